From an optimization exercise on the open Yosys and OpenROAD flow, aimed at small area; shortcuts taken in it are not production practice. RTL that was checked went through simulation tests only; none was proved equivalent to the original. Order is by start time. A run may have started before the one above it ended, and the first run may already hold edits. The series may have gaps, and a smaller design here may also do less where the tests do not look. For run 1, only the layout was checked, not whether the RTL still works. No activity file was given, so power comes from the tool's default toggle rates.

[twiddle_imag.mem]
0000000000000000
1111111111110011
1111111111100111
1111111111011010
1111111111001110
1111111111000010
1111111110110110
1111111110101010
1111111110011110
1111111110010011
1111111110000111
1111111101111100
1111111101110010
1111111101101000
1111111101011110
1111111101010100
1111111101001011
1111111101000010
1111111100111010
1111111100110010
1111111100101011
1111111100100100
1111111100011110
1111111100011001
1111111100010011
1111111100001111
1111111100001011
1111111100001000
1111111100000101
1111111100000011
1111111100000001
1111111100000000
1111111100000000
1111111100000000
1111111100000001
1111111100000011
1111111100000101
1111111100001000
1111111100001011
1111111100001111
1111111100010011
1111111100011001
1111111100011110
1111111100100100
1111111100101011
1111111100110010
1111111100111010
1111111101000010
1111111101001011
1111111101010100
1111111101011110
1111111101101000
1111111101110010
1111111101111100
1111111110000111
1111111110010011
1111111110011110
1111111110101010
1111111110110110
1111111111000010
1111111111001110
1111111111011010
1111111111100111
1111111111110011
[twiddle_real.mem]
0000000100000000
0000000100000000
0000000011111111
0000000011111101
0000000011111011
0000000011111000
0000000011110101
0000000011110001
0000000011101101
0000000011100111
0000000011100010
0000000011011100
0000000011010101
0000000011001110
0000000011000110
0000000010111110
0000000010110101
0000000010101100
0000000010100010
0000000010011000
0000000010001110
0000000010000100
0000000001111001
0000000001101101
0000000001100010
0000000001010110
0000000001001010
0000000000111110
0000000000110010
0000000000100110
0000000000011001
0000000000001101
0000000000000000
1111111111110011
1111111111100111
1111111111011010
1111111111001110
1111111111000010
1111111110110110
1111111110101010
1111111110011110
1111111110010011
1111111110000111
1111111101111100
1111111101110010
1111111101101000
1111111101011110
1111111101010100
1111111101001011
1111111101000010
1111111100111010
1111111100110010
1111111100101011
1111111100100100
1111111100011110
1111111100011001
1111111100010011
1111111100001111
1111111100001011
1111111100001000
1111111100000101
1111111100000011
1111111100000001
1111111100000000
[run.sh]
#!/bin/bash
# synth_recipe.tcl (not shown) runs the flow's synth.tcl, then flattens the netlist and writes it again
# the make line also repeats each setting of config.mk as NAME=value (left out here)
make -C /OpenROAD-flow-scripts/flow DESIGN_CONFIG=/design/flow/config.mk WORK_HOME=/design/flow/orfs CLKGATE_MAP_FILE= SYNTH_SCRIPT=/design/flow/synth_recipe.tcl finish
[config.mk]
export PLATFORM = sky130hd
export DESIGN_NAME = Top_FFT
export DESIGN_NICKNAME = Top_FFT
export VERILOG_FILES = /design/flow/design.v
export SDC_FILE = /design/flow/constraint.sdc
export NUM_CORES = 4
export LEC_CHECK = 0
export CAP_MARGIN = 20
export CORE_MARGIN = 2
export CORE_UTILIZATION = 40
export SLEW_MARGIN = 20
[constraint.sdc]
create_clock -name core_clock -period 12.0 [get_ports {clk}]
set_input_delay 2.4000 -clock core_clock [delete_from_list [all_inputs] [get_ports {clk}]]
set_output_delay 2.4000 -clock core_clock [all_outputs]
set_load 0.01 [all_outputs]
[design.v]
module delay_unit #(parameter DATA_WIDTH=32 )
(
input clk,
input reset,
input  [DATA_WIDTH-1:0] in_data,
output reg  [DATA_WIDTH-1:0] out_data
);
always @ (posedge clk, negedge reset )begin
  if(reset!=1'b1) begin
    out_data<='b0;
  end
  else begin
    out_data <= in_data;
  end
end
endmodule
module Multiplier #(
    parameter DATA_WIDTH = 16
) (
    input wire signed [DATA_WIDTH-1:0] in1, in2,
    output wire signed [2*DATA_WIDTH-1:0] out
);
  assign out = in1*in2;
endmodule
module Complex_Multiplier #(
    parameter INTEGER_SIZE = 8,
                FRACT_SIZE = 8
) (
    input   wire                                clk, rst,
    input   wire    signed  [INTEGER_SIZE+FRACT_SIZE-1:0]    in1_r,in1_i,
    input   wire    signed  [INTEGER_SIZE+FRACT_SIZE-1:0]    in2_r,in2_i,
    output  wire    signed  [INTEGER_SIZE+FRACT_SIZE-1:0]    out_r,out_i
);
localparam DATA_WIDTH = INTEGER_SIZE+FRACT_SIZE ;
wire signed [2*DATA_WIDTH-1:0] prod1, prod2, prod3, prod4;
wire signed [2*DATA_WIDTH-1:0] prod1_seq, prod2_seq, prod3_seq, prod4_seq;
wire signed [DATA_WIDTH-1:0]   out_r_comb, out_i_comb;
assign out_r_comb = (prod1_seq - prod2_seq)>>FRACT_SIZE;
assign out_i_comb = (prod3_seq + prod4_seq)>>FRACT_SIZE;
Multiplier #(.DATA_WIDTH(DATA_WIDTH)) M0 (.in1(in1_r), .in2(in2_r), .out(prod1));
Multiplier #(.DATA_WIDTH(DATA_WIDTH)) M1 (.in1(in1_i), .in2(in2_i), .out(prod2));
Multiplier #(.DATA_WIDTH(DATA_WIDTH)) M2 (.in1(in1_r), .in2(in2_i), .out(prod3));
Multiplier #(.DATA_WIDTH(DATA_WIDTH)) M3 (.in1(in2_r), .in2(in1_i), .out(prod4));
delay_unit #(.DATA_WIDTH(2*DATA_WIDTH)) D1 (.clk(clk), .reset(rst), .in_data(prod1), .out_data(prod1_seq));
delay_unit #(.DATA_WIDTH(2*DATA_WIDTH)) D2 (.clk(clk), .reset(rst), .in_data(prod2), .out_data(prod2_seq));
delay_unit #(.DATA_WIDTH(2*DATA_WIDTH)) D3 (.clk(clk), .reset(rst), .in_data(prod3), .out_data(prod3_seq));
delay_unit #(.DATA_WIDTH(2*DATA_WIDTH)) D4 (.clk(clk), .reset(rst), .in_data(prod4), .out_data(prod4_seq));
delay_unit #(.DATA_WIDTH(DATA_WIDTH)) D5_r (.clk(clk), .reset(rst), .in_data(out_r_comb), .out_data(out_r));
delay_unit #(.DATA_WIDTH(DATA_WIDTH)) D5_i (.clk(clk), .reset(rst), .in_data(out_i_comb), .out_data(out_i));
endmodule
module Complex_MUX2x1 #(
    parameter DATA_WIDTH = 16
) (
    input       wire                          sel,
    input       wire      [DATA_WIDTH-1:0]    in0_r, in0_i,
    input       wire      [DATA_WIDTH-1:0]    in1_r, in1_i,
    output      wire      [DATA_WIDTH-1:0]    out_r, out_i
);
assign out_r = sel?in1_r:in0_r;
assign out_i = sel?in1_i:in0_i;
endmodule
module Butterfly #(
    parameter   DATA_WIDTH = 16
) (
    input   wire                                          en,  
    input   wire    signed        [DATA_WIDTH-1:0]        in1_r, in1_i,
    input   wire    signed        [DATA_WIDTH-1:0]        in2_r, in2_i,
    output  wire    signed        [DATA_WIDTH-1:0]        sum_out_r, sum_out_i,
    output  wire    signed        [DATA_WIDTH-1:0]        diff_out_r, diff_out_i
);
    assign sum_out_r = en? in1_r + in2_r:'b0;
    assign sum_out_i = en? in1_i + in2_i:'b0;
    assign diff_out_r = en? in1_r - in2_r:'b0;
    assign diff_out_i = en? in1_i - in2_i:'b0;
endmodule
module Memory_Shifter 
#(parameter MEMORY_DEPTH=8 ,DATA_WIDTH=16)
 (input    [DATA_WIDTH-1:0]    data_in_r, data_in_i,
 input      clk,
 input      rst,
 output   [DATA_WIDTH-1:0] data_out_r, data_out_i
);
    genvar i ;
wire [DATA_WIDTH-1:0] out_data_r [0:MEMORY_DEPTH-1];
wire [DATA_WIDTH-1:0] out_data_i [0:MEMORY_DEPTH-1];
    generate 
        for(i=0;i<(MEMORY_DEPTH);i=i+1)begin :for_loop
            if(i==0) begin
               delay_unit #(.DATA_WIDTH(DATA_WIDTH)) u0_r   (.clk(clk),.reset(rst), .in_data(data_in_r), .out_data(out_data_r[i]) );
               delay_unit #(.DATA_WIDTH(DATA_WIDTH)) u0_i   (.clk(clk),.reset(rst), .in_data(data_in_i), .out_data(out_data_i[i]) );
            end
            else  begin
                delay_unit #(.DATA_WIDTH(DATA_WIDTH)) u1_r  (.clk(clk),.reset(rst), .in_data(out_data_r[i-1]), .out_data(out_data_r[i]) );
                delay_unit #(.DATA_WIDTH(DATA_WIDTH)) u1_i  (.clk(clk),.reset(rst), .in_data(out_data_i[i-1]), .out_data(out_data_i[i]) );
            end
        end
    endgenerate
    assign data_out_r = out_data_r[MEMORY_DEPTH-1];
    assign data_out_i = out_data_i[MEMORY_DEPTH-1];
endmodule
module Twiddle_Factor 
#(parameter NFFT = 128,  
            DATA_WIDTH = 16
)
(
    input   wire     [$clog2(NFFT/2)-1:0]      address,
    output  wire     [DATA_WIDTH-1:0]          data_real, data_imag 
);
reg     [DATA_WIDTH-1:0]    ROM_imag    [NFFT/2 - 1:0];
reg     [DATA_WIDTH-1:0]    ROM_real    [NFFT/2 - 1:0];
initial
begin
    $readmemb("twiddle_real.mem",ROM_real);
    $readmemb("twiddle_imag.mem",ROM_imag);
end
assign data_real = ROM_real[address];
assign data_imag = ROM_imag[address];   
endmodule
module Twiddle_Address_gen #(
    parameter   STAGE_NO = 1,
                NFFT = 128
) (
    input       wire                        clk, rst,
    input       wire                        Twiddle_active,
    output      reg [$clog2(NFFT/2)-1:0]    Twiddle_address
);
localparam  IDLE = 0,
            ADDRESS_GEN = 1;
reg [$clog2(NFFT):0] counter, counter_seq;
reg current_state, next_state;
always @(posedge clk or negedge rst) begin
    if(!rst) begin
        counter_seq <= 'b0;
        current_state <= IDLE;
    end
    else begin
        counter_seq <= counter;
        current_state <= next_state;
    end
end
always @(*) begin
    next_state = IDLE;
    Twiddle_address = 'b0;
    counter = 'b0;
    case (current_state)
        IDLE:begin
            Twiddle_address = 'b0;
            counter = 'b0;
            if(Twiddle_active == 1'b1) begin
                next_state = ADDRESS_GEN;
            end
            else begin
                next_state = IDLE;
            end
        end
        ADDRESS_GEN: begin
            counter = counter_seq + 1'b1;
            if(STAGE_NO == $clog2(NFFT))
                Twiddle_address = 'b0;
            else if(counter_seq[$clog2(NFFT)-STAGE_NO] )
                Twiddle_address =  2**(STAGE_NO-1) * counter_seq[$clog2(NFFT)-STAGE_NO-1:0];
            else
                Twiddle_address = 'b0;
            if(counter_seq == NFFT-1)
                next_state = IDLE;
            else
                next_state = ADDRESS_GEN;
        end
    endcase
end
endmodule
module MUX1_Control_unit #(
    parameter   NFFT = 128,
                STAGE_NO = 1
) (
    input   wire    clk, rst,
    input   wire    start_conv,
    output  reg     sel1   
);                                      
localparam  IDLE    = 0,
            INACTIVE = 1,
            ACTIVE = 2;
reg [$clog2(NFFT)-STAGE_NO:0] counter, counter_seq;      
reg [STAGE_NO:0]  end_control_counter;                   
reg [STAGE_NO:0]  end_control_counter_seq; 
reg end_control;                                         
reg [1:0] current_state, next_state;                    
always@(posedge clk or negedge rst) begin
    if(!rst) begin
        current_state <= 'b0;
        counter_seq <= 'b0;
        end_control_counter_seq <='b0;
    end
    else begin
        current_state <= next_state;
        counter_seq <= counter;
        end_control_counter_seq <= end_control_counter;
    end
end
always @(*) begin
    sel1         = 1'b0;
    end_control = 1'b1;
    counter     = 'b0;
    end_control_counter = 'b0;
    next_state  = IDLE;
    case (current_state)
        IDLE: begin
            sel1         = 1'b0;
            end_control = 1'b1;
            counter     = 'b0;
            end_control_counter = 'b0;
            if(start_conv) begin
                next_state = INACTIVE;
                end_control_counter = end_control_counter_seq + 1'b1;
                counter     = 'b0;
            end
            else begin
                next_state = IDLE;
                end_control_counter = end_control_counter_seq;
            end
        end
        INACTIVE: begin
            sel1         = 1'b0;
            end_control = 1'b0;
            if(counter_seq == 2**($clog2(NFFT)-STAGE_NO)-1) begin
                if(end_control_counter_seq == 2**(STAGE_NO-1)+1) begin
                    next_state = IDLE;
                    counter = 'b0;
                    end_control_counter = 'b0;
                end
                else begin
                    next_state  = ACTIVE;
                    sel1         = 1'b1;
                    counter = 'b0;
                    end_control_counter = end_control_counter_seq;
                end
            end
            else begin
                counter     = counter_seq + 1'b1;
                next_state  = INACTIVE;
                end_control_counter = end_control_counter_seq;
            end
        end
        ACTIVE: begin
            sel1         = 1'b1;
            end_control = 1'b0;
            if(counter_seq == 2**($clog2(NFFT)-STAGE_NO)-1) begin
                counter = 'b0;
                next_state = INACTIVE;
                sel1         = 1'b0;
                end_control_counter = end_control_counter_seq + 1'b1;
            end
            else begin
                counter     = counter_seq + 1'b1;
                next_state = ACTIVE;
                end_control_counter = end_control_counter_seq;
            end
        end
        default: begin
            sel1         = 1'b0;
            end_control = 1'b1;
            counter     = 'b0;
            end_control_counter = 'b0;
            next_state  = IDLE;
        end
    endcase
end
endmodule
module SDF_Stage #(
    parameter   INTEGER_SIZE = 8,
                FRACT_SIZE = 8,
                STAGE_NO = 1,
                NFFT = 128
) (
    input       wire                                             clk, rst,
    input       wire                                             start_conv,
    input       wire    signed  [INTEGER_SIZE+FRACT_SIZE-1:0]    serial_in_r, serial_in_i,
    output      wire    signed  [INTEGER_SIZE+FRACT_SIZE-1:0]    serial_out_r, serial_out_i
);
localparam DATA_WIDTH = INTEGER_SIZE+FRACT_SIZE ;
wire signed [DATA_WIDTH-1:0]        BUF_in_r, BUF_in_i;      
wire signed [DATA_WIDTH-1:0]        BUF_out_r, BUF_out_i;    
wire signed [DATA_WIDTH-1:0]        BFLY_out1_r, BFLY_out1_i;    
wire signed [DATA_WIDTH-1:0]        BFLY_out2_r, BFLY_out2_i;    
wire signed [DATA_WIDTH-1:0]        MUL_r_buf_in, MUL_r_buf_out;
wire signed [DATA_WIDTH-1:0]        MUL_i_buf_in, MUL_i_buf_out;
wire signed [DATA_WIDTH-1:0]        TF_r_buf_out, TF_i_buf_out;
wire signed [DATA_WIDTH-1:0]        MUX2_in0_r, MUX2_in0_i;
wire signed [DATA_WIDTH-1:0]        MUX2_in1_r, MUX2_in1_i;
wire                                sel1, sel2  ;
wire        [$clog2(NFFT/2)-1:0]    Twiddle_address;
Complex_MUX2x1 #(.DATA_WIDTH(DATA_WIDTH)) MUX1 (
    .sel(sel1),
    .in0_r(serial_in_r), 
    .in0_i(serial_in_i),
    .in1_r(BFLY_out2_r),
    .in1_i(BFLY_out2_i),
    .out_r(BUF_in_r),
    .out_i(BUF_in_i)
    );
Memory_Shifter #(   .DATA_WIDTH(DATA_WIDTH), 
                    .MEMORY_DEPTH(2**($clog2(NFFT)-STAGE_NO))) MS1 (
    .clk(clk),
    .rst(rst),
    .data_in_r(BUF_in_r),
    .data_in_i(BUF_in_i),
    .data_out_r(BUF_out_r),
    .data_out_i(BUF_out_i)
);
Butterfly #(.DATA_WIDTH(DATA_WIDTH)) BF1 (
    .en(sel1),
    .in1_r(BUF_out_r),
    .in1_i(BUF_out_i),
    .in2_r(serial_in_r),
    .in2_i(serial_in_i),
    .sum_out_r(BFLY_out1_r),
    .sum_out_i(BFLY_out1_i),
    .diff_out_r(BFLY_out2_r),
    .diff_out_i(BFLY_out2_i)
);
delay_unit #(.DATA_WIDTH(1)) DU_SEL1_MUX2 (
    .clk(clk),
    .reset(rst),
    .in_data(sel1),
    .out_data(sel2)
);
Complex_MUX2x1 #(.DATA_WIDTH(DATA_WIDTH)) MUX2 (
    .sel(sel2),
    .in0_r(MUX2_in0_r),
    .in0_i(MUX2_in0_i),
    .in1_r(MUX2_in1_r),
    .in1_i(MUX2_in1_i),
    .out_r(MUL_r_buf_in),
    .out_i(MUL_i_buf_in)
);
delay_unit #(.DATA_WIDTH(DATA_WIDTH)) DU_MUX2_MUL_r (
    .clk(clk),
    .reset(rst),
    .in_data(MUL_r_buf_in),
    .out_data(MUL_r_buf_out)
);
delay_unit #(.DATA_WIDTH(DATA_WIDTH)) DU_MUX2_MUL_i (
    .clk(clk),
    .reset(rst),
    .in_data(MUL_i_buf_in),
    .out_data(MUL_i_buf_out)
);
MUX1_Control_unit #(.NFFT(NFFT), .STAGE_NO(STAGE_NO)) CU1 (
    .clk(clk),
    .rst(rst),
    .start_conv(start_conv),
    .sel1(sel1)
);
Twiddle_Address_gen #(.STAGE_NO(STAGE_NO), .NFFT(NFFT)) CU4 (
    .clk(clk),
    .rst(rst),
    .Twiddle_active(sel2),
    .Twiddle_address(Twiddle_address)
);
Twiddle_Factor #(.NFFT(NFFT), .DATA_WIDTH(DATA_WIDTH)) TF1 (
    .address(Twiddle_address),
    .data_real(TF_r_buf_out),
    .data_imag(TF_i_buf_out)
);
Complex_Multiplier #(.INTEGER_SIZE(INTEGER_SIZE), .FRACT_SIZE(FRACT_SIZE)) MUL1 (
    .clk(clk),
    .rst(rst),
    .in1_r(MUL_r_buf_out),
    .in1_i(MUL_i_buf_out),
    .in2_r(TF_r_buf_out),
    .in2_i(TF_i_buf_out),
    .out_r(serial_out_r),
    .out_i(serial_out_i)
);
delay_unit #(.DATA_WIDTH(DATA_WIDTH)) DU1_MS_r (
    .clk(clk),
    .reset(rst),
    .in_data(BUF_out_r),
    .out_data(MUX2_in0_r)
);
delay_unit #(.DATA_WIDTH(DATA_WIDTH)) DU1_MS_i (
    .clk(clk),
    .reset(rst),
    .in_data(BUF_out_i),
    .out_data(MUX2_in0_i)
);
delay_unit #(.DATA_WIDTH(DATA_WIDTH)) DU1_BF_r (
    .clk(clk),
    .reset(rst),
    .in_data(BFLY_out1_r),
    .out_data(MUX2_in1_r)
);
delay_unit #(.DATA_WIDTH(DATA_WIDTH)) DU1_BF_i (
    .clk(clk),
    .reset(rst),
    .in_data(BFLY_out1_i),
    .out_data(MUX2_in1_i)
);
endmodule
module Top_controller #(
    parameter   NFFT = 128
) (
    input   wire    clk, rst,
    input   wire    start_FFT,
    output  reg  [$clog2(NFFT)-1:0] start_stage,
    output  reg     end_FFT, data_valid
);
    localparam  IDLE = 0,
                STAGE_OPERATION = 1,
                DATA_VALID = 3;
reg [$clog2(NFFT)-1:0] counter1, counter1_seq;   
reg [$clog2(NFFT)-1:0] counter_limit, counter_limit_seq;  
reg [$clog2(NFFT)-1:0] start_stage_seq;
reg [1:0]              current_state, next_state;
always @(posedge clk or negedge rst) begin
    if(!rst) begin
        counter1_seq <= 'b0;
        counter_limit_seq <= 'b0;
        current_state <= 2'b0;
        start_stage_seq <= 'b0;
    end
    else begin
        counter1_seq <= counter1;
        counter_limit_seq <= counter_limit;
        current_state <= next_state;
        start_stage_seq <= start_stage;
    end
end
always @(*) begin
    counter1 = 'b0;
    counter_limit = 'b0;
    next_state = IDLE;
    start_stage = 'b0;
    end_FFT = 1'b0;
    data_valid = 1'b0;
    case (current_state)
        IDLE: begin
            if(start_FFT) begin
                next_state = STAGE_OPERATION;
                start_stage = 'b1;
                counter1 = 'b0;
                counter_limit = NFFT>>1;
            end
            else begin
                next_state = IDLE;
                start_stage = 'b0;
                counter1 = 'b0;
                counter_limit = 'b0;
            end
        end 
        STAGE_OPERATION: begin
            counter_limit = counter_limit_seq;
            start_stage = start_stage_seq;
            if(counter1_seq == counter_limit_seq+3) begin
                if(start_stage[$clog2(NFFT)-1] == 1) begin  
                    next_state = DATA_VALID;
                    start_stage = 'b0;
                    counter1 = 'b0;
                    counter_limit = NFFT-1;
                    end_FFT = 1'b1;
                    data_valid = 1'b1;
                end
                else begin  
                    next_state = STAGE_OPERATION;
                    start_stage = start_stage_seq<<1;
                    counter1 = 'b0;
                    counter_limit = counter_limit_seq>>1;
                    end_FFT = 1'b0;
                end
            end
            else begin
                next_state = STAGE_OPERATION;
                counter1 = counter1_seq + 1'b1;
            end
        end
        DATA_VALID: begin
            counter_limit = counter_limit_seq;
            data_valid = 1'b1;
            if(counter1_seq == counter_limit_seq) begin  
                next_state = IDLE;
                counter1 = 'b0;
                data_valid = 1'b0;
            end
            else begin  
                next_state = DATA_VALID;
                counter1 = counter1_seq +1'b1;
            end
        end
    endcase
end
endmodule
module Top_FFT #(
    parameter   INTEGER_SIZE = 8,
                FRACT_SIZE = 8,
                NFFT = 128
) (
    input       wire                                             clk, rst,
    input       wire                                             start_FFT,
    input       wire    signed  [INTEGER_SIZE+FRACT_SIZE-1:0]    serial_in_r, serial_in_i,
    output      wire    signed  [INTEGER_SIZE+FRACT_SIZE-1:0]    serial_out_r, serial_out_i,
    output      wire                                             end_FFT, data_valid_FFT
);
localparam DATA_WIDTH = INTEGER_SIZE+FRACT_SIZE ;
genvar i;
wire    [$clog2(NFFT)-1:0]      start_stages;
wire    [DATA_WIDTH-1:0]        stage_n_in_r      [0:$clog2(NFFT)-2];
wire    [DATA_WIDTH-1:0]        stage_n_in_i      [0:$clog2(NFFT)-2];
generate
    for (i =0 ;i< $clog2(NFFT); i=i+1) begin :for_loop
        if(i==0) begin  
            SDF_Stage #(
                .INTEGER_SIZE   (INTEGER_SIZE       ), 
                .FRACT_SIZE     (FRACT_SIZE         ), 
                .STAGE_NO       (i+1                ), 
                .NFFT           (NFFT               )
                ) ST1 (
                .clk            (clk                ),
                .rst            (rst                ),
                .start_conv     (start_stages[i]    ),
                .serial_in_r    (serial_in_r        ),
                .serial_in_i    (serial_in_i        ),
                .serial_out_r   (stage_n_in_r[i]    ),
                .serial_out_i   (stage_n_in_i[i]    )
            );
        end
        else if(i==$clog2(NFFT)-1) begin  
            SDF_Stage #(
                .INTEGER_SIZE   (INTEGER_SIZE       ), 
                .FRACT_SIZE     (FRACT_SIZE         ), 
                .STAGE_NO       (i+1                ), 
                .NFFT           (NFFT               )
                ) ST3 (
                .clk            (clk                ),
                .rst            (rst                ),
                .start_conv     (start_stages[i]    ),
                .serial_in_r    (stage_n_in_r[i-1]  ),
                .serial_in_i    (stage_n_in_i[i-1]  ),
                .serial_out_r   (serial_out_r       ),
                .serial_out_i   (serial_out_i       )
            );
        end
        else begin  
            SDF_Stage #(
                .INTEGER_SIZE   (INTEGER_SIZE       ), 
                .FRACT_SIZE     (FRACT_SIZE         ), 
                .STAGE_NO       (i+1                ), 
                .NFFT           (NFFT               )
                ) ST2 (
                .clk            (clk                ),
                .rst            (rst                ),
                .start_conv     (start_stages[i]    ),
                .serial_in_r    (stage_n_in_r[i-1]  ),
                .serial_in_i    (stage_n_in_i[i-1]  ),
                .serial_out_r   (stage_n_in_r[i]    ),
                .serial_out_i   (stage_n_in_i[i]    )
            );
        end
    end
endgenerate
Top_controller #(.NFFT(NFFT)) TOP_CONT1 (
    .clk(clk),
    .rst(rst),
    .start_FFT(start_FFT),
    .start_stage(start_stages),
    .end_FFT(end_FFT),
    .data_valid(data_valid_FFT)
);
endmodule
==> flow_summary.toml, run 1 <==
[setup_path]
r2r_slack_ns = 2.10
worstReg2RegEnd = "for_loop[0].genblk1.ST1.MUL1.D4.out_data[23]"
crit_type = "flip-flop to flip-flop"
path_buf_inv = 5
required_ns = 12.93
crit_top_cell = "fa_1"
worst_setup_path_start_kind = "flip-flop"
cp.arrival_ns = 10.83
crit_path_end_kind = "flip-flop"
cp_slowest_cell = "inv_1"
slowest_delay_ns = 0.80
reg2reg_depth = 27
r2r_start = "for_loop[0].genblk1.ST1.CU4.current_state"
critical_path.max_fanout = 20
crit_family = "adder cells"
path_depth = 27

[clocking]
clk_latency_ns = 1.16
postCtsSetupBuffers = 0
holdBufCountCts = 0
cts_resized = 0
h-tree-depth = 6
cts_buffer_depth = 4
root_buffer = "clkbuf_16"
tritoncts = "yes"
cts_num_sinks = 5694
clk_pin_slew_worst_paths_ns = 0.06
cts_inserted_buffers = 595

[yosys]
synth_cell_type_count = 95
yosysTopAreaCellShare_pct = 44.1
ys_seq_area_share_pct = 44.1
ys_top_cells_by_area = "dfrtp_1 (44%), fa_1 (22%), ha_1 (9.7%)"
synth_area_um2 = 323000
synth_ff_type = "dfrtp_1"
synth.ff_latch_count = 5694
synthArstFlopShare_pct = 100
synthesis.instances = 27000
yosys.area.top_type = "dfrtp_1"
synth-edff-count = 0
avgSynthCellArea_um2 = 12.0
ys_warn_count = 27
syn-num-nets = 33000

[sta]
setup_slack_ns = 2.10
rsz0062_at_grt = "false"
finalHoldViolations = 0
setup_violations = 0
fin_tns_setup_ns = 0
slew_violations = 0
clock.fmax_ghz = 0.101
finalClockSkew_ns = 0.0901
worst_slew_pin_slew_ns = 1.12
max_slew_margin_pct = 24.9
layout_min_cycle_time_ns = 9.90
post-route-period-util_pct = 82.5

[floorplan]
die_h_um = 903
start_util_pct = 40.1
dieWidth_um = 903
pin_count = 69
core_area_um2 = 806000
num_rows = 330
die_area_um2 = 815000

[grt]
use_met3_pct = 1.93
grt_use_met2_pct = 30.5
use_met1_pct = 23.3
track_usage_pct = 17.6
busiest_layer = "met2"
grt_max_degree = 207
grt_pass1_wl_um = 1140000
grt_pass1_vias = 201000
antenna_found_initial = 36
globalRouteOverflowTotal = 0

[power]
ir_worst_vdd_uv = 147
leakage_uw = 0.186
power_density_nw_per_um2 = 110

[place]
gp_congestion = 0.874
pre_cts_slack_ns = 2.09
io_buffers = 68
dp_hpwl_um = 513000

[final_layout]
nets = 33300
syn2layout_area_growth_pct = 10.9
drive_above_1_share_pct = 5.75
filler_cell_count = 73700
utilization_pct = 44.4

[status]
outcome = "complete, no violations"

[drt]
drt_iter0_drc = 9626
vias = 181000
route.detailed.drc = 0
routedWlPerCell_um = 18.0
drtPass1Iterations = 6
drtAntennaViolNets = 0
wirelength_um = 693000
viasPerCell = 4.71

[min_path]
hp-class = "flip-flop to flip-flop"
holdPathStages = 0

[run]
cap_viol_max_count = 0
## cell usage in the layout (no fill, tap or decap), types with 220 or more instances in the layout
master / count
dfrtp_1: 5691
mux2_2: 227
o21ai_0: 568
buf_4: 232
clkbuf_16: 597
xnor2_1: 1054
ha_1: 2497
xor2_1: 289
a21oi_1: 608
nand2_1: 1537
inv_1: 5277
and2_1: 1336
nor3_1: 220
nor2_1: 1069
fa_1: 3545
nor2b_1: 338
## report_power, final
| part | switching, uW | leakage (uW) | internal, uW |
|---|---|---|---|
| combinational | 577 | 0.0999 | 193 |
| clock | 7970 | 0.0100 | 11100 |
| sequential | 156 | 0.0758 | 19500 |
| total | 8700 | 0.186 | 30800 |
## cell usage after synthesis (289+ instances only)
cell type / instances
ha_1: 2499
clkbuf_1: 689
fa_1: 3545
xor2_1: 289
dfrtp_1: 5694
nor2b_1: 338
xnor2_1: 1054
nand2_1: 1540
inv_1: 5277
and2_1: 1334
nor2_1: 1072
a21oi_1: 622
o21ai_0: 579
## stage by stage
step	instances	cell area (um2)	total power, uW	hold slack, ns
after global routing	38400	358000	41200	0.256
final	38400	358000	39500	0.258
after CTS	38400	358000	40300	0.254
after detailed placement	37400	337000	20800	0.335
after floorplan	27000	323000	20300	0.331
after global placement	37400	337000	20800	0.331
## per-layer routing
metal / share of wire (%) / up-vias
met1: 43 / 93900
met3: 3.6 / 1111
met4: 3.6 / 0
met2: 50 / 3170
li1: - / 82800
met5: 0 / -
## logic make-up (layout without fill, tap and decap cells)
family / after synthesis / after routing / synth area share, %
other cells: 0 / 13 / 0
mux: 251 / 251 / 0.866
xor+xnor: 1344 / 1344 / 3.65
simple gates: 5307 / 5307 / 8.15
compound gates: 2320 / 2320 / 4.58
fa+ha+maj: 6045 / 6045 / 31.7
flops: 5694 / 5694 / 44.1
buf+inv: 6005 / 6682 / 6.98
## final cells by class
type                            count  area, um2  share of cell area (%)
Multi-Input combinational cell  15300     158000                    44.2
Sequential cell                  5694     142000                    39.8
Inverter                         5285      19800                    5.54
Clock buffer                      814      16700                    4.68
Tap cell                        10800      13500                    3.77
Clock inverter                    254       4110                    1.15
Timing Repair Buffer              329       3020                   0.843
Antenna cell                       13       32.5                 0.00908
## worst max-delay path by stage
stage | end | start | slack, ns
6_report | for_loop[0].genblk1.ST1.MUL1.D4.out_data[23] | for_loop[0].genblk1.ST1.CU4.current_state | 2.10
3_3_place_gp | for_loop[0].genblk1.ST1.MUL1.D4.out_data[23] | for_loop[0].genblk1.ST1.CU4.current_state | 2.26
5_1_grt | for_loop[0].genblk1.ST1.MUL1.D4.out_data[23] | for_loop[0].genblk1.ST1.CU4.current_state | 1.36
4_1_cts | for_loop[0].genblk1.ST1.MUL1.D4.out_data[23] | for_loop[0].genblk1.ST1.CU4.current_state | 2.06
3_5_place_dp | for_loop[0].genblk1.ST1.MUL1.D4.out_data[23] | for_loop[0].genblk1.ST1.CU4.current_state | 2.09
2_1_floorplan | for_loop[0].genblk1.ST1.MUL1.D3.out_data[23] | for_loop[0].genblk1.ST1.CU4.counter_seq[0] | 3.74
==> inputs of run 2 (changes only) <==
==> design.v (replaced) <==
module Top_FFT #(parameter INTEGER_SIZE = 8, FRACT_SIZE = 8, NFFT = 128) (
    input  wire clk, rst,
    input  wire start_FFT,
    input  wire signed [INTEGER_SIZE+FRACT_SIZE-1:0] serial_in_r, serial_in_i,
    output wire signed [INTEGER_SIZE+FRACT_SIZE-1:0] serial_out_r, serial_out_i,
    output wire end_FFT, data_valid_FFT
);
reg [8:0] cnt;
always @(posedge clk or negedge rst)
    if (!rst) cnt <= 9'd0;
    else if (start_FFT) cnt <= 9'd1;
    else if (cnt == 9'd0 || cnt == 9'd261) cnt <= 9'd0;
    else cnt <= cnt + 9'd1;
assign data_valid_FFT = (cnt >= 9'd134) && (cnt <= 9'd261);
assign end_FFT = (cnt == 9'd134);
wire [15:0] s1_in_r = serial_in_r, s1_in_i = serial_in_i;
wire [6:0] s1_l = cnt[6:0] - 7'd0;
wire s1_b = s1_l[6];
wire [5:0] s1_j = s1_l[5:0];
reg [2047:0] s1_dl;
wire signed [15:0] s1_ar = s1_dl[2047:2032], s1_ai = s1_dl[2031:2016];
wire [15:0] s1_sr = s1_ar + s1_in_r, s1_si = s1_ai + s1_in_i;
wire [15:0] s1_dr = s1_ar - s1_in_r, s1_di = s1_ai - s1_in_i;
always @(posedge clk) s1_dl <= {s1_dl[2015:0], s1_b ? {s1_dr, s1_di} : {s1_in_r, s1_in_i}};
reg signed [9:0] s1_wr, s1_wi;
always @(*) case (s1_j)
    6'd0: begin s1_wr = 256; s1_wi = 0; end
    6'd1: begin s1_wr = 256; s1_wi = -13; end
    6'd2: begin s1_wr = 255; s1_wi = -25; end
    6'd3: begin s1_wr = 253; s1_wi = -38; end
    6'd4: begin s1_wr = 251; s1_wi = -50; end
    6'd5: begin s1_wr = 248; s1_wi = -62; end
    6'd6: begin s1_wr = 245; s1_wi = -74; end
    6'd7: begin s1_wr = 241; s1_wi = -86; end
    6'd8: begin s1_wr = 237; s1_wi = -98; end
    6'd9: begin s1_wr = 231; s1_wi = -109; end
    6'd10: begin s1_wr = 226; s1_wi = -121; end
    6'd11: begin s1_wr = 220; s1_wi = -132; end
    6'd12: begin s1_wr = 213; s1_wi = -142; end
    6'd13: begin s1_wr = 206; s1_wi = -152; end
    6'd14: begin s1_wr = 198; s1_wi = -162; end
    6'd15: begin s1_wr = 190; s1_wi = -172; end
    6'd16: begin s1_wr = 181; s1_wi = -181; end
    6'd17: begin s1_wr = 172; s1_wi = -190; end
    6'd18: begin s1_wr = 162; s1_wi = -198; end
    6'd19: begin s1_wr = 152; s1_wi = -206; end
    6'd20: begin s1_wr = 142; s1_wi = -213; end
    6'd21: begin s1_wr = 132; s1_wi = -220; end
    6'd22: begin s1_wr = 121; s1_wi = -226; end
    6'd23: begin s1_wr = 109; s1_wi = -231; end
    6'd24: begin s1_wr = 98; s1_wi = -237; end
    6'd25: begin s1_wr = 86; s1_wi = -241; end
    6'd26: begin s1_wr = 74; s1_wi = -245; end
    6'd27: begin s1_wr = 62; s1_wi = -248; end
    6'd28: begin s1_wr = 50; s1_wi = -251; end
    6'd29: begin s1_wr = 38; s1_wi = -253; end
    6'd30: begin s1_wr = 25; s1_wi = -255; end
    6'd31: begin s1_wr = 13; s1_wi = -256; end
    6'd32: begin s1_wr = 0; s1_wi = -256; end
    6'd33: begin s1_wr = -13; s1_wi = -256; end
    6'd34: begin s1_wr = -25; s1_wi = -255; end
    6'd35: begin s1_wr = -38; s1_wi = -253; end
    6'd36: begin s1_wr = -50; s1_wi = -251; end
    6'd37: begin s1_wr = -62; s1_wi = -248; end
    6'd38: begin s1_wr = -74; s1_wi = -245; end
    6'd39: begin s1_wr = -86; s1_wi = -241; end
    6'd40: begin s1_wr = -98; s1_wi = -237; end
    6'd41: begin s1_wr = -109; s1_wi = -231; end
    6'd42: begin s1_wr = -121; s1_wi = -226; end
    6'd43: begin s1_wr = -132; s1_wi = -220; end
    6'd44: begin s1_wr = -142; s1_wi = -213; end
    6'd45: begin s1_wr = -152; s1_wi = -206; end
    6'd46: begin s1_wr = -162; s1_wi = -198; end
    6'd47: begin s1_wr = -172; s1_wi = -190; end
    6'd48: begin s1_wr = -181; s1_wi = -181; end
    6'd49: begin s1_wr = -190; s1_wi = -172; end
    6'd50: begin s1_wr = -198; s1_wi = -162; end
    6'd51: begin s1_wr = -206; s1_wi = -152; end
    6'd52: begin s1_wr = -213; s1_wi = -142; end
    6'd53: begin s1_wr = -220; s1_wi = -132; end
    6'd54: begin s1_wr = -226; s1_wi = -121; end
    6'd55: begin s1_wr = -231; s1_wi = -109; end
    6'd56: begin s1_wr = -237; s1_wi = -98; end
    6'd57: begin s1_wr = -241; s1_wi = -86; end
    6'd58: begin s1_wr = -245; s1_wi = -74; end
    6'd59: begin s1_wr = -248; s1_wi = -62; end
    6'd60: begin s1_wr = -251; s1_wi = -50; end
    6'd61: begin s1_wr = -253; s1_wi = -38; end
    6'd62: begin s1_wr = -255; s1_wi = -25; end
    6'd63: begin s1_wr = -256; s1_wi = -13; end
    default: begin s1_wr = 10'sd0; s1_wi = 10'sd0; end
endcase
wire signed [25:0] s1_pr = s1_ar * s1_wr - s1_ai * s1_wi;
wire signed [25:0] s1_pi = s1_ar * s1_wi + s1_ai * s1_wr;
wire [15:0] s1_mr = s1_pr[23:8], s1_mi = s1_pi[23:8];
reg [15:0] s2_in_r, s2_in_i;
always @(posedge clk) begin
    s2_in_r <= s1_b ? s1_sr : s1_mr;
    s2_in_i <= s1_b ? s1_si : s1_mi;
end
wire [5:0] s2_l = cnt[5:0] - 6'd1;
wire s2_b = s2_l[5];
wire [4:0] s2_j = s2_l[4:0];
reg [1023:0] s2_dl;
wire signed [15:0] s2_ar = s2_dl[1023:1008], s2_ai = s2_dl[1007:992];
wire [15:0] s2_sr = s2_ar + s2_in_r, s2_si = s2_ai + s2_in_i;
wire [15:0] s2_dr = s2_ar - s2_in_r, s2_di = s2_ai - s2_in_i;
always @(posedge clk) s2_dl <= {s2_dl[991:0], s2_b ? {s2_dr, s2_di} : {s2_in_r, s2_in_i}};
reg signed [9:0] s2_wr, s2_wi;
always @(*) case (s2_j)
    5'd0: begin s2_wr = 256; s2_wi = 0; end
    5'd1: begin s2_wr = 255; s2_wi = -25; end
    5'd2: begin s2_wr = 251; s2_wi = -50; end
    5'd3: begin s2_wr = 245; s2_wi = -74; end
    5'd4: begin s2_wr = 237; s2_wi = -98; end
    5'd5: begin s2_wr = 226; s2_wi = -121; end
    5'd6: begin s2_wr = 213; s2_wi = -142; end
    5'd7: begin s2_wr = 198; s2_wi = -162; end
    5'd8: begin s2_wr = 181; s2_wi = -181; end
    5'd9: begin s2_wr = 162; s2_wi = -198; end
    5'd10: begin s2_wr = 142; s2_wi = -213; end
    5'd11: begin s2_wr = 121; s2_wi = -226; end
    5'd12: begin s2_wr = 98; s2_wi = -237; end
    5'd13: begin s2_wr = 74; s2_wi = -245; end
    5'd14: begin s2_wr = 50; s2_wi = -251; end
    5'd15: begin s2_wr = 25; s2_wi = -255; end
    5'd16: begin s2_wr = 0; s2_wi = -256; end
    5'd17: begin s2_wr = -25; s2_wi = -255; end
    5'd18: begin s2_wr = -50; s2_wi = -251; end
    5'd19: begin s2_wr = -74; s2_wi = -245; end
    5'd20: begin s2_wr = -98; s2_wi = -237; end
    5'd21: begin s2_wr = -121; s2_wi = -226; end
    5'd22: begin s2_wr = -142; s2_wi = -213; end
    5'd23: begin s2_wr = -162; s2_wi = -198; end
    5'd24: begin s2_wr = -181; s2_wi = -181; end
    5'd25: begin s2_wr = -198; s2_wi = -162; end
    5'd26: begin s2_wr = -213; s2_wi = -142; end
    5'd27: begin s2_wr = -226; s2_wi = -121; end
    5'd28: begin s2_wr = -237; s2_wi = -98; end
    5'd29: begin s2_wr = -245; s2_wi = -74; end
    5'd30: begin s2_wr = -251; s2_wi = -50; end
    5'd31: begin s2_wr = -255; s2_wi = -25; end
    default: begin s2_wr = 10'sd0; s2_wi = 10'sd0; end
endcase
wire signed [25:0] s2_pr = s2_ar * s2_wr - s2_ai * s2_wi;
wire signed [25:0] s2_pi = s2_ar * s2_wi + s2_ai * s2_wr;
wire [15:0] s2_mr = s2_pr[23:8], s2_mi = s2_pi[23:8];
reg [15:0] s3_in_r, s3_in_i;
always @(posedge clk) begin
    s3_in_r <= s2_b ? s2_sr : s2_mr;
    s3_in_i <= s2_b ? s2_si : s2_mi;
end
wire [4:0] s3_l = cnt[4:0] - 5'd2;
wire s3_b = s3_l[4];
wire [3:0] s3_j = s3_l[3:0];
reg [511:0] s3_dl;
wire signed [15:0] s3_ar = s3_dl[511:496], s3_ai = s3_dl[495:480];
wire [15:0] s3_sr = s3_ar + s3_in_r, s3_si = s3_ai + s3_in_i;
wire [15:0] s3_dr = s3_ar - s3_in_r, s3_di = s3_ai - s3_in_i;
always @(posedge clk) s3_dl <= {s3_dl[479:0], s3_b ? {s3_dr, s3_di} : {s3_in_r, s3_in_i}};
reg signed [9:0] s3_wr, s3_wi;
always @(*) case (s3_j)
    4'd0: begin s3_wr = 256; s3_wi = 0; end
    4'd1: begin s3_wr = 251; s3_wi = -50; end
    4'd2: begin s3_wr = 237; s3_wi = -98; end
    4'd3: begin s3_wr = 213; s3_wi = -142; end
    4'd4: begin s3_wr = 181; s3_wi = -181; end
    4'd5: begin s3_wr = 142; s3_wi = -213; end
    4'd6: begin s3_wr = 98; s3_wi = -237; end
    4'd7: begin s3_wr = 50; s3_wi = -251; end
    4'd8: begin s3_wr = 0; s3_wi = -256; end
    4'd9: begin s3_wr = -50; s3_wi = -251; end
    4'd10: begin s3_wr = -98; s3_wi = -237; end
    4'd11: begin s3_wr = -142; s3_wi = -213; end
    4'd12: begin s3_wr = -181; s3_wi = -181; end
    4'd13: begin s3_wr = -213; s3_wi = -142; end
    4'd14: begin s3_wr = -237; s3_wi = -98; end
    4'd15: begin s3_wr = -251; s3_wi = -50; end
    default: begin s3_wr = 10'sd0; s3_wi = 10'sd0; end
endcase
wire signed [25:0] s3_pr = s3_ar * s3_wr - s3_ai * s3_wi;
wire signed [25:0] s3_pi = s3_ar * s3_wi + s3_ai * s3_wr;
wire [15:0] s3_mr = s3_pr[23:8], s3_mi = s3_pi[23:8];
reg [15:0] s4_in_r, s4_in_i;
always @(posedge clk) begin
    s4_in_r <= s3_b ? s3_sr : s3_mr;
    s4_in_i <= s3_b ? s3_si : s3_mi;
end
wire [3:0] s4_l = cnt[3:0] - 4'd3;
wire s4_b = s4_l[3];
wire [2:0] s4_j = s4_l[2:0];
reg [255:0] s4_dl;
wire signed [15:0] s4_ar = s4_dl[255:240], s4_ai = s4_dl[239:224];
wire [15:0] s4_sr = s4_ar + s4_in_r, s4_si = s4_ai + s4_in_i;
wire [15:0] s4_dr = s4_ar - s4_in_r, s4_di = s4_ai - s4_in_i;
always @(posedge clk) s4_dl <= {s4_dl[223:0], s4_b ? {s4_dr, s4_di} : {s4_in_r, s4_in_i}};
reg signed [9:0] s4_wr, s4_wi;
always @(*) case (s4_j)
    3'd0: begin s4_wr = 256; s4_wi = 0; end
    3'd1: begin s4_wr = 237; s4_wi = -98; end
    3'd2: begin s4_wr = 181; s4_wi = -181; end
    3'd3: begin s4_wr = 98; s4_wi = -237; end
    3'd4: begin s4_wr = 0; s4_wi = -256; end
    3'd5: begin s4_wr = -98; s4_wi = -237; end
    3'd6: begin s4_wr = -181; s4_wi = -181; end
    3'd7: begin s4_wr = -237; s4_wi = -98; end
    default: begin s4_wr = 10'sd0; s4_wi = 10'sd0; end
endcase
wire signed [25:0] s4_pr = s4_ar * s4_wr - s4_ai * s4_wi;
wire signed [25:0] s4_pi = s4_ar * s4_wi + s4_ai * s4_wr;
wire [15:0] s4_mr = s4_pr[23:8], s4_mi = s4_pi[23:8];
reg [15:0] s5_in_r, s5_in_i;
always @(posedge clk) begin
    s5_in_r <= s4_b ? s4_sr : s4_mr;
    s5_in_i <= s4_b ? s4_si : s4_mi;
end
wire [2:0] s5_l = cnt[2:0] - 3'd4;
wire s5_b = s5_l[2];
wire [1:0] s5_j = s5_l[1:0];
reg [127:0] s5_dl;
wire signed [15:0] s5_ar = s5_dl[127:112], s5_ai = s5_dl[111:96];
wire [15:0] s5_sr = s5_ar + s5_in_r, s5_si = s5_ai + s5_in_i;
wire [15:0] s5_dr = s5_ar - s5_in_r, s5_di = s5_ai - s5_in_i;
always @(posedge clk) s5_dl <= {s5_dl[95:0], s5_b ? {s5_dr, s5_di} : {s5_in_r, s5_in_i}};
wire signed [16:0] s5_u = s5_ar + s5_ai;
wire signed [16:0] s5_v = s5_ai - s5_ar;
wire signed [25:0] s5_u181 = s5_u * 10'sd181, s5_v181 = s5_v * 10'sd181;
wire signed [25:0] s5_nu181 = -s5_u181;
reg [15:0] s5_mr, s5_mi;
always @(*) case (s5_j)
    2'd0: begin s5_mr = s5_ar; s5_mi = s5_ai; end
    2'd1: begin s5_mr = s5_u181[23:8]; s5_mi = s5_v181[23:8]; end
    2'd2: begin s5_mr = s5_ai; s5_mi = -s5_ar; end
    default: begin s5_mr = s5_v181[23:8]; s5_mi = s5_nu181[23:8]; end
endcase
reg [15:0] s6_in_r, s6_in_i;
always @(posedge clk) begin
    s6_in_r <= s5_b ? s5_sr : s5_mr;
    s6_in_i <= s5_b ? s5_si : s5_mi;
end
wire [1:0] s6_l = cnt[1:0] - 2'd1;
wire s6_b = s6_l[1];
wire [0:0] s6_j = s6_l[0:0];
reg [63:0] s6_dl;
wire signed [15:0] s6_ar = s6_dl[63:48], s6_ai = s6_dl[47:32];
wire [15:0] s6_sr = s6_ar + s6_in_r, s6_si = s6_ai + s6_in_i;
wire [15:0] s6_dr = s6_ar - s6_in_r, s6_di = s6_ai - s6_in_i;
always @(posedge clk) s6_dl <= {s6_dl[31:0], s6_b ? {s6_dr, s6_di} : {s6_in_r, s6_in_i}};
wire [15:0] s6_mr = s6_j ? s6_ai : s6_ar;
wire [15:0] s6_mi = s6_j ? -s6_ar : s6_ai;
reg [15:0] s7_in_r, s7_in_i;
always @(posedge clk) begin
    s7_in_r <= s6_b ? s6_sr : s6_mr;
    s7_in_i <= s6_b ? s6_si : s6_mi;
end
wire [0:0] s7_l = cnt[0:0] - 1'd0;
wire s7_b = s7_l[0];
reg [31:0] s7_dl;
wire signed [15:0] s7_ar = s7_dl[31:16], s7_ai = s7_dl[15:0];
wire [15:0] s7_sr = s7_ar + s7_in_r, s7_si = s7_ai + s7_in_i;
wire [15:0] s7_dr = s7_ar - s7_in_r, s7_di = s7_ai - s7_in_i;
always @(posedge clk) s7_dl <= s7_b ? {s7_dr, s7_di} : {s7_in_r, s7_in_i};
wire [15:0] s7_mr = s7_ar, s7_mi = s7_ai;
reg [15:0] s8_in_r, s8_in_i;
always @(posedge clk) begin
    s8_in_r <= s7_b ? s7_sr : s7_mr;
    s8_in_i <= s7_b ? s7_si : s7_mi;
end
assign serial_out_r = s8_in_r;
assign serial_out_i = s8_in_i;
endmodule
removed: twiddle_imag.mem
removed: twiddle_real.mem
==> run 2 against run 1 <==
Utilization up 0.11 points. Cell count shrank 33%. Worst hold slack got worse by 0.0070 ns. Count of clock-buffer cells in the layout decreased by 281. Clock skew grew 0.057 ns. Sequential share of layout area is 1.9 points lower. Synthesized cell count fell by 31%. Maximum frequency down 8.3%. Critical endpoint is now s3_in_i[15]. Highest routed layer is now met5.
==> flow_summary.toml, run 2 <==
[status]
outcome = "complete, no violations"

[yosys]
avgSynthCellArea_um2 = 11.0
yosysTopAreaCellShare_pct = 41.9
synth_area_um2 = 205000
synthesis.instances = 18600
ys_top_cells_by_area = "dfxtp_1 (42%), fa_1 (24%), ha_1 (8.3%)"
synth_ff_type = "dfxtp_1"
synth.ff_latch_count = 4297
synthTopCellsByCount = "dfxtp_1 (4288), inv_1 (3100), fa_1 (2482)"
ys_seq_area_share_pct = 42.0
synth_most_common_cell = "dfxtp_1"
ys_warn_count = 1
synth-edff-count = 0
synth_cell_type_count = 90
yosys.area.top_type = "dfxtp_1"
syn-num-nets = 22500
synthArstFlopShare_pct = 0.209

[place]
io_buffers = 68
gp_congestion = 0.883
post_dp_cell_area_um2 = 214000
dp_hpwl_um = 340000
pre_cts_slack_ns = 1.21

[sta]
finalHoldViolations = 0
layout_min_cycle_time_ns = 10.80
max_slew_margin_pct = 19.2
clock.fmax_ghz = 0.0926
rsz0062_at_grt = "false"
setup_slack_ns = 1.20
finalClockSkew_ns = 0.147
whs_ns = 0.251
fin_tns_setup_ns = 0
setup_violations = 0
post-route-period-util_pct = 90.0
slew_violations = 0
worst_slew_pin_slew_ns = 1.21

[setup_path]
worstSetupStartpoint = "cnt[1]"
worstReg2RegEnd = "s3_in_i[15]"
crit_path_end_kind = "flip-flop"
r2r_start = "cnt[1]"
crit_top_cell = "fa_1"
cp_slowest_cell = "dfrtp_1"
reg2reg_depth = 32
worst_setup_path_start_kind = "flip-flop"
critical_path.max_fanout = 31
crit_type = "flip-flop to flip-flop"
cp.arrival_ns = 11.65
required_ns = 12.85
r2r_slack_ns = 1.20
crit_path_end = "s3_in_i[15]"
slowest_delay_ns = 0.91

[clocking]
tritoncts = "yes"
postCtsSetupBuffers = 0
h-tree-depth = 5
cts_resized = 0
cts_inserted_buffers = 386
root_buffer = "clkbuf_16"
clk_latency_ns = 1.01
clk_pin_slew_worst_paths_ns = 0.08
cts_buffer_depth = 4
holdBufCountCts = 0
cts_num_sinks = 4297

[grt]
antenna_found_initial = 17
globalRouteOverflowTotal = 0
track_usage_pct = 17.8
grt_pass1_vias = 127000
grt_pass1_wl_um = 726000
grt_max_degree = 195

[final_layout]
ff_latch_area_um2 = 86100
drive_above_1_share_pct = 5.41
largest_reg_flops = 2048
syn2layout_area_growth_pct = 10.8
top_regs = "s1_dl x2048, s2_dl x1024, s3_dl x512"
stdcell_area_um2 = 227000
filler_cell_count = 47400
multi_input_area_um2 = 105000
top_register = "s1_dl"
final_common_cell = "dfxtp_1"
nets = 22500
layout_common_cells = "dfxtp_1 (4285), inv_1 (3099), fa_1 (2482)"

[drt]
wirelength_um = 457000
viasPerCell = 4.73
drtPass1Iterations = 9
drtAntennaViolNets = 0
vias = 121000
routedWlPerCell_um = 17.8
route.detailed.drc = 0
drt_iter0_drc = 6764

[floorplan]
pin_count = 69
die_h_um = 720
die_area_um2 = 518000
num_rows = 262
dieWidth_um = 720
start_util_pct = 40.2
core_area_um2 = 510000

[run]
cap_viol_max_count = 0

[min_path]
hp-class = "flip-flop to flip-flop"
## run 2: layout make-up
cell class / count / share of cell area [%]
Clock inverter: 167 / 1.04
Timing Repair Buffer: 315 / 1.12
Sequential cell: 4297 / 37.9
Multi-Input combinational cell: 10500 / 46.2
Inverter: 3110 / 5.14
Antenna cell: 7 / 0.00771
Tap cell: 6732 / 3.71
Clock buffer: 533 / 4.84
## run 2: kinds of logic (layout without fill, tap and decap cells)
kind of cell / Yosys count / after routing / share of synthesized area, %
other: 0 / 7 / 0
AO/OA/AOI/OAI: 1705 / 1705 / 5.29
adder cells (fa/ha/maj): 3842 / 3842 / 32.5
flip-flops: 4297 / 4297 / 42.0
AND/OR/NAND/NOR: 4117 / 4117 / 9.62
multiplexers: 71 / 71 / 0.365
XOR/XNOR: 751 / 751 / 3.21
buffers and inverters: 3837 / 4125 / 7.03
## run 2: per-stage QoR
step,std cells,utilization [%]
after floorplan,18600,-
after global placement,24900,41.9
after detailed placement,24900,41.9
after CTS,25600,44.5
after global routing,25600,44.5
final,25600,44.5
## run 2: critical path: cells and delay by family (launching register included)
family                     cells  cell delay, ns
and+or+nand+nor                5            1.21
buffers and inverters          9            1.32
DFF                            1            0.91
xor gates and xnor gates       1            0.19
AOI/OAI and AO/OA              7            2.52
adders and majority gates     10            4.47
## run 2: routing by layer
| metal | share of wire (%) | up-vias | global-route usage, % |
|---|---|---|---|
| met2 | 47 | 2728 | 30.1 |
| met4 | 4.2 | 8 | 6.76 |
| met3 | 5.0 | 876 | 2.52 |
| met1 | 43 | 60700 | 23.1 |
| li1 | - | 57000 | - |
| met5 | 0.011 | - | 0 |
## run 2: worst min path at each step
stage,from,end,slack (ns),depth (start not counted)
floorplan,s1_dl[968],s1_dl[1000],0.31,0
global placement,s3_dl[81],s3_dl[113],0.31,0
detailed placement,s1_dl[1026],s1_dl[1058],0.31,0
CTS,s1_dl[166],s1_dl[198],0.25,0
global route,s1_dl[166],s1_dl[198],0.26,0
finish,s1_dl[166],s1_dl[198],0.25,0
Power of run 2 is left out: the tool's default activity adds up to more than one toggle a clock period on the data nets, which glitch-free logic cannot reach.
==> run 3: too many edits to list; what changed since run 2 <==
design.v: 271 -> 2035 lines; modules unchanged: 0
  Top_FFT: edited, 271 -> 2035 lines, shown in part
==> module Top_FFT, changes in run 3, first 38 of 2249 lines <==
@@ -10,257 +10,2021 @@
     if (!rst) cnt <= 9'd0;
     else if (start_FFT) cnt <= 9'd1;
-    else if (cnt == 9'd0 || cnt == 9'd261) cnt <= 9'd0;
+    else if (cnt == 9'd0 || cnt == 9'd259) cnt <= 9'd0;
     else cnt <= cnt + 9'd1;
-assign data_valid_FFT = (cnt >= 9'd134) && (cnt <= 9'd261);
-assign end_FFT = (cnt == 9'd134);
-wire [15:0] s1_in_r = serial_in_r, s1_in_i = serial_in_i;
+assign data_valid_FFT = (cnt >= 9'd132) && (cnt <= 9'd259);
+assign end_FFT = (cnt == 9'd132);
+wire signed [15:0] s1_in_r = serial_in_r, s1_in_i = serial_in_i;
 wire [6:0] s1_l = cnt[6:0] - 7'd0;
 wire s1_b = s1_l[6];
 wire [5:0] s1_j = s1_l[5:0];
-reg [2047:0] s1_dl;
-wire signed [15:0] s1_ar = s1_dl[2047:2032], s1_ai = s1_dl[2031:2016];
-wire [15:0] s1_sr = s1_ar + s1_in_r, s1_si = s1_ai + s1_in_i;
-wire [15:0] s1_dr = s1_ar - s1_in_r, s1_di = s1_ai - s1_in_i;
-always @(posedge clk) s1_dl <= {s1_dl[2015:0], s1_b ? {s1_dr, s1_di} : {s1_in_r, s1_in_i}};
-reg signed [9:0] s1_wr, s1_wi;
-always @(*) case (s1_j)
-    6'd0: begin s1_wr = 256; s1_wi = 0; end
-    6'd1: begin s1_wr = 256; s1_wi = -13; end
-    6'd2: begin s1_wr = 255; s1_wi = -25; end
-    6'd3: begin s1_wr = 253; s1_wi = -38; end
-    6'd4: begin s1_wr = 251; s1_wi = -50; end
-    6'd5: begin s1_wr = 248; s1_wi = -62; end
-    6'd6: begin s1_wr = 245; s1_wi = -74; end
-    6'd7: begin s1_wr = 241; s1_wi = -86; end
-    6'd8: begin s1_wr = 237; s1_wi = -98; end
-    6'd9: begin s1_wr = 231; s1_wi = -109; end
-    6'd10: begin s1_wr = 226; s1_wi = -121; end
-    6'd11: begin s1_wr = 220; s1_wi = -132; end
-    6'd12: begin s1_wr = 213; s1_wi = -142; end
-    6'd13: begin s1_wr = 206; s1_wi = -152; end
-    6'd14: begin s1_wr = 198; s1_wi = -162; end
-    6'd15: begin s1_wr = 190; s1_wi = -172; end
==> run 3 against run 2 <==
Sequential share of layout area is 16 points higher. Global-route usage hardly changed. First-iteration DRC count is 17% lower. Die area is 33% lower. Count of clock-buffer cells in the layout is 9 higher. Critical path type is now input pin to flip-flop.
==> flow_summary.toml, run 3 <==
[status]
outcome = "complete, no violations"

[floorplan]
die_area_um2 = 349000
pin_count = 69
start_util_pct = 40.2
die_h_um = 591
num_rows = 215
core_area_um2 = 343000
dieWidth_um = 591

[grt]
grt_pass1_vias = 79900
busiest_layer = "met2"
antenna_found_initial = 16
globalRouteOverflowTotal = 0
grt_pass1_wl_um = 480000
grt_max_degree = 126
use_met1_pct = 24.5
use_met3_pct = 2.89
grt_use_met2_pct = 28.2
track_usage_pct = 17.8

[setup_path]
crit_top_cell = "fa_1"
crit_path_end_kind = "flip-flop"
crit_type = "input pin to flip-flop"
slowest_delay_ns = 0.59
cp_slowest_cell = "fa_1"
worst_setup_path_start_kind = "input pin"
cp.arrival_ns = 11.45
critical_path.max_fanout = 3
required_ns = 12.82

[yosys]
synth-edff-count = 0
synth_xor_area_share_pct = 5.55
synth_top_family_by_area = "adder cells"
avgSynthCellArea_um2 = 12.5
ys_warn_count = 1
synth_most_common_cell = "dfxtp_1"
ys_seq_area_share_pct = 61.7
ys_top_cells_by_area = "dfxtp_1 (62%), fa_1 (12%), xnor2_1 (4.3%)"
synthAdderAreaFrac_pct = 15.6
yosysTopAreaCellShare_pct = 61.5
synth_ff_type = "dfxtp_1"
synthTopCellsByCount = "dfxtp_1 (4240), fa_1 (850), inv_1 (825)"
synthesis.instances = 11000
synth-simple-area-share_pct = 4.76
synth_cell_type_count = 107
synthArstFlopShare_pct = 0.212
synth_compound_area_share_pct = 8.07
synth.ff_latch_count = 4249
yosys.area.top_type = "dfxtp_1"
synth_area_um2 = 138000
syn-num-nets = 12300
muxShareOfSynthArea_pct = 0.758

[sta]
rsz0062_at_grt = "false"
clock.fmax_ghz = 0.0940
worst_slew_pin_slew_ns = 1.34
finalHoldViolations = 0
post-route-period-util_pct = 88.6
setup_violations = 0
layout_min_cycle_time_ns = 10.64
max_slew_margin_pct = 8.23
slew_violations = 0
fin_tns_setup_ns = 0
finalClockSkew_ns = 0.100

[clocking]
cts_inserted_buffers = 378
cts_num_sinks = 4249
root_buffer = "clkbuf_16"
tritoncts = "yes"
clk_pin_slew_worst_paths_ns = 0.06
clk_latency_ns = 0.94
cts_resized = 0
cts_buffer_depth = 4
holdBufCountCts = 0
h-tree-depth = 5
postCtsSetupBuffers = 0

[final_layout]
syn2layout_area_growth_pct = 14.6
nets = 12500
final_common_cell = "dfxtp_1"
top_regs = "s1_dl x2048, s2_dl x1024, s3_dl x512"
fin_cells = 16100
drive_above_1_share_pct = 8.90
layout_common_cells = "dfxtp_1 (4240), fa_1 (850), inv_1 (825)"
largest_reg_flops = 2048
top_register = "s1_dl"

[drt]
drtAntennaViolNets = 0
routedWlPerCell_um = 19.4
drt_iter0_drc = 5626
drtPass1Iterations = 7
route.detailed.drc = 0
vias = 76900
wirelength_um = 312000
viasPerCell = 4.78

[place]
io_buffers = 68
gp_congestion = 0.913
dp_hpwl_um = 216000
place_inst = 15400

[min_path]
hp-class = "flip-flop to flip-flop"

[run]
cap_viol_max_count = 0
==> run 3: cell type report <==
cell class | count | area (um2)
flip-flops and latches | 4249 | 85100
fillers | 30500 | 185000
well taps | 4557 | 5700
multi-input cells | 5464 | 48400
clock buffers | 542 | 11100
inverters | 838 | 3150
repair buffers | 288 | 2380
clock inverters | 154 | 2220
diodes | 5 | 12.5
==> run 3: worst paths after layout <==
kind                           startpoint         end  slack, ns  depth (start not counted)
max reg2reg                        cnt[1]   s3_dl[28]       1.40                         27
max in group asynchronous             rst      cnt[5]       9.89                          1
max                        serial_in_r[0]   s1_dl[29]       1.36                         36
min                             s3_dl[97]  s3_dl[129]       0.26                          0
min in group asynchronous             rst      cnt[7]       1.76                          1
min reg2reg                     s3_dl[97]  s3_dl[129]       0.26                          0
==> run 3: per-layer routing <==
layer | part of all wire (%) | vias to the layer above | wire length, um
met3 | 5.9 | 611 | 18600
met4 | 3.5 | 10 | 10800
met1 | 46 | 37700 | 142000
met2 | 45 | 2407 | 140000
li1 | - | 36200 | -
met5 | 0.021 | - | 64
==> run 3: cells by family (layout without fill, tap and decap cells) <==
logic type	after synthesis	after routing
AO/OA/AOI/OAI	1783	1783
XOR/XNOR	867	867
adder cells (fa/ha/maj)	1210	1210
buffers and inverters	1292	1822
flip-flops	4249	4249
multiplexers	102	102
other	0	5
AND/OR/NAND/NOR	1502	1502
==> run 3: stage by stage <==
| step | hold slack (ns) | worst slack [ns] | util [%] | area, um2 |
|---|---|---|---|---|
| global placement | 0.309 | 0.433 | 42.2 | 145000 |
| finish | 0.255 | 1.36 | 46.1 | 158000 |
| floorplan | 0.310 | 1.42 | - | 138000 |
| CTS | 0.235 | 1.50 | 46.1 | 158000 |
| global route | 0.242 | 0.855 | 46.1 | 158000 |
| detailed placement | 0.312 | 0.512 | 42.2 | 145000 |
==> run 3: critical path, delay by kind of cell <==
family                     cells  cell delay (ns)
buffers and inverters          5             0.74
muxes                          1             0.26
adders and majority gates      8             3.40
and+or+nand+nor                2             0.36
AOI/OAI and AO/OA             18             3.86
xor gates and xnor gates       2             0.45
Power of run 3 is left out for the same reason.
==> inputs of run 4 (changes only) <==
--- a/design.v
+++ b/design.v
@@ -10,8 +10,8 @@
     if (!rst) cnt <= 9'd0;
     else if (start_FFT) cnt <= 9'd1;
-    else if (cnt == 9'd0 || cnt == 9'd259) cnt <= 9'd0;
+    else if (cnt == 9'd0 || cnt == 9'd258) cnt <= 9'd0;
     else cnt <= cnt + 9'd1;
-assign data_valid_FFT = (cnt >= 9'd132) && (cnt <= 9'd259);
-assign end_FFT = (cnt == 9'd132);
+assign data_valid_FFT = (cnt >= 9'd131) && (cnt <= 9'd258);
+assign end_FFT = (cnt == 9'd131);
 wire signed [15:0] s1_in_r = serial_in_r, s1_in_i = serial_in_i;
 wire [6:0] s1_l = cnt[6:0] - 7'd0;
@@ -30,5 +30,5 @@
 wire s5_b = s5_l[2];
 wire [1:0] s5_j = s5_l[1:0];
-wire [1:0] s6_l = cnt[1:0] - 2'd0;
+wire [1:0] s6_l = cnt[1:0] - 2'd3;
 wire s6_b = s6_l[1];
 wire [0:0] s6_j = s6_l[0:0];
@@ -37,37 +37,38 @@
 reg [2047:0] s1_dl;
 wire signed [15:0] s1_ar = s1_dl[2047:2032], s1_ai = s1_dl[2031:2016];
-wire s1_sr_s0, s1_sr_c0; assign {s1_sr_c0, s1_sr_s0} = s1_ar[0] + s1_in_r[0] + 1'b0;
-wire s1_sr_s1, s1_sr_c1; assign {s1_sr_c1, s1_sr_s1} = s1_ar[1] + s1_in_r[1] + s1_sr_c0;
-wire s1_sr_s2, s1_sr_c2; assign {s1_sr_c2, s1_sr_s2} = s1_ar[2] + s1_in_r[2] + s1_sr_c1;
-wire s1_sr_s3, s1_sr_c3; assign {s1_sr_c3, s1_sr_s3} = s1_ar[3] + s1_in_r[3] + s1_sr_c2;
-wire s1_sr_s4, s1_sr_c4; assign {s1_sr_c4, s1_sr_s4} = s1_ar[4] + s1_in_r[4] + s1_sr_c3;
-wire s1_sr_s5, s1_sr_c5; assign {s1_sr_c5, s1_sr_s5} = s1_ar[5] + s1_in_r[5] + s1_sr_c4;
-wire s1_sr_s6, s1_sr_c6; assign {s1_sr_c6, s1_sr_s6} = s1_ar[6] + s1_in_r[6] + s1_sr_c5;
-wire s1_sr_s7, s1_sr_c7; assign {s1_sr_c7, s1_sr_s7} = s1_ar[7] + s1_in_r[7] + s1_sr_c6;
-wire s1_sr_s8, s1_sr_c8; assign {s1_sr_c8, s1_sr_s8} = s1_ar[8] + s1_in_r[8] + s1_sr_c7;
-wire s1_sr_s9, s1_sr_c9; assign {s1_sr_c9, s1_sr_s9} = s1_ar[9] + s1_in_r[9] + s1_sr_c8;
-wire s1_sr_s10, s1_sr_c10; assign {s1_sr_c10, s1_sr_s10} = s1_ar[10] + s1_in_r[10] + s1_sr_c9;
-wire s1_sr_s11, s1_sr_c11; assign {s1_sr_c11, s1_sr_s11} = s1_ar[11] + s1_in_r[11] + s1_sr_c10;
-wire s1_sr_s12, s1_sr_c12; assign {s1_sr_c12, s1_sr_s12} = s1_ar[12] + s1_in_r[12] + s1_sr_c11;
-wire s1_sr_s13, s1_sr_c13; assign {s1_sr_c13, s1_sr_s13} = s1_ar[13] + s1_in_r[13] + s1_sr_c12;
-wire s1_sr_s14, s1_sr_c14; assign {s1_sr_c14, s1_sr_s14} = s1_ar[14] + s1_in_r[14] + s1_sr_c13;
-wire s1_sr_s15; assign s1_sr_s15 = s1_ar[15] ^ s1_in_r[15] ^ s1_sr_c14;
+wire [15:0] s1_gr = s1_in_r & {16{s1_b}}, s1_gi = s1_in_i & {16{s1_b}};
+wire s1_sr_s0, s1_sr_c0; assign {s1_sr_c0, s1_sr_s0} = s1_ar[0] + s1_gr[0] + 1'b0;
+wire s1_sr_s1, s1_sr_c1; assign {s1_sr_c1, s1_sr_s1} = s1_ar[1] + s1_gr[1] + s1_sr_c0;
+wire s1_sr_s2, s1_sr_c2; assign {s1_sr_c2, s1_sr_s2} = s1_ar[2] + s1_gr[2] + s1_sr_c1;
+wire s1_sr_s3, s1_sr_c3; assign {s1_sr_c3, s1_sr_s3} = s1_ar[3] + s1_gr[3] + s1_sr_c2;
+wire s1_sr_s4, s1_sr_c4; assign {s1_sr_c4, s1_sr_s4} = s1_ar[4] + s1_gr[4] + s1_sr_c3;
+wire s1_sr_s5, s1_sr_c5; assign {s1_sr_c5, s1_sr_s5} = s1_ar[5] + s1_gr[5] + s1_sr_c4;
+wire s1_sr_s6, s1_sr_c6; assign {s1_sr_c6, s1_sr_s6} = s1_ar[6] + s1_gr[6] + s1_sr_c5;
+wire s1_sr_s7, s1_sr_c7; assign {s1_sr_c7, s1_sr_s7} = s1_ar[7] + s1_gr[7] + s1_sr_c6;
+wire s1_sr_s8, s1_sr_c8; assign {s1_sr_c8, s1_sr_s8} = s1_ar[8] + s1_gr[8] + s1_sr_c7;
+wire s1_sr_s9, s1_sr_c9; assign {s1_sr_c9, s1_sr_s9} = s1_ar[9] + s1_gr[9] + s1_sr_c8;
+wire s1_sr_s10, s1_sr_c10; assign {s1_sr_c10, s1_sr_s10} = s1_ar[10] + s1_gr[10] + s1_sr_c9;
+wire s1_sr_s11, s1_sr_c11; assign {s1_sr_c11, s1_sr_s11} = s1_ar[11] + s1_gr[11] + s1_sr_c10;
+wire s1_sr_s12, s1_sr_c12; assign {s1_sr_c12, s1_sr_s12} = s1_ar[12] + s1_gr[12] + s1_sr_c11;
+wire s1_sr_s13, s1_sr_c13; assign {s1_sr_c13, s1_sr_s13} = s1_ar[13] + s1_gr[13] + s1_sr_c12;
+wire s1_sr_s14, s1_sr_c14; assign {s1_sr_c14, s1_sr_s14} = s1_ar[14] + s1_gr[14] + s1_sr_c13;
+wire s1_sr_s15; assign s1_sr_s15 = s1_ar[15] ^ s1_gr[15] ^ s1_sr_c14;
 wire signed [15:0] s1_sr = {s1_sr_s15, s1_sr_s14, s1_sr_s13, s1_sr_s12, s1_sr_s11, s1_sr_s10, s1_sr_s9, s1_sr_s8, s1_sr_s7, s1_sr_s6, s1_sr_s5, s1_sr_s4, s1_sr_s3, s1_sr_s2, s1_sr_s1, s1_sr_s0};
-wire s1_si_s0, s1_si_c0; assign {s1_si_c0, s1_si_s0} = s1_ai[0] + s1_in_i[0] + 1'b0;
-wire s1_si_s1, s1_si_c1; assign {s1_si_c1, s1_si_s1} = s1_ai[1] + s1_in_i[1] + s1_si_c0;
-wire s1_si_s2, s1_si_c2; assign {s1_si_c2, s1_si_s2} = s1_ai[2] + s1_in_i[2] + s1_si_c1;
-wire s1_si_s3, s1_si_c3; assign {s1_si_c3, s1_si_s3} = s1_ai[3] + s1_in_i[3] + s1_si_c2;
-wire s1_si_s4, s1_si_c4; assign {s1_si_c4, s1_si_s4} = s1_ai[4] + s1_in_i[4] + s1_si_c3;
-wire s1_si_s5, s1_si_c5; assign {s1_si_c5, s1_si_s5} = s1_ai[5] + s1_in_i[5] + s1_si_c4;
-wire s1_si_s6, s1_si_c6; assign {s1_si_c6, s1_si_s6} = s1_ai[6] + s1_in_i[6] + s1_si_c5;
-wire s1_si_s7, s1_si_c7; assign {s1_si_c7, s1_si_s7} = s1_ai[7] + s1_in_i[7] + s1_si_c6;
-wire s1_si_s8, s1_si_c8; assign {s1_si_c8, s1_si_s8} = s1_ai[8] + s1_in_i[8] + s1_si_c7;
-wire s1_si_s9, s1_si_c9; assign {s1_si_c9, s1_si_s9} = s1_ai[9] + s1_in_i[9] + s1_si_c8;
-wire s1_si_s10, s1_si_c10; assign {s1_si_c10, s1_si_s10} = s1_ai[10] + s1_in_i[10] + s1_si_c9;
-wire s1_si_s11, s1_si_c11; assign {s1_si_c11, s1_si_s11} = s1_ai[11] + s1_in_i[11] + s1_si_c10;
-wire s1_si_s12, s1_si_c12; assign {s1_si_c12, s1_si_s12} = s1_ai[12] + s1_in_i[12] + s1_si_c11;
-wire s1_si_s13, s1_si_c13; assign {s1_si_c13, s1_si_s13} = s1_ai[13] + s1_in_i[13] + s1_si_c12;
-wire s1_si_s14, s1_si_c14; assign {s1_si_c14, s1_si_s14} = s1_ai[14] + s1_in_i[14] + s1_si_c13;
-wire s1_si_s15; assign s1_si_s15 = s1_ai[15] ^ s1_in_i[15] ^ s1_si_c14;
+wire s1_si_s0, s1_si_c0; assign {s1_si_c0, s1_si_s0} = s1_ai[0] + s1_gi[0] + 1'b0;
+wire s1_si_s1, s1_si_c1; assign {s1_si_c1, s1_si_s1} = s1_ai[1] + s1_gi[1] + s1_si_c0;
+wire s1_si_s2, s1_si_c2; assign {s1_si_c2, s1_si_s2} = s1_ai[2] + s1_gi[2] + s1_si_c1;
+wire s1_si_s3, s1_si_c3; assign {s1_si_c3, s1_si_s3} = s1_ai[3] + s1_gi[3] + s1_si_c2;
+wire s1_si_s4, s1_si_c4; assign {s1_si_c4, s1_si_s4} = s1_ai[4] + s1_gi[4] + s1_si_c3;
+wire s1_si_s5, s1_si_c5; assign {s1_si_c5, s1_si_s5} = s1_ai[5] + s1_gi[5] + s1_si_c4;
+wire s1_si_s6, s1_si_c6; assign {s1_si_c6, s1_si_s6} = s1_ai[6] + s1_gi[6] + s1_si_c5;
+wire s1_si_s7, s1_si_c7; assign {s1_si_c7, s1_si_s7} = s1_ai[7] + s1_gi[7] + s1_si_c6;
+wire s1_si_s8, s1_si_c8; assign {s1_si_c8, s1_si_s8} = s1_ai[8] + s1_gi[8] + s1_si_c7;
+wire s1_si_s9, s1_si_c9; assign {s1_si_c9, s1_si_s9} = s1_ai[9] + s1_gi[9] + s1_si_c8;
+wire s1_si_s10, s1_si_c10; assign {s1_si_c10, s1_si_s10} = s1_ai[10] + s1_gi[10] + s1_si_c9;
+wire s1_si_s11, s1_si_c11; assign {s1_si_c11, s1_si_s11} = s1_ai[11] + s1_gi[11] + s1_si_c10;
+wire s1_si_s12, s1_si_c12; assign {s1_si_c12, s1_si_s12} = s1_ai[12] + s1_gi[12] + s1_si_c11;
+wire s1_si_s13, s1_si_c13; assign {s1_si_c13, s1_si_s13} = s1_ai[13] + s1_gi[13] + s1_si_c12;
+wire s1_si_s14, s1_si_c14; assign {s1_si_c14, s1_si_s14} = s1_ai[14] + s1_gi[14] + s1_si_c13;
+wire s1_si_s15; assign s1_si_s15 = s1_ai[15] ^ s1_gi[15] ^ s1_si_c14;
 wire signed [15:0] s1_si = {s1_si_s15, s1_si_s14, s1_si_s13, s1_si_s12, s1_si_s11, s1_si_s10, s1_si_s9, s1_si_s8, s1_si_s7, s1_si_s6, s1_si_s5, s1_si_s4, s1_si_s3, s1_si_s2, s1_si_s1, s1_si_s0};
 wire signed [15:0] s1_dr = s1_ar - s1_in_r, s1_di = s1_ai - s1_in_i;
@@ -146,37 +147,38 @@
 reg [511:0] s3_dl;
 wire signed [15:0] s3_ar = s3_dl[511:496], s3_ai = s3_dl[495:480];
-wire s3_sr_s0, s3_sr_c0; assign {s3_sr_c0, s3_sr_s0} = s3_ar[0] + s3_in_r[0] + 1'b0;
-wire s3_sr_s1, s3_sr_c1; assign {s3_sr_c1, s3_sr_s1} = s3_ar[1] + s3_in_r[1] + s3_sr_c0;
-wire s3_sr_s2, s3_sr_c2; assign {s3_sr_c2, s3_sr_s2} = s3_ar[2] + s3_in_r[2] + s3_sr_c1;
-wire s3_sr_s3, s3_sr_c3; assign {s3_sr_c3, s3_sr_s3} = s3_ar[3] + s3_in_r[3] + s3_sr_c2;
-wire s3_sr_s4, s3_sr_c4; assign {s3_sr_c4, s3_sr_s4} = s3_ar[4] + s3_in_r[4] + s3_sr_c3;
-wire s3_sr_s5, s3_sr_c5; assign {s3_sr_c5, s3_sr_s5} = s3_ar[5] + s3_in_r[5] + s3_sr_c4;
-wire s3_sr_s6, s3_sr_c6; assign {s3_sr_c6, s3_sr_s6} = s3_ar[6] + s3_in_r[6] + s3_sr_c5;
-wire s3_sr_s7, s3_sr_c7; assign {s3_sr_c7, s3_sr_s7} = s3_ar[7] + s3_in_r[7] + s3_sr_c6;
-wire s3_sr_s8, s3_sr_c8; assign {s3_sr_c8, s3_sr_s8} = s3_ar[8] + s3_in_r[8] + s3_sr_c7;
-wire s3_sr_s9, s3_sr_c9; assign {s3_sr_c9, s3_sr_s9} = s3_ar[9] + s3_in_r[9] + s3_sr_c8;
-wire s3_sr_s10, s3_sr_c10; assign {s3_sr_c10, s3_sr_s10} = s3_ar[10] + s3_in_r[10] + s3_sr_c9;
-wire s3_sr_s11, s3_sr_c11; assign {s3_sr_c11, s3_sr_s11} = s3_ar[11] + s3_in_r[11] + s3_sr_c10;
-wire s3_sr_s12, s3_sr_c12; assign {s3_sr_c12, s3_sr_s12} = s3_ar[12] + s3_in_r[12] + s3_sr_c11;
-wire s3_sr_s13, s3_sr_c13; assign {s3_sr_c13, s3_sr_s13} = s3_ar[13] + s3_in_r[13] + s3_sr_c12;
-wire s3_sr_s14, s3_sr_c14; assign {s3_sr_c14, s3_sr_s14} = s3_ar[14] + s3_in_r[14] + s3_sr_c13;
-wire s3_sr_s15; assign s3_sr_s15 = s3_ar[15] ^ s3_in_r[15] ^ s3_sr_c14;
+wire [15:0] s3_gr = s3_in_r & {16{s3_b}}, s3_gi = s3_in_i & {16{s3_b}};
+wire s3_sr_s0, s3_sr_c0; assign {s3_sr_c0, s3_sr_s0} = s3_ar[0] + s3_gr[0] + 1'b0;
+wire s3_sr_s1, s3_sr_c1; assign {s3_sr_c1, s3_sr_s1} = s3_ar[1] + s3_gr[1] + s3_sr_c0;
+wire s3_sr_s2, s3_sr_c2; assign {s3_sr_c2, s3_sr_s2} = s3_ar[2] + s3_gr[2] + s3_sr_c1;
+wire s3_sr_s3, s3_sr_c3; assign {s3_sr_c3, s3_sr_s3} = s3_ar[3] + s3_gr[3] + s3_sr_c2;
+wire s3_sr_s4, s3_sr_c4; assign {s3_sr_c4, s3_sr_s4} = s3_ar[4] + s3_gr[4] + s3_sr_c3;
+wire s3_sr_s5, s3_sr_c5; assign {s3_sr_c5, s3_sr_s5} = s3_ar[5] + s3_gr[5] + s3_sr_c4;
+wire s3_sr_s6, s3_sr_c6; assign {s3_sr_c6, s3_sr_s6} = s3_ar[6] + s3_gr[6] + s3_sr_c5;
+wire s3_sr_s7, s3_sr_c7; assign {s3_sr_c7, s3_sr_s7} = s3_ar[7] + s3_gr[7] + s3_sr_c6;
+wire s3_sr_s8, s3_sr_c8; assign {s3_sr_c8, s3_sr_s8} = s3_ar[8] + s3_gr[8] + s3_sr_c7;
+wire s3_sr_s9, s3_sr_c9; assign {s3_sr_c9, s3_sr_s9} = s3_ar[9] + s3_gr[9] + s3_sr_c8;
+wire s3_sr_s10, s3_sr_c10; assign {s3_sr_c10, s3_sr_s10} = s3_ar[10] + s3_gr[10] + s3_sr_c9;
+wire s3_sr_s11, s3_sr_c11; assign {s3_sr_c11, s3_sr_s11} = s3_ar[11] + s3_gr[11] + s3_sr_c10;
+wire s3_sr_s12, s3_sr_c12; assign {s3_sr_c12, s3_sr_s12} = s3_ar[12] + s3_gr[12] + s3_sr_c11;
+wire s3_sr_s13, s3_sr_c13; assign {s3_sr_c13, s3_sr_s13} = s3_ar[13] + s3_gr[13] + s3_sr_c12;
+wire s3_sr_s14, s3_sr_c14; assign {s3_sr_c14, s3_sr_s14} = s3_ar[14] + s3_gr[14] + s3_sr_c13;
+wire s3_sr_s15; assign s3_sr_s15 = s3_ar[15] ^ s3_gr[15] ^ s3_sr_c14;
 wire signed [15:0] s3_sr = {s3_sr_s15, s3_sr_s14, s3_sr_s13, s3_sr_s12, s3_sr_s11, s3_sr_s10, s3_sr_s9, s3_sr_s8, s3_sr_s7, s3_sr_s6, s3_sr_s5, s3_sr_s4, s3_sr_s3, s3_sr_s2, s3_sr_s1, s3_sr_s0};
-wire s3_si_s0, s3_si_c0; assign {s3_si_c0, s3_si_s0} = s3_ai[0] + s3_in_i[0] + 1'b0;
-wire s3_si_s1, s3_si_c1; assign {s3_si_c1, s3_si_s1} = s3_ai[1] + s3_in_i[1] + s3_si_c0;
-wire s3_si_s2, s3_si_c2; assign {s3_si_c2, s3_si_s2} = s3_ai[2] + s3_in_i[2] + s3_si_c1;
-wire s3_si_s3, s3_si_c3; assign {s3_si_c3, s3_si_s3} = s3_ai[3] + s3_in_i[3] + s3_si_c2;
-wire s3_si_s4, s3_si_c4; assign {s3_si_c4, s3_si_s4} = s3_ai[4] + s3_in_i[4] + s3_si_c3;
-wire s3_si_s5, s3_si_c5; assign {s3_si_c5, s3_si_s5} = s3_ai[5] + s3_in_i[5] + s3_si_c4;
-wire s3_si_s6, s3_si_c6; assign {s3_si_c6, s3_si_s6} = s3_ai[6] + s3_in_i[6] + s3_si_c5;
-wire s3_si_s7, s3_si_c7; assign {s3_si_c7, s3_si_s7} = s3_ai[7] + s3_in_i[7] + s3_si_c6;
-wire s3_si_s8, s3_si_c8; assign {s3_si_c8, s3_si_s8} = s3_ai[8] + s3_in_i[8] + s3_si_c7;
-wire s3_si_s9, s3_si_c9; assign {s3_si_c9, s3_si_s9} = s3_ai[9] + s3_in_i[9] + s3_si_c8;
-wire s3_si_s10, s3_si_c10; assign {s3_si_c10, s3_si_s10} = s3_ai[10] + s3_in_i[10] + s3_si_c9;
-wire s3_si_s11, s3_si_c11; assign {s3_si_c11, s3_si_s11} = s3_ai[11] + s3_in_i[11] + s3_si_c10;
-wire s3_si_s12, s3_si_c12; assign {s3_si_c12, s3_si_s12} = s3_ai[12] + s3_in_i[12] + s3_si_c11;
-wire s3_si_s13, s3_si_c13; assign {s3_si_c13, s3_si_s13} = s3_ai[13] + s3_in_i[13] + s3_si_c12;
-wire s3_si_s14, s3_si_c14; assign {s3_si_c14, s3_si_s14} = s3_ai[14] + s3_in_i[14] + s3_si_c13;
-wire s3_si_s15; assign s3_si_s15 = s3_ai[15] ^ s3_in_i[15] ^ s3_si_c14;
+wire s3_si_s0, s3_si_c0; assign {s3_si_c0, s3_si_s0} = s3_ai[0] + s3_gi[0] + 1'b0;
+wire s3_si_s1, s3_si_c1; assign {s3_si_c1, s3_si_s1} = s3_ai[1] + s3_gi[1] + s3_si_c0;
+wire s3_si_s2, s3_si_c2; assign {s3_si_c2, s3_si_s2} = s3_ai[2] + s3_gi[2] + s3_si_c1;
+wire s3_si_s3, s3_si_c3; assign {s3_si_c3, s3_si_s3} = s3_ai[3] + s3_gi[3] + s3_si_c2;
+wire s3_si_s4, s3_si_c4; assign {s3_si_c4, s3_si_s4} = s3_ai[4] + s3_gi[4] + s3_si_c3;
+wire s3_si_s5, s3_si_c5; assign {s3_si_c5, s3_si_s5} = s3_ai[5] + s3_gi[5] + s3_si_c4;
+wire s3_si_s6, s3_si_c6; assign {s3_si_c6, s3_si_s6} = s3_ai[6] + s3_gi[6] + s3_si_c5;
+wire s3_si_s7, s3_si_c7; assign {s3_si_c7, s3_si_s7} = s3_ai[7] + s3_gi[7] + s3_si_c6;
+wire s3_si_s8, s3_si_c8; assign {s3_si_c8, s3_si_s8} = s3_ai[8] + s3_gi[8] + s3_si_c7;
+wire s3_si_s9, s3_si_c9; assign {s3_si_c9, s3_si_s9} = s3_ai[9] + s3_gi[9] + s3_si_c8;
+wire s3_si_s10, s3_si_c10; assign {s3_si_c10, s3_si_s10} = s3_ai[10] + s3_gi[10] + s3_si_c9;
+wire s3_si_s11, s3_si_c11; assign {s3_si_c11, s3_si_s11} = s3_ai[11] + s3_gi[11] + s3_si_c10;
+wire s3_si_s12, s3_si_c12; assign {s3_si_c12, s3_si_s12} = s3_ai[12] + s3_gi[12] + s3_si_c11;
+wire s3_si_s13, s3_si_c13; assign {s3_si_c13, s3_si_s13} = s3_ai[13] + s3_gi[13] + s3_si_c12;
+wire s3_si_s14, s3_si_c14; assign {s3_si_c14, s3_si_s14} = s3_ai[14] + s3_gi[14] + s3_si_c13;
+wire s3_si_s15; assign s3_si_s15 = s3_ai[15] ^ s3_gi[15] ^ s3_si_c14;
 wire signed [15:0] s3_si = {s3_si_s15, s3_si_s14, s3_si_s13, s3_si_s12, s3_si_s11, s3_si_s10, s3_si_s9, s3_si_s8, s3_si_s7, s3_si_s6, s3_si_s5, s3_si_s4, s3_si_s3, s3_si_s2, s3_si_s1, s3_si_s0};
 wire signed [15:0] s3_dr = s3_ar - s3_in_r, s3_di = s3_ai - s3_in_i;
@@ -364,37 +366,38 @@
 reg [31:0] s7_dl;
 wire signed [15:0] s7_ar = s7_dl[31:16], s7_ai = s7_dl[15:0];
-wire s7_sr_s0, s7_sr_c0; assign {s7_sr_c0, s7_sr_s0} = s7_ar[0] + s7_in_r[0] + 1'b0;
-wire s7_sr_s1, s7_sr_c1; assign {s7_sr_c1, s7_sr_s1} = s7_ar[1] + s7_in_r[1] + s7_sr_c0;
-wire s7_sr_s2, s7_sr_c2; assign {s7_sr_c2, s7_sr_s2} = s7_ar[2] + s7_in_r[2] + s7_sr_c1;
-wire s7_sr_s3, s7_sr_c3; assign {s7_sr_c3, s7_sr_s3} = s7_ar[3] + s7_in_r[3] + s7_sr_c2;
-wire s7_sr_s4, s7_sr_c4; assign {s7_sr_c4, s7_sr_s4} = s7_ar[4] + s7_in_r[4] + s7_sr_c3;
-wire s7_sr_s5, s7_sr_c5; assign {s7_sr_c5, s7_sr_s5} = s7_ar[5] + s7_in_r[5] + s7_sr_c4;
-wire s7_sr_s6, s7_sr_c6; assign {s7_sr_c6, s7_sr_s6} = s7_ar[6] + s7_in_r[6] + s7_sr_c5;
-wire s7_sr_s7, s7_sr_c7; assign {s7_sr_c7, s7_sr_s7} = s7_ar[7] + s7_in_r[7] + s7_sr_c6;
-wire s7_sr_s8, s7_sr_c8; assign {s7_sr_c8, s7_sr_s8} = s7_ar[8] + s7_in_r[8] + s7_sr_c7;
-wire s7_sr_s9, s7_sr_c9; assign {s7_sr_c9, s7_sr_s9} = s7_ar[9] + s7_in_r[9] + s7_sr_c8;
-wire s7_sr_s10, s7_sr_c10; assign {s7_sr_c10, s7_sr_s10} = s7_ar[10] + s7_in_r[10] + s7_sr_c9;
-wire s7_sr_s11, s7_sr_c11; assign {s7_sr_c11, s7_sr_s11} = s7_ar[11] + s7_in_r[11] + s7_sr_c10;
-wire s7_sr_s12, s7_sr_c12; assign {s7_sr_c12, s7_sr_s12} = s7_ar[12] + s7_in_r[12] + s7_sr_c11;
-wire s7_sr_s13, s7_sr_c13; assign {s7_sr_c13, s7_sr_s13} = s7_ar[13] + s7_in_r[13] + s7_sr_c12;
-wire s7_sr_s14, s7_sr_c14; assign {s7_sr_c14, s7_sr_s14} = s7_ar[14] + s7_in_r[14] + s7_sr_c13;
-wire s7_sr_s15; assign s7_sr_s15 = s7_ar[15] ^ s7_in_r[15] ^ s7_sr_c14;
+wire [15:0] s7_gr = s7_in_r & {16{s7_b}}, s7_gi = s7_in_i & {16{s7_b}};
+wire s7_sr_s0, s7_sr_c0; assign {s7_sr_c0, s7_sr_s0} = s7_ar[0] + s7_gr[0] + 1'b0;
+wire s7_sr_s1, s7_sr_c1; assign {s7_sr_c1, s7_sr_s1} = s7_ar[1] + s7_gr[1] + s7_sr_c0;
+wire s7_sr_s2, s7_sr_c2; assign {s7_sr_c2, s7_sr_s2} = s7_ar[2] + s7_gr[2] + s7_sr_c1;
+wire s7_sr_s3, s7_sr_c3; assign {s7_sr_c3, s7_sr_s3} = s7_ar[3] + s7_gr[3] + s7_sr_c2;
+wire s7_sr_s4, s7_sr_c4; assign {s7_sr_c4, s7_sr_s4} = s7_ar[4] + s7_gr[4] + s7_sr_c3;
+wire s7_sr_s5, s7_sr_c5; assign {s7_sr_c5, s7_sr_s5} = s7_ar[5] + s7_gr[5] + s7_sr_c4;
+wire s7_sr_s6, s7_sr_c6; assign {s7_sr_c6, s7_sr_s6} = s7_ar[6] + s7_gr[6] + s7_sr_c5;
+wire s7_sr_s7, s7_sr_c7; assign {s7_sr_c7, s7_sr_s7} = s7_ar[7] + s7_gr[7] + s7_sr_c6;
+wire s7_sr_s8, s7_sr_c8; assign {s7_sr_c8, s7_sr_s8} = s7_ar[8] + s7_gr[8] + s7_sr_c7;
+wire s7_sr_s9, s7_sr_c9; assign {s7_sr_c9, s7_sr_s9} = s7_ar[9] + s7_gr[9] + s7_sr_c8;
+wire s7_sr_s10, s7_sr_c10; assign {s7_sr_c10, s7_sr_s10} = s7_ar[10] + s7_gr[10] + s7_sr_c9;
+wire s7_sr_s11, s7_sr_c11; assign {s7_sr_c11, s7_sr_s11} = s7_ar[11] + s7_gr[11] + s7_sr_c10;
+wire s7_sr_s12, s7_sr_c12; assign {s7_sr_c12, s7_sr_s12} = s7_ar[12] + s7_gr[12] + s7_sr_c11;
+wire s7_sr_s13, s7_sr_c13; assign {s7_sr_c13, s7_sr_s13} = s7_ar[13] + s7_gr[13] + s7_sr_c12;
+wire s7_sr_s14, s7_sr_c14; assign {s7_sr_c14, s7_sr_s14} = s7_ar[14] + s7_gr[14] + s7_sr_c13;
+wire s7_sr_s15; assign s7_sr_s15 = s7_ar[15] ^ s7_gr[15] ^ s7_sr_c14;
 wire signed [15:0] s7_sr = {s7_sr_s15, s7_sr_s14, s7_sr_s13, s7_sr_s12, s7_sr_s11, s7_sr_s10, s7_sr_s9, s7_sr_s8, s7_sr_s7, s7_sr_s6, s7_sr_s5, s7_sr_s4, s7_sr_s3, s7_sr_s2, s7_sr_s1, s7_sr_s0};
-wire s7_si_s0, s7_si_c0; assign {s7_si_c0, s7_si_s0} = s7_ai[0] + s7_in_i[0] + 1'b0;
-wire s7_si_s1, s7_si_c1; assign {s7_si_c1, s7_si_s1} = s7_ai[1] + s7_in_i[1] + s7_si_c0;
-wire s7_si_s2, s7_si_c2; assign {s7_si_c2, s7_si_s2} = s7_ai[2] + s7_in_i[2] + s7_si_c1;
-wire s7_si_s3, s7_si_c3; assign {s7_si_c3, s7_si_s3} = s7_ai[3] + s7_in_i[3] + s7_si_c2;
-wire s7_si_s4, s7_si_c4; assign {s7_si_c4, s7_si_s4} = s7_ai[4] + s7_in_i[4] + s7_si_c3;
-wire s7_si_s5, s7_si_c5; assign {s7_si_c5, s7_si_s5} = s7_ai[5] + s7_in_i[5] + s7_si_c4;
-wire s7_si_s6, s7_si_c6; assign {s7_si_c6, s7_si_s6} = s7_ai[6] + s7_in_i[6] + s7_si_c5;
-wire s7_si_s7, s7_si_c7; assign {s7_si_c7, s7_si_s7} = s7_ai[7] + s7_in_i[7] + s7_si_c6;
-wire s7_si_s8, s7_si_c8; assign {s7_si_c8, s7_si_s8} = s7_ai[8] + s7_in_i[8] + s7_si_c7;
-wire s7_si_s9, s7_si_c9; assign {s7_si_c9, s7_si_s9} = s7_ai[9] + s7_in_i[9] + s7_si_c8;
-wire s7_si_s10, s7_si_c10; assign {s7_si_c10, s7_si_s10} = s7_ai[10] + s7_in_i[10] + s7_si_c9;
-wire s7_si_s11, s7_si_c11; assign {s7_si_c11, s7_si_s11} = s7_ai[11] + s7_in_i[11] + s7_si_c10;
-wire s7_si_s12, s7_si_c12; assign {s7_si_c12, s7_si_s12} = s7_ai[12] + s7_in_i[12] + s7_si_c11;
-wire s7_si_s13, s7_si_c13; assign {s7_si_c13, s7_si_s13} = s7_ai[13] + s7_in_i[13] + s7_si_c12;
-wire s7_si_s14, s7_si_c14; assign {s7_si_c14, s7_si_s14} = s7_ai[14] + s7_in_i[14] + s7_si_c13;
-wire s7_si_s15; assign s7_si_s15 = s7_ai[15] ^ s7_in_i[15] ^ s7_si_c14;
+wire s7_si_s0, s7_si_c0; assign {s7_si_c0, s7_si_s0} = s7_ai[0] + s7_gi[0] + 1'b0;
+wire s7_si_s1, s7_si_c1; assign {s7_si_c1, s7_si_s1} = s7_ai[1] + s7_gi[1] + s7_si_c0;
+wire s7_si_s2, s7_si_c2; assign {s7_si_c2, s7_si_s2} = s7_ai[2] + s7_gi[2] + s7_si_c1;
+wire s7_si_s3, s7_si_c3; assign {s7_si_c3, s7_si_s3} = s7_ai[3] + s7_gi[3] + s7_si_c2;
+wire s7_si_s4, s7_si_c4; assign {s7_si_c4, s7_si_s4} = s7_ai[4] + s7_gi[4] + s7_si_c3;
+wire s7_si_s5, s7_si_c5; assign {s7_si_c5, s7_si_s5} = s7_ai[5] + s7_gi[5] + s7_si_c4;
+wire s7_si_s6, s7_si_c6; assign {s7_si_c6, s7_si_s6} = s7_ai[6] + s7_gi[6] + s7_si_c5;
+wire s7_si_s7, s7_si_c7; assign {s7_si_c7, s7_si_s7} = s7_ai[7] + s7_gi[7] + s7_si_c6;
+wire s7_si_s8, s7_si_c8; assign {s7_si_c8, s7_si_s8} = s7_ai[8] + s7_gi[8] + s7_si_c7;
+wire s7_si_s9, s7_si_c9; assign {s7_si_c9, s7_si_s9} = s7_ai[9] + s7_gi[9] + s7_si_c8;
+wire s7_si_s10, s7_si_c10; assign {s7_si_c10, s7_si_s10} = s7_ai[10] + s7_gi[10] + s7_si_c9;
+wire s7_si_s11, s7_si_c11; assign {s7_si_c11, s7_si_s11} = s7_ai[11] + s7_gi[11] + s7_si_c10;
+wire s7_si_s12, s7_si_c12; assign {s7_si_c12, s7_si_s12} = s7_ai[12] + s7_gi[12] + s7_si_c11;
+wire s7_si_s13, s7_si_c13; assign {s7_si_c13, s7_si_s13} = s7_ai[13] + s7_gi[13] + s7_si_c12;
+wire s7_si_s14, s7_si_c14; assign {s7_si_c14, s7_si_s14} = s7_ai[14] + s7_gi[14] + s7_si_c13;
+wire s7_si_s15; assign s7_si_s15 = s7_ai[15] ^ s7_gi[15] ^ s7_si_c14;
 wire signed [15:0] s7_si = {s7_si_s15, s7_si_s14, s7_si_s13, s7_si_s12, s7_si_s11, s7_si_s10, s7_si_s9, s7_si_s8, s7_si_s7, s7_si_s6, s7_si_s5, s7_si_s4, s7_si_s3, s7_si_s2, s7_si_s1, s7_si_s0};
 wire s7_dr_s0, s7_dr_c0; assign {s7_dr_c0, s7_dr_s0} = s7_ar[0] + !s7_in_r[0] + 1'b1;
@@ -1916,88 +1919,104 @@
 wire [23:0] m2_is = m2_ix + m2_iy;
 wire [15:0] m2_i = m2_is[23:8];
+wire [2:0] s5_q = cnt[2:0] - 3'd3;
 wire signed [15:0] s5_br = s5_dl[95:80], s5_bi = s5_dl[79:64];
-wire signed [15:0] s5_xr = s5_j[0] ? s5_ar : s5_br;
-wire signed [15:0] s5_xi = s5_j[0] ? s5_ai : s5_bi;
-wire s5_nr = s5_j[0] | s5_j[1];    
-wire s5_ni = ~s5_j[0] & s5_j[1];   
-wire signed [17:0] s5_z = (s5_nr ? -s5_xr : s5_xr) + (s5_ni ? -s5_xi : s5_xi);
-wire s5_y_n1, s5_y_n2, s5_y_n3, s5_y_n4, s5_y_n5, s5_y_n6, s5_y_n7, s5_y_n8, s5_y_n9, s5_y_n10, s5_y_n11, s5_y_n12, s5_y_n13, s5_y_n14, s5_y_n15, s5_y_n16, s5_y_n17, s5_y_n18, s5_y_n19, s5_y_n20, s5_y_n21, s5_y_n22, s5_y_n23, s5_y_n24, s5_y_n25, s5_y_n26, s5_y_n27, s5_y_n28, s5_y_n29, s5_y_n30, s5_y_n31, s5_y_n32, s5_y_n33, s5_y_n34, s5_y_n35, s5_y_n36, s5_y_n37, s5_y_n38, s5_y_n39, s5_y_n40, s5_y_n41, s5_y_n42, s5_y_n43, s5_y_n44, s5_y_n45, s5_y_n46, s5_y_n47, s5_y_n48, s5_y_n49, s5_y_n50, s5_y_n51, s5_y_n52, s5_y_n53, s5_y_n54, s5_y_n55, s5_y_n56, s5_y_n57, s5_y_n58, s5_y_n59, s5_y_n60, s5_y_n61, s5_y_n62, s5_y_n63, s5_y_n64, s5_y_n65, s5_y_n66, s5_y_n67, s5_y_n68, s5_y_n69, s5_y_n70, s5_y_n71, s5_y_n72, s5_y_n73, s5_y_n74, s5_y_n75, s5_y_n76, s5_y_n77, s5_y_n78, s5_y_n79, s5_y_n80, s5_y_n81, s5_y_n82, s5_y_n83, s5_y_n84, s5_y_n85, s5_y_n86, s5_y_n87, s5_y_n88, s5_y_n89, s5_y_n90, s5_y_n91, s5_y_n92, s5_y_n93, s5_y_n94, s5_y_n95, s5_y_n96, s5_y_n97, s5_y_n98, s5_y_n99, s5_y_n100, s5_y_n101, s5_y_n102, s5_y_n103, s5_y_n104, s5_y_n105, s5_y_n106, s5_y_n107, s5_y_n108, s5_y_n109, s5_y_n110;
-assign s5_y_n1 = ~s5_z[17];
-assign s5_y_n2 = ~s5_z[17];
-assign s5_y_n3 = ~s5_z[17];
-assign s5_y_n4 = ~s5_z[17];
-assign {s5_y_n6, s5_y_n5} = s5_z[0] + s5_z[2];
-assign {s5_y_n8, s5_y_n7} = s5_z[1] + s5_z[3] + s5_z[4];
-assign {s5_y_n10, s5_y_n9} = s5_z[2] + s5_z[4] + s5_z[5];
-assign {s5_y_n12, s5_y_n11} = s5_z[3] + s5_z[5] + s5_z[6];
-assign {s5_y_n14, s5_y_n13} = s5_z[4] + s5_z[6] + s5_z[7];
-assign {s5_y_n16, s5_y_n15} = s5_z[5] + s5_z[7] + s5_z[8];
-assign {s5_y_n18, s5_y_n17} = s5_z[6] + s5_z[8] + s5_z[9];
-assign {s5_y_n20, s5_y_n19} = s5_z[7] + s5_z[9] + s5_z[10];
-assign {s5_y_n22, s5_y_n21} = s5_z[8] + s5_z[10] + s5_z[11];
-assign {s5_y_n24, s5_y_n23} = s5_z[9] + s5_z[11] + s5_z[12];
-assign {s5_y_n26, s5_y_n25} = s5_z[10] + s5_z[12] + s5_z[13];
-assign {s5_y_n28, s5_y_n27} = s5_z[15] + s5_y_n4;
-assign {s5_y_n30, s5_y_n29} = s5_z[11] + s5_z[13] + s5_z[14];
-assign {s5_y_n32, s5_y_n31} = s5_z[16] + 1'b1;
-assign {s5_y_n34, s5_y_n33} = s5_z[12] + s5_z[14] + s5_z[15];
-assign {s5_y_n36, s5_y_n35} = s5_z[13] + s5_z[15];
-assign {s5_y_n38, s5_y_n37} = s5_z[0] + s5_z[1];
-assign {s5_y_n40, s5_y_n39} = s5_z[1] + s5_z[2] + s5_z[4];
-assign {s5_y_n42, s5_y_n41} = s5_z[3] + s5_z[5] + s5_z[7];
-assign {s5_y_n44, s5_y_n43} = s5_z[6] + s5_z[8] + s5_y_n7;
-assign {s5_y_n46, s5_y_n45} = s5_z[7] + s5_z[9] + s5_y_n9;
-assign {s5_y_n48, s5_y_n47} = s5_z[8] + s5_z[10] + s5_y_n11;
-assign {s5_y_n50, s5_y_n49} = s5_z[9] + s5_z[11] + s5_y_n13;
-assign {s5_y_n52, s5_y_n51} = s5_z[10] + s5_z[12] + s5_y_n15;
-assign {s5_y_n54, s5_y_n53} = s5_z[11] + s5_z[13] + s5_y_n17;
-assign {s5_y_n56, s5_y_n55} = s5_z[12] + s5_z[14] + s5_y_n19;
-assign {s5_y_n58, s5_y_n57} = s5_z[13] + s5_z[15] + s5_y_n21;
-assign {s5_y_n60, s5_y_n59} = s5_z[14] + s5_z[16] + s5_y_n23;
-assign {s5_y_n62, s5_y_n61} = 1'b1 + s5_y_n25 + s5_y_n27;
-assign {s5_y_n64, s5_y_n63} = s5_y_n29 + s5_y_n31 + s5_y_n26;
-assign {s5_y_n66, s5_y_n65} = s5_y_n3 + s5_y_n33 + s5_y_n30;
-assign {s5_y_n68, s5_y_n67} = s5_z[16] + 1'b1 + s5_y_n35;
-assign {s5_y_n70, s5_y_n69} = s5_z[14] + s5_z[16] + s5_y_n2;
-assign {s5_y_n72, s5_y_n71} = s5_z[0] + s5_z[2];
-assign {s5_y_n74, s5_y_n73} = s5_z[3] + s5_z[5] + s5_y_n37;
-assign {s5_y_n76, s5_y_n75} = s5_z[6] + s5_y_n39 + s5_y_n38;
-assign {s5_y_n78, s5_y_n77} = s5_y_n5 + s5_y_n41 + s5_y_n40;
-assign {s5_y_n80, s5_y_n79} = s5_y_n6 + s5_y_n43 + s5_y_n42;
-assign {s5_y_n82, s5_y_n81} = s5_y_n8 + s5_y_n45 + s5_y_n44;
-assign {s5_y_n84, s5_y_n83} = s5_y_n10 + s5_y_n47 + s5_y_n46;
-assign {s5_y_n86, s5_y_n85} = s5_y_n12 + s5_y_n49 + s5_y_n48;
-assign {s5_y_n88, s5_y_n87} = s5_y_n14 + s5_y_n51 + s5_y_n50;
-assign {s5_y_n90, s5_y_n89} = s5_y_n16 + s5_y_n53 + s5_y_n52;
-assign {s5_y_n92, s5_y_n91} = s5_y_n18 + s5_y_n55 + s5_y_n54;
-assign {s5_y_n94, s5_y_n93} = s5_y_n20 + s5_y_n57 + s5_y_n56;
-assign {s5_y_n96, s5_y_n95} = s5_y_n22 + s5_y_n59 + s5_y_n58;
-assign {s5_y_n98, s5_y_n97} = s5_y_n24 + s5_y_n61 + s5_y_n60;
-assign {s5_y_n100, s5_y_n99} = s5_y_n28 + s5_y_n63 + s5_y_n62;
-assign {s5_y_n102, s5_y_n101} = s5_y_n32 + s5_y_n65 + s5_y_n64;
-assign {s5_y_n104, s5_y_n103} = s5_y_n34 + s5_y_n67 + s5_y_n66;
-assign {s5_y_n106, s5_y_n105} = s5_y_n36 + s5_y_n69 + s5_y_n68;
-assign {s5_y_n108, s5_y_n107} = s5_z[15] + s5_y_n1 + s5_y_n70;
-assign {s5_y_n110, s5_y_n109} = s5_z[16] + 1'b1;
-wire [23:0] s5_y_x = {s5_y_n109, s5_y_n107, s5_y_n105, s5_y_n103, s5_y_n101, s5_y_n99, s5_y_n97, s5_y_n95, s5_y_n93, s5_y_n91, s5_y_n89, s5_y_n87, s5_y_n85, s5_y_n83, s5_y_n81, s5_y_n79, s5_y_n77, s5_y_n75, s5_y_n73, s5_z[4], s5_z[1], s5_z[0], s5_z[1], s5_z[0]};
-wire [23:0] s5_y_y = {s5_y_n108, s5_y_n106, s5_y_n104, s5_y_n102, s5_y_n100, s5_y_n98, s5_y_n96, s5_y_n94, s5_y_n92, s5_y_n90, s5_y_n88, s5_y_n86, s5_y_n84, s5_y_n82, s5_y_n80, s5_y_n78, s5_y_n76, s5_y_n74, s5_y_n72, s5_y_n71, s5_z[3], s5_z[2], 1'b0, 1'b0};
+wire signed [15:0] s5_cr = s5_dl[63:48], s5_ci = s5_dl[47:32];
+wire s5_odd = s5_q[0];
+wire signed [15:0] s5_xr = s5_odd ? s5_cr : s5_br;
+wire signed [15:0] s5_xi = s5_odd ? s5_ci : s5_bi;
+wire s5_na = (s5_q != 3'd7);             
+wire s5_ni = (s5_q == 3'd2);             
+wire [16:0] s5_za = {17{s5_na}} ^ {s5_xr[15], s5_xr};
+wire [16:0] s5_zb = {17{s5_ni}} ^ {s5_xi[15], s5_xi};
+wire [16:0] s5_z = s5_za + s5_zb + s5_na;
+wire s5_y_n1, s5_y_n2, s5_y_n3, s5_y_n4, s5_y_n5, s5_y_n6, s5_y_n7, s5_y_n8, s5_y_n9, s5_y_n10, s5_y_n11, s5_y_n12, s5_y_n13, s5_y_n14, s5_y_n15, s5_y_n16, s5_y_n17, s5_y_n18, s5_y_n19, s5_y_n20, s5_y_n21, s5_y_n22, s5_y_n23, s5_y_n24, s5_y_n25, s5_y_n26, s5_y_n27, s5_y_n28, s5_y_n29, s5_y_n30, s5_y_n31, s5_y_n32, s5_y_n33, s5_y_n34, s5_y_n35, s5_y_n36, s5_y_n37, s5_y_n38, s5_y_n39, s5_y_n40, s5_y_n41, s5_y_n42, s5_y_n43, s5_y_n44, s5_y_n45, s5_y_n46, s5_y_n47, s5_y_n48, s5_y_n49, s5_y_n50, s5_y_n51, s5_y_n52, s5_y_n53, s5_y_n54, s5_y_n55, s5_y_n56, s5_y_n57, s5_y_n58, s5_y_n59, s5_y_n60, s5_y_n61, s5_y_n62, s5_y_n63, s5_y_n64, s5_y_n65, s5_y_n66, s5_y_n67, s5_y_n68, s5_y_n69, s5_y_n70, s5_y_n71, s5_y_n72, s5_y_n73, s5_y_n74, s5_y_n75, s5_y_n76, s5_y_n77, s5_y_n78, s5_y_n79, s5_y_n80, s5_y_n81, s5_y_n82, s5_y_n83, s5_y_n84, s5_y_n85, s5_y_n86, s5_y_n87, s5_y_n88, s5_y_n89, s5_y_n90, s5_y_n91, s5_y_n92, s5_y_n93, s5_y_n94, s5_y_n95, s5_y_n96, s5_y_n97, s5_y_n98, s5_y_n99, s5_y_n100, s5_y_n101, s5_y_n102, s5_y_n103, s5_y_n104, s5_y_n105, s5_y_n106, s5_y_n107, s5_y_n108, s5_y_n109, s5_y_n110, s5_y_n111, s5_y_n112, s5_y_n113, s5_y_n114, s5_y_n115, s5_y_n116, s5_y_n117, s5_y_n118, s5_y_n119, s5_y_n120, s5_y_n121, s5_y_n122, s5_y_n123, s5_y_n124, s5_y_n125, s5_y_n126, s5_y_n127, s5_y_n128, s5_y_n129, s5_y_n130, s5_y_n131, s5_y_n132, s5_y_n133;
+assign s5_y_n1 = ~s5_z[16];
+assign s5_y_n2 = ~s5_z[16];
+assign s5_y_n3 = ~s5_z[16];
+assign s5_y_n4 = ~s5_z[16];
+assign s5_y_n5 = ~s5_z[16];
+assign {s5_y_n7, s5_y_n6} = s5_z[0] + s5_z[1];
+assign {s5_y_n9, s5_y_n8} = s5_z[1] + s5_z[2];
+assign {s5_y_n11, s5_y_n10} = s5_z[0] + s5_z[2] + s5_z[3];
+assign {s5_y_n13, s5_y_n12} = s5_z[5] + s5_z[7];
+assign {s5_y_n15, s5_y_n14} = s5_z[1] + s5_z[3] + s5_z[4];
+assign {s5_y_n17, s5_y_n16} = s5_z[6] + s5_z[8];
+assign {s5_y_n19, s5_y_n18} = s5_z[2] + s5_z[4] + s5_z[5];
+assign {s5_y_n21, s5_y_n20} = s5_z[7] + s5_z[9];
+assign {s5_y_n23, s5_y_n22} = s5_z[3] + s5_z[5] + s5_z[6];
+assign {s5_y_n25, s5_y_n24} = s5_z[8] + s5_z[10];
+assign {s5_y_n27, s5_y_n26} = s5_z[4] + s5_z[6] + s5_z[7];
+assign {s5_y_n29, s5_y_n28} = s5_z[9] + s5_z[11];
+assign {s5_y_n31, s5_y_n30} = s5_z[5] + s5_z[7] + s5_z[8];
+assign {s5_y_n33, s5_y_n32} = s5_z[10] + s5_z[12];
+assign {s5_y_n35, s5_y_n34} = s5_z[6] + s5_z[8] + s5_z[9];
+assign {s5_y_n37, s5_y_n36} = s5_z[11] + s5_z[13];
+assign {s5_y_n39, s5_y_n38} = s5_z[7] + s5_z[9] + s5_z[10];
+assign {s5_y_n41, s5_y_n40} = s5_z[12] + s5_z[14];
+assign {s5_y_n43, s5_y_n42} = s5_z[8] + s5_z[10] + s5_z[11];
+assign {s5_y_n45, s5_y_n44} = s5_z[13] + s5_z[15];
+assign {s5_y_n47, s5_y_n46} = s5_z[9] + s5_z[11] + s5_z[12];
+assign {s5_y_n49, s5_y_n48} = s5_z[14] + s5_y_n5 + 1'b1;
+assign {s5_y_n51, s5_y_n50} = s5_z[10] + s5_z[12] + s5_z[13];
+assign {s5_y_n53, s5_y_n52} = s5_z[15] + 1'b1;
+assign {s5_y_n55, s5_y_n54} = s5_z[11] + s5_z[13] + s5_z[14];
+assign {s5_y_n57, s5_y_n56} = s5_z[12] + s5_z[14];
+assign {s5_y_n59, s5_y_n58} = s5_z[0] + s5_z[2];
+assign {s5_y_n61, s5_y_n60} = s5_z[3] + s5_z[5] + s5_ni;
+assign {s5_y_n63, s5_y_n62} = s5_z[4] + s5_z[6] + s5_y_n8;
+assign {s5_y_n65, s5_y_n64} = s5_ni + s5_y_n10 + s5_y_n12;
+assign {s5_y_n67, s5_y_n66} = s5_y_n14 + s5_y_n16 + s5_y_n11;
+assign {s5_y_n69, s5_y_n68} = s5_y_n18 + s5_y_n20 + s5_y_n15;
+assign {s5_y_n71, s5_y_n70} = s5_y_n22 + s5_y_n24 + s5_y_n19;
+assign {s5_y_n73, s5_y_n72} = s5_y_n26 + s5_y_n28 + s5_y_n23;
+assign {s5_y_n75, s5_y_n74} = s5_y_n30 + s5_y_n32 + s5_y_n27;
+assign {s5_y_n77, s5_y_n76} = s5_y_n34 + s5_y_n36 + s5_y_n31;
+assign {s5_y_n79, s5_y_n78} = s5_y_n38 + s5_y_n40 + s5_y_n35;
+assign {s5_y_n81, s5_y_n80} = s5_y_n42 + s5_y_n44 + s5_y_n39;
+assign {s5_y_n83, s5_y_n82} = s5_y_n46 + s5_y_n48 + s5_y_n43;
+assign {s5_y_n85, s5_y_n84} = s5_y_n50 + s5_y_n52 + s5_y_n47;
+assign {s5_y_n87, s5_y_n86} = s5_y_n4 + s5_y_n54 + s5_y_n51;
+assign {s5_y_n89, s5_y_n88} = s5_z[15] + 1'b1 + s5_y_n56;
+assign {s5_y_n91, s5_y_n90} = s5_z[13] + s5_z[15] + s5_y_n3;
+assign {s5_y_n93, s5_y_n92} = s5_z[0] + s5_z[2];
+assign {s5_y_n95, s5_y_n94} = s5_z[1] + s5_z[3];
+assign {s5_y_n97, s5_y_n96} = s5_z[4] + s5_ni + s5_y_n58;
+assign {s5_y_n99, s5_y_n98} = s5_y_n6 + s5_y_n60 + s5_y_n59;
+assign {s5_y_n101, s5_y_n100} = s5_y_n7 + s5_y_n62 + s5_y_n61;
+assign {s5_y_n103, s5_y_n102} = s5_y_n9 + s5_y_n64 + s5_y_n63;
+assign {s5_y_n105, s5_y_n104} = s5_y_n13 + s5_y_n66 + s5_y_n65;
+assign {s5_y_n107, s5_y_n106} = s5_y_n17 + s5_y_n68 + s5_y_n67;
+assign {s5_y_n109, s5_y_n108} = s5_y_n21 + s5_y_n70 + s5_y_n69;
+assign {s5_y_n111, s5_y_n110} = s5_y_n25 + s5_y_n72 + s5_y_n71;
+assign {s5_y_n113, s5_y_n112} = s5_y_n29 + s5_y_n74 + s5_y_n73;
+assign {s5_y_n115, s5_y_n114} = s5_y_n33 + s5_y_n76 + s5_y_n75;
+assign {s5_y_n117, s5_y_n116} = s5_y_n37 + s5_y_n78 + s5_y_n77;
+assign {s5_y_n119, s5_y_n118} = s5_y_n41 + s5_y_n80 + s5_y_n79;
+assign {s5_y_n121, s5_y_n120} = s5_y_n45 + s5_y_n82 + s5_y_n81;
+assign {s5_y_n123, s5_y_n122} = s5_y_n49 + s5_y_n84 + s5_y_n83;
+assign {s5_y_n125, s5_y_n124} = s5_y_n53 + s5_y_n86 + s5_y_n85;
+assign {s5_y_n127, s5_y_n126} = s5_y_n55 + s5_y_n88 + s5_y_n87;
+assign {s5_y_n129, s5_y_n128} = s5_y_n57 + s5_y_n90 + s5_y_n89;
+assign {s5_y_n131, s5_y_n130} = s5_z[14] + s5_y_n2 + s5_y_n91;
+assign {s5_y_n133, s5_y_n132} = s5_z[15] + 1'b1;
+wire [23:0] s5_y_x = {s5_y_n1, s5_y_n132, s5_y_n130, s5_y_n128, s5_y_n126, s5_y_n124, s5_y_n122, s5_y_n120, s5_y_n118, s5_y_n116, s5_y_n114, s5_y_n112, s5_y_n110, s5_y_n108, s5_y_n106, s5_y_n104, s5_y_n102, s5_y_n100, s5_y_n98, s5_y_n96, s5_y_n94, s5_ni, s5_z[1], s5_z[0]};
+wire [23:0] s5_y_y = {s5_y_n133, s5_y_n131, s5_y_n129, s5_y_n127, s5_y_n125, s5_y_n123, s5_y_n121, s5_y_n119, s5_y_n117, s5_y_n115, s5_y_n113, s5_y_n111, s5_y_n109, s5_y_n107, s5_y_n105, s5_y_n103, s5_y_n101, s5_y_n99, s5_y_n97, s5_y_n95, s5_y_n93, s5_y_n92, 1'b0, s5_ni};
 wire [23:0] s5_y_s = s5_y_x + s5_y_y;
 wire [15:0] s5_y = s5_y_s[23:8];
-reg [15:0] s5_hold;
-always @(posedge clk) s5_hold <= s5_y;
+reg [15:0] s5_h1, s5_h2;
+always @(posedge clk) begin s5_h2 <= s5_y; s5_h1 <= s5_h2; end
 reg [15:0] s5_mr, s5_mi;
 always @(*) case (s5_j)
     2'd0: begin s5_mr = s5_ar; s5_mi = s5_ai; end
-    2'd1: begin s5_mr = s5_hold; s5_mi = s5_y; end
     2'd2: begin s5_mr = s5_ai; s5_mi = -s5_ar; end
-    default: begin s5_mr = s5_y; s5_mi = s5_hold; end
+    default: begin s5_mr = s5_h1; s5_mi = s5_h2; end
 endcase
 wire [15:0] s6_mr = s6_j ? s6_ai : s6_ar;
 wire [15:0] s6_mi = s6_j ? -s6_ar : s6_ai;
 wire [15:0] s7_mr = s7_ar, s7_mi = s7_ai;
-always @(posedge clk) s1_dl <= {s1_dl[2015:0], s1_b ? {(m1_s1 ? m1_r : s1_dr), (m1_s1 ? m1_i : s1_di)} : {s1_in_r, s1_in_i}};
+always @(posedge clk) s1_dl <= {s1_dl[2015:0], s1_b ? {(1'b1 ? m1_r : s1_dr), (1'b1 ? m1_i : s1_di)} : {s1_in_r, s1_in_i}};
 always @(*) begin
-    s2_in_r = s1_b ? s1_sr : s1_ar;
-    s2_in_i = s1_b ? s1_si : s1_ai;
+    s2_in_r = s1_sr;
+    s2_in_i = s1_si;
 end
 always @(posedge clk) s2_dl <= {s2_dl[991:0], s2_b ? {s2_dr, s2_di} : {s2_in_r, s2_in_i}};
@@ -2008,6 +2027,6 @@
 always @(posedge clk) s3_dl <= {s3_dl[479:0], s3_b ? {(m2_s3 ? m2_r : s3_dr), (m2_s3 ? m2_i : s3_di)} : {s3_in_r, s3_in_i}};
 always @(posedge clk) begin
-    s4_in_r <= s3_b ? s3_sr : s3_ar;
-    s4_in_i <= s3_b ? s3_si : s3_ai;
+    s4_in_r <= s3_sr;
+    s4_in_i <= s3_si;
 end
 always @(posedge clk) s4_dl <= {s4_dl[223:0], s4_b ? {(m2_s4push ? m2_r : s4_dr), (m2_s4push ? m2_i : s4_di)} : {s4_in_r, s4_in_i}};
@@ -2017,17 +2036,17 @@
 end
 always @(posedge clk) s5_dl <= {s5_dl[95:0], s5_b ? {s5_dr, s5_di} : {s5_in_r, s5_in_i}};
-always @(posedge clk) begin
-    s6_in_r <= s5_b ? s5_sr : s5_mr;
-    s6_in_i <= s5_b ? s5_si : s5_mi;
+always @(*) begin
+    s6_in_r = s5_b ? s5_sr : s5_mr;
+    s6_in_i = s5_b ? s5_si : s5_mi;
 end
 always @(posedge clk) s6_dl <= {s6_dl[31:0], s6_b ? {s6_dr, s6_di} : {s6_in_r, s6_in_i}};
-always @(*) begin
-    s7_in_r = s6_b ? s6_sr : s6_mr;
-    s7_in_i = s6_b ? s6_si : s6_mi;
+always @(posedge clk) begin
+    s7_in_r <= s6_b ? s6_sr : s6_mr;
+    s7_in_i <= s6_b ? s6_si : s6_mi;
 end
 always @(posedge clk) s7_dl <= s7_b ? {s7_dr, s7_di} : {s7_in_r, s7_in_i};
-always @(posedge clk) begin
-    s8_in_r <= s7_b ? s7_sr : s7_mr;
-    s8_in_i <= s7_b ? s7_si : s7_mi;
+always @(*) begin
+    s8_in_r = s7_sr;
+    s8_in_i = s7_si;
 end
 assign serial_out_r = s8_in_r;
--- a/config.mk
+++ b/config.mk
@@ -8,4 +8,7 @@
 export CAP_MARGIN = 20
 export CORE_MARGIN = 2
-export CORE_UTILIZATION = 40
+export CORE_UTILIZATION = 60
+export CTS_CLUSTER_DIAMETER = 100
+export CTS_CLUSTER_SIZE = 25
+export PLACE_DENSITY = 0.7
 export SLEW_MARGIN = 20
==> run 4 against run 3 <==
Still clean on timing, DRC and antenna. Global-route usage up 8.4 points. Cell area down 6.9%. Maximum frequency down 6.8%. Non-clock buffer count up 21. Sequential share of layout area up 3.8 points. First-iteration DRC count down 9.8%. Cell count down 14%. Synthesized cell count down 2.2%. Critical endpoint is now serial_out_r[15].
==> flow_summary.toml, run 4 <==
[drt]
viasPerCell = 5.31
drtPass1Iterations = 7
drt_iter0_drc = 5072
vias = 73600
routedWlPerCell_um = 21.5
route.detailed.drc = 0
drtAntennaViolNets = 0
wirelength_um = 298000

[sta]
setup_violations = 0
slew_violations = 0
finalHoldViolations = 0
layout_min_cycle_time_ns = 11.42
rsz0062_at_grt = "false"
finalClockSkew_ns = 0.0926
post-route-period-util_pct = 95.1
max_slew_margin_pct = 16.5
worst_slew_pin_slew_ns = 1.24
fin_tns_setup_ns = 0
clock.fmax_ghz = 0.0876

[yosys]
muxShareOfSynthArea_pct = 1.17
yosysTopAreaCellShare_pct = 61.8
synth_most_common_cell = "dfxtp_1"
synthTopCellsByCount = "dfxtp_1 (4224), fa_1 (852), inv_1 (841)"
syn-num-nets = 12000
ys_warn_count = 1
synthesis.instances = 10800
synthAdderAreaFrac_pct = 15.9
ys_seq_area_share_pct = 62.0
avgSynthCellArea_um2 = 12.7
synth_ff_type = "dfxtp_1"
synth_area_um2 = 137000
yosys.area.top_type = "dfxtp_1"
synthArstFlopShare_pct = 0.213
synth-simple-area-share_pct = 4.50
synth_xor_area_share_pct = 5.48
synth_compound_area_share_pct = 7.30
synth_cell_type_count = 102
synth.ff_latch_count = 4233
ys_top_cells_by_area = "dfxtp_1 (62%), fa_1 (12%), xnor2_1 (4.2%)"
synth-edff-count = 0
synth_top_family_by_area = "adder cells"

[setup_path]
cp_slowest_cell = "dfrtp_4"
worstReg2RegEnd = "s3_dl[30]"
worst_setup_path_start_kind = "flip-flop"
critical_path.max_fanout = 45
crit_top_cell = "fa_1"
crit_type = "flip-flop to output pin"
crit_path_end = "serial_out_r[15]"
slowest_delay_ns = 0.70
crit_path_end_kind = "output pin"
reg2reg_depth = 30
path_cells = "and2_1 -> ha_1 -> inv_1 -> fa_1 -> inv_1 -> fa_1 -> fa_1 -> fa_1 -> fa_1 -> fa_1 -> fa_1 -> fa_1 -> fa_1 -> fa_1 -> fa_1 -> fa_1 -> fa_1 -> fa_1 -> xor2_1 -> xnor2_1 -> clkdlybuf4s50_1"
cp.arrival_ns = 9.02
r2r_slack_ns = 1.49
r2r_start = "cnt[0]"
worstSetupStartpoint = "cnt[0]"
required_ns = 9.60

[clocking]
postCtsSetupBuffers = 0
h-tree-depth = 4
cts_resized = 0
cts_inserted_buffers = 192
root_buffer = "clkbuf_16"
tritoncts = "yes"
cts_buffer_depth = 3
clk_latency_ns = 0.92
holdBufCountCts = 0
clk_pin_slew_worst_paths_ns = 0.10
cts_num_sinks = 4233

[final_layout]
top_register = "s1_dl"
final_common_cell = "dfxtp_1"
top_regs = "s1_dl x2048, s2_dl x1024, s3_dl x512"
ff_latch_area_um2 = 84800
multi_input_area_um2 = 47400
utilization_pct = 64.8
syn2layout_area_growth_pct = 7.56
largest_reg_flops = 2048
drive_above_1_share_pct = 5.86
filler_cell_count = 16800
layout_common_cells = "dfxtp_1 (4224), fa_1 (852), inv_1 (841)"
nets = 12100

[grt]
track_usage_pct = 26.2
antenna_found_initial = 14
globalRouteOverflowTotal = 0
grt_max_degree = 84
grt_pass1_vias = 77300
grt_pass1_wl_um = 462000

[place]
gp_congestion = 0.932
dp_hpwl_um = 211000
io_buffers = 68

[floorplan]
pin_count = 69
die_h_um = 481
num_rows = 175
start_util_pct = 60.2
core_area_um2 = 227000
dieWidth_um = 481
die_area_um2 = 232000

[min_path]
hp-class = "flip-flop to flip-flop"

[status]
outcome = "complete, no violations"

[run]
cap_viol_max_count = 0
-- run 4: worst min-delay path by stage --
stage                 from     endpoint  depth (start not counted)
5_1_grt        s1_dl[1582]  s1_dl[1614]                          0
6_report       s1_dl[1582]  s1_dl[1614]                          0
4_1_cts        s1_dl[1454]  s1_dl[1486]                          0
3_5_place_dp   s1_dl[1130]  s1_dl[1162]                          0
3_3_place_gp    s4_dl[220]   s4_dl[252]                          0
2_1_floorplan   s1_dl[968]  s1_dl[1000]                          0
-- run 4: kinds of logic (layout without fill, tap and decap cells) --
kind of cell | count (synthesis) | after routing
xor+xnor | 848 | 848
simple gates | 1403 | 1403
mux | 158 | 158
compound gates | 1597 | 1597
other cells | 0 | 7
fa+ha+maj | 1222 | 1222
flops | 4233 | 4233
buf+inv | 1307 | 1386
-- run 4: metal layers --
layer | part of all wire (%) | vias up | GRT usage (%)
li1 | - | 34600 | -
met1 | 42 | 36200 | 33.9
met2 | 47 | 2061 | 43.2
met3 | 4.8 | 679 | 3.89
met4 | 5.5 | 8 | 12.9
met5 | 0.021 | - | 0
-- run 4: layout make-up --
type | instances | area share [%]
antenna | 7 | 0.0119
clock buffer | 195 | 3.27
clock inverter | 27 | 0.395
inverter | 855 | 2.18
multi-input combinational | 5228 | 32.2
sequential | 4233 | 57.6
tap | 3009 | 2.56
timing repair buffer | 309 | 1.71
-- run 4: through the flow --
| stage | setup WS (ns) | hold WS, ns | cells | area, um2 |
|---|---|---|---|---|
| after CTS | 0.497 | 0.271 | 13900 | 147000 |
| final | 0.583 | 0.279 | 13900 | 147000 |
| after global routing | 0.204 | 0.283 | 13900 | 147000 |
| after detailed placement | 0.404 | 0.312 | 13600 | 142000 |
| after global placement | 0.531 | 0.310 | 13600 | 142000 |
| after floorplan | 1.21 | 0.310 | 10800 | 137000 |
-- run 4: worst max-delay path, delay by kind of cell, from the launching register on --
kind | cells | cell delay (ns)
adders and majority gates | 15 | 5.96
xor gates and xnor gates | 2 | 0.46
and+or+nand+nor | 1 | 0.26
DFF | 1 | 0.70
buffers and inverters | 3 | 0.72
Power of run 4 is left out for the same reason.
==> inputs of run 5 (changes only) <==
--- a/config.mk
+++ b/config.mk
@@ -9,6 +9,6 @@
 export CORE_MARGIN = 2
 export CORE_UTILIZATION = 60
-export CTS_CLUSTER_DIAMETER = 100
-export CTS_CLUSTER_SIZE = 25
+export CTS_CLUSTER_DIAMETER = 80
+export CTS_CLUSTER_SIZE = 30
 export PLACE_DENSITY = 0.7
 export SLEW_MARGIN = 20
==> run 5 against run 4 <==
Count of clock-buffer cells in the layout fell by 15. Cell area barely moved. Register-to-register slack barely moved. Via count barely moved. Area after synthesis did not move. Highest routed layer unchanged. Global-route usage fell by 0.22 points. Critical path depth did not move. Maximum frequency rose by 0.20%. Still clean on timing, DRC and antenna. Worst hold slack got worse by 0.0096 ns. Synthesized cell count did not move.
==> flow_summary.toml, run 5 <==
[status]
outcome = "complete, no violations"

[place]
dp_hpwl_um = 211000
post_dp_cell_area_um2 = 142000
pre_cts_slack_ns = 0.404
gp_congestion = 0.932
io_buffers = 68

[grt]
grt_max_degree = 84
track_usage_pct = 26.0
globalRouteOverflowTotal = 0
antenna_found_initial = 13
grt_pass1_vias = 77100
grt_pass1_wl_um = 458000

[drt]
route.detailed.drc = 0
drtAntennaViolNets = 0
routedWlPerCell_um = 21.3
vias = 73500
drt_iter0_drc = 5155
drtPass1Iterations = 6
viasPerCell = 5.30
wirelength_um = 296000

[final_layout]
drive_above_1_share_pct = 5.89
final_common_cell = "dfxtp_1"
layout_common_cells = "dfxtp_1 (4224), fa_1 (852), inv_1 (841)"
top_regs = "s1_dl x2048, s2_dl x1024, s3_dl x512"
utilization_pct = 64.8
largest_reg_flops = 2048
nets = 12100
syn2layout_area_growth_pct = 7.58
stdcell_area_um2 = 147000
top_register = "s1_dl"

[sta]
finalHoldViolations = 0
fin_tns_setup_ns = 0
slew_violations = 0
post-route-period-util_pct = 95.0
clock.fmax_ghz = 0.0878
setup_violations = 0
layout_min_cycle_time_ns = 11.39
worst_slew_pin_slew_ns = 1.20
max_slew_margin_pct = 19.4
setup_slack_ns = 0.606
rsz0062_at_grt = "false"
finalClockSkew_ns = 0.0796

[yosys]
synth_area_um2 = 137000
synthArstFlopShare_pct = 0.213
synth_most_common_cell = "dfxtp_1"
synth_cell_type_count = 102
ys_warn_count = 1
ys_seq_area_share_pct = 62.0
ys_top_cells_by_area = "dfxtp_1 (62%), fa_1 (12%), xnor2_1 (4.2%)"
avgSynthCellArea_um2 = 12.7
synth-edff-count = 0
yosys.area.top_type = "dfxtp_1"
synthesis.instances = 10800
synthTopCellsByCount = "dfxtp_1 (4224), fa_1 (852), inv_1 (841)"
yosysTopAreaCellShare_pct = 61.8
syn-num-nets = 12000
synth.ff_latch_count = 4233
synth_ff_type = "dfxtp_1"

[setup_path]
crit_path_end_kind = "output pin"
slowest_delay_ns = 0.71
crit_family = "adder cells"
critical_path.max_fanout = 45
path_depth = 21
r2r_slack_ns = 1.50
worst_setup_path_start_kind = "flip-flop"
reg2reg_depth = 30
path_buf_inv = 3
path_cells = "and2_1 -> ha_1 -> inv_1 -> fa_1 -> inv_1 -> fa_1 -> fa_1 -> fa_1 -> fa_1 -> fa_1 -> fa_1 -> fa_1 -> fa_1 -> fa_1 -> fa_1 -> fa_1 -> fa_1 -> fa_1 -> xor2_1 -> xnor2_1 -> clkdlybuf4s50_1"
required_ns = 9.60
cp.arrival_ns = 8.99
cp_slowest_cell = "dfrtp_4"
crit_type = "flip-flop to output pin"
crit_top_cell = "fa_1"

[floorplan]
start_util_pct = 60.2
die_h_um = 481
num_rows = 175
pin_count = 69
core_area_um2 = 227000
dieWidth_um = 481
die_area_um2 = 232000

[run]
cap_viol_max_count = 0

[clocking]
cts_resized = 0
root_buffer = "clkbuf_16"
postCtsSetupBuffers = 0
holdBufCountCts = 0
clk_pin_slew_worst_paths_ns = 0.11
h-tree-depth = 4
tritoncts = "yes"
cts_num_sinks = 4233
clk_latency_ns = 0.91
cts_inserted_buffers = 174
cts_buffer_depth = 3

[min_path]
holdPathStages = 0
hp-class = "flip-flop to flip-flop"
[run 5: cell counts after synthesis]
Identical to the previous run, type by type.
[run 5: worst paths after layout]
path | start | to
min in group asynchronous | rst | cnt[8]
max in group asynchronous | rst | cnt[0]
setup / recovery | cnt[0] | serial_out_r[15]
hold reg to reg | s4_dl[140] | s4_dl[172]
setup reg to reg | cnt[0] | s3_dl[30]
hold / removal | s4_dl[140] | s4_dl[172]
[run 5: stage by stage]
step / hold WS (ns) / cells
after global routing: 0.269 / 13900
after CTS: 0.266 / 13900
after detailed placement: 0.312 / 13600
after floorplan: 0.310 / 10800
final: 0.270 / 13900
after global placement: 0.310 / 13600
[run 5: kinds of logic (layout without fill, tap and decap cells)]
logic type | Yosys count | in the layout | synth area share (%)
buffers and inverters | 1307 | 1390 | 3.71
AOI/OAI and AO/OA | 1597 | 1597 | 7.30
xor gates and xnor gates | 848 | 848 | 5.48
adders and majority gates | 1222 | 1222 | 15.9
and+or+nand+nor | 1403 | 1403 | 4.50
other | 0 | 10 | 0
muxes | 158 | 158 | 1.17
DFF | 4233 | 4233 | 62.0
[run 5: cell type report]
type	count	area (um2)
Clock inverter	46	1030
Inverter	855	3210
Fill cell	16800	79900
Sequential cell	4233	84800
Clock buffer	180	4400
Multi-Input combinational cell	5228	47400
Timing Repair Buffer	309	2510
Tap cell	3009	3760
Antenna cell	10	25.0
[run 5: routing by layer]
layer	up-vias	track usage (%)	routed length (um)
li1	34600	-	-
met1	36200	33.9	125000
met2	2120	43.0	140000
met3	615	3.77	14900
met4	6	11.9	15100
met5	-	0	46
Power of run 5 is left out for the same reason.
==> inputs of run 6 (changes only) <==
--- a/design.v
+++ b/design.v
@@ -182,5 +182,118 @@
 wire s3_si_s15; assign s3_si_s15 = s3_ai[15] ^ s3_gi[15] ^ s3_si_c14;
 wire signed [15:0] s3_si = {s3_si_s15, s3_si_s14, s3_si_s13, s3_si_s12, s3_si_s11, s3_si_s10, s3_si_s9, s3_si_s8, s3_si_s7, s3_si_s6, s3_si_s5, s3_si_s4, s3_si_s3, s3_si_s2, s3_si_s1, s3_si_s0};
-wire signed [15:0] s3_dr = s3_ar - s3_in_r, s3_di = s3_ai - s3_in_i;
+wire [15:0] s3_ncr = ~s3_in_r, s3_nci = ~s3_in_i;
+wire [15:0] s3_dru_p = s3_ar ^ s3_ncr;
+wire [15:0] s3_dru_g = s3_ar & s3_ncr;
+wire s3_dru_g0c = s3_dru_g[0] | (s3_dru_p[0] & 1'b1);
+wire s3_dru_G1 = s3_dru_g[1] | (s3_dru_p[1] & s3_dru_g0c);
+wire s3_dru_P1 = s3_dru_p[1] & s3_dru_p[0];
+wire s3_dru_G2 = s3_dru_g[3] | (s3_dru_p[3] & s3_dru_g[2]);
+wire s3_dru_P2 = s3_dru_p[3] & s3_dru_p[2];
+wire s3_dru_G3 = s3_dru_g[5] | (s3_dru_p[5] & s3_dru_g[4]);
+wire s3_dru_P3 = s3_dru_p[5] & s3_dru_p[4];
+wire s3_dru_G4 = s3_dru_g[7] | (s3_dru_p[7] & s3_dru_g[6]);
+wire s3_dru_P4 = s3_dru_p[7] & s3_dru_p[6];
+wire s3_dru_G5 = s3_dru_g[9] | (s3_dru_p[9] & s3_dru_g[8]);
+wire s3_dru_P5 = s3_dru_p[9] & s3_dru_p[8];
+wire s3_dru_G6 = s3_dru_g[11] | (s3_dru_p[11] & s3_dru_g[10]);
+wire s3_dru_P6 = s3_dru_p[11] & s3_dru_p[10];
+wire s3_dru_G7 = s3_dru_g[13] | (s3_dru_p[13] & s3_dru_g[12]);
+wire s3_dru_P7 = s3_dru_p[13] & s3_dru_p[12];
+wire s3_dru_G8 = s3_dru_g[15] | (s3_dru_p[15] & s3_dru_g[14]);
+wire s3_dru_P8 = s3_dru_p[15] & s3_dru_p[14];
+wire s3_dru_G9 = s3_dru_G2 | (s3_dru_P2 & s3_dru_G1);
+wire s3_dru_P9 = s3_dru_P2 & s3_dru_P1;
+wire s3_dru_G10 = s3_dru_G4 | (s3_dru_P4 & s3_dru_G3);
+wire s3_dru_P10 = s3_dru_P4 & s3_dru_P3;
+wire s3_dru_G11 = s3_dru_G6 | (s3_dru_P6 & s3_dru_G5);
+wire s3_dru_P11 = s3_dru_P6 & s3_dru_P5;
+wire s3_dru_G12 = s3_dru_G8 | (s3_dru_P8 & s3_dru_G7);
+wire s3_dru_P12 = s3_dru_P8 & s3_dru_P7;
+wire s3_dru_G13 = s3_dru_G10 | (s3_dru_P10 & s3_dru_G9);
+wire s3_dru_P13 = s3_dru_P10 & s3_dru_P9;
+wire s3_dru_G14 = s3_dru_G12 | (s3_dru_P12 & s3_dru_G11);
+wire s3_dru_P14 = s3_dru_P12 & s3_dru_P11;
+wire s3_dru_G15 = s3_dru_G14 | (s3_dru_P14 & s3_dru_G13);
+wire s3_dru_P15 = s3_dru_P14 & s3_dru_P13;
+wire s3_dru_G16 = s3_dru_G11 | (s3_dru_P11 & s3_dru_G13);
+wire s3_dru_P16 = s3_dru_P11 & s3_dru_P13;
+wire s3_dru_G17 = s3_dru_G3 | (s3_dru_P3 & s3_dru_G9);
+wire s3_dru_P17 = s3_dru_P3 & s3_dru_P9;
+wire s3_dru_G18 = s3_dru_G5 | (s3_dru_P5 & s3_dru_G13);
+wire s3_dru_P18 = s3_dru_P5 & s3_dru_P13;
+wire s3_dru_G19 = s3_dru_G7 | (s3_dru_P7 & s3_dru_G16);
+wire s3_dru_P19 = s3_dru_P7 & s3_dru_P16;
+wire s3_dru_G20 = s3_dru_g[2] | (s3_dru_p[2] & s3_dru_G1);
+wire s3_dru_P20 = s3_dru_p[2] & s3_dru_P1;
+wire s3_dru_G21 = s3_dru_g[4] | (s3_dru_p[4] & s3_dru_G9);
+wire s3_dru_P21 = s3_dru_p[4] & s3_dru_P9;
+wire s3_dru_G22 = s3_dru_g[6] | (s3_dru_p[6] & s3_dru_G17);
+wire s3_dru_P22 = s3_dru_p[6] & s3_dru_P17;
+wire s3_dru_G23 = s3_dru_g[8] | (s3_dru_p[8] & s3_dru_G13);
+wire s3_dru_P23 = s3_dru_p[8] & s3_dru_P13;
+wire s3_dru_G24 = s3_dru_g[10] | (s3_dru_p[10] & s3_dru_G18);
+wire s3_dru_P24 = s3_dru_p[10] & s3_dru_P18;
+wire s3_dru_G25 = s3_dru_g[12] | (s3_dru_p[12] & s3_dru_G16);
+wire s3_dru_P25 = s3_dru_p[12] & s3_dru_P16;
+wire s3_dru_G26 = s3_dru_g[14] | (s3_dru_p[14] & s3_dru_G19);
+wire s3_dru_P26 = s3_dru_p[14] & s3_dru_P19;
+wire [15:0] s3_dru = {(s3_dru_p[15] ^ s3_dru_G26), (s3_dru_p[14] ^ s3_dru_G19), (s3_dru_p[13] ^ s3_dru_G25), (s3_dru_p[12] ^ s3_dru_G16), (s3_dru_p[11] ^ s3_dru_G24), (s3_dru_p[10] ^ s3_dru_G18), (s3_dru_p[9] ^ s3_dru_G23), (s3_dru_p[8] ^ s3_dru_G13), (s3_dru_p[7] ^ s3_dru_G22), (s3_dru_p[6] ^ s3_dru_G17), (s3_dru_p[5] ^ s3_dru_G21), (s3_dru_p[4] ^ s3_dru_G9), (s3_dru_p[3] ^ s3_dru_G20), (s3_dru_p[2] ^ s3_dru_G1), (s3_dru_p[1] ^ s3_dru_g0c), (s3_dru_p[0] ^ 1'b1)};
+wire [15:0] s3_diu_p = s3_ai ^ s3_nci;
+wire [15:0] s3_diu_g = s3_ai & s3_nci;
+wire s3_diu_g0c = s3_diu_g[0] | (s3_diu_p[0] & 1'b1);
+wire s3_diu_G1 = s3_diu_g[1] | (s3_diu_p[1] & s3_diu_g0c);
+wire s3_diu_P1 = s3_diu_p[1] & s3_diu_p[0];
+wire s3_diu_G2 = s3_diu_g[3] | (s3_diu_p[3] & s3_diu_g[2]);
+wire s3_diu_P2 = s3_diu_p[3] & s3_diu_p[2];
+wire s3_diu_G3 = s3_diu_g[5] | (s3_diu_p[5] & s3_diu_g[4]);
+wire s3_diu_P3 = s3_diu_p[5] & s3_diu_p[4];
+wire s3_diu_G4 = s3_diu_g[7] | (s3_diu_p[7] & s3_diu_g[6]);
+wire s3_diu_P4 = s3_diu_p[7] & s3_diu_p[6];
+wire s3_diu_G5 = s3_diu_g[9] | (s3_diu_p[9] & s3_diu_g[8]);
+wire s3_diu_P5 = s3_diu_p[9] & s3_diu_p[8];
+wire s3_diu_G6 = s3_diu_g[11] | (s3_diu_p[11] & s3_diu_g[10]);
+wire s3_diu_P6 = s3_diu_p[11] & s3_diu_p[10];
+wire s3_diu_G7 = s3_diu_g[13] | (s3_diu_p[13] & s3_diu_g[12]);
+wire s3_diu_P7 = s3_diu_p[13] & s3_diu_p[12];
+wire s3_diu_G8 = s3_diu_g[15] | (s3_diu_p[15] & s3_diu_g[14]);
+wire s3_diu_P8 = s3_diu_p[15] & s3_diu_p[14];
+wire s3_diu_G9 = s3_diu_G2 | (s3_diu_P2 & s3_diu_G1);
+wire s3_diu_P9 = s3_diu_P2 & s3_diu_P1;
+wire s3_diu_G10 = s3_diu_G4 | (s3_diu_P4 & s3_diu_G3);
+wire s3_diu_P10 = s3_diu_P4 & s3_diu_P3;
+wire s3_diu_G11 = s3_diu_G6 | (s3_diu_P6 & s3_diu_G5);
+wire s3_diu_P11 = s3_diu_P6 & s3_diu_P5;
+wire s3_diu_G12 = s3_diu_G8 | (s3_diu_P8 & s3_diu_G7);
+wire s3_diu_P12 = s3_diu_P8 & s3_diu_P7;
+wire s3_diu_G13 = s3_diu_G10 | (s3_diu_P10 & s3_diu_G9);
+wire s3_diu_P13 = s3_diu_P10 & s3_diu_P9;
+wire s3_diu_G14 = s3_diu_G12 | (s3_diu_P12 & s3_diu_G11);
+wire s3_diu_P14 = s3_diu_P12 & s3_diu_P11;
+wire s3_diu_G15 = s3_diu_G14 | (s3_diu_P14 & s3_diu_G13);
+wire s3_diu_P15 = s3_diu_P14 & s3_diu_P13;
+wire s3_diu_G16 = s3_diu_G11 | (s3_diu_P11 & s3_diu_G13);
+wire s3_diu_P16 = s3_diu_P11 & s3_diu_P13;
+wire s3_diu_G17 = s3_diu_G3 | (s3_diu_P3 & s3_diu_G9);
+wire s3_diu_P17 = s3_diu_P3 & s3_diu_P9;
+wire s3_diu_G18 = s3_diu_G5 | (s3_diu_P5 & s3_diu_G13);
+wire s3_diu_P18 = s3_diu_P5 & s3_diu_P13;
+wire s3_diu_G19 = s3_diu_G7 | (s3_diu_P7 & s3_diu_G16);
+wire s3_diu_P19 = s3_diu_P7 & s3_diu_P16;
+wire s3_diu_G20 = s3_diu_g[2] | (s3_diu_p[2] & s3_diu_G1);
+wire s3_diu_P20 = s3_diu_p[2] & s3_diu_P1;
+wire s3_diu_G21 = s3_diu_g[4] | (s3_diu_p[4] & s3_diu_G9);
+wire s3_diu_P21 = s3_diu_p[4] & s3_diu_P9;
+wire s3_diu_G22 = s3_diu_g[6] | (s3_diu_p[6] & s3_diu_G17);
+wire s3_diu_P22 = s3_diu_p[6] & s3_diu_P17;
+wire s3_diu_G23 = s3_diu_g[8] | (s3_diu_p[8] & s3_diu_G13);
+wire s3_diu_P23 = s3_diu_p[8] & s3_diu_P13;
+wire s3_diu_G24 = s3_diu_g[10] | (s3_diu_p[10] & s3_diu_G18);
+wire s3_diu_P24 = s3_diu_p[10] & s3_diu_P18;
+wire s3_diu_G25 = s3_diu_g[12] | (s3_diu_p[12] & s3_diu_G16);
+wire s3_diu_P25 = s3_diu_p[12] & s3_diu_P16;
+wire s3_diu_G26 = s3_diu_g[14] | (s3_diu_p[14] & s3_diu_G19);
+wire s3_diu_P26 = s3_diu_p[14] & s3_diu_P19;
+wire [15:0] s3_diu = {(s3_diu_p[15] ^ s3_diu_G26), (s3_diu_p[14] ^ s3_diu_G19), (s3_diu_p[13] ^ s3_diu_G25), (s3_diu_p[12] ^ s3_diu_G16), (s3_diu_p[11] ^ s3_diu_G24), (s3_diu_p[10] ^ s3_diu_G18), (s3_diu_p[9] ^ s3_diu_G23), (s3_diu_p[8] ^ s3_diu_G13), (s3_diu_p[7] ^ s3_diu_G22), (s3_diu_p[6] ^ s3_diu_G17), (s3_diu_p[5] ^ s3_diu_G21), (s3_diu_p[4] ^ s3_diu_G9), (s3_diu_p[3] ^ s3_diu_G20), (s3_diu_p[2] ^ s3_diu_G1), (s3_diu_p[1] ^ s3_diu_g0c), (s3_diu_p[0] ^ 1'b1)};
+wire signed [15:0] s3_dr = s3_dru, s3_di = s3_diu;
 reg signed [15:0] s4_in_r, s4_in_i;
 reg [255:0] s4_dl;
@@ -220,5 +333,118 @@
 wire s4_si_s15; assign s4_si_s15 = s4_ai[15] ^ s4_in_i[15] ^ s4_si_c14;
 wire signed [15:0] s4_si = {s4_si_s15, s4_si_s14, s4_si_s13, s4_si_s12, s4_si_s11, s4_si_s10, s4_si_s9, s4_si_s8, s4_si_s7, s4_si_s6, s4_si_s5, s4_si_s4, s4_si_s3, s4_si_s2, s4_si_s1, s4_si_s0};
-wire signed [15:0] s4_dr = s4_ar - s4_in_r, s4_di = s4_ai - s4_in_i;
+wire [15:0] s4_ncr = ~s4_in_r, s4_nci = ~s4_in_i;
+wire [15:0] s4_dru_p = s4_ar ^ s4_ncr;
+wire [15:0] s4_dru_g = s4_ar & s4_ncr;
+wire s4_dru_g0c = s4_dru_g[0] | (s4_dru_p[0] & 1'b1);
+wire s4_dru_G1 = s4_dru_g[1] | (s4_dru_p[1] & s4_dru_g0c);
+wire s4_dru_P1 = s4_dru_p[1] & s4_dru_p[0];
+wire s4_dru_G2 = s4_dru_g[3] | (s4_dru_p[3] & s4_dru_g[2]);
+wire s4_dru_P2 = s4_dru_p[3] & s4_dru_p[2];
+wire s4_dru_G3 = s4_dru_g[5] | (s4_dru_p[5] & s4_dru_g[4]);
+wire s4_dru_P3 = s4_dru_p[5] & s4_dru_p[4];
+wire s4_dru_G4 = s4_dru_g[7] | (s4_dru_p[7] & s4_dru_g[6]);
+wire s4_dru_P4 = s4_dru_p[7] & s4_dru_p[6];
+wire s4_dru_G5 = s4_dru_g[9] | (s4_dru_p[9] & s4_dru_g[8]);
+wire s4_dru_P5 = s4_dru_p[9] & s4_dru_p[8];
+wire s4_dru_G6 = s4_dru_g[11] | (s4_dru_p[11] & s4_dru_g[10]);
+wire s4_dru_P6 = s4_dru_p[11] & s4_dru_p[10];
+wire s4_dru_G7 = s4_dru_g[13] | (s4_dru_p[13] & s4_dru_g[12]);
+wire s4_dru_P7 = s4_dru_p[13] & s4_dru_p[12];
+wire s4_dru_G8 = s4_dru_g[15] | (s4_dru_p[15] & s4_dru_g[14]);
+wire s4_dru_P8 = s4_dru_p[15] & s4_dru_p[14];
+wire s4_dru_G9 = s4_dru_G2 | (s4_dru_P2 & s4_dru_G1);
+wire s4_dru_P9 = s4_dru_P2 & s4_dru_P1;
+wire s4_dru_G10 = s4_dru_G4 | (s4_dru_P4 & s4_dru_G3);
+wire s4_dru_P10 = s4_dru_P4 & s4_dru_P3;
+wire s4_dru_G11 = s4_dru_G6 | (s4_dru_P6 & s4_dru_G5);
+wire s4_dru_P11 = s4_dru_P6 & s4_dru_P5;
+wire s4_dru_G12 = s4_dru_G8 | (s4_dru_P8 & s4_dru_G7);
+wire s4_dru_P12 = s4_dru_P8 & s4_dru_P7;
+wire s4_dru_G13 = s4_dru_G10 | (s4_dru_P10 & s4_dru_G9);
+wire s4_dru_P13 = s4_dru_P10 & s4_dru_P9;
+wire s4_dru_G14 = s4_dru_G12 | (s4_dru_P12 & s4_dru_G11);
+wire s4_dru_P14 = s4_dru_P12 & s4_dru_P11;
+wire s4_dru_G15 = s4_dru_G14 | (s4_dru_P14 & s4_dru_G13);
+wire s4_dru_P15 = s4_dru_P14 & s4_dru_P13;
+wire s4_dru_G16 = s4_dru_G11 | (s4_dru_P11 & s4_dru_G13);
+wire s4_dru_P16 = s4_dru_P11 & s4_dru_P13;
+wire s4_dru_G17 = s4_dru_G3 | (s4_dru_P3 & s4_dru_G9);
+wire s4_dru_P17 = s4_dru_P3 & s4_dru_P9;
+wire s4_dru_G18 = s4_dru_G5 | (s4_dru_P5 & s4_dru_G13);
+wire s4_dru_P18 = s4_dru_P5 & s4_dru_P13;
+wire s4_dru_G19 = s4_dru_G7 | (s4_dru_P7 & s4_dru_G16);
+wire s4_dru_P19 = s4_dru_P7 & s4_dru_P16;
+wire s4_dru_G20 = s4_dru_g[2] | (s4_dru_p[2] & s4_dru_G1);
+wire s4_dru_P20 = s4_dru_p[2] & s4_dru_P1;
+wire s4_dru_G21 = s4_dru_g[4] | (s4_dru_p[4] & s4_dru_G9);
+wire s4_dru_P21 = s4_dru_p[4] & s4_dru_P9;
+wire s4_dru_G22 = s4_dru_g[6] | (s4_dru_p[6] & s4_dru_G17);
+wire s4_dru_P22 = s4_dru_p[6] & s4_dru_P17;
+wire s4_dru_G23 = s4_dru_g[8] | (s4_dru_p[8] & s4_dru_G13);
+wire s4_dru_P23 = s4_dru_p[8] & s4_dru_P13;
+wire s4_dru_G24 = s4_dru_g[10] | (s4_dru_p[10] & s4_dru_G18);
+wire s4_dru_P24 = s4_dru_p[10] & s4_dru_P18;
+wire s4_dru_G25 = s4_dru_g[12] | (s4_dru_p[12] & s4_dru_G16);
+wire s4_dru_P25 = s4_dru_p[12] & s4_dru_P16;
+wire s4_dru_G26 = s4_dru_g[14] | (s4_dru_p[14] & s4_dru_G19);
+wire s4_dru_P26 = s4_dru_p[14] & s4_dru_P19;
+wire [15:0] s4_dru = {(s4_dru_p[15] ^ s4_dru_G26), (s4_dru_p[14] ^ s4_dru_G19), (s4_dru_p[13] ^ s4_dru_G25), (s4_dru_p[12] ^ s4_dru_G16), (s4_dru_p[11] ^ s4_dru_G24), (s4_dru_p[10] ^ s4_dru_G18), (s4_dru_p[9] ^ s4_dru_G23), (s4_dru_p[8] ^ s4_dru_G13), (s4_dru_p[7] ^ s4_dru_G22), (s4_dru_p[6] ^ s4_dru_G17), (s4_dru_p[5] ^ s4_dru_G21), (s4_dru_p[4] ^ s4_dru_G9), (s4_dru_p[3] ^ s4_dru_G20), (s4_dru_p[2] ^ s4_dru_G1), (s4_dru_p[1] ^ s4_dru_g0c), (s4_dru_p[0] ^ 1'b1)};
+wire [15:0] s4_diu_p = s4_ai ^ s4_nci;
+wire [15:0] s4_diu_g = s4_ai & s4_nci;
+wire s4_diu_g0c = s4_diu_g[0] | (s4_diu_p[0] & 1'b1);
+wire s4_diu_G1 = s4_diu_g[1] | (s4_diu_p[1] & s4_diu_g0c);
+wire s4_diu_P1 = s4_diu_p[1] & s4_diu_p[0];
+wire s4_diu_G2 = s4_diu_g[3] | (s4_diu_p[3] & s4_diu_g[2]);
+wire s4_diu_P2 = s4_diu_p[3] & s4_diu_p[2];
+wire s4_diu_G3 = s4_diu_g[5] | (s4_diu_p[5] & s4_diu_g[4]);
+wire s4_diu_P3 = s4_diu_p[5] & s4_diu_p[4];
+wire s4_diu_G4 = s4_diu_g[7] | (s4_diu_p[7] & s4_diu_g[6]);
+wire s4_diu_P4 = s4_diu_p[7] & s4_diu_p[6];
+wire s4_diu_G5 = s4_diu_g[9] | (s4_diu_p[9] & s4_diu_g[8]);
+wire s4_diu_P5 = s4_diu_p[9] & s4_diu_p[8];
+wire s4_diu_G6 = s4_diu_g[11] | (s4_diu_p[11] & s4_diu_g[10]);
+wire s4_diu_P6 = s4_diu_p[11] & s4_diu_p[10];
+wire s4_diu_G7 = s4_diu_g[13] | (s4_diu_p[13] & s4_diu_g[12]);
+wire s4_diu_P7 = s4_diu_p[13] & s4_diu_p[12];
+wire s4_diu_G8 = s4_diu_g[15] | (s4_diu_p[15] & s4_diu_g[14]);
+wire s4_diu_P8 = s4_diu_p[15] & s4_diu_p[14];
+wire s4_diu_G9 = s4_diu_G2 | (s4_diu_P2 & s4_diu_G1);
+wire s4_diu_P9 = s4_diu_P2 & s4_diu_P1;
+wire s4_diu_G10 = s4_diu_G4 | (s4_diu_P4 & s4_diu_G3);
+wire s4_diu_P10 = s4_diu_P4 & s4_diu_P3;
+wire s4_diu_G11 = s4_diu_G6 | (s4_diu_P6 & s4_diu_G5);
+wire s4_diu_P11 = s4_diu_P6 & s4_diu_P5;
+wire s4_diu_G12 = s4_diu_G8 | (s4_diu_P8 & s4_diu_G7);
+wire s4_diu_P12 = s4_diu_P8 & s4_diu_P7;
+wire s4_diu_G13 = s4_diu_G10 | (s4_diu_P10 & s4_diu_G9);
+wire s4_diu_P13 = s4_diu_P10 & s4_diu_P9;
+wire s4_diu_G14 = s4_diu_G12 | (s4_diu_P12 & s4_diu_G11);
+wire s4_diu_P14 = s4_diu_P12 & s4_diu_P11;
+wire s4_diu_G15 = s4_diu_G14 | (s4_diu_P14 & s4_diu_G13);
+wire s4_diu_P15 = s4_diu_P14 & s4_diu_P13;
+wire s4_diu_G16 = s4_diu_G11 | (s4_diu_P11 & s4_diu_G13);
+wire s4_diu_P16 = s4_diu_P11 & s4_diu_P13;
+wire s4_diu_G17 = s4_diu_G3 | (s4_diu_P3 & s4_diu_G9);
+wire s4_diu_P17 = s4_diu_P3 & s4_diu_P9;
+wire s4_diu_G18 = s4_diu_G5 | (s4_diu_P5 & s4_diu_G13);
+wire s4_diu_P18 = s4_diu_P5 & s4_diu_P13;
+wire s4_diu_G19 = s4_diu_G7 | (s4_diu_P7 & s4_diu_G16);
+wire s4_diu_P19 = s4_diu_P7 & s4_diu_P16;
+wire s4_diu_G20 = s4_diu_g[2] | (s4_diu_p[2] & s4_diu_G1);
+wire s4_diu_P20 = s4_diu_p[2] & s4_diu_P1;
+wire s4_diu_G21 = s4_diu_g[4] | (s4_diu_p[4] & s4_diu_G9);
+wire s4_diu_P21 = s4_diu_p[4] & s4_diu_P9;
+wire s4_diu_G22 = s4_diu_g[6] | (s4_diu_p[6] & s4_diu_G17);
+wire s4_diu_P22 = s4_diu_p[6] & s4_diu_P17;
+wire s4_diu_G23 = s4_diu_g[8] | (s4_diu_p[8] & s4_diu_G13);
+wire s4_diu_P23 = s4_diu_p[8] & s4_diu_P13;
+wire s4_diu_G24 = s4_diu_g[10] | (s4_diu_p[10] & s4_diu_G18);
+wire s4_diu_P24 = s4_diu_p[10] & s4_diu_P18;
+wire s4_diu_G25 = s4_diu_g[12] | (s4_diu_p[12] & s4_diu_G16);
+wire s4_diu_P25 = s4_diu_p[12] & s4_diu_P16;
+wire s4_diu_G26 = s4_diu_g[14] | (s4_diu_p[14] & s4_diu_G19);
+wire s4_diu_P26 = s4_diu_p[14] & s4_diu_P19;
+wire [15:0] s4_diu = {(s4_diu_p[15] ^ s4_diu_G26), (s4_diu_p[14] ^ s4_diu_G19), (s4_diu_p[13] ^ s4_diu_G25), (s4_diu_p[12] ^ s4_diu_G16), (s4_diu_p[11] ^ s4_diu_G24), (s4_diu_p[10] ^ s4_diu_G18), (s4_diu_p[9] ^ s4_diu_G23), (s4_diu_p[8] ^ s4_diu_G13), (s4_diu_p[7] ^ s4_diu_G22), (s4_diu_p[6] ^ s4_diu_G17), (s4_diu_p[5] ^ s4_diu_G21), (s4_diu_p[4] ^ s4_diu_G9), (s4_diu_p[3] ^ s4_diu_G20), (s4_diu_p[2] ^ s4_diu_G1), (s4_diu_p[1] ^ s4_diu_g0c), (s4_diu_p[0] ^ 1'b1)};
+wire signed [15:0] s4_dr = s4_dru, s4_di = s4_diu;
 reg signed [15:0] s5_in_r, s5_in_i;
 reg [127:0] s5_dl;
@@ -1583,5 +1809,89 @@
 wire [23:0] m2_rx = {m2_n481, m2_n479, m2_n477, m2_n475, m2_n473, m2_n471, m2_n469, m2_n467, m2_n465, m2_n463, m2_n461, m2_n459, m2_n457, m2_n455, m2_n453, m2_n451, m2_n449, m2_n447, m2_n445, m2_n443, m2_n441, m2_n439, m2_n437, m2_n389};
 wire [23:0] m2_ry = {m2_n480, m2_n478, m2_n476, m2_n474, m2_n472, m2_n470, m2_n468, m2_n466, m2_n464, m2_n462, m2_n460, m2_n458, m2_n456, m2_n454, m2_n452, m2_n450, m2_n448, m2_n446, m2_n444, m2_n442, m2_n440, m2_n438, m2_n436, m2_n435};
-wire [23:0] m2_rs = m2_rx + m2_ry;
+wire [23:0] m2_rs_p = m2_rx ^ m2_ry;
+wire [23:0] m2_rs_g = m2_rx & m2_ry;
+wire m2_rs_G1 = m2_rs_g[1] | (m2_rs_p[1] & m2_rs_g[0]);
+wire m2_rs_P1 = m2_rs_p[1] & m2_rs_p[0];
+wire m2_rs_G2 = m2_rs_g[3] | (m2_rs_p[3] & m2_rs_g[2]);
+wire m2_rs_P2 = m2_rs_p[3] & m2_rs_p[2];
+wire m2_rs_G3 = m2_rs_g[5] | (m2_rs_p[5] & m2_rs_g[4]);
+wire m2_rs_P3 = m2_rs_p[5] & m2_rs_p[4];
+wire m2_rs_G4 = m2_rs_g[7] | (m2_rs_p[7] & m2_rs_g[6]);
+wire m2_rs_P4 = m2_rs_p[7] & m2_rs_p[6];
+wire m2_rs_G5 = m2_rs_g[9] | (m2_rs_p[9] & m2_rs_g[8]);
+wire m2_rs_P5 = m2_rs_p[9] & m2_rs_p[8];
+wire m2_rs_G6 = m2_rs_g[11] | (m2_rs_p[11] & m2_rs_g[10]);
+wire m2_rs_P6 = m2_rs_p[11] & m2_rs_p[10];
+wire m2_rs_G7 = m2_rs_g[13] | (m2_rs_p[13] & m2_rs_g[12]);
+wire m2_rs_P7 = m2_rs_p[13] & m2_rs_p[12];
+wire m2_rs_G8 = m2_rs_g[15] | (m2_rs_p[15] & m2_rs_g[14]);
+wire m2_rs_P8 = m2_rs_p[15] & m2_rs_p[14];
+wire m2_rs_G9 = m2_rs_g[17] | (m2_rs_p[17] & m2_rs_g[16]);
+wire m2_rs_P9 = m2_rs_p[17] & m2_rs_p[16];
+wire m2_rs_G10 = m2_rs_g[19] | (m2_rs_p[19] & m2_rs_g[18]);
+wire m2_rs_P10 = m2_rs_p[19] & m2_rs_p[18];
+wire m2_rs_G11 = m2_rs_g[21] | (m2_rs_p[21] & m2_rs_g[20]);
+wire m2_rs_P11 = m2_rs_p[21] & m2_rs_p[20];
+wire m2_rs_G12 = m2_rs_g[23] | (m2_rs_p[23] & m2_rs_g[22]);
+wire m2_rs_P12 = m2_rs_p[23] & m2_rs_p[22];
+wire m2_rs_G13 = m2_rs_G2 | (m2_rs_P2 & m2_rs_G1);
+wire m2_rs_P13 = m2_rs_P2 & m2_rs_P1;
+wire m2_rs_G14 = m2_rs_G4 | (m2_rs_P4 & m2_rs_G3);
+wire m2_rs_P14 = m2_rs_P4 & m2_rs_P3;
+wire m2_rs_G15 = m2_rs_G6 | (m2_rs_P6 & m2_rs_G5);
+wire m2_rs_P15 = m2_rs_P6 & m2_rs_P5;
+wire m2_rs_G16 = m2_rs_G8 | (m2_rs_P8 & m2_rs_G7);
+wire m2_rs_P16 = m2_rs_P8 & m2_rs_P7;
+wire m2_rs_G17 = m2_rs_G10 | (m2_rs_P10 & m2_rs_G9);
+wire m2_rs_P17 = m2_rs_P10 & m2_rs_P9;
+wire m2_rs_G18 = m2_rs_G12 | (m2_rs_P12 & m2_rs_G11);
+wire m2_rs_P18 = m2_rs_P12 & m2_rs_P11;
+wire m2_rs_G19 = m2_rs_G14 | (m2_rs_P14 & m2_rs_G13);
+wire m2_rs_P19 = m2_rs_P14 & m2_rs_P13;
+wire m2_rs_G20 = m2_rs_G16 | (m2_rs_P16 & m2_rs_G15);
+wire m2_rs_P20 = m2_rs_P16 & m2_rs_P15;
+wire m2_rs_G21 = m2_rs_G18 | (m2_rs_P18 & m2_rs_G17);
+wire m2_rs_P21 = m2_rs_P18 & m2_rs_P17;
+wire m2_rs_G22 = m2_rs_G20 | (m2_rs_P20 & m2_rs_G19);
+wire m2_rs_P22 = m2_rs_P20 & m2_rs_P19;
+wire m2_rs_G23 = m2_rs_G21 | (m2_rs_P21 & m2_rs_G22);
+wire m2_rs_P23 = m2_rs_P21 & m2_rs_P22;
+wire m2_rs_G24 = m2_rs_G15 | (m2_rs_P15 & m2_rs_G19);
+wire m2_rs_P24 = m2_rs_P15 & m2_rs_P19;
+wire m2_rs_G25 = m2_rs_G17 | (m2_rs_P17 & m2_rs_G22);
+wire m2_rs_P25 = m2_rs_P17 & m2_rs_P22;
+wire m2_rs_G26 = m2_rs_G3 | (m2_rs_P3 & m2_rs_G13);
+wire m2_rs_P26 = m2_rs_P3 & m2_rs_P13;
+wire m2_rs_G27 = m2_rs_G5 | (m2_rs_P5 & m2_rs_G19);
+wire m2_rs_P27 = m2_rs_P5 & m2_rs_P19;
+wire m2_rs_G28 = m2_rs_G7 | (m2_rs_P7 & m2_rs_G24);
+wire m2_rs_P28 = m2_rs_P7 & m2_rs_P24;
+wire m2_rs_G29 = m2_rs_G9 | (m2_rs_P9 & m2_rs_G22);
+wire m2_rs_P29 = m2_rs_P9 & m2_rs_P22;
+wire m2_rs_G30 = m2_rs_G11 | (m2_rs_P11 & m2_rs_G25);
+wire m2_rs_P30 = m2_rs_P11 & m2_rs_P25;
+wire m2_rs_G31 = m2_rs_g[2] | (m2_rs_p[2] & m2_rs_G1);
+wire m2_rs_P31 = m2_rs_p[2] & m2_rs_P1;
+wire m2_rs_G32 = m2_rs_g[4] | (m2_rs_p[4] & m2_rs_G13);
+wire m2_rs_P32 = m2_rs_p[4] & m2_rs_P13;
+wire m2_rs_G33 = m2_rs_g[6] | (m2_rs_p[6] & m2_rs_G26);
+wire m2_rs_P33 = m2_rs_p[6] & m2_rs_P26;
+wire m2_rs_G34 = m2_rs_g[8] | (m2_rs_p[8] & m2_rs_G19);
+wire m2_rs_P34 = m2_rs_p[8] & m2_rs_P19;
+wire m2_rs_G35 = m2_rs_g[10] | (m2_rs_p[10] & m2_rs_G27);
+wire m2_rs_P35 = m2_rs_p[10] & m2_rs_P27;
+wire m2_rs_G36 = m2_rs_g[12] | (m2_rs_p[12] & m2_rs_G24);
+wire m2_rs_P36 = m2_rs_p[12] & m2_rs_P24;
+wire m2_rs_G37 = m2_rs_g[14] | (m2_rs_p[14] & m2_rs_G28);
+wire m2_rs_P37 = m2_rs_p[14] & m2_rs_P28;
+wire m2_rs_G38 = m2_rs_g[16] | (m2_rs_p[16] & m2_rs_G22);
+wire m2_rs_P38 = m2_rs_p[16] & m2_rs_P22;
+wire m2_rs_G39 = m2_rs_g[18] | (m2_rs_p[18] & m2_rs_G29);
+wire m2_rs_P39 = m2_rs_p[18] & m2_rs_P29;
+wire m2_rs_G40 = m2_rs_g[20] | (m2_rs_p[20] & m2_rs_G25);
+wire m2_rs_P40 = m2_rs_p[20] & m2_rs_P25;
+wire m2_rs_G41 = m2_rs_g[22] | (m2_rs_p[22] & m2_rs_G30);
+wire m2_rs_P41 = m2_rs_p[22] & m2_rs_P30;
+wire [23:0] m2_rs = {(m2_rs_p[23] ^ m2_rs_G41), (m2_rs_p[22] ^ m2_rs_G30), (m2_rs_p[21] ^ m2_rs_G40), (m2_rs_p[20] ^ m2_rs_G25), (m2_rs_p[19] ^ m2_rs_G39), (m2_rs_p[18] ^ m2_rs_G29), (m2_rs_p[17] ^ m2_rs_G38), (m2_rs_p[16] ^ m2_rs_G22), (m2_rs_p[15] ^ m2_rs_G37), (m2_rs_p[14] ^ m2_rs_G28), (m2_rs_p[13] ^ m2_rs_G36), (m2_rs_p[12] ^ m2_rs_G24), (m2_rs_p[11] ^ m2_rs_G35), (m2_rs_p[10] ^ m2_rs_G27), (m2_rs_p[9] ^ m2_rs_G34), (m2_rs_p[8] ^ m2_rs_G19), (m2_rs_p[7] ^ m2_rs_G33), (m2_rs_p[6] ^ m2_rs_G26), (m2_rs_p[5] ^ m2_rs_G32), (m2_rs_p[4] ^ m2_rs_G13), (m2_rs_p[3] ^ m2_rs_G31), (m2_rs_p[2] ^ m2_rs_G1), (m2_rs_p[1] ^ m2_rs_g[0]), m2_rs_p[0]};
 wire [15:0] m2_r = m2_rs[23:8];
 assign m2_n483 = (((m2_db[1] & m2_ar[0]) | (m2_db[0] & 1'b0)) ^ ~m2_db[2]);
@@ -1917,5 +2227,89 @@
 wire [23:0] m2_ix = {m2_n963, m2_n961, m2_n959, m2_n957, m2_n955, m2_n953, m2_n951, m2_n949, m2_n947, m2_n945, m2_n943, m2_n941, m2_n939, m2_n937, m2_n935, m2_n933, m2_n931, m2_n929, m2_n927, m2_n925, m2_n923, m2_n921, m2_n919, m2_n871};
 wire [23:0] m2_iy = {m2_n962, m2_n960, m2_n958, m2_n956, m2_n954, m2_n952, m2_n950, m2_n948, m2_n946, m2_n944, m2_n942, m2_n940, m2_n938, m2_n936, m2_n934, m2_n932, m2_n930, m2_n928, m2_n926, m2_n924, m2_n922, m2_n920, m2_n918, m2_n917};
-wire [23:0] m2_is = m2_ix + m2_iy;
+wire [23:0] m2_is_p = m2_ix ^ m2_iy;
+wire [23:0] m2_is_g = m2_ix & m2_iy;
+wire m2_is_G1 = m2_is_g[1] | (m2_is_p[1] & m2_is_g[0]);
+wire m2_is_P1 = m2_is_p[1] & m2_is_p[0];
+wire m2_is_G2 = m2_is_g[3] | (m2_is_p[3] & m2_is_g[2]);
+wire m2_is_P2 = m2_is_p[3] & m2_is_p[2];
+wire m2_is_G3 = m2_is_g[5] | (m2_is_p[5] & m2_is_g[4]);
+wire m2_is_P3 = m2_is_p[5] & m2_is_p[4];
+wire m2_is_G4 = m2_is_g[7] | (m2_is_p[7] & m2_is_g[6]);
+wire m2_is_P4 = m2_is_p[7] & m2_is_p[6];
+wire m2_is_G5 = m2_is_g[9] | (m2_is_p[9] & m2_is_g[8]);
+wire m2_is_P5 = m2_is_p[9] & m2_is_p[8];
+wire m2_is_G6 = m2_is_g[11] | (m2_is_p[11] & m2_is_g[10]);
+wire m2_is_P6 = m2_is_p[11] & m2_is_p[10];
+wire m2_is_G7 = m2_is_g[13] | (m2_is_p[13] & m2_is_g[12]);
+wire m2_is_P7 = m2_is_p[13] & m2_is_p[12];
+wire m2_is_G8 = m2_is_g[15] | (m2_is_p[15] & m2_is_g[14]);
+wire m2_is_P8 = m2_is_p[15] & m2_is_p[14];
+wire m2_is_G9 = m2_is_g[17] | (m2_is_p[17] & m2_is_g[16]);
+wire m2_is_P9 = m2_is_p[17] & m2_is_p[16];
+wire m2_is_G10 = m2_is_g[19] | (m2_is_p[19] & m2_is_g[18]);
+wire m2_is_P10 = m2_is_p[19] & m2_is_p[18];
+wire m2_is_G11 = m2_is_g[21] | (m2_is_p[21] & m2_is_g[20]);
+wire m2_is_P11 = m2_is_p[21] & m2_is_p[20];
+wire m2_is_G12 = m2_is_g[23] | (m2_is_p[23] & m2_is_g[22]);
+wire m2_is_P12 = m2_is_p[23] & m2_is_p[22];
+wire m2_is_G13 = m2_is_G2 | (m2_is_P2 & m2_is_G1);
+wire m2_is_P13 = m2_is_P2 & m2_is_P1;
+wire m2_is_G14 = m2_is_G4 | (m2_is_P4 & m2_is_G3);
+wire m2_is_P14 = m2_is_P4 & m2_is_P3;
+wire m2_is_G15 = m2_is_G6 | (m2_is_P6 & m2_is_G5);
+wire m2_is_P15 = m2_is_P6 & m2_is_P5;
+wire m2_is_G16 = m2_is_G8 | (m2_is_P8 & m2_is_G7);
+wire m2_is_P16 = m2_is_P8 & m2_is_P7;
+wire m2_is_G17 = m2_is_G10 | (m2_is_P10 & m2_is_G9);
+wire m2_is_P17 = m2_is_P10 & m2_is_P9;
+wire m2_is_G18 = m2_is_G12 | (m2_is_P12 & m2_is_G11);
+wire m2_is_P18 = m2_is_P12 & m2_is_P11;
+wire m2_is_G19 = m2_is_G14 | (m2_is_P14 & m2_is_G13);
+wire m2_is_P19 = m2_is_P14 & m2_is_P13;
+wire m2_is_G20 = m2_is_G16 | (m2_is_P16 & m2_is_G15);
+wire m2_is_P20 = m2_is_P16 & m2_is_P15;
+wire m2_is_G21 = m2_is_G18 | (m2_is_P18 & m2_is_G17);
+wire m2_is_P21 = m2_is_P18 & m2_is_P17;
+wire m2_is_G22 = m2_is_G20 | (m2_is_P20 & m2_is_G19);
+wire m2_is_P22 = m2_is_P20 & m2_is_P19;
+wire m2_is_G23 = m2_is_G21 | (m2_is_P21 & m2_is_G22);
+wire m2_is_P23 = m2_is_P21 & m2_is_P22;
+wire m2_is_G24 = m2_is_G15 | (m2_is_P15 & m2_is_G19);
+wire m2_is_P24 = m2_is_P15 & m2_is_P19;
+wire m2_is_G25 = m2_is_G17 | (m2_is_P17 & m2_is_G22);
+wire m2_is_P25 = m2_is_P17 & m2_is_P22;
+wire m2_is_G26 = m2_is_G3 | (m2_is_P3 & m2_is_G13);
+wire m2_is_P26 = m2_is_P3 & m2_is_P13;
+wire m2_is_G27 = m2_is_G5 | (m2_is_P5 & m2_is_G19);
+wire m2_is_P27 = m2_is_P5 & m2_is_P19;
+wire m2_is_G28 = m2_is_G7 | (m2_is_P7 & m2_is_G24);
+wire m2_is_P28 = m2_is_P7 & m2_is_P24;
+wire m2_is_G29 = m2_is_G9 | (m2_is_P9 & m2_is_G22);
+wire m2_is_P29 = m2_is_P9 & m2_is_P22;
+wire m2_is_G30 = m2_is_G11 | (m2_is_P11 & m2_is_G25);
+wire m2_is_P30 = m2_is_P11 & m2_is_P25;
+wire m2_is_G31 = m2_is_g[2] | (m2_is_p[2] & m2_is_G1);
+wire m2_is_P31 = m2_is_p[2] & m2_is_P1;
+wire m2_is_G32 = m2_is_g[4] | (m2_is_p[4] & m2_is_G13);
+wire m2_is_P32 = m2_is_p[4] & m2_is_P13;
+wire m2_is_G33 = m2_is_g[6] | (m2_is_p[6] & m2_is_G26);
+wire m2_is_P33 = m2_is_p[6] & m2_is_P26;
+wire m2_is_G34 = m2_is_g[8] | (m2_is_p[8] & m2_is_G19);
+wire m2_is_P34 = m2_is_p[8] & m2_is_P19;
+wire m2_is_G35 = m2_is_g[10] | (m2_is_p[10] & m2_is_G27);
+wire m2_is_P35 = m2_is_p[10] & m2_is_P27;
+wire m2_is_G36 = m2_is_g[12] | (m2_is_p[12] & m2_is_G24);
+wire m2_is_P36 = m2_is_p[12] & m2_is_P24;
+wire m2_is_G37 = m2_is_g[14] | (m2_is_p[14] & m2_is_G28);
+wire m2_is_P37 = m2_is_p[14] & m2_is_P28;
+wire m2_is_G38 = m2_is_g[16] | (m2_is_p[16] & m2_is_G22);
+wire m2_is_P38 = m2_is_p[16] & m2_is_P22;
+wire m2_is_G39 = m2_is_g[18] | (m2_is_p[18] & m2_is_G29);
+wire m2_is_P39 = m2_is_p[18] & m2_is_P29;
+wire m2_is_G40 = m2_is_g[20] | (m2_is_p[20] & m2_is_G25);
+wire m2_is_P40 = m2_is_p[20] & m2_is_P25;
+wire m2_is_G41 = m2_is_g[22] | (m2_is_p[22] & m2_is_G30);
+wire m2_is_P41 = m2_is_p[22] & m2_is_P30;
+wire [23:0] m2_is = {(m2_is_p[23] ^ m2_is_G41), (m2_is_p[22] ^ m2_is_G30), (m2_is_p[21] ^ m2_is_G40), (m2_is_p[20] ^ m2_is_G25), (m2_is_p[19] ^ m2_is_G39), (m2_is_p[18] ^ m2_is_G29), (m2_is_p[17] ^ m2_is_G38), (m2_is_p[16] ^ m2_is_G22), (m2_is_p[15] ^ m2_is_G37), (m2_is_p[14] ^ m2_is_G28), (m2_is_p[13] ^ m2_is_G36), (m2_is_p[12] ^ m2_is_G24), (m2_is_p[11] ^ m2_is_G35), (m2_is_p[10] ^ m2_is_G27), (m2_is_p[9] ^ m2_is_G34), (m2_is_p[8] ^ m2_is_G19), (m2_is_p[7] ^ m2_is_G33), (m2_is_p[6] ^ m2_is_G26), (m2_is_p[5] ^ m2_is_G32), (m2_is_p[4] ^ m2_is_G13), (m2_is_p[3] ^ m2_is_G31), (m2_is_p[2] ^ m2_is_G1), (m2_is_p[1] ^ m2_is_g[0]), m2_is_p[0]};
 wire [15:0] m2_i = m2_is[23:8];
 wire [2:0] s5_q = cnt[2:0] - 3'd3;
@@ -1929,5 +2323,62 @@
 wire [16:0] s5_za = {17{s5_na}} ^ {s5_xr[15], s5_xr};
 wire [16:0] s5_zb = {17{s5_ni}} ^ {s5_xi[15], s5_xi};
-wire [16:0] s5_z = s5_za + s5_zb + s5_na;
+wire [16:0] s5_z_p = s5_za ^ s5_zb;
+wire [16:0] s5_z_g = s5_za & s5_zb;
+wire s5_z_g0c = s5_z_g[0] | (s5_z_p[0] & s5_na);
+wire s5_z_G1 = s5_z_g[1] | (s5_z_p[1] & s5_z_g0c);
+wire s5_z_P1 = s5_z_p[1] & s5_z_p[0];
+wire s5_z_G2 = s5_z_g[3] | (s5_z_p[3] & s5_z_g[2]);
+wire s5_z_P2 = s5_z_p[3] & s5_z_p[2];
+wire s5_z_G3 = s5_z_g[5] | (s5_z_p[5] & s5_z_g[4]);
+wire s5_z_P3 = s5_z_p[5] & s5_z_p[4];
+wire s5_z_G4 = s5_z_g[7] | (s5_z_p[7] & s5_z_g[6]);
+wire s5_z_P4 = s5_z_p[7] & s5_z_p[6];
+wire s5_z_G5 = s5_z_g[9] | (s5_z_p[9] & s5_z_g[8]);
+wire s5_z_P5 = s5_z_p[9] & s5_z_p[8];
+wire s5_z_G6 = s5_z_g[11] | (s5_z_p[11] & s5_z_g[10]);
+wire s5_z_P6 = s5_z_p[11] & s5_z_p[10];
+wire s5_z_G7 = s5_z_g[13] | (s5_z_p[13] & s5_z_g[12]);
+wire s5_z_P7 = s5_z_p[13] & s5_z_p[12];
+wire s5_z_G8 = s5_z_g[15] | (s5_z_p[15] & s5_z_g[14]);
+wire s5_z_P8 = s5_z_p[15] & s5_z_p[14];
+wire s5_z_G9 = s5_z_G2 | (s5_z_P2 & s5_z_G1);
+wire s5_z_P9 = s5_z_P2 & s5_z_P1;
+wire s5_z_G10 = s5_z_G4 | (s5_z_P4 & s5_z_G3);
+wire s5_z_P10 = s5_z_P4 & s5_z_P3;
+wire s5_z_G11 = s5_z_G6 | (s5_z_P6 & s5_z_G5);
+wire s5_z_P11 = s5_z_P6 & s5_z_P5;
+wire s5_z_G12 = s5_z_G8 | (s5_z_P8 & s5_z_G7);
+wire s5_z_P12 = s5_z_P8 & s5_z_P7;
+wire s5_z_G13 = s5_z_G10 | (s5_z_P10 & s5_z_G9);
+wire s5_z_P13 = s5_z_P10 & s5_z_P9;
+wire s5_z_G14 = s5_z_G12 | (s5_z_P12 & s5_z_G11);
+wire s5_z_P14 = s5_z_P12 & s5_z_P11;
+wire s5_z_G15 = s5_z_G14 | (s5_z_P14 & s5_z_G13);
+wire s5_z_P15 = s5_z_P14 & s5_z_P13;
+wire s5_z_G16 = s5_z_G11 | (s5_z_P11 & s5_z_G13);
+wire s5_z_P16 = s5_z_P11 & s5_z_P13;
+wire s5_z_G17 = s5_z_G3 | (s5_z_P3 & s5_z_G9);
+wire s5_z_P17 = s5_z_P3 & s5_z_P9;
+wire s5_z_G18 = s5_z_G5 | (s5_z_P5 & s5_z_G13);
+wire s5_z_P18 = s5_z_P5 & s5_z_P13;
+wire s5_z_G19 = s5_z_G7 | (s5_z_P7 & s5_z_G16);
+wire s5_z_P19 = s5_z_P7 & s5_z_P16;
+wire s5_z_G20 = s5_z_g[2] | (s5_z_p[2] & s5_z_G1);
+wire s5_z_P20 = s5_z_p[2] & s5_z_P1;
+wire s5_z_G21 = s5_z_g[4] | (s5_z_p[4] & s5_z_G9);
+wire s5_z_P21 = s5_z_p[4] & s5_z_P9;
+wire s5_z_G22 = s5_z_g[6] | (s5_z_p[6] & s5_z_G17);
+wire s5_z_P22 = s5_z_p[6] & s5_z_P17;
+wire s5_z_G23 = s5_z_g[8] | (s5_z_p[8] & s5_z_G13);
+wire s5_z_P23 = s5_z_p[8] & s5_z_P13;
+wire s5_z_G24 = s5_z_g[10] | (s5_z_p[10] & s5_z_G18);
+wire s5_z_P24 = s5_z_p[10] & s5_z_P18;
+wire s5_z_G25 = s5_z_g[12] | (s5_z_p[12] & s5_z_G16);
+wire s5_z_P25 = s5_z_p[12] & s5_z_P16;
+wire s5_z_G26 = s5_z_g[14] | (s5_z_p[14] & s5_z_G19);
+wire s5_z_P26 = s5_z_p[14] & s5_z_P19;
+wire s5_z_G27 = s5_z_g[16] | (s5_z_p[16] & s5_z_G15);
+wire s5_z_P27 = s5_z_p[16] & s5_z_P15;
+wire [16:0] s5_z = {(s5_z_p[16] ^ s5_z_G15), (s5_z_p[15] ^ s5_z_G26), (s5_z_p[14] ^ s5_z_G19), (s5_z_p[13] ^ s5_z_G25), (s5_z_p[12] ^ s5_z_G16), (s5_z_p[11] ^ s5_z_G24), (s5_z_p[10] ^ s5_z_G18), (s5_z_p[9] ^ s5_z_G23), (s5_z_p[8] ^ s5_z_G13), (s5_z_p[7] ^ s5_z_G22), (s5_z_p[6] ^ s5_z_G17), (s5_z_p[5] ^ s5_z_G21), (s5_z_p[4] ^ s5_z_G9), (s5_z_p[3] ^ s5_z_G20), (s5_z_p[2] ^ s5_z_G1), (s5_z_p[1] ^ s5_z_g0c), (s5_z_p[0] ^ s5_na)};
 wire s5_y_n1, s5_y_n2, s5_y_n3, s5_y_n4, s5_y_n5, s5_y_n6, s5_y_n7, s5_y_n8, s5_y_n9, s5_y_n10, s5_y_n11, s5_y_n12, s5_y_n13, s5_y_n14, s5_y_n15, s5_y_n16, s5_y_n17, s5_y_n18, s5_y_n19, s5_y_n20, s5_y_n21, s5_y_n22, s5_y_n23, s5_y_n24, s5_y_n25, s5_y_n26, s5_y_n27, s5_y_n28, s5_y_n29, s5_y_n30, s5_y_n31, s5_y_n32, s5_y_n33, s5_y_n34, s5_y_n35, s5_y_n36, s5_y_n37, s5_y_n38, s5_y_n39, s5_y_n40, s5_y_n41, s5_y_n42, s5_y_n43, s5_y_n44, s5_y_n45, s5_y_n46, s5_y_n47, s5_y_n48, s5_y_n49, s5_y_n50, s5_y_n51, s5_y_n52, s5_y_n53, s5_y_n54, s5_y_n55, s5_y_n56, s5_y_n57, s5_y_n58, s5_y_n59, s5_y_n60, s5_y_n61, s5_y_n62, s5_y_n63, s5_y_n64, s5_y_n65, s5_y_n66, s5_y_n67, s5_y_n68, s5_y_n69, s5_y_n70, s5_y_n71, s5_y_n72, s5_y_n73, s5_y_n74, s5_y_n75, s5_y_n76, s5_y_n77, s5_y_n78, s5_y_n79, s5_y_n80, s5_y_n81, s5_y_n82, s5_y_n83, s5_y_n84, s5_y_n85, s5_y_n86, s5_y_n87, s5_y_n88, s5_y_n89, s5_y_n90, s5_y_n91, s5_y_n92, s5_y_n93, s5_y_n94, s5_y_n95, s5_y_n96, s5_y_n97, s5_y_n98, s5_y_n99, s5_y_n100, s5_y_n101, s5_y_n102, s5_y_n103, s5_y_n104, s5_y_n105, s5_y_n106, s5_y_n107, s5_y_n108, s5_y_n109, s5_y_n110, s5_y_n111, s5_y_n112, s5_y_n113, s5_y_n114, s5_y_n115, s5_y_n116, s5_y_n117, s5_y_n118, s5_y_n119, s5_y_n120, s5_y_n121, s5_y_n122, s5_y_n123, s5_y_n124, s5_y_n125, s5_y_n126, s5_y_n127, s5_y_n128, s5_y_n129, s5_y_n130, s5_y_n131, s5_y_n132, s5_y_n133;
 assign s5_y_n1 = ~s5_z[16];
@@ -2002,5 +2453,89 @@
 wire [23:0] s5_y_x = {s5_y_n1, s5_y_n132, s5_y_n130, s5_y_n128, s5_y_n126, s5_y_n124, s5_y_n122, s5_y_n120, s5_y_n118, s5_y_n116, s5_y_n114, s5_y_n112, s5_y_n110, s5_y_n108, s5_y_n106, s5_y_n104, s5_y_n102, s5_y_n100, s5_y_n98, s5_y_n96, s5_y_n94, s5_ni, s5_z[1], s5_z[0]};
 wire [23:0] s5_y_y = {s5_y_n133, s5_y_n131, s5_y_n129, s5_y_n127, s5_y_n125, s5_y_n123, s5_y_n121, s5_y_n119, s5_y_n117, s5_y_n115, s5_y_n113, s5_y_n111, s5_y_n109, s5_y_n107, s5_y_n105, s5_y_n103, s5_y_n101, s5_y_n99, s5_y_n97, s5_y_n95, s5_y_n93, s5_y_n92, 1'b0, s5_ni};
-wire [23:0] s5_y_s = s5_y_x + s5_y_y;
+wire [23:0] s5_y_s_p = s5_y_x ^ s5_y_y;
+wire [23:0] s5_y_s_g = s5_y_x & s5_y_y;
+wire s5_y_s_G1 = s5_y_s_g[1] | (s5_y_s_p[1] & s5_y_s_g[0]);
+wire s5_y_s_P1 = s5_y_s_p[1] & s5_y_s_p[0];
+wire s5_y_s_G2 = s5_y_s_g[3] | (s5_y_s_p[3] & s5_y_s_g[2]);
+wire s5_y_s_P2 = s5_y_s_p[3] & s5_y_s_p[2];
+wire s5_y_s_G3 = s5_y_s_g[5] | (s5_y_s_p[5] & s5_y_s_g[4]);
+wire s5_y_s_P3 = s5_y_s_p[5] & s5_y_s_p[4];
+wire s5_y_s_G4 = s5_y_s_g[7] | (s5_y_s_p[7] & s5_y_s_g[6]);
+wire s5_y_s_P4 = s5_y_s_p[7] & s5_y_s_p[6];
+wire s5_y_s_G5 = s5_y_s_g[9] | (s5_y_s_p[9] & s5_y_s_g[8]);
+wire s5_y_s_P5 = s5_y_s_p[9] & s5_y_s_p[8];
+wire s5_y_s_G6 = s5_y_s_g[11] | (s5_y_s_p[11] & s5_y_s_g[10]);
+wire s5_y_s_P6 = s5_y_s_p[11] & s5_y_s_p[10];
+wire s5_y_s_G7 = s5_y_s_g[13] | (s5_y_s_p[13] & s5_y_s_g[12]);
+wire s5_y_s_P7 = s5_y_s_p[13] & s5_y_s_p[12];
+wire s5_y_s_G8 = s5_y_s_g[15] | (s5_y_s_p[15] & s5_y_s_g[14]);
+wire s5_y_s_P8 = s5_y_s_p[15] & s5_y_s_p[14];
+wire s5_y_s_G9 = s5_y_s_g[17] | (s5_y_s_p[17] & s5_y_s_g[16]);
+wire s5_y_s_P9 = s5_y_s_p[17] & s5_y_s_p[16];
+wire s5_y_s_G10 = s5_y_s_g[19] | (s5_y_s_p[19] & s5_y_s_g[18]);
+wire s5_y_s_P10 = s5_y_s_p[19] & s5_y_s_p[18];
+wire s5_y_s_G11 = s5_y_s_g[21] | (s5_y_s_p[21] & s5_y_s_g[20]);
+wire s5_y_s_P11 = s5_y_s_p[21] & s5_y_s_p[20];
+wire s5_y_s_G12 = s5_y_s_g[23] | (s5_y_s_p[23] & s5_y_s_g[22]);
+wire s5_y_s_P12 = s5_y_s_p[23] & s5_y_s_p[22];
+wire s5_y_s_G13 = s5_y_s_G2 | (s5_y_s_P2 & s5_y_s_G1);
+wire s5_y_s_P13 = s5_y_s_P2 & s5_y_s_P1;
+wire s5_y_s_G14 = s5_y_s_G4 | (s5_y_s_P4 & s5_y_s_G3);
+wire s5_y_s_P14 = s5_y_s_P4 & s5_y_s_P3;
+wire s5_y_s_G15 = s5_y_s_G6 | (s5_y_s_P6 & s5_y_s_G5);
+wire s5_y_s_P15 = s5_y_s_P6 & s5_y_s_P5;
+wire s5_y_s_G16 = s5_y_s_G8 | (s5_y_s_P8 & s5_y_s_G7);
+wire s5_y_s_P16 = s5_y_s_P8 & s5_y_s_P7;
+wire s5_y_s_G17 = s5_y_s_G10 | (s5_y_s_P10 & s5_y_s_G9);
+wire s5_y_s_P17 = s5_y_s_P10 & s5_y_s_P9;
+wire s5_y_s_G18 = s5_y_s_G12 | (s5_y_s_P12 & s5_y_s_G11);
+wire s5_y_s_P18 = s5_y_s_P12 & s5_y_s_P11;
+wire s5_y_s_G19 = s5_y_s_G14 | (s5_y_s_P14 & s5_y_s_G13);
+wire s5_y_s_P19 = s5_y_s_P14 & s5_y_s_P13;
+wire s5_y_s_G20 = s5_y_s_G16 | (s5_y_s_P16 & s5_y_s_G15);
+wire s5_y_s_P20 = s5_y_s_P16 & s5_y_s_P15;
+wire s5_y_s_G21 = s5_y_s_G18 | (s5_y_s_P18 & s5_y_s_G17);
+wire s5_y_s_P21 = s5_y_s_P18 & s5_y_s_P17;
+wire s5_y_s_G22 = s5_y_s_G20 | (s5_y_s_P20 & s5_y_s_G19);
+wire s5_y_s_P22 = s5_y_s_P20 & s5_y_s_P19;
+wire s5_y_s_G23 = s5_y_s_G21 | (s5_y_s_P21 & s5_y_s_G22);
+wire s5_y_s_P23 = s5_y_s_P21 & s5_y_s_P22;
+wire s5_y_s_G24 = s5_y_s_G15 | (s5_y_s_P15 & s5_y_s_G19);
+wire s5_y_s_P24 = s5_y_s_P15 & s5_y_s_P19;
+wire s5_y_s_G25 = s5_y_s_G17 | (s5_y_s_P17 & s5_y_s_G22);
+wire s5_y_s_P25 = s5_y_s_P17 & s5_y_s_P22;
+wire s5_y_s_G26 = s5_y_s_G3 | (s5_y_s_P3 & s5_y_s_G13);
+wire s5_y_s_P26 = s5_y_s_P3 & s5_y_s_P13;
+wire s5_y_s_G27 = s5_y_s_G5 | (s5_y_s_P5 & s5_y_s_G19);
+wire s5_y_s_P27 = s5_y_s_P5 & s5_y_s_P19;
+wire s5_y_s_G28 = s5_y_s_G7 | (s5_y_s_P7 & s5_y_s_G24);
+wire s5_y_s_P28 = s5_y_s_P7 & s5_y_s_P24;
+wire s5_y_s_G29 = s5_y_s_G9 | (s5_y_s_P9 & s5_y_s_G22);
+wire s5_y_s_P29 = s5_y_s_P9 & s5_y_s_P22;
+wire s5_y_s_G30 = s5_y_s_G11 | (s5_y_s_P11 & s5_y_s_G25);
+wire s5_y_s_P30 = s5_y_s_P11 & s5_y_s_P25;
+wire s5_y_s_G31 = s5_y_s_g[2] | (s5_y_s_p[2] & s5_y_s_G1);
+wire s5_y_s_P31 = s5_y_s_p[2] & s5_y_s_P1;
+wire s5_y_s_G32 = s5_y_s_g[4] | (s5_y_s_p[4] & s5_y_s_G13);
+wire s5_y_s_P32 = s5_y_s_p[4] & s5_y_s_P13;
+wire s5_y_s_G33 = s5_y_s_g[6] | (s5_y_s_p[6] & s5_y_s_G26);
+wire s5_y_s_P33 = s5_y_s_p[6] & s5_y_s_P26;
+wire s5_y_s_G34 = s5_y_s_g[8] | (s5_y_s_p[8] & s5_y_s_G19);
+wire s5_y_s_P34 = s5_y_s_p[8] & s5_y_s_P19;
+wire s5_y_s_G35 = s5_y_s_g[10] | (s5_y_s_p[10] & s5_y_s_G27);
+wire s5_y_s_P35 = s5_y_s_p[10] & s5_y_s_P27;
+wire s5_y_s_G36 = s5_y_s_g[12] | (s5_y_s_p[12] & s5_y_s_G24);
+wire s5_y_s_P36 = s5_y_s_p[12] & s5_y_s_P24;
+wire s5_y_s_G37 = s5_y_s_g[14] | (s5_y_s_p[14] & s5_y_s_G28);
+wire s5_y_s_P37 = s5_y_s_p[14] & s5_y_s_P28;
+wire s5_y_s_G38 = s5_y_s_g[16] | (s5_y_s_p[16] & s5_y_s_G22);
+wire s5_y_s_P38 = s5_y_s_p[16] & s5_y_s_P22;
+wire s5_y_s_G39 = s5_y_s_g[18] | (s5_y_s_p[18] & s5_y_s_G29);
+wire s5_y_s_P39 = s5_y_s_p[18] & s5_y_s_P29;
+wire s5_y_s_G40 = s5_y_s_g[20] | (s5_y_s_p[20] & s5_y_s_G25);
+wire s5_y_s_P40 = s5_y_s_p[20] & s5_y_s_P25;
+wire s5_y_s_G41 = s5_y_s_g[22] | (s5_y_s_p[22] & s5_y_s_G30);
+wire s5_y_s_P41 = s5_y_s_p[22] & s5_y_s_P30;
+wire [23:0] s5_y_s = {(s5_y_s_p[23] ^ s5_y_s_G41), (s5_y_s_p[22] ^ s5_y_s_G30), (s5_y_s_p[21] ^ s5_y_s_G40), (s5_y_s_p[20] ^ s5_y_s_G25), (s5_y_s_p[19] ^ s5_y_s_G39), (s5_y_s_p[18] ^ s5_y_s_G29), (s5_y_s_p[17] ^ s5_y_s_G38), (s5_y_s_p[16] ^ s5_y_s_G22), (s5_y_s_p[15] ^ s5_y_s_G37), (s5_y_s_p[14] ^ s5_y_s_G28), (s5_y_s_p[13] ^ s5_y_s_G36), (s5_y_s_p[12] ^ s5_y_s_G24), (s5_y_s_p[11] ^ s5_y_s_G35), (s5_y_s_p[10] ^ s5_y_s_G27), (s5_y_s_p[9] ^ s5_y_s_G34), (s5_y_s_p[8] ^ s5_y_s_G19), (s5_y_s_p[7] ^ s5_y_s_G33), (s5_y_s_p[6] ^ s5_y_s_G26), (s5_y_s_p[5] ^ s5_y_s_G32), (s5_y_s_p[4] ^ s5_y_s_G13), (s5_y_s_p[3] ^ s5_y_s_G31), (s5_y_s_p[2] ^ s5_y_s_G1), (s5_y_s_p[1] ^ s5_y_s_g[0]), s5_y_s_p[0]};
 wire [15:0] s5_y = s5_y_s[23:8];
 reg [15:0] s5_h1, s5_h2;
--- a/config.mk
+++ b/config.mk
@@ -9,6 +9,6 @@
 export CORE_MARGIN = 2
 export CORE_UTILIZATION = 60
-export CTS_CLUSTER_DIAMETER = 80
-export CTS_CLUSTER_SIZE = 30
+export CTS_CLUSTER_DIAMETER = 100
+export CTS_CLUSTER_SIZE = 25
 export PLACE_DENSITY = 0.7
 export SLEW_MARGIN = 20
==> run 6 against run 5 <==
Still clean on timing, DRC and antenna. Critical path depth decreased by 2. Count of clock-buffer cells in the layout increased by 17. Cell area decreased by 1.1%. Worst hold slack got worse by 0.012 ns. First-iteration DRC count decreased by 0.99%. Synthesized cell count decreased by 3.4%. Clock skew increased by 0.022 ns. Die area decreased by 0.99%. Utilization about the same. Critical endpoint is now serial_out_i[15]. Highest routed layer unchanged.
==> flow_summary.toml, run 6 <==
[yosys]
syn-num-nets = 11700
synth_area_um2 = 135000
synth_xor_area_share_pct = 5.28
ys_top_cells_by_area = "dfxtp_1 (62%), fa_1 (13%), xnor2_1 (3.8%)"
synth_ff_type = "dfxtp_1"
synthAdderAreaFrac_pct = 16.8
synth_top_family_by_area = "adder cells"
yosysTopAreaCellShare_pct = 62.4
synthesis.instances = 10400
muxShareOfSynthArea_pct = 1.45
yosys.area.top_type = "dfxtp_1"
synthTopCellsByCount = "dfxtp_1 (4224), fa_1 (911), inv_1 (844)"
synth_cell_type_count = 93
synth_compound_area_share_pct = 6.28
synth-edff-count = 0
ys_seq_area_share_pct = 62.6
synth_most_common_cell = "dfxtp_1"
avgSynthCellArea_um2 = 13.0
synth.ff_latch_count = 4233
ys_warn_count = 1
synthArstFlopShare_pct = 0.213
synth-simple-area-share_pct = 3.94

[final_layout]
ff_latch_area_um2 = 84800
layout_common_cells = "dfxtp_1 (4224), fa_1 (911), inv_1 (844)"
filler_cell_count = 16700
top_register = "s1_dl"
drive_above_1_share_pct = 5.17
multi_input_area_um2 = 46100
largest_reg_flops = 2048
syn2layout_area_growth_pct = 7.47
final_common_cell = "dfxtp_1"
top_regs = "s1_dl x2048, s2_dl x1024, s3_dl x512"
nets = 11700

[run]
cap_viol_max_count = 0

[min_path]
holdPathEnd = "s4_dl[153]"
min_from = "s4_dl[121]"
hp-class = "flip-flop to flip-flop"
holdPathStages = 0

[sta]
rsz0062_at_grt = "false"
worst_slew_pin_slew_ns = 1.24
post-route-period-util_pct = 95.1
slew_violations = 0
setup_violations = 0
fin_tns_setup_ns = 0
max_slew_margin_pct = 17.2
clock.fmax_ghz = 0.0876
finalHoldViolations = 0
layout_min_cycle_time_ns = 11.41
finalClockSkew_ns = 0.102

[clocking]
cts_num_sinks = 4233
tritoncts = "yes"
h-tree-depth = 4
clk_pin_slew_worst_paths_ns = 0.10
clk_latency_ns = 0.88
cts_buffer_depth = 3
postCtsSetupBuffers = 0
cts_resized = 0
root_buffer = "clkbuf_16"
holdBufCountCts = 0
cts_inserted_buffers = 195

[drt]
wirelength_um = 260000
route.detailed.drc = 0
drtAntennaViolNets = 0
drt_iter0_drc = 5104
vias = 70100
routedWlPerCell_um = 19.3
drtPass1Iterations = 7
viasPerCell = 5.21

[setup_path]
slowest_delay_ns = 0.61
r2r_start = "s4_dl[240]"
reg2reg_depth = 50
cp_slowest_cell = "dfrtp_4"
required_ns = 9.60
crit_type = "flip-flop to output pin"
crit_path_end_kind = "output pin"
path_cells = "inv_2 -> buf_4 -> nor2_1 -> fa_1 -> fa_1 -> fa_1 -> fa_1 -> fa_1 -> fa_1 -> fa_1 -> fa_1 -> fa_1 -> fa_1 -> fa_1 -> fa_1 -> fa_1 -> xor2_1 -> xnor2_1 -> clkdlybuf4s50_1"
worstReg2RegEnd = "s4_dl[31]"
crit_family = "adder cells"
cp.arrival_ns = 9.01
crit_top_cell = "fa_1"
critical_path.max_fanout = 45
r2r_slack_ns = 0.90
worst_setup_path_start_kind = "flip-flop"
path_buf_inv = 3

[grt]
grt_pass1_vias = 73200
antenna_found_initial = 12
globalRouteOverflowTotal = 0
grt_max_degree = 100
grt_pass1_wl_um = 415000
track_usage_pct = 23.1

[floorplan]
core_area_um2 = 225000
die_h_um = 479
die_area_um2 = 230000
num_rows = 174
dieWidth_um = 479
pin_count = 69
start_util_pct = 60.3

[place]
dp_hpwl_um = 181000
io_buffers = 68
gp_congestion = 0.931

[status]
outcome = "complete, no violations"
run 6: cell families after synthesis:
group / Yosys count
xor gates and xnor gates: 814
DFF: 4233
AOI/OAI and AO/OA: 1347
adders and majority gates: 1269
and+or+nand+nor: 1265
buffers and inverters: 1285
muxes: 194
run 6: metrics by stage:
stage          hold WS [ns]  cells  util (%)  instance area (um2)  setup slack, ns
6_report              0.258  13500      64.8               146000            0.589
5_1_grt               0.260  13500      64.8               146000            0.148
4_1_cts               0.251  13500      64.8               146000            0.451
3_5_place_dp          0.312  13200      62.3               140000            0.695
3_3_place_gp          0.310  13200      62.3               140000            0.853
2_1_floorplan         0.310  10400         -               135000             1.26
run 6: area by class of cell:
class,count,share of cell area [%]
timing repair buffer,254,1.45
inverter,854,2.20
antenna,7,0.0120
clock inverter,33,0.483
tap,2992,2.57
clock buffer,197,3.37
multi-input combinational,4889,31.6
sequential,4233,58.3
run 6: worst max-delay path by stage:
stage,from,cells after the start,slack [ns],to
4_1_cts,cnt[0],19,0.45,serial_out_i[15]
3_5_place_dp,serial_in_r[0],34,0.70,s3_in_i[15]
6_report,cnt[0],19,0.59,serial_out_i[15]
5_1_grt,cnt[0],19,0.15,serial_out_i[15]
2_1_floorplan,cnt[0],27,1.26,serial_out_r[15]
3_3_place_gp,serial_in_r[1],36,0.85,s3_in_i[15]
run 6: routing by layer:
metal | global-route usage [%] | part of all wire [%]
met4 | 7.59 | 3.4
met5 | 0 | 0.015
met3 | 4.00 | 6.2
met1 | 32.5 | 45
met2 | 36.5 | 45
Power of run 6 is left out for the same reason.
==> inputs of run 7 (changes only) <==
--- a/config.mk
+++ b/config.mk
@@ -6,9 +6,9 @@
 export NUM_CORES = 4
 export LEC_CHECK = 0
-export CAP_MARGIN = 20
+export CAP_MARGIN = 5
 export CORE_MARGIN = 2
 export CORE_UTILIZATION = 60
-export CTS_CLUSTER_DIAMETER = 100
-export CTS_CLUSTER_SIZE = 25
+export CTS_CLUSTER_DIAMETER = 70
+export CTS_CLUSTER_SIZE = 32
 export PLACE_DENSITY = 0.7
-export SLEW_MARGIN = 20
+export SLEW_MARGIN = 5
==> run 7 against run 6 <==
Die area unchanged. Worst setup slack improved by 0.0018 ns. Register-to-register slack lost 0.08 ns. Maximum frequency is essentially flat. Sequential share of layout area is essentially flat. First-iteration DRC count rose by 2.4%. Critical path depth unchanged. Clock skew down 0.018 ns.
==> flow_summary.toml, run 7 <==
[status]
outcome = "complete, no violations"

[min_path]
holdPathEnd = "s2_dl[755]"
min_from = "s2_dl[723]"
holdPathStages = 0
hp-class = "flip-flop to flip-flop"

[floorplan]
core_area_um2 = 225000
num_rows = 174
die_h_um = 479
dieWidth_um = 479
start_util_pct = 60.3
die_area_um2 = 230000
pin_count = 69

[drt]
drtPass1Iterations = 6
met3_length_um = 15600
vias = 69800
wirelength_um = 260000
viasPerCell = 5.18
wl_met2_um = 117000
top_layer_used = "met5"
routedWlPerCell_um = 19.3
drtAntennaViolNets = 0
drt_iter0_drc = 5224
route.detailed.drc = 0
m1WireLength_um = 119000

[clocking]
holdBufCountCts = 0
postCtsSetupBuffers = 0
clk_latency_ns = 0.88
cts_resized = 0
h-tree-depth = 4
cts_inserted_buffers = 171
root_buffer = "clkbuf_16"
cts_num_sinks = 4233
cts_buffer_depth = 3
clk_pin_slew_worst_paths_ns = 0.11
tritoncts = "yes"

[setup_path]
crit_path_end_kind = "output pin"
r2r_start = "s4_dl[240]"
worst_setup_path_start_kind = "flip-flop"
critical_path.max_fanout = 45
worstReg2RegEnd = "s4_dl[31]"
reg2reg_depth = 50
crit_type = "flip-flop to output pin"
required_ns = 9.60
r2r_slack_ns = 0.82
cp.arrival_ns = 9.01

[run]
cap_viol_max_count = 0

[sta]
max_slew_margin_pct = 6.76
worst_slew_pin_slew_ns = 1.39
rsz0062_at_grt = "false"
whs_ns = 0.282
finalClockSkew_ns = 0.0835
post-route-period-util_pct = 95.1
slew_violations = 0
clock.fmax_ghz = 0.0876
fin_tns_setup_ns = 0
setup_violations = 0
layout_min_cycle_time_ns = 11.41
finalHoldViolations = 0

[final_layout]
top_register = "s1_dl"
drive_above_1_share_pct = 5.16
nets = 11700
layout_common_cells = "dfxtp_1 (4224), fa_1 (911), inv_1 (844)"
filler_cell_count = 16800
top_regs = "s1_dl x2048, s2_dl x1024, s3_dl x512"
multi_input_area_um2 = 46100
ff_latch_area_um2 = 84800
largest_reg_flops = 2048
final_common_cell = "dfxtp_1"
syn2layout_area_growth_pct = 7.38

[yosys]
synth-edff-count = 0
syn-num-nets = 11700
ys_seq_area_share_pct = 62.6
yosys.area.top_type = "dfxtp_1"
ys_warn_count = 1
synth.ff_latch_count = 4233
synth_area_um2 = 135000
synthesis.instances = 10400
synth_ff_type = "dfxtp_1"
synth_cell_type_count = 93
synthArstFlopShare_pct = 0.213
synthTopCellsByCount = "dfxtp_1 (4224), fa_1 (911), inv_1 (844)"
synth_most_common_cell = "dfxtp_1"
ys_top_cells_by_area = "dfxtp_1 (62%), fa_1 (13%), xnor2_1 (3.8%)"
yosysTopAreaCellShare_pct = 62.4
avgSynthCellArea_um2 = 13.0

[grt]
grt_max_degree = 100
grt_pass1_wl_um = 415000
track_usage_pct = 23.1
grt_pass1_vias = 72900
globalRouteOverflowTotal = 0
antenna_found_initial = 14

[place]
dp_hpwl_um = 181000
gp_congestion = 0.931
io_buffers = 68
==> run 7: cell type report <==
type                            instances  area share, %
Antenna cell                            5        0.00860
Clock buffer                          174           2.95
Clock inverter                         59          0.866
Inverter                              854           2.20
Multi-Input combinational cell       4889           31.7
Sequential cell                      4233           58.3
Tap cell                             2992           2.57
Timing Repair Buffer                  252           1.42
==> run 7: worst max path at each step <==
stage          cells after the start                to  slack, ns           start
3_5_place_dp                      34       s3_in_i[15]       0.70  serial_in_r[0]
3_3_place_gp                      36       s3_in_i[15]       0.85  serial_in_r[1]
6_report                          19  serial_out_i[15]       0.59          cnt[0]
4_1_cts                           19  serial_out_i[15]       0.45          cnt[0]
2_1_floorplan                     27  serial_out_r[15]       1.26          cnt[0]
5_1_grt                           19  serial_out_i[15]       0.15          cnt[0]
==> run 7: kinds of logic after synthesis <==
kind of cell,after synthesis,share of synthesized area [%]
flip-flops,4233,62.6
AO/OA/AOI/OAI,1347,6.28
XOR/XNOR,814,5.28
adder cells (fa/ha/maj),1269,16.8
multiplexers,194,1.45
AND/OR/NAND/NOR,1265,3.94
buffers and inverters,1285,3.67
==> run 7: metal layers <==
layer | vias to the layer above | track usage (%)
li1 | 33000 | -
met1 | 34300 | 32.8
met2 | 2014 | 36.2
met3 | 514 | 4.01
met4 | 8 | 7.71
met5 | - | 0
==> run 7: worst max-delay path, cell delays in order, from the launching register on <==
cell             delay, ns
dfrtp_4               0.62
inv_2                 0.36
buf_4                 0.54
nor2_1                0.13
fa_1                  0.42
fa_1                  0.44
fa_1                  0.44
fa_1                  0.44
fa_1                  0.44
fa_1                  0.45
fa_1                  0.43
fa_1                  0.42
fa_1                  0.44
fa_1                  0.43
fa_1                  0.42
fa_1                  0.42
fa_1                  0.41
xor2_1                0.18
xnor2_1               0.15
clkdlybuf4s50_1       0.55
==> run 7: stage by stage <==
stage | cells | utilization [%] | instance area [um2] | setup WS [ns]
4_1_cts | 13500 | 64.7 | 145000 | 0.449
5_1_grt | 13500 | 64.7 | 145000 | 0.152
2_1_floorplan | 10400 | - | 135000 | 1.26
3_5_place_dp | 13200 | 62.3 | 140000 | 0.704
3_3_place_gp | 13200 | 62.3 | 140000 | 0.853
6_report | 13500 | 64.7 | 145000 | 0.590
Power of run 7 is left out for the same reason.
==> inputs of run 8 (changes only) <==
--- a/design.v
+++ b/design.v
@@ -147,153 +147,72 @@
 reg [511:0] s3_dl;
 wire signed [15:0] s3_ar = s3_dl[511:496], s3_ai = s3_dl[495:480];
-wire [15:0] s3_gr = s3_in_r & {16{s3_b}}, s3_gi = s3_in_i & {16{s3_b}};
-wire s3_sr_s0, s3_sr_c0; assign {s3_sr_c0, s3_sr_s0} = s3_ar[0] + s3_gr[0] + 1'b0;
-wire s3_sr_s1, s3_sr_c1; assign {s3_sr_c1, s3_sr_s1} = s3_ar[1] + s3_gr[1] + s3_sr_c0;
-wire s3_sr_s2, s3_sr_c2; assign {s3_sr_c2, s3_sr_s2} = s3_ar[2] + s3_gr[2] + s3_sr_c1;
-wire s3_sr_s3, s3_sr_c3; assign {s3_sr_c3, s3_sr_s3} = s3_ar[3] + s3_gr[3] + s3_sr_c2;
-wire s3_sr_s4, s3_sr_c4; assign {s3_sr_c4, s3_sr_s4} = s3_ar[4] + s3_gr[4] + s3_sr_c3;
-wire s3_sr_s5, s3_sr_c5; assign {s3_sr_c5, s3_sr_s5} = s3_ar[5] + s3_gr[5] + s3_sr_c4;
-wire s3_sr_s6, s3_sr_c6; assign {s3_sr_c6, s3_sr_s6} = s3_ar[6] + s3_gr[6] + s3_sr_c5;
-wire s3_sr_s7, s3_sr_c7; assign {s3_sr_c7, s3_sr_s7} = s3_ar[7] + s3_gr[7] + s3_sr_c6;
-wire s3_sr_s8, s3_sr_c8; assign {s3_sr_c8, s3_sr_s8} = s3_ar[8] + s3_gr[8] + s3_sr_c7;
-wire s3_sr_s9, s3_sr_c9; assign {s3_sr_c9, s3_sr_s9} = s3_ar[9] + s3_gr[9] + s3_sr_c8;
-wire s3_sr_s10, s3_sr_c10; assign {s3_sr_c10, s3_sr_s10} = s3_ar[10] + s3_gr[10] + s3_sr_c9;
-wire s3_sr_s11, s3_sr_c11; assign {s3_sr_c11, s3_sr_s11} = s3_ar[11] + s3_gr[11] + s3_sr_c10;
-wire s3_sr_s12, s3_sr_c12; assign {s3_sr_c12, s3_sr_s12} = s3_ar[12] + s3_gr[12] + s3_sr_c11;
-wire s3_sr_s13, s3_sr_c13; assign {s3_sr_c13, s3_sr_s13} = s3_ar[13] + s3_gr[13] + s3_sr_c12;
-wire s3_sr_s14, s3_sr_c14; assign {s3_sr_c14, s3_sr_s14} = s3_ar[14] + s3_gr[14] + s3_sr_c13;
-wire s3_sr_s15; assign s3_sr_s15 = s3_ar[15] ^ s3_gr[15] ^ s3_sr_c14;
+wire s3_sr_s0, s3_sr_c0; assign {s3_sr_c0, s3_sr_s0} = s3_ar[0] + s3_in_r[0] + 1'b0;
+wire s3_sr_s1, s3_sr_c1; assign {s3_sr_c1, s3_sr_s1} = s3_ar[1] + s3_in_r[1] + s3_sr_c0;
+wire s3_sr_s2, s3_sr_c2; assign {s3_sr_c2, s3_sr_s2} = s3_ar[2] + s3_in_r[2] + s3_sr_c1;
+wire s3_sr_s3, s3_sr_c3; assign {s3_sr_c3, s3_sr_s3} = s3_ar[3] + s3_in_r[3] + s3_sr_c2;
+wire s3_sr_s4, s3_sr_c4; assign {s3_sr_c4, s3_sr_s4} = s3_ar[4] + s3_in_r[4] + s3_sr_c3;
+wire s3_sr_s5, s3_sr_c5; assign {s3_sr_c5, s3_sr_s5} = s3_ar[5] + s3_in_r[5] + s3_sr_c4;
+wire s3_sr_s6, s3_sr_c6; assign {s3_sr_c6, s3_sr_s6} = s3_ar[6] + s3_in_r[6] + s3_sr_c5;
+wire s3_sr_s7, s3_sr_c7; assign {s3_sr_c7, s3_sr_s7} = s3_ar[7] + s3_in_r[7] + s3_sr_c6;
+wire s3_sr_s8, s3_sr_c8; assign {s3_sr_c8, s3_sr_s8} = s3_ar[8] + s3_in_r[8] + s3_sr_c7;
+wire s3_sr_s9, s3_sr_c9; assign {s3_sr_c9, s3_sr_s9} = s3_ar[9] + s3_in_r[9] + s3_sr_c8;
+wire s3_sr_s10, s3_sr_c10; assign {s3_sr_c10, s3_sr_s10} = s3_ar[10] + s3_in_r[10] + s3_sr_c9;
+wire s3_sr_s11, s3_sr_c11; assign {s3_sr_c11, s3_sr_s11} = s3_ar[11] + s3_in_r[11] + s3_sr_c10;
+wire s3_sr_s12, s3_sr_c12; assign {s3_sr_c12, s3_sr_s12} = s3_ar[12] + s3_in_r[12] + s3_sr_c11;
+wire s3_sr_s13, s3_sr_c13; assign {s3_sr_c13, s3_sr_s13} = s3_ar[13] + s3_in_r[13] + s3_sr_c12;
+wire s3_sr_s14, s3_sr_c14; assign {s3_sr_c14, s3_sr_s14} = s3_ar[14] + s3_in_r[14] + s3_sr_c13;
+wire s3_sr_s15; assign s3_sr_s15 = s3_ar[15] ^ s3_in_r[15] ^ s3_sr_c14;
 wire signed [15:0] s3_sr = {s3_sr_s15, s3_sr_s14, s3_sr_s13, s3_sr_s12, s3_sr_s11, s3_sr_s10, s3_sr_s9, s3_sr_s8, s3_sr_s7, s3_sr_s6, s3_sr_s5, s3_sr_s4, s3_sr_s3, s3_sr_s2, s3_sr_s1, s3_sr_s0};
-wire s3_si_s0, s3_si_c0; assign {s3_si_c0, s3_si_s0} = s3_ai[0] + s3_gi[0] + 1'b0;
-wire s3_si_s1, s3_si_c1; assign {s3_si_c1, s3_si_s1} = s3_ai[1] + s3_gi[1] + s3_si_c0;
-wire s3_si_s2, s3_si_c2; assign {s3_si_c2, s3_si_s2} = s3_ai[2] + s3_gi[2] + s3_si_c1;
-wire s3_si_s3, s3_si_c3; assign {s3_si_c3, s3_si_s3} = s3_ai[3] + s3_gi[3] + s3_si_c2;
-wire s3_si_s4, s3_si_c4; assign {s3_si_c4, s3_si_s4} = s3_ai[4] + s3_gi[4] + s3_si_c3;
-wire s3_si_s5, s3_si_c5; assign {s3_si_c5, s3_si_s5} = s3_ai[5] + s3_gi[5] + s3_si_c4;
-wire s3_si_s6, s3_si_c6; assign {s3_si_c6, s3_si_s6} = s3_ai[6] + s3_gi[6] + s3_si_c5;
-wire s3_si_s7, s3_si_c7; assign {s3_si_c7, s3_si_s7} = s3_ai[7] + s3_gi[7] + s3_si_c6;
-wire s3_si_s8, s3_si_c8; assign {s3_si_c8, s3_si_s8} = s3_ai[8] + s3_gi[8] + s3_si_c7;
-wire s3_si_s9, s3_si_c9; assign {s3_si_c9, s3_si_s9} = s3_ai[9] + s3_gi[9] + s3_si_c8;
-wire s3_si_s10, s3_si_c10; assign {s3_si_c10, s3_si_s10} = s3_ai[10] + s3_gi[10] + s3_si_c9;
-wire s3_si_s11, s3_si_c11; assign {s3_si_c11, s3_si_s11} = s3_ai[11] + s3_gi[11] + s3_si_c10;
-wire s3_si_s12, s3_si_c12; assign {s3_si_c12, s3_si_s12} = s3_ai[12] + s3_gi[12] + s3_si_c11;
-wire s3_si_s13, s3_si_c13; assign {s3_si_c13, s3_si_s13} = s3_ai[13] + s3_gi[13] + s3_si_c12;
-wire s3_si_s14, s3_si_c14; assign {s3_si_c14, s3_si_s14} = s3_ai[14] + s3_gi[14] + s3_si_c13;
-wire s3_si_s15; assign s3_si_s15 = s3_ai[15] ^ s3_gi[15] ^ s3_si_c14;
+wire s3_si_s0, s3_si_c0; assign {s3_si_c0, s3_si_s0} = s3_ai[0] + s3_in_i[0] + 1'b0;
+wire s3_si_s1, s3_si_c1; assign {s3_si_c1, s3_si_s1} = s3_ai[1] + s3_in_i[1] + s3_si_c0;
+wire s3_si_s2, s3_si_c2; assign {s3_si_c2, s3_si_s2} = s3_ai[2] + s3_in_i[2] + s3_si_c1;
+wire s3_si_s3, s3_si_c3; assign {s3_si_c3, s3_si_s3} = s3_ai[3] + s3_in_i[3] + s3_si_c2;
+wire s3_si_s4, s3_si_c4; assign {s3_si_c4, s3_si_s4} = s3_ai[4] + s3_in_i[4] + s3_si_c3;
+wire s3_si_s5, s3_si_c5; assign {s3_si_c5, s3_si_s5} = s3_ai[5] + s3_in_i[5] + s3_si_c4;
+wire s3_si_s6, s3_si_c6; assign {s3_si_c6, s3_si_s6} = s3_ai[6] + s3_in_i[6] + s3_si_c5;
+wire s3_si_s7, s3_si_c7; assign {s3_si_c7, s3_si_s7} = s3_ai[7] + s3_in_i[7] + s3_si_c6;
+wire s3_si_s8, s3_si_c8; assign {s3_si_c8, s3_si_s8} = s3_ai[8] + s3_in_i[8] + s3_si_c7;
+wire s3_si_s9, s3_si_c9; assign {s3_si_c9, s3_si_s9} = s3_ai[9] + s3_in_i[9] + s3_si_c8;
+wire s3_si_s10, s3_si_c10; assign {s3_si_c10, s3_si_s10} = s3_ai[10] + s3_in_i[10] + s3_si_c9;
+wire s3_si_s11, s3_si_c11; assign {s3_si_c11, s3_si_s11} = s3_ai[11] + s3_in_i[11] + s3_si_c10;
+wire s3_si_s12, s3_si_c12; assign {s3_si_c12, s3_si_s12} = s3_ai[12] + s3_in_i[12] + s3_si_c11;
+wire s3_si_s13, s3_si_c13; assign {s3_si_c13, s3_si_s13} = s3_ai[13] + s3_in_i[13] + s3_si_c12;
+wire s3_si_s14, s3_si_c14; assign {s3_si_c14, s3_si_s14} = s3_ai[14] + s3_in_i[14] + s3_si_c13;
+wire s3_si_s15; assign s3_si_s15 = s3_ai[15] ^ s3_in_i[15] ^ s3_si_c14;
 wire signed [15:0] s3_si = {s3_si_s15, s3_si_s14, s3_si_s13, s3_si_s12, s3_si_s11, s3_si_s10, s3_si_s9, s3_si_s8, s3_si_s7, s3_si_s6, s3_si_s5, s3_si_s4, s3_si_s3, s3_si_s2, s3_si_s1, s3_si_s0};
-wire [15:0] s3_ncr = ~s3_in_r, s3_nci = ~s3_in_i;
-wire [15:0] s3_dru_p = s3_ar ^ s3_ncr;
-wire [15:0] s3_dru_g = s3_ar & s3_ncr;
-wire s3_dru_g0c = s3_dru_g[0] | (s3_dru_p[0] & 1'b1);
-wire s3_dru_G1 = s3_dru_g[1] | (s3_dru_p[1] & s3_dru_g0c);
-wire s3_dru_P1 = s3_dru_p[1] & s3_dru_p[0];
-wire s3_dru_G2 = s3_dru_g[3] | (s3_dru_p[3] & s3_dru_g[2]);
-wire s3_dru_P2 = s3_dru_p[3] & s3_dru_p[2];
-wire s3_dru_G3 = s3_dru_g[5] | (s3_dru_p[5] & s3_dru_g[4]);
-wire s3_dru_P3 = s3_dru_p[5] & s3_dru_p[4];
-wire s3_dru_G4 = s3_dru_g[7] | (s3_dru_p[7] & s3_dru_g[6]);
-wire s3_dru_P4 = s3_dru_p[7] & s3_dru_p[6];
-wire s3_dru_G5 = s3_dru_g[9] | (s3_dru_p[9] & s3_dru_g[8]);
-wire s3_dru_P5 = s3_dru_p[9] & s3_dru_p[8];
-wire s3_dru_G6 = s3_dru_g[11] | (s3_dru_p[11] & s3_dru_g[10]);
-wire s3_dru_P6 = s3_dru_p[11] & s3_dru_p[10];
-wire s3_dru_G7 = s3_dru_g[13] | (s3_dru_p[13] & s3_dru_g[12]);
-wire s3_dru_P7 = s3_dru_p[13] & s3_dru_p[12];
-wire s3_dru_G8 = s3_dru_g[15] | (s3_dru_p[15] & s3_dru_g[14]);
-wire s3_dru_P8 = s3_dru_p[15] & s3_dru_p[14];
-wire s3_dru_G9 = s3_dru_G2 | (s3_dru_P2 & s3_dru_G1);
-wire s3_dru_P9 = s3_dru_P2 & s3_dru_P1;
-wire s3_dru_G10 = s3_dru_G4 | (s3_dru_P4 & s3_dru_G3);
-wire s3_dru_P10 = s3_dru_P4 & s3_dru_P3;
-wire s3_dru_G11 = s3_dru_G6 | (s3_dru_P6 & s3_dru_G5);
-wire s3_dru_P11 = s3_dru_P6 & s3_dru_P5;
-wire s3_dru_G12 = s3_dru_G8 | (s3_dru_P8 & s3_dru_G7);
-wire s3_dru_P12 = s3_dru_P8 & s3_dru_P7;
-wire s3_dru_G13 = s3_dru_G10 | (s3_dru_P10 & s3_dru_G9);
-wire s3_dru_P13 = s3_dru_P10 & s3_dru_P9;
-wire s3_dru_G14 = s3_dru_G12 | (s3_dru_P12 & s3_dru_G11);
-wire s3_dru_P14 = s3_dru_P12 & s3_dru_P11;
-wire s3_dru_G15 = s3_dru_G14 | (s3_dru_P14 & s3_dru_G13);
-wire s3_dru_P15 = s3_dru_P14 & s3_dru_P13;
-wire s3_dru_G16 = s3_dru_G11 | (s3_dru_P11 & s3_dru_G13);
-wire s3_dru_P16 = s3_dru_P11 & s3_dru_P13;
-wire s3_dru_G17 = s3_dru_G3 | (s3_dru_P3 & s3_dru_G9);
-wire s3_dru_P17 = s3_dru_P3 & s3_dru_P9;
-wire s3_dru_G18 = s3_dru_G5 | (s3_dru_P5 & s3_dru_G13);
-wire s3_dru_P18 = s3_dru_P5 & s3_dru_P13;
-wire s3_dru_G19 = s3_dru_G7 | (s3_dru_P7 & s3_dru_G16);
-wire s3_dru_P19 = s3_dru_P7 & s3_dru_P16;
-wire s3_dru_G20 = s3_dru_g[2] | (s3_dru_p[2] & s3_dru_G1);
-wire s3_dru_P20 = s3_dru_p[2] & s3_dru_P1;
-wire s3_dru_G21 = s3_dru_g[4] | (s3_dru_p[4] & s3_dru_G9);
-wire s3_dru_P21 = s3_dru_p[4] & s3_dru_P9;
-wire s3_dru_G22 = s3_dru_g[6] | (s3_dru_p[6] & s3_dru_G17);
-wire s3_dru_P22 = s3_dru_p[6] & s3_dru_P17;
-wire s3_dru_G23 = s3_dru_g[8] | (s3_dru_p[8] & s3_dru_G13);
-wire s3_dru_P23 = s3_dru_p[8] & s3_dru_P13;
-wire s3_dru_G24 = s3_dru_g[10] | (s3_dru_p[10] & s3_dru_G18);
-wire s3_dru_P24 = s3_dru_p[10] & s3_dru_P18;
-wire s3_dru_G25 = s3_dru_g[12] | (s3_dru_p[12] & s3_dru_G16);
-wire s3_dru_P25 = s3_dru_p[12] & s3_dru_P16;
-wire s3_dru_G26 = s3_dru_g[14] | (s3_dru_p[14] & s3_dru_G19);
-wire s3_dru_P26 = s3_dru_p[14] & s3_dru_P19;
-wire [15:0] s3_dru = {(s3_dru_p[15] ^ s3_dru_G26), (s3_dru_p[14] ^ s3_dru_G19), (s3_dru_p[13] ^ s3_dru_G25), (s3_dru_p[12] ^ s3_dru_G16), (s3_dru_p[11] ^ s3_dru_G24), (s3_dru_p[10] ^ s3_dru_G18), (s3_dru_p[9] ^ s3_dru_G23), (s3_dru_p[8] ^ s3_dru_G13), (s3_dru_p[7] ^ s3_dru_G22), (s3_dru_p[6] ^ s3_dru_G17), (s3_dru_p[5] ^ s3_dru_G21), (s3_dru_p[4] ^ s3_dru_G9), (s3_dru_p[3] ^ s3_dru_G20), (s3_dru_p[2] ^ s3_dru_G1), (s3_dru_p[1] ^ s3_dru_g0c), (s3_dru_p[0] ^ 1'b1)};
-wire [15:0] s3_diu_p = s3_ai ^ s3_nci;
-wire [15:0] s3_diu_g = s3_ai & s3_nci;
-wire s3_diu_g0c = s3_diu_g[0] | (s3_diu_p[0] & 1'b1);
-wire s3_diu_G1 = s3_diu_g[1] | (s3_diu_p[1] & s3_diu_g0c);
-wire s3_diu_P1 = s3_diu_p[1] & s3_diu_p[0];
-wire s3_diu_G2 = s3_diu_g[3] | (s3_diu_p[3] & s3_diu_g[2]);
-wire s3_diu_P2 = s3_diu_p[3] & s3_diu_p[2];
-wire s3_diu_G3 = s3_diu_g[5] | (s3_diu_p[5] & s3_diu_g[4]);
-wire s3_diu_P3 = s3_diu_p[5] & s3_diu_p[4];
-wire s3_diu_G4 = s3_diu_g[7] | (s3_diu_p[7] & s3_diu_g[6]);
-wire s3_diu_P4 = s3_diu_p[7] & s3_diu_p[6];
-wire s3_diu_G5 = s3_diu_g[9] | (s3_diu_p[9] & s3_diu_g[8]);
-wire s3_diu_P5 = s3_diu_p[9] & s3_diu_p[8];
-wire s3_diu_G6 = s3_diu_g[11] | (s3_diu_p[11] & s3_diu_g[10]);
-wire s3_diu_P6 = s3_diu_p[11] & s3_diu_p[10];
-wire s3_diu_G7 = s3_diu_g[13] | (s3_diu_p[13] & s3_diu_g[12]);
-wire s3_diu_P7 = s3_diu_p[13] & s3_diu_p[12];
-wire s3_diu_G8 = s3_diu_g[15] | (s3_diu_p[15] & s3_diu_g[14]);
-wire s3_diu_P8 = s3_diu_p[15] & s3_diu_p[14];
-wire s3_diu_G9 = s3_diu_G2 | (s3_diu_P2 & s3_diu_G1);
-wire s3_diu_P9 = s3_diu_P2 & s3_diu_P1;
-wire s3_diu_G10 = s3_diu_G4 | (s3_diu_P4 & s3_diu_G3);
-wire s3_diu_P10 = s3_diu_P4 & s3_diu_P3;
-wire s3_diu_G11 = s3_diu_G6 | (s3_diu_P6 & s3_diu_G5);
-wire s3_diu_P11 = s3_diu_P6 & s3_diu_P5;
-wire s3_diu_G12 = s3_diu_G8 | (s3_diu_P8 & s3_diu_G7);
-wire s3_diu_P12 = s3_diu_P8 & s3_diu_P7;
-wire s3_diu_G13 = s3_diu_G10 | (s3_diu_P10 & s3_diu_G9);
-wire s3_diu_P13 = s3_diu_P10 & s3_diu_P9;
-wire s3_diu_G14 = s3_diu_G12 | (s3_diu_P12 & s3_diu_G11);
-wire s3_diu_P14 = s3_diu_P12 & s3_diu_P11;
-wire s3_diu_G15 = s3_diu_G14 | (s3_diu_P14 & s3_diu_G13);
-wire s3_diu_P15 = s3_diu_P14 & s3_diu_P13;
-wire s3_diu_G16 = s3_diu_G11 | (s3_diu_P11 & s3_diu_G13);
-wire s3_diu_P16 = s3_diu_P11 & s3_diu_P13;
-wire s3_diu_G17 = s3_diu_G3 | (s3_diu_P3 & s3_diu_G9);
-wire s3_diu_P17 = s3_diu_P3 & s3_diu_P9;
-wire s3_diu_G18 = s3_diu_G5 | (s3_diu_P5 & s3_diu_G13);
-wire s3_diu_P18 = s3_diu_P5 & s3_diu_P13;
-wire s3_diu_G19 = s3_diu_G7 | (s3_diu_P7 & s3_diu_G16);
-wire s3_diu_P19 = s3_diu_P7 & s3_diu_P16;
-wire s3_diu_G20 = s3_diu_g[2] | (s3_diu_p[2] & s3_diu_G1);
-wire s3_diu_P20 = s3_diu_p[2] & s3_diu_P1;
-wire s3_diu_G21 = s3_diu_g[4] | (s3_diu_p[4] & s3_diu_G9);
-wire s3_diu_P21 = s3_diu_p[4] & s3_diu_P9;
-wire s3_diu_G22 = s3_diu_g[6] | (s3_diu_p[6] & s3_diu_G17);
-wire s3_diu_P22 = s3_diu_p[6] & s3_diu_P17;
-wire s3_diu_G23 = s3_diu_g[8] | (s3_diu_p[8] & s3_diu_G13);
-wire s3_diu_P23 = s3_diu_p[8] & s3_diu_P13;
-wire s3_diu_G24 = s3_diu_g[10] | (s3_diu_p[10] & s3_diu_G18);
-wire s3_diu_P24 = s3_diu_p[10] & s3_diu_P18;
-wire s3_diu_G25 = s3_diu_g[12] | (s3_diu_p[12] & s3_diu_G16);
-wire s3_diu_P25 = s3_diu_p[12] & s3_diu_P16;
-wire s3_diu_G26 = s3_diu_g[14] | (s3_diu_p[14] & s3_diu_G19);
-wire s3_diu_P26 = s3_diu_p[14] & s3_diu_P19;
-wire [15:0] s3_diu = {(s3_diu_p[15] ^ s3_diu_G26), (s3_diu_p[14] ^ s3_diu_G19), (s3_diu_p[13] ^ s3_diu_G25), (s3_diu_p[12] ^ s3_diu_G16), (s3_diu_p[11] ^ s3_diu_G24), (s3_diu_p[10] ^ s3_diu_G18), (s3_diu_p[9] ^ s3_diu_G23), (s3_diu_p[8] ^ s3_diu_G13), (s3_diu_p[7] ^ s3_diu_G22), (s3_diu_p[6] ^ s3_diu_G17), (s3_diu_p[5] ^ s3_diu_G21), (s3_diu_p[4] ^ s3_diu_G9), (s3_diu_p[3] ^ s3_diu_G20), (s3_diu_p[2] ^ s3_diu_G1), (s3_diu_p[1] ^ s3_diu_g0c), (s3_diu_p[0] ^ 1'b1)};
-wire signed [15:0] s3_dr = s3_dru, s3_di = s3_diu;
+wire s3_dr_s0, s3_dr_c0; assign {s3_dr_c0, s3_dr_s0} = s3_ar[0] + !s3_in_r[0] + 1'b1;
+wire s3_dr_s1, s3_dr_c1; assign {s3_dr_c1, s3_dr_s1} = s3_ar[1] + !s3_in_r[1] + s3_dr_c0;
+wire s3_dr_s2, s3_dr_c2; assign {s3_dr_c2, s3_dr_s2} = s3_ar[2] + !s3_in_r[2] + s3_dr_c1;
+wire s3_dr_s3, s3_dr_c3; assign {s3_dr_c3, s3_dr_s3} = s3_ar[3] + !s3_in_r[3] + s3_dr_c2;
+wire s3_dr_s4, s3_dr_c4; assign {s3_dr_c4, s3_dr_s4} = s3_ar[4] + !s3_in_r[4] + s3_dr_c3;
+wire s3_dr_s5, s3_dr_c5; assign {s3_dr_c5, s3_dr_s5} = s3_ar[5] + !s3_in_r[5] + s3_dr_c4;
+wire s3_dr_s6, s3_dr_c6; assign {s3_dr_c6, s3_dr_s6} = s3_ar[6] + !s3_in_r[6] + s3_dr_c5;
+wire s3_dr_s7, s3_dr_c7; assign {s3_dr_c7, s3_dr_s7} = s3_ar[7] + !s3_in_r[7] + s3_dr_c6;
+wire s3_dr_s8, s3_dr_c8; assign {s3_dr_c8, s3_dr_s8} = s3_ar[8] + !s3_in_r[8] + s3_dr_c7;
+wire s3_dr_s9, s3_dr_c9; assign {s3_dr_c9, s3_dr_s9} = s3_ar[9] + !s3_in_r[9] + s3_dr_c8;
+wire s3_dr_s10, s3_dr_c10; assign {s3_dr_c10, s3_dr_s10} = s3_ar[10] + !s3_in_r[10] + s3_dr_c9;
+wire s3_dr_s11, s3_dr_c11; assign {s3_dr_c11, s3_dr_s11} = s3_ar[11] + !s3_in_r[11] + s3_dr_c10;
+wire s3_dr_s12, s3_dr_c12; assign {s3_dr_c12, s3_dr_s12} = s3_ar[12] + !s3_in_r[12] + s3_dr_c11;
+wire s3_dr_s13, s3_dr_c13; assign {s3_dr_c13, s3_dr_s13} = s3_ar[13] + !s3_in_r[13] + s3_dr_c12;
+wire s3_dr_s14, s3_dr_c14; assign {s3_dr_c14, s3_dr_s14} = s3_ar[14] + !s3_in_r[14] + s3_dr_c13;
+wire s3_dr_s15; assign s3_dr_s15 = s3_ar[15] ^ !s3_in_r[15] ^ s3_dr_c14;
+wire signed [15:0] s3_dr = {s3_dr_s15, s3_dr_s14, s3_dr_s13, s3_dr_s12, s3_dr_s11, s3_dr_s10, s3_dr_s9, s3_dr_s8, s3_dr_s7, s3_dr_s6, s3_dr_s5, s3_dr_s4, s3_dr_s3, s3_dr_s2, s3_dr_s1, s3_dr_s0};
+wire s3_di_s0, s3_di_c0; assign {s3_di_c0, s3_di_s0} = s3_ai[0] + !s3_in_i[0] + 1'b1;
+wire s3_di_s1, s3_di_c1; assign {s3_di_c1, s3_di_s1} = s3_ai[1] + !s3_in_i[1] + s3_di_c0;
+wire s3_di_s2, s3_di_c2; assign {s3_di_c2, s3_di_s2} = s3_ai[2] + !s3_in_i[2] + s3_di_c1;
+wire s3_di_s3, s3_di_c3; assign {s3_di_c3, s3_di_s3} = s3_ai[3] + !s3_in_i[3] + s3_di_c2;
+wire s3_di_s4, s3_di_c4; assign {s3_di_c4, s3_di_s4} = s3_ai[4] + !s3_in_i[4] + s3_di_c3;
+wire s3_di_s5, s3_di_c5; assign {s3_di_c5, s3_di_s5} = s3_ai[5] + !s3_in_i[5] + s3_di_c4;
+wire s3_di_s6, s3_di_c6; assign {s3_di_c6, s3_di_s6} = s3_ai[6] + !s3_in_i[6] + s3_di_c5;
+wire s3_di_s7, s3_di_c7; assign {s3_di_c7, s3_di_s7} = s3_ai[7] + !s3_in_i[7] + s3_di_c6;
+wire s3_di_s8, s3_di_c8; assign {s3_di_c8, s3_di_s8} = s3_ai[8] + !s3_in_i[8] + s3_di_c7;
+wire s3_di_s9, s3_di_c9; assign {s3_di_c9, s3_di_s9} = s3_ai[9] + !s3_in_i[9] + s3_di_c8;
+wire s3_di_s10, s3_di_c10; assign {s3_di_c10, s3_di_s10} = s3_ai[10] + !s3_in_i[10] + s3_di_c9;
+wire s3_di_s11, s3_di_c11; assign {s3_di_c11, s3_di_s11} = s3_ai[11] + !s3_in_i[11] + s3_di_c10;
+wire s3_di_s12, s3_di_c12; assign {s3_di_c12, s3_di_s12} = s3_ai[12] + !s3_in_i[12] + s3_di_c11;
+wire s3_di_s13, s3_di_c13; assign {s3_di_c13, s3_di_s13} = s3_ai[13] + !s3_in_i[13] + s3_di_c12;
+wire s3_di_s14, s3_di_c14; assign {s3_di_c14, s3_di_s14} = s3_ai[14] + !s3_in_i[14] + s3_di_c13;
+wire s3_di_s15; assign s3_di_s15 = s3_ai[15] ^ !s3_in_i[15] ^ s3_di_c14;
+wire signed [15:0] s3_di = {s3_di_s15, s3_di_s14, s3_di_s13, s3_di_s12, s3_di_s11, s3_di_s10, s3_di_s9, s3_di_s8, s3_di_s7, s3_di_s6, s3_di_s5, s3_di_s4, s3_di_s3, s3_di_s2, s3_di_s1, s3_di_s0};
 reg signed [15:0] s4_in_r, s4_in_i;
 reg [255:0] s4_dl;
@@ -450,38 +369,4 @@
 reg [127:0] s5_dl;
 wire signed [15:0] s5_ar = s5_dl[127:112], s5_ai = s5_dl[111:96];
-wire s5_sr_s0, s5_sr_c0; assign {s5_sr_c0, s5_sr_s0} = s5_ar[0] + s5_in_r[0] + 1'b0;
-wire s5_sr_s1, s5_sr_c1; assign {s5_sr_c1, s5_sr_s1} = s5_ar[1] + s5_in_r[1] + s5_sr_c0;
-wire s5_sr_s2, s5_sr_c2; assign {s5_sr_c2, s5_sr_s2} = s5_ar[2] + s5_in_r[2] + s5_sr_c1;
-wire s5_sr_s3, s5_sr_c3; assign {s5_sr_c3, s5_sr_s3} = s5_ar[3] + s5_in_r[3] + s5_sr_c2;
-wire s5_sr_s4, s5_sr_c4; assign {s5_sr_c4, s5_sr_s4} = s5_ar[4] + s5_in_r[4] + s5_sr_c3;
-wire s5_sr_s5, s5_sr_c5; assign {s5_sr_c5, s5_sr_s5} = s5_ar[5] + s5_in_r[5] + s5_sr_c4;
-wire s5_sr_s6, s5_sr_c6; assign {s5_sr_c6, s5_sr_s6} = s5_ar[6] + s5_in_r[6] + s5_sr_c5;
-wire s5_sr_s7, s5_sr_c7; assign {s5_sr_c7, s5_sr_s7} = s5_ar[7] + s5_in_r[7] + s5_sr_c6;
-wire s5_sr_s8, s5_sr_c8; assign {s5_sr_c8, s5_sr_s8} = s5_ar[8] + s5_in_r[8] + s5_sr_c7;
-wire s5_sr_s9, s5_sr_c9; assign {s5_sr_c9, s5_sr_s9} = s5_ar[9] + s5_in_r[9] + s5_sr_c8;
-wire s5_sr_s10, s5_sr_c10; assign {s5_sr_c10, s5_sr_s10} = s5_ar[10] + s5_in_r[10] + s5_sr_c9;
-wire s5_sr_s11, s5_sr_c11; assign {s5_sr_c11, s5_sr_s11} = s5_ar[11] + s5_in_r[11] + s5_sr_c10;
-wire s5_sr_s12, s5_sr_c12; assign {s5_sr_c12, s5_sr_s12} = s5_ar[12] + s5_in_r[12] + s5_sr_c11;
-wire s5_sr_s13, s5_sr_c13; assign {s5_sr_c13, s5_sr_s13} = s5_ar[13] + s5_in_r[13] + s5_sr_c12;
-wire s5_sr_s14, s5_sr_c14; assign {s5_sr_c14, s5_sr_s14} = s5_ar[14] + s5_in_r[14] + s5_sr_c13;
-wire s5_sr_s15; assign s5_sr_s15 = s5_ar[15] ^ s5_in_r[15] ^ s5_sr_c14;
-wire signed [15:0] s5_sr = {s5_sr_s15, s5_sr_s14, s5_sr_s13, s5_sr_s12, s5_sr_s11, s5_sr_s10, s5_sr_s9, s5_sr_s8, s5_sr_s7, s5_sr_s6, s5_sr_s5, s5_sr_s4, s5_sr_s3, s5_sr_s2, s5_sr_s1, s5_sr_s0};
-wire s5_si_s0, s5_si_c0; assign {s5_si_c0, s5_si_s0} = s5_ai[0] + s5_in_i[0] + 1'b0;
-wire s5_si_s1, s5_si_c1; assign {s5_si_c1, s5_si_s1} = s5_ai[1] + s5_in_i[1] + s5_si_c0;
-wire s5_si_s2, s5_si_c2; assign {s5_si_c2, s5_si_s2} = s5_ai[2] + s5_in_i[2] + s5_si_c1;
-wire s5_si_s3, s5_si_c3; assign {s5_si_c3, s5_si_s3} = s5_ai[3] + s5_in_i[3] + s5_si_c2;
-wire s5_si_s4, s5_si_c4; assign {s5_si_c4, s5_si_s4} = s5_ai[4] + s5_in_i[4] + s5_si_c3;
-wire s5_si_s5, s5_si_c5; assign {s5_si_c5, s5_si_s5} = s5_ai[5] + s5_in_i[5] + s5_si_c4;
-wire s5_si_s6, s5_si_c6; assign {s5_si_c6, s5_si_s6} = s5_ai[6] + s5_in_i[6] + s5_si_c5;
-wire s5_si_s7, s5_si_c7; assign {s5_si_c7, s5_si_s7} = s5_ai[7] + s5_in_i[7] + s5_si_c6;
-wire s5_si_s8, s5_si_c8; assign {s5_si_c8, s5_si_s8} = s5_ai[8] + s5_in_i[8] + s5_si_c7;
-wire s5_si_s9, s5_si_c9; assign {s5_si_c9, s5_si_s9} = s5_ai[9] + s5_in_i[9] + s5_si_c8;
-wire s5_si_s10, s5_si_c10; assign {s5_si_c10, s5_si_s10} = s5_ai[10] + s5_in_i[10] + s5_si_c9;
-wire s5_si_s11, s5_si_c11; assign {s5_si_c11, s5_si_s11} = s5_ai[11] + s5_in_i[11] + s5_si_c10;
-wire s5_si_s12, s5_si_c12; assign {s5_si_c12, s5_si_s12} = s5_ai[12] + s5_in_i[12] + s5_si_c11;
-wire s5_si_s13, s5_si_c13; assign {s5_si_c13, s5_si_s13} = s5_ai[13] + s5_in_i[13] + s5_si_c12;
-wire s5_si_s14, s5_si_c14; assign {s5_si_c14, s5_si_s14} = s5_ai[14] + s5_in_i[14] + s5_si_c13;
-wire s5_si_s15; assign s5_si_s15 = s5_ai[15] ^ s5_in_i[15] ^ s5_si_c14;
-wire signed [15:0] s5_si = {s5_si_s15, s5_si_s14, s5_si_s13, s5_si_s12, s5_si_s11, s5_si_s10, s5_si_s9, s5_si_s8, s5_si_s7, s5_si_s6, s5_si_s5, s5_si_s4, s5_si_s3, s5_si_s2, s5_si_s1, s5_si_s0};
 wire s5_dr_s0, s5_dr_c0; assign {s5_dr_c0, s5_dr_s0} = s5_ar[0] + !s5_in_r[0] + 1'b1;
 wire s5_dr_s1, s5_dr_c1; assign {s5_dr_c1, s5_dr_s1} = s5_ar[1] + !s5_in_r[1] + s5_dr_c0;
@@ -521,38 +406,4 @@
 reg [63:0] s6_dl;
 wire signed [15:0] s6_ar = s6_dl[63:48], s6_ai = s6_dl[47:32];
-wire s6_sr_s0, s6_sr_c0; assign {s6_sr_c0, s6_sr_s0} = s6_ar[0] + s6_in_r[0] + 1'b0;
-wire s6_sr_s1, s6_sr_c1; assign {s6_sr_c1, s6_sr_s1} = s6_ar[1] + s6_in_r[1] + s6_sr_c0;
-wire s6_sr_s2, s6_sr_c2; assign {s6_sr_c2, s6_sr_s2} = s6_ar[2] + s6_in_r[2] + s6_sr_c1;
-wire s6_sr_s3, s6_sr_c3; assign {s6_sr_c3, s6_sr_s3} = s6_ar[3] + s6_in_r[3] + s6_sr_c2;
-wire s6_sr_s4, s6_sr_c4; assign {s6_sr_c4, s6_sr_s4} = s6_ar[4] + s6_in_r[4] + s6_sr_c3;
-wire s6_sr_s5, s6_sr_c5; assign {s6_sr_c5, s6_sr_s5} = s6_ar[5] + s6_in_r[5] + s6_sr_c4;
-wire s6_sr_s6, s6_sr_c6; assign {s6_sr_c6, s6_sr_s6} = s6_ar[6] + s6_in_r[6] + s6_sr_c5;
-wire s6_sr_s7, s6_sr_c7; assign {s6_sr_c7, s6_sr_s7} = s6_ar[7] + s6_in_r[7] + s6_sr_c6;
-wire s6_sr_s8, s6_sr_c8; assign {s6_sr_c8, s6_sr_s8} = s6_ar[8] + s6_in_r[8] + s6_sr_c7;
-wire s6_sr_s9, s6_sr_c9; assign {s6_sr_c9, s6_sr_s9} = s6_ar[9] + s6_in_r[9] + s6_sr_c8;
-wire s6_sr_s10, s6_sr_c10; assign {s6_sr_c10, s6_sr_s10} = s6_ar[10] + s6_in_r[10] + s6_sr_c9;
-wire s6_sr_s11, s6_sr_c11; assign {s6_sr_c11, s6_sr_s11} = s6_ar[11] + s6_in_r[11] + s6_sr_c10;
-wire s6_sr_s12, s6_sr_c12; assign {s6_sr_c12, s6_sr_s12} = s6_ar[12] + s6_in_r[12] + s6_sr_c11;
-wire s6_sr_s13, s6_sr_c13; assign {s6_sr_c13, s6_sr_s13} = s6_ar[13] + s6_in_r[13] + s6_sr_c12;
-wire s6_sr_s14, s6_sr_c14; assign {s6_sr_c14, s6_sr_s14} = s6_ar[14] + s6_in_r[14] + s6_sr_c13;
-wire s6_sr_s15; assign s6_sr_s15 = s6_ar[15] ^ s6_in_r[15] ^ s6_sr_c14;
-wire signed [15:0] s6_sr = {s6_sr_s15, s6_sr_s14, s6_sr_s13, s6_sr_s12, s6_sr_s11, s6_sr_s10, s6_sr_s9, s6_sr_s8, s6_sr_s7, s6_sr_s6, s6_sr_s5, s6_sr_s4, s6_sr_s3, s6_sr_s2, s6_sr_s1, s6_sr_s0};
-wire s6_si_s0, s6_si_c0; assign {s6_si_c0, s6_si_s0} = s6_ai[0] + s6_in_i[0] + 1'b0;
-wire s6_si_s1, s6_si_c1; assign {s6_si_c1, s6_si_s1} = s6_ai[1] + s6_in_i[1] + s6_si_c0;
-wire s6_si_s2, s6_si_c2; assign {s6_si_c2, s6_si_s2} = s6_ai[2] + s6_in_i[2] + s6_si_c1;
-wire s6_si_s3, s6_si_c3; assign {s6_si_c3, s6_si_s3} = s6_ai[3] + s6_in_i[3] + s6_si_c2;
-wire s6_si_s4, s6_si_c4; assign {s6_si_c4, s6_si_s4} = s6_ai[4] + s6_in_i[4] + s6_si_c3;
-wire s6_si_s5, s6_si_c5; assign {s6_si_c5, s6_si_s5} = s6_ai[5] + s6_in_i[5] + s6_si_c4;
-wire s6_si_s6, s6_si_c6; assign {s6_si_c6, s6_si_s6} = s6_ai[6] + s6_in_i[6] + s6_si_c5;
-wire s6_si_s7, s6_si_c7; assign {s6_si_c7, s6_si_s7} = s6_ai[7] + s6_in_i[7] + s6_si_c6;
-wire s6_si_s8, s6_si_c8; assign {s6_si_c8, s6_si_s8} = s6_ai[8] + s6_in_i[8] + s6_si_c7;
-wire s6_si_s9, s6_si_c9; assign {s6_si_c9, s6_si_s9} = s6_ai[9] + s6_in_i[9] + s6_si_c8;
-wire s6_si_s10, s6_si_c10; assign {s6_si_c10, s6_si_s10} = s6_ai[10] + s6_in_i[10] + s6_si_c9;
-wire s6_si_s11, s6_si_c11; assign {s6_si_c11, s6_si_s11} = s6_ai[11] + s6_in_i[11] + s6_si_c10;
-wire s6_si_s12, s6_si_c12; assign {s6_si_c12, s6_si_s12} = s6_ai[12] + s6_in_i[12] + s6_si_c11;
-wire s6_si_s13, s6_si_c13; assign {s6_si_c13, s6_si_s13} = s6_ai[13] + s6_in_i[13] + s6_si_c12;
-wire s6_si_s14, s6_si_c14; assign {s6_si_c14, s6_si_s14} = s6_ai[14] + s6_in_i[14] + s6_si_c13;
-wire s6_si_s15; assign s6_si_s15 = s6_ai[15] ^ s6_in_i[15] ^ s6_si_c14;
-wire signed [15:0] s6_si = {s6_si_s15, s6_si_s14, s6_si_s13, s6_si_s12, s6_si_s11, s6_si_s10, s6_si_s9, s6_si_s8, s6_si_s7, s6_si_s6, s6_si_s5, s6_si_s4, s6_si_s3, s6_si_s2, s6_si_s1, s6_si_s0};
 wire s6_dr_s0, s6_dr_c0; assign {s6_dr_c0, s6_dr_s0} = s6_ar[0] + !s6_in_r[0] + 1'b1;
 wire s6_dr_s1, s6_dr_c1; assign {s6_dr_c1, s6_dr_s1} = s6_ar[1] + !s6_in_r[1] + s6_dr_c0;
@@ -1403,8 +1254,9 @@
 wire [23:0] m1_is = m1_ix + m1_iy;
 wire [15:0] m1_i = m1_is[23:8];
-wire m2_s3 = s3_b && (s3_j != 4'd0);
-wire m2_s4push = s4_l[4] && s4_b;
-wire signed [15:0] m2_ar = m2_s3 ? s3_dr : m2_s4push ? s4_dr : s4_ar;
-wire signed [15:0] m2_ai = m2_s3 ? s3_di : m2_s4push ? s4_di : s4_ai;
+wire m2_s3 = ~s3_b && (s3_j != 4'd0);
+wire m2_s4push = ~s4_l[4] && s4_b;
+wire m2_s4pop = ~s4_l[4];
+wire signed [15:0] m2_ar = m2_s3 ? s3_ar : m2_s4push ? s4_dr : s4_ar;
+wire signed [15:0] m2_ai = m2_s3 ? s3_ai : m2_s4push ? s4_di : s4_ai;
 wire [5:0] m2_k = m2_s3 ? {s3_j, 2'b00} : {s4_j, 3'b000};
 reg [14:0] m2_da, m2_db;
@@ -2541,12 +2393,81 @@
 reg [15:0] s5_h1, s5_h2;
 always @(posedge clk) begin s5_h2 <= s5_y; s5_h1 <= s5_h2; end
-reg [15:0] s5_mr, s5_mi;
-always @(*) case (s5_j)
-    2'd0: begin s5_mr = s5_ar; s5_mi = s5_ai; end
-    2'd2: begin s5_mr = s5_ai; s5_mi = -s5_ar; end
-    default: begin s5_mr = s5_h1; s5_mi = s5_h2; end
-endcase
-wire [15:0] s6_mr = s6_j ? s6_ai : s6_ar;
-wire [15:0] s6_mi = s6_j ? -s6_ar : s6_ai;
+wire s5_w32 = ~s5_b & (s5_j == 2'd2);
+wire s5_wh = ~s5_b & s5_j[0];
+wire [15:0] s5_or = s5_w32 ? s5_ai : s5_wh ? s5_h1 : s5_ar;
+wire [15:0] s5_oi = s5_w32 ? ~s5_ar : s5_wh ? s5_h2 : s5_ai;
+wire [15:0] s5_gr = s5_in_r & {16{s5_b}}, s5_gi = s5_in_i & {16{s5_b}};
+wire s5_sr_s0, s5_sr_c0; assign {s5_sr_c0, s5_sr_s0} = s5_or[0] + s5_gr[0] + 1'b0;
+wire s5_sr_s1, s5_sr_c1; assign {s5_sr_c1, s5_sr_s1} = s5_or[1] + s5_gr[1] + s5_sr_c0;
+wire s5_sr_s2, s5_sr_c2; assign {s5_sr_c2, s5_sr_s2} = s5_or[2] + s5_gr[2] + s5_sr_c1;
+wire s5_sr_s3, s5_sr_c3; assign {s5_sr_c3, s5_sr_s3} = s5_or[3] + s5_gr[3] + s5_sr_c2;
+wire s5_sr_s4, s5_sr_c4; assign {s5_sr_c4, s5_sr_s4} = s5_or[4] + s5_gr[4] + s5_sr_c3;
+wire s5_sr_s5, s5_sr_c5; assign {s5_sr_c5, s5_sr_s5} = s5_or[5] + s5_gr[5] + s5_sr_c4;
+wire s5_sr_s6, s5_sr_c6; assign {s5_sr_c6, s5_sr_s6} = s5_or[6] + s5_gr[6] + s5_sr_c5;
+wire s5_sr_s7, s5_sr_c7; assign {s5_sr_c7, s5_sr_s7} = s5_or[7] + s5_gr[7] + s5_sr_c6;
+wire s5_sr_s8, s5_sr_c8; assign {s5_sr_c8, s5_sr_s8} = s5_or[8] + s5_gr[8] + s5_sr_c7;
+wire s5_sr_s9, s5_sr_c9; assign {s5_sr_c9, s5_sr_s9} = s5_or[9] + s5_gr[9] + s5_sr_c8;
+wire s5_sr_s10, s5_sr_c10; assign {s5_sr_c10, s5_sr_s10} = s5_or[10] + s5_gr[10] + s5_sr_c9;
+wire s5_sr_s11, s5_sr_c11; assign {s5_sr_c11, s5_sr_s11} = s5_or[11] + s5_gr[11] + s5_sr_c10;
+wire s5_sr_s12, s5_sr_c12; assign {s5_sr_c12, s5_sr_s12} = s5_or[12] + s5_gr[12] + s5_sr_c11;
+wire s5_sr_s13, s5_sr_c13; assign {s5_sr_c13, s5_sr_s13} = s5_or[13] + s5_gr[13] + s5_sr_c12;
+wire s5_sr_s14, s5_sr_c14; assign {s5_sr_c14, s5_sr_s14} = s5_or[14] + s5_gr[14] + s5_sr_c13;
+wire s5_sr_s15; assign s5_sr_s15 = s5_or[15] ^ s5_gr[15] ^ s5_sr_c14;
+wire signed [15:0] s5_sr = {s5_sr_s15, s5_sr_s14, s5_sr_s13, s5_sr_s12, s5_sr_s11, s5_sr_s10, s5_sr_s9, s5_sr_s8, s5_sr_s7, s5_sr_s6, s5_sr_s5, s5_sr_s4, s5_sr_s3, s5_sr_s2, s5_sr_s1, s5_sr_s0};
+wire s5_si_s0, s5_si_c0; assign {s5_si_c0, s5_si_s0} = s5_oi[0] + s5_gi[0] + s5_w32;
+wire s5_si_s1, s5_si_c1; assign {s5_si_c1, s5_si_s1} = s5_oi[1] + s5_gi[1] + s5_si_c0;
+wire s5_si_s2, s5_si_c2; assign {s5_si_c2, s5_si_s2} = s5_oi[2] + s5_gi[2] + s5_si_c1;
+wire s5_si_s3, s5_si_c3; assign {s5_si_c3, s5_si_s3} = s5_oi[3] + s5_gi[3] + s5_si_c2;
+wire s5_si_s4, s5_si_c4; assign {s5_si_c4, s5_si_s4} = s5_oi[4] + s5_gi[4] + s5_si_c3;
+wire s5_si_s5, s5_si_c5; assign {s5_si_c5, s5_si_s5} = s5_oi[5] + s5_gi[5] + s5_si_c4;
+wire s5_si_s6, s5_si_c6; assign {s5_si_c6, s5_si_s6} = s5_oi[6] + s5_gi[6] + s5_si_c5;
+wire s5_si_s7, s5_si_c7; assign {s5_si_c7, s5_si_s7} = s5_oi[7] + s5_gi[7] + s5_si_c6;
+wire s5_si_s8, s5_si_c8; assign {s5_si_c8, s5_si_s8} = s5_oi[8] + s5_gi[8] + s5_si_c7;
+wire s5_si_s9, s5_si_c9; assign {s5_si_c9, s5_si_s9} = s5_oi[9] + s5_gi[9] + s5_si_c8;
+wire s5_si_s10, s5_si_c10; assign {s5_si_c10, s5_si_s10} = s5_oi[10] + s5_gi[10] + s5_si_c9;
+wire s5_si_s11, s5_si_c11; assign {s5_si_c11, s5_si_s11} = s5_oi[11] + s5_gi[11] + s5_si_c10;
+wire s5_si_s12, s5_si_c12; assign {s5_si_c12, s5_si_s12} = s5_oi[12] + s5_gi[12] + s5_si_c11;
+wire s5_si_s13, s5_si_c13; assign {s5_si_c13, s5_si_s13} = s5_oi[13] + s5_gi[13] + s5_si_c12;
+wire s5_si_s14, s5_si_c14; assign {s5_si_c14, s5_si_s14} = s5_oi[14] + s5_gi[14] + s5_si_c13;
+wire s5_si_s15; assign s5_si_s15 = s5_oi[15] ^ s5_gi[15] ^ s5_si_c14;
+wire signed [15:0] s5_si = {s5_si_s15, s5_si_s14, s5_si_s13, s5_si_s12, s5_si_s11, s5_si_s10, s5_si_s9, s5_si_s8, s5_si_s7, s5_si_s6, s5_si_s5, s5_si_s4, s5_si_s3, s5_si_s2, s5_si_s1, s5_si_s0};
+wire s6_w32 = ~s6_b & s6_j;
+wire [15:0] s6_xr = s6_w32 ? s6_ai : s6_ar;
+wire [15:0] s6_xi = s6_w32 ? ~s6_ar : s6_ai;
+wire [15:0] s6_gr = s6_in_r & {16{s6_b}}, s6_gi = s6_in_i & {16{s6_b}};
+wire s6_sr_s0, s6_sr_c0; assign {s6_sr_c0, s6_sr_s0} = s6_xr[0] + s6_gr[0] + 1'b0;
+wire s6_sr_s1, s6_sr_c1; assign {s6_sr_c1, s6_sr_s1} = s6_xr[1] + s6_gr[1] + s6_sr_c0;
+wire s6_sr_s2, s6_sr_c2; assign {s6_sr_c2, s6_sr_s2} = s6_xr[2] + s6_gr[2] + s6_sr_c1;
+wire s6_sr_s3, s6_sr_c3; assign {s6_sr_c3, s6_sr_s3} = s6_xr[3] + s6_gr[3] + s6_sr_c2;
+wire s6_sr_s4, s6_sr_c4; assign {s6_sr_c4, s6_sr_s4} = s6_xr[4] + s6_gr[4] + s6_sr_c3;
+wire s6_sr_s5, s6_sr_c5; assign {s6_sr_c5, s6_sr_s5} = s6_xr[5] + s6_gr[5] + s6_sr_c4;
+wire s6_sr_s6, s6_sr_c6; assign {s6_sr_c6, s6_sr_s6} = s6_xr[6] + s6_gr[6] + s6_sr_c5;
+wire s6_sr_s7, s6_sr_c7; assign {s6_sr_c7, s6_sr_s7} = s6_xr[7] + s6_gr[7] + s6_sr_c6;
+wire s6_sr_s8, s6_sr_c8; assign {s6_sr_c8, s6_sr_s8} = s6_xr[8] + s6_gr[8] + s6_sr_c7;
+wire s6_sr_s9, s6_sr_c9; assign {s6_sr_c9, s6_sr_s9} = s6_xr[9] + s6_gr[9] + s6_sr_c8;
+wire s6_sr_s10, s6_sr_c10; assign {s6_sr_c10, s6_sr_s10} = s6_xr[10] + s6_gr[10] + s6_sr_c9;
+wire s6_sr_s11, s6_sr_c11; assign {s6_sr_c11, s6_sr_s11} = s6_xr[11] + s6_gr[11] + s6_sr_c10;
+wire s6_sr_s12, s6_sr_c12; assign {s6_sr_c12, s6_sr_s12} = s6_xr[12] + s6_gr[12] + s6_sr_c11;
+wire s6_sr_s13, s6_sr_c13; assign {s6_sr_c13, s6_sr_s13} = s6_xr[13] + s6_gr[13] + s6_sr_c12;
+wire s6_sr_s14, s6_sr_c14; assign {s6_sr_c14, s6_sr_s14} = s6_xr[14] + s6_gr[14] + s6_sr_c13;
+wire s6_sr_s15; assign s6_sr_s15 = s6_xr[15] ^ s6_gr[15] ^ s6_sr_c14;
+wire signed [15:0] s6_sr = {s6_sr_s15, s6_sr_s14, s6_sr_s13, s6_sr_s12, s6_sr_s11, s6_sr_s10, s6_sr_s9, s6_sr_s8, s6_sr_s7, s6_sr_s6, s6_sr_s5, s6_sr_s4, s6_sr_s3, s6_sr_s2, s6_sr_s1, s6_sr_s0};
+wire s6_si_s0, s6_si_c0; assign {s6_si_c0, s6_si_s0} = s6_xi[0] + s6_gi[0] + s6_w32;
+wire s6_si_s1, s6_si_c1; assign {s6_si_c1, s6_si_s1} = s6_xi[1] + s6_gi[1] + s6_si_c0;
+wire s6_si_s2, s6_si_c2; assign {s6_si_c2, s6_si_s2} = s6_xi[2] + s6_gi[2] + s6_si_c1;
+wire s6_si_s3, s6_si_c3; assign {s6_si_c3, s6_si_s3} = s6_xi[3] + s6_gi[3] + s6_si_c2;
+wire s6_si_s4, s6_si_c4; assign {s6_si_c4, s6_si_s4} = s6_xi[4] + s6_gi[4] + s6_si_c3;
+wire s6_si_s5, s6_si_c5; assign {s6_si_c5, s6_si_s5} = s6_xi[5] + s6_gi[5] + s6_si_c4;
+wire s6_si_s6, s6_si_c6; assign {s6_si_c6, s6_si_s6} = s6_xi[6] + s6_gi[6] + s6_si_c5;
+wire s6_si_s7, s6_si_c7; assign {s6_si_c7, s6_si_s7} = s6_xi[7] + s6_gi[7] + s6_si_c6;
+wire s6_si_s8, s6_si_c8; assign {s6_si_c8, s6_si_s8} = s6_xi[8] + s6_gi[8] + s6_si_c7;
+wire s6_si_s9, s6_si_c9; assign {s6_si_c9, s6_si_s9} = s6_xi[9] + s6_gi[9] + s6_si_c8;
+wire s6_si_s10, s6_si_c10; assign {s6_si_c10, s6_si_s10} = s6_xi[10] + s6_gi[10] + s6_si_c9;
+wire s6_si_s11, s6_si_c11; assign {s6_si_c11, s6_si_s11} = s6_xi[11] + s6_gi[11] + s6_si_c10;
+wire s6_si_s12, s6_si_c12; assign {s6_si_c12, s6_si_s12} = s6_xi[12] + s6_gi[12] + s6_si_c11;
+wire s6_si_s13, s6_si_c13; assign {s6_si_c13, s6_si_s13} = s6_xi[13] + s6_gi[13] + s6_si_c12;
+wire s6_si_s14, s6_si_c14; assign {s6_si_c14, s6_si_s14} = s6_xi[14] + s6_gi[14] + s6_si_c13;
+wire s6_si_s15; assign s6_si_s15 = s6_xi[15] ^ s6_gi[15] ^ s6_si_c14;
+wire signed [15:0] s6_si = {s6_si_s15, s6_si_s14, s6_si_s13, s6_si_s12, s6_si_s11, s6_si_s10, s6_si_s9, s6_si_s8, s6_si_s7, s6_si_s6, s6_si_s5, s6_si_s4, s6_si_s3, s6_si_s2, s6_si_s1, s6_si_s0};
 wire [15:0] s7_mr = s7_ar, s7_mi = s7_ai;
 always @(posedge clk) s1_dl <= {s1_dl[2015:0], s1_b ? {(1'b1 ? m1_r : s1_dr), (1'b1 ? m1_i : s1_di)} : {s1_in_r, s1_in_i}};
@@ -2560,23 +2481,23 @@
     s3_in_i <= s2_b ? s2_si : (1'b1 ? m1_i : s2_ai);
 end
-always @(posedge clk) s3_dl <= {s3_dl[479:0], s3_b ? {(m2_s3 ? m2_r : s3_dr), (m2_s3 ? m2_i : s3_di)} : {s3_in_r, s3_in_i}};
+always @(posedge clk) s3_dl <= {s3_dl[479:0], s3_b ? {s3_dr, s3_di} : {s3_in_r, s3_in_i}};
 always @(posedge clk) begin
-    s4_in_r <= s3_sr;
-    s4_in_i <= s3_si;
+    s4_in_r <= s3_b ? s3_sr : (m2_s3 ? m2_r : s3_ar);
+    s4_in_i <= s3_b ? s3_si : (m2_s3 ? m2_i : s3_ai);
 end
 always @(posedge clk) s4_dl <= {s4_dl[223:0], s4_b ? {(m2_s4push ? m2_r : s4_dr), (m2_s4push ? m2_i : s4_di)} : {s4_in_r, s4_in_i}};
 always @(posedge clk) begin
-    s5_in_r <= s4_b ? s4_sr : (s4_l[4] ? m2_r : s4_ar);
-    s5_in_i <= s4_b ? s4_si : (s4_l[4] ? m2_i : s4_ai);
+    s5_in_r <= s4_b ? s4_sr : (m2_s4pop ? m2_r : s4_ar);
+    s5_in_i <= s4_b ? s4_si : (m2_s4pop ? m2_i : s4_ai);
 end
 always @(posedge clk) s5_dl <= {s5_dl[95:0], s5_b ? {s5_dr, s5_di} : {s5_in_r, s5_in_i}};
 always @(*) begin
-    s6_in_r = s5_b ? s5_sr : s5_mr;
-    s6_in_i = s5_b ? s5_si : s5_mi;
+    s6_in_r = s5_sr;
+    s6_in_i = s5_si;
 end
 always @(posedge clk) s6_dl <= {s6_dl[31:0], s6_b ? {s6_dr, s6_di} : {s6_in_r, s6_in_i}};
 always @(posedge clk) begin
-    s7_in_r <= s6_b ? s6_sr : s6_mr;
-    s7_in_i <= s6_b ? s6_si : s6_mi;
+    s7_in_r <= s6_sr;
+    s7_in_i <= s6_si;
 end
 always @(posedge clk) s7_dl <= s7_b ? {s7_dr, s7_di} : {s7_in_r, s7_in_i};
==> run 8 against run 7 <==
Critical path type unchanged. Worst hold slack worse by 0.012 ns. Sequential share of layout area grew 0.20 points. Via count is 0.81% higher. Area after synthesis decreased by 0.47%. Synthesized cell count shrank 0.27%.
==> flow_summary.toml, run 8 <==
[setup_path]
r2r_start = "cnt[0]"
path_cells = "inv_2 -> nor2_1 -> ha_1 -> inv_1 -> fa_1 -> inv_1 -> fa_1 -> fa_1 -> fa_1 -> fa_1 -> fa_1 -> fa_1 -> fa_1 -> fa_1 -> fa_1 -> fa_1 -> fa_1 -> fa_1 -> fa_1 -> xor2_1 -> xnor2_1 -> clkdlybuf4s50_1"
crit_top_cell = "fa_1"
crit_family = "adder cells"
path_buf_inv = 4
cp.arrival_ns = 9.11
r2r_slack_ns = 0.94
reg2reg_depth = 36
worstSetupStartpoint = "cnt[0]"
worstReg2RegEnd = "s5_h2[15]"
slowest_delay_ns = 0.62
crit_path_end = "serial_out_i[15]"
crit_path_end_kind = "output pin"
worst_setup_path_start_kind = "flip-flop"
path_depth = 22
required_ns = 9.60
cp_slowest_cell = "clkdlybuf4s50_1"
critical_path.max_fanout = 12
crit_type = "flip-flop to output pin"

[final_layout]
final_common_cell = "dfxtp_1"
ff_latch_area_um2 = 84800
top_regs = "s1_dl x2048, s2_dl x1024, s3_dl x512"
layout_common_cells = "dfxtp_1 (4224), fa_1 (909), inv_1 (784)"
drive_above_1_share_pct = 5.39
multi_input_area_um2 = 45700
top_register = "s1_dl"
filler_cell_count = 16300
syn2layout_area_growth_pct = 7.51
largest_reg_flops = 2048
nets = 11700

[sta]
post-route-period-util_pct = 95.9
layout_min_cycle_time_ns = 11.51
max_slew_margin_pct = 16.9
finalClockSkew_ns = 0.0726
worst_slew_pin_slew_ns = 1.24
clock.fmax_ghz = 0.0869
fin_tns_setup_ns = 0
finalHoldViolations = 0
rsz0062_at_grt = "false"
slew_violations = 0
setup_violations = 0

[yosys]
ys_warn_count = 1
yosysTopAreaCellShare_pct = 62.7
ys_seq_area_share_pct = 62.9
synth_cell_type_count = 93
avgSynthCellArea_um2 = 13.0
synthTopCellsByCount = "dfxtp_1 (4224), fa_1 (909), inv_1 (784)"
synth.ff_latch_count = 4233
synth_most_common_cell = "dfxtp_1"
synthArstFlopShare_pct = 0.213
yosys.area.top_type = "dfxtp_1"
ys_top_cells_by_area = "dfxtp_1 (63%), fa_1 (14%), xnor2_1 (3.8%)"
synthesis.instances = 10400
synth_ff_type = "dfxtp_1"
synth_area_um2 = 135000
syn-num-nets = 11700
synth-edff-count = 0

[grt]
globalRouteOverflowTotal = 0
grt_pass1_vias = 74300
grt_max_degree = 72
grt_pass1_wl_um = 447000
antenna_found_initial = 10
track_usage_pct = 25.6

[clocking]
tritoncts = "yes"
clk_pin_slew_worst_paths_ns = 0.11
clk_latency_ns = 0.88
cts_buffer_depth = 3
h-tree-depth = 4
holdBufCountCts = 0
cts_inserted_buffers = 168
cts_num_sinks = 4233
root_buffer = "clkbuf_16"

[floorplan]
die_area_um2 = 228000
dieWidth_um = 478
die_h_um = 478
start_util_pct = 60.5
pin_count = 69
num_rows = 173
core_area_um2 = 223000

[drt]
drtAntennaViolNets = 0
route.detailed.drc = 0
drtPass1Iterations = 6
vias = 70300
wirelength_um = 287000
viasPerCell = 5.23
routedWlPerCell_um = 21.4
drt_iter0_drc = 4712

[min_path]
hp-class = "flip-flop to flip-flop"

[status]
outcome = "complete, no violations"

[place]
gp_congestion = 0.974
dp_hpwl_um = 203000
io_buffers = 68

[run]
cap_viol_max_count = 0
[run 8: logic make-up after synthesis]
| family | count (synthesis) | share of synthesized area, % |
|---|---|---|
| DFF | 4233 | 62.9 |
| AOI/OAI and AO/OA | 1470 | 6.79 |
| and+or+nand+nor | 1297 | 4.08 |
| adders and majority gates | 1253 | 16.7 |
| buffers and inverters | 1230 | 3.55 |
| xor gates and xnor gates | 750 | 4.88 |
| muxes | 146 | 1.10 |
[run 8: layout make-up]
| type | instances | share of cell area [%] |
|---|---|---|
| Sequential cell | 4233 | 58.5 |
| Clock buffer | 174 | 2.97 |
| Timing Repair Buffer | 281 | 1.58 |
| Tap cell | 2975 | 2.57 |
| Inverter | 803 | 2.08 |
| Multi-Input combinational cell | 4916 | 31.5 |
| Antenna cell | 13 | 0.0224 |
| Clock inverter | 56 | 0.754 |
[run 8: how the worst min path moves through the flow]
| stage | start | endpoint | cells after the start |
|---|---|---|---|
| floorplan | s1_dl[968] | s1_dl[1000] | 0 |
| global placement | s4_dl[83] | s4_dl[115] | 0 |
| finish | s1_dl[900] | s1_dl[932] | 0 |
| global route | s2_dl[120] | s2_dl[152] | 0 |
| CTS | s2_dl[120] | s2_dl[152] | 0 |
| detailed placement | s1_dl[1115] | s1_dl[1147] | 0 |
[run 8: routing by layer]
layer | wire [um] | global-route usage, % | part of all wire, % | up-vias
li1 | - | - | - | 33100
met1 | 124000 | 33.9 | 43 | 34900
met2 | 136000 | 42.3 | 47 | 1813
met3 | 13400 | 3.67 | 4.7 | 567
met4 | 13400 | 10.8 | 4.7 | 2
met5 | 13 | 0 | 0.0045 | -
[run 8: per-stage QoR]
| stage | hold slack (ns) | std cells | worst slack, ns | area (um2) | util (%) |
|---|---|---|---|---|---|
| final | 0.269 | 13500 | 0.488 | 145000 | 65.1 |
| after floorplan | 0.310 | 10400 | 1.30 | 135000 | - |
| after detailed placement | 0.312 | 13200 | 0.461 | 139000 | 62.6 |
| after CTS | 0.269 | 13400 | 0.152 | 145000 | 65.0 |
| after global routing | 0.282 | 13400 | 0.132 | 145000 | 65.1 |
| after global placement | 0.310 | 13200 | 0.464 | 139000 | 62.6 |
[run 8: what timing repair did]
| action | 4_1_cts | 5_1_grt |
|---|---|---|
| buffers inserted | 0 | 0 |
| endpoints found under the hold margin | 0 | 0 |
| setup endpoints to repair | 0 | 1 |
| resized for setup | 0 | 1 |
Power of run 8 is left out for the same reason.
==> inputs of run 9 (changes only) <==
--- a/config.mk
+++ b/config.mk
@@ -8,7 +8,7 @@
 export CAP_MARGIN = 5
 export CORE_MARGIN = 2
-export CORE_UTILIZATION = 60
+export CORE_UTILIZATION = 45
 export CTS_CLUSTER_DIAMETER = 70
 export CTS_CLUSTER_SIZE = 32
-export PLACE_DENSITY = 0.7
+export PLACE_DENSITY = 0.6
 export SLEW_MARGIN = 5
==> run 9 against run 8 <==
Synthesized cell count did not move. Global-route usage fell by 6.3 points. Via count rose by 0.35%. Die area rose by 33%. Sequential cell count did not move. Sequential share of layout area fell by 0.81 points. Cell area rose by 1.4%. Largest cell class unchanged.
==> flow_summary.toml, run 9 <==
[yosys]
syn-num-nets = 11700
ys_warn_count = 1
synthAdderAreaFrac_pct = 16.7
synth_area_um2 = 135000
yosys.area.top_type = "dfxtp_1"
muxShareOfSynthArea_pct = 1.10
synth_ff_type = "dfxtp_1"
ys_seq_area_share_pct = 62.9
synth_compound_area_share_pct = 6.79
yosysTopAreaCellShare_pct = 62.7
synthesis.instances = 10400
synth_most_common_cell = "dfxtp_1"
ys_top_cells_by_area = "dfxtp_1 (63%), fa_1 (14%), xnor2_1 (3.8%)"
synth_xor_area_share_pct = 4.88
synthArstFlopShare_pct = 0.213
synth-edff-count = 0
avgSynthCellArea_um2 = 13.0
synth_top_family_by_area = "adder cells"
synth.ff_latch_count = 4233
synth_cell_type_count = 93
synthTopCellsByCount = "dfxtp_1 (4224), fa_1 (909), inv_1 (784)"
synth-simple-area-share_pct = 4.08

[sta]
fin_tns_setup_ns = 0
slew_violations = 0
finalClockSkew_ns = 0.0766
worst_slew_pin_slew_ns = 1.33
post-route-period-util_pct = 96.7
layout_min_cycle_time_ns = 11.61
max_slew_margin_pct = 10.4
setup_violations = 0
finalHoldViolations = 0
rsz0062_at_grt = "false"
clock.fmax_ghz = 0.0862

[clocking]
cts_buffer_depth = 4
postCtsSetupBuffers = 0
cts_num_sinks = 4233
clk_pin_slew_worst_paths_ns = 0.11
cts_resized = 0
root_buffer = "clkbuf_16"
cts_inserted_buffers = 184
clk_latency_ns = 0.92
holdBufCountCts = 0
tritoncts = "yes"
h-tree-depth = 4

[floorplan]
core_area_um2 = 298000
die_h_um = 551
start_util_pct = 45.3
die_area_um2 = 304000
dieWidth_um = 551
pin_count = 69
num_rows = 200

[place]
dp_hpwl_um = 205000
io_buffers = 68
gp_congestion = 0.957

[final_layout]
top_regs = "s1_dl x2048, s2_dl x1024, s3_dl x512"
top_register = "s1_dl"
filler_cell_count = 25700
nets = 11800
ff_latch_area_um2 = 84800
syn2layout_area_growth_pct = 9.02
layout_common_cells = "dfxtp_1 (4224), fa_1 (909), inv_1 (784)"
final_common_cell = "dfxtp_1"
multi_input_area_um2 = 45700
largest_reg_flops = 2048
drive_above_1_share_pct = 5.96

[setup_path]
required_ns = 9.60
path_buf_inv = 4
path_cells = "inv_2 -> nor2_1 -> ha_1 -> inv_1 -> fa_1 -> inv_1 -> fa_1 -> fa_1 -> fa_1 -> fa_1 -> fa_1 -> fa_1 -> fa_1 -> fa_1 -> fa_1 -> fa_1 -> fa_1 -> fa_1 -> fa_1 -> xor2_1 -> xnor2_1 -> clkdlybuf4s50_1"
cp.arrival_ns = 9.21
cp_slowest_cell = "dfrtp_4"
crit_top_cell = "fa_1"
crit_path_end_kind = "output pin"
slowest_delay_ns = 0.61
crit_family = "adder cells"
crit_type = "flip-flop to output pin"
critical_path.max_fanout = 18
worst_setup_path_start_kind = "flip-flop"

[status]
outcome = "complete, no violations"

[drt]
viasPerCell = 4.87
vias = 70600
drtPass1Iterations = 6
wirelength_um = 288000
route.detailed.drc = 0
routedWlPerCell_um = 19.9
drtAntennaViolNets = 0
drt_iter0_drc = 4687

[grt]
grt_pass1_vias = 73300
globalRouteOverflowTotal = 0
grt_max_degree = 86
track_usage_pct = 19.2
grt_pass1_wl_um = 448000
antenna_found_initial = 17

[run]
cap_viol_max_count = 0

[min_path]
hp-class = "flip-flop to flip-flop"
==> run 9: metrics by stage <==
stage / hold slack, ns / worst slack, ns / instance area (um2) / cells / util [%]
floorplan: 0.310 / 1.30 / 135000 / 10400 / -
global placement: 0.310 / 0.435 / 141000 / 14200 / 47.4
detailed placement: 0.312 / 0.431 / 141000 / 14200 / 47.4
CTS: 0.265 / 0.222 / 147000 / 14500 / 49.4
global route: 0.279 / 0.0380 / 147000 / 14500 / 49.4
finish: 0.279 / 0.393 / 147000 / 14500 / 49.4
==> run 9: layout make-up <==
cell class / instances / area share [%]
diodes: 7 / 0.0119
clock buffers: 197 / 3.25
clock inverters: 59 / 0.782
inverters: 803 / 2.05
multi-input cells: 4916 / 31.1
flip-flops and latches: 4233 / 57.7
well taps: 3939 / 3.35
repair buffers: 325 / 1.78
==> run 9: logic make-up (layout without fill, tap and decap cells) <==
family          count (synthesis)  count (layout)
flops                        4233            4233
compound gates               1470            1470
simple gates                 1297            1297
fa+ha+maj                    1253            1253
buf+inv                      1230            1384
xor+xnor                      750             750
mux                           146             146
other cells                     0               7
==> run 9: layer usage <==
layer	global-route usage (%)	vias to the layer above	routed length [um]
met2	30.8	1710	130000
met3	2.69	525	14200
met4	7.74	8	12600
met1	26.4	35100	131000
met5	0	-	39
li1	-	33300	-
==> run 9: final timing paths <==
kind	depth (start not counted)	endpoint	slack, ns	startpoint
hold reg to reg	0	s1_dl[1079]	0.28	s1_dl[1047]
max in group asynchronous	1	cnt[0]	9.33	rst
min in group asynchronous	1	cnt[5]	2.02	rst
setup reg to reg	35	s5_in_i[15]	1.03	cnt[1]
hold / removal	0	s1_dl[1079]	0.28	s1_dl[1047]
setup / recovery	22	serial_out_i[15]	0.39	cnt[0]
Power of run 9 is left out for the same reason.
==> inputs of run 10 (changes only) <==
--- a/design.v
+++ b/design.v
@@ -918,5 +918,89 @@
 wire [23:0] m1_rx = {m1_n481, m1_n479, m1_n477, m1_n475, m1_n473, m1_n471, m1_n469, m1_n467, m1_n465, m1_n463, m1_n461, m1_n459, m1_n457, m1_n455, m1_n453, m1_n451, m1_n449, m1_n447, m1_n445, m1_n443, m1_n441, m1_n439, m1_n437, m1_n389};
 wire [23:0] m1_ry = {m1_n480, m1_n478, m1_n476, m1_n474, m1_n472, m1_n470, m1_n468, m1_n466, m1_n464, m1_n462, m1_n460, m1_n458, m1_n456, m1_n454, m1_n452, m1_n450, m1_n448, m1_n446, m1_n444, m1_n442, m1_n440, m1_n438, m1_n436, m1_n435};
-wire [23:0] m1_rs = m1_rx + m1_ry;
+wire [23:0] m1_rs_p = m1_rx ^ m1_ry;
+wire [23:0] m1_rs_g = m1_rx & m1_ry;
+wire m1_rs_G1 = m1_rs_g[1] | (m1_rs_p[1] & m1_rs_g[0]);
+wire m1_rs_P1 = m1_rs_p[1] & m1_rs_p[0];
+wire m1_rs_G2 = m1_rs_g[3] | (m1_rs_p[3] & m1_rs_g[2]);
+wire m1_rs_P2 = m1_rs_p[3] & m1_rs_p[2];
+wire m1_rs_G3 = m1_rs_g[5] | (m1_rs_p[5] & m1_rs_g[4]);
+wire m1_rs_P3 = m1_rs_p[5] & m1_rs_p[4];
+wire m1_rs_G4 = m1_rs_g[7] | (m1_rs_p[7] & m1_rs_g[6]);
+wire m1_rs_P4 = m1_rs_p[7] & m1_rs_p[6];
+wire m1_rs_G5 = m1_rs_g[9] | (m1_rs_p[9] & m1_rs_g[8]);
+wire m1_rs_P5 = m1_rs_p[9] & m1_rs_p[8];
+wire m1_rs_G6 = m1_rs_g[11] | (m1_rs_p[11] & m1_rs_g[10]);
+wire m1_rs_P6 = m1_rs_p[11] & m1_rs_p[10];
+wire m1_rs_G7 = m1_rs_g[13] | (m1_rs_p[13] & m1_rs_g[12]);
+wire m1_rs_P7 = m1_rs_p[13] & m1_rs_p[12];
+wire m1_rs_G8 = m1_rs_g[15] | (m1_rs_p[15] & m1_rs_g[14]);
+wire m1_rs_P8 = m1_rs_p[15] & m1_rs_p[14];
+wire m1_rs_G9 = m1_rs_g[17] | (m1_rs_p[17] & m1_rs_g[16]);
+wire m1_rs_P9 = m1_rs_p[17] & m1_rs_p[16];
+wire m1_rs_G10 = m1_rs_g[19] | (m1_rs_p[19] & m1_rs_g[18]);
+wire m1_rs_P10 = m1_rs_p[19] & m1_rs_p[18];
+wire m1_rs_G11 = m1_rs_g[21] | (m1_rs_p[21] & m1_rs_g[20]);
+wire m1_rs_P11 = m1_rs_p[21] & m1_rs_p[20];
+wire m1_rs_G12 = m1_rs_g[23] | (m1_rs_p[23] & m1_rs_g[22]);
+wire m1_rs_P12 = m1_rs_p[23] & m1_rs_p[22];
+wire m1_rs_G13 = m1_rs_G2 | (m1_rs_P2 & m1_rs_G1);
+wire m1_rs_P13 = m1_rs_P2 & m1_rs_P1;
+wire m1_rs_G14 = m1_rs_G4 | (m1_rs_P4 & m1_rs_G3);
+wire m1_rs_P14 = m1_rs_P4 & m1_rs_P3;
+wire m1_rs_G15 = m1_rs_G6 | (m1_rs_P6 & m1_rs_G5);
+wire m1_rs_P15 = m1_rs_P6 & m1_rs_P5;
+wire m1_rs_G16 = m1_rs_G8 | (m1_rs_P8 & m1_rs_G7);
+wire m1_rs_P16 = m1_rs_P8 & m1_rs_P7;
+wire m1_rs_G17 = m1_rs_G10 | (m1_rs_P10 & m1_rs_G9);
+wire m1_rs_P17 = m1_rs_P10 & m1_rs_P9;
+wire m1_rs_G18 = m1_rs_G12 | (m1_rs_P12 & m1_rs_G11);
+wire m1_rs_P18 = m1_rs_P12 & m1_rs_P11;
+wire m1_rs_G19 = m1_rs_G14 | (m1_rs_P14 & m1_rs_G13);
+wire m1_rs_P19 = m1_rs_P14 & m1_rs_P13;
+wire m1_rs_G20 = m1_rs_G16 | (m1_rs_P16 & m1_rs_G15);
+wire m1_rs_P20 = m1_rs_P16 & m1_rs_P15;
+wire m1_rs_G21 = m1_rs_G18 | (m1_rs_P18 & m1_rs_G17);
+wire m1_rs_P21 = m1_rs_P18 & m1_rs_P17;
+wire m1_rs_G22 = m1_rs_G20 | (m1_rs_P20 & m1_rs_G19);
+wire m1_rs_P22 = m1_rs_P20 & m1_rs_P19;
+wire m1_rs_G23 = m1_rs_G21 | (m1_rs_P21 & m1_rs_G22);
+wire m1_rs_P23 = m1_rs_P21 & m1_rs_P22;
+wire m1_rs_G24 = m1_rs_G15 | (m1_rs_P15 & m1_rs_G19);
+wire m1_rs_P24 = m1_rs_P15 & m1_rs_P19;
+wire m1_rs_G25 = m1_rs_G17 | (m1_rs_P17 & m1_rs_G22);
+wire m1_rs_P25 = m1_rs_P17 & m1_rs_P22;
+wire m1_rs_G26 = m1_rs_G3 | (m1_rs_P3 & m1_rs_G13);
+wire m1_rs_P26 = m1_rs_P3 & m1_rs_P13;
+wire m1_rs_G27 = m1_rs_G5 | (m1_rs_P5 & m1_rs_G19);
+wire m1_rs_P27 = m1_rs_P5 & m1_rs_P19;
+wire m1_rs_G28 = m1_rs_G7 | (m1_rs_P7 & m1_rs_G24);
+wire m1_rs_P28 = m1_rs_P7 & m1_rs_P24;
+wire m1_rs_G29 = m1_rs_G9 | (m1_rs_P9 & m1_rs_G22);
+wire m1_rs_P29 = m1_rs_P9 & m1_rs_P22;
+wire m1_rs_G30 = m1_rs_G11 | (m1_rs_P11 & m1_rs_G25);
+wire m1_rs_P30 = m1_rs_P11 & m1_rs_P25;
+wire m1_rs_G31 = m1_rs_g[2] | (m1_rs_p[2] & m1_rs_G1);
+wire m1_rs_P31 = m1_rs_p[2] & m1_rs_P1;
+wire m1_rs_G32 = m1_rs_g[4] | (m1_rs_p[4] & m1_rs_G13);
+wire m1_rs_P32 = m1_rs_p[4] & m1_rs_P13;
+wire m1_rs_G33 = m1_rs_g[6] | (m1_rs_p[6] & m1_rs_G26);
+wire m1_rs_P33 = m1_rs_p[6] & m1_rs_P26;
+wire m1_rs_G34 = m1_rs_g[8] | (m1_rs_p[8] & m1_rs_G19);
+wire m1_rs_P34 = m1_rs_p[8] & m1_rs_P19;
+wire m1_rs_G35 = m1_rs_g[10] | (m1_rs_p[10] & m1_rs_G27);
+wire m1_rs_P35 = m1_rs_p[10] & m1_rs_P27;
+wire m1_rs_G36 = m1_rs_g[12] | (m1_rs_p[12] & m1_rs_G24);
+wire m1_rs_P36 = m1_rs_p[12] & m1_rs_P24;
+wire m1_rs_G37 = m1_rs_g[14] | (m1_rs_p[14] & m1_rs_G28);
+wire m1_rs_P37 = m1_rs_p[14] & m1_rs_P28;
+wire m1_rs_G38 = m1_rs_g[16] | (m1_rs_p[16] & m1_rs_G22);
+wire m1_rs_P38 = m1_rs_p[16] & m1_rs_P22;
+wire m1_rs_G39 = m1_rs_g[18] | (m1_rs_p[18] & m1_rs_G29);
+wire m1_rs_P39 = m1_rs_p[18] & m1_rs_P29;
+wire m1_rs_G40 = m1_rs_g[20] | (m1_rs_p[20] & m1_rs_G25);
+wire m1_rs_P40 = m1_rs_p[20] & m1_rs_P25;
+wire m1_rs_G41 = m1_rs_g[22] | (m1_rs_p[22] & m1_rs_G30);
+wire m1_rs_P41 = m1_rs_p[22] & m1_rs_P30;
+wire [23:0] m1_rs = {(m1_rs_p[23] ^ m1_rs_G41), (m1_rs_p[22] ^ m1_rs_G30), (m1_rs_p[21] ^ m1_rs_G40), (m1_rs_p[20] ^ m1_rs_G25), (m1_rs_p[19] ^ m1_rs_G39), (m1_rs_p[18] ^ m1_rs_G29), (m1_rs_p[17] ^ m1_rs_G38), (m1_rs_p[16] ^ m1_rs_G22), (m1_rs_p[15] ^ m1_rs_G37), (m1_rs_p[14] ^ m1_rs_G28), (m1_rs_p[13] ^ m1_rs_G36), (m1_rs_p[12] ^ m1_rs_G24), (m1_rs_p[11] ^ m1_rs_G35), (m1_rs_p[10] ^ m1_rs_G27), (m1_rs_p[9] ^ m1_rs_G34), (m1_rs_p[8] ^ m1_rs_G19), (m1_rs_p[7] ^ m1_rs_G33), (m1_rs_p[6] ^ m1_rs_G26), (m1_rs_p[5] ^ m1_rs_G32), (m1_rs_p[4] ^ m1_rs_G13), (m1_rs_p[3] ^ m1_rs_G31), (m1_rs_p[2] ^ m1_rs_G1), (m1_rs_p[1] ^ m1_rs_g[0]), m1_rs_p[0]};
 wire [15:0] m1_r = m1_rs[23:8];
 assign m1_n483 = (((m1_db[1] & m1_ar[0]) | (m1_db[0] & 1'b0)) ^ ~m1_db[2]);
@@ -1252,5 +1336,89 @@
 wire [23:0] m1_ix = {m1_n963, m1_n961, m1_n959, m1_n957, m1_n955, m1_n953, m1_n951, m1_n949, m1_n947, m1_n945, m1_n943, m1_n941, m1_n939, m1_n937, m1_n935, m1_n933, m1_n931, m1_n929, m1_n927, m1_n925, m1_n923, m1_n921, m1_n919, m1_n871};
 wire [23:0] m1_iy = {m1_n962, m1_n960, m1_n958, m1_n956, m1_n954, m1_n952, m1_n950, m1_n948, m1_n946, m1_n944, m1_n942, m1_n940, m1_n938, m1_n936, m1_n934, m1_n932, m1_n930, m1_n928, m1_n926, m1_n924, m1_n922, m1_n920, m1_n918, m1_n917};
-wire [23:0] m1_is = m1_ix + m1_iy;
+wire [23:0] m1_is_p = m1_ix ^ m1_iy;
+wire [23:0] m1_is_g = m1_ix & m1_iy;
+wire m1_is_G1 = m1_is_g[1] | (m1_is_p[1] & m1_is_g[0]);
+wire m1_is_P1 = m1_is_p[1] & m1_is_p[0];
+wire m1_is_G2 = m1_is_g[3] | (m1_is_p[3] & m1_is_g[2]);
+wire m1_is_P2 = m1_is_p[3] & m1_is_p[2];
+wire m1_is_G3 = m1_is_g[5] | (m1_is_p[5] & m1_is_g[4]);
+wire m1_is_P3 = m1_is_p[5] & m1_is_p[4];
+wire m1_is_G4 = m1_is_g[7] | (m1_is_p[7] & m1_is_g[6]);
+wire m1_is_P4 = m1_is_p[7] & m1_is_p[6];
+wire m1_is_G5 = m1_is_g[9] | (m1_is_p[9] & m1_is_g[8]);
+wire m1_is_P5 = m1_is_p[9] & m1_is_p[8];
+wire m1_is_G6 = m1_is_g[11] | (m1_is_p[11] & m1_is_g[10]);
+wire m1_is_P6 = m1_is_p[11] & m1_is_p[10];
+wire m1_is_G7 = m1_is_g[13] | (m1_is_p[13] & m1_is_g[12]);
+wire m1_is_P7 = m1_is_p[13] & m1_is_p[12];
+wire m1_is_G8 = m1_is_g[15] | (m1_is_p[15] & m1_is_g[14]);
+wire m1_is_P8 = m1_is_p[15] & m1_is_p[14];
+wire m1_is_G9 = m1_is_g[17] | (m1_is_p[17] & m1_is_g[16]);
+wire m1_is_P9 = m1_is_p[17] & m1_is_p[16];
+wire m1_is_G10 = m1_is_g[19] | (m1_is_p[19] & m1_is_g[18]);
+wire m1_is_P10 = m1_is_p[19] & m1_is_p[18];
+wire m1_is_G11 = m1_is_g[21] | (m1_is_p[21] & m1_is_g[20]);
+wire m1_is_P11 = m1_is_p[21] & m1_is_p[20];
+wire m1_is_G12 = m1_is_g[23] | (m1_is_p[23] & m1_is_g[22]);
+wire m1_is_P12 = m1_is_p[23] & m1_is_p[22];
+wire m1_is_G13 = m1_is_G2 | (m1_is_P2 & m1_is_G1);
+wire m1_is_P13 = m1_is_P2 & m1_is_P1;
+wire m1_is_G14 = m1_is_G4 | (m1_is_P4 & m1_is_G3);
+wire m1_is_P14 = m1_is_P4 & m1_is_P3;
+wire m1_is_G15 = m1_is_G6 | (m1_is_P6 & m1_is_G5);
+wire m1_is_P15 = m1_is_P6 & m1_is_P5;
+wire m1_is_G16 = m1_is_G8 | (m1_is_P8 & m1_is_G7);
+wire m1_is_P16 = m1_is_P8 & m1_is_P7;
+wire m1_is_G17 = m1_is_G10 | (m1_is_P10 & m1_is_G9);
+wire m1_is_P17 = m1_is_P10 & m1_is_P9;
+wire m1_is_G18 = m1_is_G12 | (m1_is_P12 & m1_is_G11);
+wire m1_is_P18 = m1_is_P12 & m1_is_P11;
+wire m1_is_G19 = m1_is_G14 | (m1_is_P14 & m1_is_G13);
+wire m1_is_P19 = m1_is_P14 & m1_is_P13;
+wire m1_is_G20 = m1_is_G16 | (m1_is_P16 & m1_is_G15);
+wire m1_is_P20 = m1_is_P16 & m1_is_P15;
+wire m1_is_G21 = m1_is_G18 | (m1_is_P18 & m1_is_G17);
+wire m1_is_P21 = m1_is_P18 & m1_is_P17;
+wire m1_is_G22 = m1_is_G20 | (m1_is_P20 & m1_is_G19);
+wire m1_is_P22 = m1_is_P20 & m1_is_P19;
+wire m1_is_G23 = m1_is_G21 | (m1_is_P21 & m1_is_G22);
+wire m1_is_P23 = m1_is_P21 & m1_is_P22;
+wire m1_is_G24 = m1_is_G15 | (m1_is_P15 & m1_is_G19);
+wire m1_is_P24 = m1_is_P15 & m1_is_P19;
+wire m1_is_G25 = m1_is_G17 | (m1_is_P17 & m1_is_G22);
+wire m1_is_P25 = m1_is_P17 & m1_is_P22;
+wire m1_is_G26 = m1_is_G3 | (m1_is_P3 & m1_is_G13);
+wire m1_is_P26 = m1_is_P3 & m1_is_P13;
+wire m1_is_G27 = m1_is_G5 | (m1_is_P5 & m1_is_G19);
+wire m1_is_P27 = m1_is_P5 & m1_is_P19;
+wire m1_is_G28 = m1_is_G7 | (m1_is_P7 & m1_is_G24);
+wire m1_is_P28 = m1_is_P7 & m1_is_P24;
+wire m1_is_G29 = m1_is_G9 | (m1_is_P9 & m1_is_G22);
+wire m1_is_P29 = m1_is_P9 & m1_is_P22;
+wire m1_is_G30 = m1_is_G11 | (m1_is_P11 & m1_is_G25);
+wire m1_is_P30 = m1_is_P11 & m1_is_P25;
+wire m1_is_G31 = m1_is_g[2] | (m1_is_p[2] & m1_is_G1);
+wire m1_is_P31 = m1_is_p[2] & m1_is_P1;
+wire m1_is_G32 = m1_is_g[4] | (m1_is_p[4] & m1_is_G13);
+wire m1_is_P32 = m1_is_p[4] & m1_is_P13;
+wire m1_is_G33 = m1_is_g[6] | (m1_is_p[6] & m1_is_G26);
+wire m1_is_P33 = m1_is_p[6] & m1_is_P26;
+wire m1_is_G34 = m1_is_g[8] | (m1_is_p[8] & m1_is_G19);
+wire m1_is_P34 = m1_is_p[8] & m1_is_P19;
+wire m1_is_G35 = m1_is_g[10] | (m1_is_p[10] & m1_is_G27);
+wire m1_is_P35 = m1_is_p[10] & m1_is_P27;
+wire m1_is_G36 = m1_is_g[12] | (m1_is_p[12] & m1_is_G24);
+wire m1_is_P36 = m1_is_p[12] & m1_is_P24;
+wire m1_is_G37 = m1_is_g[14] | (m1_is_p[14] & m1_is_G28);
+wire m1_is_P37 = m1_is_p[14] & m1_is_P28;
+wire m1_is_G38 = m1_is_g[16] | (m1_is_p[16] & m1_is_G22);
+wire m1_is_P38 = m1_is_p[16] & m1_is_P22;
+wire m1_is_G39 = m1_is_g[18] | (m1_is_p[18] & m1_is_G29);
+wire m1_is_P39 = m1_is_p[18] & m1_is_P29;
+wire m1_is_G40 = m1_is_g[20] | (m1_is_p[20] & m1_is_G25);
+wire m1_is_P40 = m1_is_p[20] & m1_is_P25;
+wire m1_is_G41 = m1_is_g[22] | (m1_is_p[22] & m1_is_G30);
+wire m1_is_P41 = m1_is_p[22] & m1_is_P30;
+wire [23:0] m1_is = {(m1_is_p[23] ^ m1_is_G41), (m1_is_p[22] ^ m1_is_G30), (m1_is_p[21] ^ m1_is_G40), (m1_is_p[20] ^ m1_is_G25), (m1_is_p[19] ^ m1_is_G39), (m1_is_p[18] ^ m1_is_G29), (m1_is_p[17] ^ m1_is_G38), (m1_is_p[16] ^ m1_is_G22), (m1_is_p[15] ^ m1_is_G37), (m1_is_p[14] ^ m1_is_G28), (m1_is_p[13] ^ m1_is_G36), (m1_is_p[12] ^ m1_is_G24), (m1_is_p[11] ^ m1_is_G35), (m1_is_p[10] ^ m1_is_G27), (m1_is_p[9] ^ m1_is_G34), (m1_is_p[8] ^ m1_is_G19), (m1_is_p[7] ^ m1_is_G33), (m1_is_p[6] ^ m1_is_G26), (m1_is_p[5] ^ m1_is_G32), (m1_is_p[4] ^ m1_is_G13), (m1_is_p[3] ^ m1_is_G31), (m1_is_p[2] ^ m1_is_G1), (m1_is_p[1] ^ m1_is_g[0]), m1_is_p[0]};
 wire [15:0] m1_i = m1_is[23:8];
 wire m2_s3 = ~s3_b && (s3_j != 4'd0);
--- a/config.mk
+++ b/config.mk
@@ -8,7 +8,7 @@
 export CAP_MARGIN = 5
 export CORE_MARGIN = 2
-export CORE_UTILIZATION = 45
+export CORE_UTILIZATION = 60
 export CTS_CLUSTER_DIAMETER = 70
 export CTS_CLUSTER_SIZE = 32
-export PLACE_DENSITY = 0.6
+export PLACE_DENSITY = 0.7
 export SLEW_MARGIN = 5
==> run 10 against run 9 <==
Still clean on timing, DRC and antenna. Count of clock-buffer cells in the layout is 22 lower. Sequential share of layout area increased by 0.93 points. Non-clock buffer count down 37. Cell area is 1.6% lower. Utilization rose by 16 points. Worst setup slack gained 0.30 ns. Sequential cell count did not move. Largest cell class unchanged.
==> flow_summary.toml, run 10 <==
[drt]
wirelength_um = 269000
drtAntennaViolNets = 0
routedWlPerCell_um = 20.1
drtPass1Iterations = 5
viasPerCell = 5.17
drt_iter0_drc = 5308
vias = 69100
route.detailed.drc = 0

[final_layout]
largest_reg_flops = 2048
stdcell_area_um2 = 145000
final_common_cell = "dfxtp_1"
syn2layout_area_growth_pct = 7.55
layout_common_cells = "dfxtp_1 (4224), fa_1 (925), inv_1 (796)"
drive_above_1_share_pct = 5.61
nets = 11600
top_register = "s1_dl"
top_regs = "s1_dl x2048, s2_dl x1024, s3_dl x512"

[clocking]
h-tree-depth = 4
cts_inserted_buffers = 171
cts_num_sinks = 4233
postCtsSetupBuffers = 0
root_buffer = "clkbuf_16"
clk_pin_slew_worst_paths_ns = 0.11
cts_resized = 0
cts_buffer_depth = 3
tritoncts = "yes"
clk_latency_ns = 0.88
holdBufCountCts = 0

[yosys]
yosys.area.top_type = "dfxtp_1"
synth_compound_area_share_pct = 6.39
synth-edff-count = 0
synth_most_common_cell = "dfxtp_1"
avgSynthCellArea_um2 = 13.1
ys_top_cells_by_area = "dfxtp_1 (63%), fa_1 (14%), xnor2_1 (3.9%)"
synth_cell_type_count = 87
syn-num-nets = 11600
synthesis.instances = 10300
synthArstFlopShare_pct = 0.213
muxShareOfSynthArea_pct = 1.07
yosysTopAreaCellShare_pct = 62.9
synth_area_um2 = 134000
ys_warn_count = 1
synthAdderAreaFrac_pct = 17.0
synth.ff_latch_count = 4233
ys_seq_area_share_pct = 63.1
synth_xor_area_share_pct = 4.91
synthTopCellsByCount = "dfxtp_1 (4224), fa_1 (925), inv_1 (796)"
synth_ff_type = "dfxtp_1"
synth-simple-area-share_pct = 3.97
synth_top_family_by_area = "adder cells"

[grt]
grt_pass1_vias = 71600
grt_use_met2_pct = 37.0
busiest_layer = "met2"
globalRouteOverflowTotal = 0
use_met3_pct = 3.74
grt_pass1_wl_um = 423000
use_met1_pct = 34.9
track_usage_pct = 24.0
grt_max_degree = 85
antenna_found_initial = 4

[setup_path]
cp_slowest_cell = "dfrtp_4"
cp.arrival_ns = 8.91
required_ns = 9.60
r2r_slack_ns = 0.97
crit_top_cell = "fa_1"
critical_path.max_fanout = 8
path_cells = "clkinv_2 -> buf_4 -> nor2_1 -> ha_1 -> inv_1 -> fa_1 -> inv_1 -> fa_1 -> fa_1 -> fa_1 -> fa_1 -> fa_1 -> fa_1 -> fa_1 -> fa_1 -> fa_1 -> fa_1 -> fa_1 -> fa_1 -> fa_1 -> xor2_1 -> xnor2_1 -> clkdlybuf4s50_1"
slowest_delay_ns = 0.62
crit_family = "adder cells"
crit_path_end_kind = "output pin"
crit_type = "flip-flop to output pin"
worst_setup_path_start_kind = "flip-flop"
path_buf_inv = 5

[place]
gp_congestion = 0.928
dp_hpwl_um = 189000
post_dp_cell_area_um2 = 139000
io_buffers = 68

[sta]
finalHoldViolations = 0
worst_slew_pin_slew_ns = 1.19
setup_violations = 0
finalClockSkew_ns = 0.0903
max_slew_margin_pct = 20.6
rsz0062_at_grt = "false"
fin_tns_setup_ns = 0
layout_min_cycle_time_ns = 11.31
slew_violations = 0
whs_ns = 0.244
clock.fmax_ghz = 0.0884
post-route-period-util_pct = 94.3

[min_path]
hp-class = "flip-flop to flip-flop"

[floorplan]
core_area_um2 = 223000
start_util_pct = 60.4
die_area_um2 = 228000
die_h_um = 477
pin_count = 69
num_rows = 173
dieWidth_um = 477

[run]
cap_viol_max_count = 0

[status]
outcome = "complete, no violations"
## run 10: final timing paths
path / cells past startpoint / startpoint / endpoint
worst max register to register: 44 / s4_dl[240] / s4_in_r[15]
worst min-delay path: 0 / s3_dl[30] / s3_dl[62]
min in group asynchronous: 1 / rst / cnt[5]
max in group asynchronous: 1 / rst / cnt[0]
worst max-delay path: 23 / cnt[0] / serial_out_i[15]
worst min register to register: 0 / s3_dl[30] / s3_dl[62]
## run 10: stage by stage
step | cells | utilization (%) | worst slack [ns]
2_1_floorplan | 10300 | - | 1.44
3_3_place_gp | 13100 | 62.5 | 0.176
3_5_place_dp | 13100 | 62.5 | 0.0864
4_1_cts | 13300 | 65.0 | 0.496
5_1_grt | 13400 | 65.0 | 0.218
6_report | 13400 | 65.0 | 0.689
## run 10: metal layers
layer  vias up  wire, um
met5         -         0
met4         0      9150
met3       432     15800
met2      1968    119000
met1     34100    125000
li1      32600         -
## run 10: area by class of cell
| type | count | area (um2) |
|---|---|---|
| Clock inverter | 56 | 1170 |
| Tap cell | 2975 | 3720 |
| Sequential cell | 4233 | 84800 |
| Timing Repair Buffer | 288 | 2330 |
| Antenna cell | 5 | 12.5 |
| Multi-Input combinational cell | 4811 | 45200 |
| Fill cell | 16600 | 77900 |
| Inverter | 810 | 3040 |
| Clock buffer | 175 | 4320 |
## run 10: cells by family (layout without fill, tap and decap cells)
kind of cell,Yosys count,count (layout)
simple gates,1245,1245
buf+inv,1260,1329
other cells,0,5
mux,141,141
flops,4233,4233
fa+ha+maj,1267,1267
compound gates,1405,1405
xor+xnor,753,753
Power of run 10 is left out for the same reason.
==> inputs of run 11 (changes only) <==
--- a/config.mk
+++ b/config.mk
@@ -9,6 +9,7 @@
 export CORE_MARGIN = 2
 export CORE_UTILIZATION = 60
-export CTS_CLUSTER_DIAMETER = 70
-export CTS_CLUSTER_SIZE = 32
+export CTS_BUF_LIST = sky130_fd_sc_hd__clkbuf_8
+export CTS_CLUSTER_DIAMETER = 60
+export CTS_CLUSTER_SIZE = 16
 export PLACE_DENSITY = 0.7
 export SLEW_MARGIN = 5
==> run 11 against run 10 <==
First-iteration DRC count fell by 1.5%. Critical path depth unchanged. Synthesized cell count did not move. Largest cell class unchanged. Non-clock buffer count unchanged. Clock skew increased by 0.049 ns.
==> flow_summary.toml, run 11 <==
[sta]
clock.fmax_ghz = 0.0873
max_slew_margin_pct = 22.0
layout_min_cycle_time_ns = 11.45
setup_violations = 0
post-route-period-util_pct = 95.4
finalHoldViolations = 0
worst_slew_pin_slew_ns = 1.17
slew_violations = 0
fin_tns_setup_ns = 0
rsz0062_at_grt = "false"
finalClockSkew_ns = 0.139

[yosys]
synth_ff_type = "dfxtp_1"
synthTopCellsByCount = "dfxtp_1 (4224), fa_1 (925), inv_1 (796)"
ys_top_cells_by_area = "dfxtp_1 (63%), fa_1 (14%), xnor2_1 (3.9%)"
avgSynthCellArea_um2 = 13.1
synthArstFlopShare_pct = 0.213
synth_area_um2 = 134000
synthesis.instances = 10300
ys_warn_count = 1
ys_seq_area_share_pct = 63.1
yosys.area.top_type = "dfxtp_1"
synth_cell_type_count = 87
yosysTopAreaCellShare_pct = 62.9
syn-num-nets = 11600
synth.ff_latch_count = 4233
synth-edff-count = 0
synth_most_common_cell = "dfxtp_1"

[grt]
grt_pass1_vias = 72900
grt_max_degree = 85
grt_pass1_wl_um = 425000
track_usage_pct = 24.1
antenna_found_initial = 7
globalRouteOverflowTotal = 0

[floorplan]
num_rows = 173
die_area_um2 = 228000
die_h_um = 477
dieWidth_um = 477
start_util_pct = 60.4
core_area_um2 = 223000
pin_count = 69

[place]
gp_congestion = 0.928
dp_hpwl_um = 189000
io_buffers = 68

[final_layout]
top_register = "s1_dl"
filler_cell_count = 16600
final_common_cell = "dfxtp_1"
layout_common_cells = "dfxtp_1 (4224), fa_1 (925), inv_1 (801)"
multi_input_area_um2 = 45200
largest_reg_flops = 2048
top_regs = "s1_dl x2048, s2_dl x1024, s3_dl x512"
nets = 11800
ff_latch_area_um2 = 84800
syn2layout_area_growth_pct = 7.25
drive_above_1_share_pct = 6.88

[setup_path]
worstSetupStartpoint = "cnt[0]"
r2r_start = "s4_dl[240]"
crit_type = "flip-flop to output pin"
cp.arrival_ns = 9.05
required_ns = 9.60
critical_path.max_fanout = 8
crit_path_end_kind = "output pin"
worst_setup_path_start_kind = "flip-flop"

[drt]
vias = 69900
routedWlPerCell_um = 20.0
drt_iter0_drc = 5227
drtAntennaViolNets = 0
viasPerCell = 5.18
wirelength_um = 269000
drtPass1Iterations = 9
route.detailed.drc = 0

[status]
outcome = "complete, no violations"

[run]
cap_viol_max_count = 0

[clocking]
clk_pin_slew_worst_paths_ns = 0.10
cts_buffer_depth = 4
h-tree-depth = 5
cts_inserted_buffers = 328
root_buffer = "clkbuf_8"
cts_resized = 0
cts_num_sinks = 4233
postCtsSetupBuffers = 0
clk_latency_ns = 1.11
holdBufCountCts = 0
tritoncts = "yes"

[min_path]
min_from = "s1_dl[1852]"
hp-class = "flip-flop to flip-flop"
[run 11: final timing paths]
check / slack, ns / end / cells after the start
worst max-delay path: 0.55 / serial_out_i[15] / 23
worst min-delay path: 0.22 / s1_dl[1884] / 0
worst max register to register: 1.05 / s4_in_r[15] / 44
worst min register to register: 0.22 / s1_dl[1884] / 0
max in group asynchronous: 10.05 / cnt[0] / 1
min in group asynchronous: 1.64 / cnt[5] / 1
[run 11: metal layers]
metal | global-route usage, % | vias to the layer above | share of wire, %
li1 | - | 32800 | -
met1 | 34.7 | 34400 | 46
met2 | 36.8 | 2095 | 44
met3 | 4.02 | 548 | 6.1
met4 | 9.12 | 0 | 4.0
met5 | 0 | - | 0
[run 11: worst max-delay path, stage by stage (launching register included)]
cell	delay (ns)
dfrtp_4	0.60
clkinv_2	0.11
buf_4	0.25
nor2_1	0.08
ha_1	0.18
inv_1	0.08
fa_1	0.17
inv_1	0.05
fa_1	0.41
fa_1	0.43
fa_1	0.42
fa_1	0.42
fa_1	0.44
fa_1	0.43
fa_1	0.43
fa_1	0.42
fa_1	0.43
fa_1	0.42
fa_1	0.43
fa_1	0.43
fa_1	0.43
xor2_1	0.18
xnor2_1	0.15
clkdlybuf4s50_1	0.57
[run 11: final cells by class]
type,count,area share [%]
Clock inverter,39,0.326
Tap cell,2975,2.58
Timing Repair Buffer,288,1.62
Clock buffer,335,3.20
Inverter,810,2.11
Multi-Input combinational cell,4811,31.4
Sequential cell,4233,58.8
Antenna cell,7,0.0121
[run 11: cell families after synthesis]
family,count (synthesis),synth area share [%]
flops,4233,63.1
fa+ha+maj,1267,17.0
compound gates,1405,6.39
mux,141,1.07
xor+xnor,753,4.91
simple gates,1245,3.97
buf+inv,1260,3.65
[run 11: metrics by stage]
step           setup slack (ns)  instance area [um2]  util (%)  hold slack [ns]  instances
6_report                  0.548               144000      64.8            0.223      13500
4_1_cts                   0.304               144000      64.8            0.214      13500
2_1_floorplan              1.44               134000         -            0.310      10300
3_5_place_dp             0.0864               139000      62.5            0.312      13100
5_1_grt                  0.0679               144000      64.8            0.229      13500
3_3_place_gp              0.176               139000      62.5            0.310      13100
Power of run 11 is left out for the same reason.
==> inputs of run 12 (changes only) <==
--- a/config.mk
+++ b/config.mk
@@ -10,6 +10,6 @@
 export CORE_UTILIZATION = 60
 export CTS_BUF_LIST = sky130_fd_sc_hd__clkbuf_8
-export CTS_CLUSTER_DIAMETER = 60
-export CTS_CLUSTER_SIZE = 16
+export CTS_CLUSTER_DIAMETER = 50
+export CTS_CLUSTER_SIZE = 20
 export PLACE_DENSITY = 0.7
 export SLEW_MARGIN = 5
==> run 12 against run 11 <==
Maximum frequency is 0.40% higher. Via count hardly changed. Non-clock buffer count stayed put. Worst setup slack better by 0.046 ns. Cell count increased by 0.33%. Sequential cell count unchanged. Sequential share of layout area fell by 0.16 points. Count of clock-buffer cells in the layout down 25. Critical path type unchanged. Largest cell class unchanged. Highest routed layer unchanged.
==> flow_summary.toml, run 12 <==
[sta]
fin_tns_setup_ns = 0
slew_violations = 0
finalHoldViolations = 0
setup_violations = 0
clock.fmax_ghz = 0.0877
rsz0062_at_grt = "false"
finalClockSkew_ns = 0.130
max_slew_margin_pct = 20.1
layout_min_cycle_time_ns = 11.41
worst_slew_pin_slew_ns = 1.20
post-route-period-util_pct = 95.1

[clocking]
root_buffer = "clkbuf_8"
clk_latency_ns = 1.08
tritoncts = "yes"
cts_buffer_depth = 4
clk_pin_slew_worst_paths_ns = 0.11
cts_resized = 0
h-tree-depth = 5
holdBufCountCts = 0
cts_num_sinks = 4233
postCtsSetupBuffers = 0
cts_inserted_buffers = 300

[yosys]
synth.ff_latch_count = 4233
synth_cell_type_count = 87
synth_top_family_by_area = "adder cells"
muxShareOfSynthArea_pct = 1.07
avgSynthCellArea_um2 = 13.1
ys_top_cells_by_area = "dfxtp_1 (63%), fa_1 (14%), xnor2_1 (3.9%)"
syn-num-nets = 11600
synthAdderAreaFrac_pct = 17.0
yosysTopAreaCellShare_pct = 62.9
synth_most_common_cell = "dfxtp_1"
synthTopCellsByCount = "dfxtp_1 (4224), fa_1 (925), inv_1 (796)"
synth-edff-count = 0
synth_compound_area_share_pct = 6.39
synth_xor_area_share_pct = 4.91
synthesis.instances = 10300
synth-simple-area-share_pct = 3.97
synth_ff_type = "dfxtp_1"
yosys.area.top_type = "dfxtp_1"
synth_area_um2 = 134000
ys_warn_count = 1
synthArstFlopShare_pct = 0.213
ys_seq_area_share_pct = 63.1

[place]
io_buffers = 68
post_dp_cell_area_um2 = 139000
dp_hpwl_um = 189000
gp_congestion = 0.928

[grt]
grt_max_degree = 85
antenna_found_initial = 4
grt_pass1_wl_um = 425000
grt_pass1_vias = 72800
track_usage_pct = 24.1
globalRouteOverflowTotal = 0

[drt]
routedWlPerCell_um = 19.9
viasPerCell = 5.16
drtPass1Iterations = 6
route.detailed.drc = 0
vias = 69800
drt_iter0_drc = 5274
drtAntennaViolNets = 0
wirelength_um = 270000

[setup_path]
required_ns = 9.60
cp_slowest_cell = "dfrtp_4"
cp.arrival_ns = 9.01
crit_path_end_kind = "output pin"
crit_type = "flip-flop to output pin"
critical_path.max_fanout = 8
crit_top_cell = "fa_1"
slowest_delay_ns = 0.61
worst_setup_path_start_kind = "flip-flop"
path_cells = "clkinv_2 -> buf_4 -> nor2_1 -> ha_1 -> inv_1 -> fa_1 -> inv_1 -> fa_1 -> fa_1 -> fa_1 -> fa_1 -> fa_1 -> fa_1 -> fa_1 -> fa_1 -> fa_1 -> fa_1 -> fa_1 -> fa_1 -> fa_1 -> xor2_1 -> xnor2_1 -> clkdlybuf4s50_1"

[final_layout]
top_regs = "s1_dl x2048, s2_dl x1024, s3_dl x512"
nets = 11700
top_register = "s1_dl"
layout_common_cells = "dfxtp_1 (4224), fa_1 (925), inv_1 (817)"
stdcell_area_um2 = 145000
largest_reg_flops = 2048
syn2layout_area_growth_pct = 7.55
drive_above_1_share_pct = 7.10
final_common_cell = "dfxtp_1"

[min_path]
hp-class = "flip-flop to flip-flop"

[status]
outcome = "complete, no violations"

[floorplan]
die_area_um2 = 228000
pin_count = 69
die_h_um = 477
core_area_um2 = 223000
num_rows = 173
dieWidth_um = 477
start_util_pct = 60.4

[run]
cap_viol_max_count = 0
run 12: cell type report:
| type | instances | area, um2 |
|---|---|---|
| diodes | 8 | 20.0 |
| well taps | 2975 | 3720 |
| inverters | 810 | 3040 |
| repair buffers | 288 | 2330 |
| clock buffers | 310 | 4270 |
| clock inverters | 107 | 1220 |
| multi-input cells | 4811 | 45200 |
| fillers | 16600 | 77900 |
| flip-flops and latches | 4233 | 84800 |
run 12: critical path, delay by kind of cell, from the launching register on:
kind | cells | cell delay [ns]
xor+xnor | 2 | 0.35
simple gates | 1 | 0.08
fa+ha+maj | 15 | 5.90
flops | 1 | 0.61
buf+inv | 5 | 1.05
run 12: cell families after synthesis:
kind of cell | after synthesis
fa+ha+maj | 1267
mux | 141
simple gates | 1245
xor+xnor | 753
compound gates | 1405
buf+inv | 1260
flops | 4233
run 12: final timing paths:
check	cells past startpoint	start	slack, ns	end
worst min-delay path	0	s2_dl[561]	0.26	s2_dl[593]
max in group asynchronous	1	rst	9.98	cnt[0]
worst max-delay path	23	cnt[0]	0.59	serial_out_i[15]
worst max register to register	44	s4_dl[240]	1.08	s4_in_r[15]
min in group asynchronous	1	rst	1.70	cnt[8]
worst min register to register	0	s2_dl[561]	0.26	s2_dl[593]
run 12: per-layer routing:
metal	part of all wire [%]	track usage [%]	routed length, um
met1	46	34.6	125000
met2	44	36.6	118000
met3	6.0	4.29	16100
met4	4.0	9.31	10700
met5	0	0	0
run 12: per-stage QoR:
step | utilization (%) | hold slack (ns) | cells | setup WS, ns
floorplan | - | 0.310 | 10300 | 1.44
global placement | 62.5 | 0.310 | 13100 | 0.176
detailed placement | 62.5 | 0.312 | 13100 | 0.0864
CTS | 65.0 | 0.251 | 13500 | 0.380
global route | 65.0 | 0.268 | 13500 | 0.104
finish | 65.0 | 0.262 | 13500 | 0.594
Power of run 12 is left out for the same reason.
==> inputs of run 13 (changes only) <==
--- a/config.mk
+++ b/config.mk
@@ -8,8 +8,8 @@
 export CAP_MARGIN = 5
 export CORE_MARGIN = 2
-export CORE_UTILIZATION = 60
+export CORE_UTILIZATION = 65
 export CTS_BUF_LIST = sky130_fd_sc_hd__clkbuf_8
-export CTS_CLUSTER_DIAMETER = 50
-export CTS_CLUSTER_SIZE = 20
-export PLACE_DENSITY = 0.7
+export CTS_CLUSTER_DIAMETER = 60
+export CTS_CLUSTER_SIZE = 16
+export PLACE_DENSITY = 0.72
 export SLEW_MARGIN = 5
==> run 13 against run 12 <==
Critical path type unchanged. First-iteration DRC count up 0.36%. Cell area down 0.67%. Sequential cell count unchanged. Sequential share of layout area up 0.39 points. Global-route usage up 1.8 points. Synthesized cell count unchanged. Via count about the same. Still clean on timing, DRC and antenna. Clock skew down 0.015 ns. Worst hold slack worse by 0.022 ns. Register-to-register slack worse by 0.17 ns. Wire length down 1.8%. Highest routed layer is now met5.
==> flow_summary.toml, run 13 <==
[setup_path]
reg2reg_depth = 35
r2r_slack_ns = 0.91
crit_type = "flip-flop to output pin"
worst_setup_path_start_kind = "flip-flop"
cp.arrival_ns = 9.00
crit_path_end_kind = "output pin"
required_ns = 9.60
critical_path.max_fanout = 48
worstReg2RegEnd = "s3_in_r[15]"
r2r_start = "cnt[6]"

[floorplan]
num_rows = 166
pin_count = 69
die_h_um = 459
dieWidth_um = 459
start_util_pct = 65.5
core_area_um2 = 205000
die_area_um2 = 211000

[yosys]
avgSynthCellArea_um2 = 13.1
synth_cell_type_count = 87
synthTopCellsByCount = "dfxtp_1 (4224), fa_1 (925), inv_1 (796)"
synth-simple-area-share_pct = 3.97
synth_compound_area_share_pct = 6.39
synthAdderAreaFrac_pct = 17.0
synth_ff_type = "dfxtp_1"
ys_warn_count = 1
synth_top_family_by_area = "adder cells"
ys_top_cells_by_area = "dfxtp_1 (63%), fa_1 (14%), xnor2_1 (3.9%)"
yosysTopAreaCellShare_pct = 62.9
syn-num-nets = 11600
ys_seq_area_share_pct = 63.1
muxShareOfSynthArea_pct = 1.07
synthesis.instances = 10300
synthArstFlopShare_pct = 0.213
yosys.area.top_type = "dfxtp_1"
synth_most_common_cell = "dfxtp_1"
synth-edff-count = 0
synth_area_um2 = 134000
synth.ff_latch_count = 4233
synth_xor_area_share_pct = 4.91

[sta]
whs_ns = 0.241
post-route-period-util_pct = 95.0
layout_min_cycle_time_ns = 11.40
worst_slew_pin_slew_ns = 1.25
setup_violations = 0
clock.fmax_ghz = 0.0877
slew_violations = 0
rsz0062_at_grt = "false"
fin_tns_setup_ns = 0
finalHoldViolations = 0
finalClockSkew_ns = 0.114
max_slew_margin_pct = 16.9

[clocking]
clk_latency_ns = 1.12
postCtsSetupBuffers = 0
cts_buffer_depth = 4
tritoncts = "yes"
cts_num_sinks = 4233
cts_resized = 0
h-tree-depth = 5
root_buffer = "clkbuf_8"
holdBufCountCts = 0
clk_pin_slew_worst_paths_ns = 0.09
cts_inserted_buffers = 327

[final_layout]
largest_reg_flops = 2048
ff_latch_area_um2 = 84800
drive_above_1_share_pct = 6.60
filler_cell_count = 14000
fin_cells = 13200
nets = 11700
top_register = "s1_dl"
final_common_cell = "dfxtp_1"
layout_common_cells = "dfxtp_1 (4224), fa_1 (925), inv_1 (802)"
top_regs = "s1_dl x2048, s2_dl x1024, s3_dl x512"
syn2layout_area_growth_pct = 6.84
multi_input_area_um2 = 45200

[drt]
routedWlPerCell_um = 20.1
drt_iter0_drc = 5293
viasPerCell = 5.30
route.detailed.drc = 0
drtAntennaViolNets = 0
wirelength_um = 265000
vias = 69900
drtPass1Iterations = 6

[grt]
globalRouteOverflowTotal = 0
grt_pass1_vias = 73800
grt_max_degree = 83
track_usage_pct = 25.9
grt_pass1_wl_um = 422000
antenna_found_initial = 10

[min_path]
holdPathStages = 0
min_from = "s1_dl[701]"
holdPathEnd = "s1_dl[733]"
hp-class = "flip-flop to flip-flop"

[status]
outcome = "complete, no violations"

[place]
dp_hpwl_um = 183000
place_inst = 12800
gp_congestion = 0.948
io_buffers = 68

[run]
cap_viol_max_count = 0
[run 13: cell type report]
type / count / area share [%]
Antenna cell: 7 / 0.0122
Sequential cell: 4233 / 59.0
Inverter: 810 / 2.12
Clock inverter: 44 / 0.366
Multi-Input combinational cell: 4811 / 31.5
Clock buffer: 335 / 3.21
Tap cell: 2688 / 2.34
Timing Repair Buffer: 252 / 1.46
[run 13: kinds of logic (layout without fill, tap and decap cells)]
family / count (synthesis) / after routing
DFF: 4233 / 4233
AOI/OAI and AO/OA: 1405 / 1405
adders and majority gates: 1267 / 1267
buffers and inverters: 1260 / 1441
and+or+nand+nor: 1245 / 1245
xor gates and xnor gates: 753 / 753
muxes: 141 / 141
other: 0 / 7
[run 13: layer usage]
metal | global-route usage, % | wire (um) | up-vias
li1 | - | - | 32800
met1 | 36.9 | 120000 | 34400
met2 | 39.6 | 117000 | 2150
met3 | 5.12 | 17300 | 504
met4 | 9.73 | 10000 | 4
met5 | 0 | 28 | -
[run 13: worst max-delay path by stage]
stage	start	to	slack, ns
2_1_floorplan	serial_in_r[0]	s1_dl[15]	1.44
3_3_place_gp	serial_in_r[0]	s3_in_r[15]	0.31
3_5_place_dp	serial_in_r[0]	s3_in_r[15]	0.20
4_1_cts	cnt[0]	serial_out_r[15]	0.43
5_1_grt	cnt[0]	serial_out_i[15]	0.02
6_report	cnt[0]	serial_out_r[15]	0.60
[run 13: critical path, stage by stage, from the launching register on]
cell and delay, ns:
dfrtp_4 0.49, clkinv_2 0.07, buf_12 0.22, nor2_1 0.10, ha_1 0.20, inv_1 0.08
fa_1 0.17, inv_1 0.05, fa_1 0.41, fa_1 0.44, fa_1 0.43, fa_1 0.43
fa_1 0.43, fa_1 0.43, fa_1 0.43, fa_1 0.42, fa_1 0.42, fa_1 0.44
fa_1 0.43, fa_1 0.44, fa_1 0.42, xor2_1 0.18, xnor2_1 0.17, clkdlybuf4s50_1 0.57
[run 13: stage by stage]
step,instance area (um2),util (%),setup WS (ns)
4_1_cts,144000,70.0,0.426
3_3_place_gp,139000,67.5,0.306
6_report,144000,70.0,0.600
3_5_place_dp,139000,67.5,0.196
2_1_floorplan,134000,-,1.44
5_1_grt,144000,70.0,0.0232
Power of run 13 is left out for the same reason.
==> inputs of run 14 (changes only) <==
--- a/config.mk
+++ b/config.mk
@@ -10,6 +10,6 @@
 export CORE_UTILIZATION = 65
 export CTS_BUF_LIST = sky130_fd_sc_hd__clkbuf_8
-export CTS_CLUSTER_DIAMETER = 60
-export CTS_CLUSTER_SIZE = 16
+export CTS_CLUSTER_DIAMETER = 70
+export CTS_CLUSTER_SIZE = 14
 export PLACE_DENSITY = 0.72
 export SLEW_MARGIN = 5
==> run 14 against run 13 <==
Still clean. Worst hold slack improved by 0.014 ns. Critical path depth did not move. Maximum frequency increased by 0.18%. Count of clock-buffer cells in the layout grew 28. Sequential cell count unchanged. Via count grew 0.28%. Wire length shrank 0.34%. Clock skew grew 0.010 ns. Register-to-register slack better by 0.15 ns. Utilization grew 0.068 points. Highest routed layer unchanged. Area after synthesis unchanged.
==> flow_summary.toml, run 14 <==
[setup_path]
path_buf_inv = 5
crit_family = "adder cells"
crit_path_end = "serial_out_r[15]"
critical_path.max_fanout = 48
cp_slowest_cell = "clkdlybuf4s50_1"
r2r_start = "cnt[6]"
worstReg2RegEnd = "s3_in_r[15]"
path_depth = 23
worst_setup_path_start_kind = "flip-flop"
reg2reg_depth = 35
path_cells = "clkinv_2 -> buf_12 -> nor2_1 -> ha_1 -> inv_1 -> fa_1 -> inv_1 -> fa_1 -> fa_1 -> fa_1 -> fa_1 -> fa_1 -> fa_1 -> fa_1 -> fa_1 -> fa_1 -> fa_1 -> fa_1 -> fa_1 -> fa_1 -> xor2_1 -> xnor2_1 -> clkdlybuf4s50_1"
required_ns = 9.60
worstSetupStartpoint = "cnt[0]"
r2r_slack_ns = 1.06
slowest_delay_ns = 0.57
crit_path_end_kind = "output pin"
crit_type = "flip-flop to output pin"
crit_top_cell = "fa_1"
cp.arrival_ns = 8.98

[yosys]
synth_ff_type = "dfxtp_1"
synth_area_um2 = 134000
avgSynthCellArea_um2 = 13.1
muxShareOfSynthArea_pct = 1.07
synthTopCellsByCount = "dfxtp_1 (4224), fa_1 (925), inv_1 (796)"
synth_cell_type_count = 87
ys_top_cells_by_area = "dfxtp_1 (63%), fa_1 (14%), xnor2_1 (3.9%)"
synth_top_family_by_area = "adder cells"
synth-simple-area-share_pct = 3.97
syn-num-nets = 11600
synth_compound_area_share_pct = 6.39
synthesis.instances = 10300
yosysTopAreaCellShare_pct = 62.9
ys_seq_area_share_pct = 63.1
synthArstFlopShare_pct = 0.213
yosys.area.top_type = "dfxtp_1"
synth_most_common_cell = "dfxtp_1"
ys_warn_count = 1
synth.ff_latch_count = 4233
synthAdderAreaFrac_pct = 17.0
synth_xor_area_share_pct = 4.91
synth-edff-count = 0

[clocking]
cts_resized = 0
root_buffer = "clkbuf_8"
cts_buffer_depth = 4
cts_inserted_buffers = 359
clk_latency_ns = 1.12
tritoncts = "yes"
h-tree-depth = 5
clk_pin_slew_worst_paths_ns = 0.08
cts_num_sinks = 4233
holdBufCountCts = 0
postCtsSetupBuffers = 0

[grt]
globalRouteOverflowTotal = 0
track_usage_pct = 25.9
grt_pass1_vias = 73900
grt_max_degree = 83
grt_pass1_wl_um = 423000
antenna_found_initial = 11

[final_layout]
drive_above_1_share_pct = 6.75
multi_input_area_um2 = 45200
top_regs = "s1_dl x2048, s2_dl x1024, s3_dl x512"
utilization_pct = 70.1
syn2layout_area_growth_pct = 6.94
top_register = "s1_dl"
filler_cell_count = 14000
final_common_cell = "dfxtp_1"
layout_common_cells = "dfxtp_1 (4224), fa_1 (925), inv_1 (801)"
nets = 11800
largest_reg_flops = 2048
ff_latch_area_um2 = 84800

[status]
outcome = "complete, no violations"

[floorplan]
start_util_pct = 65.5
die_area_um2 = 211000
core_area_um2 = 205000
die_h_um = 459
num_rows = 166
pin_count = 69
dieWidth_um = 459

[sta]
layout_min_cycle_time_ns = 11.38
finalHoldViolations = 0
clock.fmax_ghz = 0.0879
post-route-period-util_pct = 94.8
finalClockSkew_ns = 0.125
max_slew_margin_pct = 16.1
setup_violations = 0
worst_slew_pin_slew_ns = 1.26
slew_violations = 0
rsz0062_at_grt = "false"
fin_tns_setup_ns = 0

[min_path]
hp-class = "flip-flop to flip-flop"

[drt]
drtPass1Iterations = 6
vias = 70000
route.detailed.drc = 0
wirelength_um = 264000
routedWlPerCell_um = 20.0
viasPerCell = 5.31
drt_iter0_drc = 5304
drtAntennaViolNets = 0

[place]
gp_congestion = 0.948
io_buffers = 68
dp_hpwl_um = 183000

[run]
cap_viol_max_count = 0
-- run 14: cells by family (layout without fill, tap and decap cells) --
logic type,count (synthesis),count (layout)
mux,141,141
other cells,0,7
xor+xnor,753,753
fa+ha+maj,1267,1267
compound gates,1405,1405
simple gates,1245,1245
buf+inv,1260,1457
flops,4233,4233
-- run 14: worst min-delay path by stage --
| stage | startpoint | endpoint | slack [ns] | cells past startpoint |
|---|---|---|---|---|
| after floorplan | s1_dl[968] | s1_dl[1000] | 0.31 | 0 |
| after global placement | s1_dl[404] | s1_dl[436] | 0.31 | 0 |
| after detailed placement | s1_dl[1214] | s1_dl[1246] | 0.31 | 0 |
| after CTS | s5_h2[15] | s5_h1[15] | 0.23 | 0 |
| after global routing | s5_h2[15] | s5_h1[15] | 0.25 | 0 |
| final | s2_dl[450] | s2_dl[482] | 0.26 | 0 |
-- run 14: per-layer routing --
layer	track usage (%)	vias to the layer above	share of wire, %
met4	10.3	4	4.0
met5	0	-	0.010
li1	-	32800	-
met2	39.6	2256	44
met3	4.75	540	6.6
met1	37.0	34400	45
-- run 14: worst reg2reg max path: cells and delay by family, from the launching register on --
| family | cells | cell delay, ns |
|---|---|---|
| buffers and inverters | 4 | 1.06 |
| adders and majority gates | 9 | 3.85 |
| DFF | 1 | 0.62 |
| muxes | 1 | 0.10 |
| xor gates and xnor gates | 5 | 0.85 |
| AOI/OAI and AO/OA | 13 | 3.75 |
| and+or+nand+nor | 3 | 0.66 |
-- run 14: final cells by class --
class,count,area share (%)
Sequential cell,4233,59.0
Multi-Input combinational cell,4811,31.4
Clock buffer,363,3.47
Tap cell,2688,2.34
Inverter,810,2.12
Timing Repair Buffer,252,1.46
Clock inverter,32,0.194
Antenna cell,7,0.0122
-- run 14: metrics by stage --
stage	hold slack, ns	cell area, um2	cells	setup slack (ns)
after global routing	0.246	144000	13200	0.0663
after floorplan	0.310	134000	10300	1.44
after CTS	0.233	144000	13200	0.454
after detailed placement	0.312	139000	12800	0.196
final	0.255	144000	13200	0.620
after global placement	0.310	139000	12800	0.306
Power of run 14 is left out for the same reason.
==> run 15: too many edits to list; what changed since run 14 <==
design.v: 2678 -> 2676 lines; modules unchanged: 0
  Top_FFT: edited, 2678 -> 2676 lines, shown in part
==> module Top_FFT, changes in run 15, first 3 of 1123 lines <==
@@ -1496,5 +1496,5 @@
     default: begin m2_da = 15'd0; m2_db = 15'd0; end
 endcase
--- a/config.mk
+++ b/config.mk
@@ -10,6 +10,6 @@
 export CORE_UTILIZATION = 65
 export CTS_BUF_LIST = sky130_fd_sc_hd__clkbuf_8
-export CTS_CLUSTER_DIAMETER = 70
-export CTS_CLUSTER_SIZE = 14
+export CTS_CLUSTER_DIAMETER = 60
+export CTS_CLUSTER_SIZE = 16
 export PLACE_DENSITY = 0.72
 export SLEW_MARGIN = 5
==> run 15 against run 14 <==
Global-route usage increased by 0.56 points. Count of clock-buffer cells in the layout down 30. Sequential share of layout area is 0.15 points higher. Wire length rose by 2.5%. Synthesized cell count shrank 1.3%. Clock skew increased by 0.0069 ns. Utilization about the same. Cell area shrank 0.25%.
==> flow_summary.toml, run 15 <==
[final_layout]
layout_common_cells = "dfxtp_1 (4224), fa_1 (929), inv_1 (734)"
fin_cells = 13100
largest_reg_flops = 2048
top_regs = "s1_dl x2048, s2_dl x1024, s3_dl x512"
top_register = "s1_dl"
nets = 11600
syn2layout_area_growth_pct = 7.07
drive_above_1_share_pct = 7.18
stdcell_area_um2 = 143000
final_common_cell = "dfxtp_1"

[yosys]
synthArstFlopShare_pct = 0.213
yosys.area.top_type = "dfxtp_1"
ys_warn_count = 1
synth_cell_type_count = 92
yosysTopAreaCellShare_pct = 63.1
synth-edff-count = 0
synthTopCellsByCount = "dfxtp_1 (4224), fa_1 (929), inv_1 (726)"
synth_area_um2 = 134000
syn-num-nets = 11500
ys_seq_area_share_pct = 63.3
synth.ff_latch_count = 4233
synth_ff_type = "dfxtp_1"
synthesis.instances = 10200
ys_top_cells_by_area = "dfxtp_1 (63%), fa_1 (14%), xnor2_1 (3.5%)"
avgSynthCellArea_um2 = 13.2
synth_most_common_cell = "dfxtp_1"

[floorplan]
die_h_um = 458
start_util_pct = 65.4
pin_count = 69
dieWidth_um = 458
die_area_um2 = 210000
num_rows = 166
core_area_um2 = 205000

[clocking]
cts_inserted_buffers = 327
root_buffer = "clkbuf_8"
h-tree-depth = 5
clk_latency_ns = 1.08
tritoncts = "yes"
clk_pin_slew_worst_paths_ns = 0.09
cts_buffer_depth = 4
cts_num_sinks = 4233
holdBufCountCts = 0

[sta]
finalClockSkew_ns = 0.131
whs_ns = 0.230
clock.fmax_ghz = 0.0864
setup_violations = 0
slew_violations = 0
max_slew_margin_pct = 7.49
finalHoldViolations = 0
worst_slew_pin_slew_ns = 1.39
post-route-period-util_pct = 96.4
layout_min_cycle_time_ns = 11.57
fin_tns_setup_ns = 0
rsz0062_at_grt = "false"

[drt]
drtAntennaViolNets = 0
viasPerCell = 5.32
wirelength_um = 271000
drtPass1Iterations = 5
route.detailed.drc = 0
routedWlPerCell_um = 20.7
vias = 69600
drt_iter0_drc = 4965

[place]
io_buffers = 68
place_inst = 12700
dp_hpwl_um = 190000
gp_congestion = 0.921
post_dp_cell_area_um2 = 138000

[min_path]
hp-class = "flip-flop to flip-flop"
holdPathEnd = "s2_dl[364]"
min_from = "s2_dl[332]"
holdPathStages = 0

[setup_path]
cp.arrival_ns = 9.17
required_ns = 9.60
worstReg2RegEnd = "s5_in_i[15]"
crit_path_end_kind = "output pin"
r2r_slack_ns = 0.90
r2r_start = "s4_dl[240]"
critical_path.max_fanout = 54
reg2reg_depth = 41
worst_setup_path_start_kind = "flip-flop"
crit_type = "flip-flop to output pin"

[status]
outcome = "complete, no violations"

[grt]
grt_max_degree = 63
antenna_found_initial = 23
globalRouteOverflowTotal = 0
grt_pass1_vias = 73700
track_usage_pct = 26.5
grt_pass1_wl_um = 427000

[run]
cap_viol_max_count = 0
## run 15: cell types whose count changed after synthesis, moves of 21 or more
cell      before  now
a211oi_1      16   37
a21oi_1      396  353
a22oi_1      183    6
inv_1        796  726
mux2i_1      118  155
nand2_1      483  406
nor2b_1       45   15
o21ai_0      280  303
o21ai_1       38   17
o22ai_1      218  413
xnor2_1      595  531
xor2_1       157  220
## run 15: worst max path at each step
stage / start / endpoint / slack (ns) / cells after the start
floorplan: serial_in_r[0] / s1_dl[15] / 1.02 / 35
global placement: serial_in_r[0] / s1_dl[15] / 0.23 / 38
detailed placement: serial_in_r[0] / s1_dl[15] / 0.27 / 37
CTS: cnt[0] / serial_out_r[15] / 0.11 / 22
global route: cnt[0] / serial_out_r[15] / 0.05 / 20
finish: cnt[0] / serial_out_r[15] / 0.43 / 20
## run 15: kinds of logic (layout without fill, tap and decap cells)
| kind of cell | after synthesis | after routing | synth area share (%) |
|---|---|---|---|
| xor+xnor | 752 | 752 | 4.93 |
| buf+inv | 1191 | 1422 | 3.45 |
| compound gates | 1386 | 1386 | 6.26 |
| other cells | 0 | 6 | 0 |
| fa+ha+maj | 1254 | 1254 | 16.9 |
| flops | 4233 | 4233 | 63.3 |
| simple gates | 1165 | 1165 | 3.73 |
| mux | 187 | 187 | 1.43 |
## run 15: area by class of cell
| class | count | area [um2] |
|---|---|---|
| flip-flops and latches | 4233 | 84800 |
| fillers | 13700 | 61400 |
| multi-input cells | 4744 | 45000 |
| clock buffers | 333 | 4580 |
| well taps | 2688 | 3360 |
| inverters | 742 | 2790 |
| repair buffers | 304 | 2480 |
| clock inverters | 43 | 408 |
| diodes | 6 | 15.0 |
## run 15: metrics by stage
step           util (%)  worst slack, ns
6_report           70.0            0.429
5_1_grt            70.0           0.0494
4_1_cts            70.0            0.110
3_5_place_dp       67.6            0.266
3_3_place_gp       67.6            0.229
2_1_floorplan         -             1.02
## run 15: timing repair
item	in CTS	in global routing
resized for setup	0	2
setup endpoints to repair	0	1
buffers inserted	0	0
## run 15: per-layer routing
layer,GRT usage [%],share of wire [%],up-vias
li1,-,-,32600
met1,35.8,43,34200
met2,42.1,46,2025
met3,4.63,5.7,695
met4,12.0,4.9,18
met5,0,0.045,-
## run 15: worst max-delay path, cell delays in order (launching register included)
cell	delay, ns
dfrtp_4	0.50
inv_2	0.07
buf_4	0.32
buf_6	0.47
nor2_1	0.13
fa_1	0.41
fa_1	0.45
fa_1	0.44
fa_1	0.43
fa_1	0.43
fa_1	0.43
fa_1	0.43
fa_1	0.44
fa_1	0.43
fa_1	0.45
fa_1	0.43
fa_1	0.43
fa_1	0.41
xor2_1	0.18
xnor2_1	0.25
clkdlybuf4s50_1	0.60
Power of run 15 is left out for the same reason.
==> inputs of run 16 (changes only) <==
==> flow/run.sh (new file) <==
#!/bin/bash
# The standard layout (standard.sh) with one change: clock tree synthesis without dummy loads.
# The CTS arguments are otherwise those that config.mk's CTS settings give the standard flow.
set -o pipefail
export CTS_ARGS="-sink_clustering_enable -repair_clock_nets -sink_clustering_size 16 -sink_clustering_max_diameter 60 -buf_list sky130_fd_sc_hd__clkbuf_8 -dont_use_dummy_load"
echo "CTS_ARGS=$CTS_ARGS" > run.log
bash standard.sh > standard.log 2>&1
status=$?
echo "standard.sh exit $status" >> run.log
exit $status
==> standard.sh (new file) <==
#!/bin/bash
# synth_recipe.tcl (not shown) runs the flow's synth.tcl, then flattens the netlist and writes it again
# the make line also repeats each setting of config.mk as NAME=value (left out here)
make -C /OpenROAD-flow-scripts/flow DESIGN_CONFIG=/design/flow/config.mk WORK_HOME=/design/flow/orfs CLKGATE_MAP_FILE= SYNTH_SCRIPT=/design/flow/synth_recipe.tcl "${@:-finish}"
removed: run.sh
==> run 16 against run 15 <==
Utilization fell by 0.24 points. Via count decreased by 0.11%. Count of clock-buffer cells in the layout down 6. Non-clock buffer count unchanged. Global-route usage shrank 0.15 points. Cell area decreased by 0.34%. Cell count down 0.37%. Worst setup slack better by 0.0057 ns. Clock skew grew 0.0067 ns. Die area unchanged. First-iteration DRC count is 1.7% lower. Register-to-register slack worse by 0.05 ns.
==> flow_summary.toml, run 16 <==
[final_layout]
nets = 11600
top_regs = "s1_dl x2048, s2_dl x1024, s3_dl x512"
layout_common_cells = "dfxtp_1 (4224), fa_1 (929), inv_1 (726)"
syn2layout_area_growth_pct = 6.71
final_common_cell = "dfxtp_1"
top_register = "s1_dl"
filler_cell_count = 13800
largest_reg_flops = 2048
drive_above_1_share_pct = 6.82

[yosys]
avgSynthCellArea_um2 = 13.2
yosys.area.top_type = "dfxtp_1"
synth-edff-count = 0
synth.ff_latch_count = 4233
synth_most_common_cell = "dfxtp_1"
synthesis.instances = 10200
synthTopCellsByCount = "dfxtp_1 (4224), fa_1 (929), inv_1 (726)"
ys_warn_count = 1
ys_top_cells_by_area = "dfxtp_1 (63%), fa_1 (14%), xnor2_1 (3.5%)"
synth_area_um2 = 134000
yosysTopAreaCellShare_pct = 63.1
syn-num-nets = 11500
ys_seq_area_share_pct = 63.3
synthArstFlopShare_pct = 0.213
synth_cell_type_count = 92
synth_ff_type = "dfxtp_1"

[setup_path]
r2r_start = "s4_dl[240]"
critical_path.max_fanout = 54
r2r_slack_ns = 0.85
crit_path_end_kind = "output pin"
reg2reg_depth = 41
required_ns = 9.60
cp.arrival_ns = 9.16
crit_type = "flip-flop to output pin"
worst_setup_path_start_kind = "flip-flop"
worstReg2RegEnd = "s5_in_i[15]"

[place]
io_buffers = 68
dp_hpwl_um = 190000
gp_congestion = 0.921

[sta]
finalClockSkew_ns = 0.138
setup_violations = 0
finalHoldViolations = 0
slew_violations = 0
layout_min_cycle_time_ns = 11.56
fin_tns_setup_ns = 0
post-route-period-util_pct = 96.4
worst_slew_pin_slew_ns = 1.37
rsz0062_at_grt = "false"
max_slew_margin_pct = 8.48
clock.fmax_ghz = 0.0865

[clocking]
tritoncts = "yes"
holdBufCountCts = 0
root_buffer = "clkbuf_8"
h-tree-depth = 5
cts_inserted_buffers = 327
clk_latency_ns = 1.06
cts_buffer_depth = 4
cts_num_sinks = 4233
clk_pin_slew_worst_paths_ns = 0.10

[floorplan]
start_util_pct = 65.4
core_area_um2 = 205000
die_area_um2 = 210000
die_h_um = 458
pin_count = 69
num_rows = 166
dieWidth_um = 458

[grt]
antenna_found_initial = 21
grt_max_degree = 63
track_usage_pct = 26.3
grt_pass1_vias = 73600
grt_pass1_wl_um = 425000
globalRouteOverflowTotal = 0

[drt]
routedWlPerCell_um = 20.7
drtPass1Iterations = 9
vias = 69500
wirelength_um = 269000
route.detailed.drc = 0
drtAntennaViolNets = 0
viasPerCell = 5.33
drt_iter0_drc = 4879

[min_path]
hp-class = "flip-flop to flip-flop"
holdPathStages = 0
min_from = "s6_dl[6]"
holdPathEnd = "s6_dl[38]"

[run]
cap_viol_max_count = 0

[status]
outcome = "complete, no violations"
run 16: cell counts after synthesis:
Identical to the previous run, type by type.
run 16: critical path, cell delays in order (launching register included):
cell,delay [ns]
dfrtp_4,0.50
inv_2,0.07
buf_4,0.32
buf_6,0.47
nor2_1,0.13
fa_1,0.41
fa_1,0.45
fa_1,0.44
fa_1,0.44
fa_1,0.43
fa_1,0.43
fa_1,0.43
fa_1,0.44
fa_1,0.43
fa_1,0.46
fa_1,0.43
fa_1,0.43
fa_1,0.41
xor2_1,0.18
xnor2_1,0.25
clkdlybuf4s50_1,0.60
run 16: how the worst max path moves through the flow:
stage	from	end	slack (ns)
after detailed placement	serial_in_r[0]	s1_dl[15]	0.27
after global routing	cnt[0]	serial_out_r[15]	0.07
after floorplan	serial_in_r[0]	s1_dl[15]	1.02
after CTS	cnt[0]	serial_out_r[15]	0.13
final	cnt[0]	serial_out_r[15]	0.44
after global placement	serial_in_r[0]	s1_dl[15]	0.23
run 16: routing by layer:
layer	GRT usage, %	vias to the layer above	share of wire [%]
met2	41.7	2068	46
met3	4.60	676	5.9
li1	-	32600	-
met1	35.6	34200	43
met4	12.1	18	4.8
met5	0	-	0.046
run 16: per-stage QoR:
step / setup slack (ns) / hold slack [ns] / util (%) / instances / instance area (um2)
3_3_place_gp: 0.229 / 0.310 / 67.6 / 12700 / 138000
2_1_floorplan: 1.02 / 0.310 / - / 10200 / 134000
6_report: 0.435 / 0.243 / 69.8 / 13000 / 143000
5_1_grt: 0.0690 / 0.238 / 69.8 / 13000 / 143000
4_1_cts: 0.130 / 0.234 / 69.8 / 13000 / 143000
3_5_place_dp: 0.266 / 0.312 / 67.6 / 12700 / 138000
run 16: logic make-up (layout without fill, tap and decap cells):
group | after synthesis | in the layout | synth area share, %
buf+inv | 1191 | 1373 | 3.45
other cells | 0 | 7 | 0
compound gates | 1386 | 1386 | 6.26
xor+xnor | 752 | 752 | 4.93
fa+ha+maj | 1254 | 1254 | 16.9
flops | 4233 | 4233 | 63.3
simple gates | 1165 | 1165 | 3.73
mux | 187 | 187 | 1.43
run 16: layout make-up:
| class | instances | area (um2) | area share, % |
|---|---|---|---|
| sequential | 4233 | 84800 | 59.3 |
| multi-input combinational | 4744 | 45000 | 31.5 |
| clock buffer | 327 | 4500 | 3.15 |
| tap | 2688 | 3360 | 2.35 |
| inverter | 742 | 2790 | 1.95 |
| timing repair buffer | 304 | 2480 | 1.74 |
| antenna | 7 | 17.5 | 0.0123 |
run 16: timing repair:
action | 4_1_cts | 5_1_grt
resized for setup | 0 | 2
endpoints found under the setup margin | 0 | 1
setup buffers | 0 | 0
Power of run 16 is left out for the same reason.
==> inputs of run 17 (changes only) <==
==> run.sh (new file) <==
#!/bin/bash
# synth_recipe.tcl (not shown) runs the flow's synth.tcl, then flattens the netlist and writes it again
# the make line also repeats each setting of config.mk as NAME=value (left out here)
make -C /OpenROAD-flow-scripts/flow DESIGN_CONFIG=/design/flow/config.mk WORK_HOME=/design/flow/orfs CLKGATE_MAP_FILE= SYNTH_SCRIPT=/design/flow/synth_recipe.tcl finish
--- a/config.mk
+++ b/config.mk
@@ -10,6 +10,6 @@
 export CORE_UTILIZATION = 65
 export CTS_BUF_LIST = sky130_fd_sc_hd__clkbuf_8
-export CTS_CLUSTER_DIAMETER = 60
-export CTS_CLUSTER_SIZE = 16
+export CTS_CLUSTER_DIAMETER = 70
+export CTS_CLUSTER_SIZE = 14
 export PLACE_DENSITY = 0.72
 export SLEW_MARGIN = 5
removed: flow/run.sh
removed: standard.sh
==> run 17 against run 16 <==
Cell area rose by 0.54%. Worst hold slack improved by 0.0023 ns. Die area did not move. Critical path depth did not move. Clock skew fell by 0.027 ns. Non-clock buffer count did not move. Maximum frequency fell by 0.21%. Count of clock-buffer cells in the layout rose by 36. Register-to-register slack improved by 0.13 ns. Sequential share of layout area fell by 0.32 points. Worst setup slack got worse by 0.024 ns. Cell count rose by 0.51%. Critical path type unchanged.
==> flow_summary.toml, run 17 <==
[status]
outcome = "complete, no violations"

[grt]
grt_pass1_vias = 74200
antenna_found_initial = 24
grt_pass1_wl_um = 429000
track_usage_pct = 26.7
grt_max_degree = 63
globalRouteOverflowTotal = 0

[sta]
layout_min_cycle_time_ns = 11.59
worst_slew_pin_slew_ns = 1.39
slew_violations = 0
rsz0062_at_grt = "false"
finalClockSkew_ns = 0.111
fin_tns_setup_ns = 0
post-route-period-util_pct = 96.6
finalHoldViolations = 0
clock.fmax_ghz = 0.0863
setup_violations = 0
max_slew_margin_pct = 7.21

[final_layout]
largest_reg_flops = 2048
nets = 11700
final_common_cell = "dfxtp_1"
filler_cell_count = 13800
syn2layout_area_growth_pct = 7.29
top_regs = "s1_dl x2048, s2_dl x1024, s3_dl x512"
drive_above_1_share_pct = 7.36
top_register = "s1_dl"
layout_common_cells = "dfxtp_1 (4224), fa_1 (929), inv_1 (731)"

[min_path]
holdPathStages = 0
hp-class = "flip-flop to flip-flop"

[setup_path]
worst_setup_path_start_kind = "flip-flop"
required_ns = 9.60
cp.arrival_ns = 9.19
reg2reg_depth = 41
critical_path.max_fanout = 54
crit_type = "flip-flop to output pin"
crit_path_end_kind = "output pin"

[yosys]
synth_area_um2 = 134000
synth.ff_latch_count = 4233
synth_ff_type = "dfxtp_1"
synthesis.instances = 10200
synth_cell_type_count = 92
avgSynthCellArea_um2 = 13.2
yosys.area.top_type = "dfxtp_1"
ys_seq_area_share_pct = 63.3
synthTopCellsByCount = "dfxtp_1 (4224), fa_1 (929), inv_1 (726)"
yosysTopAreaCellShare_pct = 63.1
syn-num-nets = 11500
synthArstFlopShare_pct = 0.213
synth_most_common_cell = "dfxtp_1"
ys_top_cells_by_area = "dfxtp_1 (63%), fa_1 (14%), xnor2_1 (3.5%)"
synth-edff-count = 0
ys_warn_count = 1

[clocking]
postCtsSetupBuffers = 0
root_buffer = "clkbuf_8"
clk_pin_slew_worst_paths_ns = 0.09
holdBufCountCts = 0
cts_inserted_buffers = 358
clk_latency_ns = 1.09
cts_buffer_depth = 4
cts_num_sinks = 4233
h-tree-depth = 5
tritoncts = "yes"

[floorplan]
core_area_um2 = 205000
start_util_pct = 65.4
num_rows = 166
pin_count = 69
die_area_um2 = 210000
dieWidth_um = 458
die_h_um = 458

[place]
io_buffers = 68
dp_hpwl_um = 190000
gp_congestion = 0.921

[drt]
route.detailed.drc = 0
wirelength_um = 273000
drt_iter0_drc = 4844
viasPerCell = 5.33
vias = 69900
drtPass1Iterations = 6
routedWlPerCell_um = 20.8
drtAntennaViolNets = 0

[run]
cap_viol_max_count = 0
-- run 17: logic make-up (layout without fill, tap and decap cells) --
logic type / Yosys count / in the layout / share of synthesized area (%)
adder cells (fa/ha/maj): 1254 / 1254 / 16.9
other: 0 / 8 / 0
buffers and inverters: 1191 / 1439 / 3.45
multiplexers: 187 / 187 / 1.43
XOR/XNOR: 752 / 752 / 4.93
AO/OA/AOI/OAI: 1386 / 1386 / 6.26
flip-flops: 4233 / 4233 / 63.3
AND/OR/NAND/NOR: 1165 / 1165 / 3.73
-- run 17: metal layers --
layer	vias up	wire length [um]	track usage [%]
met2	2132	126000	42.4
li1	32700	-	-
met5	-	126	0
met3	679	15700	4.36
met1	34400	118000	36.2
met4	18	12800	12.4
-- run 17: cell type report --
| type | count | area [um2] | area share (%) |
|---|---|---|---|
| clock inverters | 30 | 282 | 0.196 |
| multi-input cells | 4744 | 45000 | 31.3 |
| diodes | 8 | 20.0 | 0.0139 |
| clock buffers | 363 | 5000 | 3.48 |
| repair buffers | 304 | 2480 | 1.73 |
| flip-flops and latches | 4233 | 84800 | 59.0 |
| well taps | 2688 | 3360 | 2.34 |
| inverters | 742 | 2790 | 1.94 |
-- run 17: final timing paths --
check                      startpoint          endpoint  slack (ns)
min in group asynchronous         rst            cnt[5]        1.72
hold / removal               s2_dl[1]         s2_dl[33]        0.25
setup reg to reg           s4_dl[240]       s5_in_i[15]        0.98
hold reg to reg              s2_dl[1]         s2_dl[33]        0.25
max in group asynchronous         rst            cnt[6]        9.85
setup / recovery               cnt[0]  serial_out_r[15]        0.41
-- run 17: worst max-delay path, cell delays in order, from the launching register on --
cell	delay, ns
dfrtp_4	0.50
inv_2	0.07
buf_4	0.32
buf_6	0.46
nor2_1	0.13
fa_1	0.41
fa_1	0.45
fa_1	0.44
fa_1	0.43
fa_1	0.43
fa_1	0.43
fa_1	0.43
fa_1	0.44
fa_1	0.43
fa_1	0.45
fa_1	0.43
fa_1	0.43
fa_1	0.41
xor2_1	0.18
xnor2_1	0.25
clkdlybuf4s50_1	0.60
-- run 17: stage by stage --
stage                     instances  instance area (um2)  hold WS, ns  setup WS, ns  utilization (%)
final                         13100               144000        0.245         0.411             70.2
after global routing          13100               144000        0.236        0.0216             70.2
after CTS                     13100               144000        0.235        0.0903             70.2
after detailed placement      12700               138000        0.312         0.266             67.6
after global placement        12700               138000        0.310         0.229             67.6
after floorplan               10200               134000        0.310          1.02                -
-- run 17: repair_timing --
item,CTS,global route
hold endpoints to repair,0,0
resized for setup,0,2
setup endpoints to repair,0,1
Power of run 17 is left out for the same reason.
==> inputs of run 18 (changes only) <==
==> flow/run.sh (new file) <==
#!/bin/bash
# The standard layout (standard.sh) with two changes: clock tree synthesis without dummy loads
# (the CTS arguments are otherwise those that config.mk's CTS settings give the standard flow), and
# every input and output port still gets its own buffer, but a sky130_fd_sc_hd__buf_1.
set -o pipefail
export CTS_ARGS="-sink_clustering_enable -repair_clock_nets -sink_clustering_size 16 -sink_clustering_max_diameter 60 -buf_list sky130_fd_sc_hd__clkbuf_8 -dont_use_dummy_load"
export BUFFER_PORTS_ARGS="-buffer_cell sky130_fd_sc_hd__buf_1"
echo "CTS_ARGS=$CTS_ARGS" > run.log
echo "BUFFER_PORTS_ARGS=$BUFFER_PORTS_ARGS" >> run.log
bash standard.sh > standard.log 2>&1
status=$?
echo "standard.sh exit $status" >> run.log
exit $status
==> standard.sh (new file) <==
#!/bin/bash
# synth_recipe.tcl (not shown) runs the flow's synth.tcl, then flattens the netlist and writes it again
# the make line also repeats each setting of config.mk as NAME=value (left out here)
make -C /OpenROAD-flow-scripts/flow DESIGN_CONFIG=/design/flow/config.mk WORK_HOME=/design/flow/orfs CLKGATE_MAP_FILE= SYNTH_SCRIPT=/design/flow/synth_recipe.tcl "${@:-finish}"
--- a/config.mk
+++ b/config.mk
@@ -10,6 +10,6 @@
 export CORE_UTILIZATION = 65
 export CTS_BUF_LIST = sky130_fd_sc_hd__clkbuf_8
-export CTS_CLUSTER_DIAMETER = 70
-export CTS_CLUSTER_SIZE = 14
+export CTS_CLUSTER_DIAMETER = 60
+export CTS_CLUSTER_SIZE = 16
 export PLACE_DENSITY = 0.72
 export SLEW_MARGIN = 5
removed: run.sh
==> run 18 against run 17 <==
Still clean on timing, DRC and antenna. Die area unchanged. Sequential share of layout area up 0.56 points. Global-route usage shrank 0.33 points. Critical path depth did not move. Synthesized cell count stayed put. Register-to-register slack worse by 0.06 ns. Highest routed layer unchanged.
==> flow_summary.toml, run 18 <==
[setup_path]
crit_path_end_kind = "output pin"
crit_family = "adder cells"
worst_setup_path_start_kind = "flip-flop"
crit_top_cell = "fa_1"
path_buf_inv = 4
slowest_delay_ns = 0.64
path_cells = "inv_2 -> buf_4 -> buf_4 -> nor2_1 -> fa_1 -> fa_1 -> fa_1 -> fa_1 -> fa_1 -> fa_1 -> fa_1 -> fa_1 -> fa_1 -> fa_1 -> fa_1 -> fa_1 -> fa_1 -> xor2_1 -> xnor2_1 -> buf_1"
required_ns = 9.60
crit_type = "flip-flop to output pin"
critical_path.max_fanout = 56
cp.arrival_ns = 9.00
cp_slowest_cell = "buf_4"

[sta]
slew_violations = 0
worst_slew_pin_slew_ns = 1.31
clock.fmax_ghz = 0.0877
finalClockSkew_ns = 0.170
post-route-period-util_pct = 95.0
rsz0062_at_grt = "false"
layout_min_cycle_time_ns = 11.40
fin_tns_setup_ns = 0
max_slew_margin_pct = 12.9
finalHoldViolations = 0
setup_violations = 0

[final_layout]
top_register = "s1_dl"
drive_above_1_share_pct = 6.68
largest_reg_flops = 2048
final_common_cell = "dfxtp_1"
layout_common_cells = "dfxtp_1 (4224), fa_1 (929), inv_1 (726)"
nets = 11600
top_regs = "s1_dl x2048, s2_dl x1024, s3_dl x512"
syn2layout_area_growth_pct = 6.28
filler_cell_count = 14000

[clocking]
cts_buffer_depth = 4
cts_num_sinks = 4233
root_buffer = "clkbuf_8"
cts_inserted_buffers = 323
postCtsSetupBuffers = 0
tritoncts = "yes"
holdBufCountCts = 0
clk_pin_slew_worst_paths_ns = 0.09
clk_latency_ns = 1.10
cts_resized = 0
h-tree-depth = 5

[yosys]
ys_top_cells_by_area = "dfxtp_1 (63%), fa_1 (14%), xnor2_1 (3.5%)"
synthTopCellsByCount = "dfxtp_1 (4224), fa_1 (929), inv_1 (726)"
avgSynthCellArea_um2 = 13.2
ys_warn_count = 1
synth_area_um2 = 134000
yosys.area.top_type = "dfxtp_1"
synthArstFlopShare_pct = 0.213
synth_most_common_cell = "dfxtp_1"
synthesis.instances = 10200
synth_ff_type = "dfxtp_1"
ys_seq_area_share_pct = 63.3
synth_cell_type_count = 92
synth-edff-count = 0
synth.ff_latch_count = 4233
syn-num-nets = 11500
yosysTopAreaCellShare_pct = 63.1

[drt]
drtAntennaViolNets = 0
route.detailed.drc = 0
drtPass1Iterations = 6
vias = 69700
drt_iter0_drc = 5530
viasPerCell = 5.35
wirelength_um = 272000
routedWlPerCell_um = 20.9

[status]
outcome = "complete, no violations"

[grt]
globalRouteOverflowTotal = 0
grt_pass1_vias = 72400
grt_pass1_wl_um = 424000
grt_max_degree = 64
antenna_found_initial = 24
track_usage_pct = 26.4

[floorplan]
pin_count = 69
core_area_um2 = 205000
dieWidth_um = 458
start_util_pct = 65.4
die_area_um2 = 210000
die_h_um = 458
num_rows = 166

[run]
cap_viol_max_count = 0

[place]
gp_congestion = 0.942
dp_hpwl_um = 191000
io_buffers = 68

[min_path]
hp-class = "flip-flop to flip-flop"
run 18: per-layer routing:
metal / part of all wire (%) / track usage [%] / wire length, um / up-vias
li1: - / - / - / 32500
met1: 44 / 36.7 / 120000 / 34300
met2: 46 / 41.4 / 124000 / 2226
met3: 5.8 / 4.19 / 15600 / 655
met4: 4.5 / 11.2 / 12300 / 14
met5: 0.035 / 0 / 95 / -
run 18: cells by family (layout without fill, tap and decap cells):
family                     Yosys count  in the layout  synth area share, %
AOI/OAI and AO/OA                 1386           1386                 6.26
muxes                              187            187                 1.43
other                                0             11                    0
buffers and inverters             1191           1357                 3.45
adders and majority gates         1254           1254                 16.9
DFF                               4233           4233                 63.3
xor gates and xnor gates           752            752                 4.93
and+or+nand+nor                   1165           1165                 3.73
run 18: worst paths after layout:
| path | start | end | slack, ns | cells past startpoint |
|---|---|---|---|---|
| max | cnt[0] | serial_out_r[15] | 0.60 | 20 |
| min | s3_dl[51] | s3_dl[83] | 0.23 | 0 |
| max reg2reg | s4_dl[240] | s4_dl[15] | 0.92 | 45 |
| min reg2reg | s3_dl[51] | s3_dl[83] | 0.23 | 0 |
| max in group asynchronous | rst | cnt[5] | 10.19 | 1 |
| min in group asynchronous | rst | cnt[1] | 1.36 | 1 |
run 18: cell type report:
type | instances | area [um2] | share of cell area [%]
Sequential cell | 4233 | 84800 | 59.6
Multi-Input combinational cell | 4744 | 45000 | 31.6
Clock buffer | 323 | 4450 | 3.12
Tap cell | 2688 | 3360 | 2.36
Inverter | 742 | 2790 | 1.96
Timing Repair Buffer | 292 | 1960 | 1.38
Antenna cell | 11 | 27.5 | 0.0193
run 18: metrics by stage:
| step | utilization, % | hold slack, ns | area [um2] | instances | setup slack [ns] |
|---|---|---|---|---|---|
| finish | 69.5 | 0.234 | 142000 | 13000 | 0.597 |
| global route | 69.5 | 0.231 | 142000 | 13000 | 0.208 |
| CTS | 69.5 | 0.218 | 142000 | 13000 | 0.446 |
| detailed placement | 67.3 | 0.312 | 138000 | 12700 | 0.377 |
| global placement | 67.3 | 0.309 | 138000 | 12700 | 0.401 |
| floorplan | - | 0.310 | 134000 | 10200 | 1.02 |
Power of run 18 is left out for the same reason.

==> port drivers added, routing unchanged <==
The results above use ideal ports. As a check the final layouts listed here were re-extracted and re-timed, cells and wires unchanged. Step 1, drivers: a clkbuf_16 drives clk and a buf_2 each remaining input, both assumed. Step 2 moves the port delays by t, midway between the first and last clock arrival at a register: inputs arrive t later, outputs are due t later. That takes back most of the time a late clock gives input paths. a / b / c = no drivers / after step 1 / after step 2; a / b = the first two.
run	t (ns)	setup slack, ns	clock arrival spread, ns	pins driven straight from the clock port
run 1	1.254	2.097 / 2.097 / 2.097	0.177 / 0.177	1
run 2	1.098	1.196 / 1.196 / 1.196	0.231 / 0.231	1
run 3	1.000	1.365 / 1.398 / 0.411	0.107 / 0.107	1
run 4	0.968	0.583 / 0.488 / 0.201	0.105 / 0.105	1
run 5	0.963	0.606 / 0.512 / 0.217	0.082 / 0.082	1
run 6	0.921	0.589 / 0.494 / 0.528	0.110 / 0.110	1
run 7	0.939	0.590 / 0.495 / 0.528	0.088 / 0.088	1
run 8	0.937	0.488 / 0.390 / 0.420	0.075 / 0.076	1
run 9	0.978	0.393 / 0.298 / 0.407	0.083 / 0.083	1
run 10	0.921	0.689 / 0.600 / -0.022	0.091 / 0.091	1
run 11	1.122	0.548 / 0.465 / -0.079	0.142 / 0.142	1
run 12	1.104	0.594 / 0.504 / -0.019	0.136 / 0.136	1
run 13	1.155	0.600 / 0.504 / 0.094	0.117 / 0.117	1
run 14	1.139	0.620 / 0.534 / 0.169	0.133 / 0.134	1
run 15	1.107	0.429 / 0.343 / 0.118	0.154 / 0.154	1
run 16	1.097	0.435 / 0.348 / 0.135	0.169 / 0.169	1
run 17	1.119	0.411 / 0.328 / 0.184	0.123 / 0.123	1
run 18	1.103	0.597 / 0.514 / 0.230	0.180 / 0.180	1
Met with ideal ports but missed after step 2: setup timing in run 10, run 11 and run 12. The setup slack of run 3, which loses most, moves by +0.033 ns with the drivers and by -0.954 ns with both steps.
